This is an optimization exercise on Yosys and OpenROAD, whose aim is small area, a short achievable clock period and few clock cycles per item, not a production implementation.
RTL that was checked went through simulation tests only; none was proved equivalent to the original.
Order is by start time. A run may have started before the one above it ended, and the first run may already hold edits.
The series may have gaps, and a smaller design here may also do less where the tests do not look.
Function not checked in runs 5 to 9, 16 to 19, 21, 22, 24, 27, 28, 34, 38, 39 and 43: the RTL went through the layout flow alone.
Power and IR drop assume default switching activity.

===== design/flow/run.sh =====
#!/bin/bash
# synth_recipe.tcl (not shown) runs the flow's synth.tcl, then flattens the netlist and writes it again
# the make line also repeats each setting of config.mk as NAME=value (left out here)
make -C /OpenROAD-flow-scripts/flow DESIGN_CONFIG=/design/flow/config.mk WORK_HOME=/design/flow/orfs CLKGATE_MAP_FILE= SYNTH_SCRIPT=/design/flow/synth_recipe.tcl finish

===== design/flow/config.mk =====
export PLATFORM = sky130hd
export DESIGN_NAME = lpc_decoder
export DESIGN_NICKNAME = lpc_decoder
export VERILOG_FILES = /design/flow/design.v
export SDC_FILE = /design/flow/constraint.sdc
export NUM_CORES = 4
export LEC_CHECK = 0
export CAP_MARGIN = 20
export CORE_MARGIN = 2
export CORE_UTILIZATION = 40
export SLEW_MARGIN = 20

===== design/flow/constraint.sdc =====
create_clock -name core_clock -period 5.0 [get_ports {ACLK}]
set_input_delay 1.0000 -clock core_clock [delete_from_list [all_inputs] [get_ports {ACLK}]]
set_output_delay 1.0000 -clock core_clock [all_outputs]
set_load 0.01 [all_outputs]

===== design/flow/design.v =====
module lpc_decoder(
			input wire ACLK,
			input wire ARESET_N,
			input wire[79:0] TDATA,
			input wire TVALID,
			output wire TREADY,
			input wire EN,
			input wire TUSER,
			input wire TLAST,
			output wire[15:0] OUT_DECODED,
			output wire OUT_VALID,
			input wire OUT_READY,
			output wire OUT_LAST,
			output wire OUT_USER
		);
	localparam RECEIVE_STATE=3'b000;
	localparam SYNDROME_STATE=3'b001;
	localparam CORRECTION_STATE=3'b010;
	localparam APPLY_STATE=3'b011;
	localparam TRANSMIT_STATE=3'b100;
	reg[79:0] data_reg, data_nxt;
	reg ready_reg, ready_nxt;
	reg valid_reg, valid_nxt;
	reg[3:0] state_reg, state_nxt;
	reg[7:0] ph_reg, ph_nxt;
	reg[7:0] pv_reg, pv_nxt;
	reg[3:0] cnt_reg, cnt_nxt;
	reg [3:0] out_last_reg, out_last_nxt;
	reg [3:0] out_user_reg, out_user_nxt;
	reg[3:0] idx;
	reg[4:0] err_pos_row_reg, err_pos_row_nxt;
	reg[4:0] err_pos_col_reg, err_pos_col_nxt;
	always@(posedge ACLK or negedge ARESET_N)begin
		if(~ARESET_N)begin
			data_reg<=0;
			ready_reg<=1;
			valid_reg<=0;
			state_reg<=RECEIVE_STATE;
			pv_reg<=0;
			ph_reg<=0;
			err_pos_row_reg<=8;
			err_pos_col_reg<=8;
			cnt_reg<=0;
			out_last_reg<=0;
			out_user_reg<=0;
		end else begin
			data_reg<=data_nxt;
			ready_reg<=ready_nxt;
			valid_reg<=valid_nxt;
			state_reg<=state_nxt;
			pv_reg<=pv_nxt;
			ph_reg<=ph_nxt;
			err_pos_row_reg<=err_pos_row_nxt;
			err_pos_col_reg<=err_pos_col_nxt;
			cnt_reg<=cnt_nxt;
			out_last_reg<=out_last_nxt;
			out_user_reg<=out_user_nxt;
		end
	end
	always@(*)begin
		data_nxt=data_reg;
		ready_nxt=ready_reg;
		valid_nxt=valid_reg;
		state_nxt=state_reg;
		pv_nxt=pv_reg;
		ph_nxt=ph_reg;
		err_pos_row_nxt=err_pos_row_reg;
		err_pos_col_nxt=err_pos_col_reg;
		cnt_nxt=cnt_reg;
		out_last_nxt=out_last_reg;
		out_user_nxt=out_user_reg;
		case(state_reg)
			RECEIVE_STATE: begin
				if(TREADY&TVALID)begin
					data_nxt=TDATA;
					out_last_nxt={TLAST, 3'b0};
					out_user_nxt={3'b0, TUSER};
					ready_nxt=0;
					valid_nxt=0;
					pv_nxt=0;
					ph_nxt=0;
					err_pos_col_nxt=8;
					err_pos_row_nxt=8;
					if(EN)begin
						state_nxt=SYNDROME_STATE;
					end else begin
						state_nxt=TRANSMIT_STATE;
						valid_nxt=1;
					end
				end
			end
			SYNDROME_STATE: begin
				for(idx=0; idx<8; idx=idx+1)begin
					pv_nxt[idx]=^data_reg[8*idx+:8];
				end
				ph_nxt[0]=data_reg[0]^data_reg[8]^data_reg[16]^data_reg[24]^data_reg[32]^data_reg[40]^data_reg[48]^data_reg[56];
				ph_nxt[1]=data_reg[1]^data_reg[9]^data_reg[17]^data_reg[25]^data_reg[33]^data_reg[41]^data_reg[49]^data_reg[57];
				ph_nxt[2]=data_reg[2]^data_reg[10]^data_reg[18]^data_reg[26]^data_reg[34]^data_reg[42]^data_reg[50]^data_reg[58];
				ph_nxt[3]=data_reg[3]^data_reg[11]^data_reg[19]^data_reg[27]^data_reg[35]^data_reg[43]^data_reg[51]^data_reg[59];
				ph_nxt[4]=data_reg[4]^data_reg[12]^data_reg[20]^data_reg[28]^data_reg[36]^data_reg[44]^data_reg[52]^data_reg[60];
				ph_nxt[5]=data_reg[5]^data_reg[13]^data_reg[21]^data_reg[29]^data_reg[37]^data_reg[45]^data_reg[53]^data_reg[61];
				ph_nxt[6]=data_reg[6]^data_reg[14]^data_reg[22]^data_reg[30]^data_reg[38]^data_reg[46]^data_reg[54]^data_reg[62];
				ph_nxt[7]=data_reg[7]^data_reg[15]^data_reg[23]^data_reg[31]^data_reg[39]^data_reg[47]^data_reg[55]^data_reg[63];
				ready_nxt=0;
				valid_nxt=0;
				state_nxt=CORRECTION_STATE;
				err_pos_col_nxt=8;
				err_pos_row_nxt=8;
			end
			CORRECTION_STATE: begin
				ready_nxt=0;
				valid_nxt=0;
				for(idx=0; idx<8; idx=idx+1)begin
					if(pv_reg[idx]!=data_reg[64+idx])begin
						err_pos_row_nxt=idx;
					end
				end
				for(idx=0; idx<8; idx=idx+1)begin
					if(ph_reg[idx]!=data_reg[72+idx])begin
						err_pos_col_nxt=idx;
					end
				end
				state_nxt=APPLY_STATE;
			end
			APPLY_STATE: 	begin
				if(err_pos_col_reg!=8 && err_pos_row_reg!=8)begin
					data_nxt[err_pos_row_reg*8+err_pos_col_reg]= ~data_reg[err_pos_row_reg*8+err_pos_col_reg];
				end
				valid_nxt=1;
				state_nxt=TRANSMIT_STATE;
			end
			TRANSMIT_STATE: begin
				if(OUT_VALID&OUT_READY)begin
					if(cnt_reg==3)begin
						valid_nxt=0;
						ready_nxt=1;
						cnt_nxt=0;
						state_nxt=RECEIVE_STATE;
						err_pos_row_nxt=8;
						err_pos_col_nxt=8;
						ph_nxt=0;
						pv_nxt=0;
						data_nxt=0;
						out_last_nxt=0;
					end else begin
						valid_nxt=1;
						ready_nxt=0;
						cnt_nxt=cnt_reg+1;
						state_nxt=TRANSMIT_STATE;
						data_nxt=data_reg>>16;
						out_last_nxt=out_last_reg>>1;
						out_user_nxt=out_user_reg>>1;
					end
				end
			end
		endcase
	end
assign TREADY=ready_reg;
assign OUT_VALID=valid_reg;
assign OUT_DECODED= {data_reg[7:0],data_reg[15:8]};
assign OUT_LAST = out_last_reg[0];
assign OUT_USER = out_user_reg[0];
endmodule

==> metrics.cfg, run 1 <==
[run_status]
status=no timing/DRC/antenna violations

[layout]
syn_to_final_growth_pct=15.4
layout.nets=1302
largest_register_ffs=80
final_cell_mix=nor2_1 (136), dfrtp_1 (114), xnor2_1 (109)
final_common_cell=nor2_1
layout-drive-gt1-share_pct=9.57

[critical_path]
crit_buf_inv=2
setup.worst_path.start_class=flop
cp.depth=12
critical_path_class=flop to flop
critPathMaxStageDelay_ps=680
crit_start=err_pos_col_reg[3]
crit_required_ps=5320
path_delay_family=simple AND/OR/NAND/NOR gates
critPathMostFrequentCell=ha_1
crit_arrival_ps=4400
slowest_stage=nor2_1
r2r_start=err_pos_col_reg[3]
cp_max_fo=10
worstPathCellList=ha_1 > ha_1 > and3_1 > inv_1 > ha_1 > nand2b_1 > inv_1 > o311ai_1 > nor2_1 > nand3_1 > mux2i_1 > a211o_1
end_kind=flop
ff2ff_path_depth=12

[global_route]
grt_pass1_vias=9264
grt_pass1_wl_um=60200
grt_max_degree=71
antenna_found_initial=2
grtUsageTotal_pct=29.9
grt_overflow=0

[timing]
drv_slew=0
finalSetupViolCount=0
clock_skew_ps=17.3
clock.fmax_mhz=245
finalCritPeriodShare_pct=81.6
finalHoldViolations=0
setup_tns_ps=0
tightest_slew_ps=1060
period_needed_ps=4080
rsz0062_at_grt=false
slew_headroom_pct=29.3

[placement]
gp_congestion=1.01
portBuffers=106
dp.final_hpwl_um=28500

[detailed_routing]
maxUsedRoutingLayer=met4
first_pass_iters=6
drt-met1-wl_um=16900
met3_length_um=3500
vias=9948
ant_nets=0
drc=0
wire_per_inst_um=25.7
drtIter0Drc=1166
avgViaCountPerCell=6.40
wl_met2_um=17600
drt-total-wl_um=40000

[floorplan]
dieWidth_um=165
start_util_pct=41.0
pin_count=107
core.rowCount=58
dieArea_um2=27200
fp.coreArea_um2=25300
die_h_um=165

[hold_path]
hp-start=out_last_reg[1]
worstHoldPathType=flop to flop
min_path_cells=2

[clock_tree]
clock_latency_ps=440
cts_buffers=17
cts.sinks=118
htree_levels=4
cts_resized=0
cts_setup_buffers=0
hold_buffers=0
cts_tree=yes
cts_root_buffer=clkbuf_16
clk_pin_slew_ps=70
clockBufferDepth=2

[synthesis]
synth_area_um2=10300
syn_nets=1294
syn_inst=1202
synth_seq_cells=118
synth-seq-area-share_pct=28.6
syn_avg_cell_area_um2=8.60
synth_edf_count=0
ys_types=87
yosysWarnings=1
async_flop_share_pct=100
yosys_most_used_dff=dfrtp_1

[job]
max-cap-violations=0

[worst reg2reg max path: stages, from the launching register on]
cell	delay, ps
dfstp_2	580
ha_1	210
ha_1	280
and3_1	440
inv_1	140
ha_1	260
nand2b_1	390
inv_1	140
o311ai_1	230
nor2_1	680
nand3_1	180
mux2i_1	160
a211o_1	300
[logic make-up (layout without fill, tap and decap cells)]
group | count (synthesis) | after routing | share of synthesized area, %
AND/OR/NAND/NOR | 388 | 388 | 19.6
AO/OA/AOI/OAI | 342 | 342 | 25.1
buffers and inverters | 156 | 177 | 7.66
XOR/XNOR | 135 | 135 | 11.8
flip-flops | 118 | 118 | 28.6
multiplexers | 58 | 58 | 6.62
adder cells (fa/ha/maj) | 5 | 5 | 0.605
other | 0 | 1 | 0
[synthesized netlist by cell type (4+ instances only)]
cell type,number,area (um2)
mux4_2,8,180
ha_1,5,62.6
xor2_1,24,210
o21ai_0,48,240
a21oi_1,23,115
a22o_1,23,201
and2_1,12,75.1
nor3_1,8,40.0
a31oi_1,32,200
a221o_1,9,90.1
nor4_2,6,75.1
nand3b_1,5,37.5
a221oi_2,5,75.1
a41oi_1,9,78.8
o31ai_1,26,195
nand2b_1,9,56.3
o211ai_1,6,45.0
nor3b_1,4,30.0
nor2_1,139,522
nand4_1,8,50.1
and4_1,15,131
mux2i_1,47,470
o22ai_1,10,62.6
nor2b_1,9,56.3
clkbuf_1,74,278
a221oi_1,68,596
xnor2_1,109,955
nor3_2,5,50.1
or3_1,4,25.0
buf_6,5,56.3
o21ai_1,6,30.0
buf_2,34,170
buf_1,10,37.5
buf_4,22,165
and3_1,22,138
nand2_1,87,327
nand3_1,34,170
dfrtp_1,115,2880
a22oi_1,16,120
a211o_1,23,201
inv_1,7,26.3
[area by class of cell]
cell class	count	area [um2]
diodes	1	2.50
clock buffers	19	433
multi-input cells	928	6630
clock inverters	13	173
inverters	8	30.0
well taps	330	413
repair buffers	137	1290
fillers	2462	13300
flip-flops and latches	118	2960
[stage by stage]
| step | worst slack (ps) | hold slack (ps) | cells | util (%) | instance area, um2 |
|---|---|---|---|---|---|
| after floorplan | 1750 | 438 | 1202 | - | 10300 |
| after global placement | 1030 | 457 | 1521 | 44.8 | 11300 |
| after detailed placement | 1030 | 459 | 1521 | 44.8 | 11300 |
| after CTS | 1010 | 478 | 1553 | 47.2 | 11900 |
| after global routing | 743 | 529 | 1553 | 47.2 | 11900 |
| final | 922 | 480 | 1554 | 47.2 | 11900 |
[worst paths after layout]
check	endpoint	slack, ps
worst min-delay path	out_last_reg[1]	480
min in group asynchronous	data_reg[72]	640
worst max-delay path	data_reg[9]	920
worst max register to register	data_reg[9]	920
max in group asynchronous	data_reg[65]	3300
worst min register to register	out_last_reg[1]	480
[metal layers]
metal  vias up  track usage, %
met3       108            5.17
met1      4816            41.5
met4         0            13.9
met5         -               0
met2       555            45.5
li1       4469               -
Testbench counts, summed over its fixed seeds: cycles 24,394, items 3,200.
Power of run 1 is not shown: the default activity estimate is doubtful for this run.
==> inputs of run 2 (changes only) <==
==> design/flow/design.v (replaced) <==
module lpc_decoder(
			input wire ACLK,
			input wire ARESET_N,
			input wire[79:0] TDATA,
			input wire TVALID,
			output wire TREADY,
			input wire EN,
			input wire TUSER,
			input wire TLAST,
			output wire[15:0] OUT_DECODED,
			output wire OUT_VALID,
			input wire OUT_READY,
			output wire OUT_LAST,
			output wire OUT_USER
		);
	reg        rdy;        
	reg        r_full;     
	reg        r_half;     
	reg [63:0] r_d;
	reg [7:0]  r_rm;       
	reg [7:0]  r_cm;       
	reg        r_en, r_user, r_last;
	reg [15:0] o_lo, o_hi;
	reg        o_v, o_hv;
	reg        o_user, o_last, o_hi_last;
	integer i, j;
	reg [7:0] rm, cm;
	always @(*) begin
		for (i = 0; i < 8; i = i + 1)
			rm[i] = ^TDATA[8*i +: 8] ^ TDATA[64+i];
		for (j = 0; j < 8; j = j + 1) begin
			cm[j] = TDATA[72+j];
			for (i = 0; i < 8; i = i + 1)
				cm[j] = cm[j] ^ TDATA[8*i+j];
		end
	end
	reg [7:0] rh, ch;
	always @(*) begin
		for (i = 0; i < 8; i = i + 1) begin
			rh[i] = r_rm[i] & ~|(r_rm >> (i+1));
			ch[i] = r_cm[i] & ~|(r_cm >> (i+1));
		end
	end
	wire [31:0] pd  = r_half ? r_d[63:32] : r_d[31:0];
	wire [3:0]  prh = r_half ? rh[7:4] : rh[3:0];
	reg  [31:0] cp;
	always @(*) begin
		for (i = 0; i < 4; i = i + 1)
			for (j = 0; j < 8; j = j + 1)
				cp[8*i+j] = pd[8*i+j] ^ (r_en & prh[i] & ch[j]);
	end
	wire xfer   = o_v & OUT_READY;
	wire o_free = ~o_v | (OUT_READY & ~o_hv);
	wire load   = r_full & o_free;
	wire acc    = rdy & TVALID;
	always @(posedge ACLK or negedge ARESET_N) begin
		if (~ARESET_N) begin
			rdy    <= 1'b1;
			r_full <= 1'b0;
			r_half <= 1'b0;
			o_v    <= 1'b0;
			o_hv   <= 1'b0;
		end else begin
			if (acc) begin
				rdy    <= 1'b0;
				r_full <= 1'b1;
				r_half <= 1'b0;
			end else if (load) begin
				r_half <= 1'b1;
				if (r_half) begin
					r_full <= 1'b0;
					rdy    <= 1'b1;
				end
			end
			if (load) begin
				o_v  <= 1'b1;
				o_hv <= 1'b1;
			end else if (xfer) begin
				o_v  <= o_hv;
				o_hv <= 1'b0;
			end
		end
	end
	always @(posedge ACLK) begin
		if (rdy) begin
			r_d    <= TDATA[63:0];
			r_rm   <= rm;
			r_cm   <= cm;
			r_en   <= EN;
			r_user <= TUSER;
			r_last <= TLAST;
		end
		if (load) begin
			o_lo      <= {cp[7:0], cp[15:8]};
			o_hi      <= {cp[23:16], cp[31:24]};
			o_user    <= ~r_half & r_user;
			o_last    <= 1'b0;
			o_hi_last <= r_half & r_last;
		end else if (xfer) begin
			o_lo      <= o_hi;
			o_user    <= 1'b0;
			o_last    <= o_hi_last;
		end
	end
	assign TREADY      = rdy;
	assign OUT_VALID   = o_v;
	assign OUT_DECODED = o_lo;
	assign OUT_USER    = o_user;
	assign OUT_LAST    = o_last;
endmodule
==> run 2 against run 1 <==
Net effect:
- first-iteration DRC count down 84%
- final cell count down 52%
- synthesized cell count down 64%
- clock-buffer cell count up 3
- sequential share of layout area up 22 points
==> metrics.cfg, run 2 <==
[run_status]
status=no timing/DRC/antenna violations  ; unchanged

[floorplan]
core.rowCount=44  ; was 58
dieWidth_um=127  ; was 165 um
start_util_pct=41.1  ; was 41.0%
die_h_um=127  ; was 165 um
dieArea_um2=16100  ; was 27200 um2
fp.coreArea_um2=14600  ; was 25300 um2
pin_count=107  ; unchanged

[power_and_ir_drop]
p_int_mw=2.09
p_sw_uw=533
p_per_area_nw_per_um2=334
power_frac_comb_pct=11.7
power_frac_seq_pct=43.5
leakage_nw=2.50
pwr-share-clk_pct=44.8
p_sw_share_pct=20.3
vdd_ir_drop_max_mv=0.272

[critical_path]
cp.depth=7  ; was 12
critical_path_class=primary input to flop  ; was flop to flop
r2r_setup_slack_ps=2400  ; was 920 ps
crit_buf_inv=3  ; was 2
cp_max_fo=35  ; was 10
crit_arrival_ps=3400  ; was 4400 ps
r2r_start=r_half  ; was err_pos_col_reg[3]
end_kind=flop  ; unchanged
crit_required_ps=5290  ; was 5320 ps
setup.worst_path.start_class=primary input  ; was flop
path_delay_family=buffers and inverters  ; was simple AND/OR/NAND/NOR gates
rr_endpoint=o_lo[13]  ; was data_reg[9]
slowest_stage=inv_1  ; was nor2_1
worstPathCellList=clkdlybuf4s50_1 > inv_1 > o21ai_1 > nand2_1 > inv_1 > nand2_1 > a22o_1  ; was ha_1 > ha_1 > and3_1 > inv_1 > ha_1 > nand2b_1 > inv_1 > o311ai_1 > nor2_1 > nand3_1 > mux2i_1 > a211o_1
critPathMaxStageDelay_ps=770  ; was 680 ps
ff2ff_path_depth=6  ; was 12

[global_route]
grt_max_degree=75  ; was 71
grt_pass1_wl_um=19600  ; was 60200 um
use_met2_pct=24.4  ; was 45.5%
grt_overflow=0  ; unchanged
grt_pass1_vias=3530  ; was 9264
grtUsageTotal_pct=16.5  ; was 29.9%
grt_util_met3_pct=4.26  ; was 5.17%
grt_use_met1_pct=23.6  ; was 41.5%
antenna_found_initial=0  ; was 2
grt_most_used_layer=met2  ; unchanged

[synthesis]
synth-seq-area-share_pct=60.7  ; was 28.6%
syn_inst=434  ; was 1202
async_flop_share_pct=4.07  ; was 100%
ys_types=35  ; was 87
synth.area.top_cells=edfxtp_1 (58%), xnor2_1 (16%), xor2_1 (7.0%)  ; was dfrtp_1 (28%), xnor2_1 (9.2%), a221oi_1 (5.8%)
synth_seq_cells=123  ; was 118
synth_area_um2=6020  ; was 10300 um2
yosys_most_used_dff=edfxtp_1  ; was dfrtp_1
syn_nets=521  ; was 1294
syn_avg_cell_area_um2=13.9  ; was 8.60 um2
synth_edf_count=117  ; was 0
yosysWarnings=1  ; unchanged
yosysMostFrequentCell=edfxtp_1  ; was nor2_1
synth_top_cell_by_area=edfxtp_1  ; was dfrtp_1
synth.top_cell.area_share_pct=58.3  ; was 27.8%
synthTopCellsByCount=edfxtp_1 (117), xnor2_1 (112), xor2_1 (48)  ; was nor2_1 (139), dfrtp_1 (115), xnor2_1 (109)

[clock_tree]
hold_buffers=0  ; unchanged
cts_setup_buffers=0  ; unchanged
cts_buffers=17  ; unchanged
cts_tree=yes  ; unchanged
cts_root_buffer=clkbuf_16  ; unchanged
htree_levels=4  ; unchanged
cts_resized=0  ; unchanged
clk_pin_slew_ps=50  ; was 70 ps
cts.sinks=123  ; was 118
clock_latency_ps=410  ; was 440 ps
clockBufferDepth=2  ; unchanged

[timing]
clock.fmax_mhz=322  ; was 245 MHz
setup_tns_ps=0  ; unchanged
finalCritPeriodShare_pct=62.2  ; was 81.6%
period_needed_ps=3110  ; was 4080 ps
rsz0062_at_grt=false  ; unchanged
finalSetupViolCount=0  ; unchanged
drv_slew=0  ; unchanged
tightest_slew_ps=927  ; was 1060 ps
finalHoldViolations=0  ; unchanged
clock_skew_ps=9.25  ; was 17.3 ps
slew_headroom_pct=38.2  ; was 29.3%

[layout]
num-fill-cells=1258  ; was 2462
syn_to_final_growth_pct=30.6  ; was 15.4%
layout.nets=639  ; was 1302
final_core_util_pct=53.7  ; was 47.2%
layout-drive-gt1-share_pct=6.90  ; was 9.57%
final_common_cell=edfxtp_1  ; was nor2_1
final_cell_mix=edfxtp_1 (117), xnor2_1 (112), clkdlybuf4s50_1 (106)  ; was nor2_1 (136), dfrtp_1 (114), xnor2_1 (109)
num_antenna_cells=0  ; was 1
largest_register_ffs=64  ; was 80

[detailed_routing]
first_pass_iters=5  ; was 6
drt-total-wl_um=12400  ; was 40000 um
vias=3459  ; was 9948
ant_nets=0  ; unchanged
drc=0  ; unchanged
drtIter0Drc=187  ; was 1166
wire_per_inst_um=16.6  ; was 25.7 um
avgViaCountPerCell=4.62  ; was 6.40

[hold_path]
worstHoldPathType=flop to flop  ; unchanged
hold_end=o_last  ; was out_last_reg[1]
min_path_cells=2  ; unchanged
hp-start=o_last  ; was out_last_reg[1]

[placement]
gp_congestion=0.798  ; was 1.01
dp.final_hpwl_um=9590  ; was 28500 um
portBuffers=106  ; unchanged

[job]
max-cap-violations=0  ; unchanged

run 2: tightest hold or removal path, cell delays in order, from the launching register on:
cell and delay (ps):
dfxtp_1 310, nand2_1 50, a21oi_1 50
run 2: cell type report:
class	count	area, um2	share of cell area (%)
Sequential cell	123	3660	46.6
Multi-Input combinational cell	296	2300	29.3
Timing Repair Buffer	109	1080	13.8
Clock buffer	22	444	5.64
Tap cell	184	230	2.93
Clock inverter	10	124	1.57
Inverter	5	18.8	0.239
run 2: logic make-up after synthesis:
| family | count (synthesis) | synth area share (%) |
|---|---|---|
| flops | 123 | 60.7 |
| simple gates | 70 | 6.42 |
| xor+xnor | 160 | 23.3 |
| compound gates | 33 | 3.07 |
| mux | 33 | 5.48 |
| buf+inv | 15 | 1.02 |
run 2: worst max path at each step:
stage / from / to / slack, ps
2_1_floorplan: rdy / TREADY / 2500
3_3_place_gp: OUT_READY / r_full / 1530
3_5_place_dp: OUT_READY / r_full / 1410
4_1_cts: OUT_READY / r_full / 1840
5_1_grt: OUT_READY / r_full / 1610
6_report: OUT_READY / r_full / 1890
run 2: routing by layer:
layer,part of all wire (%),vias up
li1,-,1764
met1,49,1579
met2,46,107
met3,4.6,9
met4,1.2,0
met5,0,-
run 2: power groups by stage:
stage / combinational [mW] / sequential [mW] / clock, mW
4_1_cts: 0.313 / 1.14 / 1.20
2_1_floorplan: 0.178 / 1.16 / 0
6_report: 0.307 / 1.14 / 1.18
5_1_grt: 0.334 / 1.14 / 1.26
3_5_place_dp: 0.311 / 1.16 / 0
3_3_place_gp: 0.310 / 1.16 / 0
run 2: metrics by stage:
stage               setup slack (ps)  hold slack (ps)  cells  total power [mW]  instance area (um2)
finish                          1890              456    749              2.63                 7870
detailed placement              1410              454    717              1.47                 7300
CTS                             1840              461    749              2.66                 7870
global placement                1530              461    717              1.47                 7300
floorplan                       2500              460    434              1.34                 6020
global route                    1610              494    749              2.73                 7870
Testbench counts for the RTL of run 2, summed over its fixed seeds: cycles 12,816, items 3,200.
==> inputs of run 3 (changes only) <==
--- a/design/flow/config.mk
+++ b/design/flow/config.mk
@@ -9,3 +9,4 @@
 export CORE_MARGIN = 2
 export CORE_UTILIZATION = 40
+export SETUP_SLACK_MARGIN = 3.2
 export SLEW_MARGIN = 20
==> run 3 against run 2 <==
Net effect:
- flip-flop and latch count is the same
- clock skew is essentially flat
- sequential share of layout area shrank 4.5 points
- critical endpoint is now TREADY
- global-route usage grew 1.8 points
- maximum frequency grew 42%
==> metrics.cfg, run 3 <==
[run_status]
status=no timing/DRC/antenna violations  ; unchanged

[synthesis]
syn_avg_cell_area_um2=13.9  ; unchanged
synth_edf_count=117  ; unchanged
synth_top_cell_by_area=edfxtp_1  ; unchanged
yosysMostFrequentCell=edfxtp_1  ; unchanged
synth_area_um2=6020  ; unchanged
synthTopCellsByCount=edfxtp_1 (117), xnor2_1 (112), xor2_1 (48)  ; unchanged
ys_types=35  ; unchanged
synth.top_cell.area_share_pct=58.3  ; unchanged
synth_seq_cells=123  ; unchanged
syn_inst=434  ; unchanged
async_flop_share_pct=4.07  ; unchanged
synth.area.top_cells=edfxtp_1 (58%), xnor2_1 (16%), xor2_1 (7.0%)  ; unchanged
syn_nets=521  ; unchanged
yosysWarnings=1  ; unchanged
synth-seq-area-share_pct=60.7  ; unchanged
yosys_most_used_dff=edfxtp_1  ; unchanged

[clock_tree]
cts_root_buffer=clkbuf_16  ; unchanged
htree_levels=4  ; unchanged
cts_buffers=17  ; unchanged
clk_pin_slew_ps=50  ; about the same
cts.sinks=123  ; unchanged
clock_latency_ps=420  ; was 410 ps
clockBufferDepth=2  ; unchanged
cts_tree=yes  ; unchanged

[layout]
final_cell_mix=edfxtp_1 (117), xnor2_1 (73), dlygate4sd2_1 (56)  ; was edfxtp_1 (117), xnor2_1 (112), clkdlybuf4s50_1 (106)
num-fill-cells=1190  ; was 1258
layout-drive-gt1-share_pct=33.7  ; was 6.90%
final_common_cell=edfxtp_1  ; unchanged
largest_register_ffs=64  ; unchanged
layout.nets=679  ; was 639
num_antenna_cells=0  ; unchanged
syn_to_final_growth_pct=44.8  ; was 30.6%
final_core_util_pct=59.6  ; was 53.7%

[detailed_routing]
drt-total-wl_um=14300  ; was 12400 um
first_pass_iters=4  ; was 5
drc=0  ; unchanged
avgViaCountPerCell=4.84  ; was 4.62
vias=3815  ; was 3459
wire_per_inst_um=18.1  ; was 16.6 um
ant_nets=0  ; unchanged
drtIter0Drc=210  ; was 187

[floorplan]
core.rowCount=44  ; unchanged
die_h_um=127  ; unchanged
pin_count=107  ; unchanged
fp.coreArea_um2=14600  ; unchanged
dieArea_um2=16100  ; unchanged
dieWidth_um=127  ; unchanged
start_util_pct=41.1  ; unchanged

[global_route]
grt_pass1_wl_um=21600  ; was 19600 um
grt_max_degree=56  ; was 75
grt_pass1_vias=3868  ; was 3530
antenna_found_initial=0  ; unchanged
grt_overflow=0  ; unchanged
grtUsageTotal_pct=18.4  ; was 16.5%

[critical_path]
critical_path_class=flop to output port  ; was primary input to flop
path_delay_family=flip-flops  ; was buffers and inverters
slowest_stage=dfstp_4  ; was inv_1
ff2ff_path_depth=5  ; was 6
crit_buf_inv=1  ; was 3
end_kind=output port  ; was flop
crit_arrival_ps=1190  ; was 3400 ps
setup.worst_path.start_class=flop  ; was primary input
cp_max_fo=2  ; was 35
critPathMaxStageDelay_ps=660  ; was 770 ps
crit_required_ps=4000  ; was 5290 ps
worstPathCellList=buf_6  ; was clkdlybuf4s50_1 > inv_1 > o21ai_1 > nand2_1 > inv_1 > nand2_1 > a22o_1
cp.depth=1  ; was 7

[timing]
setup_tns_ps=0  ; unchanged
clock.fmax_mhz=457  ; was 322 MHz
drv_slew=0  ; unchanged
finalCritPeriodShare_pct=43.8  ; was 62.2%
finalSetupViolCount=0  ; unchanged
slew_headroom_pct=61.5  ; was 38.2%
period_needed_ps=2190  ; was 3110 ps
tightest_slew_ps=575  ; was 927 ps
rsz0062_at_grt=true  ; was false
clock_skew_ps=9.15  ; was 9.25 ps
whs_ps=479  ; was 456 ps
finalHoldViolations=0  ; unchanged

[placement]
dp.final_hpwl_um=9580  ; was 9590 um
portBuffers=106  ; unchanged
gp_congestion=0.763  ; was 0.798

[power_and_ir_drop]
finalPower_mw=2.59  ; was 2.63 mW
p_per_area_nw_per_um2=297  ; was 334 nW/um2
leakage_nw=3.12  ; was 2.50 nW
vdd_ir_drop_max_mv=0.244  ; was 0.272 mV

[hold_path]
min_path_cells=2  ; unchanged
worstHoldPathType=flop to flop  ; unchanged

[job]
max-cap-violations=0  ; unchanged

## run 3: report_power, final
| part | internal [mW] | switching, mW | leakage, nW |
|---|---|---|---|
| clock | 0.723 | 0.409 | 0.266 |
| combinational | 0.173 | 0.145 | 1.73 |
| sequential | 1.14 | 0.000479 | 1.13 |
## run 3: layout make-up
cell class                      instances  area (um2)  area share, %
Clock buffer                           22         444           5.09
Clock inverter                         10         100           1.15
Inverter                                5        30.0          0.344
Multi-Input combinational cell        298        2970           34.1
Sequential cell                       123        3670           42.0
Tap cell                              184         230           2.64
Timing Repair Buffer                  145        1270           14.5
Timing Repair inverter                  2        15.0          0.172
## run 3: metal layers
metal	GRT usage, %	wire length [um]	vias up
met2	29.4	6900	117
met1	24.3	6360	1830
met5	0	0	-
met3	4.85	774	26
met4	6.59	271	0
li1	-	-	1842
## run 3: logic make-up (layout without fill, tap and decap cells)
| logic type | count (synthesis) | after routing | share of synthesized area [%] |
|---|---|---|---|
| DFF | 123 | 123 | 60.7 |
| and+or+nand+nor | 70 | 72 | 6.42 |
| xor gates and xnor gates | 160 | 160 | 23.3 |
| muxes | 33 | 33 | 5.48 |
| buffers and inverters | 15 | 184 | 1.02 |
| AOI/OAI and AO/OA | 33 | 33 | 3.07 |
## run 3: through the flow
stage               instance area, um2  worst slack, ps  instances
floorplan                         6070             2900        434
global placement                  7330             2190        716
detailed placement                7330             2120        716
CTS                               8300             2790        775
global route                      8720             2790        789
finish                            8720             2810        789
## run 3: worst paths after layout
path                            startpoint      end  slack (ps)
worst min register to register      o_last   o_last         480
min in group asynchronous         ARESET_N     o_hv         800
max in group asynchronous         ARESET_N      rdy        3950
worst min-delay path                o_last   o_last         480
worst max-delay path                   rdy   TREADY        2810
worst max register to register     r_cm[6]  o_hi[2]        2970
## run 3: repair_timing
action	CTS	global route
hold buffers	0	0
gates resized for setup	241	92
gates cloned	5	1
buffers inserted	22	13
endpoints found under the setup margin	163	140
pin swaps	92	57
==> inputs of run 4 (changes only) <==
--- a/design/flow/config.mk
+++ b/design/flow/config.mk
@@ -9,4 +9,4 @@
 export CORE_MARGIN = 2
 export CORE_UTILIZATION = 40
-export SETUP_SLACK_MARGIN = 3.2
+export SETUP_SLACK_MARGIN = 2.5
 export SLEW_MARGIN = 20
==> run 4 against run 3 <==
Net effect:
- still clean
- synthesized cell count unchanged
- synthesized area unchanged
- clock skew down 4.0 ps
- worst hold slack worse by 23 ps
- sequential share of layout area up 4.3 points
- highest routed layer unchanged
==> metrics.cfg, run 4 <==
[global_route]
antenna_found_initial=0  ; unchanged
grt_overflow=0  ; unchanged
grt_pass1_vias=3546  ; was 3868
grt_pass1_wl_um=19800  ; was 21600 um
grt_max_degree=75  ; was 56
grtUsageTotal_pct=16.8  ; was 18.4%

[run_status]
status=no timing/DRC/antenna violations  ; unchanged

[detailed_routing]
first_pass_iters=4  ; unchanged
vias=3462  ; was 3815
ant_nets=0  ; unchanged
drtIter0Drc=209  ; was 210
avgViaCountPerCell=4.61  ; was 4.84
drc=0  ; unchanged
drt-total-wl_um=12700  ; was 14300 um
wire_per_inst_um=16.9  ; was 18.1 um

[synthesis]
synth.area.top_cells=edfxtp_1 (58%), xnor2_1 (16%), xor2_1 (7.0%)  ; unchanged
synth_edf_count=117  ; unchanged
synth_top_cell_by_area=edfxtp_1  ; unchanged
ys_types=35  ; unchanged
synth.top_cell.area_share_pct=58.3  ; unchanged
synthTopCellsByCount=edfxtp_1 (117), xnor2_1 (112), xor2_1 (48)  ; unchanged
synth-seq-area-share_pct=60.7  ; unchanged
yosysWarnings=1  ; unchanged
syn_avg_cell_area_um2=13.9  ; unchanged
async_flop_share_pct=4.07  ; unchanged
syn_inst=434  ; unchanged
syn_nets=521  ; unchanged
synth_area_um2=6020  ; unchanged
yosysMostFrequentCell=edfxtp_1  ; unchanged
synth_seq_cells=123  ; unchanged
yosys_most_used_dff=edfxtp_1  ; unchanged

[critical_path]
critical_path_class=primary input to flop  ; was flop to output port
r2r_setup_slack_ps=2820  ; was 2970 ps
crit_required_ps=5290  ; was 4000 ps
critPathMaxStageDelay_ps=490  ; was 660 ps
cp_max_fo=36  ; was 2
crit_arrival_ps=2640  ; was 1190 ps
ff2ff_path_depth=6  ; was 5
slowest_stage=clkdlybuf4s50_1  ; was dfstp_4
worstPathCellList=clkdlybuf4s50_1 > inv_1 > o21ai_1 > nand2_4 > clkinvlp_4 > nand2_1 > a22o_1  ; was buf_6
end_kind=flop  ; was output port
setup.worst_path.start_class=primary input  ; was flop

[timing]
drv_slew=0  ; unchanged
finalSetupViolCount=0  ; unchanged
setup_tns_ps=0  ; unchanged
slew_headroom_pct=38.5  ; was 61.5%
clock.fmax_mhz=426  ; was 457 MHz
tightest_slew_ps=922  ; was 575 ps
period_needed_ps=2350  ; was 2190 ps
clock_skew_ps=5.20  ; was 9.15 ps
setup_ws_ps=2650  ; was 2810 ps
finalHoldViolations=0  ; unchanged
finalCritPeriodShare_pct=47.0  ; was 43.8%
rsz0062_at_grt=false  ; was true

[power_and_ir_drop]
power_frac_comb_pct=11.7  ; was 12.3%
p_sw_uw=536  ; was 555 uW
p_int_mw=2.09  ; was 2.04 mW
leakage_nw=2.51  ; was 3.12 nW
p_sw_share_pct=20.4  ; was 21.4%
vdd_ir_drop_max_mv=0.272  ; was 0.244 mV
power_frac_seq_pct=43.4  ; was 44.1%
p_per_area_nw_per_um2=333  ; was 297 nW/um2
pwr-share-clk_pct=44.9  ; was 43.7%

[placement]
dp.final_hpwl_um=9590  ; was 9580 um
portBuffers=106  ; unchanged
place_area_um2=7300  ; was 7330 um2
post-place-ws_ps=1410  ; was 2120 ps
gp_congestion=0.798  ; was 0.763
placedCellCount=717  ; was 716

[floorplan]
die_h_um=127  ; unchanged
dieWidth_um=127  ; unchanged
start_util_pct=41.1  ; unchanged
fp.coreArea_um2=14600  ; unchanged
pin_count=107  ; unchanged
core.rowCount=44  ; unchanged
dieArea_um2=16100  ; unchanged

[layout]
design_area_um2=7900  ; was 8720 um2
multi_input_area_um2=2320  ; was 2970 um2
final_core_util_pct=54.0  ; was 59.6%
final_cell_mix=edfxtp_1 (117), xnor2_1 (112), clkdlybuf4s50_1 (105)  ; was edfxtp_1 (117), xnor2_1 (73), dlygate4sd2_1 (56)
layout-drive-gt1-share_pct=7.76  ; was 33.7%
num_antenna_cells=0  ; unchanged
final_common_cell=edfxtp_1  ; unchanged
fin_cells=751  ; was 789
layout.nets=641  ; was 679
num-fill-cells=1257  ; was 1190
syn_to_final_growth_pct=31.2  ; was 44.8%
register_area_um2=3660  ; was 3670 um2
largest_register_ffs=64  ; unchanged

[clock_tree]
cts_tree=yes  ; unchanged
cts.sinks=123  ; unchanged
clk_pin_slew_ps=50  ; about the same
cts_root_buffer=clkbuf_16  ; unchanged
hold_buffers=0  ; unchanged
clock_latency_ps=400  ; was 420 ps
htree_levels=4  ; unchanged
clockBufferDepth=2  ; unchanged
cts_buffers=17  ; unchanged

[job]
max-cap-violations=0  ; unchanged

[hold_path]
min_path_cells=2  ; unchanged
worstHoldPathType=flop to flop  ; unchanged

==> run 4: cell counts after synthesis <==
Identical to the previous run, type by type.
==> run 4: area by class of cell <==
class | count | area share (%)
clock inverter | 10 | 1.57
multi-input combinational | 296 | 29.3
inverter | 5 | 0.285
timing repair inverter | 1 | 0.0950
tap | 184 | 2.91
sequential | 123 | 46.4
timing repair buffer | 110 | 13.8
clock buffer | 22 | 5.62
==> run 4: metal layers <==
layer  vias up  track usage, %  share of wire (%)
li1       1768               -                  -
met1      1584            23.9                 48
met2       101            24.8                 46
met3         9            4.26                5.2
met4         0            6.21                1.2
met5         -               0                  0
==> run 4: kinds of logic after synthesis <==
logic type	Yosys count	share of synthesized area (%)
xor gates and xnor gates	160	23.3
DFF	123	60.7
and+or+nand+nor	70	6.42
AOI/OAI and AO/OA	33	3.07
muxes	33	5.48
buffers and inverters	15	1.02
==> run 4: final timing paths <==
| path | startpoint | endpoint |
|---|---|---|
| max | OUT_READY | r_full |
| min | o_last | o_last |
| max reg2reg | r_half | o_lo[4] |
| min reg2reg | o_last | o_last |
| max in group asynchronous | ARESET_N | rdy |
| min in group asynchronous | ARESET_N | r_half |
==> run 4: metrics by stage <==
stage               hold WS (ps)  total power, mW
global placement             461             1.47
CTS                          461             2.66
finish                       456             2.63
global route                 494             2.73
detailed placement           454             1.47
floorplan                    460             1.34
==> run 4: repair_timing <==
action,4_1_cts,5_1_grt
buffers inserted,1,0
resized for setup,5,2
setup endpoints to repair,31,24
gates cloned,1,0
==> run 4: critical path, delay by kind of cell <==
| kind | cells | cell delay (ps) |
|---|---|---|
| compound gates | 2 | 470 |
| buf+inv | 3 | 810 |
| simple gates | 2 | 350 |
==> run 4: power groups by stage <==
stage	combinational (mW)	sequential, mW	clock (mW)
finish	0.307	1.14	1.18
global route	0.334	1.14	1.26
detailed placement	0.311	1.16	0
global placement	0.310	1.16	0
CTS	0.313	1.14	1.20
floorplan	0.178	1.16	0
==> inputs of run 5 (changes only) <==
==> design/flow/design.v (replaced) <==
module lpc_decoder(
			input wire ACLK,
			input wire ARESET_N,
			input wire[79:0] TDATA,
			input wire TVALID,
			output wire TREADY,
			input wire EN,
			input wire TUSER,
			input wire TLAST,
			output wire[15:0] OUT_DECODED,
			output wire OUT_VALID,
			input wire OUT_READY,
			output wire OUT_LAST,
			output wire OUT_USER
		);
	integer i, j;
	reg [7:0] rm, cm;
	always @(*) begin
		for (i = 0; i < 8; i = i + 1)
			rm[i] = ^TDATA[8*i +: 8] ^ TDATA[64+i];
		for (j = 0; j < 8; j = j + 1) begin
			cm[j] = TDATA[72+j];
			for (i = 0; i < 8; i = i + 1)
				cm[j] = cm[j] ^ TDATA[8*i+j];
		end
	end
	reg [7:0] y_rm, y_cm;
	always @(posedge ACLK) begin
		y_rm <= rm;
		y_cm <= cm;
	end
	reg [7:0] rh, ch;
	reg [2:0] rn, cn;
	always @(*) begin
		for (i = 0; i < 8; i = i + 1) begin
			rh[i] = y_rm[i] & ~|(y_rm >> (i+1));
			ch[i] = y_cm[i] & ~|(y_cm >> (i+1));
		end
		rn = {|rh[7:4], |{rh[7:6], rh[3:2]}, |{rh[7], rh[5], rh[3], rh[1]}};
		cn = {|ch[7:4], |{ch[7:6], ch[3:2]}, |{ch[7], ch[5], ch[3], ch[1]}};
	end
	reg        rdy;        
	reg        r_busy;     
	reg [1:0]  k;          
	reg [63:0] r_d;
	reg        r_user, r_last;
	reg        f_v;        
	reg [2:0]  f_row, f_col;    
	reg [15:0] o_d;
	reg        o_v, o_user, o_last;
	wire acc    = rdy & TVALID;
	wire o_free = ~o_v | OUT_READY;
	wire mv     = r_busy & o_free;             
	wire byp    = acc & o_free;                
	wire r_busy_n = acc ? 1'b1 : (mv ? (k != 2'd3) : r_busy);
	wire [15:0] beat_r = k == 2'd0 ? r_d[15:0] : k == 2'd1 ? r_d[31:16] :
	                     k == 2'd2 ? r_d[47:32] : r_d[63:48];
	wire [15:0] beat   = acc ? TDATA[15:0] : beat_r;
	wire        s_v    = acc ? (EN & |y_rm & |y_cm) : f_v;
	wire [2:0]  s_row  = acc ? rn : f_row;
	wire [2:0]  s_col  = acc ? cn : f_col;
	wire [1:0]  s_k    = acc ? 2'd0 : k;
	reg  [15:0] flip;
	always @(*) begin
		for (j = 0; j < 8; j = j + 1) begin
			flip[j]   = s_v & (s_row == {s_k, 1'b0}) & (s_col == j);
			flip[8+j] = s_v & (s_row == {s_k, 1'b1}) & (s_col == j);
		end
	end
	wire [15:0] beat_c = beat ^ flip;           
	always @(posedge ACLK or negedge ARESET_N) begin
		if (~ARESET_N) begin
			rdy    <= 1'b0;
			r_busy <= 1'b0;
			k      <= 2'd0;
			o_v    <= 1'b0;
		end else begin
			rdy <= TVALID & ~acc & ~r_busy_n;
			if (acc) begin
				r_busy <= 1'b1;
				k      <= byp ? 2'd1 : 2'd0;
			end else if (mv) begin
				k <= k + 2'd1;
				if (k == 2'd3)
					r_busy <= 1'b0;
			end
			if (byp | mv)
				o_v <= 1'b1;
			else if (OUT_READY)
				o_v <= 1'b0;
		end
	end
	always @(posedge ACLK) begin
		if (acc) begin
			r_d    <= TDATA[63:0];
			r_user <= TUSER;
			r_last <= TLAST;
			f_v    <= EN & |y_rm & |y_cm;
			f_row  <= rn;
			f_col  <= cn;
		end
		if (byp | mv) begin
			o_d    <= {beat_c[7:0], beat_c[15:8]};
			o_user <= acc ? TUSER : (k == 2'd0) & r_user;
			o_last <= acc ? 1'b0 : (k == 2'd3) & r_last;
		end
	end
	assign TREADY      = rdy;
	assign OUT_VALID   = o_v;
	assign OUT_DECODED = o_d;
	assign OUT_USER    = o_user;
	assign OUT_LAST    = o_last;
endmodule
--- a/design/flow/config.mk
+++ b/design/flow/config.mk
@@ -9,4 +9,4 @@
 export CORE_MARGIN = 2
 export CORE_UTILIZATION = 40
-export SETUP_SLACK_MARGIN = 2.5
+export SETUP_SLACK_MARGIN = 3.0
 export SLEW_MARGIN = 20
==> run 5 against run 4 <==
Net effect:
- still clean on timing, DRC and antenna
- global-route usage is 1.8 points higher
- sequential power up 28%
- total power increased by 52%
- via count is 13% higher
- first-iteration DRC count grew 11%
- sequential share of layout area is 8.2 points lower
- worst hold slack improved by 54 ps
- synthesized area fell by 5.4%
- non-clock buffer count increased by 31
- maximum frequency increased by 16%
==> metrics.cfg, run 5 <==
[global_route]
grt_pass1_wl_um=20900  ; was 19800 um
grt_overflow=0  ; unchanged
grtUsageTotal_pct=18.6  ; was 16.8%
grt_max_degree=34  ; was 75
grt_pass1_vias=3849  ; was 3546
antenna_found_initial=0  ; unchanged

[critical_path]
critical_path_class=primary input to flop  ; unchanged
end_kind=flop  ; unchanged
crit_start=TVALID  ; was OUT_READY
setup.worst_path.start_class=primary input  ; unchanged
ff2ff_path_depth=5  ; was 6
r2r_start=k[0]  ; was r_half
cp_max_fo=6  ; was 36
crit_required_ps=5080  ; was 5290 ps
crit_arrival_ps=2110  ; was 2640 ps

[floorplan]
dieWidth_um=123  ; was 127 um
core.rowCount=43  ; was 44
dieArea_um2=15200  ; was 16100 um2
pin_count=107  ; unchanged
start_util_pct=41.1  ; about the same
fp.coreArea_um2=13900  ; was 14600 um2
die_h_um=123  ; was 127 um

[clock_tree]
htree_levels=3  ; was 4
cts_root_buffer=clkbuf_16  ; unchanged
clk_pin_slew_ps=70  ; was 50 ps
clock_latency_ps=340  ; was 400 ps
cts.sinks=112  ; was 123
cts_buffers=9  ; was 17
clockBufferDepth=2  ; unchanged
cts_tree=yes  ; unchanged

[hold_path]
hp-start=f_row[2]  ; was o_last
worstHoldPathType=flop to flop  ; unchanged
min_path_cells=2  ; unchanged

[detailed_routing]
drtIter0Drc=231  ; was 209
drt-total-wl_um=13700  ; was 12700 um
avgViaCountPerCell=4.92  ; was 4.61
wire_per_inst_um=17.3  ; was 16.9 um
vias=3895  ; was 3462
ant_nets=0  ; unchanged
drc=0  ; unchanged
first_pass_iters=7  ; was 4

[timing]
clock_skew_ps=7.39  ; was 5.20 ps
period_needed_ps=2030  ; was 2350 ps
drv_slew=0  ; unchanged
tightest_slew_ps=378  ; was 922 ps
slew_headroom_pct=74.7  ; was 38.5%
finalSetupViolCount=0  ; unchanged
finalHoldViolations=0  ; unchanged
rsz0062_at_grt=true  ; was false
finalCritPeriodShare_pct=40.5  ; was 47.0%
setup_tns_ps=0  ; unchanged
clock.fmax_mhz=493  ; was 426 MHz

[synthesis]
synth.area.top_cells=edfxtp_1 (44%), xnor2_1 (16%), dfxtp_1 (8.1%)  ; was edfxtp_1 (58%), xnor2_1 (16%), xor2_1 (7.0%)
synth-seq-area-share_pct=54.5  ; was 60.7%
yosysMostFrequentCell=xnor2_1  ; was edfxtp_1
synthTopCellsByCount=xnor2_1 (102), edfxtp_1 (84), xor2_1 (44)  ; was edfxtp_1 (117), xnor2_1 (112), xor2_1 (48)
syn_avg_cell_area_um2=12.3  ; was 13.9 um2
syn_nets=553  ; was 521
ys_types=40  ; was 35
yosys_most_used_dff=edfxtp_1  ; unchanged
synth_edf_count=84  ; was 117
synth_area_um2=5700  ; was 6020 um2
yosysWarnings=1  ; unchanged
synth_seq_cells=112  ; was 123
synth.top_cell.area_share_pct=44.2  ; was 58.3%
async_flop_share_pct=4.46  ; was 4.07%
synth_top_cell_by_area=edfxtp_1  ; unchanged
syn_inst=462  ; was 434

[power_and_ir_drop]
p_per_area_nw_per_um2=492  ; was 333 nW/um2
vdd_ir_drop_max_mv=0.203  ; was 0.272 mV
leakage_nw=3.03  ; was 2.51 nW

[layout]
layout.nets=698  ; was 641
multi_input_area_um2=2930  ; was 2320 um2
layout-drive-gt1-share_pct=19.4  ; was 7.76%
final_core_util_pct=58.6  ; was 54.0%
register_area_um2=3110  ; was 3660 um2
final_common_cell=xnor2_1  ; was edfxtp_1
num_antenna_cells=0  ; unchanged
final_cell_mix=xnor2_1 (86), edfxtp_1 (84), clkdlybuf4s50_1 (57)  ; was edfxtp_1 (117), xnor2_1 (112), clkdlybuf4s50_1 (105)
num-fill-cells=1111  ; was 1257
syn_to_final_growth_pct=42.8  ; was 31.2%
largest_register_ffs=64  ; unchanged

[run_status]
status=no timing/DRC/antenna violations  ; unchanged

[placement]
dp.final_hpwl_um=9300  ; was 9590 um
gp_congestion=0.826  ; was 0.798
portBuffers=106  ; unchanged

[job]
max-cap-violations=0  ; unchanged

## run 5: cell count changes after synthesis, moves of 6 or more
cell and change:
nand4_1 +7, nor2_1 +10, o21ai_0 +17, nor4_2 +8, o21ai_1 -6, edfxtp_1 -33
xnor2_1 -10, dfxtp_1 +22
## run 5: per-stage QoR
step	hold WS, ps	cell area, um2	std cells	setup WS (ps)	total power, mW
after detailed placement	493	7000	734	1380	2.89
after global routing	527	8140	792	2930	4.22
final	510	8140	792	2970	4.01
after CTS	505	7890	787	2980	3.91
after global placement	492	7000	734	1400	2.87
after floorplan	478	5810	462	2830	2.42
## run 5: layer usage
metal	global-route usage [%]	vias up	part of all wire, %
li1	-	1915	-
met2	31.2	103	50
met1	24.5	1869	44
met3	2.35	8	4.4
met4	6.89	0	1.1
met5	0	-	0
## run 5: logic make-up after synthesis
logic type	share of synthesized area (%)
simple gates	8.58
compound gates	5.86
mux	5.62
flops	54.5
fa+ha+maj	0.878
xor+xnor	22.4
buf+inv	2.11
## run 5: final cells by class
type	instances	share of cell area (%)
clock buffers	12	3.03
repair inverters	5	0.477
clock inverters	4	0.246
flip-flops and latches	112	38.2
repair buffers	141	18.4
well taps	180	2.77
multi-input cells	328	36.0
inverters	10	0.907
## run 5: report_power, final
part	switching, mW	internal, mW
logic	1.01	0.875
registers	0.146	1.31
clock network	0.314	0.349
total	1.47	2.54
## run 5: path summary, 6_finish.rpt
check | to | slack (ps)
worst max-delay path | o_d[5] | 2970
worst min-delay path | f_row[2] | 510
worst max register to register | o_d[10] | 3000
worst min register to register | f_row[2] | 510
max in group asynchronous | rdy | 3890
min in group asynchronous | o_v | 890
## run 5: timing repair
action                     4_1_cts  5_1_grt
hold buffers                     0        0
hold endpoints to repair         0        0
cloned                          10        0
setup buffers                   27        5
setup endpoints to repair      136       60
pin swaps                       25       27
gates resized for setup        101       59
## run 5: worst max-delay path, cell delays in order
cell	delay, ps
buf_12	90
nand2_8	100
inv_16	90
nor2_4	30
a31o_4	240
buf_12	160
nor4_4	300
xor2_1	90
==> inputs of run 6 (changes only) <==
--- a/design/flow/config.mk
+++ b/design/flow/config.mk
@@ -9,4 +9,3 @@
 export CORE_MARGIN = 2
 export CORE_UTILIZATION = 40
-export SETUP_SLACK_MARGIN = 3.0
 export SLEW_MARGIN = 20
==> run 6 against run 5 <==
Net effect:
- clock power is 9.0% higher
- critical path depth stayed put
- clock-buffer cell count stayed put
- non-clock buffer count is 33 lower
- die area stayed put
- total power is 12% lower
- final area is 11% lower
- sequential share of layout area is 4.9 points higher
- synthesized area stayed put
- worst setup slack worse by 1100 ps
- final cell count is 5.2% lower
- register-to-register slack worse by 700 ps
==> metrics.cfg, run 6 <==
[layout]
largest_register_ffs=64  ; unchanged
num_antenna_cells=0  ; unchanged
syn_to_final_growth_pct=26.6  ; was 42.8%
design_area_um2=7210  ; was 8140 um2
final_cell_mix=clkdlybuf4s50_1 (106), xnor2_1 (102), edfxtp_1 (84)  ; was xnor2_1 (86), edfxtp_1 (84), clkdlybuf4s50_1 (57)
layout.nets=657  ; was 698
layout-drive-gt1-share_pct=6.30  ; was 19.4%
multi_input_area_um2=2470  ; was 2930 um2
num-fill-cells=1258  ; was 1111
fin_cells=751  ; was 792
register_area_um2=3110  ; about the same
final_common_cell=clkdlybuf4s50_1  ; was xnor2_1
final_core_util_pct=52.0  ; was 58.6%

[timing]
finalCritPeriodShare_pct=63.3  ; was 40.5%
clock_skew_ps=8.99  ; was 7.39 ps
clock.fmax_mhz=316  ; was 493 MHz
tightest_slew_ps=1100  ; was 378 ps
slew_headroom_pct=26.9  ; was 74.7%
period_needed_ps=3160  ; was 2030 ps
finalHoldViolations=0  ; unchanged
drv_slew=0  ; unchanged
finalSetupViolCount=0  ; unchanged
setup_ws_ps=1840  ; was 2970 ps
rsz0062_at_grt=false  ; was true
whs_ps=501  ; was 510 ps
setup_tns_ps=0  ; unchanged

[detailed_routing]
drt-total-wl_um=12300  ; was 13700 um
ant_nets=0  ; unchanged
vias=3643  ; was 3895
first_pass_iters=4  ; was 7
drtIter0Drc=197  ; was 231
drc=0  ; unchanged
avgViaCountPerCell=4.85  ; was 4.92
wire_per_inst_um=16.4  ; was 17.3 um

[placement]
post-place-ws_ps=1480  ; was 1380 ps
portBuffers=106  ; unchanged
gp_congestion=0.883  ; was 0.826
dp.final_hpwl_um=9530  ; was 9300 um
placedCellCount=735  ; was 734
place_area_um2=6920  ; was 7000 um2

[power_and_ir_drop]
vdd_ir_drop_max_mv=0.192  ; was 0.203 mV
p_sw_share_pct=34.3  ; was 36.6%
leakage_nw=2.43  ; was 3.03 nW
power_frac_comb_pct=38.5  ; was 47.0%
power_frac_seq_pct=41.1  ; was 36.4%
finalPower_mw=3.54  ; was 4.01 mW
p_per_area_nw_per_um2=490  ; was 492 nW/um2
p_sw_mw=1.21  ; was 1.47 mW
pwr-share-clk_pct=20.4  ; was 16.6%
p_int_mw=2.32  ; was 2.54 mW

[global_route]
grt_pass1_vias=3636  ; was 3849
grt_overflow=0  ; unchanged
grtUsageTotal_pct=17.2  ; was 18.6%
antenna_found_initial=0  ; unchanged
grt_pass1_wl_um=19400  ; was 20900 um
grt_max_degree=67  ; was 34

[clock_tree]
clk_pin_slew_ps=70  ; about the same
hold_buffers=0  ; unchanged
htree_levels=3  ; unchanged
cts_tree=yes  ; unchanged
cts_setup_buffers=0  ; was 27
clock_latency_ps=350  ; was 340 ps
cts_buffers=9  ; unchanged
clockBufferDepth=2  ; unchanged
cts_root_buffer=clkbuf_16  ; unchanged
cts_resized=0  ; was 101
cts.sinks=112  ; unchanged

[synthesis]
async_flop_share_pct=4.46  ; unchanged
synth_area_um2=5700  ; unchanged
synth_edf_count=84  ; unchanged
syn_avg_cell_area_um2=12.3  ; unchanged
yosys_most_used_dff=edfxtp_1  ; unchanged
syn_nets=553  ; unchanged
syn_inst=462  ; unchanged
synthTopCellsByCount=xnor2_1 (102), edfxtp_1 (84), xor2_1 (44)  ; unchanged
synth_seq_cells=112  ; unchanged
synth-seq-area-share_pct=54.5  ; unchanged
yosysWarnings=1  ; unchanged
synth_top_cell_by_area=edfxtp_1  ; unchanged
yosysMostFrequentCell=xnor2_1  ; unchanged
synth.area.top_cells=edfxtp_1 (44%), xnor2_1 (16%), dfxtp_1 (8.1%)  ; unchanged
ys_types=40  ; unchanged
synth.top_cell.area_share_pct=44.2  ; unchanged

[critical_path]
worstPathCellList=clkdlybuf4s50_1 > nand2_2 > clkinv_2 > nor2_1 > a31o_1 > inv_2 > nor4_1 > xor2_1  ; was buf_12 > nand2_8 > inv_16 > nor2_4 > a31o_4 > buf_12 > nor4_4 > xor2_1
cp_max_fo=28  ; was 6
critPathMaxStageDelay_ps=450  ; was 300 ps
r2r_setup_slack_ps=2300  ; was 3000 ps
r2r_start=k[0]  ; unchanged
critical_path_class=primary input to flop  ; unchanged
setup.worst_path.start_class=primary input  ; unchanged
slowest_stage=clkdlybuf4s50_1  ; was nor4_4
crit_start=TVALID  ; unchanged
crit_arrival_ps=3250  ; was 2110 ps
crit_required_ps=5090  ; was 5080 ps
end_kind=flop  ; unchanged

[floorplan]
start_util_pct=41.1  ; unchanged
die_h_um=123  ; unchanged
fp.coreArea_um2=13900  ; unchanged
dieWidth_um=123  ; unchanged
dieArea_um2=15200  ; unchanged
pin_count=107  ; unchanged
core.rowCount=43  ; unchanged

[job]
max-cap-violations=0  ; unchanged

[run_status]
status=no timing/DRC/antenna violations  ; unchanged

[hold_path]
worstHoldPathType=flop to flop  ; unchanged
hp-start=rdy  ; was f_row[2]

[run 6: cells by family (layout without fill, tap and decap cells)]
logic type	Yosys count	in the layout	share of synthesized area, %
adder cells (fa/ha/maj)	4	4	0.878
AND/OR/NAND/NOR	86	86	8.58
AO/OA/AOI/OAI	57	57	5.86
flip-flops	112	112	54.5
buffers and inverters	25	134	2.11
XOR/XNOR	146	146	22.4
multiplexers	32	32	5.62
[run 6: routing by layer]
| metal | track usage, % | part of all wire [%] |
|---|---|---|
| met1 | 23.5 | 46 |
| met2 | 27.5 | 47 |
| met3 | 3.14 | 4.8 |
| met4 | 5.89 | 1.4 |
| met5 | 0 | 0 |
[run 6: power by group through the flow]
stage	combinational (mW)	clock, mW	sequential (mW)
final	1.36	0.723	1.45
after global routing	1.51	0.760	1.48
after CTS	1.37	0.728	1.46
after detailed placement	1.37	0	1.47
after global placement	1.36	0	1.47
after floorplan	0.871	0	1.49
[run 6: path summary, 6_finish.rpt]
path                                 to  cells after the start
worst max-delay path            o_d[14]                      8
worst min-delay path                rdy                      1
worst max register to register   o_d[4]                      7
worst min register to register      rdy                      1
max in group asynchronous           rdy                      1
min in group asynchronous          k[0]                      1
[run 6: worst max-delay path, delay by kind of cell]
family / cells / cell delay, ps
xor gates and xnor gates: 1 / 120
and+or+nand+nor: 3 / 750
AOI/OAI and AO/OA: 1 / 390
buffers and inverters: 3 / 980
[run 6: layout make-up]
class / instances / share of cell area [%]
timing repair buffer: 108 / 14.9
sequential: 112 / 43.1
clock inverter: 4 / 0.624
multi-input combinational: 325 / 34.3
tap: 180 / 3.12
inverter: 10 / 0.538
clock buffer: 12 / 3.42
==> inputs of run 7 (changes only) <==
==> design/flow/flow/run.sh (new file) <==
#!/bin/bash
# The standard layout (standard.sh: ORFS synthesis to finish) with three
# changes: port buffers are buf_1 cells instead of the delay cells ORFS picks,
# clock tree synthesis adds no dummy loads, and it may use smaller clock buffers.
# Each make run writes its full output to a log file in this folder.
set -euo pipefail
here=$(pwd)
CTS="-sink_clustering_enable -repair_clock_nets -dont_use_dummy_load"
bash standard.sh \
  BUFFER_PORTS_ARGS="-buffer_cell sky130_fd_sc_hd__buf_1" \
  CTS_ARGS="$CTS" \
  finish > "$here/standard_make.log" 2>&1
==> design/flow/standard.sh (new file) <==
#!/bin/bash
# synth_recipe.tcl (not shown) runs the flow's synth.tcl, then flattens the netlist and writes it again
# the make line also repeats each setting of config.mk as NAME=value (left out here)
make -C /OpenROAD-flow-scripts/flow DESIGN_CONFIG=/design/flow/config.mk WORK_HOME=/design/flow/orfs CLKGATE_MAP_FILE= SYNTH_SCRIPT=/design/flow/synth_recipe.tcl "${@:-finish}"
removed: design/flow/run.sh
==> run 7 against run 6 <==
Net effect:
- flip-flop and latch count unchanged
- largest power group unchanged
- synthesized cell count is the same
- clock skew rose by 1.6 ps
==> metrics.cfg, run 7 <==
[clock_tree]
clock_latency_ps=340  ; was 350 ps
cts_setup_buffers=0  ; unchanged
cts_tree=yes  ; unchanged
htree_levels=3  ; unchanged
cts_resized=0  ; unchanged
clockBufferDepth=2  ; unchanged
cts.sinks=112  ; unchanged
cts_root_buffer=clkbuf_16  ; unchanged
hold_buffers=0  ; unchanged
cts_buffers=9  ; unchanged
clk_pin_slew_ps=60  ; was 70 ps

[critical_path]
setup.worst_path.start_class=primary input  ; unchanged
end_kind=flop  ; unchanged
crit_arrival_ps=3180  ; was 3250 ps
cp_max_fo=48  ; was 28
crit_required_ps=5070  ; was 5090 ps
critical_path_class=primary input to flop  ; unchanged

[job]
max-cap-violations=0  ; unchanged

[synthesis]
synth.top_cell.area_share_pct=44.2  ; unchanged
syn_inst=462  ; unchanged
synth_seq_cells=112  ; unchanged
async_flop_share_pct=4.46  ; unchanged
syn_avg_cell_area_um2=12.3  ; unchanged
synth-seq-area-share_pct=54.5  ; unchanged
syn_nets=553  ; unchanged
yosysMostFrequentCell=xnor2_1  ; unchanged
ys_types=40  ; unchanged
yosys_most_used_dff=edfxtp_1  ; unchanged
yosysWarnings=1  ; unchanged
synthTopCellsByCount=xnor2_1 (102), edfxtp_1 (84), xor2_1 (44)  ; unchanged
synth_edf_count=84  ; unchanged
synth.area.top_cells=edfxtp_1 (44%), xnor2_1 (16%), dfxtp_1 (8.1%)  ; unchanged
synth_area_um2=5700  ; unchanged
synth_top_cell_by_area=edfxtp_1  ; unchanged

[timing]
whs_ps=506  ; was 501 ps
rsz0062_at_grt=false  ; unchanged
setup_tns_ps=0  ; unchanged
drv_slew=0  ; unchanged
finalCritPeriodShare_pct=62.2  ; was 63.3%
finalSetupViolCount=0  ; unchanged
finalHoldViolations=0  ; unchanged
tightest_slew_ps=1060  ; was 1100 ps
clock.fmax_mhz=321  ; was 316 MHz
slew_headroom_pct=29.4  ; was 26.9%
period_needed_ps=3110  ; was 3160 ps
clock_skew_ps=10.6  ; was 8.99 ps

[layout]
final_cell_mix=buf_1 (106), xnor2_1 (102), edfxtp_1 (84)  ; was clkdlybuf4s50_1 (106), xnor2_1 (102), edfxtp_1 (84)
num-fill-cells=1339  ; was 1258
num_antenna_cells=0  ; unchanged
layout-drive-gt1-share_pct=5.32  ; was 6.30%
final_common_cell=buf_1  ; was clkdlybuf4s50_1
design_area_um2=6480  ; was 7210 um2
syn_to_final_growth_pct=13.7  ; was 26.6%
layout.nets=657  ; unchanged
final_core_util_pct=46.7  ; was 52.0%
largest_register_ffs=64  ; unchanged

[power_and_ir_drop]
power_frac_seq_pct=44.3  ; was 41.1%
pwr-share-clk_pct=18.4  ; was 20.4%
p_sw_mw=1.18  ; was 1.21 mW
vdd_ir_drop_max_mv=0.172  ; was 0.192 mV
p_per_area_nw_per_um2=506  ; was 490 nW/um2
power_frac_comb_pct=37.4  ; was 38.5%
p_sw_share_pct=36.0  ; was 34.3%
p_int_mw=2.10  ; was 2.32 mW
finalPower_mw=3.28  ; was 3.54 mW
leakage_nw=2.10  ; was 2.43 nW

[detailed_routing]
wire_per_inst_um=16.0  ; was 16.4 um
avgViaCountPerCell=4.85  ; about the same
vias=3612  ; was 3643
drt-total-wl_um=11900  ; was 12300 um
drtIter0Drc=210  ; was 197
drc=0  ; unchanged
ant_nets=0  ; unchanged
first_pass_iters=4  ; unchanged

[placement]
dp.final_hpwl_um=9310  ; was 9530 um
portBuffers=106  ; unchanged
gp_congestion=0.894  ; was 0.883
place_area_um2=6260  ; was 6920 um2

[floorplan]
dieArea_um2=15200  ; unchanged
dieWidth_um=123  ; unchanged
core.rowCount=43  ; unchanged
pin_count=107  ; unchanged
fp.coreArea_um2=13900  ; unchanged
start_util_pct=41.1  ; unchanged
die_h_um=123  ; unchanged

[global_route]
grt_overflow=0  ; unchanged
grtUsageTotal_pct=16.6  ; was 17.2%
grt_pass1_vias=3570  ; was 3636
antenna_found_initial=0  ; unchanged
grt_max_degree=61  ; was 67
grt_pass1_wl_um=18700  ; was 19400 um

[run_status]
status=no timing/DRC/antenna violations  ; unchanged

[hold_path]
worstHoldPathType=primary input to async pin  ; was flop to flop

-- run 7: cell count changes in the layout (fill, tap and decap cells not counted) --
| cell | change |
|---|---|
| clkbuf_8 | -1 |
| clkdlybuf4s50_1 | -106 |
| ha_2 | -1 |
| ha_1 | +1 |
| bufinv_16 | -1 |
| buf_1 | +106 |
| clkinv_2 | -3 |
| clkbuf_1 | -2 |
-- run 7: cells by family (layout without fill, tap and decap cells) --
family	Yosys count	count (layout)	synth area share, %
xor gates and xnor gates	146	146	22.4
and+or+nand+nor	86	86	8.58
buffers and inverters	25	127	2.11
DFF	112	112	54.5
muxes	32	32	5.62
adders and majority gates	4	4	0.878
AOI/OAI and AO/OA	57	57	5.86
-- run 7: critical path: stages --
cell and delay (ps):
buf_1 140, nand2_2 170, clkinv_2 190, buf_4 470
a31o_1 510, inv_2 180, nor4_1 390, xor2_1 120
-- run 7: final timing paths --
path / startpoint / end / slack, ps / cells after the start
min in group core_clock: f_col[2] / f_col[2] / 510 / 2
min: ARESET_N / o_v / 510 / 1
min reg2reg: f_col[2] / f_col[2] / 510 / 2
max reg2reg: k[0] / o_d[4] / 2260 / 7
max in group asynchronous: ARESET_N / r_busy / 4280 / 1
max: TVALID / o_d[12] / 1890 / 8
-- run 7: per-stage QoR --
step,cells,setup WS (ps)
final,744,1890
after global routing,744,1660
after CTS,744,1890
after detailed placement,735,1530
after global placement,735,1640
after floorplan,462,1170
-- run 7: cell type report --
class	count	area [um2]	area share, %
Sequential cell	112	3110	47.9
Clock buffer	9	225	3.47
Tap cell	180	225	3.47
Inverter	10	38.8	0.598
Multi-Input combinational cell	325	2470	38.1
Timing Repair Buffer	108	413	6.37
-- run 7: power by group through the flow --
stage	clock [mW]	sequential (mW)	combinational, mW
2_1_floorplan	0	1.49	0.871
3_3_place_gp	0	1.47	1.22
3_5_place_dp	0	1.47	1.24
4_1_cts	0.616	1.45	1.24
5_1_grt	0.652	1.48	1.37
6_report	0.603	1.45	1.22
-- run 7: per-layer routing --
metal / share of wire (%) / vias up / GRT usage (%)
li1: - / 1812 / -
met1: 47 / 1693 / 23.0
met2: 47 / 93 / 26.4
met3: 4.6 / 14 / 3.09
met4: 1.6 / 0 / 5.04
met5: 0 / - / 0
==> inputs of run 8 (changes only) <==
--- a/design/flow/design.v
+++ b/design/flow/design.v
@@ -49,5 +49,5 @@
 	reg [15:0] o_d;
 	reg        o_v, o_user, o_last;
-	wire acc    = rdy & TVALID;
+	wire acc    = rdy;                         
 	wire o_free = ~o_v | OUT_READY;
 	wire mv     = r_busy & o_free;             
--- a/design/flow/config.mk
+++ b/design/flow/config.mk
@@ -9,3 +9,4 @@
 export CORE_MARGIN = 2
 export CORE_UTILIZATION = 40
+export SETUP_SLACK_MARGIN = 3.2
 export SLEW_MARGIN = 20
==> run 8 against run 7 <==
Net effect:
- clock skew grew 1.8 ps
- final area grew 8.6%
- clock-buffer cell count is the same
- sequential power grew 7%
- non-clock buffer count grew 30
- utilization grew 4.0 points
- sequential share of layout area shrank 3.7 points
- die area shrank 0.22%
- critical endpoint is now TREADY
- combinational power grew 41%
- synthesized cell count grew 0.65%
- synthesized area shrank 0.22%
- register-to-register slack gained 790 ps
==> metrics.cfg, run 8 <==
[critical_path]
setup.worst_path.start_class=flop  ; was primary input
critical_path_class=flop to output port  ; was primary input to flop
crit_buf_inv=1  ; was 4
r2r_start=rdy  ; was k[0]
critPathMaxStageDelay_ps=560  ; was 510 ps
path_delay_family=flip-flops  ; was buffers and inverters
end_kind=output port  ; was flop
ff2ff_path_depth=6  ; was 7
crit_required_ps=4000  ; was 5070 ps
worstPathCellList=buf_6  ; was buf_1 > nand2_2 > clkinv_2 > buf_4 > a31o_1 > inv_2 > nor4_1 > xor2_1
crit_arrival_ps=1050  ; was 3180 ps
r2r_setup_slack_ps=3050  ; was 2260 ps
cp_max_fo=5  ; was 48
rr_endpoint=o_d[11]  ; was o_d[4]
slowest_stage=dfrtp_4  ; was a31o_1
cp.depth=1  ; was 8

[hold_path]
worstHoldPathType=flop to flop  ; was primary input to async pin
hp-start=f_row[2]
hold_end=f_row[2]
min_path_cells=2

[timing]
setup_tns_ps=0  ; unchanged
clock_skew_ps=12.3  ; was 10.6 ps
drv_slew=0  ; unchanged
rsz0062_at_grt=true  ; was false
finalSetupViolCount=0  ; unchanged
tightest_slew_ps=450  ; was 1060 ps
slew_headroom_pct=70.0  ; was 29.4%
finalHoldViolations=0  ; unchanged
clock.fmax_mhz=488  ; was 321 MHz
finalCritPeriodShare_pct=41.0  ; was 62.2%
period_needed_ps=2050  ; was 3110 ps

[layout]
syn_to_final_growth_pct=23.8  ; was 13.7%
final_core_util_pct=50.7  ; was 46.7%
num-fill-cells=1291  ; was 1339
final_common_cell=xnor2_1  ; was buf_1
layout.nets=690  ; was 657
final_cell_mix=xnor2_1 (113), buf_1 (87), edfxtp_1 (84)  ; was buf_1 (106), xnor2_1 (102), edfxtp_1 (84)
layout-drive-gt1-share_pct=16.2  ; was 5.32%
fin_cells=777  ; was 744
num_antenna_cells=0  ; unchanged
largest_register_ffs=64  ; unchanged

[synthesis]
synth_edf_count=84  ; unchanged
synth_seq_cells=112  ; unchanged
synth_compound_gate_area_share_pct=7.28  ; was 5.86%
synthSimpleGateAreaFrac_pct=7.28  ; was 8.58%
synth_top_family_by_area=XOR/XNOR gates  ; unchanged
synth_xor_area_share_pct=22.5  ; was 22.4%
synthAdderAreaFrac_pct=0.880  ; was 0.878%
syn_inst=465  ; was 462
yosys-mux-area-fraction_pct=5.63  ; was 5.62%
synth.top_cell.area_share_pct=44.3  ; was 44.2%
yosysWarnings=1  ; unchanged
synth.area.top_cells=edfxtp_1 (44%), xnor2_1 (18%), dfxtp_1 (8.1%)  ; was edfxtp_1 (44%), xnor2_1 (16%), dfxtp_1 (8.1%)
yosysMostFrequentCell=xnor2_1  ; unchanged
async_flop_share_pct=4.46  ; unchanged
synth_area_um2=5690  ; was 5700 um2
syn_avg_cell_area_um2=12.2  ; was 12.3 um2
synth_top_cell_by_area=edfxtp_1  ; unchanged
yosys_most_used_dff=edfxtp_1  ; unchanged
synth-seq-area-share_pct=54.6  ; was 54.5%
syn_nets=556  ; was 553
synthTopCellsByCount=xnor2_1 (114), edfxtp_1 (84), nand2_1 (44)  ; was xnor2_1 (102), edfxtp_1 (84), xor2_1 (44)
ys_types=42  ; was 40

[global_route]
grt_pass1_wl_um=20900  ; was 18700 um
antenna_found_initial=0  ; unchanged
grt_max_degree=54  ; was 61
grt_pass1_vias=3738  ; was 3570
grt_overflow=0  ; unchanged
grtUsageTotal_pct=18.8  ; was 16.6%

[detailed_routing]
drt-total-wl_um=13800  ; was 11900 um
vias=3827  ; was 3612
ant_nets=0  ; unchanged
wire_per_inst_um=17.7  ; was 16.0 um
avgViaCountPerCell=4.93  ; was 4.85
first_pass_iters=4  ; unchanged
drc=0  ; unchanged
drtIter0Drc=213  ; was 210

[floorplan]
die_h_um=123  ; about the same
dieWidth_um=123  ; about the same
pin_count=107  ; unchanged
start_util_pct=41.0  ; was 41.1%
fp.coreArea_um2=13900  ; unchanged
dieArea_um2=15200  ; about the same
core.rowCount=43  ; unchanged

[clock_tree]
htree_levels=3  ; unchanged
clk_pin_slew_ps=60  ; about the same
cts.sinks=112  ; unchanged
clock_latency_ps=340  ; about the same
cts_tree=yes  ; unchanged
cts_root_buffer=clkbuf_16  ; unchanged
hold_buffers=0  ; unchanged
clockBufferDepth=2  ; unchanged
cts_buffers=9  ; unchanged

[placement]
dp.final_hpwl_um=9580  ; was 9310 um
gp_congestion=0.852  ; was 0.894
placedCellCount=736  ; was 735
portBuffers=106  ; unchanged

[power_and_ir_drop]
leakage_nw=2.35  ; was 2.10 nW
p_per_area_nw_per_um2=550  ; was 506 nW/um2
vdd_ir_drop_max_mv=0.184  ; was 0.172 mV

[job]
max-cap-violations=0  ; unchanged

[run_status]
status=no timing/DRC/antenna violations  ; unchanged

run 8: worst max-delay path by stage:
stage	startpoint	end	slack, ps
2_1_floorplan	rdy	o_d[10]	2790
3_3_place_gp	rdy	o_d[15]	2430
3_5_place_dp	k[0]	o_d[9]	2370
4_1_cts	rdy	TREADY	2930
5_1_grt	rdy	TREADY	2940
6_report	rdy	TREADY	2950
run 8: timing repair:
item,CTS,global route
buffers inserted,19,11
cloned,2,0
pin swaps,11,6
gates resized for setup,32,42
setup endpoints to repair,82,36
run 8: final cells by class:
class | instances | area [um2] | share of cell area, %
Sequential cell | 112 | 3120 | 44.3
Inverter | 6 | 30.0 | 0.426
Tap cell | 180 | 225 | 3.20
Multi-Input combinational cell | 332 | 2660 | 37.8
Clock buffer | 9 | 225 | 3.20
Timing Repair Buffer | 138 | 782 | 11.1
run 8: report_power, final:
part           internal, mW  leakage [nW]  total [mW]  switching [mW]
Sequential             1.36          1.03        1.55           0.185
Combinational         0.794          1.21        1.72           0.925
Clock                 0.318         0.111       0.603           0.285
run 8: through the flow:
stage	instance area [um2]	power, mW	hold slack, ps	setup slack [ps]
floorplan	5710	2.48	457	2790
global placement	6250	2.82	478	2430
detailed placement	6250	2.85	475	2370
CTS	6860	3.75	486	2930
global route	7040	4.10	515	2940
finish	7040	3.87	488	2950
run 8: per-layer routing:
| metal | global-route usage (%) | wire length, um |
|---|---|---|
| met5 | 0 | 0 |
| met4 | 7.74 | 388 |
| met3 | 2.95 | 672 |
| met2 | 29.9 | 6460 |
| met1 | 25.6 | 6260 |
run 8: cells by family after synthesis:
kind of cell | after synthesis
xor+xnor | 146
compound gates | 63
flops | 112
simple gates | 86
buf+inv | 22
mux | 32
fa+ha+maj | 4
==> inputs of run 9 (changes only) <==
--- a/design/flow/config.mk
+++ b/design/flow/config.mk
@@ -9,4 +9,4 @@
 export CORE_MARGIN = 2
 export CORE_UTILIZATION = 40
-export SETUP_SLACK_MARGIN = 3.2
+export SETUP_SLACK_MARGIN = 2.5
 export SLEW_MARGIN = 20
==> run 9 against run 8 <==
Net effect:
- utilization decreased by 3.7 points
- clock-buffer cell count unchanged
- routed wire length decreased by 8.0%
- sequential power about the same
- synthesized cell count unchanged
- flip-flop and latch count unchanged
- die area unchanged
- combinational power decreased by 24%
- maximum frequency decreased by 12%
- largest cell class unchanged
==> metrics.cfg, run 9 <==
[floorplan]
dieWidth_um=123  ; unchanged
start_util_pct=41.0  ; unchanged
fp.coreArea_um2=13900  ; unchanged
core.rowCount=43  ; unchanged
pin_count=107  ; unchanged
die_h_um=123  ; unchanged
dieArea_um2=15200  ; unchanged

[placement]
dp.final_hpwl_um=9470  ; was 9580 um
gp_congestion=0.842  ; was 0.852
place_area_um2=6240  ; was 6250 um2
placedCellCount=736  ; unchanged
portBuffers=106  ; unchanged
post-place-ws_ps=2160  ; was 2370 ps

[clock_tree]
cts.sinks=112  ; unchanged
clockBufferDepth=2  ; unchanged
htree_levels=3  ; unchanged
clock_latency_ps=340  ; about the same
clk_pin_slew_ps=70  ; was 60 ps
cts_buffers=9  ; unchanged
cts_tree=yes  ; unchanged
hold_buffers=0  ; unchanged
cts_root_buffer=clkbuf_16  ; unchanged

[global_route]
grt_overflow=0  ; unchanged
grt_pass1_vias=3479  ; was 3738
grt_max_degree=47  ; was 54
grt_pass1_wl_um=19300  ; was 20900 um
grtUsageTotal_pct=17.2  ; was 18.8%
antenna_found_initial=0  ; unchanged

[synthesis]
syn_nets=556  ; unchanged
synth_top_cell_by_area=edfxtp_1  ; unchanged
synthTopCellsByCount=xnor2_1 (114), edfxtp_1 (84), nand2_1 (44)  ; unchanged
yosys_most_used_dff=edfxtp_1  ; unchanged
synth_seq_cells=112  ; unchanged
yosysMostFrequentCell=xnor2_1  ; unchanged
synth_area_um2=5690  ; unchanged
async_flop_share_pct=4.46  ; unchanged
synth.top_cell.area_share_pct=44.3  ; unchanged
syn_inst=465  ; unchanged
synth.area.top_cells=edfxtp_1 (44%), xnor2_1 (18%), dfxtp_1 (8.1%)  ; unchanged
syn_avg_cell_area_um2=12.2  ; unchanged
synth-seq-area-share_pct=54.6  ; unchanged
synth_edf_count=84  ; unchanged
ys_types=42  ; unchanged
yosysWarnings=1  ; unchanged

[timing]
rsz0062_at_grt=false  ; was true
finalSetupViolCount=0  ; unchanged
whs_ps=491  ; was 488 ps
slew_headroom_pct=60.0  ; was 70.0%
finalHoldViolations=0  ; unchanged
setup_ws_ps=2670  ; was 2950 ps
drv_slew=0  ; unchanged
clock.fmax_mhz=429  ; was 488 MHz
tightest_slew_ps=600  ; was 450 ps
clock_skew_ps=12.6  ; was 12.3 ps
period_needed_ps=2330  ; was 2050 ps
setup_tns_ps=0  ; unchanged
finalCritPeriodShare_pct=46.7  ; was 41.0%

[critical_path]
critPathMaxStageDelay_ps=650  ; was 560 ps
setup.worst_path.start_class=flop  ; unchanged
crit_arrival_ps=2410  ; was 1050 ps
slowest_stage=dfrtp_4  ; unchanged
crit_start=rdy  ; unchanged
critical_path_class=flop to flop  ; was flop to output port
crit_required_ps=5080  ; was 4000 ps
worstPathCellList=inv_2 > a2111o_1 > a211oi_4 > o2111ai_1 > xnor2_1  ; was buf_6
end_kind=flop  ; was output port
cp_max_fo=22  ; was 5
path_delay_family=compound AO/OA/AOI/OAI gates  ; was flip-flops
r2r_start=rdy  ; unchanged
crit_buf_inv=1  ; unchanged

[layout]
syn_to_final_growth_pct=14.8  ; was 23.8%
largest_register_ffs=64  ; unchanged
multi_input_area_um2=2490  ; was 2660 um2
num_antenna_cells=0  ; unchanged
num-fill-cells=1292  ; was 1291
register_area_um2=3110  ; was 3120 um2
fin_cells=747  ; was 777
design_area_um2=6530  ; was 7040 um2
final_common_cell=xnor2_1  ; unchanged
final_core_util_pct=47.0  ; was 50.7%
final_cell_mix=xnor2_1 (114), buf_1 (106), edfxtp_1 (84)  ; was xnor2_1 (113), buf_1 (87), edfxtp_1 (84)
layout-drive-gt1-share_pct=4.41  ; was 16.2%
layout.nets=660  ; was 690

[power_and_ir_drop]
p_int_mw=2.21  ; was 2.48 mW
vdd_ir_drop_max_mv=0.216  ; was 0.184 mV
p_per_area_nw_per_um2=530  ; was 550 nW/um2
power_frac_comb_pct=38.0  ; was 44.4%
power_frac_seq_pct=44.4  ; was 40.0%
pwr-share-clk_pct=17.6  ; was 15.6%
finalPower_mw=3.46  ; was 3.87 mW
leakage_nw=2.09  ; was 2.35 nW
p_sw_mw=1.25  ; was 1.39 mW
p_sw_share_pct=36.2  ; was 36.0%

[job]
max-cap-violations=0  ; unchanged

[detailed_routing]
ant_nets=0  ; unchanged
vias=3642  ; was 3827
avgViaCountPerCell=4.88  ; was 4.93
drtIter0Drc=191  ; was 213
drt-total-wl_um=12700  ; was 13800 um
first_pass_iters=4  ; unchanged
drc=0  ; unchanged
wire_per_inst_um=17.0  ; was 17.7 um

[hold_path]
worstHoldPathType=primary input to async pin  ; was flop to flop

[run_status]
status=no timing/DRC/antenna violations  ; unchanged

run 9: final timing paths:
| path | slack, ps | cells past startpoint | end |
|---|---|---|---|
| worst max-delay path | 2670 | 5 | o_d[11] |
| worst min-delay path | 490 | 1 | o_v |
| worst max register to register | 2670 | 5 | o_d[11] |
| worst min register to register | 490 | 2 | f_row[2] |
| max in group asynchronous | 4280 | 1 | rdy |
| min in group core_clock | 490 | 2 | f_row[2] |
run 9: power groups by stage:
| stage | logic [mW] | clock network [mW] | registers (mW) |
|---|---|---|---|
| 6_report | 1.31 | 0.610 | 1.54 |
| 5_1_grt | 1.46 | 0.656 | 1.57 |
| 4_1_cts | 1.30 | 0.625 | 1.55 |
| 3_5_place_dp | 1.25 | 0 | 1.60 |
| 3_3_place_gp | 1.22 | 0 | 1.59 |
| 2_1_floorplan | 0.897 | 0 | 1.58 |
run 9: layout make-up:
type	count	share of cell area, %
Sequential cell	112	47.7
Tap cell	180	3.45
Timing Repair Buffer	109	6.94
Multi-Input combinational cell	331	38.2
Inverter	6	0.345
Clock buffer	9	3.45
run 9: logic make-up (layout without fill, tap and decap cells):
kind of cell | Yosys count | after routing | share of synthesized area [%]
mux | 32 | 32 | 5.63
flops | 112 | 112 | 54.6
compound gates | 63 | 63 | 7.28
simple gates | 86 | 86 | 7.28
xor+xnor | 146 | 146 | 22.5
fa+ha+maj | 4 | 4 | 0.880
buf+inv | 22 | 124 | 1.80
run 9: metal layers:
layer	part of all wire, %	vias to the layer above	track usage [%]	wire length [um]
met5	0	-	0	0
met4	0.94	0	4.47	119
met3	4.8	13	3.04	607
met2	46	102	26.8	5880
met1	48	1700	24.8	6080
li1	-	1827	-	-
run 9: timing repair:
action,CTS,global route
setup buffers,1,1
endpoints found under the hold margin,0,0
cloned,0,0
endpoints found under the setup margin,17,11
resized for setup,3,1
==> inputs of run 10 (changes only) <==
--- a/design/flow/design.v
+++ b/design/flow/design.v
@@ -71,10 +71,8 @@
 	always @(posedge ACLK or negedge ARESET_N) begin
 		if (~ARESET_N) begin
-			rdy    <= 1'b0;
 			r_busy <= 1'b0;
 			k      <= 2'd0;
 			o_v    <= 1'b0;
 		end else begin
-			rdy <= TVALID & ~acc & ~r_busy_n;
 			if (acc) begin
 				r_busy <= 1'b1;
@@ -91,4 +89,6 @@
 		end
 	end
+	always @(posedge ACLK)
+		rdy <= TVALID & ~acc & ~r_busy_n;
 	always @(posedge ACLK) begin
 		if (acc) begin
--- a/design/flow/flow/run.sh
+++ b/design/flow/flow/run.sh
@@ -6,5 +6,5 @@
 set -euo pipefail
 here=$(pwd)
-CTS="-sink_clustering_enable -repair_clock_nets -dont_use_dummy_load"
+CTS="-sink_clustering_enable -repair_clock_nets -dont_use_dummy_load -buf_list {sky130_fd_sc_hd__clkbuf_4 sky130_fd_sc_hd__clkbuf_8}"
 bash standard.sh \
   BUFFER_PORTS_ARGS="-buffer_cell sky130_fd_sc_hd__buf_1" \
--- a/design/flow/config.mk
+++ b/design/flow/config.mk
@@ -9,4 +9,4 @@
 export CORE_MARGIN = 2
 export CORE_UTILIZATION = 40
-export SETUP_SLACK_MARGIN = 2.5
+export SETUP_SLACK_MARGIN = 3.0
 export SLEW_MARGIN = 20
==> run 10 against run 9 <==
Net effect:
- maximum frequency up 16%
- critical path depth increased by 1
- routed wire length up 11%
- sequential share of layout area shrank 2.6 points
- final cell count rose by 4.6%
- clock-buffer cell count unchanged
- combinational power grew 25%
- synthesized cell count unchanged
- global-route usage increased by 1.2 points
- register-to-register slack better by 330 ps
- critical endpoint is now o_d[15]
- highest routed layer unchanged
==> metrics.cfg, run 10 <==
[layout]
syn_to_final_growth_pct=21.7  ; was 14.8%
layout.nets=694  ; was 660
num_antenna_cells=0  ; unchanged
final_cell_mix=xnor2_1 (113), buf_1 (105), edfxtp_1 (84)  ; was xnor2_1 (114), buf_1 (106), edfxtp_1 (84)
final_common_cell=xnor2_1  ; unchanged
largest_register_ffs=64  ; unchanged
layout-drive-gt1-share_pct=12.8  ; was 4.41%

[power_and_ir_drop]
p_per_area_nw_per_um2=525  ; was 530 nW/um2
vdd_ir_drop_max_mv=0.219  ; was 0.216 mV
p_sw_mw=1.38  ; was 1.25 mW
finalPower_mw=3.63  ; was 3.46 mW
pwr-share-clk_pct=12.1  ; was 17.6%
leakage_nw=2.26  ; was 2.09 nW
power_frac_seq_pct=42.7  ; was 44.4%
p_int_mw=2.24  ; was 2.21 mW
p_sw_share_pct=38.1  ; was 36.2%
power_frac_comb_pct=45.2  ; was 38.0%

[synthesis]
yosys-mux-area-fraction_pct=5.64  ; was 5.63%
syn_inst=465  ; unchanged
synth_compound_gate_area_share_pct=7.29  ; was 7.28%
syn_nets=556  ; unchanged
yosysMostFrequentCell=xnor2_1  ; unchanged
synthAdderAreaFrac_pct=0.881  ; was 0.880%
synth-seq-area-share_pct=54.6  ; about the same
synth.area.top_cells=edfxtp_1 (44%), xnor2_1 (18%), dfxtp_1 (8.5%)  ; was edfxtp_1 (44%), xnor2_1 (18%), dfxtp_1 (8.1%)
synthTopCellsByCount=xnor2_1 (114), edfxtp_1 (84), nand2_1 (44)  ; unchanged
synth_area_um2=5680  ; was 5690 um2
async_flop_share_pct=3.57  ; was 4.46%
synth_xor_area_share_pct=22.5  ; about the same
synth_edf_count=84  ; unchanged
synth_seq_cells=112  ; unchanged
yosys_most_used_dff=edfxtp_1  ; unchanged
yosysWarnings=1  ; unchanged
synth_top_cell_by_area=edfxtp_1  ; unchanged
ys_types=42  ; unchanged
syn_avg_cell_area_um2=12.2  ; about the same
synthSimpleGateAreaFrac_pct=7.29  ; was 7.28%
synth.top_cell.area_share_pct=44.4  ; was 44.3%
synth_top_family_by_area=XOR/XNOR gates  ; unchanged

[critical_path]
path_delay_family=compound AO/OA/AOI/OAI gates  ; unchanged
crit_start=rdy  ; unchanged
setup.worst_path.start_class=flop  ; unchanged
crit_required_ps=5140  ; was 5080 ps
r2r_start=rdy  ; unchanged
critical_path_class=flop to flop  ; unchanged
worstPathCellList=clkinv_8 > a2111o_1 > a211oi_4 > buf_6 > o2111ai_1 > xnor2_1  ; was inv_2 > a2111o_1 > a211oi_4 > o2111ai_1 > xnor2_1
cp_max_fo=4  ; was 22
crit_buf_inv=2  ; was 1
slowest_stage=dfxtp_4  ; was dfrtp_4
crit_arrival_ps=2140  ; was 2410 ps
critPathMaxStageDelay_ps=470  ; was 650 ps
end_kind=flop  ; unchanged

[global_route]
antenna_found_initial=0  ; unchanged
grt_overflow=0  ; unchanged
grt_max_degree=62  ; was 47
grtUsageTotal_pct=18.4  ; was 17.2%
grt_pass1_vias=3761  ; was 3479
grt_pass1_wl_um=20500  ; was 19300 um

[timing]
finalSetupViolCount=0  ; unchanged
setup_tns_ps=0  ; unchanged
period_needed_ps=2000  ; was 2330 ps
clock.fmax_mhz=499  ; was 429 MHz
finalCritPeriodShare_pct=40.1  ; was 46.7%
finalHoldViolations=0  ; unchanged
clock_skew_ps=30.4  ; was 12.6 ps
drv_slew=0  ; unchanged
rsz0062_at_grt=true  ; was false
tightest_slew_ps=521  ; was 600 ps
slew_headroom_pct=65.3  ; was 60.0%

[detailed_routing]
drc=0  ; unchanged
drtIter0Drc=217  ; was 191
first_pass_iters=5  ; was 4
ant_nets=0  ; unchanged
vias=3935  ; was 3642
drt-total-wl_um=14000  ; was 12700 um
wire_per_inst_um=17.9  ; was 17.0 um
avgViaCountPerCell=5.04  ; was 4.88

[floorplan]
dieWidth_um=123  ; about the same
pin_count=107  ; unchanged
die_h_um=123  ; about the same
dieArea_um2=15200  ; about the same
core.rowCount=43  ; unchanged
start_util_pct=40.9  ; was 41.0%
fp.coreArea_um2=13900  ; unchanged

[clock_tree]
htree_levels=3  ; unchanged
clockBufferDepth=2  ; unchanged
hold_buffers=0  ; unchanged
clk_pin_slew_ps=110  ; was 70 ps
cts_root_buffer=clkbuf_8  ; was clkbuf_16
cts_buffers=9  ; unchanged
clock_latency_ps=380  ; was 340 ps
cts.sinks=112  ; unchanged
cts_tree=yes  ; unchanged

[run_status]
status=no timing/DRC/antenna violations  ; unchanged

[placement]
dp.final_hpwl_um=9630  ; was 9470 um
portBuffers=106  ; unchanged
gp_congestion=0.895  ; was 0.842

[hold_path]
worstHoldPathType=primary input to async pin  ; unchanged

[job]
max-cap-violations=0  ; unchanged

==> run 10: changes by cell type after synthesis <==
cell | previous run | this run
dfrtp_1 | 5 | 4
dfxtp_1 | 23 | 24
==> run 10: worst paths after layout <==
path | endpoint | slack [ps] | cells past startpoint
setup / recovery | o_d[15] | 3000 | 6
hold reg to reg | f_row[1] | 510 | 2
hold / removal | r_busy | 420 | 1
max in group asynchronous | k[1] | 4390 | 1
setup reg to reg | o_d[15] | 3000 | 6
min in group core_clock | f_row[1] | 510 | 2
==> run 10: power by group through the flow <==
stage	clock [mW]	combinational [mW]	sequential [mW]
after detailed placement	0	1.26	1.59
after global routing	0.474	1.79	1.58
after CTS	0.448	1.47	1.54
final	0.438	1.64	1.55
after floorplan	0	0.904	1.58
after global placement	0	1.23	1.59
==> run 10: worst register-to-register path: stages, from the launching register on <==
cell and delay [ps]:
dfxtp_4 470, clkinv_8 80, a2111o_1 470, a211oi_4 250, buf_6 170, o2111ai_1 160, xnor2_1 170
==> run 10: layout make-up <==
class                           instances  area (um2)
Fill cell                            1295        6960
Sequential cell                       112        3110
Multi-Input combinational cell        333        2670
Timing Repair Buffer                  141         748
Tap cell                              180         225
Clock buffer                            9         124
Inverter                                6        37.5
==> run 10: per-stage QoR <==
| step | std cells | util [%] | area [um2] | worst slack, ps | hold slack (ps) |
|---|---|---|---|---|---|
| global route | 781 | 49.8 | 6920 | 2970 | 426 |
| global placement | 736 | 45.0 | 6250 | 2460 | 475 |
| floorplan | 465 | - | 5700 | 2860 | 457 |
| CTS | 766 | 47.7 | 6630 | 3000 | 417 |
| finish | 781 | 49.8 | 6920 | 3000 | 419 |
| detailed placement | 736 | 45.0 | 6250 | 2360 | 484 |
==> run 10: timing repair <==
| action | CTS | global route |
|---|---|---|
| cloned | 0 | 2 |
| resized for setup | 17 | 32 |
| setup buffers | 21 | 13 |
| setup endpoints to repair | 17 | 17 |
| pin swaps | 5 | 19 |
==> run 10: per-layer routing <==
layer / GRT usage (%) / up-vias / part of all wire, %
li1: - / 1905 / -
met1: 25.8 / 1879 / 46
met2: 29.6 / 132 / 48
met3: 2.26 / 19 / 4.9
met4: 6.04 / 0 / 1.7
met5: 0 / - / 0
==> run 10: logic make-up (layout without fill, tap and decap cells) <==
kind of cell | after synthesis | in the layout
and+or+nand+nor | 86 | 86
AOI/OAI and AO/OA | 63 | 65
xor gates and xnor gates | 146 | 146
DFF | 112 | 112
muxes | 32 | 32
buffers and inverters | 22 | 156
adders and majority gates | 4 | 4
Testbench counts for the RTL of run 10, summed over its fixed seeds: cycles 12,816, items 3,200.
==> inputs of run 11 (changes only) <==
--- a/design/flow/flow/run.sh
+++ b/design/flow/flow/run.sh
@@ -6,5 +6,5 @@
 set -euo pipefail
 here=$(pwd)
-CTS="-sink_clustering_enable -repair_clock_nets -dont_use_dummy_load -buf_list {sky130_fd_sc_hd__clkbuf_4 sky130_fd_sc_hd__clkbuf_8}"
+CTS="-sink_clustering_enable -repair_clock_nets -dont_use_dummy_load"
 bash standard.sh \
   BUFFER_PORTS_ARGS="-buffer_cell sky130_fd_sc_hd__buf_1" \
==> run 11 against run 10 <==
Net effect:
- still clean
- via count shrank 2.9%
- final area decreased by 1.0%
- critical path depth unchanged
- global-route usage is 0.52 points lower
- worst setup slack gained 33 ps
- highest routed layer unchanged
==> metrics.cfg, run 11 <==
[global_route]
grtUsageTotal_pct=17.9  ; was 18.4%
antenna_found_initial=0  ; unchanged
grt_pass1_wl_um=20000  ; was 20500 um
grt_max_degree=62  ; unchanged
grt_pass1_vias=3678  ; was 3761
grt_overflow=0  ; unchanged

[critical_path]
cp_max_fo=4  ; unchanged
slowest_stage=a2111o_1  ; was dfxtp_4
setup.worst_path.start_class=flop  ; unchanged
critPathMaxStageDelay_ps=460  ; was 470 ps
crit_required_ps=5070  ; was 5140 ps
crit_arrival_ps=2040  ; was 2140 ps
end_kind=flop  ; unchanged
critical_path_class=flop to flop  ; unchanged
worstPathCellList=nor2b_1 > a2111o_1 > a211oi_4 > buf_4 > o2111ai_1 > xnor2_1  ; was clkinv_8 > a2111o_1 > a211oi_4 > buf_6 > o2111ai_1 > xnor2_1

[timing]
clock_skew_ps=21.7  ; was 30.4 ps
rsz0062_at_grt=true  ; unchanged
drv_slew=0  ; unchanged
whs_ps=471  ; was 419 ps
finalSetupViolCount=0  ; unchanged
period_needed_ps=1970  ; was 2000 ps
clock.fmax_mhz=508  ; was 499 MHz
slew_headroom_pct=65.3  ; about the same
setup_tns_ps=0  ; unchanged
finalHoldViolations=0  ; unchanged
tightest_slew_ps=517  ; was 521 ps
finalCritPeriodShare_pct=39.4  ; was 40.1%

[placement]
portBuffers=106  ; unchanged
place_area_um2=6250  ; unchanged
dp.final_hpwl_um=9630  ; unchanged
gp_congestion=0.895  ; unchanged

[floorplan]
dieArea_um2=15200  ; unchanged
pin_count=107  ; unchanged
die_h_um=123  ; unchanged
core.rowCount=43  ; unchanged
start_util_pct=40.9  ; unchanged
dieWidth_um=123  ; unchanged
fp.coreArea_um2=13900  ; unchanged

[power_and_ir_drop]
p_per_area_nw_per_um2=541  ; was 525 nW/um2
vdd_ir_drop_max_mv=0.229  ; was 0.219 mV
finalPower_mw=3.70  ; was 3.63 mW
leakage_nw=2.25  ; was 2.26 nW

[synthesis]
synth_edf_count=84  ; unchanged
syn_inst=465  ; unchanged
synth-seq-area-share_pct=54.6  ; unchanged
yosys_most_used_dff=edfxtp_1  ; unchanged
synth_area_um2=5680  ; unchanged
synth_top_cell_by_area=edfxtp_1  ; unchanged
synth.area.top_cells=edfxtp_1 (44%), xnor2_1 (18%), dfxtp_1 (8.5%)  ; unchanged
synthTopCellsByCount=xnor2_1 (114), edfxtp_1 (84), nand2_1 (44)  ; unchanged
synth_seq_cells=112  ; unchanged
yosysMostFrequentCell=xnor2_1  ; unchanged
ys_types=42  ; unchanged
synth.top_cell.area_share_pct=44.4  ; unchanged
syn_nets=556  ; unchanged
syn_avg_cell_area_um2=12.2  ; unchanged
async_flop_share_pct=3.57  ; unchanged
yosysWarnings=1  ; unchanged

[clock_tree]
cts_tree=yes  ; unchanged
cts_buffers=9  ; unchanged
clock_latency_ps=340  ; was 380 ps
cts_root_buffer=clkbuf_16  ; was clkbuf_8
cts.sinks=112  ; unchanged
clk_pin_slew_ps=80  ; was 110 ps
clockBufferDepth=2  ; unchanged
hold_buffers=0  ; unchanged
htree_levels=3  ; unchanged

[layout]
largest_register_ffs=64  ; unchanged
num_antenna_cells=0  ; unchanged
final_cell_mix=xnor2_1 (113), buf_1 (106), edfxtp_1 (84)  ; was xnor2_1 (113), buf_1 (105), edfxtp_1 (84)
design_area_um2=6850  ; was 6920 um2
syn_to_final_growth_pct=20.5  ; was 21.7%
layout.nets=685  ; was 694
final_common_cell=xnor2_1  ; unchanged
layout-drive-gt1-share_pct=10.3  ; was 12.8%

[detailed_routing]
first_pass_iters=4  ; was 5
drt-total-wl_um=13500  ; was 14000 um
drtIter0Drc=183  ; was 217
wire_per_inst_um=17.5  ; was 17.9 um
ant_nets=0  ; unchanged
avgViaCountPerCell=4.95  ; was 5.04
vias=3820  ; was 3935
drc=0  ; unchanged

[run_status]
status=no timing/DRC/antenna violations  ; unchanged

[job]
max-cap-violations=0  ; unchanged

[hold_path]
worstHoldPathType=primary input to async pin  ; unchanged

run 11: cell counts after synthesis:
Identical to the previous run, type by type.
run 11: cells by family (layout without fill, tap and decap cells):
family	count (synthesis)	count (layout)	synth area share, %
xor+xnor	146	146	22.5
flops	112	112	54.6
simple gates	86	86	7.29
compound gates	63	63	7.29
mux	32	32	5.64
buf+inv	22	149	1.81
fa+ha+maj	4	4	0.881
run 11: path summary, 6_finish.rpt:
kind,from,endpoint,slack [ps],depth (start not counted)
setup / recovery,y_rm[5],o_d[10],3030,6
hold / removal,ARESET_N,r_busy,470,1
setup reg to reg,y_rm[5],o_d[10],3030,6
hold reg to reg,f_col[1],f_col[1],520,2
max in group asynchronous,ARESET_N,k[1],4330,1
min in group core_clock,f_col[1],f_col[1],520,2
run 11: metrics by stage:
step / worst slack, ps / util (%) / instances
2_1_floorplan: 2860 / - / 465
3_3_place_gp: 2460 / 45.0 / 736
3_5_place_dp: 2360 / 45.0 / 736
4_1_cts: 3000 / 48.4 / 764
5_1_grt: 2970 / 49.3 / 772
6_report: 3030 / 49.3 / 772
run 11: what timing repair did:
| action | in CTS | in global routing |
|---|---|---|
| setup buffers | 19 | 8 |
| pin swaps | 3 | 9 |
| setup endpoints to repair | 17 | 17 |
| resized for setup | 13 | 16 |
run 11: final cells by class:
class | instances | area [um2]
well taps | 180 | 225
repair buffers | 134 | 682
inverters | 6 | 27.5
clock buffers | 9 | 225
multi-input cells | 331 | 2570
fillers | 1307 | 7040
flip-flops and latches | 112 | 3110
run 11: worst max-delay path: cells and delay by family, from the launching register on:
family / cells / cell delay (ps)
AO/OA/AOI/OAI: 3 / 860
flip-flops: 1 / 350
buffers and inverters: 1 / 180
XOR/XNOR: 1 / 180
AND/OR/NAND/NOR: 1 / 140
run 11: per-layer routing:
layer | up-vias | share of wire (%) | wire, um | global-route usage, %
met5 | - | 0 | 0 | 0
met4 | 0 | 1.3 | 182 | 4.19
met3 | 13 | 6.5 | 880 | 2.95
met2 | 130 | 47 | 6370 | 28.7
met1 | 1792 | 45 | 6100 | 25.4
li1 | 1885 | - | - | -
run 11: power by group:
part,total [mW],switching [mW],internal (mW)
logic,1.55,0.873,0.677
registers,1.54,0.179,1.36
clock network,0.608,0.290,0.319
==> inputs of run 12 (changes only) <==
--- a/design/flow/config.mk
+++ b/design/flow/config.mk
@@ -9,4 +9,4 @@
 export CORE_MARGIN = 2
 export CORE_UTILIZATION = 40
-export SETUP_SLACK_MARGIN = 3.0
+export SETUP_SLACK_MARGIN = 3.25
 export SLEW_MARGIN = 20
==> run 12 against run 11 <==
Net effect:
- via count up 3.0%
- total power up 7.8%
- register-to-register slack better by 20 ps
- synthesized cell count unchanged
- non-clock buffer count up 3
- flip-flop and latch count unchanged
- first-iteration DRC count up 0.55%
- sequential share of layout area down 2.1 points
- utilization up 2.5 points
- synthesized area unchanged
- critical endpoint unchanged
- highest routed layer unchanged
==> metrics.cfg, run 12 <==
[run_status]
status=no timing/DRC/antenna violations  ; unchanged

[synthesis]
async_flop_share_pct=3.57  ; unchanged
yosysWarnings=1  ; unchanged
synth_area_um2=5680  ; unchanged
yosys_most_used_dff=edfxtp_1  ; unchanged
synth_top_cell_by_area=edfxtp_1  ; unchanged
synthTopCellsByCount=xnor2_1 (114), edfxtp_1 (84), nand2_1 (44)  ; unchanged
ys_types=42  ; unchanged
synth-seq-area-share_pct=54.6  ; unchanged
synth_seq_cells=112  ; unchanged
synth.area.top_cells=edfxtp_1 (44%), xnor2_1 (18%), dfxtp_1 (8.5%)  ; unchanged
synth.top_cell.area_share_pct=44.4  ; unchanged
syn_nets=556  ; unchanged
synth_edf_count=84  ; unchanged
syn_inst=465  ; unchanged
yosysMostFrequentCell=xnor2_1  ; unchanged
syn_avg_cell_area_um2=12.2  ; unchanged

[timing]
tightest_slew_ps=457  ; was 517 ps
drv_slew=0  ; unchanged
clock.fmax_mhz=512  ; was 508 MHz
finalCritPeriodShare_pct=39.1  ; was 39.4%
finalSetupViolCount=0  ; unchanged
slew_headroom_pct=69.4  ; was 65.3%
clock_skew_ps=16.6  ; was 21.7 ps
rsz0062_at_grt=true  ; unchanged
period_needed_ps=1950  ; was 1970 ps
setup_tns_ps=0  ; unchanged
finalHoldViolations=0  ; unchanged

[detailed_routing]
drtIter0Drc=184  ; was 183
avgViaCountPerCell=5.06  ; was 4.95
drc=0  ; unchanged
wire_per_inst_um=18.6  ; was 17.5 um
drt-total-wl_um=14500  ; was 13500 um
first_pass_iters=4  ; unchanged
vias=3933  ; was 3820
ant_nets=0  ; unchanged

[power_and_ir_drop]
power_frac_seq_pct=39.2  ; was 41.7%
leakage_nw=2.39  ; was 2.25 nW
p_sw_share_pct=37.4  ; was 36.3%
vdd_ir_drop_max_mv=0.211  ; was 0.229 mV
p_sw_mw=1.49  ; was 1.34 mW
finalPower_mw=3.99  ; was 3.70 mW
p_per_area_nw_per_um2=554  ; was 541 nW/um2
power_frac_comb_pct=45.4  ; was 41.9%
pwr-share-clk_pct=15.4  ; was 16.4%
p_int_mw=2.50  ; was 2.36 mW

[critical_path]
rr_endpoint=o_d[10]  ; unchanged
setup.worst_path.start_class=flop  ; unchanged
r2r_start=y_rm[5]  ; unchanged
end_kind=flop  ; unchanged
crit_arrival_ps=2030  ; was 2040 ps
cp_max_fo=4  ; unchanged
slowest_stage=a2111o_1  ; unchanged
worstPathCellList=buf_4 > nor2b_1 > a2111o_1 > a211oi_4 > buf_6 > o2111ai_2 > xnor2_1  ; was nor2b_1 > a2111o_1 > a211oi_4 > buf_4 > o2111ai_1 > xnor2_1
path_delay_family=compound AO/OA/AOI/OAI gates  ; unchanged
crit_buf_inv=2  ; was 1
crit_required_ps=5070  ; about the same
critPathMaxStageDelay_ps=370  ; was 460 ps
r2r_setup_slack_ps=3050  ; was 3030 ps
critical_path_class=flop to flop  ; unchanged
ff2ff_path_depth=7  ; was 6

[layout]
syn_to_final_growth_pct=26.6  ; was 20.5%
largest_register_ffs=64  ; unchanged
layout-drive-gt1-share_pct=18.7  ; was 10.3%
num-fill-cells=1260  ; was 1307
register_area_um2=3120  ; was 3110 um2
final_cell_mix=xnor2_1 (110), buf_1 (87), edfxtp_1 (84)  ; was xnor2_1 (113), buf_1 (106), edfxtp_1 (84)
final_common_cell=xnor2_1  ; unchanged
layout.nets=691  ; was 685
multi_input_area_um2=2810  ; was 2570 um2
num_antenna_cells=0  ; unchanged

[floorplan]
core.rowCount=43  ; unchanged
start_util_pct=40.9  ; unchanged
dieWidth_um=123  ; unchanged
die_h_um=123  ; unchanged
fp.coreArea_um2=13900  ; unchanged
dieArea_um2=15200  ; unchanged
pin_count=107  ; unchanged

[clock_tree]
clock_latency_ps=340  ; about the same
clk_pin_slew_ps=70  ; was 80 ps
clockBufferDepth=2  ; unchanged
cts.sinks=112  ; unchanged
cts_buffers=9  ; unchanged
hold_buffers=0  ; unchanged
htree_levels=3  ; unchanged
cts_tree=yes  ; unchanged
cts_root_buffer=clkbuf_16  ; unchanged

[global_route]
grt_max_degree=77  ; was 62
grt_pass1_wl_um=21900  ; was 20000 um
grt_overflow=0  ; unchanged
antenna_found_initial=0  ; unchanged
grtUsageTotal_pct=19.5  ; was 17.9%
grt_pass1_vias=3932  ; was 3678

[placement]
portBuffers=106  ; unchanged
gp_congestion=0.883  ; was 0.895
dp.final_hpwl_um=9590  ; was 9630 um

[hold_path]
worstHoldPathType=primary input to async pin  ; unchanged

[job]
max-cap-violations=0  ; unchanged

-- run 12: metrics by stage --
| stage | utilization (%) | cells | area, um2 | hold slack (ps) | setup slack, ps |
|---|---|---|---|---|---|
| final | 51.8 | 778 | 7200 | 479 | 3050 |
| after detailed placement | 45.0 | 736 | 6250 | 478 | 2380 |
| after global placement | 45.0 | 736 | 6250 | 475 | 2460 |
| after floorplan | - | 465 | 5700 | 457 | 2860 |
| after global routing | 51.8 | 778 | 7200 | 482 | 2960 |
| after CTS | 51.1 | 773 | 7090 | 474 | 3080 |
-- run 12: power by group through the flow --
stage                     clock network, mW  logic, mW  registers, mW
after CTS                             0.623       1.72           1.55
after global routing                  0.656       1.95           1.58
after global placement                    0       1.24           1.57
after detailed placement                  0       1.28           1.58
after floorplan                           0      0.905           1.58
final                                 0.615       1.81           1.56
-- run 12: logic make-up (layout without fill, tap and decap cells) --
group                    after synthesis  in the layout  synth area share, %
buffers and inverters                 22            152                 1.81
flip-flops                           112            112                 54.6
AO/OA/AOI/OAI                         63             66                 7.29
adder cells (fa/ha/maj)                4              4                0.881
AND/OR/NAND/NOR                       86             86                 7.29
multiplexers                          32             32                 5.64
XOR/XNOR                             146            146                 22.5
-- run 12: layout make-up --
type	count	share of cell area (%)
inverter	6	0.452
clock buffer	9	3.13
tap	180	3.13
timing repair buffer	137	10.9
sequential	112	43.3
multi-input combinational	334	39.1
-- run 12: how the worst max path moves through the flow --
stage                        from      end  depth (start not counted)
after detailed placement     k[0]   o_d[9]                          7
after global placement       k[0]   o_d[9]                          7
after CTS                     rdy   TREADY                          1
after floorplan               rdy  o_d[10]                          5
final                     y_rm[5]  o_d[10]                          7
after global routing      y_rm[5]  o_d[10]                          6
-- run 12: worst reg2reg max path: cells and delay by family (launching register included) --
kind / cells / cell delay (ps)
xor gates and xnor gates: 1 / 170
AOI/OAI and AO/OA: 3 / 720
DFF: 1 / 360
buffers and inverters: 2 / 300
and+or+nand+nor: 1 / 120
-- run 12: metal layers --
| layer | GRT usage (%) | wire length, um | vias to the layer above |
|---|---|---|---|
| li1 | - | - | 1898 |
| met5 | 0 | 0 | - |
| met3 | 3.74 | 852 | 30 |
| met1 | 26.4 | 6360 | 1860 |
| met4 | 6.61 | 329 | 0 |
| met2 | 31.5 | 6950 | 145 |
-- run 12: timing repair --
item	4_1_cts	5_1_grt
gates resized for setup	70	29
setup buffers	25	4
setup endpoints to repair	113	55
pin swaps	31	20
cloned	3	1
==> inputs of run 13 (changes only) <==
--- a/design/flow/config.mk
+++ b/design/flow/config.mk
@@ -8,5 +8,5 @@
 export CAP_MARGIN = 20
 export CORE_MARGIN = 2
-export CORE_UTILIZATION = 40
-export SETUP_SLACK_MARGIN = 3.25
+export CORE_UTILIZATION = 65
+export SETUP_SLACK_MARGIN = 3.0
 export SLEW_MARGIN = 20
==> run 13 against run 12 <==
Net effect:
- synthesized area stayed put
- total power is 11% lower
- synthesized cell count stayed put
- worst hold slack worse by 26 ps
- global-route usage is 7.2 points higher
- critical path depth is 2 higher
- sequential share of layout area is 3.3 points higher
- first-iteration DRC count is 64% higher
- clock-buffer cell count stayed put
- sequential power hardly changed
- still clean on timing, DRC and antenna
- non-clock buffer count is 5 lower
==> metrics.cfg, run 13 <==
[detailed_routing]
drt-total-wl_um=13300  ; was 14500 um
vias=3966  ; was 3933
drc=0  ; unchanged
avgViaCountPerCell=5.67  ; was 5.06
wire_per_inst_um=19.0  ; was 18.6 um
first_pass_iters=5  ; was 4
drtIter0Drc=302  ; was 184
ant_nets=0  ; unchanged

[synthesis]
syn_avg_cell_area_um2=12.2  ; unchanged
ys_types=42  ; unchanged
synth.area.top_cells=edfxtp_1 (44%), xnor2_1 (18%), dfxtp_1 (8.5%)  ; unchanged
yosys_most_used_dff=edfxtp_1  ; unchanged
yosysMostFrequentCell=xnor2_1  ; unchanged
synthTopCellsByCount=xnor2_1 (114), edfxtp_1 (84), nand2_1 (44)  ; unchanged
synthSimpleGateAreaFrac_pct=7.29  ; unchanged
synth_area_um2=5680  ; unchanged
synth_xor_area_share_pct=22.5  ; unchanged
synth_seq_cells=112  ; unchanged
synth.top_cell.area_share_pct=44.4  ; unchanged
synth-seq-area-share_pct=54.6  ; unchanged
yosys-mux-area-fraction_pct=5.64  ; unchanged
syn_inst=465  ; unchanged
async_flop_share_pct=3.57  ; unchanged
synthAdderAreaFrac_pct=0.881  ; unchanged
synth_top_cell_by_area=edfxtp_1  ; unchanged
synth_top_family_by_area=XOR/XNOR gates  ; unchanged
yosysWarnings=1  ; unchanged
synth_edf_count=84  ; unchanged
syn_nets=556  ; unchanged
synth_compound_gate_area_share_pct=7.29  ; unchanged

[timing]
clock_skew_ps=24.0  ; was 16.6 ps
setup_ws_ps=3000  ; was 3050 ps
period_needed_ps=2000  ; was 1950 ps
setup_tns_ps=0  ; unchanged
clock.fmax_mhz=500  ; was 512 MHz
finalHoldViolations=0  ; unchanged
finalSetupViolCount=0  ; unchanged
tightest_slew_ps=654  ; was 457 ps
finalCritPeriodShare_pct=40.0  ; was 39.1%
drv_slew=0  ; unchanged
slew_headroom_pct=56.4  ; was 69.4%
rsz0062_at_grt=true  ; unchanged

[global_route]
grt_max_degree=78  ; was 77
grt_pass1_vias=3826  ; was 3932
antenna_found_initial=0  ; unchanged
grt_overflow=0  ; unchanged
grt_pass1_wl_um=19700  ; was 21900 um
grtUsageTotal_pct=26.7  ; was 19.5%

[placement]
gp_congestion=0.830  ; was 0.883
portBuffers=106  ; unchanged
dp.final_hpwl_um=8960  ; was 9590 um
post-place-ws_ps=2310  ; was 2380 ps

[critical_path]
worstPathCellList=inv_4 > ha_4 > buf_12 > buf_4 > mux2i_1 > o21ai_1 > mux2i_1 > o21ai_0 > xnor2_1  ; was buf_4 > nor2b_1 > a2111o_1 > a211oi_4 > buf_6 > o2111ai_2 > xnor2_1
crit_buf_inv=3  ; was 2
setup.worst_path.start_class=flop  ; unchanged
ff2ff_path_depth=9  ; was 7
critPathMaxStageDelay_ps=450  ; was 370 ps
cp_max_fo=6  ; was 4
path_delay_family=compound AO/OA/AOI/OAI gates  ; unchanged
rr_endpoint=o_d[4]  ; was o_d[10]
critPathMostFrequentCell=mux2i_1
crit_required_ps=5110  ; was 5070 ps
critical_path_class=flop to flop  ; unchanged
r2r_start=k[0]  ; was y_rm[5]
end_kind=flop  ; unchanged
r2r_setup_slack_ps=3000  ; was 3050 ps
crit_arrival_ps=2110  ; was 2030 ps
slowest_stage=dfrtp_2  ; was a2111o_1

[floorplan]
start_util_pct=66.1  ; was 40.9%
die_h_um=97.5  ; was 123 um
dieWidth_um=97.5  ; was 123 um
dieArea_um2=9510  ; was 15200 um2
pin_count=107  ; unchanged
core.rowCount=34  ; was 43
fp.coreArea_um2=8590  ; was 13900 um2

[clock_tree]
clk_pin_slew_ps=100  ; was 70 ps
htree_levels=3  ; unchanged
cts_buffers=9  ; unchanged
cts.sinks=112  ; unchanged
cts_tree=yes  ; unchanged
clock_latency_ps=370  ; was 340 ps
cts_root_buffer=clkbuf_8  ; was clkbuf_16
hold_buffers=0  ; unchanged
clockBufferDepth=2  ; unchanged

[job]
max-cap-violations=0  ; unchanged

[layout]
num_antenna_cells=0  ; unchanged
syn_to_final_growth_pct=17.3  ; was 26.6%
final_cell_mix=xnor2_1 (112), buf_1 (105), edfxtp_1 (84)  ; was xnor2_1 (110), buf_1 (87), edfxtp_1 (84)
largest_register_ffs=64  ; unchanged
layout-drive-gt1-share_pct=11.7  ; was 18.7%
layout.nets=685  ; was 691
final_common_cell=xnor2_1  ; unchanged

[hold_path]
worstHoldPathType=primary input to async pin  ; unchanged

[power_and_ir_drop]
leakage_nw=2.21  ; was 2.39 nW
p_per_area_nw_per_um2=535  ; was 554 nW/um2
vdd_ir_drop_max_mv=0.271  ; was 0.211 mV

[run_status]
status=no timing/DRC/antenna violations  ; unchanged

run 13: cell counts after synthesis:
Identical to the previous run, type by type.
run 13: area by class of cell:
type                       count  area (um2)
clock buffer                   9         124
fill                         570        1930
multi-input combinational    333        2630
tap                          108         135
timing repair buffer         132         638
inverter                       6        27.5
sequential                   112        3110
run 13: worst register-to-register path, stage by stage, from the launching register on:
cell and delay [ps]:
dfrtp_2 450, inv_4 70, ha_4 180, buf_12 140
buf_4 130, mux2i_1 110, o21ai_1 120, mux2i_1 80
o21ai_0 350, xnor2_1 120
run 13: worst max-delay path by stage:
stage                       start  endpoint  slack, ps  cells past startpoint
after global routing      y_cm[5]   o_d[13]       2950                      6
after global placement       k[0]    o_d[6]       2410                      7
after CTS                    k[0]    o_d[9]       2980                      8
after detailed placement     k[0]    o_d[1]       2310                      7
after floorplan               rdy   o_d[10]       2860                      5
final                        k[0]    o_d[4]       3000                      9
run 13: timing repair:
item | in CTS | in global routing
resized for setup | 13 | 27
pin swaps | 2 | 7
gates cloned | 0 | 2
buffers inserted | 14 | 11
setup endpoints to repair | 35 | 17
run 13: logic make-up (layout without fill, tap and decap cells):
kind of cell             Yosys count  after routing
multiplexers                      32             32
AO/OA/AOI/OAI                     63             65
buffers and inverters             22            147
XOR/XNOR                         146            146
AND/OR/NAND/NOR                   86             86
flip-flops                       112            112
adder cells (fa/ha/maj)            4              4
run 13: through the flow:
step	hold slack (ps)	instances	util (%)	power [mW]	area, um2
floorplan	457	465	-	2.48	5700
global placement	477	664	71.7	2.79	6160
detailed placement	478	664	71.7	2.85	6160
CTS	462	687	75.3	3.38	6470
global route	459	700	77.6	3.75	6670
finish	454	700	77.6	3.57	6670
run 13: power by group:
part	total, mW	switching [mW]	internal (mW)
Clock	0.438	0.275	0.163
Combinational	1.59	0.911	0.675
Sequential	1.55	0.182	1.36
Total	3.57	1.37	2.20
run 13: metal layers:
| layer | global-route usage, % | vias up | share of wire (%) |
|---|---|---|---|
| li1 | - | 1885 | - |
| met1 | 36.7 | 1856 | 42 |
| met2 | 45.0 | 202 | 49 |
| met3 | 4.39 | 23 | 6.7 |
| met4 | 6.41 | 0 | 1.6 |
| met5 | 0 | - | 0 |
==> inputs of run 14 (changes only) <==
--- a/design/flow/design.v
+++ b/design/flow/design.v
@@ -57,14 +57,13 @@
 	                     k == 2'd2 ? r_d[47:32] : r_d[63:48];
 	wire [15:0] beat   = acc ? TDATA[15:0] : beat_r;
-	wire        s_v    = acc ? (EN & |y_rm & |y_cm) : f_v;
-	wire [2:0]  s_row  = acc ? rn : f_row;
-	wire [2:0]  s_col  = acc ? cn : f_col;
-	wire [1:0]  s_k    = acc ? 2'd0 : k;
-	reg  [15:0] flip;
+	reg  [15:0] flip_y, flip_f, flip;
 	always @(*) begin
 		for (j = 0; j < 8; j = j + 1) begin
-			flip[j]   = s_v & (s_row == {s_k, 1'b0}) & (s_col == j);
-			flip[8+j] = s_v & (s_row == {s_k, 1'b1}) & (s_col == j);
+			flip_y[j]   = EN & rh[0] & ch[j];
+			flip_y[8+j] = EN & rh[1] & ch[j];
+			flip_f[j]   = f_v & (f_row == {k, 1'b0}) & (f_col == j);
+			flip_f[8+j] = f_v & (f_row == {k, 1'b1}) & (f_col == j);
 		end
+		flip = acc ? flip_y : flip_f;
 	end
 	wire [15:0] beat_c = beat ^ flip;           
@@ -79,5 +78,5 @@
 				k      <= byp ? 2'd1 : 2'd0;
 			end else if (mv) begin
-				k <= k + 2'd1;
+				k <= {k[1] ^ k[0], ~k[0]};
 				if (k == 2'd3)
 					r_busy <= 1'b0;
--- a/design/flow/config.mk
+++ b/design/flow/config.mk
@@ -8,5 +8,5 @@
 export CAP_MARGIN = 20
 export CORE_MARGIN = 2
-export CORE_UTILIZATION = 65
-export SETUP_SLACK_MARGIN = 3.0
+export CORE_UTILIZATION = 50
+export SETUP_SLACK_MARGIN = 3.1
 export SLEW_MARGIN = 20
==> run 14 against run 13 <==
Net effect:
- highest routed layer unchanged
- total power rose by 0.51%
- routed wire length is 0.29% lower
- global-route usage down 4.3 points
- register-to-register slack better by 60 ps
- worst hold slack better by 23 ps
- critical path depth is 2 lower
- still clean on timing, DRC and antenna
- synthesized cell count shrank 6.0%
- critical path type unchanged
- clock-buffer cell count unchanged
- non-clock buffer count is 10 lower
- synthesized area decreased by 0.26%
- worst setup slack better by 60 ps
==> metrics.cfg, run 14 <==
[detailed_routing]
vias=3739  ; was 3966
ant_nets=0  ; unchanged
first_pass_iters=5  ; unchanged
drtIter0Drc=249  ; was 302
drt-total-wl_um=13300  ; about the same
avgViaCountPerCell=5.37  ; was 5.67
wire_per_inst_um=19.1  ; was 19.0 um
drc=0  ; unchanged

[clock_tree]
hold_buffers=0  ; unchanged
htree_levels=3  ; unchanged
clk_pin_slew_ps=70  ; was 100 ps
cts.sinks=112  ; unchanged
clockBufferDepth=2  ; unchanged
clock_latency_ps=350  ; was 370 ps
cts_tree=yes  ; unchanged
cts_root_buffer=clkbuf_16  ; was clkbuf_8
cts_buffers=9  ; unchanged

[hold_path]
worstHoldPathType=primary input to async pin  ; unchanged

[critical_path]
r2r_setup_slack_ps=3060  ; was 3000 ps
crit_start=k[0]  ; unchanged
r2r_start=k[0]  ; unchanged
crit_end=o_d[7]  ; was o_d[4]
critical_path_class=flop to flop  ; unchanged
end_kind=flop  ; unchanged
setup.worst_path.start_class=flop  ; unchanged
cp_max_fo=5  ; was 6
ff2ff_path_depth=7  ; was 9
crit_arrival_ps=2030  ; was 2110 ps
crit_required_ps=5090  ; was 5110 ps
rr_endpoint=o_d[7]  ; was o_d[4]

[power_and_ir_drop]
p_per_area_nw_per_um2=529  ; was 535 nW/um2
finalPower_mw=3.59  ; was 3.57 mW
leakage_nw=2.21  ; about the same
vdd_ir_drop_max_mv=0.362  ; was 0.271 mV

[synthesis]
synth.area.top_cells=edfxtp_1 (48%), xnor2_1 (16%), xor2_1 (6.5%)  ; was edfxtp_1 (44%), xnor2_1 (18%), dfxtp_1 (8.5%)
yosys_most_used_dff=edfxtp_1  ; unchanged
synth.top_cell.area_share_pct=48.2  ; was 44.4%
yosysMostFrequentCell=xnor2_1  ; unchanged
async_flop_share_pct=3.57  ; unchanged
yosysWarnings=1  ; unchanged
synth_area_um2=5670  ; was 5680 um2
synth_top_cell_by_area=edfxtp_1  ; unchanged
syn_nets=528  ; was 556
synthTopCellsByCount=xnor2_1 (104), edfxtp_1 (91), xor2_1 (42)  ; was xnor2_1 (114), edfxtp_1 (84), nand2_1 (44)
synth_edf_count=91  ; was 84
syn_avg_cell_area_um2=13.0  ; was 12.2 um2
ys_types=39  ; was 42
synth_seq_cells=112  ; unchanged
syn_inst=437  ; was 465
synth-seq-area-share_pct=56.0  ; was 54.6%

[timing]
clock.fmax_mhz=515  ; was 500 MHz
finalCritPeriodShare_pct=38.8  ; was 40.0%
rsz0062_at_grt=true  ; unchanged
finalHoldViolations=0  ; unchanged
clock_skew_ps=15.3  ; was 24.0 ps
slew_headroom_pct=56.8  ; was 56.4%
period_needed_ps=1940  ; was 2000 ps
tightest_slew_ps=643  ; was 654 ps
drv_slew=0  ; unchanged
whs_ps=477  ; was 454 ps
setup_tns_ps=0  ; unchanged
finalSetupViolCount=0  ; unchanged

[job]
max-cap-violations=0  ; unchanged

[floorplan]
die_h_um=110  ; was 97.5 um
start_util_pct=51.8  ; was 66.1%
dieArea_um2=12200  ; was 9510 um2
core.rowCount=38  ; was 34
pin_count=107  ; unchanged
dieWidth_um=110  ; was 97.5 um
fp.coreArea_um2=10900  ; was 8590 um2

[layout]
final_common_cell=xnor2_1  ; unchanged
fin_cells=696  ; was 700
layout-drive-gt1-share_pct=13.8  ; was 11.7%
syn_to_final_growth_pct=19.6  ; was 17.3%
num_antenna_cells=0  ; unchanged
layout.nets=649  ; was 685
multi_input_area_um2=2570  ; was 2630 um2
final_cell_mix=xnor2_1 (103), buf_1 (100), edfxtp_1 (91)  ; was xnor2_1 (112), buf_1 (105), edfxtp_1 (84)
largest_register_ffs=64  ; unchanged
register_area_um2=3180  ; was 3110 um2
num-fill-cells=909  ; was 570
final_core_util_pct=62.0  ; was 77.6%

[placement]
placedCellCount=674  ; was 664
dp.final_hpwl_um=9210  ; was 8960 um
gp_congestion=0.807  ; was 0.830
portBuffers=106  ; unchanged

[global_route]
grt_overflow=0  ; unchanged
antenna_found_initial=0  ; unchanged
grt_pass1_vias=3661  ; was 3826
grt_max_degree=45  ; was 78
grt_pass1_wl_um=20700  ; was 19700 um
grtUsageTotal_pct=22.4  ; was 26.7%

[run_status]
status=no timing/DRC/antenna violations  ; unchanged

## run 14: report_power, final
group,internal [mW],switching (mW)
clock,0.319,0.295
sequential,1.36,0.135
combinational,0.635,0.840
## run 14: worst min-delay path by stage
stage,end,start,cells after the start
after floorplan,o_last,r_last,2
after global placement,o_last,r_last,2
after detailed placement,o_last,r_last,2
after CTS,o_v,ARESET_N,1
after global routing,o_v,ARESET_N,1
final,o_v,ARESET_N,1
## run 14: cell families (layout without fill, tap and decap cells)
kind of cell / after synthesis / after routing / share of synthesized area [%]
DFF: 112 / 112 / 56.0
AOI/OAI and AO/OA: 76 / 76 / 9.32
muxes: 16 / 16 / 3.18
xor gates and xnor gates: 146 / 146 / 22.6
adders and majority gates: 4 / 4 / 0.883
and+or+nand+nor: 62 / 62 / 6.49
buffers and inverters: 21 / 140 / 1.59
## run 14: layout make-up
| class | instances | area share [%] |
|---|---|---|
| Multi-Input combinational cell | 304 | 37.8 |
| Tap cell | 140 | 2.58 |
| Inverter | 9 | 0.572 |
| Sequential cell | 112 | 46.9 |
| Clock buffer | 9 | 3.32 |
| Timing Repair Buffer | 122 | 8.80 |
## run 14: metrics by stage
step | setup WS, ps | instance area (um2)
after floorplan | 3100 | 5740
after global placement | 2360 | 6260
after detailed placement | 2350 | 6260
after CTS | 3090 | 6690
after global routing | 3000 | 6780
final | 3060 | 6780
## run 14: layer usage
| metal | track usage (%) | wire [um] | up-vias |
|---|---|---|---|
| met5 | 0 | 0 | - |
| met4 | 7.42 | 173 | 0 |
| met3 | 4.17 | 838 | 11 |
| met2 | 35.3 | 6130 | 155 |
| met1 | 31.5 | 6120 | 1761 |
| li1 | - | - | 1812 |
## run 14: worst max-delay path, stage by stage (launching register included)
cell and delay, ps:
dfrtp_2 410, inv_2 70, ha_4 150, buf_12 120, mux2_2 340, o211ai_1 290
a2bb2oi_2 120, xor2_1 180
## run 14: repair_timing
action,in CTS,in global routing
gates resized for setup,14,20
pin swaps,7,20
setup buffers,13,0
setup endpoints to repair,18,22
Testbench counts for the RTL of run 14, summed over its fixed seeds: cycles 12,816, items 3,200.
==> inputs of run 15 (changes only) <==
--- a/design/flow/config.mk
+++ b/design/flow/config.mk
@@ -6,7 +6,8 @@
 export NUM_CORES = 4
 export LEC_CHECK = 0
+export ABC_AREA = 1
 export CAP_MARGIN = 20
 export CORE_MARGIN = 2
-export CORE_UTILIZATION = 50
-export SETUP_SLACK_MARGIN = 3.1
+export CORE_UTILIZATION = 40
+export SETUP_SLACK_MARGIN = 3.0
 export SLEW_MARGIN = 20
==> run 15 against run 14 <==
Net effect:
- still clean on timing, DRC and antenna
- die area grew 41%
- largest power group is now combinational logic
- combinational power grew 12%
- total power grew 4.8%
- critical path depth shrank 6
==> metrics.cfg, run 15 <==
[floorplan]
die_h_um=131  ; was 110 um
dieWidth_um=131  ; was 110 um
core.rowCount=46  ; was 38
dieArea_um2=17200  ; was 12200 um2
pin_count=107  ; unchanged
fp.coreArea_um2=15900  ; was 10900 um2
start_util_pct=40.8  ; was 51.8%

[layout]
num_antenna_cells=0  ; unchanged
final_cell_mix=nand2_1 (287), buf_1 (105), edfxtp_1 (91)  ; was xnor2_1 (103), buf_1 (100), edfxtp_1 (91)
register_area_um2=3180  ; about the same
num-fill-cells=1617  ; was 909
layout-drive-gt1-share_pct=6.78  ; was 13.8%
multi_input_area_um2=2970  ; was 2570 um2
final_common_cell=nand2_1  ; was xnor2_1
layout.nets=993  ; was 649
syn_to_final_growth_pct=16.0  ; was 19.6%
largest_register_ffs=64  ; unchanged

[critical_path]
r2r_start=k[1]  ; was k[0]
crit_arrival_ps=950  ; was 2030 ps
critPathMaxStageDelay_ps=430  ; was 410 ps
rr_endpoint=o_d[8]  ; was o_d[7]
path_delay_family=flip-flops  ; unchanged
setup.worst_path.start_class=flop  ; unchanged
crit_buf_inv=1  ; was 2
ff2ff_path_depth=10  ; was 7
worstPathCellList=buf_1  ; was inv_2 > ha_4 > buf_12 > mux2_2 > o211ai_1 > a2bb2oi_2 > xor2_1
r2r_setup_slack_ps=3130  ; was 3060 ps
critical_path_class=flop to output port  ; was flop to flop
cp_max_fo=9  ; was 5
slowest_stage=dfxtp_4  ; was dfrtp_2
end_kind=output port  ; was flop
crit_required_ps=4000  ; was 5090 ps

[job]
max-cap-violations=0  ; unchanged

[power_and_ir_drop]
leakage_nw=3.27  ; was 2.21 nW
p_sw_mw=1.49  ; was 1.27 mW
p_sw_share_pct=39.6  ; was 35.4%
power_frac_seq_pct=39.9  ; was 41.8%
power_frac_comb_pct=43.6  ; was 41.1%
finalPower_mw=3.76  ; was 3.59 mW
pwr-share-clk_pct=16.5  ; was 17.1%
p_int_mw=2.27  ; was 2.32 mW
p_per_area_nw_per_um2=500  ; was 529 nW/um2
vdd_ir_drop_max_mv=0.202  ; was 0.362 mV

[clock_tree]
clock_latency_ps=360  ; was 350 ps
hold_buffers=0  ; unchanged
cts.sinks=112  ; unchanged
clk_pin_slew_ps=70  ; about the same
clockBufferDepth=2  ; unchanged
cts_buffers=9  ; unchanged
cts_tree=yes  ; unchanged
cts_root_buffer=clkbuf_16  ; unchanged
htree_levels=3  ; unchanged

[hold_path]
worstHoldPathType=primary input to async pin  ; unchanged

[timing]
finalCritPeriodShare_pct=38.9  ; was 38.8%
slew_headroom_pct=57.2  ; was 56.8%
setup_tns_ps=0  ; unchanged
clock_skew_ps=14.9  ; was 15.3 ps
clock.fmax_mhz=514  ; was 515 MHz
period_needed_ps=1950  ; was 1940 ps
finalHoldViolations=0  ; unchanged
finalSetupViolCount=0  ; unchanged
rsz0062_at_grt=false  ; was true
drv_slew=0  ; unchanged
tightest_slew_ps=643  ; about the same

[global_route]
grt_overflow=0  ; unchanged
grt_pass1_wl_um=25400  ; was 20700 um
antenna_found_initial=0  ; unchanged
grt_max_degree=54  ; was 45
grt_pass1_vias=4735  ; was 3661
grtUsageTotal_pct=19.1  ; was 22.4%

[synthesis]
yosys_most_used_dff=edfxtp_1  ; unchanged
ys_types=37  ; was 39
synth.area.top_cells=edfxtp_1 (42%), nand2_1 (17%), xnor2_1 (8.2%)  ; was edfxtp_1 (48%), xnor2_1 (16%), xor2_1 (6.5%)
async_flop_share_pct=3.57  ; unchanged
syn_nets=873  ; was 528
synthTopCellsByCount=nand2_1 (287), edfxtp_1 (91), inv_1 (76), nand3_1 (76), nor2_1 (65)  ; was xnor2_1 (104), edfxtp_1 (91), xor2_1 (42)
synth-seq-area-share_pct=48.9  ; was 56.0%
syn_avg_cell_area_um2=8.29  ; was 13.0 um2
yosysMostFrequentCell=nand2_1  ; was xnor2_1
synth_seq_cells=112  ; unchanged
synth.top_cell.area_share_pct=42.2  ; was 48.2%
synth_area_um2=6480  ; was 5670 um2
syn_inst=782  ; was 437
synth_top_cell_by_area=edfxtp_1  ; unchanged
synth_edf_count=91  ; unchanged
yosysWarnings=1  ; unchanged

[detailed_routing]
drtIter0Drc=310  ; was 249
first_pass_iters=5  ; unchanged
avgViaCountPerCell=4.58  ; was 5.37
vias=5109  ; was 3739
drt-total-wl_um=15900  ; was 13300 um
drc=0  ; unchanged
wire_per_inst_um=14.2  ; was 19.1 um
ant_nets=0  ; unchanged

[placement]
dp.final_hpwl_um=11800  ; was 9210 um
portBuffers=106  ; unchanged
gp_congestion=0.811  ; was 0.807

[run_status]
status=no timing/DRC/antenna violations  ; unchanged

run 15: power by group through the flow:
stage               clock [mW]  combinational (mW)  sequential [mW]
floorplan                    0               0.994             1.58
global placement             0                1.38             1.58
detailed placement           0                1.39             1.57
CTS                      0.639                1.57             1.51
global route             0.667                1.87             1.53
finish                   0.621                1.64             1.50
run 15: cell type report:
class                   instances  share of cell area, %
flip-flops and latches        112                   42.3
multi-input cells             575                   39.4
repair buffers                123                   7.55
inverters                      80                   4.08
well taps                     216                   3.59
clock buffers                   9                   2.99
repair inverters                1                 0.0998
run 15: what timing repair did:
item | in CTS | in global routing
setup buffers | 7 | 9
cloned | 1 | 0
gates resized for setup | 7 | 5
setup endpoints to repair | 35 | 16
pin swaps | 0 | 0
run 15: cells by family after synthesis:
logic type               Yosys count  synth area share (%)
AND/OR/NAND/NOR                  472                  31.5
flip-flops                       112                  48.9
buffers and inverters             95                  6.00
XOR/XNOR                          83                  11.2
AO/OA/AOI/OAI                     16                  1.56
adder cells (fa/ha/maj)            4                 0.772
run 15: layer usage:
layer | up-vias | wire [um] | global-route usage (%)
met4 | 0 | 340 | 7.91
met3 | 19 | 671 | 2.74
met2 | 122 | 6860 | 28.9
met5 | - | 0 | 0
li1 | 2718 | - | -
met1 | 2250 | 7980 | 27.4
run 15: how the worst max path moves through the flow:
stage | start | to | slack [ps] | depth (start not counted)
global route | TDATA[3] | y_cm[3] | 3010 | 9
finish | rdy | TREADY | 3050 | 1
floorplan | rdy | o_d[0] | 3010 | 4
global placement | k[0] | o_d[8] | 2600 | 11
detailed placement | k[0] | o_d[8] | 2600 | 11
CTS | rdy | TREADY | 2900 | 1
run 15: through the flow:
stage,hold slack [ps],instances,cell area (um2),util (%),worst slack [ps]
6_report,463,1116,7520,47.3,3050
5_1_grt,473,1116,7520,47.3,3010
4_1_cts,460,1107,7440,46.8,2900
3_5_place_dp,510,1090,7080,44.6,2600
3_3_place_gp,509,1090,7080,44.6,2600
2_1_floorplan,491,782,6500,-,3010
==> inputs of run 16 (changes only) <==
--- a/design/flow/design.v
+++ b/design/flow/design.v
@@ -25,26 +25,10 @@
 		end
 	end
-	reg [7:0] y_rm, y_cm;
-	always @(posedge ACLK) begin
-		y_rm <= rm;
-		y_cm <= cm;
-	end
-	reg [7:0] rh, ch;
-	reg [2:0] rn, cn;
-	always @(*) begin
-		for (i = 0; i < 8; i = i + 1) begin
-			rh[i] = y_rm[i] & ~|(y_rm >> (i+1));
-			ch[i] = y_cm[i] & ~|(y_cm >> (i+1));
-		end
-		rn = {|rh[7:4], |{rh[7:6], rh[3:2]}, |{rh[7], rh[5], rh[3], rh[1]}};
-		cn = {|ch[7:4], |{ch[7:6], ch[3:2]}, |{ch[7], ch[5], ch[3], ch[1]}};
-	end
 	reg        rdy;        
 	reg        r_busy;     
 	reg [1:0]  k;          
 	reg [63:0] r_d;
-	reg        r_user, r_last;
-	reg        f_v;        
-	reg [2:0]  f_row, f_col;    
+	reg        r_en, r_user, r_last;
+	reg [7:0]  y_rm, y_cm;
 	reg [15:0] o_d;
 	reg        o_v, o_user, o_last;
@@ -54,18 +38,18 @@
 	wire byp    = acc & o_free;                
 	wire r_busy_n = acc ? 1'b1 : (mv ? (k != 2'd3) : r_busy);
+	reg [7:0] rh, ch;
+	always @(*) begin
+		for (i = 0; i < 8; i = i + 1) begin
+			rh[i] = y_rm[i] & ~|(y_rm >> (i+1));
+			ch[i] = y_cm[i] & ~|(y_cm >> (i+1));
+		end
+	end
 	wire [15:0] beat_r = k == 2'd0 ? r_d[15:0] : k == 2'd1 ? r_d[31:16] :
 	                     k == 2'd2 ? r_d[47:32] : r_d[63:48];
 	wire [15:0] beat   = acc ? TDATA[15:0] : beat_r;
-	reg  [15:0] flip_y, flip_f, flip;
-	always @(*) begin
-		for (j = 0; j < 8; j = j + 1) begin
-			flip_y[j]   = EN & rh[0] & ch[j];
-			flip_y[8+j] = EN & rh[1] & ch[j];
-			flip_f[j]   = f_v & (f_row == {k, 1'b0}) & (f_col == j);
-			flip_f[8+j] = f_v & (f_row == {k, 1'b1}) & (f_col == j);
-		end
-		flip = acc ? flip_y : flip_f;
-	end
-	wire [15:0] beat_c = beat ^ flip;           
+	wire [1:0]  rh_k   = k == 2'd0 ? rh[1:0] : k == 2'd1 ? rh[3:2] :
+	                     k == 2'd2 ? rh[5:4] : rh[7:6];
+	wire [1:0]  sel    = acc ? {2{EN}} & rh[1:0] : {2{r_en}} & rh_k;
+	wire [15:0] beat_c = beat ^ {{8{sel[1]}} & ch, {8{sel[0]}} & ch};
 	always @(posedge ACLK or negedge ARESET_N) begin
 		if (~ARESET_N) begin
@@ -91,11 +75,13 @@
 		rdy <= TVALID & ~acc & ~r_busy_n;
 	always @(posedge ACLK) begin
+		if (~r_busy_n) begin
+			y_rm <= rm;
+			y_cm <= cm;
+		end
 		if (acc) begin
 			r_d    <= TDATA[63:0];
+			r_en   <= EN;
 			r_user <= TUSER;
 			r_last <= TLAST;
-			f_v    <= EN & |y_rm & |y_cm;
-			f_row  <= rn;
-			f_col  <= cn;
 		end
 		if (byp | mv) begin
--- a/design/flow/config.mk
+++ b/design/flow/config.mk
@@ -6,5 +6,4 @@
 export NUM_CORES = 4
 export LEC_CHECK = 0
-export ABC_AREA = 1
 export CAP_MARGIN = 20
 export CORE_MARGIN = 2
==> run 16 against run 15 <==
Net effect:
- sequential power about the same
- combinational power down 3%
- die area down 12%
- critical path depth up 6
==> metrics.cfg, run 16 <==
[floorplan]
start_util_pct=40.9  ; was 40.8%
pin_count=107  ; unchanged
die_h_um=123  ; was 131 um
fp.coreArea_um2=13800  ; was 15900 um2
dieArea_um2=15100  ; was 17200 um2
core.rowCount=43  ; was 46
dieWidth_um=123  ; was 131 um

[timing]
rsz0062_at_grt=true  ; was false
period_needed_ps=2000  ; was 1950 ps
finalHoldViolations=0  ; unchanged
slew_headroom_pct=62.2  ; was 57.2%
setup_tns_ps=0  ; unchanged
finalCritPeriodShare_pct=39.9  ; was 38.9%
tightest_slew_ps=562  ; was 643 ps
setup_ws_ps=3000  ; was 3050 ps
finalSetupViolCount=0  ; unchanged
drv_slew=0  ; unchanged
clock.fmax_mhz=501  ; was 514 MHz
clock_skew_ps=10.7  ; was 14.9 ps

[detailed_routing]
vias=3758  ; was 5109
drtIter0Drc=213  ; was 310
drc=0  ; unchanged
avgViaCountPerCell=5.06  ; was 4.58
ant_nets=0  ; unchanged
first_pass_iters=4  ; was 5
wire_per_inst_um=18.1  ; was 14.2 um
drt-total-wl_um=13400  ; was 15900 um

[synthesis]
syn_inst=438  ; was 782
async_flop_share_pct=3.77  ; was 3.57%
syn_nets=529  ; was 873
synth.area.top_cells=edfxtp_1 (54%), xnor2_1 (18%), o211ai_1 (4.3%)  ; was edfxtp_1 (42%), nand2_1 (17%), xnor2_1 (8.2%)
yosysWarnings=1  ; unchanged
synth_edf_count=101  ; was 91
syn_avg_cell_area_um2=12.9  ; was 8.29 um2
yosys_most_used_dff=edfxtp_1  ; unchanged
yosysMostFrequentCell=xnor2_1  ; was nand2_1
synth-seq-area-share_pct=55.8  ; was 48.9%
synth_area_um2=5650  ; was 6480 um2
ys_types=38  ; was 37
synth_top_cell_by_area=edfxtp_1  ; unchanged
synth_seq_cells=106  ; was 112
synthTopCellsByCount=xnor2_1 (117), edfxtp_1 (101), nand2_1 (42)  ; was nand2_1 (287), edfxtp_1 (91), inv_1 (76), nand3_1 (76), nor2_1 (65)
synth.top_cell.area_share_pct=53.7  ; was 42.2%

[job]
max-cap-violations=0  ; unchanged

[global_route]
grtUsageTotal_pct=18.3  ; was 19.1%
grt_max_degree=62  ; was 54
grt_overflow=0  ; unchanged
grt_pass1_wl_um=20400  ; was 25400 um
antenna_found_initial=0  ; unchanged
grt_pass1_vias=3669  ; was 4735

[clock_tree]
cts.sinks=106  ; was 112
clock_latency_ps=340  ; was 360 ps
cts_buffers=9  ; unchanged
cts_root_buffer=clkbuf_16  ; unchanged
htree_levels=3  ; unchanged
clockBufferDepth=2  ; unchanged
cts_tree=yes  ; unchanged
hold_buffers=0  ; unchanged
clk_pin_slew_ps=60  ; was 70 ps

[critical_path]
critical_path_class=flop to flop  ; was flop to output port
cp_max_fo=8  ; was 9
end_kind=flop  ; was output port
setup.worst_path.start_class=flop  ; unchanged
crit_arrival_ps=2080  ; was 950 ps
crit_required_ps=5080  ; was 4000 ps

[layout]
final_common_cell=xnor2_1  ; was nand2_1
layout.nets=656  ; was 993
num_antenna_cells=0  ; unchanged
final_cell_mix=xnor2_1 (117), buf_1 (106), edfxtp_1 (101)  ; was nand2_1 (287), buf_1 (105), edfxtp_1 (91)
syn_to_final_growth_pct=22.0  ; was 16.0%
largest_register_ffs=64  ; unchanged
layout-drive-gt1-share_pct=10.8  ; was 6.78%
num-fill-cells=1262  ; was 1617

[placement]
portBuffers=106  ; unchanged
gp_congestion=0.854  ; was 0.811
post-place-ws_ps=2220  ; was 2600 ps
dp.final_hpwl_um=9390  ; was 11800 um

[hold_path]
worstHoldPathType=primary input to async pin  ; unchanged

[power_and_ir_drop]
vdd_ir_drop_max_mv=0.178  ; was 0.202 mV
leakage_nw=2.11  ; was 3.27 nW
p_per_area_nw_per_um2=536  ; was 500 nW/um2

[run_status]
status=no timing/DRC/antenna violations  ; unchanged

==> run 16: changes by cell type after synthesis, moves of 31 or more <==
cell      delta
inv_1       -70
xnor2_1     +56
o211ai_1    +31
nand3_1     -70
nand2_1    -245
nor2_1      -61
==> run 16: repair_timing <==
item | CTS | global route
cloned | 2 | 1
resized for setup | 24 | 14
pin swaps | 6 | 13
setup buffers | 9 | 9
endpoints found under the setup margin | 35 | 50
==> run 16: metrics by stage <==
stage | utilization (%) | total power, mW | cell area, um2 | hold WS [ps] | cells
after floorplan | - | 2.41 | 5690 | 530 | 438
after global placement | 45.3 | 2.77 | 6260 | 555 | 713
after detailed placement | 45.3 | 2.80 | 6260 | 574 | 713
after CTS | 48.6 | 3.59 | 6720 | 486 | 733
after global routing | 49.9 | 3.89 | 6890 | 501 | 743
final | 49.9 | 3.69 | 6890 | 490 | 743
==> run 16: path summary, 6_finish.rpt <==
path | start | endpoint | slack, ps | cells past startpoint
hold / removal | ARESET_N | o_v | 490 | 1
setup reg to reg | k[0] | o_d[1] | 3000 | 7
hold reg to reg | o_v | o_v | 580 | 2
min in group core_clock | o_v | o_v | 580 | 2
max in group asynchronous | ARESET_N | k[0] | 4300 | 1
setup / recovery | k[0] | o_d[1] | 3000 | 7
==> run 16: cell type report <==
class	count	area [um2]	area share (%)
flip-flops and latches	106	3160	45.8
repair buffers	127	623	9.04
inverters	6	28.8	0.417
clock buffers	9	225	3.27
repair inverters	1	7.51	0.109
well taps	180	225	3.27
multi-input cells	314	2630	38.1
==> run 16: logic make-up (layout without fill, tap and decap cells) <==
group	after synthesis	count (layout)	synth area share [%]
flip-flops	106	106	55.8
adder cells (fa/ha/maj)	4	4	0.886
multiplexers	16	16	2.83
AO/OA/AOI/OAI	60	61	7.79
AND/OR/NAND/NOR	90	90	8.99
XOR/XNOR	143	143	22.2
buffers and inverters	19	143	1.55
==> run 16: layer usage <==
metal  share of wire [%]  global-route usage, %
met4                 1.4                   5.68
met5                   0                      0
met1                  43                   24.8
met2                  50                   29.9
met3                 5.7                   2.97
==> run 16: critical path: stages (launching register included) <==
cell	delay, ps
dfrtp_2	460
inv_4	90
ha_4	160
buf_12	130
and3b_1	230
o2111ai_4	360
a31oi_1	160
xnor2_1	150
==> run 16: power breakdown <==
group	total (mW)	internal (mW)	switching (mW)
combinational	1.59	0.704	0.890
clock	0.600	0.318	0.281
sequential	1.50	1.35	0.152
==> inputs of run 17 (changes only) <==
--- a/design/flow/design.v
+++ b/design/flow/design.v
@@ -26,6 +26,5 @@
 	end
 	reg        rdy;        
-	reg        r_busy;     
-	reg [1:0]  k;          
+	reg [3:0]  kh;         
 	reg [63:0] r_d;
 	reg        r_en, r_user, r_last;
@@ -35,7 +34,8 @@
 	wire acc    = rdy;                         
 	wire o_free = ~o_v | OUT_READY;
+	wire r_busy = |kh;                         
 	wire mv     = r_busy & o_free;             
 	wire byp    = acc & o_free;                
-	wire r_busy_n = acc ? 1'b1 : (mv ? (k != 2'd3) : r_busy);
+	wire r_busy_n = acc | (mv ? |kh[2:0] : r_busy);
 	reg [7:0] rh, ch;
 	always @(*) begin
@@ -45,25 +45,20 @@
 		end
 	end
-	wire [15:0] beat_r = k == 2'd0 ? r_d[15:0] : k == 2'd1 ? r_d[31:16] :
-	                     k == 2'd2 ? r_d[47:32] : r_d[63:48];
-	wire [15:0] beat   = acc ? TDATA[15:0] : beat_r;
-	wire [1:0]  rh_k   = k == 2'd0 ? rh[1:0] : k == 2'd1 ? rh[3:2] :
-	                     k == 2'd2 ? rh[5:4] : rh[7:6];
-	wire [1:0]  sel    = acc ? {2{EN}} & rh[1:0] : {2{r_en}} & rh_k;
+	wire [15:0] beat   = {16{acc}} & TDATA[15:0] | {16{kh[0]}} & r_d[15:0] |
+	                     {16{kh[1]}} & r_d[31:16] | {16{kh[2]}} & r_d[47:32] |
+	                     {16{kh[3]}} & r_d[63:48];
+	wire [1:0]  rh_k   = {2{kh[0]}} & rh[1:0] | {2{kh[1]}} & rh[3:2] |
+	                     {2{kh[2]}} & rh[5:4] | {2{kh[3]}} & rh[7:6];
+	wire [1:0]  sel    = {2{acc & EN}} & rh[1:0] | {2{r_en}} & rh_k;
 	wire [15:0] beat_c = beat ^ {{8{sel[1]}} & ch, {8{sel[0]}} & ch};
 	always @(posedge ACLK or negedge ARESET_N) begin
 		if (~ARESET_N) begin
-			r_busy <= 1'b0;
-			k      <= 2'd0;
+			kh     <= 4'd0;
 			o_v    <= 1'b0;
 		end else begin
-			if (acc) begin
-				r_busy <= 1'b1;
-				k      <= byp ? 2'd1 : 2'd0;
-			end else if (mv) begin
-				k <= {k[1] ^ k[0], ~k[0]};
-				if (k == 2'd3)
-					r_busy <= 1'b0;
-			end
+			if (acc)
+				kh <= byp ? 4'b0010 : 4'b0001;
+			else if (mv)
+				kh <= {kh[2:0], 1'b0};
 			if (byp | mv)
 				o_v <= 1'b1;
@@ -87,6 +82,6 @@
 		if (byp | mv) begin
 			o_d    <= {beat_c[7:0], beat_c[15:8]};
-			o_user <= acc ? TUSER : (k == 2'd0) & r_user;
-			o_last <= acc ? 1'b0 : (k == 2'd3) & r_last;
+			o_user <= acc ? TUSER : kh[0] & r_user;
+			o_last <= kh[3] & r_last;
 		end
 	end
==> run 17 against run 16 <==
Net effect:
- worst hold slack better by 26 ps
- flip-flop and latch count rose by 1
- worst setup slack worse by 29 ps
- synthesized cell count shrank 10%
- clock power down 1%
- sequential power is 13% higher
- largest cell class unchanged
- clock skew fell by 1.4 ps
- sequential share of layout area is 3.4 points higher
==> metrics.cfg, run 17 <==
[critical_path]
crit_buf_inv=1  ; was 2
critPathMaxStageDelay_ps=590  ; was 460 ps
end_kind=flop  ; unchanged
path_delay_family=simple AND/OR/NAND/NOR gates  ; was compound AO/OA/AOI/OAI gates
slowest_stage=or4_4  ; was dfrtp_2
critical_path_class=flop to flop  ; unchanged
cp_max_fo=8  ; unchanged
ff2ff_path_depth=5  ; was 7
worstPathCellList=or4_4 > a2111oi_4 > buf_6 > o311ai_4 > xnor2_1  ; was inv_4 > ha_4 > buf_12 > and3b_1 > o2111ai_4 > a31oi_1 > xnor2_1
crit_start=y_rm[5]  ; was k[0]
r2r_start=y_rm[5]  ; was k[0]
crit_required_ps=5080  ; about the same
setup.worst_path.start_class=flop  ; unchanged
crit_arrival_ps=2110  ; was 2080 ps
cp.depth=5  ; was 7

[detailed_routing]
drc=0  ; unchanged
avgViaCountPerCell=5.19  ; was 5.06
wire_per_inst_um=18.4  ; was 18.1 um
drtIter0Drc=333  ; was 213
ant_nets=0  ; unchanged
first_pass_iters=5  ; was 4
vias=3593  ; was 3758
drt-total-wl_um=12800  ; was 13400 um

[timing]
tightest_slew_ps=691  ; was 562 ps
rsz0062_at_grt=true  ; unchanged
setup_ws_ps=2970  ; was 3000 ps
finalHoldViolations=0  ; unchanged
finalCritPeriodShare_pct=40.5  ; was 39.9%
slew_headroom_pct=54.0  ; was 62.2%
clock.fmax_mhz=494  ; was 501 MHz
setup_tns_ps=0  ; unchanged
finalSetupViolCount=0  ; unchanged
drv_slew=0  ; unchanged
clock_skew_ps=9.29  ; was 10.7 ps
period_needed_ps=2030  ; was 2000 ps
whs_ps=516  ; was 490 ps

[synthesis]
synth_seq_cells=107  ; was 106
synth_area_um2=5370  ; was 5650 um2
synth-seq-area-share_pct=59.2  ; was 55.8%
async_flop_share_pct=4.67  ; was 3.77%
synthTopCellsByCount=xnor2_1 (110), edfxtp_1 (101), nand2_1 (34), xor2_1 (34)  ; was xnor2_1 (117), edfxtp_1 (101), nand2_1 (42)
syn_nets=481  ; was 529
ys_types=38  ; unchanged
yosys_most_used_dff=edfxtp_1  ; unchanged
synth_top_cell_by_area=edfxtp_1  ; unchanged
syn_avg_cell_area_um2=13.6  ; was 12.9 um2
yosysWarnings=1  ; unchanged
yosysMostFrequentCell=xnor2_1  ; unchanged
syn_inst=394  ; was 438
synth.top_cell.area_share_pct=56.5  ; was 53.7%
synth.area.top_cells=edfxtp_1 (56%), xnor2_1 (18%), xor2_1 (5.5%)  ; was edfxtp_1 (54%), xnor2_1 (18%), o211ai_1 (4.3%)
synth_edf_count=101  ; unchanged

[layout]
design_area_um2=6480  ; was 6890 um2
fin_cells=692  ; was 743
num_antenna_cells=0  ; unchanged
syn_to_final_growth_pct=20.6  ; was 22.0%
largest_register_ffs=64  ; unchanged
num-fill-cells=1212  ; was 1262
final_cell_mix=xnor2_1 (110), buf_1 (106), edfxtp_1 (101)  ; was xnor2_1 (117), buf_1 (106), edfxtp_1 (101)
layout-drive-gt1-share_pct=9.88  ; was 10.8%
layout.nets=605  ; was 656
final_common_cell=xnor2_1  ; unchanged
final_core_util_pct=49.1  ; was 49.9%

[placement]
portBuffers=106  ; unchanged
gp_congestion=0.854  ; about the same
place_area_um2=5980  ; was 6260 um2
post-place-ws_ps=2500  ; was 2220 ps
dp.final_hpwl_um=9180  ; was 9390 um
placedCellCount=666  ; was 713

[global_route]
grt_overflow=0  ; unchanged
grtUsageTotal_pct=18.2  ; was 18.3%
grt_pass1_vias=3564  ; was 3669
antenna_found_initial=0  ; unchanged
grt_pass1_wl_um=19500  ; was 20400 um
grt_max_degree=61  ; was 62

[clock_tree]
clk_pin_slew_ps=60  ; about the same
htree_levels=3  ; unchanged
clockBufferDepth=2  ; unchanged
cts_root_buffer=clkbuf_16  ; unchanged
cts_buffers=9  ; unchanged
clock_latency_ps=340  ; about the same
cts_tree=yes  ; unchanged
cts.sinks=107  ; was 106

[floorplan]
dieWidth_um=120  ; was 123 um
fp.coreArea_um2=13200  ; was 13800 um2
dieArea_um2=14400  ; was 15100 um2
die_h_um=120  ; was 123 um
core.rowCount=42  ; was 43
pin_count=107  ; unchanged
start_util_pct=40.7  ; was 40.9%

[power_and_ir_drop]
finalPower_mw=3.59  ; was 3.69 mW
vdd_ir_drop_max_mv=0.202  ; was 0.178 mV
leakage_nw=2.04  ; was 2.11 nW
p_per_area_nw_per_um2=554  ; was 536 nW/um2

[hold_path]
worstHoldPathType=primary input to async pin  ; unchanged

[run_status]
status=no timing/DRC/antenna violations  ; unchanged

[job]
max-cap-violations=0  ; unchanged

[run 17: changes by cell type after synthesis, moves of 5 or more]
cell / change
a222oi_1: +16
a22oi_1: +16
a31oi_1: -15
clkbuf_1: +5
mux2i_1: -16
nand2_1: -8
nor2b_1: -15
o211ai_1: -32
xnor2_1: -7
xor2_1: +8
[run 17: final cells by class]
cell class	count	area [um2]	share of cell area, %
flip-flops and latches	107	3190	49.3
clock buffers	9	225	3.48
repair buffers	125	556	8.57
well taps	176	220	3.40
multi-input cells	273	2280	35.2
inverters	2	7.51	0.116
[run 17: power breakdown]
part / switching, mW / internal [mW]
Combinational: 0.814 / 0.483
Sequential: 0.213 / 1.49
Clock: 0.276 / 0.318
[run 17: worst paths after layout]
| check | to | slack, ps |
|---|---|---|
| worst max-delay path | o_d[8] | 2970 |
| worst min register to register | o_last | 530 |
| worst min-delay path | kh[1] | 520 |
| worst max register to register | o_d[8] | 2970 |
| min in group core_clock | o_last | 530 |
| max in group asynchronous | kh[0] | 4230 |
[run 17: worst register-to-register path, stage by stage, from the launching register on]
cell and delay (ps):
edfxtp_1 410, or4_4 590, a2111oi_4 300, buf_6 210, o311ai_4 100, xnor2_1 160
[run 17: kinds of logic (layout without fill, tap and decap cells)]
group | Yosys count | after routing | share of synthesized area [%]
xor gates and xnor gates | 144 | 144 | 23.5
DFF | 107 | 107 | 59.2
and+or+nand+nor | 72 | 72 | 7.17
AOI/OAI and AO/OA | 57 | 57 | 9.18
buffers and inverters | 14 | 136 | 1.00
[run 17: layer usage]
metal | vias up | routed length (um) | track usage (%)
met5 | - | 0 | 0
met4 | 0 | 291 | 5.96
met3 | 21 | 718 | 3.09
met2 | 142 | 6380 | 31.1
met1 | 1720 | 5370 | 23.6
li1 | 1710 | - | -
[run 17: what timing repair did]
item | CTS | global route
resized for setup | 13 | 12
setup buffers | 12 | 5
hold buffers | 0 | 0
setup endpoints to repair | 35 | 16
pin swaps | 7 | 9
==> inputs of run 18 (changes only) <==
--- a/design/flow/design.v
+++ b/design/flow/design.v
@@ -25,9 +25,25 @@
 		end
 	end
+	reg [7:0] y_rm, y_cm;
+	always @(posedge ACLK) begin
+		y_rm <= rm;
+		y_cm <= cm;
+	end
+	reg [7:0] rh, ch;
+	reg [2:0] rn, cn;
+	always @(*) begin
+		for (i = 0; i < 8; i = i + 1) begin
+			rh[i] = y_rm[i] & ~|(y_rm >> (i+1));
+			ch[i] = y_cm[i] & ~|(y_cm >> (i+1));
+		end
+		rn = {|rh[7:4], |{rh[7:6], rh[3:2]}, |{rh[7], rh[5], rh[3], rh[1]}};
+		cn = {|ch[7:4], |{ch[7:6], ch[3:2]}, |{ch[7], ch[5], ch[3], ch[1]}};
+	end
 	reg        rdy;        
 	reg [3:0]  kh;         
 	reg [63:0] r_d;
-	reg        r_en, r_user, r_last;
-	reg [7:0]  y_rm, y_cm;
+	reg        r_user, r_last;
+	reg        f_v;        
+	reg [2:0]  f_row, f_col;    
 	reg [15:0] o_d;
 	reg        o_v, o_user, o_last;
@@ -38,18 +54,19 @@
 	wire byp    = acc & o_free;                
 	wire r_busy_n = acc | (mv ? |kh[2:0] : r_busy);
-	reg [7:0] rh, ch;
-	always @(*) begin
-		for (i = 0; i < 8; i = i + 1) begin
-			rh[i] = y_rm[i] & ~|(y_rm >> (i+1));
-			ch[i] = y_cm[i] & ~|(y_cm >> (i+1));
-		end
-	end
 	wire [15:0] beat   = {16{acc}} & TDATA[15:0] | {16{kh[0]}} & r_d[15:0] |
 	                     {16{kh[1]}} & r_d[31:16] | {16{kh[2]}} & r_d[47:32] |
 	                     {16{kh[3]}} & r_d[63:48];
-	wire [1:0]  rh_k   = {2{kh[0]}} & rh[1:0] | {2{kh[1]}} & rh[3:2] |
-	                     {2{kh[2]}} & rh[5:4] | {2{kh[3]}} & rh[7:6];
-	wire [1:0]  sel    = {2{acc & EN}} & rh[1:0] | {2{r_en}} & rh_k;
-	wire [15:0] beat_c = beat ^ {{8{sel[1]}} & ch, {8{sel[0]}} & ch};
+	wire [1:0]  k      = {kh[3] | kh[2], kh[3] | kh[1]};
+	reg  [15:0] flip_y, flip_f, flip;
+	always @(*) begin
+		for (j = 0; j < 8; j = j + 1) begin
+			flip_y[j]   = EN & rh[0] & ch[j];
+			flip_y[8+j] = EN & rh[1] & ch[j];
+			flip_f[j]   = f_v & (f_row == {k, 1'b0}) & (f_col == j);
+			flip_f[8+j] = f_v & (f_row == {k, 1'b1}) & (f_col == j);
+		end
+		flip = acc ? flip_y : flip_f;
+	end
+	wire [15:0] beat_c = beat ^ flip;           
 	always @(posedge ACLK or negedge ARESET_N) begin
 		if (~ARESET_N) begin
@@ -70,13 +87,11 @@
 		rdy <= TVALID & ~acc & ~r_busy_n;
 	always @(posedge ACLK) begin
-		if (~r_busy_n) begin
-			y_rm <= rm;
-			y_cm <= cm;
-		end
 		if (acc) begin
 			r_d    <= TDATA[63:0];
-			r_en   <= EN;
 			r_user <= TUSER;
 			r_last <= TLAST;
+			f_v    <= EN & |y_rm & |y_cm;
+			f_row  <= rn;
+			f_col  <= cn;
 		end
 		if (byp | mv) begin
==> run 18 against run 17 <==
Net effect:
- flip-flop and latch count grew 6
- clock-buffer cell count grew 8
- non-clock buffer count shrank 11
- utilization grew 0.43 points
- critical path depth shrank 4
- via count grew 4.4%
- total power grew 5.1%
==> metrics.cfg, run 18 <==
[layout]
syn_to_final_growth_pct=20.5  ; was 20.6%
layout.nets=630  ; was 605
layout-drive-gt1-share_pct=8.32  ; was 9.88%
largest_register_ffs=64  ; unchanged
final_common_cell=xnor2_1  ; unchanged
final_cell_mix=xnor2_1 (112), buf_1 (105), edfxtp_1 (91)  ; was xnor2_1 (110), buf_1 (106), edfxtp_1 (101)
num_antenna_cells=0  ; unchanged

[detailed_routing]
drtIter0Drc=381  ; was 333
wire_per_inst_um=18.6  ; was 18.4 um
avgViaCountPerCell=5.23  ; was 5.19
drc=0  ; unchanged
ant_nets=0  ; unchanged
drt-total-wl_um=13400  ; was 12800 um
vias=3752  ; was 3593
first_pass_iters=7  ; was 5

[timing]
slew_headroom_pct=55.4  ; was 54.0%
drv_slew=0  ; unchanged
finalSetupViolCount=0  ; unchanged
setup_tns_ps=0  ; unchanged
whs_ps=444  ; was 516 ps
finalCritPeriodShare_pct=39.6  ; was 40.5%
period_needed_ps=1980  ; was 2030 ps
clock_skew_ps=18.3  ; was 9.29 ps
rsz0062_at_grt=false  ; was true
finalHoldViolations=0  ; unchanged
tightest_slew_ps=668  ; was 691 ps
clock.fmax_mhz=506  ; was 494 MHz

[clock_tree]
clockBufferDepth=2  ; unchanged
hold_buffers=0  ; unchanged
clk_pin_slew_ps=50  ; was 60 ps
cts_root_buffer=clkbuf_16  ; unchanged
cts_buffers=17  ; was 9
clock_latency_ps=400  ; was 340 ps
htree_levels=4  ; was 3
cts_tree=yes  ; unchanged
cts.sinks=113  ; was 107

[floorplan]
fp.coreArea_um2=13300  ; was 13200 um2
pin_count=107  ; unchanged
die_h_um=121  ; was 120 um
core.rowCount=42  ; unchanged
dieArea_um2=14700  ; was 14400 um2
dieWidth_um=121  ; was 120 um
start_util_pct=41.1  ; was 40.7%

[global_route]
grt_max_degree=52  ; was 61
grt_overflow=0  ; unchanged
grt_pass1_wl_um=19900  ; was 19500 um
grtUsageTotal_pct=18.5  ; was 18.2%
grt_pass1_vias=3639  ; was 3564
antenna_found_initial=0  ; unchanged

[synthesis]
synthTopCellsByCount=xnor2_1 (112), edfxtp_1 (91), xor2_1 (33)  ; was xnor2_1 (110), edfxtp_1 (101), nand2_1 (34), xor2_1 (34)
syn_nets=508  ; was 481
synth_edf_count=91  ; was 101
async_flop_share_pct=4.42  ; was 4.67%
synth.top_cell.area_share_pct=49.8  ; was 56.5%
synth_area_um2=5490  ; was 5370 um2
yosysWarnings=1  ; unchanged
syn_avg_cell_area_um2=13.0  ; was 13.6 um2
synth_top_cell_by_area=edfxtp_1  ; unchanged
synth-seq-area-share_pct=58.2  ; was 59.2%
yosys_most_used_dff=edfxtp_1  ; unchanged
ys_types=38  ; unchanged
synth_seq_cells=113  ; was 107
yosysMostFrequentCell=xnor2_1  ; unchanged
syn_inst=421  ; was 394
synth.area.top_cells=edfxtp_1 (50%), xnor2_1 (18%), dfxtp_1 (6.2%)  ; was edfxtp_1 (56%), xnor2_1 (18%), xor2_1 (5.5%)

[job]
max-cap-violations=0  ; unchanged

[placement]
portBuffers=106  ; unchanged
dp.final_hpwl_um=9290  ; was 9180 um
gp_congestion=0.791  ; was 0.854

[critical_path]
crit_start=rdy  ; was y_rm[5]
cp_max_fo=7  ; was 8
crit_required_ps=4000  ; was 5080 ps
slowest_stage=dfxtp_4  ; was or4_4
r2r_start=kh[2]  ; was y_rm[5]
cp.depth=1  ; was 5
path_delay_family=flip-flops  ; was simple AND/OR/NAND/NOR gates
ff2ff_path_depth=5  ; unchanged
crit_end=TREADY  ; was o_d[8]
r2r_setup_slack_ps=3060  ; was 2970 ps
rr_endpoint=o_d[8]  ; unchanged
crit_buf_inv=1  ; unchanged
end_kind=output port  ; was flop
setup.worst_path.start_class=flop  ; unchanged
critical_path_class=flop to output port  ; was flop to flop
crit_arrival_ps=980  ; was 2110 ps
critPathMaxStageDelay_ps=420  ; was 590 ps
worstPathCellList=clkbuf_2  ; was or4_4 > a2111oi_4 > buf_6 > o311ai_4 > xnor2_1

[power_and_ir_drop]
p_per_area_nw_per_um2=570  ; was 554 nW/um2
leakage_nw=2.12  ; was 2.04 nW
vdd_ir_drop_max_mv=0.234  ; was 0.202 mV
finalPower_mw=3.77  ; was 3.59 mW

[hold_path]
worstHoldPathType=primary input to async pin  ; unchanged

[run_status]
status=no timing/DRC/antenna violations  ; unchanged

-- run 18: cell count changes after synthesis, sizes merged, moves of 10 or more --
cell,change
dfxtp,+16
nor2,+15
a31oi,+12
edfxtp,-10
-- run 18: timing repair --
item                                   4_1_cts  5_1_grt
endpoints found under the hold margin        0        0
setup endpoints to repair                   35       17
gates cloned                                 0        1
buffers inserted                             2        5
resized for setup                            4        7
-- run 18: worst min-delay path by stage --
| stage | end | cells after the start |
|---|---|---|
| 3_5_place_dp | o_last | 1 |
| 4_1_cts | kh[0] | 1 |
| 2_1_floorplan | o_last | 1 |
| 6_report | kh[0] | 1 |
| 5_1_grt | kh[0] | 1 |
| 3_3_place_gp | o_last | 1 |
-- run 18: cell type report --
type / instances / area (um2)
clock buffers: 17 / 425
fillers: 1221 / 6730
inverters: 6 / 22.5
multi-input cells: 291 / 2250
flip-flops and latches: 113 / 3210
well taps: 176 / 220
repair buffers: 114 / 483
-- run 18: worst reg2reg max path: cells and delay by family, from the launching register on --
| family | cells | cell delay (ps) |
|---|---|---|
| AO/OA/AOI/OAI | 3 | 730 |
| XOR/XNOR | 2 | 370 |
| flip-flops | 1 | 580 |
-- run 18: per-layer routing --
| layer | up-vias | wire [um] | GRT usage [%] |
|---|---|---|---|
| met3 | 9 | 901 | 4.75 |
| li1 | 1770 | - | - |
| met4 | 0 | 115 | 5.32 |
| met2 | 166 | 6570 | 30.3 |
| met1 | 1807 | 5780 | 24.4 |
| met5 | - | 0 | 0 |
-- run 18: stage by stage --
stage	instances	setup slack (ps)	utilization, %	instance area [um2]
global placement	692	2810	45.5	6070
global route	717	3000	49.6	6620
floorplan	421	3010	-	5500
detailed placement	692	2710	45.5	6070
finish	717	3020	49.6	6620
CTS	711	2920	49.0	6540
-- run 18: cell families (layout without fill, tap and decap cells) --
logic type      after synthesis  after routing  synth area share [%]
flops                       113            113                  58.2
compound gates               61             62                  8.75
simple gates                 84             84                  8.41
buf+inv                      18            137                  1.46
xor+xnor                    145            145                  23.1
-- run 18: power breakdown --
group	internal, mW	switching [mW]
Sequential	1.44	0.255
Combinational	0.463	0.689
Clock	0.584	0.345
Total	2.48	1.29
==> inputs of run 19 (changes only) <==
--- a/design/flow/design.v
+++ b/design/flow/design.v
@@ -25,25 +25,9 @@
 		end
 	end
-	reg [7:0] y_rm, y_cm;
-	always @(posedge ACLK) begin
-		y_rm <= rm;
-		y_cm <= cm;
-	end
-	reg [7:0] rh, ch;
-	reg [2:0] rn, cn;
-	always @(*) begin
-		for (i = 0; i < 8; i = i + 1) begin
-			rh[i] = y_rm[i] & ~|(y_rm >> (i+1));
-			ch[i] = y_cm[i] & ~|(y_cm >> (i+1));
-		end
-		rn = {|rh[7:4], |{rh[7:6], rh[3:2]}, |{rh[7], rh[5], rh[3], rh[1]}};
-		cn = {|ch[7:4], |{ch[7:6], ch[3:2]}, |{ch[7], ch[5], ch[3], ch[1]}};
-	end
 	reg        rdy;        
 	reg [3:0]  kh;         
 	reg [63:0] r_d;
-	reg        r_user, r_last;
-	reg        f_v;        
-	reg [2:0]  f_row, f_col;    
+	reg        r_en, r_user, r_last;
+	reg [7:0]  y_rm, y_cm;
 	reg [15:0] o_d;
 	reg        o_v, o_user, o_last;
@@ -54,19 +38,18 @@
 	wire byp    = acc & o_free;                
 	wire r_busy_n = acc | (mv ? |kh[2:0] : r_busy);
+	reg [7:0] rh, ch;
+	always @(*) begin
+		for (i = 0; i < 8; i = i + 1) begin
+			rh[i] = y_rm[i] & ~|(y_rm >> (i+1));
+			ch[i] = y_cm[i] & ~|(y_cm >> (i+1));
+		end
+	end
 	wire [15:0] beat   = {16{acc}} & TDATA[15:0] | {16{kh[0]}} & r_d[15:0] |
 	                     {16{kh[1]}} & r_d[31:16] | {16{kh[2]}} & r_d[47:32] |
 	                     {16{kh[3]}} & r_d[63:48];
-	wire [1:0]  k      = {kh[3] | kh[2], kh[3] | kh[1]};
-	reg  [15:0] flip_y, flip_f, flip;
-	always @(*) begin
-		for (j = 0; j < 8; j = j + 1) begin
-			flip_y[j]   = EN & rh[0] & ch[j];
-			flip_y[8+j] = EN & rh[1] & ch[j];
-			flip_f[j]   = f_v & (f_row == {k, 1'b0}) & (f_col == j);
-			flip_f[8+j] = f_v & (f_row == {k, 1'b1}) & (f_col == j);
-		end
-		flip = acc ? flip_y : flip_f;
-	end
-	wire [15:0] beat_c = beat ^ flip;           
+	wire [1:0]  rh_k   = {2{kh[0]}} & rh[1:0] | {2{kh[1]}} & rh[3:2] |
+	                     {2{kh[2]}} & rh[5:4] | {2{kh[3]}} & rh[7:6];
+	wire [1:0]  sel    = {2{acc & EN}} & rh[1:0] | {2{r_en}} & rh_k;
+	wire [15:0] beat_c = beat ^ {{8{sel[1]}} & ch, {8{sel[0]}} & ch};
 	always @(posedge ACLK or negedge ARESET_N) begin
 		if (~ARESET_N) begin
@@ -87,11 +70,13 @@
 		rdy <= TVALID & ~acc & ~r_busy_n;
 	always @(posedge ACLK) begin
+		if (~r_busy_n) begin
+			y_rm <= rm;
+			y_cm <= cm;
+		end
 		if (acc) begin
 			r_d    <= TDATA[63:0];
+			r_en   <= EN;
 			r_user <= TUSER;
 			r_last <= TLAST;
-			f_v    <= EN & |y_rm & |y_cm;
-			f_row  <= rn;
-			f_col  <= cn;
 		end
 		if (byp | mv) begin
--- a/design/flow/config.mk
+++ b/design/flow/config.mk
@@ -6,4 +6,5 @@
 export NUM_CORES = 4
 export LEC_CHECK = 0
+export ABC_CLOCK_PERIOD_IN_PS = 1500
 export CAP_MARGIN = 20
 export CORE_MARGIN = 2
==> run 19 against run 18 <==
Net effect:
- still clean
- sequential power about the same
- clock skew decreased by 9.0 ps
- maximum frequency decreased by 2.4%
- global-route usage decreased by 0.32 points
- via count decreased by 4.2%
- die area decreased by 2.1%
- utilization decreased by 0.43 points
- critical endpoint is now o_d[8]
- highest routed layer unchanged
==> metrics.cfg, run 19 <==
[run_status]
status=no timing/DRC/antenna violations  ; unchanged

[synthesis]
yosys_most_used_dff=edfxtp_1  ; unchanged
synthTopCellsByCount=xnor2_1 (110), edfxtp_1 (101), nand2_1 (34), xor2_1 (34)  ; was xnor2_1 (112), edfxtp_1 (91), xor2_1 (33)
yosysWarnings=1  ; unchanged
yosysMostFrequentCell=xnor2_1  ; unchanged
syn_nets=481  ; was 508
syn_inst=394  ; was 421
synth_area_um2=5370  ; was 5490 um2
synth-seq-area-share_pct=59.2  ; was 58.2%
synth_seq_cells=107  ; was 113
synth.area.top_cells=edfxtp_1 (56%), xnor2_1 (18%), xor2_1 (5.5%)  ; was edfxtp_1 (50%), xnor2_1 (18%), dfxtp_1 (6.2%)
synth_top_cell_by_area=edfxtp_1  ; unchanged
synth_edf_count=101  ; was 91
synth.top_cell.area_share_pct=56.5  ; was 49.8%
async_flop_share_pct=4.67  ; was 4.42%
syn_avg_cell_area_um2=13.6  ; was 13.0 um2
ys_types=38  ; unchanged

[clock_tree]
clk_pin_slew_ps=60  ; was 50 ps
cts.sinks=107  ; was 113
htree_levels=3  ; was 4
cts_root_buffer=clkbuf_16  ; unchanged
hold_buffers=0  ; unchanged
cts_tree=yes  ; unchanged
clockBufferDepth=2  ; unchanged
clock_latency_ps=340  ; was 400 ps
cts_buffers=9  ; was 17

[layout]
register_area_um2=3190  ; was 3210 um2
layout.nets=605  ; was 630
design_area_um2=6480  ; was 6620 um2
largest_register_ffs=64  ; unchanged
num_antenna_cells=0  ; unchanged
multi_input_area_um2=2280  ; was 2250 um2
layout-drive-gt1-share_pct=9.88  ; was 8.32%
final_common_cell=xnor2_1  ; unchanged
final_cell_mix=xnor2_1 (110), buf_1 (106), edfxtp_1 (101)  ; was xnor2_1 (112), buf_1 (105), edfxtp_1 (91)
syn_to_final_growth_pct=20.6  ; was 20.5%
num-fill-cells=1212  ; was 1221

[critical_path]
end_kind=flop  ; was output port
r2r_start=y_rm[5]  ; was kh[2]
crit_required_ps=5080  ; was 4000 ps
crit_arrival_ps=2110  ; was 980 ps
setup.worst_path.start_class=flop  ; unchanged
cp_max_fo=8  ; was 7
critical_path_class=flop to flop  ; was flop to output port
crit_start=y_rm[5]  ; was rdy

[placement]
post-place-ws_ps=2500  ; was 2710 ps
portBuffers=106  ; unchanged
dp.final_hpwl_um=9180  ; was 9290 um
place_area_um2=5980  ; was 6070 um2
gp_congestion=0.854  ; was 0.791

[timing]
slew_headroom_pct=54.0  ; was 55.4%
clock.fmax_mhz=494  ; was 506 MHz
tightest_slew_ps=691  ; was 668 ps
drv_slew=0  ; unchanged
setup_ws_ps=2970  ; was 3020 ps
finalSetupViolCount=0  ; unchanged
period_needed_ps=2030  ; was 1980 ps
rsz0062_at_grt=true  ; was false
whs_ps=516  ; was 444 ps
finalCritPeriodShare_pct=40.5  ; was 39.6%
finalHoldViolations=0  ; unchanged
clock_skew_ps=9.29  ; was 18.3 ps
setup_tns_ps=0  ; unchanged

[global_route]
grt_pass1_wl_um=19500  ; was 19900 um
antenna_found_initial=0  ; unchanged
grt_max_degree=61  ; was 52
grt_overflow=0  ; unchanged
grtUsageTotal_pct=18.2  ; was 18.5%
grt_pass1_vias=3564  ; was 3639

[power_and_ir_drop]
vdd_ir_drop_max_mv=0.202  ; was 0.234 mV
leakage_nw=2.04  ; was 2.12 nW
p_per_area_nw_per_um2=554  ; was 570 nW/um2
finalPower_mw=3.59  ; was 3.77 mW

[detailed_routing]
drc=0  ; unchanged
vias=3593  ; was 3752
avgViaCountPerCell=5.19  ; was 5.23
first_pass_iters=5  ; was 7
drtIter0Drc=333  ; was 381
wire_per_inst_um=18.4  ; was 18.6 um
drt-total-wl_um=12800  ; was 13400 um
ant_nets=0  ; unchanged

[floorplan]
die_h_um=120  ; was 121 um
pin_count=107  ; unchanged
fp.coreArea_um2=13200  ; was 13300 um2
start_util_pct=40.7  ; was 41.1%
dieWidth_um=120  ; was 121 um
core.rowCount=42  ; unchanged
dieArea_um2=14400  ; was 14700 um2

[hold_path]
worstHoldPathType=primary input to async pin  ; unchanged

[job]
max-cap-violations=0  ; unchanged

-- run 19: cell count changes after synthesis, moves of 10 or more --
cell	delta
a31oi_1	-12
nor2_1	-15
edfxtp_1	+10
dfxtp_1	-16
-- run 19: through the flow --
step | cells | util (%)
2_1_floorplan | 394 | -
6_report | 692 | 49.1
3_5_place_dp | 666 | 45.3
5_1_grt | 692 | 49.1
4_1_cts | 687 | 48.2
3_3_place_gp | 666 | 45.3
-- run 19: kinds of logic after synthesis --
kind of cell    count (synthesis)  share of synthesized area (%)
compound gates                 57                           9.18
xor+xnor                      144                           23.5
flops                         107                           59.2
simple gates                   72                           7.17
buf+inv                        14                           1.00
-- run 19: timing repair --
action | 4_1_cts | 5_1_grt
pin swaps | 7 | 9
setup buffers | 12 | 5
setup endpoints to repair | 35 | 16
gates resized for setup | 13 | 12
-- run 19: final timing paths --
check	cells past startpoint	slack, ps	endpoint
min	1	520	kh[1]
min in group core_clock	1	530	o_last
max reg2reg	5	2970	o_d[8]
max	5	2970	o_d[8]
min reg2reg	1	530	o_last
max in group asynchronous	1	4230	kh[0]
-- run 19: final cells by class --
class	instances	area share, %
Sequential cell	107	49.3
Multi-Input combinational cell	273	35.2
Timing Repair Buffer	125	8.57
Clock buffer	9	3.48
Tap cell	176	3.40
Inverter	2	0.116
-- run 19: power by group --
| group | internal [mW] | switching (mW) | leakage (nW) |
|---|---|---|---|
| registers | 1.49 | 0.213 | 1.02 |
| logic | 0.483 | 0.814 | 0.902 |
| clock network | 0.318 | 0.276 | 0.111 |
| total | 2.29 | 1.30 | 2.04 |
-- run 19: per-layer routing --
layer | GRT usage [%] | up-vias | wire (um)
met5 | 0 | - | 0
met4 | 5.96 | 0 | 291
met3 | 3.09 | 21 | 718
met2 | 31.1 | 142 | 6380
met1 | 23.6 | 1720 | 5370
li1 | - | 1710 | -
-- run 19: critical path: stages (launching register included) --
cell and delay, ps:
edfxtp_1 410, or4_4 590, a2111oi_4 300, buf_6 210, o311ai_4 90, xnor2_1 160
==> inputs of run 20 (changes only) <==
==> design/flow/design.v: back to that of run 14 <==
--- a/design/flow/config.mk
+++ b/design/flow/config.mk
@@ -6,5 +6,4 @@
 export NUM_CORES = 4
 export LEC_CHECK = 0
-export ABC_CLOCK_PERIOD_IN_PS = 1500
 export CAP_MARGIN = 20
 export CORE_MARGIN = 2
==> run 20 against run 19 <==
Net effect:
- maximum frequency rose by 4.3%
- clock-buffer cell count is the same
- synthesized cell count is 11% higher
- worst hold slack worse by 23 ps
- worst setup slack gained 83 ps
- critical path depth increased by 2
- via count is 0.92% higher
- non-clock buffer count is 9 lower
- combinational power about the same
- register-to-register slack better by 80 ps
==> metrics.cfg, run 20 <==
[timing]
setup_tns_ps=0  ; unchanged
drv_slew=0  ; unchanged
finalCritPeriodShare_pct=38.9  ; was 40.5%
finalSetupViolCount=0  ; unchanged
period_needed_ps=1940  ; was 2030 ps
slew_headroom_pct=59.9  ; was 54.0%
clock_skew_ps=8.78  ; was 9.29 ps
whs_ps=493  ; was 516 ps
finalHoldViolations=0  ; unchanged
rsz0062_at_grt=true  ; unchanged
tightest_slew_ps=598  ; was 691 ps
clock.fmax_mhz=515  ; was 494 MHz

[synthesis]
synth_area_um2=5670  ; was 5370 um2
synthTopCellsByCount=xnor2_1 (104), edfxtp_1 (91), xor2_1 (42)  ; was xnor2_1 (110), edfxtp_1 (101), nand2_1 (34), xor2_1 (34)
synth.top_cell.area_share_pct=48.2  ; was 56.5%
syn_avg_cell_area_um2=13.0  ; was 13.6 um2
ys_types=39  ; was 38
yosysWarnings=1  ; unchanged
synth_edf_count=91  ; was 101
yosysMostFrequentCell=xnor2_1  ; unchanged
async_flop_share_pct=3.57  ; was 4.67%
synth_seq_cells=112  ; was 107
synth-seq-area-share_pct=56.0  ; was 59.2%
syn_nets=528  ; was 481
syn_inst=437  ; was 394
yosys_most_used_dff=edfxtp_1  ; unchanged
synth_top_cell_by_area=edfxtp_1  ; unchanged
synth.area.top_cells=edfxtp_1 (48%), xnor2_1 (16%), xor2_1 (6.5%)  ; was edfxtp_1 (56%), xnor2_1 (18%), xor2_1 (5.5%)

[critical_path]
critPathMaxStageDelay_ps=430  ; was 590 ps
end_kind=flop  ; unchanged
r2r_start=k[0]  ; was y_rm[5]
setup.worst_path.start_class=flop  ; unchanged
cp_max_fo=11  ; was 8
crit_start=k[0]  ; was y_rm[5]
crit_buf_inv=2  ; was 1
worstPathCellList=inv_4 > ha_4 > buf_12 > mux2_2 > o211ai_1 > a2bb2oi_2 > xor2_1  ; was or4_4 > a2111oi_4 > buf_6 > o311ai_4 > xnor2_1
crit_required_ps=5080  ; about the same
path_delay_family=flip-flops  ; was simple AND/OR/NAND/NOR gates
critical_path_class=flop to flop  ; unchanged
slowest_stage=dfrtp_2  ; was or4_4
crit_arrival_ps=2020  ; was 2110 ps

[floorplan]
dieWidth_um=123  ; was 120 um
start_util_pct=40.8  ; was 40.7%
dieArea_um2=15100  ; was 14400 um2
pin_count=107  ; unchanged
fp.coreArea_um2=13900  ; was 13200 um2
core.rowCount=43  ; was 42
die_h_um=123  ; was 120 um

[clock_tree]
hold_buffers=0  ; unchanged
htree_levels=3  ; unchanged
cts_root_buffer=clkbuf_16  ; unchanged
cts_buffers=9  ; unchanged
clockBufferDepth=2  ; unchanged
clk_pin_slew_ps=60  ; about the same
clock_latency_ps=340  ; about the same
cts.sinks=112  ; was 107
cts_tree=yes  ; unchanged

[layout]
num_antenna_cells=0  ; unchanged
largest_register_ffs=64  ; unchanged
syn_to_final_growth_pct=17.1  ; was 20.6%
layout-drive-gt1-share_pct=8.91  ; was 9.88%
final_cell_mix=buf_1 (106), xnor2_1 (104), edfxtp_1 (91)  ; was xnor2_1 (110), buf_1 (106), edfxtp_1 (101)
final_common_cell=buf_1  ; was xnor2_1
layout.nets=643  ; was 605

[hold_path]
worstHoldPathType=primary input to async pin  ; unchanged

[detailed_routing]
drt-total-wl_um=12900  ; was 12800 um
avgViaCountPerCell=4.97  ; was 5.19
ant_nets=0  ; unchanged
wire_per_inst_um=17.6  ; was 18.4 um
drc=0  ; unchanged
first_pass_iters=4  ; was 5
drtIter0Drc=184  ; was 333
vias=3626  ; was 3593

[power_and_ir_drop]
finalPower_mw=3.43  ; was 3.59 mW
vdd_ir_drop_max_mv=0.202  ; about the same
leakage_nw=2.13  ; was 2.04 nW
p_per_area_nw_per_um2=517  ; was 554 nW/um2

[global_route]
grt_max_degree=39  ; was 61
grt_overflow=0  ; unchanged
grt_pass1_wl_um=19700  ; was 19500 um
antenna_found_initial=0  ; unchanged
grt_pass1_vias=3514  ; was 3564
grtUsageTotal_pct=17.7  ; was 18.2%

[placement]
dp.final_hpwl_um=9480  ; was 9180 um
gp_congestion=0.838  ; was 0.854
portBuffers=106  ; unchanged

[job]
max-cap-violations=0  ; unchanged

[run_status]
status=no timing/DRC/antenna violations  ; unchanged

-- run 20: kinds of logic (layout without fill, tap and decap cells) --
family | Yosys count | count (layout) | share of synthesized area, %
XOR/XNOR | 146 | 146 | 22.6
multiplexers | 16 | 16 | 3.18
adder cells (fa/ha/maj) | 4 | 4 | 0.883
buffers and inverters | 21 | 134 | 1.59
AND/OR/NAND/NOR | 62 | 62 | 6.49
flip-flops | 112 | 112 | 56.0
AO/OA/AOI/OAI | 76 | 76 | 9.32
-- run 20: area by class of cell --
class / instances / area [um2]
Fill cell: 1281 / 7240
Multi-Input combinational cell: 304 / 2440
Sequential cell: 112 / 3180
Timing Repair Buffer: 116 / 526
Tap cell: 180 / 225
Inverter: 9 / 40.0
Clock buffer: 9 / 225
-- run 20: per-stage QoR --
step	cell area (um2)	utilization [%]	worst slack [ps]	std cells
floorplan	5690	-	3010	437
global placement	6270	45.2	2490	714
detailed placement	6270	45.2	2450	714
CTS	6600	47.6	3000	728
global route	6640	47.8	2990	730
finish	6640	47.8	3060	730
-- run 20: per-layer routing --
| layer | wire length, um | track usage, % |
|---|---|---|
| met1 | 5910 | 24.8 |
| met2 | 5940 | 27.1 |
| met3 | 752 | 3.64 |
| met4 | 270 | 6.39 |
| met5 | 0 | 0 |
-- run 20: timing repair --
item,4_1_cts,5_1_grt
endpoints found under the hold margin,0,0
endpoints found under the setup margin,17,14
gates resized for setup,8,2
pin swaps,0,2
buffers inserted,5,2
-- run 20: worst paths after layout --
kind | slack [ps] | end | cells after the start
max | 3060 | o_d[7] | 7
min | 490 | k[1] | 1
max reg2reg | 3060 | o_d[7] | 7
min reg2reg | 560 | o_last | 2
max in group asynchronous | 4290 | k[0] | 1
min in group core_clock | 560 | o_last | 2
-- run 20: where the power goes --
part / total (mW) / internal, mW / switching, mW
Sequential: 1.50 / 1.36 / 0.135
Clock: 0.607 / 0.319 / 0.288
Combinational: 1.33 / 0.559 / 0.771
Total: 3.43 / 2.24 / 1.19
Testbench counts for the RTL of run 20, summed over its fixed seeds: cycles 12,816, items 3,200.
==> inputs of run 21 (changes only) <==
--- a/design/flow/design.v
+++ b/design/flow/design.v
@@ -41,6 +41,5 @@
 	end
 	reg        rdy;        
-	reg        r_busy;     
-	reg [1:0]  k;          
+	reg [3:0]  kh;         
 	reg [63:0] r_d;
 	reg        r_user, r_last;
@@ -51,10 +50,12 @@
 	wire acc    = rdy;                         
 	wire o_free = ~o_v | OUT_READY;
+	wire r_busy = |kh;                         
 	wire mv     = r_busy & o_free;             
 	wire byp    = acc & o_free;                
-	wire r_busy_n = acc ? 1'b1 : (mv ? (k != 2'd3) : r_busy);
-	wire [15:0] beat_r = k == 2'd0 ? r_d[15:0] : k == 2'd1 ? r_d[31:16] :
-	                     k == 2'd2 ? r_d[47:32] : r_d[63:48];
-	wire [15:0] beat   = acc ? TDATA[15:0] : beat_r;
+	wire r_busy_n = acc | (mv ? |kh[2:0] : r_busy);
+	wire [15:0] beat   = {16{acc}} & TDATA[15:0] | {16{kh[0]}} & r_d[15:0] |
+	                     {16{kh[1]}} & r_d[31:16] | {16{kh[2]}} & r_d[47:32] |
+	                     {16{kh[3]}} & r_d[63:48];
+	wire [1:0]  k      = {kh[3] | kh[2], kh[3] | kh[1]};
 	reg  [15:0] flip_y, flip_f, flip;
 	always @(*) begin
@@ -70,16 +71,11 @@
 	always @(posedge ACLK or negedge ARESET_N) begin
 		if (~ARESET_N) begin
-			r_busy <= 1'b0;
-			k      <= 2'd0;
+			kh     <= 4'd0;
 			o_v    <= 1'b0;
 		end else begin
-			if (acc) begin
-				r_busy <= 1'b1;
-				k      <= byp ? 2'd1 : 2'd0;
-			end else if (mv) begin
-				k <= {k[1] ^ k[0], ~k[0]};
-				if (k == 2'd3)
-					r_busy <= 1'b0;
-			end
+			if (acc)
+				kh <= byp ? 4'b0010 : 4'b0001;
+			else if (mv)
+				kh <= {kh[2:0], 1'b0};
 			if (byp | mv)
 				o_v <= 1'b1;
@@ -101,6 +97,6 @@
 		if (byp | mv) begin
 			o_d    <= {beat_c[7:0], beat_c[15:8]};
-			o_user <= acc ? TUSER : (k == 2'd0) & r_user;
-			o_last <= acc ? 1'b0 : (k == 2'd3) & r_last;
+			o_user <= acc ? TUSER : kh[0] & r_user;
+			o_last <= kh[3] & r_last;
 		end
 	end
--- a/design/flow/flow/run.sh
+++ b/design/flow/flow/run.sh
@@ -6,5 +6,5 @@
 set -euo pipefail
 here=$(pwd)
-CTS="-sink_clustering_enable -repair_clock_nets -dont_use_dummy_load"
+CTS="-sink_clustering_enable -repair_clock_nets -dont_use_dummy_load -sink_clustering_size 30 -sink_clustering_max_diameter 100"
 bash standard.sh \
   BUFFER_PORTS_ARGS="-buffer_cell sky130_fd_sc_hd__buf_1" \
==> run 21 against run 20 <==
Net effect:
- sequential share of layout area is 0.71 points higher
- worst hold slack worse by 49 ps
- routed wire length is 3.8% higher
- clock skew is 9.5 ps higher
- clock-buffer cell count is 8 higher
- combinational power is 14% lower
- total power is 9.8% higher
- critical path type is now flop to output port
- highest routed layer unchanged
==> metrics.cfg, run 21 <==
[layout]
final_core_util_pct=49.6  ; was 47.8%
syn_to_final_growth_pct=20.5  ; was 17.1%
largest_register_ffs=64  ; unchanged
register_area_um2=3210  ; was 3180 um2
num_antenna_cells=0  ; unchanged
layout-drive-gt1-share_pct=8.32  ; was 8.91%
layout.nets=630  ; was 643
multi_input_area_um2=2250  ; was 2440 um2
fin_cells=717  ; was 730
final_common_cell=xnor2_1  ; was buf_1
final_cell_mix=xnor2_1 (112), buf_1 (105), edfxtp_1 (91)  ; was buf_1 (106), xnor2_1 (104), edfxtp_1 (91)
num-fill-cells=1221  ; was 1281

[clock_tree]
cts.sinks=113  ; was 112
clk_pin_slew_ps=50  ; was 60 ps
cts_tree=yes  ; unchanged
clock_latency_ps=400  ; was 340 ps
cts_root_buffer=clkbuf_16  ; unchanged
cts_buffers=17  ; was 9
clockBufferDepth=2  ; unchanged
hold_buffers=0  ; unchanged
htree_levels=4  ; was 3

[global_route]
grt_max_degree=52  ; was 39
grt_use_met1_pct=24.4  ; was 24.8%
grt_util_met3_pct=4.75  ; was 3.64%
antenna_found_initial=0  ; unchanged
grt_pass1_wl_um=19900  ; was 19700 um
grtUsageTotal_pct=18.5  ; was 17.7%
grt_overflow=0  ; unchanged
grt_pass1_vias=3639  ; was 3514
grt_most_used_layer=met2  ; unchanged
use_met2_pct=30.3  ; was 27.1%

[timing]
period_needed_ps=1980  ; was 1940 ps
clock_skew_ps=18.3  ; was 8.78 ps
finalHoldViolations=0  ; unchanged
drv_slew=0  ; unchanged
finalSetupViolCount=0  ; unchanged
clock.fmax_mhz=506  ; was 515 MHz
slew_headroom_pct=55.4  ; was 59.9%
rsz0062_at_grt=false  ; was true
tightest_slew_ps=668  ; was 598 ps
finalCritPeriodShare_pct=39.6  ; was 38.9%
setup_tns_ps=0  ; unchanged

[power_and_ir_drop]
leakage_nw=2.12  ; was 2.13 nW
p_int_mw=2.48  ; was 2.24 mW
pwr-share-clk_pct=24.6  ; was 17.7%
p_sw_mw=1.29  ; was 1.19 mW
p_per_area_nw_per_um2=570  ; was 517 nW/um2
p_sw_share_pct=34.2  ; was 34.8%
power_frac_comb_pct=30.6  ; was 38.7%
power_frac_seq_pct=44.8  ; was 43.6%
vdd_ir_drop_max_mv=0.234  ; was 0.202 mV

[critical_path]
path_delay_family=flip-flops  ; unchanged
crit_arrival_ps=980  ; was 2020 ps
worstPathCellList=clkbuf_2  ; was inv_4 > ha_4 > buf_12 > mux2_2 > o211ai_1 > a2bb2oi_2 > xor2_1
critical_path_class=flop to output port  ; was flop to flop
crit_buf_inv=1  ; was 2
critPathMaxStageDelay_ps=420  ; was 430 ps
end_kind=output port  ; was flop
crit_required_ps=4000  ; was 5080 ps
slowest_stage=dfxtp_4  ; was dfrtp_2
setup.worst_path.start_class=flop  ; unchanged
cp_max_fo=7  ; was 11

[detailed_routing]
wire_per_inst_um=18.6  ; was 17.6 um
vias=3752  ; was 3626
drtIter0Drc=381  ; was 184
ant_nets=0  ; unchanged
first_pass_iters=7  ; was 4
drc=0  ; unchanged
drt-total-wl_um=13400  ; was 12900 um
avgViaCountPerCell=5.23  ; was 4.97

[hold_path]
worstHoldPathType=primary input to async pin  ; unchanged

[synthesis]
yosysMostFrequentCell=xnor2_1  ; unchanged
ys_types=38  ; was 39
yosysWarnings=1  ; unchanged
synth_seq_cells=113  ; was 112
synth.top_cell.area_share_pct=49.8  ; was 48.2%
synth_xor_area_share_pct=23.1  ; was 22.6%
synth_edf_count=91  ; unchanged
synthTopCellsByCount=xnor2_1 (112), edfxtp_1 (91), xor2_1 (33)  ; was xnor2_1 (104), edfxtp_1 (91), xor2_1 (42)
syn_inst=421  ; was 437
synth-seq-area-share_pct=58.2  ; was 56.0%
synthSimpleGateAreaFrac_pct=8.41  ; was 6.49%
yosys_most_used_dff=edfxtp_1  ; unchanged
synth_top_family_by_area=XOR/XNOR gates  ; unchanged
async_flop_share_pct=4.42  ; was 3.57%
synth_compound_gate_area_share_pct=8.75  ; was 9.32%
synth_top_cell_by_area=edfxtp_1  ; unchanged
yosys-mux-area-fraction_pct=0  ; was 3.18%
synth_area_um2=5490  ; was 5670 um2
synth.area.top_cells=edfxtp_1 (50%), xnor2_1 (18%), dfxtp_1 (6.2%)  ; was edfxtp_1 (48%), xnor2_1 (16%), xor2_1 (6.5%)
synthAdderAreaFrac_pct=0  ; was 0.883%
syn_avg_cell_area_um2=13.0  ; about the same
syn_nets=508  ; was 528

[floorplan]
die_h_um=121  ; was 123 um
fp.coreArea_um2=13300  ; was 13900 um2
core.rowCount=42  ; was 43
dieWidth_um=121  ; was 123 um
dieArea_um2=14700  ; was 15100 um2
pin_count=107  ; unchanged
start_util_pct=41.1  ; was 40.8%

[placement]
portBuffers=106  ; unchanged
dp.final_hpwl_um=9290  ; was 9480 um
placedCellCount=692  ; was 714
gp_congestion=0.791  ; was 0.838

[run_status]
status=no timing/DRC/antenna violations  ; unchanged

[job]
max-cap-violations=0  ; unchanged

[run 21: cell types whose count changed after synthesis, sizes merged, moves of 12 or more]
cell / delta
a222oi: +16
a22oi: +16
a2bb2oi: -16
mux2: -16
nand2: +18
nand2b: -17
nor2: +12
o211ai: -16
o22ai: -16
[run 21: final timing paths]
check	end	from	slack, ps	cells after the start
setup / recovery	TREADY	rdy	3020	1
hold / removal	kh[0]	ARESET_N	440	1
setup reg to reg	o_d[8]	kh[2]	3060	5
hold reg to reg	o_last	r_last	530	1
max in group asynchronous	kh[3]	ARESET_N	4310	1
min in group core_clock	o_last	r_last	530	1
[run 21: per-stage QoR]
step | instance area (um2) | power [mW] | setup slack, ps | hold WS (ps)
floorplan | 5500 | 2.38 | 3010 | 503
global placement | 6070 | 2.73 | 2810 | 513
detailed placement | 6070 | 2.75 | 2710 | 520
CTS | 6540 | 3.71 | 2920 | 443
global route | 6620 | 3.97 | 3000 | 448
finish | 6620 | 3.77 | 3020 | 444
[run 21: power by group through the flow]
stage / registers (mW) / clock network [mW] / logic [mW]
2_1_floorplan: 1.67 / 0 / 0.719
3_3_place_gp: 1.74 / 0 / 0.989
3_5_place_dp: 1.75 / 0 / 1.00
4_1_cts: 1.70 / 0.941 / 1.07
5_1_grt: 1.73 / 0.982 / 1.26
6_report: 1.69 / 0.928 / 1.15
[run 21: repair_timing]
action,CTS,global route
endpoints found under the setup margin,35,17
gates resized for setup,4,7
setup buffers,2,5
cloned,0,1
[run 21: metal layers]
metal | vias up | routed length, um
li1 | 1770 | -
met1 | 1807 | 5780
met2 | 166 | 6570
met3 | 9 | 901
met4 | 0 | 115
met5 | - | 0
[run 21: cell type report]
cell class | instances | area share (%)
clock buffer | 17 | 6.43
inverter | 6 | 0.340
multi-input combinational | 291 | 34.0
timing repair buffer | 114 | 7.30
sequential | 113 | 48.6
tap | 176 | 3.33
[run 21: kinds of logic after synthesis]
family,Yosys count
simple gates,84
compound gates,61
xor+xnor,145
flops,113
buf+inv,18
==> inputs of run 22 (changes only) <==
--- a/design/flow/design.v
+++ b/design/flow/design.v
@@ -95,9 +95,10 @@
 			f_col  <= cn;
 		end
-		if (byp | mv) begin
-			o_d    <= {beat_c[7:0], beat_c[15:8]};
-			o_user <= acc ? TUSER : kh[0] & r_user;
-			o_last <= kh[3] & r_last;
-		end
+	end
+	wire ld = byp | mv;
+	always @(posedge ACLK) begin
+		o_d    <= {16{ld}} & {beat_c[7:0], beat_c[15:8]} | {16{~ld}} & o_d;
+		o_user <= ld & (acc ? TUSER : kh[0] & r_user) | ~ld & o_user;
+		o_last <= ld & kh[3] & r_last | ~ld & o_last;
 	end
 	assign TREADY      = rdy;
--- a/design/flow/flow/run.sh
+++ b/design/flow/flow/run.sh
@@ -6,5 +6,5 @@
 set -euo pipefail
 here=$(pwd)
-CTS="-sink_clustering_enable -repair_clock_nets -dont_use_dummy_load -sink_clustering_size 30 -sink_clustering_max_diameter 100"
+CTS="-sink_clustering_enable -repair_clock_nets -dont_use_dummy_load"
 bash standard.sh \
   BUFFER_PORTS_ARGS="-buffer_cell sky130_fd_sc_hd__buf_1" \
--- a/design/flow/config.mk
+++ b/design/flow/config.mk
@@ -9,4 +9,4 @@
 export CORE_MARGIN = 2
 export CORE_UTILIZATION = 40
-export SETUP_SLACK_MARGIN = 3.0
+export SETUP_SLACK_MARGIN = 3.15
 export SLEW_MARGIN = 20
==> run 22 against run 21 <==
Net effect:
- synthesized area is 0.32% lower
- utilization rose by 2.6 points
- sequential share of layout area shrank 2.3 points
- register-to-register slack about the same
- combinational power rose by 26%
- first-iteration DRC count fell by 0.79%
- routed wire length up 3.3%
- flip-flop and latch count unchanged
- worst hold slack better by 7.0 ps
- via count up 3.5%
- critical path depth up 5
- critical path type is now flop to flop
==> metrics.cfg, run 22 <==
[critical_path]
critical_path_class=flop to flop  ; was flop to output port
setup.worst_path.start_class=flop  ; unchanged
end_kind=flop  ; was output port
crit_required_ps=5140  ; was 4000 ps
crit_arrival_ps=2090  ; was 980 ps
crit_start=kh[2]  ; was rdy
cp_max_fo=8  ; was 7
r2r_start=kh[2]  ; unchanged

[placement]
place_area_um2=6110  ; was 6070 um2
placedCellCount=698  ; was 692
post-place-ws_ps=2410  ; was 2710 ps
dp.final_hpwl_um=9590  ; was 9290 um
portBuffers=106  ; unchanged
gp_congestion=0.806  ; was 0.791

[clock_tree]
cts_root_buffer=clkbuf_16  ; unchanged
cts_buffers=17  ; unchanged
clock_latency_ps=400  ; about the same
clk_pin_slew_ps=50  ; about the same
cts_tree=yes  ; unchanged
clockBufferDepth=2  ; unchanged
htree_levels=4  ; unchanged
hold_buffers=0  ; unchanged
cts.sinks=113  ; unchanged

[timing]
finalHoldViolations=0  ; unchanged
tightest_slew_ps=485  ; was 668 ps
rsz0062_at_grt=true  ; was false
clock.fmax_mhz=514  ; was 506 MHz
setup_ws_ps=3050  ; was 3020 ps
clock_skew_ps=14.6  ; was 18.3 ps
slew_headroom_pct=67.6  ; was 55.4%
finalSetupViolCount=0  ; unchanged
finalCritPeriodShare_pct=38.9  ; was 39.6%
drv_slew=0  ; unchanged
setup_tns_ps=0  ; unchanged
period_needed_ps=1950  ; was 1980 ps
whs_ps=451  ; was 444 ps

[floorplan]
pin_count=107  ; unchanged
core.rowCount=42  ; unchanged
dieArea_um2=14600  ; was 14700 um2
start_util_pct=41.2  ; was 41.1%
dieWidth_um=121  ; about the same
fp.coreArea_um2=13300  ; about the same
die_h_um=121  ; about the same

[layout]
final_core_util_pct=52.2  ; was 49.6%
layout.nets=648  ; was 630
layout-drive-gt1-share_pct=16.5  ; was 8.32%
final_common_cell=xnor2_1  ; unchanged
syn_to_final_growth_pct=26.7  ; was 20.5%
design_area_um2=6930  ; was 6620 um2
final_cell_mix=xnor2_1 (98), edfxtp_1 (90), buf_1 (90)  ; was xnor2_1 (112), buf_1 (105), edfxtp_1 (91)
fin_cells=735  ; was 717
num_antenna_cells=0  ; unchanged

[global_route]
grt_pass1_wl_um=21100  ; was 19900 um
antenna_found_initial=0  ; unchanged
grtUsageTotal_pct=19.6  ; was 18.5%
grt_overflow=0  ; unchanged
grt_max_degree=36  ; was 52
grt_pass1_vias=3931  ; was 3639

[detailed_routing]
first_pass_iters=6  ; was 7
wire_per_inst_um=18.8  ; was 18.6 um
ant_nets=0  ; unchanged
avgViaCountPerCell=5.29  ; was 5.23
drt-total-wl_um=13800  ; was 13400 um
vias=3885  ; was 3752
drc=0  ; unchanged
drtIter0Drc=378  ; was 381

[synthesis]
yosys_most_used_dff=edfxtp_1  ; unchanged
yosysMostFrequentCell=xnor2_1  ; unchanged
syn_avg_cell_area_um2=12.8  ; was 13.0 um2
synth_top_cell_by_area=edfxtp_1  ; unchanged
async_flop_share_pct=4.42  ; unchanged
synthTopCellsByCount=xnor2_1 (98), edfxtp_1 (90), xor2_1 (47)  ; was xnor2_1 (112), edfxtp_1 (91), xor2_1 (33)
synth.top_cell.area_share_pct=49.4  ; was 49.8%
syn_inst=428  ; was 421
ys_types=43  ; was 38
synth.area.top_cells=edfxtp_1 (49%), xnor2_1 (16%), xor2_1 (7.5%)  ; was edfxtp_1 (50%), xnor2_1 (18%), dfxtp_1 (6.2%)
synth_seq_cells=113  ; unchanged
synth_edf_count=90  ; was 91
synth-seq-area-share_pct=58.3  ; was 58.2%
yosysWarnings=1  ; unchanged
syn_nets=515  ; was 508
synth_area_um2=5470  ; was 5490 um2

[power_and_ir_drop]
finalPower_mw=4.08  ; was 3.77 mW
vdd_ir_drop_max_mv=0.259  ; was 0.234 mV
leakage_nw=2.36  ; was 2.12 nW
p_per_area_nw_per_um2=588  ; was 570 nW/um2

[job]
max-cap-violations=0  ; unchanged

[run_status]
status=no timing/DRC/antenna violations  ; unchanged

[hold_path]
worstHoldPathType=primary input to async pin  ; unchanged

run 22: critical path: stages (launching register included):
cell and delay (ps):
dfrtp_4 470, xor2_1 150, or4_4 440, o211a_4 230
buf_6 140, o31ai_4 170, xor2_1 100
run 22: layer usage:
layer	vias to the layer above	track usage (%)	wire, um
met2	171	31.8	6660
met1	1873	25.3	5860
met5	-	0	0
met3	26	4.37	964
li1	1815	-	-
met4	0	8.50	321
run 22: logic make-up after synthesis:
logic type      synth area share (%)
buf+inv                         1.35
xor+xnor                        23.2
compound gates                  8.78
simple gates                    8.41
flops                           58.3
run 22: path summary, 6_finish.rpt:
path                                to  slack (ps)  depth (start not counted)
worst max register to register    flop        3050                          6
min in group core_clock         o_last         460                          2
max in group asynchronous        kh[3]        4300                          1
worst min register to register  o_last         460                          2
worst max-delay path              flop        3050                          6
worst min-delay path             kh[0]         450                          1
run 22: what timing repair did:
| item | in CTS | in global routing |
|---|---|---|
| pin swaps | 9 | 8 |
| cloned | 1 | 0 |
| resized for setup | 32 | 26 |
| setup buffers | 15 | 4 |
| setup endpoints to repair | 54 | 52 |
run 22: power breakdown:
part | total [mW] | switching, mW | leakage, nW | internal, mW
logic | 1.45 | 0.869 | 1.10 | 0.584
clock network | 0.929 | 0.345 | 0.209 | 0.584
registers | 1.70 | 0.207 | 1.05 | 1.49
run 22: final cells by class:
| type | count | area (um2) |
|---|---|---|
| inverter | 6 | 22.5 |
| sequential | 113 | 3210 |
| fill | 1151 | 6360 |
| multi-input combinational | 297 | 2420 |
| tap | 176 | 220 |
| clock buffer | 17 | 425 |
| timing repair buffer | 126 | 634 |
==> inputs of run 23 (changes only) <==
--- a/design/flow/design.v
+++ b/design/flow/design.v
@@ -41,5 +41,6 @@
 	end
 	reg        rdy;        
-	reg [3:0]  kh;         
+	reg        r_busy;     
+	reg [1:0]  k;          
 	reg [63:0] r_d;
 	reg        r_user, r_last;
@@ -50,12 +51,11 @@
 	wire acc    = rdy;                         
 	wire o_free = ~o_v | OUT_READY;
-	wire r_busy = |kh;                         
 	wire mv     = r_busy & o_free;             
 	wire byp    = acc & o_free;                
-	wire r_busy_n = acc | (mv ? |kh[2:0] : r_busy);
+	wire r_busy_n = acc | (mv ? ~&k : r_busy);
+	wire [3:0] kh = {4{r_busy}} & {k == 2'd3, k == 2'd2, k == 2'd1, k == 2'd0};
 	wire [15:0] beat   = {16{acc}} & TDATA[15:0] | {16{kh[0]}} & r_d[15:0] |
 	                     {16{kh[1]}} & r_d[31:16] | {16{kh[2]}} & r_d[47:32] |
 	                     {16{kh[3]}} & r_d[63:48];
-	wire [1:0]  k      = {kh[3] | kh[2], kh[3] | kh[1]};
 	reg  [15:0] flip_y, flip_f, flip;
 	always @(*) begin
@@ -71,11 +71,16 @@
 	always @(posedge ACLK or negedge ARESET_N) begin
 		if (~ARESET_N) begin
-			kh     <= 4'd0;
+			r_busy <= 1'b0;
+			k      <= 2'd0;
 			o_v    <= 1'b0;
 		end else begin
-			if (acc)
-				kh <= byp ? 4'b0010 : 4'b0001;
-			else if (mv)
-				kh <= {kh[2:0], 1'b0};
+			if (acc) begin
+				r_busy <= 1'b1;
+				k      <= {1'b0, byp};
+			end else if (mv) begin
+				k <= {k[1] ^ k[0], ~k[0]};
+				if (&k)
+					r_busy <= 1'b0;
+			end
 			if (byp | mv)
 				o_v <= 1'b1;
@@ -95,10 +100,9 @@
 			f_col  <= cn;
 		end
-	end
-	wire ld = byp | mv;
-	always @(posedge ACLK) begin
-		o_d    <= {16{ld}} & {beat_c[7:0], beat_c[15:8]} | {16{~ld}} & o_d;
-		o_user <= ld & (acc ? TUSER : kh[0] & r_user) | ~ld & o_user;
-		o_last <= ld & kh[3] & r_last | ~ld & o_last;
+		if (byp | mv) begin
+			o_d    <= {beat_c[7:0], beat_c[15:8]};
+			o_user <= acc ? TUSER : kh[0] & r_user;
+			o_last <= kh[3] & r_last;
+		end
 	end
 	assign TREADY      = rdy;
--- a/design/flow/config.mk
+++ b/design/flow/config.mk
@@ -9,4 +9,4 @@
 export CORE_MARGIN = 2
 export CORE_UTILIZATION = 40
-export SETUP_SLACK_MARGIN = 3.15
+export SETUP_SLACK_MARGIN = 3.0
 export SLEW_MARGIN = 20
==> run 23 against run 22 <==
Net effect:
- first-iteration DRC count fell by 28%
- flip-flop and latch count decreased by 1
- largest cell class unchanged
- synthesized cell count down 1.6%
- total power fell by 21%
- sequential share of layout area up 3.7 points
- global-route usage down 1.8 points
- clock power fell by 36%
- sequential power decreased by about 10%
- register-to-register slack better by 90 ps
- synthesized area shrank 0.11%
- still clean on timing, DRC and antenna
==> metrics.cfg, run 23 <==
[global_route]
grt_util_met3_pct=4.04  ; was 4.37%
antenna_found_initial=0  ; unchanged
grt_most_used_layer=met2  ; unchanged
grtUsageTotal_pct=17.8  ; was 19.6%
grt_max_degree=55  ; was 36
use_met2_pct=27.1  ; was 31.8%
grt_overflow=0  ; unchanged
grt_pass1_wl_um=19400  ; was 21100 um
grt_use_met1_pct=25.5  ; was 25.3%
grt_pass1_vias=3546  ; was 3931

[synthesis]
synth.area.top_cells=edfxtp_1 (50%), xnor2_1 (19%), a22oi_1 (6.6%)  ; was edfxtp_1 (49%), xnor2_1 (16%), xor2_1 (7.5%)
syn_inst=421  ; was 428
async_flop_share_pct=3.57  ; was 4.42%
synth_xor_area_share_pct=23.4  ; was 23.2%
synth-seq-area-share_pct=58.0  ; was 58.3%
ys_types=32  ; was 43
synthSimpleGateAreaFrac_pct=6.64  ; was 8.41%
synth_top_family_by_area=XOR/XNOR gates  ; unchanged
synthAdderAreaFrac_pct=0.916  ; was 0%
yosys_most_used_dff=edfxtp_1  ; unchanged
synthTopCellsByCount=xnor2_1 (120), edfxtp_1 (91), a22oi_1 (48)  ; was xnor2_1 (98), edfxtp_1 (90), xor2_1 (47)
synth_seq_cells=112  ; was 113
yosysMostFrequentCell=xnor2_1  ; unchanged
synth_area_um2=5470  ; about the same
syn_avg_cell_area_um2=13.0  ; was 12.8 um2
synth_top_cell_by_area=edfxtp_1  ; unchanged
yosys-mux-area-fraction_pct=0  ; unchanged
syn_nets=512  ; was 515
synth_edf_count=91  ; was 90
synth.top_cell.area_share_pct=50.0  ; was 49.4%
yosysWarnings=1  ; unchanged
synth_compound_gate_area_share_pct=9.64  ; was 8.78%

[layout]
design_area_um2=6350  ; was 6930 um2
final_common_cell=xnor2_1  ; unchanged
num-fill-cells=1214  ; was 1151
layout-drive-gt1-share_pct=5.29  ; was 16.5%
syn_to_final_growth_pct=16.2  ; was 26.7%
layout.nets=622  ; was 648
num_antenna_cells=0  ; unchanged
register_area_um2=3180  ; was 3210 um2
largest_register_ffs=64
multi_input_area_um2=2240  ; was 2420 um2
final_cell_mix=xnor2_1 (120), buf_1 (106), edfxtp_1 (91)  ; was xnor2_1 (98), edfxtp_1 (90), buf_1 (90)

[critical_path]
slowest_stage=dfxtp_4  ; was dfrtp_4
path_delay_family=flip-flops  ; unchanged
worstPathCellList=buf_1  ; was xor2_1 > or4_4 > o211a_4 > buf_6 > o31ai_4 > xor2_1
crit_required_ps=4000  ; was 5140 ps
crit_buf_inv=1  ; unchanged
crit_arrival_ps=910  ; was 2090 ps
setup.worst_path.start_class=flop  ; unchanged
cp_max_fo=8  ; unchanged
critical_path_class=flop to output port  ; was flop to flop
end_kind=output port  ; was flop
critPathMaxStageDelay_ps=410  ; was 470 ps

[detailed_routing]
avgViaCountPerCell=5.09  ; was 5.29
first_pass_iters=4  ; was 6
drt-total-wl_um=12700  ; was 13800 um
wire_per_inst_um=18.0  ; was 18.8 um
vias=3587  ; was 3885
drc=0  ; unchanged
drtIter0Drc=273  ; was 378
ant_nets=0  ; unchanged

[placement]
place_area_um2=6060  ; was 6110 um2
dp.final_hpwl_um=9540  ; was 9590 um
gp_congestion=0.849  ; was 0.806
portBuffers=106  ; unchanged

[timing]
rsz0062_at_grt=false  ; was true
finalCritPeriodShare_pct=38.2  ; was 38.9%
setup_tns_ps=0  ; unchanged
clock_skew_ps=8.68  ; was 14.6 ps
finalSetupViolCount=0  ; unchanged
slew_headroom_pct=43.6  ; was 67.6%
finalHoldViolations=0  ; unchanged
clock.fmax_mhz=524  ; was 514 MHz
tightest_slew_ps=846  ; was 485 ps
drv_slew=0  ; unchanged
period_needed_ps=1910  ; was 1950 ps

[clock_tree]
cts_tree=yes  ; unchanged
htree_levels=3  ; was 4
cts.sinks=112  ; was 113
cts_buffers=9  ; was 17
cts_root_buffer=clkbuf_16  ; unchanged
clk_pin_slew_ps=60  ; was 50 ps
clockBufferDepth=2  ; unchanged
clock_latency_ps=330  ; was 400 ps

[power_and_ir_drop]
leakage_nw=2.02  ; was 2.36 nW
p_per_area_nw_per_um2=510  ; was 588 nW/um2
vdd_ir_drop_max_mv=0.192  ; was 0.259 mV

[floorplan]
fp.coreArea_um2=13300  ; unchanged
dieArea_um2=14600  ; about the same
start_util_pct=41.1  ; was 41.2%
core.rowCount=42  ; unchanged
die_h_um=121  ; about the same
dieWidth_um=121  ; about the same
pin_count=107  ; unchanged

[job]
max-cap-violations=0  ; unchanged

[hold_path]
worstHoldPathType=primary input to async pin  ; unchanged

[run_status]
status=no timing/DRC/antenna violations  ; unchanged

run 23: changes by cell type after synthesis, moves of 3 or more:
cell	previous run	this run
a22oi_1	16	48
xnor2_1	98	120
xor2_1	47	26
a222oi_1	16	0
nand2_1	39	26
o22ai_1	9	16
nand3_1	8	3
nor2_1	15	10
clkbuf_1	9	13
ha_1	0	4
nand4_1	2	5
run 23: area by class of cell:
type / count / area share, %
flip-flops and latches: 112 / 50.0
repair buffers: 112 / 7.29
multi-input cells: 289 / 35.3
inverters: 7 / 0.414
clock buffers: 9 / 3.55
well taps: 176 / 3.47
run 23: layer usage:
layer	wire length [um]	up-vias
li1	-	1730
met1	5730	1730
met2	5950	117
met3	828	10
met4	153	0
met5	0	-
run 23: kinds of logic after synthesis:
| logic type | Yosys count |
|---|---|
| fa+ha+maj | 4 |
| compound gates | 75 |
| flops | 112 |
| simple gates | 64 |
| xor+xnor | 146 |
| buf+inv | 20 |
run 23: path summary, 6_finish.rpt:
kind	from	to	slack, ps	depth (start not counted)
worst max register to register	r_busy	o_d[5]	3140	2
worst min-delay path	ARESET_N	r_busy	480	1
min in group core_clock	rdy	o_v	580	2
worst max-delay path	rdy	TREADY	3090	1
worst min register to register	rdy	o_v	580	2
max in group asynchronous	ARESET_N	k[1]	4330	1
run 23: repair_timing:
action | CTS | global route
hold buffers | 0 | 0
resized for setup | 4 | 0
cloned | 0 | 0
setup endpoints to repair | 17 | 1
buffers inserted | 2 | 3
run 23: metrics by stage:
step	std cells	hold WS, ps	total power [mW]	utilization, %	setup WS (ps)
floorplan	421	535	2.28	-	3000
global placement	691	567	2.60	45.6	2870
detailed placement	691	570	2.62	45.6	2870
CTS	702	484	3.25	47.6	3000
global route	705	490	3.44	47.8	3010
finish	705	485	3.24	47.8	3090
run 23: power by group:
group	internal, mW	switching [mW]
registers	1.36	0.173
clock network	0.318	0.280
logic	0.452	0.658
Testbench counts for the RTL of run 23, summed over its fixed seeds: cycles 12,816, items 3,200.
==> inputs of run 24 (changes only) <==
--- a/design/flow/design.v
+++ b/design/flow/design.v
@@ -55,5 +55,6 @@
 	wire r_busy_n = acc | (mv ? ~&k : r_busy);
 	wire [3:0] kh = {4{r_busy}} & {k == 2'd3, k == 2'd2, k == 2'd1, k == 2'd0};
-	wire [15:0] beat   = {16{acc}} & TDATA[15:0] | {16{kh[0]}} & r_d[15:0] |
+	wire idle = ~r_busy;
+	wire [15:0] beat   = {16{idle}} & TDATA[15:0] | {16{kh[0]}} & r_d[15:0] |
 	                     {16{kh[1]}} & r_d[31:16] | {16{kh[2]}} & r_d[47:32] |
 	                     {16{kh[3]}} & r_d[63:48];
@@ -66,5 +67,5 @@
 			flip_f[8+j] = f_v & (f_row == {k, 1'b1}) & (f_col == j);
 		end
-		flip = acc ? flip_y : flip_f;
+		flip = idle ? flip_y : flip_f;
 	end
 	wire [15:0] beat_c = beat ^ flip;           
@@ -92,5 +93,5 @@
 		rdy <= TVALID & ~acc & ~r_busy_n;
 	always @(posedge ACLK) begin
-		if (acc) begin
+		if (idle) begin
 			r_d    <= TDATA[63:0];
 			r_user <= TUSER;
@@ -102,5 +103,5 @@
 		if (byp | mv) begin
 			o_d    <= {beat_c[7:0], beat_c[15:8]};
-			o_user <= acc ? TUSER : kh[0] & r_user;
+			o_user <= idle ? TUSER : kh[0] & r_user;
 			o_last <= kh[3] & r_last;
 		end
--- a/design/flow/config.mk
+++ b/design/flow/config.mk
@@ -9,4 +9,4 @@
 export CORE_MARGIN = 2
 export CORE_UTILIZATION = 40
-export SETUP_SLACK_MARGIN = 3.0
+export SETUP_SLACK_MARGIN = 3.1
 export SLEW_MARGIN = 20
==> run 24 against run 23 <==
Net effect:
- first-iteration DRC count is 14% lower
- final cell count is 0.57% higher
- final area up 1.5%
- worst hold slack got worse by 26 ps
- clock power rose by 2%
- clock skew about the same
- combinational power increased by 12%
- critical path type unchanged
- highest routed layer unchanged
==> metrics.cfg, run 24 <==
[run_status]
status=no timing/DRC/antenna violations  ; unchanged

[synthesis]
synth_area_um2=5520  ; was 5470 um2
syn_nets=520  ; was 512
synthTopCellsByCount=xnor2_1 (112), edfxtp_1 (91), a21oi_1 (36), xor2_1 (36), a22oi_1 (34)  ; was xnor2_1 (120), edfxtp_1 (91), a22oi_1 (48)
syn_avg_cell_area_um2=12.9  ; was 13.0 um2
synth_top_cell_by_area=edfxtp_1  ; unchanged
synth-seq-area-share_pct=57.5  ; was 58.0%
synth_seq_cells=112  ; unchanged
ys_types=36  ; was 32
synth.top_cell.area_share_pct=49.5  ; was 50.0%
async_flop_share_pct=3.57  ; unchanged
synth_edf_count=91  ; unchanged
yosysWarnings=1  ; unchanged
synth.area.top_cells=edfxtp_1 (50%), xnor2_1 (18%), dfxtp_1 (6.2%)  ; was edfxtp_1 (50%), xnor2_1 (19%), a22oi_1 (6.6%)
yosysMostFrequentCell=xnor2_1  ; unchanged
yosys_most_used_dff=edfxtp_1  ; unchanged
syn_inst=429  ; was 421

[timing]
clock_skew_ps=8.73  ; was 8.68 ps
tightest_slew_ps=513  ; was 846 ps
rsz0062_at_grt=true  ; was false
drv_slew=0  ; unchanged
finalHoldViolations=0  ; unchanged
whs_ps=459  ; was 485 ps
clock.fmax_mhz=521  ; was 524 MHz
period_needed_ps=1920  ; was 1910 ps
finalSetupViolCount=0  ; unchanged
slew_headroom_pct=65.8  ; was 43.6%
setup_tns_ps=0  ; unchanged
finalCritPeriodShare_pct=38.4  ; was 38.2%

[global_route]
grt_max_degree=56  ; was 55
grtUsageTotal_pct=18.2  ; was 17.8%
grt_pass1_vias=3582  ; was 3546
grt_pass1_wl_um=19900  ; was 19400 um
antenna_found_initial=0  ; unchanged
grt_overflow=0  ; unchanged

[layout]
syn_to_final_growth_pct=16.8  ; was 16.2%
final_cell_mix=xnor2_1 (112), buf_1 (101), edfxtp_1 (91)  ; was xnor2_1 (120), buf_1 (106), edfxtp_1 (91)
largest_register_ffs=64  ; unchanged
final_common_cell=xnor2_1  ; unchanged
layout.nets=626  ; was 622
layout-drive-gt1-share_pct=6.57  ; was 5.29%
num_antenna_cells=0  ; unchanged
design_area_um2=6440  ; was 6350 um2

[power_and_ir_drop]
power_frac_seq_pct=47.0  ; was 47.3%
p_int_mw=2.23  ; was 2.13 mW
power_frac_comb_pct=35.6  ; was 34.2%
pwr-share-clk_pct=17.5  ; was 18.5%
finalPower_mw=3.48  ; was 3.24 mW
p_sw_mw=1.25  ; was 1.11 mW
leakage_nw=1.99  ; was 2.02 nW
vdd_ir_drop_max_mv=0.217  ; was 0.192 mV
p_per_area_nw_per_um2=540  ; was 510 nW/um2
p_sw_share_pct=36.0  ; was 34.3%

[detailed_routing]
drc=0  ; unchanged
drt-total-wl_um=13300  ; was 12700 um
ant_nets=0  ; unchanged
avgViaCountPerCell=5.18  ; was 5.09
vias=3676  ; was 3587
drtIter0Drc=235  ; was 273
wire_per_inst_um=18.7  ; was 18.0 um
first_pass_iters=4  ; unchanged

[critical_path]
end_kind=output port  ; unchanged
crit_buf_inv=1  ; unchanged
crit_required_ps=4000  ; about the same
critical_path_class=flop to output port  ; unchanged
worstPathCellList=clkbuf_2  ; was buf_1
crit_arrival_ps=920  ; was 910 ps
critPathMaxStageDelay_ps=430  ; was 410 ps
setup.worst_path.start_class=flop  ; unchanged
path_delay_family=flip-flops  ; unchanged
slowest_stage=edfxtp_1  ; was dfxtp_4
cp_max_fo=1  ; was 8

[floorplan]
core.rowCount=42  ; unchanged
fp.coreArea_um2=13300  ; about the same
start_util_pct=41.3  ; was 41.1%
dieWidth_um=121  ; about the same
dieArea_um2=14800  ; was 14600 um2
pin_count=107  ; unchanged
die_h_um=121  ; about the same

[placement]
dp.final_hpwl_um=9600  ; was 9540 um
place_area_um2=6090  ; was 6060 um2
portBuffers=106  ; unchanged
gp_congestion=0.810  ; was 0.849

[clock_tree]
cts.sinks=112  ; unchanged
cts_root_buffer=clkbuf_16  ; unchanged
hold_buffers=0  ; unchanged
clockBufferDepth=2  ; unchanged
cts_tree=yes  ; unchanged
clk_pin_slew_ps=70  ; was 60 ps
htree_levels=3  ; unchanged
clock_latency_ps=340  ; was 330 ps
cts_buffers=9  ; unchanged

[job]
max-cap-violations=0  ; unchanged

[hold_path]
worstHoldPathType=flop to flop  ; was primary input to async pin

-- run 24: area by class of cell --
type / count / area (um2)
flip-flops and latches: 112 / 3180
inverters: 8 / 42.5
multi-input cells: 295 / 2340
clock buffers: 9 / 225
repair buffers: 109 / 434
well taps: 176 / 220
fillers: 1235 / 6900
-- run 24: worst paths after layout --
kind / from / to / slack [ps] / cells after the start
setup / recovery: o_d[3] / OUT_DECODED[3] / 3080 / 1
hold / removal: rdy / k[1] / 460 / 1
setup reg to reg: k[0] / o_d[6] / 3140 / 6
hold reg to reg: rdy / k[1] / 460 / 1
max in group asynchronous: ARESET_N / k[0] / 4300 / 1
min in group asynchronous: ARESET_N / o_v / 480 / 1
-- run 24: logic make-up after synthesis --
kind of cell,after synthesis,share of synthesized area [%]
buffers and inverters,22,1.68
DFF,112,57.5
xor gates and xnor gates,148,23.5
and+or+nand+nor,50,5.56
adders and majority gates,4,0.907
AOI/OAI and AO/OA,93,10.9
-- run 24: repair_timing --
item                       CTS  global route
resized for setup           15            13
setup endpoints to repair   60            19
pin swaps                    0             3
setup buffers                0             2
-- run 24: metal layers --
layer / vias to the layer above / routed length (um) / track usage (%)
met2: 130 / 6420 / 29.5
met4: 0 / 147 / 4.31
li1: 1757 / - / -
met1: 1776 / 5850 / 25.2
met3: 13 / 848 / 3.52
met5: - / 0 / 0
-- run 24: through the flow --
stage,setup WS [ps],util [%],cells
after floorplan,3090,-,429
after global placement,2490,45.6,698
after detailed placement,2320,45.6,698
after CTS,3080,47.8,707
after global routing,3030,48.3,709
final,3080,48.3,709
-- run 24: power groups by stage --
stage | clock, mW | combinational (mW) | sequential [mW]
final | 0.609 | 1.24 | 1.63
after global routing | 0.652 | 1.35 | 1.66
after CTS | 0.617 | 1.20 | 1.63
after detailed placement | 0 | 1.15 | 1.64
after global placement | 0 | 1.12 | 1.63
after floorplan | 0 | 0.797 | 1.61
==> inputs of run 25 (changes only) <==
--- a/design/flow/design.v
+++ b/design/flow/design.v
@@ -55,6 +55,5 @@
 	wire r_busy_n = acc | (mv ? ~&k : r_busy);
 	wire [3:0] kh = {4{r_busy}} & {k == 2'd3, k == 2'd2, k == 2'd1, k == 2'd0};
-	wire idle = ~r_busy;
-	wire [15:0] beat   = {16{idle}} & TDATA[15:0] | {16{kh[0]}} & r_d[15:0] |
+	wire [15:0] beat   = {16{acc}} & TDATA[15:0] | {16{kh[0]}} & r_d[15:0] |
 	                     {16{kh[1]}} & r_d[31:16] | {16{kh[2]}} & r_d[47:32] |
 	                     {16{kh[3]}} & r_d[63:48];
@@ -67,5 +66,5 @@
 			flip_f[8+j] = f_v & (f_row == {k, 1'b1}) & (f_col == j);
 		end
-		flip = idle ? flip_y : flip_f;
+		flip = acc ? flip_y : flip_f;
 	end
 	wire [15:0] beat_c = beat ^ flip;           
@@ -93,5 +92,5 @@
 		rdy <= TVALID & ~acc & ~r_busy_n;
 	always @(posedge ACLK) begin
-		if (idle) begin
+		if (acc) begin
 			r_d    <= TDATA[63:0];
 			r_user <= TUSER;
@@ -103,5 +102,5 @@
 		if (byp | mv) begin
 			o_d    <= {beat_c[7:0], beat_c[15:8]};
-			o_user <= idle ? TUSER : kh[0] & r_user;
+			o_user <= acc ? TUSER : kh[0] & r_user;
 			o_last <= kh[3] & r_last;
 		end
--- a/design/flow/flow/run.sh
+++ b/design/flow/flow/run.sh
@@ -6,5 +6,5 @@
 set -euo pipefail
 here=$(pwd)
-CTS="-sink_clustering_enable -repair_clock_nets -dont_use_dummy_load"
+CTS="-sink_clustering_enable -repair_clock_nets -dont_use_dummy_load -buf_list sky130_fd_sc_hd__clkbuf_8 -root_buf sky130_fd_sc_hd__clkbuf_16"
 bash standard.sh \
   BUFFER_PORTS_ARGS="-buffer_cell sky130_fd_sc_hd__buf_1" \
--- a/design/flow/config.mk
+++ b/design/flow/config.mk
@@ -9,4 +9,4 @@
 export CORE_MARGIN = 2
 export CORE_UTILIZATION = 40
-export SETUP_SLACK_MARGIN = 3.1
+export SETUP_SLACK_MARGIN = 3.0
 export SLEW_MARGIN = 20
==> run 25 against run 24 <==
Net effect:
- critical path type unchanged
- total power shrank 6.9%
- clock power fell by 2%
- still clean
- via count down 2.4%
==> metrics.cfg, run 25 <==
[run_status]
status=no timing/DRC/antenna violations  ; unchanged

[placement]
portBuffers=106  ; unchanged
gp_congestion=0.849  ; was 0.810
post-place-ws_ps=2870  ; was 2320 ps
dp.final_hpwl_um=9540  ; was 9600 um

[timing]
drv_slew=0  ; unchanged
finalCritPeriodShare_pct=38.2  ; was 38.4%
period_needed_ps=1910  ; was 1920 ps
clock.fmax_mhz=524  ; was 521 MHz
finalSetupViolCount=0  ; unchanged
finalHoldViolations=0  ; unchanged
slew_headroom_pct=43.6  ; was 65.8%
rsz0062_at_grt=false  ; was true
setup_ws_ps=3090  ; was 3080 ps
clock_skew_ps=8.68  ; was 8.73 ps
tightest_slew_ps=846  ; was 513 ps
setup_tns_ps=0  ; unchanged

[detailed_routing]
wl_met2_um=5950  ; was 6420 um
met3_length_um=828  ; was 848 um
maxUsedRoutingLayer=met4  ; unchanged
vias=3587  ; was 3676
drt-met1-wl_um=5730  ; was 5850 um
first_pass_iters=4  ; unchanged
avgViaCountPerCell=5.09  ; was 5.18
wire_per_inst_um=18.0  ; was 18.7 um
ant_nets=0  ; unchanged
drtIter0Drc=273  ; was 235
drt-total-wl_um=12700  ; was 13300 um
drc=0  ; unchanged

[clock_tree]
cts_root_buffer=clkbuf_16  ; unchanged
clock_latency_ps=330  ; was 340 ps
cts.sinks=112  ; unchanged
hold_buffers=0  ; unchanged
cts_buffers=9  ; unchanged
clockBufferDepth=2  ; unchanged
htree_levels=3  ; unchanged
clk_pin_slew_ps=60  ; was 70 ps
cts_tree=yes  ; unchanged

[critical_path]
critical_path_class=flop to output port  ; unchanged
worstPathCellList=buf_1  ; was clkbuf_2
critPathMaxStageDelay_ps=410  ; was 430 ps
cp_max_fo=8  ; was 1
crit_required_ps=4000  ; about the same
end_kind=output port  ; unchanged
setup.worst_path.start_class=flop  ; unchanged
crit_buf_inv=1  ; unchanged
crit_arrival_ps=910  ; was 920 ps
slowest_stage=dfxtp_4  ; was edfxtp_1
path_delay_family=flip-flops  ; unchanged

[layout]
num-fill-cells=1214  ; was 1235
final_cell_mix=xnor2_1 (120), buf_1 (106), edfxtp_1 (91)  ; was xnor2_1 (112), buf_1 (101), edfxtp_1 (91)
largest_register_ffs=64  ; unchanged
num_antenna_cells=0  ; unchanged
final_common_cell=xnor2_1  ; unchanged
layout.nets=622  ; was 626
syn_to_final_growth_pct=16.2  ; was 16.8%
layout-drive-gt1-share_pct=5.29  ; was 6.57%

[global_route]
grt_max_degree=55  ; was 56
grt_overflow=0  ; unchanged
grt_pass1_wl_um=19400  ; was 19900 um
antenna_found_initial=0  ; unchanged
grt_pass1_vias=3546  ; was 3582
grtUsageTotal_pct=17.8  ; was 18.2%

[synthesis]
yosys_most_used_dff=edfxtp_1  ; unchanged
synth_edf_count=91  ; unchanged
ys_types=32  ; was 36
synth_seq_cells=112  ; unchanged
synth_area_um2=5470  ; was 5520 um2
async_flop_share_pct=3.57  ; unchanged
syn_nets=512  ; was 520
synth.top_cell.area_share_pct=50.0  ; was 49.5%
synth.area.top_cells=edfxtp_1 (50%), xnor2_1 (19%), a22oi_1 (6.6%)  ; was edfxtp_1 (50%), xnor2_1 (18%), dfxtp_1 (6.2%)
syn_inst=421  ; was 429
synth_top_cell_by_area=edfxtp_1  ; unchanged
yosysWarnings=1  ; unchanged
synthTopCellsByCount=xnor2_1 (120), edfxtp_1 (91), a22oi_1 (48)  ; was xnor2_1 (112), edfxtp_1 (91), a21oi_1 (36), xor2_1 (36), a22oi_1 (34)
yosysMostFrequentCell=xnor2_1  ; unchanged
syn_avg_cell_area_um2=13.0  ; was 12.9 um2
synth-seq-area-share_pct=58.0  ; was 57.5%

[floorplan]
core.rowCount=42  ; unchanged
die_h_um=121  ; about the same
dieWidth_um=121  ; about the same
start_util_pct=41.1  ; was 41.3%
dieArea_um2=14600  ; was 14800 um2
fp.coreArea_um2=13300  ; about the same
pin_count=107  ; unchanged

[power_and_ir_drop]
p_sw_share_pct=34.3  ; was 36.0%
p_sw_mw=1.11  ; was 1.25 mW
p_per_area_nw_per_um2=510  ; was 540 nW/um2
power_frac_seq_pct=47.3  ; was 47.0%
pwr-share-clk_pct=18.5  ; was 17.5%
vdd_ir_drop_max_mv=0.192  ; was 0.217 mV
leakage_nw=2.02  ; was 1.99 nW
p_int_mw=2.13  ; was 2.23 mW
power_frac_comb_pct=34.2  ; was 35.6%

[job]
max-cap-violations=0  ; unchanged

[hold_path]
worstHoldPathType=primary input to async pin  ; was flop to flop

## run 25: cell types whose count changed in the layout (fill, tap and decap cells not counted), moves of 5 or more
cell      change
a21oi_1      -33
a32oi_1       -6
buf_1         +5
xnor2_1       +8
xor2_1       -10
o22ai_1      +11
clkbuf_2      -5
a22oi_1      +14
nand2_1      +17
## run 25: area by class of cell
cell class / instances / area (um2) / share of cell area (%)
Timing Repair Buffer: 112 / 463 / 7.29
Inverter: 7 / 26.3 / 0.414
Tap cell: 176 / 220 / 3.47
Multi-Input combinational cell: 289 / 2240 / 35.3
Sequential cell: 112 / 3180 / 50.0
Clock buffer: 9 / 225 / 3.55
## run 25: per-stage QoR
stage | util (%) | instance area, um2 | hold WS (ps) | power [mW] | std cells
CTS | 47.6 | 6330 | 484 | 3.25 | 702
global route | 47.8 | 6350 | 490 | 3.44 | 705
finish | 47.8 | 6350 | 485 | 3.24 | 705
detailed placement | 45.6 | 6060 | 570 | 2.62 | 691
floorplan | - | 5500 | 535 | 2.28 | 421
global placement | 45.6 | 6060 | 567 | 2.60 | 691
## run 25: cells by family after synthesis
kind of cell / synth area share [%]
xor+xnor: 23.4
buf+inv: 1.37
compound gates: 9.64
fa+ha+maj: 0.916
simple gates: 6.64
flops: 58.0
## run 25: worst register-to-register path: stages, from the launching register on
cell and delay, ps:
dfrtp_1 890, nor2_2 110, nor2_4 480
## run 25: power groups by stage
stage               Clock (mW)  Sequential [mW]  Combinational [mW]
global placement             0             1.58                1.02
finish                   0.598             1.53                1.11
CTS                      0.611             1.54                1.10
global route             0.651             1.56                1.23
detailed placement           0             1.58                1.05
floorplan                    0             1.57               0.708
## run 25: worst paths after layout
path / startpoint / to / slack (ps) / cells after the start
min: ARESET_N / r_busy / 480 / 1
max in group asynchronous: ARESET_N / k[1] / 4330 / 1
max reg2reg: r_busy / o_d[5] / 3140 / 2
min reg2reg: rdy / o_v / 580 / 2
max: rdy / TREADY / 3090 / 1
min in group core_clock: rdy / o_v / 580 / 2
## run 25: repair_timing
item | in CTS | in global routing
gates resized for setup | 4 | 0
setup endpoints to repair | 17 | 1
buffers inserted | 2 | 3
## run 25: layer usage
| metal | up-vias | global-route usage [%] |
|---|---|---|
| met5 | - | 0 |
| met4 | 0 | 5.23 |
| met3 | 10 | 4.04 |
| met2 | 117 | 27.1 |
| met1 | 1730 | 25.5 |
| li1 | 1730 | - |
Testbench counts for the RTL of run 25, summed over its fixed seeds: cycles 12,816, items 3,200.
==> inputs of run 26 (changes only) <==
--- a/design/flow/flow/run.sh
+++ b/design/flow/flow/run.sh
@@ -6,5 +6,5 @@
 set -euo pipefail
 here=$(pwd)
-CTS="-sink_clustering_enable -repair_clock_nets -dont_use_dummy_load -buf_list sky130_fd_sc_hd__clkbuf_8 -root_buf sky130_fd_sc_hd__clkbuf_16"
+CTS="-sink_clustering_enable -repair_clock_nets -dont_use_dummy_load"
 bash standard.sh \
   BUFFER_PORTS_ARGS="-buffer_cell sky130_fd_sc_hd__buf_1" \
--- a/design/flow/config.mk
+++ b/design/flow/config.mk
@@ -9,4 +9,4 @@
 export CORE_MARGIN = 2
 export CORE_UTILIZATION = 40
-export SETUP_SLACK_MARGIN = 3.0
+export SETUP_SLACK_MARGIN = 3.15
 export SLEW_MARGIN = 20
==> run 26 against run 25 <==
Net effect:
- worst setup slack improved by 11 ps
- maximum frequency rose by 0.60%
- sequential share of layout area shrank 1.6 points
- combinational power is 8% higher
- clock-buffer cell count unchanged
- still clean on timing, DRC and antenna
- critical path type unchanged
- clock power about the same
==> metrics.cfg, run 26 <==
[global_route]
use_met2_pct=28.7  ; was 27.1%
grt_pass1_vias=3497  ; was 3546
grt_most_used_layer=met2  ; unchanged
antenna_found_initial=0  ; unchanged
grt_use_met1_pct=26.4  ; was 25.5%
grt_max_degree=36  ; was 55
grt_overflow=0  ; unchanged
grt_pass1_wl_um=20000  ; was 19400 um
grt_util_met3_pct=4.23  ; was 4.04%
grtUsageTotal_pct=18.5  ; was 17.8%

[critical_path]
crit_required_ps=4000  ; about the same
crit_buf_inv=1  ; unchanged
crit_arrival_ps=900  ; was 910 ps
cp_max_fo=1  ; was 8
path_delay_family=flip-flops  ; unchanged
critPathMaxStageDelay_ps=420  ; was 410 ps
cp.depth=1  ; unchanged
r2r_setup_slack_ps=3210  ; was 3140 ps
slowest_stage=edfxtp_1  ; was dfxtp_4
critical_path_class=flop to output port  ; unchanged
setup.worst_path.start_class=flop  ; unchanged
ff2ff_path_depth=6  ; was 2
worstPathCellList=clkbuf_2  ; was buf_1
end_kind=output port  ; unchanged

[synthesis]
synth_edf_count=91  ; unchanged
synth_seq_cells=112  ; unchanged
synthTopCellsByCount=xnor2_1 (120), edfxtp_1 (91), a22oi_1 (48)  ; unchanged
yosys_most_used_dff=edfxtp_1  ; unchanged
async_flop_share_pct=3.57  ; unchanged
synth_area_um2=5470  ; unchanged
synth-seq-area-share_pct=58.0  ; unchanged
syn_inst=421  ; unchanged
yosysMostFrequentCell=xnor2_1  ; unchanged
syn_nets=512  ; unchanged
yosysWarnings=1  ; unchanged
synth.top_cell.area_share_pct=50.0  ; unchanged
synth.area.top_cells=edfxtp_1 (50%), xnor2_1 (19%), a22oi_1 (6.6%)  ; unchanged
ys_types=32  ; unchanged
syn_avg_cell_area_um2=13.0  ; unchanged
synth_top_cell_by_area=edfxtp_1  ; unchanged

[layout]
num-fill-cells=1200  ; was 1214
num_antenna_cells=0  ; unchanged
syn_to_final_growth_pct=20.1  ; was 16.2%
final_common_cell=xnor2_1  ; unchanged
register_area_um2=3180  ; about the same
layout-drive-gt1-share_pct=13.2  ; was 5.29%
layout.nets=623  ; was 622
largest_register_ffs=64  ; unchanged
design_area_um2=6570  ; was 6350 um2
final_cell_mix=xnor2_1 (120), edfxtp_1 (91), buf_1 (89)  ; was xnor2_1 (120), buf_1 (106), edfxtp_1 (91)
multi_input_area_um2=2410  ; was 2240 um2

[run_status]
status=no timing/DRC/antenna violations  ; unchanged

[floorplan]
dieWidth_um=121  ; unchanged
dieArea_um2=14600  ; unchanged
die_h_um=121  ; unchanged
start_util_pct=41.1  ; unchanged
pin_count=107  ; unchanged
core.rowCount=42  ; unchanged
fp.coreArea_um2=13300  ; unchanged

[placement]
portBuffers=106  ; unchanged
place_area_um2=6160  ; was 6060 um2
dp.final_hpwl_um=9630  ; was 9540 um
gp_congestion=0.796  ; was 0.849

[detailed_routing]
vias=3590  ; was 3587
drt-total-wl_um=13000  ; was 12700 um
drc=0  ; unchanged
drtIter0Drc=232  ; was 273
avgViaCountPerCell=5.08  ; was 5.09
first_pass_iters=5  ; was 4
wire_per_inst_um=18.4  ; was 18.0 um
ant_nets=0  ; unchanged

[job]
max-cap-violations=0  ; unchanged

[timing]
finalHoldViolations=0  ; unchanged
rsz0062_at_grt=true  ; was false
period_needed_ps=1900  ; was 1910 ps
clock_skew_ps=10.4  ; was 8.68 ps
drv_slew=0  ; unchanged
finalCritPeriodShare_pct=38.0  ; was 38.2%
finalSetupViolCount=0  ; unchanged
setup_tns_ps=0  ; unchanged
slew_headroom_pct=63.4  ; was 43.6%
clock.fmax_mhz=527  ; was 524 MHz
tightest_slew_ps=548  ; was 846 ps

[clock_tree]
clk_pin_slew_ps=70  ; was 60 ps
clock_latency_ps=340  ; was 330 ps
cts.sinks=112  ; unchanged
htree_levels=3  ; unchanged
cts_tree=yes  ; unchanged
cts_buffers=9  ; unchanged
clockBufferDepth=2  ; unchanged
cts_root_buffer=clkbuf_16  ; unchanged

[power_and_ir_drop]
finalPower_mw=3.34  ; was 3.24 mW
p_per_area_nw_per_um2=509  ; was 510 nW/um2
leakage_nw=2.09  ; was 2.02 nW
vdd_ir_drop_max_mv=0.173  ; was 0.192 mV

[hold_path]
worstHoldPathType=primary input to async pin  ; unchanged

## run 26: per-stage QoR
| stage | std cells | setup slack, ps | hold slack (ps) | util [%] |
|---|---|---|---|---|
| finish | 706 | 3100 | 482 | 49.4 |
| global route | 706 | 3060 | 486 | 49.4 |
| CTS | 703 | 3090 | 479 | 48.7 |
| detailed placement | 691 | 2840 | 560 | 46.4 |
| global placement | 691 | 2850 | 567 | 46.4 |
| floorplan | 421 | 3010 | 535 | - |
## run 26: kinds of logic after synthesis
| logic type | synth area share, % |
|---|---|
| buf+inv | 1.37 |
| flops | 58.0 |
| xor+xnor | 23.4 |
| fa+ha+maj | 0.916 |
| compound gates | 9.64 |
| simple gates | 6.64 |
## run 26: worst register-to-register path, delay by kind of cell (launching register included)
family	cells	cell delay, ps
adders and majority gates	1	260
xor gates and xnor gates	1	120
buffers and inverters	1	150
and+or+nand+nor	1	80
DFF	1	430
AOI/OAI and AO/OA	2	510
## run 26: what timing repair did
| action | 4_1_cts | 5_1_grt |
|---|---|---|
| endpoints found under the setup margin | 45 | 35 |
| hold buffers | 0 | 0 |
| resized for setup | 10 | 26 |
| pin swaps | 0 | 4 |
| setup buffers | 3 | 3 |
## run 26: final cells by class
class,instances,area share [%]
Sequential cell,112,48.4
Multi-Input combinational cell,289,36.7
Timing Repair Buffer,113,7.68
Clock buffer,9,3.43
Tap cell,176,3.35
Inverter,7,0.400
## run 26: where the power goes
group | switching [mW] | internal, mW
Combinational | 0.697 | 0.506
Sequential | 0.180 | 1.36
Clock | 0.281 | 0.318
## run 26: final timing paths
check / start / to
hold / removal: ARESET_N / k[1]
min in group core_clock: r_last / o_last
setup reg to reg: k[0] / o_d[5]
max in group asynchronous: ARESET_N / k[0]
setup / recovery: o_d[2] / OUT_DECODED[2]
hold reg to reg: r_last / o_last
## run 26: per-layer routing
metal	wire length (um)	share of wire (%)
met5	0	0
met3	792	6.1
met4	106	0.82
met1	5980	46
met2	6090	47
==> inputs of run 27 (changes only) <==
--- a/design/flow/design.v
+++ b/design/flow/design.v
@@ -92,5 +92,5 @@
 		rdy <= TVALID & ~acc & ~r_busy_n;
 	always @(posedge ACLK) begin
-		if (acc) begin
+		if (~r_busy) begin
 			r_d    <= TDATA[63:0];
 			r_user <= TUSER;
@@ -100,9 +100,13 @@
 			f_col  <= cn;
 		end
-		if (byp | mv) begin
-			o_d    <= {beat_c[7:0], beat_c[15:8]};
-			o_user <= acc ? TUSER : kh[0] & r_user;
-			o_last <= kh[3] & r_last;
-		end
+	end
+	wire        ld     = byp | mv;
+	wire [15:0] o_d_n  = {beat_c[7:0], beat_c[15:8]};
+	wire        o_user_n = acc ? TUSER : kh[0] & r_user;
+	wire        o_last_n = kh[3] & r_last;
+	always @(posedge ACLK) begin
+		o_d    <= o_d    ^ ({16{ld}} & (o_d_n ^ o_d));
+		o_user <= o_user ^ (ld & (o_user_n ^ o_user));
+		o_last <= o_last ^ (ld & (o_last_n ^ o_last));
 	end
 	assign TREADY      = rdy;
--- a/design/flow/config.mk
+++ b/design/flow/config.mk
@@ -9,4 +9,4 @@
 export CORE_MARGIN = 2
 export CORE_UTILIZATION = 40
-export SETUP_SLACK_MARGIN = 3.15
+export SETUP_SLACK_MARGIN = 3.1
 export SLEW_MARGIN = 20
==> run 27 against run 26 <==
Net effect:
- still clean on timing, DRC and antenna
- utilization decreased by 0.92 points
- first-iteration DRC count increased by 66%
- worst setup slack got worse by 38 ps
- final area increased by 1.3%
- final cell count increased by 2.1%
- non-clock buffer count increased by 5
- clock-buffer cell count unchanged
- clock skew increased by 1.6 ps
- critical endpoint is now TREADY
- largest cell class unchanged
- highest routed layer unchanged
==> metrics.cfg, run 27 <==
[run_status]
status=no timing/DRC/antenna violations  ; unchanged

[layout]
layout.nets=634  ; was 623
design_area_um2=6650  ; was 6570 um2
final_common_cell=xnor2_1  ; unchanged
num_antenna_cells=0  ; unchanged
syn_to_final_growth_pct=19.7  ; was 20.1%
final_cell_mix=xnor2_1 (107), buf_1 (103), edfxtp_1 (91)  ; was xnor2_1 (120), edfxtp_1 (91), buf_1 (89)
fin_cells=721  ; was 706
layout-drive-gt1-share_pct=9.24  ; was 13.2%
final_core_util_pct=48.5  ; was 49.4%

[timing]
setup_tns_ps=0  ; unchanged
setup_ws_ps=3060  ; was 3100 ps
period_needed_ps=1940  ; was 1900 ps
finalCritPeriodShare_pct=38.7  ; was 38.0%
finalSetupViolCount=0  ; unchanged
clock.fmax_mhz=516  ; was 527 MHz
drv_slew=0  ; unchanged
finalHoldViolations=0  ; unchanged
slew_headroom_pct=63.6  ; was 63.4%
tightest_slew_ps=544  ; was 548 ps
rsz0062_at_grt=true  ; unchanged
clock_skew_ps=12.0  ; was 10.4 ps

[synthesis]
async_flop_share_pct=3.57  ; unchanged
yosys_most_used_dff=edfxtp_1  ; unchanged
synth_edf_count=91  ; unchanged
synth.area.top_cells=edfxtp_1 (49%), xnor2_1 (17%), xor2_1 (6.1%)  ; was edfxtp_1 (50%), xnor2_1 (19%), a22oi_1 (6.6%)
synth_seq_cells=112  ; unchanged
synth.top_cell.area_share_pct=49.2  ; was 50.0%
yosysWarnings=1  ; unchanged
yosysMostFrequentCell=xnor2_1  ; unchanged
synth_top_cell_by_area=edfxtp_1  ; unchanged
synthTopCellsByCount=xnor2_1 (107), edfxtp_1 (91), xor2_1 (39)  ; was xnor2_1 (120), edfxtp_1 (91), a22oi_1 (48)
synth_area_um2=5560  ; was 5470 um2
syn_inst=428  ; was 421
ys_types=40  ; was 32
syn_nets=519  ; was 512
synth-seq-area-share_pct=57.1  ; was 58.0%
syn_avg_cell_area_um2=13.0  ; about the same

[power_and_ir_drop]
p_sw_mw=1.27  ; was 1.16 mW
pwr-share-clk_pct=17.1  ; was 17.9%
vdd_ir_drop_max_mv=0.216  ; was 0.173 mV
power_frac_comb_pct=37.5  ; was 36.0%
power_frac_seq_pct=45.4  ; was 46.1%
p_per_area_nw_per_um2=535  ; was 509 nW/um2
p_sw_share_pct=35.6  ; was 34.6%
leakage_nw=2.06  ; was 2.09 nW
p_int_mw=2.29  ; was 2.18 mW

[clock_tree]
cts_tree=yes  ; unchanged
cts_root_buffer=clkbuf_16  ; unchanged
htree_levels=3  ; unchanged
hold_buffers=0  ; unchanged
clock_latency_ps=350  ; was 340 ps
clk_pin_slew_ps=70  ; about the same
cts.sinks=112  ; unchanged
clockBufferDepth=2  ; unchanged
cts_buffers=9  ; unchanged

[placement]
gp_congestion=0.868  ; was 0.796
placedCellCount=702  ; was 691
post-place-ws_ps=2780  ; was 2840 ps
dp.final_hpwl_um=9570  ; was 9630 um
portBuffers=106  ; unchanged
place_area_um2=6150  ; was 6160 um2

[global_route]
antenna_found_initial=0  ; unchanged
grt_pass1_vias=3643  ; was 3497
grt_overflow=0  ; unchanged
grtUsageTotal_pct=18.0  ; was 18.5%
grt_pass1_wl_um=19800  ; was 20000 um
grt_max_degree=48  ; was 36

[critical_path]
slowest_stage=dfxtp_4  ; was edfxtp_1
critical_path_class=flop to output port  ; unchanged
crit_arrival_ps=940  ; was 900 ps
r2r_setup_slack_ps=3160  ; was 3210 ps
r2r_start=f_row[1]  ; was k[0]
cp_max_fo=4  ; was 1
setup.worst_path.start_class=flop  ; unchanged
critPathMaxStageDelay_ps=350  ; was 420 ps
worstPathCellList=buf_12 > buf_6  ; was clkbuf_2
crit_required_ps=4000  ; about the same
ff2ff_path_depth=5  ; was 6
end_kind=output port  ; unchanged

[floorplan]
start_util_pct=40.5  ; was 41.1%
dieArea_um2=14800  ; was 14600 um2
dieWidth_um=122  ; was 121 um
die_h_um=122  ; was 121 um
fp.coreArea_um2=13700  ; was 13300 um2
pin_count=107  ; unchanged
core.rowCount=43  ; was 42

[detailed_routing]
drc=0  ; unchanged
wire_per_inst_um=18.2  ; was 18.4 um
first_pass_iters=5  ; unchanged
ant_nets=0  ; unchanged
vias=3673  ; was 3590
avgViaCountPerCell=5.09  ; was 5.08
drtIter0Drc=386  ; was 232
drt-total-wl_um=13100  ; was 13000 um

[hold_path]
worstHoldPathType=primary input to async pin  ; unchanged

[job]
max-cap-violations=0  ; unchanged

==> run 27: changes by cell type after synthesis, moves of 4 or more <==
cell	before	now
a21oi_1	3	36
a22oi_1	48	32
a32oi_1	0	9
xnor2_1	120	107
o22ai_1	16	0
xor2_1	26	39
nand2_1	26	6
o2bb2ai_1	0	4
==> run 27: cell families after synthesis <==
group | count (synthesis) | synth area share [%]
xor gates and xnor gates | 146 | 23.0
DFF | 112 | 57.1
AOI/OAI and AO/OA | 92 | 11.4
and+or+nand+nor | 52 | 5.97
buffers and inverters | 22 | 1.62
adders and majority gates | 4 | 0.901
==> run 27: timing repair <==
action	4_1_cts	5_1_grt
setup buffers	2	7
setup endpoints to repair	20	18
resized for setup	13	24
cloned	1	0
pin swaps	1	6
==> run 27: layout make-up <==
cell class / count / area [um2]
Clock buffer: 9 / 225
Fill cell: 1259 / 7070
Inverter: 8 / 37.5
Multi-Input combinational cell: 294 / 2430
Sequential cell: 112 / 3180
Tap cell: 180 / 225
Timing Repair Buffer: 118 / 548
==> run 27: power by group through the flow <==
stage	Sequential (mW)	Combinational [mW]	Clock [mW]
after global placement	1.61	1.16	0
after CTS	1.60	1.23	0.616
after detailed placement	1.61	1.18	0
after global routing	1.65	1.46	0.654
after floorplan	1.61	0.786	0
final	1.62	1.33	0.610
==> run 27: through the flow <==
stage	power, mW	hold WS, ps
2_1_floorplan	2.39	535
3_3_place_gp	2.76	507
3_5_place_dp	2.79	509
4_1_cts	3.44	477
5_1_grt	3.76	493
6_report	3.56	476
==> run 27: per-layer routing <==
| layer | GRT usage (%) | up-vias | wire, um |
|---|---|---|---|
| li1 | - | 1782 | - |
| met1 | 24.7 | 1737 | 5900 |
| met2 | 28.8 | 135 | 6210 |
| met3 | 3.37 | 19 | 738 |
| met4 | 6.54 | 0 | 263 |
| met5 | 0 | - | 0 |
==> run 27: worst max path at each step <==
| stage | from | to | slack (ps) |
|---|---|---|---|
| finish | rdy | TREADY | 3060 |
| global route | k[0] | flop | 3040 |
| CTS | rdy | TREADY | 3020 |
| detailed placement | EN | flop | 2780 |
| global placement | r_busy | flop | 2800 |
| floorplan | EN | flop | 3100 |
==> run 27: worst max-delay path, delay by kind of cell (launching register included) <==
family	cells	cell delay [ps]
buffers and inverters	2	240
flip-flops	1	350
==> inputs of run 28 (changes only) <==
--- a/design/flow/design.v
+++ b/design/flow/design.v
@@ -92,5 +92,5 @@
 		rdy <= TVALID & ~acc & ~r_busy_n;
 	always @(posedge ACLK) begin
-		if (~r_busy) begin
+		if (acc) begin
 			r_d    <= TDATA[63:0];
 			r_user <= TUSER;
==> run 28 against run 27 <==
Net effect:
- sequential power down 4%
- utilization shrank 0.13 points
- via count up 0.49%
==> metrics.cfg, run 28 <==
[layout]
layout.nets=633  ; was 634
syn_to_final_growth_pct=19.4  ; was 19.7%
final_common_cell=xnor2_1  ; unchanged
num_antenna_cells=0  ; unchanged
design_area_um2=6660  ; was 6650 um2
layout-drive-gt1-share_pct=9.26  ; was 9.24%
final_cell_mix=xnor2_1 (107), buf_1 (103), edfxtp_1 (91)  ; unchanged

[clock_tree]
cts_root_buffer=clkbuf_16  ; unchanged
cts_tree=yes  ; unchanged
clock_latency_ps=350  ; about the same
cts.sinks=112  ; unchanged
clk_pin_slew_ps=70  ; about the same
clockBufferDepth=2  ; unchanged
hold_buffers=0  ; unchanged
htree_levels=3  ; unchanged
cts_buffers=9  ; unchanged

[global_route]
use_met2_pct=31.4  ; was 28.8%
grt_overflow=0  ; unchanged
grt_use_met1_pct=25.9  ; was 24.7%
grt_pass1_wl_um=20900  ; was 19800 um
grt_max_degree=39  ; was 48
grt_most_used_layer=met2  ; unchanged
grt_pass1_vias=3726  ; was 3643
grtUsageTotal_pct=19.1  ; was 18.0%
antenna_found_initial=0  ; unchanged
grt_util_met3_pct=2.39  ; was 3.37%

[critical_path]
critPathMaxStageDelay_ps=410  ; was 350 ps
worstPathCellList=buf_6  ; was buf_12 > buf_6
crit_arrival_ps=870  ; was 940 ps
critical_path_class=flop to output port  ; unchanged
path_delay_family=flip-flops  ; unchanged
crit_required_ps=4000  ; about the same
setup.worst_path.start_class=flop  ; unchanged
slowest_stage=dfxtp_4  ; unchanged
end_kind=output port  ; unchanged
cp_max_fo=4  ; unchanged
crit_buf_inv=1  ; was 2

[timing]
whs_ps=488  ; was 476 ps
setup_tns_ps=0  ; unchanged
finalHoldViolations=0  ; unchanged
rsz0062_at_grt=true  ; unchanged
clock.fmax_mhz=535  ; was 516 MHz
finalSetupViolCount=0  ; unchanged
finalCritPeriodShare_pct=37.4  ; was 38.7%
drv_slew=0  ; unchanged
clock_skew_ps=7.97  ; was 12.0 ps
tightest_slew_ps=534  ; was 544 ps
slew_headroom_pct=64.3  ; was 63.6%
period_needed_ps=1870  ; was 1940 ps

[power_and_ir_drop]
power_frac_comb_pct=37.5  ; about the same
power_frac_seq_pct=45.0  ; was 45.4%
finalPower_mw=3.47  ; was 3.56 mW
p_sw_mw=1.25  ; was 1.27 mW
p_int_mw=2.22  ; was 2.29 mW
pwr-share-clk_pct=17.5  ; was 17.1%
leakage_nw=2.10  ; was 2.06 nW
p_per_area_nw_per_um2=521  ; was 535 nW/um2
p_sw_share_pct=36.1  ; was 35.6%
vdd_ir_drop_max_mv=0.212  ; was 0.216 mV

[synthesis]
synth.area.top_cells=edfxtp_1 (49%), xnor2_1 (17%), a22oi_1 (6.5%)  ; was edfxtp_1 (49%), xnor2_1 (17%), xor2_1 (6.1%)
async_flop_share_pct=3.57  ; unchanged
synth_xor_area_share_pct=22.9  ; was 23.0%
ys_types=40  ; unchanged
synth_seq_cells=112  ; unchanged
synthAdderAreaFrac_pct=0.898  ; was 0.901%
synth_area_um2=5580  ; was 5560 um2
synthSimpleGateAreaFrac_pct=7.07  ; was 5.97%
yosys-mux-area-fraction_pct=0  ; unchanged
synth_compound_gate_area_share_pct=10.6  ; was 11.4%
synth.top_cell.area_share_pct=49.0  ; was 49.2%
synth_top_cell_by_area=edfxtp_1  ; unchanged
yosys_most_used_dff=edfxtp_1  ; unchanged
synthTopCellsByCount=xnor2_1 (107), edfxtp_1 (91), a22oi_1 (48)  ; was xnor2_1 (107), edfxtp_1 (91), xor2_1 (39)
yosysWarnings=1  ; unchanged
synth-seq-area-share_pct=56.9  ; was 57.1%
syn_inst=428  ; unchanged
syn_nets=519  ; unchanged
syn_avg_cell_area_um2=13.0  ; about the same
synth_edf_count=91  ; unchanged
synth_top_family_by_area=XOR/XNOR gates  ; unchanged
yosysMostFrequentCell=xnor2_1  ; unchanged

[floorplan]
dieArea_um2=14900  ; was 14800 um2
core.rowCount=43  ; unchanged
die_h_um=122  ; about the same
pin_count=107  ; unchanged
fp.coreArea_um2=13800  ; was 13700 um2
dieWidth_um=122  ; about the same
start_util_pct=40.5  ; about the same

[detailed_routing]
vias=3691  ; was 3673
wire_per_inst_um=19.1  ; was 18.2 um
ant_nets=0  ; unchanged
drt-total-wl_um=13700  ; was 13100 um
drtIter0Drc=241  ; was 386
avgViaCountPerCell=5.13  ; was 5.09
first_pass_iters=4  ; was 5
drc=0  ; unchanged

[placement]
dp.final_hpwl_um=9860  ; was 9570 um
portBuffers=106  ; unchanged
place_area_um2=6160  ; was 6150 um2
gp_congestion=0.818  ; was 0.868

[hold_path]
worstHoldPathType=primary input to async pin  ; unchanged

[job]
max-cap-violations=0  ; unchanged

[run_status]
status=no timing/DRC/antenna violations  ; unchanged

## run 28: changes by cell type in the layout (fill, tap and decap cells not counted), moves of 2 or more
cell / before / now
a22oi_1: 32 / 41
nor4_4: 2 / 4
a22oi_2: 0 / 7
a21oi_2: 2 / 0
buf_8: 0 / 2
nand2_1: 6 / 24
a21oi_1: 34 / 3
nor4_2: 3 / 1
buf_4: 9 / 7
## run 28: cells by family (layout without fill, tap and decap cells)
kind of cell | Yosys count | count (layout)
xor+xnor | 146 | 146
fa+ha+maj | 4 | 4
compound gates | 76 | 76
simple gates | 69 | 69
flops | 112 | 112
buf+inv | 21 | 133
## run 28: power by group through the flow
stage / clock network, mW / registers, mW / logic (mW)
3_5_place_dp: 0 / 1.63 / 1.07
5_1_grt: 0.650 / 1.59 / 1.44
6_report: 0.608 / 1.56 / 1.30
4_1_cts: 0.620 / 1.55 / 1.21
2_1_floorplan: 0 / 1.59 / 0.713
3_3_place_gp: 0 / 1.63 / 1.06
## run 28: final timing paths
kind                           from      to  slack (ps)  depth (start not counted)
max                             rdy  TREADY        3130                          1
min                        ARESET_N  r_busy         490                          1
max reg2reg                    k[1]    flop        3140                          4
min reg2reg                  r_last    flop         560                          1
max in group asynchronous  ARESET_N    k[0]        4290                          1
min in group core_clock      r_last    flop         560                          1
## run 28: final cells by class
cell class | count | area (um2)
flip-flops and latches | 112 | 3180
fillers | 1270 | 7110
repair buffers | 117 | 522
clock buffers | 9 | 225
multi-input cells | 295 | 2480
inverters | 7 | 26.3
well taps | 180 | 225
## run 28: metrics by stage
stage	std cells	util (%)	worst slack, ps
global route	720	48.3	3030
floorplan	428	-	3050
finish	720	48.3	3130
CTS	714	47.2	3070
detailed placement	701	44.7	2550
global placement	701	44.7	2570
## run 28: worst reg2reg max path, cell delays in order, from the launching register on
cell and delay, ps:
dfrtp_2 470, xor2_2 270, or4_1 540, o32ai_2 250
xnor2_1 90
## run 28: timing repair
item,CTS,global route
setup endpoints to repair,35,18
setup buffers,4,6
gates resized for setup,14,19
pin swaps,1,3
## run 28: per-layer routing
metal | up-vias | routed length, um
met4 | 0 | 262
met3 | 18 | 670
met5 | - | 0
li1 | 1789 | -
met2 | 115 | 6790
met1 | 1769 | 6000
==> inputs of run 29 (changes only) <==
--- a/design/flow/design.v
+++ b/design/flow/design.v
@@ -100,13 +100,9 @@
 			f_col  <= cn;
 		end
-	end
-	wire        ld     = byp | mv;
-	wire [15:0] o_d_n  = {beat_c[7:0], beat_c[15:8]};
-	wire        o_user_n = acc ? TUSER : kh[0] & r_user;
-	wire        o_last_n = kh[3] & r_last;
-	always @(posedge ACLK) begin
-		o_d    <= o_d    ^ ({16{ld}} & (o_d_n ^ o_d));
-		o_user <= o_user ^ (ld & (o_user_n ^ o_user));
-		o_last <= o_last ^ (ld & (o_last_n ^ o_last));
+		if (byp | mv) begin
+			o_d    <= {beat_c[7:0], beat_c[15:8]};
+			o_user <= acc ? TUSER : kh[0] & r_user;
+			o_last <= kh[3] & r_last;
+		end
 	end
 	assign TREADY      = rdy;
--- a/design/flow/config.mk
+++ b/design/flow/config.mk
@@ -9,4 +9,4 @@
 export CORE_MARGIN = 2
 export CORE_UTILIZATION = 40
-export SETUP_SLACK_MARGIN = 3.1
+export SETUP_SLACK_MARGIN = 2.9
 export SLEW_MARGIN = 20
==> run 29 against run 28 <==
Net effect:
- final cell count is 2.5% lower
- critical path depth stayed put
- worst setup slack worse by 180 ps
- flip-flop and latch count stayed put
- final area is 5.0% lower
- global-route usage is 1.3 points lower
- critical endpoint unchanged
==> metrics.cfg, run 29 <==
[timing]
period_needed_ps=2060  ; was 1870 ps
finalHoldViolations=0  ; unchanged
clock_skew_ps=11.9  ; was 7.97 ps
finalSetupViolCount=0  ; unchanged
finalCritPeriodShare_pct=41.1  ; was 37.4%
clock.fmax_mhz=486  ; was 535 MHz
rsz0062_at_grt=false  ; was true
drv_slew=0  ; unchanged
tightest_slew_ps=819  ; was 534 ps
setup_tns_ps=0  ; unchanged
setup_ws_ps=2940  ; was 3130 ps
slew_headroom_pct=45.4  ; was 64.3%

[power_and_ir_drop]
vdd_ir_drop_max_mv=0.188  ; was 0.212 mV
leakage_nw=2.00  ; was 2.10 nW
p_per_area_nw_per_um2=510  ; was 521 nW/um2

[synthesis]
yosysWarnings=1  ; unchanged
yosysMostFrequentCell=xnor2_1  ; unchanged
synthTopCellsByCount=xnor2_1 (120), edfxtp_1 (91), a22oi_1 (48)  ; was xnor2_1 (107), edfxtp_1 (91), a22oi_1 (48)
synth.top_cell.area_share_pct=50.0  ; was 49.0%
synth_area_um2=5470  ; was 5580 um2
yosys_most_used_dff=edfxtp_1  ; unchanged
synth_edf_count=91  ; unchanged
syn_inst=421  ; was 428
async_flop_share_pct=3.57  ; unchanged
synth_seq_cells=112  ; unchanged
synth.area.top_cells=edfxtp_1 (50%), xnor2_1 (19%), a22oi_1 (6.6%)  ; was edfxtp_1 (49%), xnor2_1 (17%), a22oi_1 (6.5%)
synth-seq-area-share_pct=58.0  ; was 56.9%
syn_nets=512  ; was 519
syn_avg_cell_area_um2=13.0  ; about the same
synth_top_cell_by_area=edfxtp_1  ; unchanged
ys_types=32  ; was 40

[floorplan]
start_util_pct=41.1  ; was 40.5%
fp.coreArea_um2=13300  ; was 13800 um2
die_h_um=121  ; was 122 um
pin_count=107  ; unchanged
core.rowCount=42  ; was 43
dieArea_um2=14600  ; was 14900 um2
dieWidth_um=121  ; was 122 um

[detailed_routing]
drtIter0Drc=235  ; was 241
vias=3561  ; was 3691
drt-total-wl_um=12500  ; was 13700 um
drc=0  ; unchanged
first_pass_iters=4  ; unchanged
ant_nets=0  ; unchanged
wire_per_inst_um=17.9  ; was 19.1 um
avgViaCountPerCell=5.07  ; was 5.13

[placement]
gp_congestion=0.884  ; was 0.818
placedCellCount=691  ; was 701
post-place-ws_ps=2750  ; was 2550 ps
place_area_um2=6050  ; was 6160 um2
dp.final_hpwl_um=9410  ; was 9860 um
portBuffers=106  ; unchanged

[critical_path]
crit_required_ps=4000  ; about the same
crit_arrival_ps=1060  ; was 870 ps
cp_max_fo=20  ; was 4
slowest_stage=dfxtp_4  ; unchanged
critPathMaxStageDelay_ps=530  ; was 410 ps
end_kind=output port  ; unchanged
setup.worst_path.start_class=flop  ; unchanged
critical_path_class=flop to output port  ; unchanged
path_delay_family=flip-flops  ; unchanged
worstPathCellList=buf_1  ; was buf_6
crit_buf_inv=1  ; unchanged

[layout]
syn_to_final_growth_pct=15.7  ; was 19.4%
largest_register_ffs=64
layout-drive-gt1-share_pct=4.37  ; was 9.26%
layout.nets=619  ; was 633
final_cell_mix=xnor2_1 (120), buf_1 (106), edfxtp_1 (91)  ; was xnor2_1 (107), buf_1 (103), edfxtp_1 (91)
num_antenna_cells=0  ; unchanged
final_common_cell=xnor2_1  ; unchanged
final_core_util_pct=47.6  ; was 48.3%
design_area_um2=6320  ; was 6660 um2
fin_cells=702  ; was 720

[global_route]
antenna_found_initial=0  ; unchanged
grt_overflow=0  ; unchanged
grt_max_degree=36  ; was 39
grtUsageTotal_pct=17.8  ; was 19.1%
grt_pass1_vias=3546  ; was 3726
grt_pass1_wl_um=19500  ; was 20900 um

[job]
max-cap-violations=0  ; unchanged

[clock_tree]
clock_latency_ps=340  ; was 350 ps
hold_buffers=0  ; unchanged
clk_pin_slew_ps=60  ; was 70 ps
cts_tree=yes  ; unchanged
cts_buffers=9  ; unchanged
clockBufferDepth=2  ; unchanged
htree_levels=3  ; unchanged
cts.sinks=112  ; unchanged
cts_root_buffer=clkbuf_16  ; unchanged

[hold_path]
worstHoldPathType=primary input to async pin  ; unchanged

[run_status]
status=no timing/DRC/antenna violations  ; unchanged

==> run 29: kinds of logic after synthesis <==
logic type	synth area share [%]
xor+xnor	23.4
buf+inv	1.37
compound gates	9.64
simple gates	6.64
fa+ha+maj	0.916
flops	58.0
==> run 29: area by class of cell <==
| class | count | area (um2) |
|---|---|---|
| clock buffer | 9 | 225 |
| sequential | 112 | 3180 |
| timing repair buffer | 109 | 440 |
| multi-input combinational | 289 | 2240 |
| tap | 176 | 220 |
| fill | 1250 | 6970 |
| inverter | 7 | 26.3 |
==> run 29: through the flow <==
step | power (mW) | hold slack [ps]
global route | 3.42 | 496
CTS | 3.24 | 486
floorplan | 2.26 | 535
finish | 3.23 | 490
global placement | 2.60 | 554
detailed placement | 2.62 | 550
==> run 29: what timing repair did <==
item                                    in CTS  in global routing
pin swaps                                    0                  0
endpoints found under the setup margin       3                 16
buffers inserted                             2                  0
hold endpoints to repair                     0                  0
gates resized for setup                      0                  4
==> run 29: per-layer routing <==
layer	vias up	GRT usage, %	wire length, um
met4	0	6.54	231
met1	1689	24.7	5590
li1	1731	-	-
met2	124	27.5	5890
met5	-	0	0
met3	17	4.09	836
==> run 29: power breakdown <==
group / leakage, nW / total (mW) / switching [mW] / internal (mW)
clock network: 0.111 / 0.600 / 0.281 / 0.318
registers: 1.04 / 1.54 / 0.182 / 1.36
logic: 0.851 / 1.09 / 0.649 / 0.440
total: 2.00 / 3.23 / 1.11 / 2.12
==> run 29: path summary, 6_finish.rpt <==
check,startpoint,to,slack [ps],cells after the start
max,rdy,TREADY,2940,1
min,ARESET_N,r_busy,490,1
max reg2reg,r_busy,o_d[5],3080,2
min reg2reg,r_last,o_last,570,1
max in group asynchronous,ARESET_N,k[1],4320,1
min in group core_clock,r_last,o_last,570,1
Testbench counts for the RTL of run 29, summed over its fixed seeds: cycles 12,816, items 3,200.
==> inputs of run 30 (changes only) <==
--- a/design/flow/config.mk
+++ b/design/flow/config.mk
@@ -9,4 +9,4 @@
 export CORE_MARGIN = 2
 export CORE_UTILIZATION = 40
-export SETUP_SLACK_MARGIN = 2.9
+export SETUP_SLACK_MARGIN = 3.05
 export SLEW_MARGIN = 20
==> run 30 against run 29 <==
Net effect:
- clock-buffer cell count is the same
- worst setup slack better by 160 ps
- synthesized area unchanged
- via count decreased by 1.0%
- sequential power hardly changed
- utilization up 0.81 points
- register-to-register slack improved by 50 ps
- synthesized cell count did not move
- worst hold slack got worse by 9.9 ps
==> metrics.cfg, run 30 <==
[global_route]
antenna_found_initial=0  ; unchanged
grtUsageTotal_pct=18.2  ; was 17.8%
grt_pass1_wl_um=19600  ; was 19500 um
grt_overflow=0  ; unchanged
grt_max_degree=48  ; was 36
grt_pass1_vias=3480  ; was 3546

[synthesis]
syn_inst=421  ; unchanged
synth-seq-area-share_pct=58.0  ; unchanged
yosysWarnings=1  ; unchanged
async_flop_share_pct=3.57  ; unchanged
yosys_most_used_dff=edfxtp_1  ; unchanged
synth.area.top_cells=edfxtp_1 (50%), xnor2_1 (19%), a22oi_1 (6.6%)  ; unchanged
synth_seq_cells=112  ; unchanged
syn_nets=512  ; unchanged
synth_area_um2=5470  ; unchanged
synth_edf_count=91  ; unchanged
synthTopCellsByCount=xnor2_1 (120), edfxtp_1 (91), a22oi_1 (48)  ; unchanged
synth_top_cell_by_area=edfxtp_1  ; unchanged
syn_avg_cell_area_um2=13.0  ; unchanged
synth.top_cell.area_share_pct=50.0  ; unchanged
ys_types=32  ; unchanged
yosysMostFrequentCell=xnor2_1  ; unchanged

[clock_tree]
clock_latency_ps=350  ; was 340 ps
htree_levels=3  ; unchanged
cts_buffers=9  ; unchanged
cts.sinks=112  ; unchanged
clk_pin_slew_ps=60  ; about the same
clockBufferDepth=2  ; unchanged
cts_root_buffer=clkbuf_16  ; unchanged
hold_buffers=0  ; unchanged
cts_tree=yes  ; unchanged

[layout]
final_cell_mix=xnor2_1 (120), buf_1 (106), edfxtp_1 (91)  ; unchanged
layout.nets=621  ; was 619
design_area_um2=6430  ; was 6320 um2
syn_to_final_growth_pct=17.7  ; was 15.7%
fin_cells=704  ; was 702
final_core_util_pct=48.4  ; was 47.6%
final_common_cell=xnor2_1  ; unchanged
num_antenna_cells=0  ; unchanged
largest_register_ffs=64  ; unchanged
layout-drive-gt1-share_pct=6.44  ; was 4.37%

[run_status]
status=no timing/DRC/antenna violations  ; unchanged

[critical_path]
slowest_stage=dfxtp_4  ; unchanged
path_delay_family=flip-flops  ; unchanged
cp_max_fo=4  ; was 20
r2r_start=k[0]  ; was r_busy
crit_buf_inv=1  ; unchanged
ff2ff_path_depth=6  ; was 2
end_kind=output port  ; unchanged
critPathMaxStageDelay_ps=400  ; was 530 ps
critical_path_class=flop to output port  ; unchanged
setup.worst_path.start_class=flop  ; unchanged
crit_required_ps=4000  ; about the same
r2r_setup_slack_ps=3130  ; was 3080 ps
crit_arrival_ps=900  ; was 1060 ps
worstPathCellList=buf_1  ; unchanged
rr_endpoint=o_d[5]  ; unchanged

[hold_path]
worstHoldPathType=primary input to async pin  ; unchanged

[placement]
placedCellCount=691  ; unchanged
portBuffers=106  ; unchanged
place_area_um2=6060  ; was 6050 um2
gp_congestion=0.818  ; was 0.884
dp.final_hpwl_um=9300  ; was 9410 um
post-place-ws_ps=2540  ; was 2750 ps

[timing]
rsz0062_at_grt=false  ; unchanged
drv_slew=0  ; unchanged
slew_headroom_pct=64.4  ; was 45.4%
tightest_slew_ps=529  ; was 819 ps
finalSetupViolCount=0  ; unchanged
finalCritPeriodShare_pct=38.0  ; was 41.1%
finalHoldViolations=0  ; unchanged
clock_skew_ps=10.4  ; was 11.9 ps
setup_ws_ps=3100  ; was 2940 ps
period_needed_ps=1900  ; was 2060 ps
setup_tns_ps=0  ; unchanged
clock.fmax_mhz=526  ; was 486 MHz
whs_ps=480  ; was 490 ps

[floorplan]
fp.coreArea_um2=13300  ; unchanged
die_h_um=121  ; unchanged
pin_count=107  ; unchanged
core.rowCount=42  ; unchanged
dieWidth_um=121  ; unchanged
start_util_pct=41.1  ; unchanged
dieArea_um2=14600  ; unchanged

[power_and_ir_drop]
power_frac_seq_pct=45.9  ; was 47.7%
p_sw_share_pct=35.2  ; was 34.4%
leakage_nw=2.02  ; was 2.00 nW
vdd_ir_drop_max_mv=0.179  ; was 0.188 mV
p_int_mw=2.16  ; was 2.12 mW
pwr-share-clk_pct=18.3  ; was 18.6%
finalPower_mw=3.34  ; was 3.23 mW
p_sw_mw=1.17  ; was 1.11 mW
power_frac_comb_pct=35.9  ; was 33.7%
p_per_area_nw_per_um2=519  ; was 510 nW/um2

[job]
max-cap-violations=0  ; unchanged

[detailed_routing]
first_pass_iters=4  ; unchanged
drtIter0Drc=263  ; was 235
wire_per_inst_um=18.1  ; was 17.9 um
drc=0  ; unchanged
avgViaCountPerCell=5.01  ; was 5.07
drt-total-wl_um=12700  ; was 12500 um
ant_nets=0  ; unchanged
vias=3525  ; was 3561

run 30: timing repair:
action,in CTS,in global routing
endpoints found under the setup margin,17,33
setup buffers,4,0
resized for setup,5,14
run 30: per-layer routing:
layer / wire (um) / track usage (%) / up-vias
met5: 0 / 0 / -
met4: 165 / 5.23 / 0
met3: 686 / 2.96 / 11
met2: 6060 / 28.6 / 102
met1: 5830 / 25.9 / 1676
li1: - / - / 1736
run 30: final cells by class:
type	instances	area [um2]
repair buffers	111	472
well taps	176	220
clock buffers	9	225
inverters	7	26.3
multi-input cells	289	2310
fillers	1233	6860
flip-flops and latches	112	3180
run 30: how the worst max path moves through the flow:
stage               from  endpoint  slack [ps]  depth (start not counted)
floorplan            rdy    o_d[0]        3010                          4
global placement     rdy    o_d[4]        2620                          5
detailed placement   rdy    o_d[9]        2540                          5
CTS                 k[0]    o_d[1]        3060                          6
global route        k[0]   o_d[11]        3050                          6
finish               rdy    TREADY        3100                          1
run 30: kinds of logic after synthesis:
logic type               synth area share (%)
adder cells (fa/ha/maj)                 0.916
flip-flops                               58.0
AO/OA/AOI/OAI                            9.64
XOR/XNOR                                 23.4
AND/OR/NAND/NOR                          6.64
buffers and inverters                    1.37
run 30: power groups by stage:
stage	Sequential [mW]	Combinational, mW	Clock (mW)
finish	1.53	1.20	0.610
global route	1.56	1.31	0.652
CTS	1.52	1.17	0.620
detailed placement	1.58	1.07	0
global placement	1.57	1.06	0
floorplan	1.57	0.712	0
==> inputs of run 31 (changes only) <==
--- a/design/flow/config.mk
+++ b/design/flow/config.mk
@@ -9,4 +9,5 @@
 export CORE_MARGIN = 2
 export CORE_UTILIZATION = 40
-export SETUP_SLACK_MARGIN = 3.05
+export GPL_TIMING_DRIVEN = 0
+export SETUP_SLACK_MARGIN = 3.0
 export SLEW_MARGIN = 20
==> run 31 against run 30 <==
Net effect:
- still clean
- die area unchanged
- final cell count up 2.4%
- clock-buffer cell count unchanged
- global-route usage up 0.89 points
- worst hold slack better by 3.2 ps
- critical path depth unchanged
- utilization up 1.1 points
- final area up 2.2%
- critical path type unchanged
- highest routed layer unchanged
==> metrics.cfg, run 31 <==
[clock_tree]
cts_buffers=9  ; unchanged
cts_root_buffer=clkbuf_16  ; unchanged
clk_pin_slew_ps=70  ; was 60 ps
cts_tree=yes  ; unchanged
clockBufferDepth=2  ; unchanged
hold_buffers=0  ; unchanged
cts.sinks=112  ; unchanged
htree_levels=3  ; unchanged
clock_latency_ps=340  ; was 350 ps

[placement]
place_area_um2=6120  ; was 6060 um2
portBuffers=106  ; unchanged
placedCellCount=703  ; was 691
dp.final_hpwl_um=9910  ; was 9300 um
gp_congestion=0.802  ; was 0.818
post-place-ws_ps=2510  ; was 2540 ps

[power_and_ir_drop]
finalPower_mw=3.42  ; was 3.34 mW
leakage_nw=2.10  ; was 2.02 nW
p_per_area_nw_per_um2=520  ; was 519 nW/um2
vdd_ir_drop_max_mv=0.192  ; was 0.179 mV

[timing]
finalHoldViolations=0  ; unchanged
period_needed_ps=1970  ; was 1900 ps
setup_ws_ps=3030  ; was 3100 ps
slew_headroom_pct=54.1  ; was 64.4%
clock.fmax_mhz=508  ; was 526 MHz
finalSetupViolCount=0  ; unchanged
rsz0062_at_grt=true  ; was false
drv_slew=0  ; unchanged
setup_tns_ps=0  ; unchanged
finalCritPeriodShare_pct=39.4  ; was 38.0%
clock_skew_ps=6.93  ; was 10.4 ps
tightest_slew_ps=689  ; was 529 ps

[floorplan]
dieArea_um2=14600  ; unchanged
dieWidth_um=121  ; unchanged
fp.coreArea_um2=13300  ; unchanged
start_util_pct=41.1  ; unchanged
die_h_um=121  ; unchanged
pin_count=107  ; unchanged
core.rowCount=42  ; unchanged

[detailed_routing]
drtIter0Drc=198  ; was 263
drt-total-wl_um=13400  ; was 12700 um
ant_nets=0  ; unchanged
drc=0  ; unchanged
wire_per_inst_um=18.6  ; was 18.1 um
avgViaCountPerCell=5.12  ; was 5.01
vias=3695  ; was 3525
first_pass_iters=5  ; was 4

[global_route]
grt_overflow=0  ; unchanged
grtUsageTotal_pct=19.0  ; was 18.2%
antenna_found_initial=0  ; unchanged
grt_max_degree=38  ; was 48
grt_pass1_vias=3657  ; was 3480
grt_pass1_wl_um=20600  ; was 19600 um

[layout]
num_antenna_cells=0  ; unchanged
layout.nets=638  ; was 621
layout-drive-gt1-share_pct=10.1  ; was 6.44%
final_cell_mix=xnor2_1 (120), buf_1 (106), edfxtp_1 (91)  ; unchanged
fin_cells=721  ; was 704
design_area_um2=6580  ; was 6430 um2
largest_register_ffs=64  ; unchanged
syn_to_final_growth_pct=20.3  ; was 17.7%
final_common_cell=xnor2_1  ; unchanged

[synthesis]
synth_top_cell_by_area=edfxtp_1  ; unchanged
yosysMostFrequentCell=xnor2_1  ; unchanged
synth.area.top_cells=edfxtp_1 (50%), xnor2_1 (19%), a22oi_1 (6.6%)  ; unchanged
yosys_most_used_dff=edfxtp_1  ; unchanged
synth-seq-area-share_pct=58.0  ; unchanged
synth_area_um2=5470  ; unchanged
yosysWarnings=1  ; unchanged
async_flop_share_pct=3.57  ; unchanged
synth_edf_count=91  ; unchanged
syn_nets=512  ; unchanged
syn_inst=421  ; unchanged
synthTopCellsByCount=xnor2_1 (120), edfxtp_1 (91), a22oi_1 (48)  ; unchanged
synth_seq_cells=112  ; unchanged
syn_avg_cell_area_um2=13.0  ; unchanged
synth.top_cell.area_share_pct=50.0  ; unchanged
ys_types=32  ; unchanged

[hold_path]
worstHoldPathType=primary input to async pin  ; unchanged

[critical_path]
worstPathCellList=buf_1  ; unchanged
crit_buf_inv=1  ; unchanged
setup.worst_path.start_class=flop  ; unchanged
critical_path_class=flop to output port  ; unchanged
slowest_stage=dfxtp_4  ; unchanged
end_kind=output port  ; unchanged
crit_required_ps=4000  ; about the same
critPathMaxStageDelay_ps=460  ; was 400 ps
cp_max_fo=10  ; was 4
crit_arrival_ps=970  ; was 900 ps
path_delay_family=flip-flops  ; unchanged

[run_status]
status=no timing/DRC/antenna violations  ; unchanged

[job]
max-cap-violations=0  ; unchanged

==> run 31: routing by layer <==
metal  vias to the layer above  GRT usage [%]  wire length (um)
li1                       1767              -                 -
met1                      1780           26.1              5900
met2                       138           31.6              6620
met3                        10           2.82               764
met4                         0           5.31               165
met5                         -              0                 0
==> run 31: logic make-up (layout without fill, tap and decap cells) <==
| family | count (synthesis) | after routing | synth area share, % |
|---|---|---|---|
| AO/OA/AOI/OAI | 75 | 75 | 9.64 |
| AND/OR/NAND/NOR | 64 | 64 | 6.64 |
| buffers and inverters | 20 | 144 | 1.37 |
| XOR/XNOR | 146 | 146 | 23.4 |
| adder cells (fa/ha/maj) | 4 | 4 | 0.916 |
| flip-flops | 112 | 112 | 58.0 |
==> run 31: where the power goes <==
part / internal (mW) / total [mW] / switching (mW)
Sequential: 1.36 / 1.51 / 0.153
Clock: 0.318 / 0.606 / 0.287
Combinational: 0.539 / 1.30 / 0.764
Total: 2.22 / 3.42 / 1.21
==> run 31: area by class of cell <==
class / count / area, um2
fill: 1223 / 6720
sequential: 112 / 3180
multi-input combinational: 289 / 2310
timing repair buffer: 115 / 489
clock buffer: 9 / 225
tap: 176 / 220
buffer: 13 / 124
inverter: 7 / 26.3
==> run 31: stage by stage <==
| step | util (%) | hold WS (ps) |
|---|---|---|
| 2_1_floorplan | - | 535 |
| 3_3_place_gp | 46.0 | 549 |
| 3_5_place_dp | 46.0 | 566 |
| 4_1_cts | 48.9 | 486 |
| 5_1_grt | 49.5 | 494 |
| 6_report | 49.5 | 483 |
==> run 31: timing repair <==
action / in CTS / in global routing
pin swaps: 0 / 3
resized for setup: 31 / 7
endpoints found under the setup margin: 39 / 13
setup buffers: 4 / 5
==> run 31: worst paths after layout <==
path                                from       to  slack, ps  cells after the start
worst max-delay path                 rdy   TREADY       3030                      1
worst min-delay path            ARESET_N     k[0]        480                      1
worst max register to register      k[0]  o_d[15]       3040                      8
worst min register to register    r_last   o_last        570                      1
max in group asynchronous       ARESET_N     k[1]       4300                      1
min in group core_clock           r_last   o_last        570                      1
==> inputs of run 32 (changes only) <==
--- a/design/flow/config.mk
+++ b/design/flow/config.mk
@@ -8,6 +8,5 @@
 export CAP_MARGIN = 20
 export CORE_MARGIN = 2
-export CORE_UTILIZATION = 40
-export GPL_TIMING_DRIVEN = 0
+export CORE_UTILIZATION = 50
 export SETUP_SLACK_MARGIN = 3.0
 export SLEW_MARGIN = 20
==> run 32 against run 31 <==
Net effect:
- still clean
- maximum frequency increased by 2.0%
- sequential power about the same
- non-clock buffer count decreased by 17
- combinational power decreased by 15%
- worst hold slack got worse by 21 ps
- critical path type unchanged
==> metrics.cfg, run 32 <==
[placement]
post-place-ws_ps=2870  ; was 2510 ps
placedCellCount=655  ; was 703
place_area_um2=6010  ; was 6120 um2
portBuffers=106  ; unchanged
gp_congestion=0.800  ; was 0.802
dp.final_hpwl_um=9210  ; was 9910 um

[layout]
final_core_util_pct=57.7  ; was 49.5%
num_antenna_cells=0  ; unchanged
layout.nets=621  ; was 638
layout-drive-gt1-share_pct=5.11  ; was 10.1%
largest_register_ffs=64  ; unchanged
num-fill-cells=939  ; was 1223
final_cell_mix=xnor2_1 (120), buf_1 (106), edfxtp_1 (91)  ; unchanged
syn_to_final_growth_pct=13.3  ; was 20.3%
fin_cells=668  ; was 721
final_common_cell=xnor2_1  ; unchanged
design_area_um2=6190  ; was 6580 um2

[critical_path]
r2r_start=k[0]  ; unchanged
slowest_stage=edfxtp_1  ; was dfxtp_4
critPathMaxStageDelay_ps=420  ; was 460 ps
path_delay_family=flip-flops  ; unchanged
crit_arrival_ps=930  ; was 970 ps
crit_required_ps=4000  ; about the same
ff2ff_path_depth=6  ; was 8
rr_endpoint=o_d[2]  ; was o_d[15]
crit_buf_inv=1  ; unchanged
critical_path_class=flop to output port  ; unchanged
r2r_setup_slack_ps=3120  ; was 3040 ps
worstPathCellList=buf_1  ; unchanged
cp_max_fo=1  ; was 10
end_kind=output port  ; unchanged
setup.worst_path.start_class=flop  ; unchanged

[timing]
finalCritPeriodShare_pct=38.6  ; was 39.4%
setup_tns_ps=0  ; unchanged
setup_ws_ps=3070  ; was 3030 ps
clock.fmax_mhz=518  ; was 508 MHz
tightest_slew_ps=801  ; was 689 ps
finalSetupViolCount=0  ; unchanged
finalHoldViolations=0  ; unchanged
whs_ps=462  ; was 483 ps
rsz0062_at_grt=false  ; was true
clock_skew_ps=22.8  ; was 6.93 ps
period_needed_ps=1930  ; was 1970 ps
slew_headroom_pct=46.6  ; was 54.1%
drv_slew=0  ; unchanged

[floorplan]
die_h_um=109  ; was 121 um
pin_count=107  ; unchanged
core.rowCount=38  ; was 42
start_util_pct=50.9  ; was 41.1%
fp.coreArea_um2=10700  ; was 13300 um2
dieWidth_um=109  ; was 121 um
dieArea_um2=11800  ; was 14600 um2

[clock_tree]
clockBufferDepth=2  ; unchanged
htree_levels=3  ; unchanged
clk_pin_slew_ps=90  ; was 70 ps
cts_tree=yes  ; unchanged
cts_buffers=9  ; unchanged
clock_latency_ps=370  ; was 340 ps
cts_root_buffer=clkbuf_8  ; was clkbuf_16
hold_buffers=0  ; unchanged
cts.sinks=112  ; unchanged

[power_and_ir_drop]
p_sw_share_pct=35.9  ; was 35.2%
finalPower_mw=3.07  ; was 3.42 mW
leakage_nw=1.96  ; was 2.10 nW
vdd_ir_drop_max_mv=0.233  ; was 0.192 mV
pwr-share-clk_pct=14.0  ; was 17.7%
p_int_mw=1.97  ; was 2.22 mW
p_per_area_nw_per_um2=495  ; was 520 nW/um2
p_sw_mw=1.10  ; was 1.21 mW
power_frac_seq_pct=49.7  ; was 44.2%
power_frac_comb_pct=36.3  ; was 38.1%

[synthesis]
synth_edf_count=91  ; unchanged
yosysMostFrequentCell=xnor2_1  ; unchanged
synth_seq_cells=112  ; unchanged
syn_inst=421  ; unchanged
async_flop_share_pct=3.57  ; unchanged
syn_avg_cell_area_um2=13.0  ; unchanged
ys_types=32  ; unchanged
synthTopCellsByCount=xnor2_1 (120), edfxtp_1 (91), a22oi_1 (48)  ; unchanged
synth-seq-area-share_pct=58.0  ; unchanged
synth_area_um2=5470  ; unchanged
synth.top_cell.area_share_pct=50.0  ; unchanged
synth.area.top_cells=edfxtp_1 (50%), xnor2_1 (19%), a22oi_1 (6.6%)  ; unchanged
yosys_most_used_dff=edfxtp_1  ; unchanged
syn_nets=512  ; unchanged
yosysWarnings=1  ; unchanged
synth_top_cell_by_area=edfxtp_1  ; unchanged

[global_route]
grt_pass1_vias=3472  ; was 3657
grt_pass1_wl_um=19400  ; was 20600 um
grt_overflow=0  ; unchanged
grtUsageTotal_pct=22.6  ; was 19.0%
grt_max_degree=47  ; was 38
antenna_found_initial=0  ; unchanged

[detailed_routing]
vias=3590  ; was 3695
drc=0  ; unchanged
avgViaCountPerCell=5.37  ; was 5.12
drt-total-wl_um=12500  ; was 13400 um
wire_per_inst_um=18.7  ; was 18.6 um
ant_nets=0  ; unchanged
drtIter0Drc=224  ; was 198
first_pass_iters=5  ; unchanged

[job]
max-cap-violations=0  ; unchanged

[hold_path]
worstHoldPathType=primary input to async pin  ; unchanged

[run_status]
status=no timing/DRC/antenna violations  ; unchanged

==> run 32: layout make-up <==
class / count / area [um2] / share of cell area, %
Clock buffer: 9 / 124 / 2.00
Inverter: 7 / 26.3 / 0.424
Tap cell: 140 / 175 / 2.83
Multi-Input combinational cell: 289 / 2240 / 36.2
Sequential cell: 112 / 3180 / 51.3
Timing Repair Buffer: 111 / 452 / 7.29
==> run 32: worst max path at each step <==
stage	cells after the start	slack (ps)	start	endpoint
2_1_floorplan	4	3000	rdy	o_d[0]
4_1_cts	1	3050	o_d[5]	OUT_DECODED[5]
3_5_place_dp	5	2870	EN	o_d[5]
6_report	1	3070	o_d[5]	OUT_DECODED[5]
5_1_grt	4	3010	y_cm[7]	o_d[9]
3_3_place_gp	5	2880	EN	o_d[5]
==> run 32: power by group through the flow <==
stage / sequential, mW / combinational (mW) / clock [mW]
after floorplan: 1.57 / 0.708 / 0
after global placement: 1.58 / 1.02 / 0
after detailed placement: 1.59 / 1.03 / 0
after CTS: 1.52 / 1.12 / 0.439
after global routing: 1.55 / 1.22 / 0.474
final: 1.52 / 1.11 / 0.430
==> run 32: cell families after synthesis <==
kind of cell             Yosys count  share of synthesized area (%)
AO/OA/AOI/OAI                     75                           9.64
XOR/XNOR                         146                           23.4
adder cells (fa/ha/maj)            4                          0.916
flip-flops                       112                           58.0
AND/OR/NAND/NOR                   64                           6.64
buffers and inverters             20                           1.37
==> run 32: metal layers <==
layer / global-route usage, % / part of all wire [%] / wire (um)
met5: 0 / 0 / 0
met3: 3.62 / 5.9 / 735
met4: 7.23 / 1.1 / 135
met2: 33.8 / 45 / 5690
met1: 33.9 / 48 / 5960
==> run 32: repair_timing <==
action / 4_1_cts / 5_1_grt
resized for setup: 4 / 0
setup buffers: 4 / 0
setup endpoints to repair: 16 / 0
==> inputs of run 33 (changes only) <==
--- a/design/flow/config.mk
+++ b/design/flow/config.mk
@@ -8,5 +8,5 @@
 export CAP_MARGIN = 20
 export CORE_MARGIN = 2
-export CORE_UTILIZATION = 50
+export CORE_UTILIZATION = 55
 export SETUP_SLACK_MARGIN = 3.0
 export SLEW_MARGIN = 20
==> run 33 against run 32 <==
Net effect:
- still clean on timing, DRC and antenna
- total power is 0.12% higher
- global-route usage up 0.97 points
- via count up 0.31%
- die area decreased by 8.8%
- final cell count is 0.60% lower
- maximum frequency is 1.5% lower
- routed wire length fell by 0.65%
- worst setup slack got worse by 29 ps
- clock-buffer cell count is the same
- sequential share of layout area is 0.14 points lower
- critical path type unchanged
- largest cell class unchanged
==> metrics.cfg, run 33 <==
[run_status]
status=no timing/DRC/antenna violations  ; unchanged

[synthesis]
synth_top_cell_by_area=edfxtp_1  ; unchanged
synth_seq_cells=112  ; unchanged
synth-seq-area-share_pct=58.0  ; unchanged
syn_inst=421  ; unchanged
async_flop_share_pct=3.57  ; unchanged
yosysMostFrequentCell=xnor2_1  ; unchanged
syn_avg_cell_area_um2=13.0  ; unchanged
synth_edf_count=91  ; unchanged
yosys_most_used_dff=edfxtp_1  ; unchanged
syn_nets=512  ; unchanged
yosysWarnings=1  ; unchanged
synth.area.top_cells=edfxtp_1 (50%), xnor2_1 (19%), a22oi_1 (6.6%)  ; unchanged
synth.top_cell.area_share_pct=50.0  ; unchanged
synth_area_um2=5470  ; unchanged
ys_types=32  ; unchanged
synthTopCellsByCount=xnor2_1 (120), edfxtp_1 (91), a22oi_1 (48)  ; unchanged

[clock_tree]
hold_buffers=0  ; unchanged
clockBufferDepth=2  ; unchanged
cts_buffers=9  ; unchanged
cts.sinks=112  ; unchanged
clk_pin_slew_ps=90  ; about the same
htree_levels=3  ; unchanged
cts_tree=yes  ; unchanged
cts_root_buffer=clkbuf_8  ; unchanged
clock_latency_ps=380  ; was 370 ps

[critical_path]
critical_path_class=flop to output port  ; unchanged
rr_endpoint=o_d[5]  ; was o_d[2]
ff2ff_path_depth=6  ; unchanged
slowest_stage=dfxtp_4  ; was edfxtp_1
cp_max_fo=6  ; was 1
end_kind=output port  ; unchanged
worstPathCellList=buf_1  ; unchanged
setup.worst_path.start_class=flop  ; unchanged
crit_required_ps=4000  ; about the same
crit_start=rdy  ; was o_d[5]
crit_buf_inv=1  ; unchanged
r2r_start=k[0]  ; unchanged
critPathMaxStageDelay_ps=430  ; was 420 ps
r2r_setup_slack_ps=3160  ; was 3120 ps
path_delay_family=flip-flops  ; unchanged
crit_arrival_ps=960  ; was 930 ps

[placement]
gp_congestion=0.866  ; was 0.800
place_area_um2=6010  ; about the same
dp.final_hpwl_um=9130  ; was 9210 um
post-place-ws_ps=2870  ; about the same
portBuffers=106  ; unchanged

[detailed_routing]
vias=3601  ; was 3590
drtIter0Drc=247  ; was 224
ant_nets=0  ; unchanged
wire_per_inst_um=18.7  ; about the same
drc=0  ; unchanged
drt-total-wl_um=12400  ; was 12500 um
avgViaCountPerCell=5.42  ; was 5.37
first_pass_iters=5  ; unchanged

[timing]
clock_skew_ps=27.6  ; was 22.8 ps
finalSetupViolCount=0  ; unchanged
period_needed_ps=1960  ; was 1930 ps
finalHoldViolations=0  ; unchanged
slew_headroom_pct=44.2  ; was 46.6%
clock.fmax_mhz=510  ; was 518 MHz
finalCritPeriodShare_pct=39.2  ; was 38.6%
tightest_slew_ps=837  ; was 801 ps
rsz0062_at_grt=false  ; unchanged
setup_tns_ps=0  ; unchanged
setup_ws_ps=3040  ; was 3070 ps
drv_slew=0  ; unchanged

[global_route]
grt_pass1_vias=3493  ; was 3472
antenna_found_initial=0  ; unchanged
grt_overflow=0  ; unchanged
grt_max_degree=44  ; was 47
grtUsageTotal_pct=23.6  ; was 22.6%
grt_pass1_wl_um=19300  ; was 19400 um

[power_and_ir_drop]
p_per_area_nw_per_um2=494  ; was 495 nW/um2
finalPower_mw=3.07  ; about the same
vdd_ir_drop_max_mv=0.274  ; was 0.233 mV
leakage_nw=1.98  ; was 1.96 nW

[layout]
multi_input_area_um2=2240  ; unchanged
layout-drive-gt1-share_pct=5.65  ; was 5.11%
layout.nets=624  ; was 621
final_cell_mix=xnor2_1 (120), buf_1 (106), edfxtp_1 (91)  ; unchanged
design_area_um2=6210  ; was 6190 um2
register_area_um2=3180  ; unchanged
final_common_cell=xnor2_1  ; unchanged
num_antenna_cells=0  ; unchanged
syn_to_final_growth_pct=13.6  ; was 13.3%
num-fill-cells=836  ; was 939
largest_register_ffs=64  ; unchanged

[floorplan]
dieWidth_um=104  ; was 109 um
fp.coreArea_um2=9730  ; was 10700 um2
dieArea_um2=10800  ; was 11800 um2
pin_count=107  ; unchanged
start_util_pct=56.2  ; was 50.9%
core.rowCount=36  ; was 38
die_h_um=104  ; was 109 um

[job]
max-cap-violations=0  ; unchanged

[hold_path]
worstHoldPathType=primary input to async pin  ; unchanged

==> run 33: logic make-up after synthesis <==
group / share of synthesized area [%]
XOR/XNOR: 23.4
flip-flops: 58.0
AO/OA/AOI/OAI: 9.64
AND/OR/NAND/NOR: 6.64
buffers and inverters: 1.37
adder cells (fa/ha/maj): 0.916
==> run 33: worst max path at each step <==
stage                     slack [ps]  cells past startpoint       to
final                           3040                      1   TREADY
after global routing            3020                      6   o_d[2]
after CTS                       2900                      1   TREADY
after detailed placement        2870                      3   o_d[4]
after global placement          2880                      3  o_d[14]
after floorplan                 3000                      4   o_d[0]
==> run 33: per-stage QoR <==
stage	hold slack, ps	instances	utilization (%)
after floorplan	535	421	-
after global placement	560	648	61.7
after detailed placement	559	648	61.7
after CTS	451	659	63.5
after global routing	477	664	63.9
final	464	664	63.9
==> run 33: layout make-up <==
type,count,share of cell area (%)
Timing Repair Buffer,114,7.69
Tap cell,133,2.68
Clock buffer,9,1.99
Sequential cell,112,51.1
Multi-Input combinational cell,289,36.1
Inverter,7,0.423
==> run 33: repair_timing <==
item,in CTS,in global routing
setup endpoints to repair,17,1
gates cloned,0,0
buffers inserted,2,5
gates resized for setup,4,0
==> run 33: where the power goes <==
group	internal (mW)	total, mW	switching [mW]
Clock	0.162	0.426	0.264
Combinational	0.457	1.11	0.655
Sequential	1.36	1.53	0.176
Total	1.98	3.07	1.09
==> run 33: layer usage <==
layer / vias to the layer above / wire (um) / GRT usage (%)
li1: 1736 / - / -
met1: 1680 / 5810 / 36.2
met2: 169 / 5530 / 34.2
met3: 16 / 947 / 4.66
met4: 0 / 150 / 7.14
met5: - / 0 / 0
==> inputs of run 34 (changes only) <==
--- a/design/flow/design.v
+++ b/design/flow/design.v
@@ -92,5 +92,5 @@
 		rdy <= TVALID & ~acc & ~r_busy_n;
 	always @(posedge ACLK) begin
-		if (acc) begin
+		if (~r_busy) begin
 			r_d    <= TDATA[63:0];
 			r_user <= TUSER;
--- a/design/flow/config.mk
+++ b/design/flow/config.mk
@@ -8,5 +8,5 @@
 export CAP_MARGIN = 20
 export CORE_MARGIN = 2
-export CORE_UTILIZATION = 55
+export CORE_UTILIZATION = 45
 export SETUP_SLACK_MARGIN = 3.0
 export SLEW_MARGIN = 20
==> run 34 against run 33 <==
Net effect:
- still clean
- clock-buffer cell count is the same
- critical path type unchanged
- final area rose by 1.0%
- clock skew decreased by 13 ps
- final cell count grew 1.4%
- global-route usage down 3.6 points
==> metrics.cfg, run 34 <==
[run_status]
status=no timing/DRC/antenna violations  ; unchanged

[layout]
fin_cells=673  ; was 664
layout-drive-gt1-share_pct=4.56  ; was 5.65%
syn_to_final_growth_pct=15.2  ; was 13.6%
register_area_um2=3180  ; unchanged
multi_input_area_um2=2210  ; was 2240 um2
num-fill-cells=1097  ; was 836
final_common_cell=xnor2_1  ; unchanged
largest_register_ffs=64  ; unchanged
final_cell_mix=xnor2_1 (120), buf_1 (106), edfxtp_1 (91)  ; unchanged
num_antenna_cells=0  ; unchanged
layout.nets=619  ; was 624

[synthesis]
synth_area_um2=5450  ; was 5470 um2
synth_seq_cells=112  ; unchanged
syn_inst=420  ; was 421
yosysMostFrequentCell=xnor2_1  ; unchanged
ys_types=34  ; was 32
synthAdderAreaFrac_pct=0.919  ; was 0.916%
synth_edf_count=91  ; unchanged
synth.top_cell.area_share_pct=50.2  ; was 50.0%
yosysWarnings=1  ; unchanged
syn_nets=511  ; was 512
synth_top_family_by_area=XOR/XNOR gates  ; unchanged
syn_avg_cell_area_um2=13.0  ; about the same
synth-seq-area-share_pct=58.2  ; was 58.0%
async_flop_share_pct=3.57  ; unchanged
synth_xor_area_share_pct=23.5  ; was 23.4%
yosys_most_used_dff=edfxtp_1  ; unchanged
synth.area.top_cells=edfxtp_1 (50%), xnor2_1 (19%), dfxtp_1 (6.2%)  ; was edfxtp_1 (50%), xnor2_1 (19%), a22oi_1 (6.6%)
synth_compound_gate_area_share_pct=10.5  ; was 9.64%
yosys-mux-area-fraction_pct=0  ; unchanged
synthSimpleGateAreaFrac_pct=5.37  ; was 6.64%
synth_top_cell_by_area=edfxtp_1  ; unchanged
synthTopCellsByCount=xnor2_1 (120), edfxtp_1 (91), a21oi_1 (36)  ; was xnor2_1 (120), edfxtp_1 (91), a22oi_1 (48)

[critical_path]
critPathMaxStageDelay_ps=430  ; about the same
critical_path_class=flop to output port  ; unchanged
crit_arrival_ps=920  ; was 960 ps
setup.worst_path.start_class=flop  ; unchanged
end_kind=output port  ; unchanged
cp_max_fo=1  ; was 6
crit_required_ps=4000  ; about the same
worstPathCellList=buf_1  ; unchanged
path_delay_family=flip-flops  ; unchanged
slowest_stage=edfxtp_1  ; was dfxtp_4
crit_buf_inv=1  ; unchanged

[placement]
gp_congestion=0.826  ; was 0.866
dp.final_hpwl_um=9380  ; was 9130 um
post-place-ws_ps=2640  ; was 2870 ps
placedCellCount=662  ; was 648
portBuffers=106  ; unchanged

[timing]
drv_slew=0  ; unchanged
finalSetupViolCount=0  ; unchanged
clock_skew_ps=14.5  ; was 27.6 ps
slew_headroom_pct=62.9  ; was 44.2%
setup_ws_ps=3080  ; was 3040 ps
rsz0062_at_grt=false  ; unchanged
period_needed_ps=1920  ; was 1960 ps
clock.fmax_mhz=520  ; was 510 MHz
tightest_slew_ps=552  ; was 837 ps
setup_tns_ps=0  ; unchanged
finalCritPeriodShare_pct=38.5  ; was 39.2%
finalHoldViolations=0  ; unchanged

[power_and_ir_drop]
vdd_ir_drop_max_mv=0.199  ; was 0.274 mV
p_per_area_nw_per_um2=540  ; was 494 nW/um2
finalPower_mw=3.39  ; was 3.07 mW
leakage_nw=1.95  ; was 1.98 nW

[floorplan]
pin_count=107  ; unchanged
dieArea_um2=13000  ; was 10800 um2
dieWidth_um=114  ; was 104 um
start_util_pct=45.7  ; was 56.2%
fp.coreArea_um2=11900  ; was 9730 um2
core.rowCount=40  ; was 36
die_h_um=114  ; was 104 um

[detailed_routing]
drc=0  ; unchanged
ant_nets=0  ; unchanged
vias=3575  ; was 3601
avgViaCountPerCell=5.31  ; was 5.42
first_pass_iters=5  ; unchanged
drtIter0Drc=300  ; was 247
drt-total-wl_um=12600  ; was 12400 um
wire_per_inst_um=18.8  ; was 18.7 um

[global_route]
antenna_found_initial=0  ; unchanged
grt_pass1_wl_um=19400  ; was 19300 um
grt_pass1_vias=3515  ; was 3493
grt_max_degree=51  ; was 44
grtUsageTotal_pct=20.1  ; was 23.6%
grt_overflow=0  ; unchanged

[clock_tree]
cts_tree=yes  ; unchanged
cts_root_buffer=clkbuf_16  ; was clkbuf_8
cts_buffers=9  ; unchanged
hold_buffers=0  ; unchanged
htree_levels=3  ; unchanged
cts.sinks=112  ; unchanged
clockBufferDepth=2  ; unchanged
clk_pin_slew_ps=70  ; was 90 ps
clock_latency_ps=340  ; was 380 ps

[hold_path]
worstHoldPathType=primary input to async pin  ; unchanged

[job]
max-cap-violations=0  ; unchanged

[run 34: cell count changes after synthesis]
cell      change
a21oi_1      +33
nand2_1      -18
a22oi_1      -16
clkbuf_1      -5
buf_2         +4
a21o_1        -1
inv_1         +1
nand3_1       -1
nand3b_1      -1
nor2_1        +1
o32ai_1       +1
or2_1         +1
[run 34: worst reg2reg max path: stages, from the launching register on]
cell and delay (ps):
dfrtp_1 430, inv_1 140, ha_2 470, a22oi_1 150, a21oi_1 190, a21oi_1 100, xnor2_1 150
[run 34: per-layer routing]
metal  vias up  part of all wire, %  global-route usage (%)
met1      1703                   48                    30.3
li1       1733                    -                       -
met3        13                  5.1                    3.56
met5         -                    0                       0
met4         0                  1.6                    5.77
met2       126                   45                    29.8
[run 34: power by group]
part | internal (mW) | switching, mW | leakage (nW)
registers | 1.43 | 0.166 | 1.05
logic | 0.466 | 0.722 | 0.787
clock network | 0.319 | 0.289 | 0.111
total | 2.21 | 1.18 | 1.95
[run 34: through the flow]
stage / hold slack [ps] / utilization (%) / instance area (um2)
after floorplan: 521 / - / 5450
after global placement: 513 / 50.3 / 5990
after detailed placement: 546 / 50.3 / 5990
after CTS: 511 / 52.5 / 6250
after global routing: 504 / 52.7 / 6270
final: 499 / 52.7 / 6270
[run 34: area by class of cell]
class | instances | share of cell area [%]
well taps | 147 | 2.93
inverters | 8 | 0.698
multi-input cells | 288 | 35.3
repair buffers | 109 | 6.90
clock buffers | 9 | 3.59
flip-flops and latches | 112 | 50.6
[run 34: worst paths after layout]
kind | startpoint | endpoint | slack [ps] | cells past startpoint
setup reg to reg | k[0] | o_d[12] | 3140 | 6
min in group core_clock | o_v | o_v | 570 | 2
setup / recovery | o_d[3] | OUT_DECODED[3] | 3080 | 1
hold / removal | ARESET_N | r_busy | 500 | 1
hold reg to reg | o_v | o_v | 570 | 2
max in group asynchronous | ARESET_N | k[1] | 4270 | 1
[run 34: cell families after synthesis]
logic type	count (synthesis)
xor gates and xnor gates	146
DFF	112
adders and majority gates	4
and+or+nand+nor	46
buffers and inverters	20
AOI/OAI and AO/OA	92
[run 34: repair_timing]
action,4_1_cts,5_1_grt
resized for setup,9,4
setup endpoints to repair,37,4
setup buffers,1,1
hold endpoints to repair,0,0
==> inputs of run 35 (changes only) <==
--- a/design/flow/design.v
+++ b/design/flow/design.v
@@ -92,5 +92,5 @@
 		rdy <= TVALID & ~acc & ~r_busy_n;
 	always @(posedge ACLK) begin
-		if (~r_busy) begin
+		if (acc) begin
 			r_d    <= TDATA[63:0];
 			r_user <= TUSER;
==> run 35 against run 34 <==
Net effect:
- maximum frequency up 1.7%
- largest cell class unchanged
- global-route usage up 0.77 points
- critical path type unchanged
- die area up 0.33%
- critical path depth unchanged
- flip-flop and latch count unchanged
- sequential share of layout area down 0.24 points
- first-iteration DRC count down 16%
- routed wire length up 3.4%
- still clean
- utilization up 0.25 points
==> metrics.cfg, run 35 <==
[synthesis]
synth.top_cell.area_share_pct=50.0  ; was 50.2%
synth_top_cell_by_area=edfxtp_1  ; unchanged
synth.area.top_cells=edfxtp_1 (50%), xnor2_1 (19%), a22oi_1 (6.6%)  ; was edfxtp_1 (50%), xnor2_1 (19%), dfxtp_1 (6.2%)
synth_top_family_by_area=XOR/XNOR gates  ; unchanged
synthAdderAreaFrac_pct=0.916  ; was 0.919%
ys_types=32  ; was 34
yosys_most_used_dff=edfxtp_1  ; unchanged
async_flop_share_pct=3.57  ; unchanged
synth-seq-area-share_pct=58.0  ; was 58.2%
synth_edf_count=91  ; unchanged
yosysMostFrequentCell=xnor2_1  ; unchanged
synth_area_um2=5470  ; was 5450 um2
yosys-mux-area-fraction_pct=0  ; unchanged
synth_seq_cells=112  ; unchanged
synthTopCellsByCount=xnor2_1 (120), edfxtp_1 (91), a22oi_1 (48)  ; was xnor2_1 (120), edfxtp_1 (91), a21oi_1 (36)
syn_avg_cell_area_um2=13.0  ; about the same
synth_compound_gate_area_share_pct=9.64  ; was 10.5%
syn_nets=512  ; was 511
synth_xor_area_share_pct=23.4  ; was 23.5%
syn_inst=421  ; was 420
yosysWarnings=1  ; unchanged
synthSimpleGateAreaFrac_pct=6.64  ; was 5.37%

[layout]
num_antenna_cells=0  ; unchanged
layout.nets=621  ; was 619
final_common_cell=xnor2_1  ; unchanged
design_area_um2=6300  ; was 6270 um2
final_cell_mix=xnor2_1 (120), buf_1 (106), edfxtp_1 (91)  ; unchanged
syn_to_final_growth_pct=15.3  ; was 15.2%
register_area_um2=3180  ; unchanged
num-fill-cells=1089  ; was 1097
largest_register_ffs=64  ; unchanged
multi_input_area_um2=2240  ; was 2210 um2
fin_cells=675  ; was 673
layout-drive-gt1-share_pct=5.11  ; was 4.56%

[critical_path]
crit_arrival_ps=890  ; was 920 ps
crit_buf_inv=1  ; unchanged
critPathMaxStageDelay_ps=390  ; was 430 ps
end_kind=output port  ; unchanged
path_delay_family=flip-flops  ; unchanged
critical_path_class=flop to output port  ; unchanged
worstPathCellList=buf_1  ; unchanged
cp_max_fo=1  ; unchanged
r2r_setup_slack_ps=3140  ; about the same
crit_required_ps=4000  ; about the same
slowest_stage=edfxtp_1  ; unchanged
setup.worst_path.start_class=flop  ; unchanged

[clock_tree]
cts.sinks=112  ; unchanged
cts_tree=yes  ; unchanged
clock_latency_ps=350  ; was 340 ps
clk_pin_slew_ps=70  ; about the same
hold_buffers=0  ; unchanged
clockBufferDepth=2  ; unchanged
cts_buffers=9  ; unchanged
cts_root_buffer=clkbuf_16  ; unchanged
htree_levels=3  ; unchanged

[detailed_routing]
drt-total-wl_um=13100  ; was 12600 um
ant_nets=0  ; unchanged
drc=0  ; unchanged
vias=3649  ; was 3575
first_pass_iters=5  ; unchanged
drtIter0Drc=251  ; was 300
avgViaCountPerCell=5.41  ; was 5.31
wire_per_inst_um=19.4  ; was 18.8 um

[power_and_ir_drop]
p_per_area_nw_per_um2=516  ; was 540 nW/um2
vdd_ir_drop_max_mv=0.181  ; was 0.199 mV
leakage_nw=2.01  ; was 1.95 nW

[hold_path]
worstHoldPathType=primary input to async pin  ; unchanged

[floorplan]
pin_count=107  ; unchanged
fp.coreArea_um2=11900  ; unchanged
die_h_um=114  ; about the same
core.rowCount=40  ; unchanged
dieWidth_um=114  ; about the same
start_util_pct=45.9  ; was 45.7%
dieArea_um2=13000  ; about the same

[run_status]
status=no timing/DRC/antenna violations  ; unchanged

[global_route]
grt_overflow=0  ; unchanged
grt_use_met1_pct=30.6  ; was 30.3%
grt_most_used_layer=met2  ; was met1
use_met2_pct=30.8  ; was 29.8%
grt_max_degree=46  ; was 51
antenna_found_initial=0  ; unchanged
grtUsageTotal_pct=20.8  ; was 20.1%
grt_pass1_wl_um=19900  ; was 19400 um
grt_pass1_vias=3480  ; was 3515
grt_util_met3_pct=3.65  ; was 3.56%

[timing]
finalHoldViolations=0  ; unchanged
setup_tns_ps=0  ; unchanged
tightest_slew_ps=816  ; was 552 ps
drv_slew=0  ; unchanged
clock_skew_ps=13.2  ; was 14.5 ps
finalCritPeriodShare_pct=37.8  ; was 38.5%
slew_headroom_pct=45.6  ; was 62.9%
rsz0062_at_grt=false  ; unchanged
finalSetupViolCount=0  ; unchanged
period_needed_ps=1890  ; was 1920 ps
clock.fmax_mhz=529  ; was 520 MHz

[placement]
dp.final_hpwl_um=9600  ; was 9380 um
portBuffers=106  ; unchanged
placedCellCount=662  ; unchanged
gp_congestion=0.880  ; was 0.826
place_area_um2=6020  ; was 5990 um2

[job]
max-cap-violations=0  ; unchanged

run 35: changes by cell type after synthesis, sizes merged, moves of 4 or more:
cell    before  now
a21oi       36    3
nand2        8   26
a22oi       32   48
clkbuf       8   13
buf          4    0
run 35: final timing paths:
path | startpoint | end | depth (start not counted)
worst max register to register | r_busy | o_d[7] | 2
worst min register to register | r_last | o_last | 1
worst min-delay path | ARESET_N | k[1] | 1
min in group core_clock | r_last | o_last | 1
max in group asynchronous | ARESET_N | r_busy | 1
worst max-delay path | o_d[3] | OUT_DECODED[3] | 1
run 35: per-layer routing:
layer	vias to the layer above	share of wire, %
li1	1728	-
met1	1753	47
met2	155	45
met3	13	6.3
met4	0	1.9
met5	-	0
run 35: metrics by stage:
stage	util, %	hold slack [ps]	setup WS [ps]	power, mW
final	52.9	480	3110	3.26
after global routing	52.9	488	3030	3.44
after CTS	52.9	484	3040	3.27
after detailed placement	50.6	575	2840	2.63
after global placement	50.6	560	2820	2.60
after floorplan	-	535	3000	2.28
run 35: report_power, final:
part	leakage, nW	total (mW)	internal [mW]	switching (mW)
Combinational	0.862	1.11	0.447	0.668
Sequential	1.04	1.53	1.36	0.172
Clock	0.111	0.609	0.318	0.291
run 35: layout make-up:
class	count	area share [%]
clock buffers	9	3.57
inverters	7	0.417
flip-flops and latches	112	50.4
repair buffers	111	7.16
well taps	147	2.92
multi-input cells	289	35.5
run 35: repair_timing:
action / in CTS / in global routing
gates cloned: 0 / 0
endpoints found under the setup margin: 13 / 15
resized for setup: 3 / 1
buffers inserted: 4 / 0
run 35: cell families after synthesis:
family,after synthesis
XOR/XNOR,146
flip-flops,112
AO/OA/AOI/OAI,75
AND/OR/NAND/NOR,64
buffers and inverters,20
adder cells (fa/ha/maj),4
Testbench counts for the RTL of run 35, summed over its fixed seeds: cycles 12,816, items 3,200.
==> inputs of run 36 (changes only) <==
--- a/design/flow/config.mk
+++ b/design/flow/config.mk
@@ -9,4 +9,5 @@
 export CORE_MARGIN = 2
 export CORE_UTILIZATION = 45
+export PLACE_DENSITY = 0.75
 export SETUP_SLACK_MARGIN = 3.0
 export SLEW_MARGIN = 20
==> run 36 against run 35 <==
Net effect:
- still clean
- sequential power about the same
- combinational power about the same
- clock-buffer cell count unchanged
- global-route usage down 1.3 points
- critical path type unchanged
- largest cell class unchanged
==> metrics.cfg, run 36 <==
[synthesis]
synth.top_cell.area_share_pct=50.0  ; unchanged
synth-seq-area-share_pct=58.0  ; unchanged
synth_top_family_by_area=XOR/XNOR gates  ; unchanged
syn_avg_cell_area_um2=13.0  ; unchanged
syn_inst=421  ; unchanged
syn_nets=512  ; unchanged
synth_seq_cells=112  ; unchanged
async_flop_share_pct=3.57  ; unchanged
ys_types=32  ; unchanged
yosys-mux-area-fraction_pct=0  ; unchanged
synthAdderAreaFrac_pct=0.916  ; unchanged
synthTopCellsByCount=xnor2_1 (120), edfxtp_1 (91), a22oi_1 (48)  ; unchanged
synth.area.top_cells=edfxtp_1 (50%), xnor2_1 (19%), a22oi_1 (6.6%)  ; unchanged
synthSimpleGateAreaFrac_pct=6.64  ; unchanged
yosysMostFrequentCell=xnor2_1  ; unchanged
synth_top_cell_by_area=edfxtp_1  ; unchanged
synth_area_um2=5470  ; unchanged
yosysWarnings=1  ; unchanged
synth_xor_area_share_pct=23.4  ; unchanged
synth_edf_count=91  ; unchanged
yosys_most_used_dff=edfxtp_1  ; unchanged
synth_compound_gate_area_share_pct=9.64  ; unchanged

[power_and_ir_drop]
p_sw_mw=1.11  ; was 1.13 mW
p_int_mw=2.13  ; was 2.12 mW
vdd_ir_drop_max_mv=0.221  ; was 0.181 mV
p_sw_share_pct=34.3  ; was 34.8%
power_frac_seq_pct=47.4  ; was 47.0%
p_per_area_nw_per_um2=513  ; was 516 nW/um2
power_frac_comb_pct=34.0  ; was 34.2%
leakage_nw=2.02  ; was 2.01 nW
pwr-share-clk_pct=18.6  ; was 18.7%

[layout]
num-fill-cells=1030  ; was 1089
register_area_um2=3180  ; unchanged
multi_input_area_um2=2240  ; unchanged
final_cell_mix=xnor2_1 (120), buf_1 (106), edfxtp_1 (91)  ; unchanged
syn_to_final_growth_pct=15.6  ; was 15.3%
layout-drive-gt1-share_pct=5.65  ; was 5.11%
final_common_cell=xnor2_1  ; unchanged
num_antenna_cells=0  ; unchanged
largest_register_ffs=64  ; unchanged
layout.nets=624  ; was 621

[global_route]
grt_pass1_wl_um=19100  ; was 19900 um
grt_overflow=0  ; unchanged
grt_max_degree=73  ; was 46
grt_pass1_vias=3486  ; was 3480
grtUsageTotal_pct=19.5  ; was 20.8%
antenna_found_initial=0  ; unchanged

[floorplan]
core.rowCount=40  ; unchanged
die_h_um=114  ; unchanged
fp.coreArea_um2=11900  ; unchanged
dieWidth_um=114  ; unchanged
start_util_pct=45.9  ; unchanged
dieArea_um2=13000  ; unchanged
pin_count=107  ; unchanged

[timing]
clock_skew_ps=8.33  ; was 13.2 ps
period_needed_ps=1930  ; was 1890 ps
tightest_slew_ps=802  ; was 816 ps
finalCritPeriodShare_pct=38.6  ; was 37.8%
setup_tns_ps=0  ; unchanged
finalHoldViolations=0  ; unchanged
setup_ws_ps=3070  ; was 3110 ps
finalSetupViolCount=0  ; unchanged
slew_headroom_pct=46.6  ; was 45.6%
clock.fmax_mhz=518  ; was 529 MHz
drv_slew=0  ; unchanged
rsz0062_at_grt=false  ; unchanged

[placement]
post-place-ws_ps=2890  ; was 2840 ps
gp_congestion=0.880  ; about the same
portBuffers=106  ; unchanged
dp.final_hpwl_um=9400  ; was 9600 um

[critical_path]
path_delay_family=flip-flops  ; unchanged
ff2ff_path_depth=6  ; was 2
setup.worst_path.start_class=flop  ; unchanged
end_kind=output port  ; unchanged
critical_path_class=flop to output port  ; unchanged
crit_buf_inv=1  ; unchanged
cp_max_fo=11  ; was 1
cp.depth=1  ; unchanged
crit_required_ps=4000  ; about the same
critPathMaxStageDelay_ps=420  ; was 390 ps
worstPathCellList=buf_1  ; unchanged
crit_arrival_ps=930  ; was 890 ps
slowest_stage=dfxtp_4  ; was edfxtp_1

[run_status]
status=no timing/DRC/antenna violations  ; unchanged

[clock_tree]
cts_tree=yes  ; unchanged
hold_buffers=0  ; unchanged
cts_root_buffer=clkbuf_16  ; unchanged
clk_pin_slew_ps=60  ; was 70 ps
clockBufferDepth=2  ; unchanged
cts_buffers=9  ; unchanged
cts.sinks=112  ; unchanged
htree_levels=3  ; unchanged
clock_latency_ps=340  ; was 350 ps

[job]
max-cap-violations=0  ; unchanged

[detailed_routing]
ant_nets=0  ; unchanged
avgViaCountPerCell=5.41  ; about the same
wire_per_inst_um=18.5  ; was 19.4 um
drt-total-wl_um=12500  ; was 13100 um
vias=3667  ; was 3649
first_pass_iters=5  ; unchanged
drtIter0Drc=303  ; was 251
drc=0  ; unchanged

[hold_path]
worstHoldPathType=primary input to async pin  ; unchanged

[run 36: repair_timing]
action	in CTS	in global routing
gates resized for setup	3	2
endpoints found under the setup margin	11	15
endpoints found under the hold margin	0	0
setup buffers	1	6
[run 36: worst paths after layout]
| kind | endpoint | slack (ps) | start |
|---|---|---|---|
| setup reg to reg | o_d[9] | 3170 | k[0] |
| hold / removal | o_v | 500 | ARESET_N |
| hold reg to reg | f_col[2] | 570 | rdy |
| min in group core_clock | f_col[2] | 570 | rdy |
| setup / recovery | TREADY | 3070 | rdy |
| max in group asynchronous | k[0] | 4300 | ARESET_N |
[run 36: per-layer routing]
layer,track usage (%),routed length (um),up-vias
met5,0,0,-
met3,3.44,737,14
met4,5.69,171,0
met2,31.5,6080,147
li1,-,-,1735
met1,27.1,5540,1771
[run 36: power groups by stage]
| stage | clock network (mW) | registers [mW] | logic, mW |
|---|---|---|---|
| after floorplan | 0 | 1.57 | 0.708 |
| after global placement | 0 | 1.56 | 1.01 |
| after detailed placement | 0 | 1.57 | 1.05 |
| after CTS | 0.607 | 1.54 | 1.07 |
| after global routing | 0.639 | 1.56 | 1.21 |
| final | 0.603 | 1.54 | 1.10 |
[run 36: final cells by class]
class / count / area share [%]
sequential: 112 / 50.3
inverter: 7 / 0.416
tap: 147 / 2.91
timing repair buffer: 114 / 7.37
clock buffer: 9 / 3.56
multi-input combinational: 289 / 35.5
[run 36: per-stage QoR]
step	cells	utilization (%)	hold slack [ps]	power [mW]	instance area, um2
floorplan	421	-	535	2.28	5500
global placement	662	50.6	566	2.57	6020
detailed placement	662	50.6	570	2.61	6020
CTS	672	52.6	499	3.22	6270
global route	678	53.0	499	3.41	6320
finish	678	53.0	496	3.24	6320
[run 36: cell families after synthesis]
kind of cell | after synthesis
flops | 112
buf+inv | 20
xor+xnor | 146
simple gates | 64
compound gates | 75
fa+ha+maj | 4
==> inputs of run 37 (changes only) <==
--- a/design/flow/config.mk
+++ b/design/flow/config.mk
@@ -9,5 +9,5 @@
 export CORE_MARGIN = 2
 export CORE_UTILIZATION = 45
-export PLACE_DENSITY = 0.75
+export PLACE_DENSITY = 0.5
 export SETUP_SLACK_MARGIN = 3.0
 export SLEW_MARGIN = 20
==> run 37 against run 36 <==
Net effect:
- still clean
- combinational power barely moved
- sequential power barely moved
- final cell count fell by 0.44%
- synthesized area did not move
- critical path depth did not move
- clock power rose by 0.7%
- die area did not move
- via count fell by 3.4%
- first-iteration DRC count fell by 11%
- worst setup slack got worse by 8.7 ps
- total power rose by 0.51%
- sequential share of layout area barely moved
- critical endpoint unchanged
- largest power group unchanged
- highest routed layer unchanged
==> metrics.cfg, run 37 <==
[layout]
layout.nets=621  ; was 624
final_common_cell=xnor2_1  ; unchanged
num_antenna_cells=0  ; unchanged
syn_to_final_growth_pct=15.6  ; about the same
design_area_um2=6320  ; about the same
fin_cells=675  ; was 678
final_core_util_pct=53.1  ; was 53.0%
largest_register_ffs=64  ; unchanged
final_cell_mix=xnor2_1 (120), buf_1 (106), edfxtp_1 (91)  ; unchanged
layout-drive-gt1-share_pct=5.30  ; was 5.65%

[critical_path]
crit_buf_inv=1  ; unchanged
critPathMaxStageDelay_ps=410  ; was 420 ps
r2r_setup_slack_ps=3130  ; was 3170 ps
rr_endpoint=o_d[5]  ; was o_d[9]
path_delay_family=flip-flops  ; unchanged
cp_max_fo=8  ; was 11
worstPathCellList=buf_1  ; unchanged
crit_end=TREADY  ; unchanged
r2r_start=rdy  ; was k[0]
setup.worst_path.start_class=flop  ; unchanged
end_kind=output port  ; unchanged
crit_start=rdy  ; unchanged
cp.depth=1  ; unchanged
crit_arrival_ps=940  ; was 930 ps
crit_required_ps=4000  ; about the same
slowest_stage=dfxtp_4  ; unchanged
ff2ff_path_depth=4  ; was 6
critical_path_class=flop to output port  ; unchanged

[clock_tree]
cts_root_buffer=clkbuf_16  ; unchanged
cts_buffers=9  ; unchanged
cts.sinks=112  ; unchanged
cts_tree=yes  ; unchanged
htree_levels=3  ; unchanged
clock_latency_ps=340  ; about the same
clockBufferDepth=2  ; unchanged
clk_pin_slew_ps=70  ; was 60 ps

[timing]
clock_skew_ps=6.14  ; was 8.33 ps
finalHoldViolations=0  ; unchanged
setup_tns_ps=0  ; unchanged
clock.fmax_mhz=516  ; was 518 MHz
rsz0062_at_grt=false  ; unchanged
tightest_slew_ps=864  ; was 802 ps
setup_ws_ps=3060  ; was 3070 ps
drv_slew=0  ; unchanged
whs_ps=475  ; was 496 ps
period_needed_ps=1940  ; was 1930 ps
finalSetupViolCount=0  ; unchanged
finalCritPeriodShare_pct=38.8  ; was 38.6%
slew_headroom_pct=42.4  ; was 46.6%

[power_and_ir_drop]
leakage_nw=2.01  ; was 2.02 nW
power_frac_comb_pct=34.8  ; was 34.0%
power_frac_seq_pct=46.6  ; was 47.4%
pwr-share-clk_pct=18.6  ; about the same
p_sw_mw=1.13  ; was 1.11 mW
p_int_mw=2.13  ; about the same
p_sw_share_pct=34.6  ; was 34.3%
p_per_area_nw_per_um2=516  ; was 513 nW/um2
vdd_ir_drop_max_mv=0.178  ; was 0.221 mV
finalPower_mw=3.26  ; was 3.24 mW

[job]
max-cap-violations=0  ; unchanged

[synthesis]
yosysMostFrequentCell=xnor2_1  ; unchanged
synth_edf_count=91  ; unchanged
synth_area_um2=5470  ; unchanged
synthTopCellsByCount=xnor2_1 (120), edfxtp_1 (91), a22oi_1 (48)  ; unchanged
syn_avg_cell_area_um2=13.0  ; unchanged
synth-seq-area-share_pct=58.0  ; unchanged
yosysWarnings=1  ; unchanged
ys_types=32  ; unchanged
async_flop_share_pct=3.57  ; unchanged
synth_seq_cells=112  ; unchanged
synth.area.top_cells=edfxtp_1 (50%), xnor2_1 (19%), a22oi_1 (6.6%)  ; unchanged
syn_nets=512  ; unchanged
synth_top_cell_by_area=edfxtp_1  ; unchanged
syn_inst=421  ; unchanged
yosys_most_used_dff=edfxtp_1  ; unchanged
synth.top_cell.area_share_pct=50.0  ; unchanged

[placement]
post-place-ws_ps=2670  ; was 2890 ps
placedCellCount=662  ; unchanged
gp_congestion=0.791  ; was 0.880
place_area_um2=6020  ; unchanged
portBuffers=106  ; unchanged
dp.final_hpwl_um=9540  ; was 9400 um

[global_route]
antenna_found_initial=0  ; unchanged
grt_max_degree=57  ; was 73
grt_pass1_vias=3433  ; was 3486
grt_pass1_wl_um=19200  ; was 19100 um
grtUsageTotal_pct=20.3  ; was 19.5%
grt_overflow=0  ; unchanged

[run_status]
status=no timing/DRC/antenna violations  ; unchanged

[detailed_routing]
first_pass_iters=4  ; was 5
drc=0  ; unchanged
ant_nets=0  ; unchanged
vias=3542  ; was 3667
drt-total-wl_um=12700  ; was 12500 um
avgViaCountPerCell=5.25  ; was 5.41
drtIter0Drc=269  ; was 303
wire_per_inst_um=18.7  ; was 18.5 um

[floorplan]
core.rowCount=40  ; unchanged
start_util_pct=45.9  ; unchanged
die_h_um=114  ; unchanged
dieArea_um2=13000  ; unchanged
pin_count=107  ; unchanged
dieWidth_um=114  ; unchanged
fp.coreArea_um2=11900  ; unchanged

[hold_path]
worstHoldPathType=primary input to async pin  ; unchanged

## run 37: cell counts after synthesis
Identical to the previous run, type by type.
## run 37: power groups by stage
stage	clock network, mW	logic, mW	registers, mW
after CTS	0.618	1.14	1.52
after detailed placement	0	1.06	1.57
after global placement	0	1.05	1.57
after floorplan	0	0.708	1.57
after global routing	0.648	1.25	1.55
final	0.607	1.13	1.52
## run 37: repair_timing
item	4_1_cts	5_1_grt
setup endpoints to repair	35	1
hold buffers	0	0
hold endpoints to repair	0	0
setup buffers	4	0
resized for setup	5	1
## run 37: how the worst min path moves through the flow
stage	from	end	slack, ps	depth (start not counted)
CTS	ARESET_N	o_v	480	1
global route	ARESET_N	o_v	490	1
finish	ARESET_N	o_v	480	1
global placement	r_last	o_last	550	1
floorplan	r_last	o_last	530	1
detailed placement	r_last	o_last	550	1
## run 37: layout make-up
type / instances / area, um2
repair buffers: 111 / 463
inverters: 7 / 26.3
well taps: 147 / 184
flip-flops and latches: 112 / 3180
clock buffers: 9 / 225
fillers: 1081 / 5590
multi-input cells: 289 / 2250
## run 37: cell families after synthesis
group | share of synthesized area (%)
DFF | 58.0
adders and majority gates | 0.916
xor gates and xnor gates | 23.4
AOI/OAI and AO/OA | 9.64
buffers and inverters | 1.37
and+or+nand+nor | 6.64
## run 37: layer usage
layer  track usage (%)  vias up  part of all wire (%)
met5                 0        -                     0
met4              8.13        0                   1.8
met3              2.65       15                   4.3
met2              30.8      109                    46
met1              29.8     1686                    48
li1                  -     1732                     -
==> inputs of run 38 (changes only) <==
--- a/design/flow/design.v
+++ b/design/flow/design.v
@@ -26,10 +26,5 @@
 	end
 	reg [7:0] y_rm, y_cm;
-	always @(posedge ACLK) begin
-		y_rm <= rm;
-		y_cm <= cm;
-	end
 	reg [7:0] rh, ch;
-	reg [2:0] rn, cn;
 	always @(*) begin
 		for (i = 0; i < 8; i = i + 1) begin
@@ -37,6 +32,4 @@
 			ch[i] = y_cm[i] & ~|(y_cm >> (i+1));
 		end
-		rn = {|rh[7:4], |{rh[7:6], rh[3:2]}, |{rh[7], rh[5], rh[3], rh[1]}};
-		cn = {|ch[7:4], |{ch[7:6], ch[3:2]}, |{ch[7], ch[5], ch[3], ch[1]}};
 	end
 	reg        rdy;        
@@ -44,7 +37,5 @@
 	reg [1:0]  k;          
 	reg [63:0] r_d;
-	reg        r_user, r_last;
-	reg        f_v;        
-	reg [2:0]  f_row, f_col;    
+	reg        r_en, r_user, r_last;
 	reg [15:0] o_d;
 	reg        o_v, o_user, o_last;
@@ -58,14 +49,8 @@
 	                     {16{kh[1]}} & r_d[31:16] | {16{kh[2]}} & r_d[47:32] |
 	                     {16{kh[3]}} & r_d[63:48];
-	reg  [15:0] flip_y, flip_f, flip;
-	always @(*) begin
-		for (j = 0; j < 8; j = j + 1) begin
-			flip_y[j]   = EN & rh[0] & ch[j];
-			flip_y[8+j] = EN & rh[1] & ch[j];
-			flip_f[j]   = f_v & (f_row == {k, 1'b0}) & (f_col == j);
-			flip_f[8+j] = f_v & (f_row == {k, 1'b1}) & (f_col == j);
-		end
-		flip = acc ? flip_y : flip_f;
-	end
+	wire [1:0]  rh_k   = {2{kh[0]}} & rh[1:0] | {2{kh[1]}} & rh[3:2] |
+	                     {2{kh[2]}} & rh[5:4] | {2{kh[3]}} & rh[7:6];
+	wire [1:0]  sel    = {2{acc & EN}} & rh[1:0] | {2{r_en}} & rh_k;
+	wire [15:0] flip   = {{8{sel[1]}} & ch, {8{sel[0]}} & ch};
 	wire [15:0] beat_c = beat ^ flip;           
 	always @(posedge ACLK or negedge ARESET_N) begin
@@ -92,11 +77,13 @@
 		rdy <= TVALID & ~acc & ~r_busy_n;
 	always @(posedge ACLK) begin
+		if (~r_busy_n) begin
+			y_rm <= rm;
+			y_cm <= cm;
+		end
 		if (acc) begin
 			r_d    <= TDATA[63:0];
+			r_en   <= EN;
 			r_user <= TUSER;
 			r_last <= TLAST;
-			f_v    <= EN & |y_rm & |y_cm;
-			f_row  <= rn;
-			f_col  <= cn;
 		end
 		if (byp | mv) begin
--- a/design/flow/config.mk
+++ b/design/flow/config.mk
@@ -9,5 +9,4 @@
 export CORE_MARGIN = 2
 export CORE_UTILIZATION = 45
-export PLACE_DENSITY = 0.5
 export SETUP_SLACK_MARGIN = 3.0
 export SLEW_MARGIN = 20
==> run 38 against run 37 <==
Net effect:
- critical endpoint is now o_d[11]
- flip-flop and latch count shrank 6
- maximum frequency shrank 7.4%
- via count shrank 2.6%
- worst hold slack gained 31 ps
- die area shrank 1.8%
- total power grew 0.57%
==> metrics.cfg, run 38 <==
[floorplan]
die_h_um=113  ; was 114 um
core.rowCount=39  ; was 40
dieArea_um2=12800  ; was 13000 um2
start_util_pct=46.6  ; was 45.9%
dieWidth_um=113  ; was 114 um
pin_count=107  ; unchanged
fp.coreArea_um2=11500  ; was 11900 um2

[synthesis]
ys_types=35  ; was 32
synth_top_cell_by_area=edfxtp_1  ; unchanged
synth.area.top_cells=edfxtp_1 (57%), xnor2_1 (18%), a22oi_1 (6.7%)  ; was edfxtp_1 (50%), xnor2_1 (19%), a22oi_1 (6.6%)
syn_inst=401  ; was 421
synth-seq-area-share_pct=58.8  ; was 58.0%
synth.top_cell.area_share_pct=56.6  ; was 50.0%
async_flop_share_pct=3.77  ; was 3.57%
synth_edf_count=101  ; was 91
synth_seq_cells=106  ; was 112
syn_avg_cell_area_um2=13.4  ; was 13.0 um2
synth_area_um2=5360  ; was 5470 um2
synthTopCellsByCount=xnor2_1 (112), edfxtp_1 (101), a22oi_1 (48)  ; was xnor2_1 (120), edfxtp_1 (91), a22oi_1 (48)
yosysWarnings=1  ; unchanged
yosys_most_used_dff=edfxtp_1  ; unchanged
syn_nets=492  ; was 512
yosysMostFrequentCell=xnor2_1  ; unchanged

[critical_path]
crit_arrival_ps=2170  ; was 940 ps
setup.worst_path.start_class=flop  ; unchanged
critPathMaxStageDelay_ps=570  ; was 410 ps
critical_path_class=flop to flop  ; was flop to output port
crit_required_ps=5080  ; was 4000 ps
slowest_stage=or4_4  ; was dfxtp_4
cp_max_fo=8  ; unchanged
end_kind=flop  ; was output port
r2r_setup_slack_ps=2910  ; was 3130 ps
worstPathCellList=or4_4 > or3_4 > o32a_4 > a21oi_2 > xnor2_1  ; was buf_1

[layout]
largest_register_ffs=64  ; unchanged
layout.nets=611  ; was 621
final_cell_mix=xnor2_1 (112), buf_1 (105), edfxtp_1 (101)  ; was xnor2_1 (120), buf_1 (106), edfxtp_1 (91)
final_common_cell=xnor2_1  ; unchanged
num_antenna_cells=0  ; unchanged
syn_to_final_growth_pct=18.7  ; was 15.6%
layout-drive-gt1-share_pct=10.6  ; was 5.30%

[clock_tree]
cts_root_buffer=clkbuf_16  ; unchanged
htree_levels=3  ; unchanged
hold_buffers=0  ; unchanged
cts_tree=yes  ; unchanged
cts_buffers=9  ; unchanged
clock_latency_ps=340  ; about the same
clockBufferDepth=2  ; unchanged
cts.sinks=106  ; was 112
clk_pin_slew_ps=70  ; about the same

[detailed_routing]
ant_nets=0  ; unchanged
vias=3449  ; was 3542
first_pass_iters=15  ; was 4
drt-total-wl_um=12000  ; was 12700 um
drc=0  ; unchanged
wire_per_inst_um=18.1  ; was 18.7 um
avgViaCountPerCell=5.22  ; was 5.25
drtIter0Drc=258  ; was 269

[timing]
finalCritPeriodShare_pct=41.8  ; was 38.8%
rsz0062_at_grt=true  ; was false
period_needed_ps=2090  ; was 1940 ps
setup_tns_ps=0  ; unchanged
finalHoldViolations=0  ; unchanged
slew_headroom_pct=54.0  ; was 42.4%
clock.fmax_mhz=478  ; was 516 MHz
clock_skew_ps=10.1  ; was 6.14 ps
tightest_slew_ps=689  ; was 864 ps
finalSetupViolCount=0  ; unchanged
drv_slew=0  ; unchanged

[placement]
dp.final_hpwl_um=8910  ; was 9540 um
gp_congestion=0.828  ; was 0.791
portBuffers=106  ; unchanged

[global_route]
grt_pass1_vias=3341  ; was 3433
grtUsageTotal_pct=20.1  ; was 20.3%
grt_max_degree=81  ; was 57
grt_most_used_layer=met2  ; unchanged
grt_util_met3_pct=2.95  ; was 2.65%
grt_use_met1_pct=29.7  ; was 29.8%
use_met2_pct=30.7  ; was 30.8%
grt_overflow=0  ; unchanged
grt_pass1_wl_um=19000  ; was 19200 um
antenna_found_initial=0  ; unchanged

[power_and_ir_drop]
finalPower_mw=3.28  ; was 3.26 mW
leakage_nw=2.01  ; about the same
vdd_ir_drop_max_mv=0.186  ; was 0.178 mV
p_per_area_nw_per_um2=515  ; was 516 nW/um2

[hold_path]
worstHoldPathType=primary input to async pin  ; unchanged

[run_status]
status=no timing/DRC/antenna violations  ; unchanged

[job]
max-cap-violations=0  ; unchanged

run 38: cells by family after synthesis:
logic type | count (synthesis) | share of synthesized area (%)
adders and majority gates | 4 | 0.933
and+or+nand+nor | 64 | 6.00
DFF | 106 | 58.8
xor gates and xnor gates | 144 | 23.5
buffers and inverters | 17 | 1.52
AOI/OAI and AO/OA | 66 | 9.24
run 38: worst max-delay path, delay by kind of cell (launching register included):
kind | cells | cell delay (ps)
simple gates | 2 | 920
compound gates | 2 | 440
flops | 1 | 390
xor+xnor | 1 | 90
run 38: metrics by stage:
| stage | setup WS (ps) | instances | area (um2) | util (%) | hold slack [ps] |
|---|---|---|---|---|---|
| global route | 2810 | 661 | 6360 | 55.3 | 527 |
| floorplan | 2900 | 401 | 5400 | - | 529 |
| global placement | 2550 | 638 | 5910 | 51.3 | 540 |
| CTS | 2890 | 657 | 6300 | 54.7 | 506 |
| finish | 2910 | 661 | 6360 | 55.3 | 506 |
| detailed placement | 2480 | 638 | 5910 | 51.3 | 553 |
run 38: area by class of cell:
type / instances / area [um2]
Fill cell: 1005 / 5150
Sequential cell: 106 / 3160
Multi-Input combinational cell: 278 / 2250
Timing Repair Buffer: 121 / 528
Clock buffer: 9 / 225
Tap cell: 143 / 179
Inverter: 4 / 17.5
run 38: metal layers:
metal / vias to the layer above / wire (um)
met4: 0 / 176
met5: - / 0
li1: 1674 / -
met3: 12 / 506
met2: 103 / 5590
met1: 1660 / 5710
run 38: path summary, 6_finish.rpt:
kind,startpoint,end,depth (start not counted)
max in group asynchronous,ARESET_N,r_busy,1
worst min register to register,r_last,o_last,1
min in group core_clock,r_last,o_last,1
worst max register to register,y_rm[4],o_d[11],5
worst max-delay path,y_rm[4],o_d[11],5
worst min-delay path,ARESET_N,o_v,1
run 38: timing repair:
item / CTS / global route
setup endpoints to repair: 35 / 32
pin swaps: 14 / 16
buffers inserted: 10 / 4
gates resized for setup: 19 / 6
run 38: where the power goes:
group          switching (mW)  internal (mW)
clock network           0.272          0.318
registers               0.135           1.34
logic                   0.710          0.505
total                    1.12           2.16
==> inputs of run 39 (changes only) <==
--- a/design/flow/design.v
+++ b/design/flow/design.v
@@ -87,5 +87,5 @@
 			r_last <= TLAST;
 		end
-		if (byp | mv) begin
+		if (o_free) begin
 			o_d    <= {beat_c[7:0], beat_c[15:8]};
 			o_user <= acc ? TUSER : kh[0] & r_user;
==> run 39 against run 38 <==
Net effect:
- utilization increased by 0.63 points
- highest routed layer is now met5
- critical path type unchanged
- still clean
- global-route usage up 0.28 points
- worst hold slack worse by 22 ps
- final cell count rose by 0.61%
- largest power group unchanged
- critical path depth decreased by 1
==> metrics.cfg, run 39 <==
[run_status]
status=no timing/DRC/antenna violations  ; unchanged

[timing]
tightest_slew_ps=525  ; was 689 ps
slew_headroom_pct=65.0  ; was 54.0%
rsz0062_at_grt=true  ; unchanged
period_needed_ps=2110  ; was 2090 ps
setup_tns_ps=0  ; unchanged
finalHoldViolations=0  ; unchanged
clock.fmax_mhz=474  ; was 478 MHz
drv_slew=0  ; unchanged
clock_skew_ps=22.2  ; was 10.1 ps
finalSetupViolCount=0  ; unchanged
finalCritPeriodShare_pct=42.2  ; was 41.8%

[layout]
syn_to_final_growth_pct=20.2  ; was 18.7%
layout-drive-gt1-share_pct=12.3  ; was 10.6%
fin_cells=665  ; was 661
final_cell_mix=xnor2_1 (112), buf_1 (106), edfxtp_1 (101)  ; was xnor2_1 (112), buf_1 (105), edfxtp_1 (101)
final_common_cell=xnor2_1  ; unchanged
layout.nets=615  ; was 611
num_antenna_cells=0  ; unchanged
final_core_util_pct=55.9  ; was 55.3%
largest_register_ffs=64  ; unchanged
design_area_um2=6440  ; was 6360 um2

[placement]
place_area_um2=5920  ; was 5910 um2
gp_congestion=0.847  ; was 0.828
dp.final_hpwl_um=8790  ; was 8910 um
portBuffers=106  ; unchanged
placedCellCount=636  ; was 638

[synthesis]
synth-seq-area-share_pct=58.9  ; was 58.8%
async_flop_share_pct=3.77  ; unchanged
synth.top_cell.area_share_pct=56.6  ; about the same
synthTopCellsByCount=xnor2_1 (112), edfxtp_1 (101), a22oi_1 (48)  ; unchanged
syn_avg_cell_area_um2=13.4  ; about the same
syn_nets=490  ; was 492
ys_types=35  ; unchanged
synth_top_cell_by_area=edfxtp_1  ; unchanged
yosys_most_used_dff=edfxtp_1  ; unchanged
synth_area_um2=5360  ; about the same
synth_seq_cells=106  ; unchanged
yosysMostFrequentCell=xnor2_1  ; unchanged
synth.area.top_cells=edfxtp_1 (57%), xnor2_1 (18%), a22oi_1 (6.7%)  ; unchanged
syn_inst=399  ; was 401
synth_edf_count=101  ; unchanged
yosysWarnings=1  ; unchanged

[critical_path]
path_delay_family=simple AND/OR/NAND/NOR gates  ; unchanged
crit_buf_inv=0  ; unchanged
critPathMostFrequentCell=or4_4
setup.worst_path.start_class=flop  ; unchanged
crit_required_ps=5070  ; was 5080 ps
crit_arrival_ps=2180  ; was 2170 ps
worstPathCellList=or4_4 > or4_4 > a21oi_2 > xnor2_1  ; was or4_4 > or3_4 > o32a_4 > a21oi_2 > xnor2_1
cp_max_fo=8  ; unchanged
slowest_stage=or4_4  ; unchanged
end_kind=flop  ; unchanged
critical_path_class=flop to flop  ; unchanged
critPathMaxStageDelay_ps=600  ; was 570 ps

[detailed_routing]
avgViaCountPerCell=5.25  ; was 5.22
drc=0  ; unchanged
wire_per_inst_um=18.9  ; was 18.1 um
drtIter0Drc=212  ; was 258
first_pass_iters=24  ; was 15
vias=3491  ; was 3449
ant_nets=0  ; unchanged
drt-total-wl_um=12600  ; was 12000 um

[power_and_ir_drop]
p_per_area_nw_per_um2=517  ; was 515 nW/um2
leakage_nw=2.05  ; was 2.01 nW
vdd_ir_drop_max_mv=0.195  ; was 0.186 mV
finalPower_mw=3.32  ; was 3.28 mW

[clock_tree]
cts_buffers=9  ; unchanged
clockBufferDepth=2  ; unchanged
cts_tree=yes  ; unchanged
hold_buffers=0  ; unchanged
cts_root_buffer=clkbuf_16  ; unchanged
htree_levels=3  ; unchanged
clock_latency_ps=340  ; about the same
clk_pin_slew_ps=70  ; about the same
cts.sinks=106  ; unchanged

[floorplan]
pin_count=107  ; unchanged
fp.coreArea_um2=11500  ; unchanged
dieWidth_um=113  ; about the same
die_h_um=113  ; about the same
dieArea_um2=12800  ; about the same
core.rowCount=39  ; unchanged
start_util_pct=46.5  ; was 46.6%

[global_route]
grt_pass1_vias=3435  ; was 3341
use_met2_pct=31.6  ; was 30.7%
grt_overflow=0  ; unchanged
grt_use_met1_pct=29.9  ; was 29.7%
grt_pass1_wl_um=19400  ; was 19000 um
grt_most_used_layer=met2  ; unchanged
grt_max_degree=45  ; was 81
grt_util_met3_pct=3.96  ; was 2.95%
grtUsageTotal_pct=20.3  ; was 20.1%
antenna_found_initial=1  ; was 0

[job]
max-cap-violations=0  ; unchanged

[hold_path]
worstHoldPathType=primary input to async pin  ; unchanged

run 39: power by group:
group          switching, mW  total [mW]  internal, mW
logic                  0.717        1.26         0.539
registers              0.143        1.47          1.33
clock network          0.279       0.598         0.318
total                   1.14        3.32          2.19
run 39: worst register-to-register path, delay by kind of cell (launching register included):
family / cells / cell delay [ps]
AND/OR/NAND/NOR: 2 / 1140
AO/OA/AOI/OAI: 1 / 200
flip-flops: 1 / 440
XOR/XNOR: 1 / 80
run 39: layout make-up:
| type | count | area, um2 |
|---|---|---|
| Timing Repair Buffer | 127 | 584 |
| Multi-Input combinational cell | 275 | 2250 |
| Fill cell | 998 | 5080 |
| Sequential cell | 106 | 3160 |
| Inverter | 5 | 31.3 |
| Clock buffer | 9 | 225 |
| Tap cell | 143 | 179 |
run 39: final timing paths:
| kind | start | to | slack (ps) | depth (start not counted) |
|---|---|---|---|---|
| setup / recovery | y_rm[7] | o_d[13] | 2890 | 4 |
| hold / removal | ARESET_N | o_v | 480 | 1 |
| setup reg to reg | y_rm[7] | o_d[13] | 2890 | 4 |
| hold reg to reg | r_last | o_last | 590 | 1 |
| max in group asynchronous | ARESET_N | r_busy | 4280 | 1 |
| min in group core_clock | r_last | o_last | 590 | 1 |
run 39: routing by layer:
metal | wire [um] | part of all wire (%)
met3 | 805 | 6.4
met2 | 6000 | 48
met1 | 5640 | 45
met4 | 119 | 0.95
met5 | 13 | 0.10
run 39: cells by family (layout without fill, tap and decap cells):
kind of cell | count (synthesis) | in the layout | synth area share [%]
xor+xnor | 144 | 144 | 23.6
flops | 106 | 106 | 58.9
compound gates | 66 | 66 | 9.25
simple gates | 61 | 61 | 5.79
buf+inv | 18 | 141 | 1.59
fa+ha+maj | 4 | 4 | 0.935
run 39: metrics by stage:
stage | hold WS [ps] | setup WS (ps)
2_1_floorplan | 529 | 2900
3_3_place_gp | 554 | 2550
3_5_place_dp | 557 | 2480
4_1_cts | 487 | 2930
5_1_grt | 491 | 2850
6_report | 484 | 2890
run 39: repair_timing:
action	4_1_cts	5_1_grt
resized for setup	17	9
buffers inserted	14	6
pin swaps	14	10
endpoints found under the setup margin	35	32
hold endpoints to repair	0	0
==> inputs of run 40 (changes only) <==
--- a/design/flow/design.v
+++ b/design/flow/design.v
@@ -26,5 +26,10 @@
 	end
 	reg [7:0] y_rm, y_cm;
+	always @(posedge ACLK) begin
+		y_rm <= rm;
+		y_cm <= cm;
+	end
 	reg [7:0] rh, ch;
+	reg [2:0] rn, cn;
 	always @(*) begin
 		for (i = 0; i < 8; i = i + 1) begin
@@ -32,4 +37,6 @@
 			ch[i] = y_cm[i] & ~|(y_cm >> (i+1));
 		end
+		rn = {|rh[7:4], |{rh[7:6], rh[3:2]}, |{rh[7], rh[5], rh[3], rh[1]}};
+		cn = {|ch[7:4], |{ch[7:6], ch[3:2]}, |{ch[7], ch[5], ch[3], ch[1]}};
 	end
 	reg        rdy;        
@@ -37,5 +44,7 @@
 	reg [1:0]  k;          
 	reg [63:0] r_d;
-	reg        r_en, r_user, r_last;
+	reg        r_user, r_last;
+	reg        f_v;        
+	reg [2:0]  f_row, f_col;    
 	reg [15:0] o_d;
 	reg        o_v, o_user, o_last;
@@ -49,8 +58,14 @@
 	                     {16{kh[1]}} & r_d[31:16] | {16{kh[2]}} & r_d[47:32] |
 	                     {16{kh[3]}} & r_d[63:48];
-	wire [1:0]  rh_k   = {2{kh[0]}} & rh[1:0] | {2{kh[1]}} & rh[3:2] |
-	                     {2{kh[2]}} & rh[5:4] | {2{kh[3]}} & rh[7:6];
-	wire [1:0]  sel    = {2{acc & EN}} & rh[1:0] | {2{r_en}} & rh_k;
-	wire [15:0] flip   = {{8{sel[1]}} & ch, {8{sel[0]}} & ch};
+	reg  [15:0] flip_y, flip_f, flip;
+	always @(*) begin
+		for (j = 0; j < 8; j = j + 1) begin
+			flip_y[j]   = EN & rh[0] & ch[j];
+			flip_y[8+j] = EN & rh[1] & ch[j];
+			flip_f[j]   = f_v & (f_row == {k, 1'b0}) & (f_col == j);
+			flip_f[8+j] = f_v & (f_row == {k, 1'b1}) & (f_col == j);
+		end
+		flip = acc ? flip_y : flip_f;
+	end
 	wire [15:0] beat_c = beat ^ flip;           
 	always @(posedge ACLK or negedge ARESET_N) begin
@@ -77,13 +92,11 @@
 		rdy <= TVALID & ~acc & ~r_busy_n;
 	always @(posedge ACLK) begin
-		if (~r_busy_n) begin
-			y_rm <= rm;
-			y_cm <= cm;
-		end
 		if (acc) begin
 			r_d    <= TDATA[63:0];
-			r_en   <= EN;
 			r_user <= TUSER;
 			r_last <= TLAST;
+			f_v    <= EN & |y_rm & |y_cm;
+			f_row  <= rn;
+			f_col  <= cn;
 		end
 		if (o_free) begin
==> run 40 against run 39 <==
Net effect:
- highest routed layer is now met4
- die area increased by 1.9%
- largest power group unchanged
- sequential share of layout area increased by 1.4 points
- final area decreased by 2.3%
- maximum frequency increased by 14%
- flip-flop and latch count increased by 6
- clock power increased by 2%
- routed wire length decreased by 0.33%
- still clean
==> metrics.cfg, run 40 <==
[layout]
final_cell_mix=xnor2_1 (120), buf_1 (106), edfxtp_1 (91)  ; was xnor2_1 (112), buf_1 (106), edfxtp_1 (101)
largest_register_ffs=64  ; unchanged
final_common_cell=xnor2_1  ; unchanged
layout-drive-gt1-share_pct=4.95  ; was 12.3%
layout.nets=618  ; was 615
num_antenna_cells=0  ; unchanged
syn_to_final_growth_pct=15.2  ; was 20.2%

[detailed_routing]
drtIter0Drc=244  ; was 212
ant_nets=0  ; unchanged
first_pass_iters=5  ; was 24
drc=0  ; unchanged
wire_per_inst_um=18.7  ; was 18.9 um
avgViaCountPerCell=5.20  ; was 5.25
vias=3494  ; was 3491
drt-total-wl_um=12500  ; was 12600 um

[placement]
post-place-ws_ps=2800  ; was 2480 ps
dp.final_hpwl_um=9290  ; was 8790 um
gp_congestion=0.848  ; was 0.847
portBuffers=106  ; unchanged

[hold_path]
worstHoldPathType=primary input to async pin  ; unchanged

[clock_tree]
cts_tree=yes  ; unchanged
cts_buffers=9  ; unchanged
cts_root_buffer=clkbuf_16  ; unchanged
clockBufferDepth=2  ; unchanged
hold_buffers=0  ; unchanged
cts.sinks=112  ; was 106
clk_pin_slew_ps=60  ; was 70 ps
clock_latency_ps=350  ; was 340 ps
htree_levels=3  ; unchanged

[timing]
whs_ps=490  ; was 484 ps
tightest_slew_ps=808  ; was 525 ps
slew_headroom_pct=46.1  ; was 65.0%
clock_skew_ps=16.9  ; was 22.2 ps
period_needed_ps=1860  ; was 2110 ps
rsz0062_at_grt=false  ; was true
setup_tns_ps=0  ; unchanged
finalSetupViolCount=0  ; unchanged
finalHoldViolations=0  ; unchanged
clock.fmax_mhz=538  ; was 474 MHz
finalCritPeriodShare_pct=37.2  ; was 42.2%
setup_ws_ps=3140  ; was 2890 ps
drv_slew=0  ; unchanged

[job]
max-cap-violations=0  ; unchanged

[critical_path]
crit_buf_inv=1  ; was 0
cp_max_fo=2  ; was 8
critical_path_class=flop to output port  ; was flop to flop
critPathMaxStageDelay_ps=360  ; was 600 ps
path_delay_family=flip-flops  ; was simple AND/OR/NAND/NOR gates
crit_required_ps=4000  ; was 5070 ps
slowest_stage=dfxtp_4  ; was or4_4
worstPathCellList=buf_1  ; was or4_4 > or4_4 > a21oi_2 > xnor2_1
setup.worst_path.start_class=flop  ; unchanged
crit_arrival_ps=860  ; was 2180 ps
end_kind=output port  ; was flop

[synthesis]
synth-seq-area-share_pct=58.1  ; was 58.9%
async_flop_share_pct=3.57  ; was 3.77%
yosys_most_used_dff=edfxtp_1  ; unchanged
synth_top_cell_by_area=edfxtp_1  ; unchanged
synth_seq_cells=112  ; was 106
synth_edf_count=91  ; was 101
synth.area.top_cells=edfxtp_1 (50%), xnor2_1 (19%), a22oi_1 (6.6%)  ; was edfxtp_1 (57%), xnor2_1 (18%), a22oi_1 (6.7%)
syn_nets=510  ; was 490
syn_avg_cell_area_um2=13.0  ; was 13.4 um2
yosysMostFrequentCell=xnor2_1  ; unchanged
synth_area_um2=5460  ; was 5360 um2
syn_inst=419  ; was 399
yosysWarnings=1  ; unchanged
synthTopCellsByCount=xnor2_1 (120), edfxtp_1 (91), a22oi_1 (48)  ; was xnor2_1 (112), edfxtp_1 (101), a22oi_1 (48)
synth.top_cell.area_share_pct=50.1  ; was 56.6%
ys_types=33  ; was 35

[floorplan]
die_h_um=114  ; was 113 um
dieArea_um2=13000  ; was 12800 um2
core.rowCount=40  ; was 39
pin_count=107  ; unchanged
start_util_pct=45.8  ; was 46.5%
dieWidth_um=114  ; was 113 um
fp.coreArea_um2=11900  ; was 11500 um2

[global_route]
grt_overflow=0  ; unchanged
grt_pass1_vias=3408  ; was 3435
grt_pass1_wl_um=19500  ; was 19400 um
grtUsageTotal_pct=20.2  ; was 20.3%
antenna_found_initial=0  ; was 1
grt_max_degree=35  ; was 45

[power_and_ir_drop]
p_per_area_nw_per_um2=510  ; was 517 nW/um2
leakage_nw=2.00  ; was 2.05 nW
finalPower_mw=3.21  ; was 3.32 mW
vdd_ir_drop_max_mv=0.164  ; was 0.195 mV

[run_status]
status=no timing/DRC/antenna violations  ; unchanged

-- run 40: changes by cell type in the layout (fill, tap and decap cells not counted), sizes merged, moves of 6 or more --
cell	delta
nand4	+7
xor2	-6
o22ai	+16
xnor2	+8
buf	-17
dfxtp	+16
edfxtp	-10
a21oi	-9
-- run 40: cells by family (layout without fill, tap and decap cells) --
| logic type | count (synthesis) | in the layout | share of synthesized area [%] |
|---|---|---|---|
| AOI/OAI and AO/OA | 75 | 75 | 9.65 |
| DFF | 112 | 112 | 58.1 |
| adders and majority gates | 4 | 4 | 0.917 |
| and+or+nand+nor | 61 | 61 | 6.44 |
| buffers and inverters | 21 | 127 | 1.44 |
| xor gates and xnor gates | 146 | 146 | 23.4 |
-- run 40: repair_timing --
| action | 4_1_cts | 5_1_grt |
|---|---|---|
| pin swaps | 0 | 0 |
| hold endpoints to repair | 0 | 0 |
| setup endpoints to repair | 17 | 2 |
| setup buffers | 3 | 0 |
| resized for setup | 4 | 2 |
-- run 40: routing by layer --
| metal | global-route usage (%) | share of wire, % |
|---|---|---|
| met5 | 0 | 0 |
| met4 | 5.12 | 0.84 |
| met3 | 3.60 | 5.0 |
| met2 | 30.2 | 45 |
| met1 | 30.5 | 49 |
-- run 40: final cells by class --
| cell class | instances | area [um2] |
|---|---|---|
| clock buffers | 9 | 225 |
| fillers | 1094 | 5620 |
| inverters | 8 | 30.0 |
| multi-input cells | 286 | 2220 |
| flip-flops and latches | 112 | 3180 |
| well taps | 147 | 184 |
| repair buffers | 110 | 448 |
-- run 40: where the power goes --
group / switching [mW] / internal (mW) / total, mW
clock network: 0.289 / 0.319 / 0.607
registers: 0.161 / 1.35 / 1.51
logic: 0.648 / 0.443 / 1.09
total: 1.10 / 2.11 / 3.21
-- run 40: metrics by stage --
| step | instance area, um2 | instances | utilization (%) |
|---|---|---|---|
| 4_1_cts | 6280 | 672 | 52.8 |
| 2_1_floorplan | 5480 | 419 | - |
| 5_1_grt | 6290 | 672 | 52.8 |
| 6_report | 6290 | 672 | 52.8 |
| 3_3_place_gp | 6010 | 660 | 50.4 |
| 3_5_place_dp | 6010 | 660 | 50.4 |
-- run 40: worst paths after layout --
check                               from      to  slack [ps]  depth (start not counted)
min in group core_clock           r_last  o_last         580                          1
max in group asynchronous       ARESET_N    k[0]        4290                          1
worst min-delay path            ARESET_N     o_v         490                          1
worst max register to register      k[1]  o_d[4]        3170                          6
worst min register to register    r_last  o_last         580                          1
worst max-delay path                 rdy  TREADY        3140                          1
Testbench counts for the RTL of run 40, summed over its fixed seeds: cycles 12,816, items 3,200.
==> inputs of run 41 (changes only) <==
--- a/design/flow/config.mk
+++ b/design/flow/config.mk
@@ -9,4 +9,4 @@
 export CORE_MARGIN = 2
 export CORE_UTILIZATION = 45
-export SETUP_SLACK_MARGIN = 3.0
+export SETUP_SLACK_MARGIN = 3.15
 export SLEW_MARGIN = 20
==> run 41 against run 40 <==
Net effect:
- still clean on timing, DRC and antenna
- clock power is 1% lower
- sequential share of layout area is 1.0 points lower
- critical path depth stayed put
- critical path type unchanged
- highest routed layer unchanged
==> metrics.cfg, run 41 <==
[run_status]
status=no timing/DRC/antenna violations  ; unchanged

[global_route]
antenna_found_initial=0  ; unchanged
grt_max_degree=37  ; was 35
grt_pass1_wl_um=20000  ; was 19500 um
grt_overflow=0  ; unchanged
grt_pass1_vias=3459  ; was 3408
grtUsageTotal_pct=21.0  ; was 20.2%

[detailed_routing]
drtIter0Drc=313  ; was 244
wire_per_inst_um=19.4  ; was 18.7 um
drt-total-wl_um=13000  ; was 12500 um
ant_nets=0  ; unchanged
first_pass_iters=4  ; was 5
drc=0  ; unchanged
avgViaCountPerCell=5.35  ; was 5.20
vias=3599  ; was 3494

[power_and_ir_drop]
power_frac_seq_pct=46.5  ; was 47.1%
vdd_ir_drop_max_mv=0.190  ; was 0.164 mV
p_sw_share_pct=34.4  ; was 34.2%
p_per_area_nw_per_um2=513  ; was 510 nW/um2
pwr-share-clk_pct=18.2  ; was 18.9%
power_frac_comb_pct=35.3  ; was 34.0%
p_int_mw=2.16  ; was 2.11 mW
p_sw_mw=1.14  ; was 1.10 mW
leakage_nw=2.06  ; was 2.00 nW

[clock_tree]
clk_pin_slew_ps=70  ; was 60 ps
clock_latency_ps=340  ; was 350 ps
cts_tree=yes  ; unchanged
htree_levels=3  ; unchanged
cts.sinks=112  ; unchanged
clockBufferDepth=2  ; unchanged
cts_root_buffer=clkbuf_16  ; unchanged
cts_buffers=9  ; unchanged
hold_buffers=0  ; unchanged

[timing]
clock.fmax_mhz=535  ; was 538 MHz
slew_headroom_pct=40.4  ; was 46.1%
period_needed_ps=1870  ; was 1860 ps
tightest_slew_ps=894  ; was 808 ps
setup_tns_ps=0  ; unchanged
finalHoldViolations=0  ; unchanged
clock_skew_ps=13.5  ; was 16.9 ps
finalCritPeriodShare_pct=37.4  ; was 37.2%
rsz0062_at_grt=true  ; was false
drv_slew=0  ; unchanged
finalSetupViolCount=0  ; unchanged

[layout]
design_area_um2=6420  ; was 6290 um2
largest_register_ffs=64  ; unchanged
final_common_cell=xnor2_1  ; unchanged
layout-drive-gt1-share_pct=9.70  ; was 4.95%
final_core_util_pct=53.9  ; was 52.8%
final_cell_mix=xnor2_1 (120), buf_1 (94), edfxtp_1 (91)  ; was xnor2_1 (120), buf_1 (106), edfxtp_1 (91)
fin_cells=673  ; was 672
layout.nets=619  ; was 618
num_antenna_cells=0  ; unchanged
syn_to_final_growth_pct=17.7  ; was 15.2%

[critical_path]
worstPathCellList=clkbuf_2  ; was buf_1
path_delay_family=flip-flops  ; unchanged
ff2ff_path_depth=4  ; was 6
crit_arrival_ps=870  ; was 860 ps
r2r_start=k[1]  ; unchanged
end_kind=output port  ; unchanged
critical_path_class=flop to output port  ; unchanged
rr_endpoint=o_d[8]  ; was o_d[4]
critPathMaxStageDelay_ps=390  ; was 360 ps
crit_buf_inv=1  ; unchanged
r2r_setup_slack_ps=3230  ; was 3170 ps
crit_required_ps=4000  ; about the same
slowest_stage=edfxtp_1  ; was dfxtp_4
cp_max_fo=1  ; was 2
setup.worst_path.start_class=flop  ; unchanged

[synthesis]
synth_top_cell_by_area=edfxtp_1  ; unchanged
async_flop_share_pct=3.57  ; unchanged
synth_seq_cells=112  ; unchanged
yosysMostFrequentCell=xnor2_1  ; unchanged
synth.top_cell.area_share_pct=50.1  ; unchanged
syn_avg_cell_area_um2=13.0  ; unchanged
synth.area.top_cells=edfxtp_1 (50%), xnor2_1 (19%), a22oi_1 (6.6%)  ; unchanged
synthTopCellsByCount=xnor2_1 (120), edfxtp_1 (91), a22oi_1 (48)  ; unchanged
syn_inst=419  ; unchanged
ys_types=33  ; unchanged
syn_nets=510  ; unchanged
synth-seq-area-share_pct=58.1  ; unchanged
synth_area_um2=5460  ; unchanged
yosysWarnings=1  ; unchanged
yosys_most_used_dff=edfxtp_1  ; unchanged
synth_edf_count=91  ; unchanged

[placement]
gp_congestion=0.844  ; was 0.848
dp.final_hpwl_um=9500  ; was 9290 um
placedCellCount=660  ; unchanged
portBuffers=106  ; unchanged
place_area_um2=6030  ; was 6010 um2

[hold_path]
worstHoldPathType=primary input to async pin  ; unchanged

[floorplan]
start_util_pct=45.8  ; unchanged
pin_count=107  ; unchanged
fp.coreArea_um2=11900  ; unchanged
die_h_um=114  ; unchanged
core.rowCount=40  ; unchanged
dieArea_um2=13000  ; unchanged
dieWidth_um=114  ; unchanged

[job]
max-cap-violations=0  ; unchanged

[run 41: kinds of logic (layout without fill, tap and decap cells)]
kind of cell | Yosys count | count (layout) | share of synthesized area [%]
XOR/XNOR | 146 | 146 | 23.4
flip-flops | 112 | 112 | 58.1
AO/OA/AOI/OAI | 75 | 75 | 9.65
AND/OR/NAND/NOR | 61 | 61 | 6.44
buffers and inverters | 21 | 128 | 1.44
adder cells (fa/ha/maj) | 4 | 4 | 0.917
[run 41: metal layers]
| metal | up-vias | share of wire, % | track usage (%) |
|---|---|---|---|
| met5 | - | 0 | 0 |
| met4 | 0 | 1.1 | 5.77 |
| met3 | 9 | 6.3 | 3.49 |
| met2 | 137 | 45 | 30.0 |
| met1 | 1724 | 48 | 32.8 |
| li1 | 1729 | - | - |
[run 41: how the worst max path moves through the flow]
| stage | start | endpoint | slack (ps) | cells past startpoint |
|---|---|---|---|---|
| after global placement | EN | o_d[10] | 2870 | 5 |
| after global routing | o_d[6] | OUT_DECODED[6] | 3080 | 1 |
| after CTS | o_d[5] | OUT_DECODED[5] | 3110 | 1 |
| after detailed placement | EN | o_d[0] | 2860 | 5 |
| final | o_d[5] | OUT_DECODED[5] | 3130 | 1 |
| after floorplan | rdy | o_d[10] | 3060 | 5 |
[run 41: stage by stage]
step | setup slack [ps] | power (mW) | hold slack [ps]
2_1_floorplan | 3060 | 2.25 | 535
3_3_place_gp | 2870 | 2.56 | 578
3_5_place_dp | 2860 | 2.58 | 565
4_1_cts | 3110 | 3.23 | 514
5_1_grt | 3080 | 3.50 | 508
6_report | 3130 | 3.30 | 520
[run 41: repair_timing]
action / 4_1_cts / 5_1_grt
buffers inserted: 4 / 0
setup endpoints to repair: 25 / 33
resized for setup: 4 / 28
[run 41: layout make-up]
cell class	count	area [um2]
well taps	147	184
repair buffers	111	477
inverters	8	30.0
multi-input cells	286	2330
clock buffers	9	225
fillers	1049	5490
flip-flops and latches	112	3180
[run 41: power groups by stage]
stage	combinational [mW]	clock (mW)	sequential [mW]
after floorplan	0.692	0	1.56
final	1.16	0.601	1.53
after global routing	1.28	0.655	1.56
after detailed placement	1.00	0	1.58
after CTS	1.10	0.613	1.51
after global placement	0.979	0	1.58
[run 41: worst register-to-register path, cell delays in order (launching register included)]
cell and delay [ps]:
dfrtp_2 470, xnor2_1 350, nand4_1 300, o22ai_1 280
xnor2_1 120
==> inputs of run 42 (changes only) <==
--- a/design/flow/config.mk
+++ b/design/flow/config.mk
@@ -8,5 +8,5 @@
 export CAP_MARGIN = 20
 export CORE_MARGIN = 2
-export CORE_UTILIZATION = 45
-export SETUP_SLACK_MARGIN = 3.15
+export CORE_UTILIZATION = 50
+export SETUP_SLACK_MARGIN = 3.0
 export SLEW_MARGIN = 20
==> run 42 against run 41 <==
Net effect:
- still clean
- sequential share of layout area up 1.6 points
- combinational power barely moved
- final area fell by 3.3%
- non-clock buffer count unchanged
- sequential power is essentially flat
- utilization grew 3.9 points
- via count fell by 1.9%
- synthesized cell count stayed put
- largest power group unchanged
- highest routed layer unchanged
==> metrics.cfg, run 42 <==
[power_and_ir_drop]
finalPower_mw=3.08  ; was 3.30 mW
p_per_area_nw_per_um2=496  ; was 513 nW/um2
leakage_nw=1.97  ; was 2.06 nW
vdd_ir_drop_max_mv=0.235  ; was 0.190 mV

[floorplan]
dieArea_um2=11800  ; was 13000 um2
start_util_pct=50.8  ; was 45.8%
fp.coreArea_um2=10700  ; was 11900 um2
pin_count=107  ; unchanged
die_h_um=108  ; was 114 um
dieWidth_um=108  ; was 114 um
core.rowCount=38  ; was 40

[global_route]
grtUsageTotal_pct=23.2  ; was 21.0%
grt_overflow=0  ; unchanged
antenna_found_initial=0  ; unchanged
grt_pass1_vias=3468  ; was 3459
grt_pass1_wl_um=19900  ; was 20000 um
grt_max_degree=38  ; was 37

[detailed_routing]
drc=0  ; unchanged
wire_per_inst_um=19.2  ; was 19.4 um
drtIter0Drc=201  ; was 313
first_pass_iters=5  ; was 4
drt-total-wl_um=12800  ; was 13000 um
ant_nets=0  ; unchanged
avgViaCountPerCell=5.30  ; was 5.35
vias=3532  ; was 3599

[timing]
tightest_slew_ps=897  ; was 894 ps
finalSetupViolCount=0  ; unchanged
period_needed_ps=1920  ; was 1870 ps
rsz0062_at_grt=false  ; was true
finalHoldViolations=0  ; unchanged
finalCritPeriodShare_pct=38.4  ; was 37.4%
slew_headroom_pct=40.2  ; was 40.4%
clock_skew_ps=30.9  ; was 13.5 ps
clock.fmax_mhz=521  ; was 535 MHz
drv_slew=0  ; unchanged
setup_tns_ps=0  ; unchanged
whs_ps=426  ; was 520 ps

[clock_tree]
clockBufferDepth=2  ; unchanged
clk_pin_slew_ps=110  ; was 70 ps
cts_root_buffer=clkbuf_8  ; was clkbuf_16
cts_buffers=9  ; unchanged
cts.sinks=112  ; unchanged
hold_buffers=0  ; unchanged
clock_latency_ps=380  ; was 340 ps
cts_tree=yes  ; unchanged
htree_levels=3  ; unchanged

[hold_path]
worstHoldPathType=primary input to async pin  ; unchanged

[synthesis]
synthTopCellsByCount=xnor2_1 (120), edfxtp_1 (91), a22oi_1 (48)  ; unchanged
synth.area.top_cells=edfxtp_1 (50%), xnor2_1 (19%), a22oi_1 (6.6%)  ; unchanged
synth_seq_cells=112  ; unchanged
synth_top_family_by_area=XOR/XNOR gates  ; unchanged
synth_edf_count=91  ; unchanged
syn_nets=510  ; unchanged
synth.top_cell.area_share_pct=50.1  ; unchanged
yosysMostFrequentCell=xnor2_1  ; unchanged
syn_inst=419  ; unchanged
synth_area_um2=5460  ; unchanged
syn_avg_cell_area_um2=13.0  ; unchanged
synth_compound_gate_area_share_pct=9.65  ; unchanged
synth_top_cell_by_area=edfxtp_1  ; unchanged
yosys_most_used_dff=edfxtp_1  ; unchanged
synthSimpleGateAreaFrac_pct=6.44  ; unchanged
async_flop_share_pct=3.57  ; unchanged
yosys-mux-area-fraction_pct=0  ; unchanged
yosysWarnings=1  ; unchanged
synthAdderAreaFrac_pct=0.917  ; unchanged
ys_types=33  ; unchanged
synth_xor_area_share_pct=23.4  ; unchanged
synth-seq-area-share_pct=58.1  ; unchanged

[critical_path]
crit_required_ps=4000  ; about the same
ff2ff_path_depth=6  ; was 4
rr_endpoint=o_d[2]  ; was o_d[8]
crit_buf_inv=1  ; unchanged
r2r_start=k[1]  ; unchanged
r2r_setup_slack_ps=3090  ; was 3230 ps
cp_max_fo=3  ; was 1
critPathMaxStageDelay_ps=390  ; about the same
end_kind=output port  ; unchanged
slowest_stage=dfxtp_4  ; was edfxtp_1
setup.worst_path.start_class=flop  ; unchanged
crit_arrival_ps=920  ; was 870 ps
critical_path_class=flop to output port  ; unchanged
worstPathCellList=buf_1  ; was clkbuf_2
path_delay_family=flip-flops  ; unchanged

[layout]
final_cell_mix=xnor2_1 (120), buf_1 (106), edfxtp_1 (91)  ; was xnor2_1 (120), buf_1 (94), edfxtp_1 (91)
layout.nets=619  ; unchanged
layout-drive-gt1-share_pct=4.94  ; was 9.70%
syn_to_final_growth_pct=13.9  ; was 17.7%
register_area_um2=3180  ; about the same
num_antenna_cells=0  ; unchanged
num-fill-cells=936  ; was 1049
largest_register_ffs=64  ; unchanged
multi_input_area_um2=2250  ; was 2330 um2
final_common_cell=xnor2_1  ; unchanged

[job]
max-cap-violations=0  ; unchanged

[placement]
dp.final_hpwl_um=8990  ; was 9500 um
gp_congestion=0.795  ; was 0.844
portBuffers=106  ; unchanged

[run_status]
status=no timing/DRC/antenna violations  ; unchanged

-- run 42: layout make-up --
| type | count | area share, % |
|---|---|---|
| clock buffer | 9 | 1.99 |
| inverter | 8 | 0.483 |
| multi-input combinational | 286 | 36.2 |
| sequential | 112 | 51.1 |
| tap | 140 | 2.82 |
| timing repair buffer | 111 | 7.39 |
-- run 42: timing repair --
action                                  4_1_cts  5_1_grt
setup buffers                                 3        1
gates resized for setup                       4        4
endpoints found under the setup margin       17       11
endpoints found under the hold margin         0        0
pin swaps                                     0        0
-- run 42: kinds of logic (layout without fill, tap and decap cells) --
| group | Yosys count | count (layout) |
|---|---|---|
| fa+ha+maj | 4 | 4 |
| buf+inv | 21 | 128 |
| compound gates | 75 | 75 |
| simple gates | 61 | 61 |
| xor+xnor | 146 | 146 |
| flops | 112 | 112 |
-- run 42: how the worst max path moves through the flow --
stage | from | end | cells past startpoint
3_3_place_gp | rdy | TREADY | 1
3_5_place_dp | OUT_READY | k[1] | 6
6_report | rdy | TREADY | 1
5_1_grt | k[1] | o_d[5] | 6
2_1_floorplan | rdy | o_d[4] | 5
4_1_cts | rdy | TREADY | 1
-- run 42: power by group --
group / switching [mW] / internal [mW] / total [mW]
combinational: 0.676 / 0.464 / 1.14
sequential: 0.161 / 1.35 / 1.51
clock: 0.270 / 0.163 / 0.433
-- run 42: per-layer routing --
metal  GRT usage (%)  share of wire, %  vias to the layer above
met3            3.25               6.3                       10
met4            5.59              0.91                        0
met5               0                 0                        -
li1                -                 -                     1722
met1            35.2                47                     1666
met2            35.3                46                      134
-- run 42: metrics by stage --
step           std cells  setup slack, ps  cell area [um2]  util (%)
2_1_floorplan        419             3060             5480         -
5_1_grt              666             2980             6220      57.8
3_3_place_gp         653             2830             6000      55.8
3_5_place_dp         653             2720             6000      55.8
6_report             666             3080             6220      57.8
4_1_cts              665             2940             6180      57.5
==> inputs of run 43 (changes only) <==
--- a/design/flow/design.v
+++ b/design/flow/design.v
@@ -92,5 +92,5 @@
 		rdy <= TVALID & ~acc & ~r_busy_n;
 	always @(posedge ACLK) begin
-		if (acc) begin
+		if (~r_busy) begin
 			r_d    <= TDATA[63:0];
 			r_user <= TUSER;
--- a/design/flow/config.mk
+++ b/design/flow/config.mk
@@ -8,5 +8,5 @@
 export CAP_MARGIN = 20
 export CORE_MARGIN = 2
-export CORE_UTILIZATION = 50
+export CORE_UTILIZATION = 45
 export SETUP_SLACK_MARGIN = 3.0
 export SLEW_MARGIN = 20
==> run 43 against run 42 <==
Net effect:
- worst hold slack improved by 65 ps
- synthesized cell count decreased by 0.24%
- first-iteration DRC count increased by 29%
- worst setup slack got worse by 15 ps
- critical path type is now primary input to flop
- critical endpoint is now o_d[9]
- largest cell class unchanged
- largest power group unchanged
==> metrics.cfg, run 43 <==
[critical_path]
r2r_start=y_cm[7]  ; was k[1]
ff2ff_path_depth=4  ; was 6
slowest_stage=o22ai_1  ; was dfxtp_4
critical_path_class=primary input to flop  ; was flop to output port
r2r_setup_slack_ps=3130  ; was 3090 ps
crit_arrival_ps=2010  ; was 920 ps
crit_required_ps=5080  ; was 4000 ps
setup.worst_path.start_class=primary input  ; was flop
end_kind=flop  ; was output port
rr_endpoint=o_d[9]  ; was o_d[2]
critPathMaxStageDelay_ps=320  ; was 390 ps
cp_max_fo=8  ; was 3
worstPathCellList=buf_1 > and2_1 > nand4_4 > o22ai_1 > xnor2_1  ; was buf_1

[synthesis]
ys_types=35  ; was 33
synth_seq_cells=112  ; unchanged
syn_inst=418  ; was 419
synth_top_cell_by_area=edfxtp_1  ; unchanged
async_flop_share_pct=3.57  ; unchanged
yosysMostFrequentCell=xnor2_1  ; unchanged
yosysWarnings=1  ; unchanged
synth-seq-area-share_pct=58.3  ; was 58.1%
yosys_most_used_dff=edfxtp_1  ; unchanged
synthTopCellsByCount=xnor2_1 (120), edfxtp_1 (91), a21oi_1 (36)  ; was xnor2_1 (120), edfxtp_1 (91), a22oi_1 (48)
syn_avg_cell_area_um2=13.0  ; about the same
synth.area.top_cells=edfxtp_1 (50%), xnor2_1 (19%), dfxtp_1 (6.3%)  ; was edfxtp_1 (50%), xnor2_1 (19%), a22oi_1 (6.6%)
syn_nets=509  ; was 510
synth.top_cell.area_share_pct=50.2  ; was 50.1%
synth_area_um2=5440  ; was 5460 um2
synth_edf_count=91  ; unchanged

[detailed_routing]
wire_per_inst_um=18.6  ; was 19.2 um
first_pass_iters=7  ; was 5
vias=3550  ; was 3532
maxUsedRoutingLayer=met4  ; unchanged
avgViaCountPerCell=5.27  ; was 5.30
drt-met1-wl_um=5990  ; was 6020 um
drc=0  ; unchanged
wl_met2_um=5790  ; was 5820 um
drtIter0Drc=260  ; was 201
met3_length_um=613  ; was 810 um
drt-total-wl_um=12500  ; was 12800 um
ant_nets=0  ; unchanged

[clock_tree]
clockBufferDepth=2  ; unchanged
cts_buffers=9  ; unchanged
htree_levels=3  ; unchanged
clock_latency_ps=330  ; was 380 ps
cts.sinks=112  ; unchanged
cts_tree=yes  ; unchanged
hold_buffers=0  ; unchanged
cts_root_buffer=clkbuf_16  ; was clkbuf_8
clk_pin_slew_ps=70  ; was 110 ps

[power_and_ir_drop]
vdd_ir_drop_max_mv=0.193  ; was 0.235 mV
p_per_area_nw_per_um2=538  ; was 496 nW/um2
leakage_nw=1.96  ; was 1.97 nW

[timing]
finalCritPeriodShare_pct=38.7  ; was 38.4%
rsz0062_at_grt=true  ; was false
drv_slew=0  ; unchanged
clock.fmax_mhz=517  ; was 521 MHz
period_needed_ps=1930  ; was 1920 ps
tightest_slew_ps=544  ; was 897 ps
setup_tns_ps=0  ; unchanged
finalSetupViolCount=0  ; unchanged
clock_skew_ps=11.7  ; was 30.9 ps
slew_headroom_pct=63.5  ; was 40.2%
setup_ws_ps=3070  ; was 3080 ps
finalHoldViolations=0  ; unchanged

[layout]
layout.nets=619  ; unchanged
num_antenna_cells=0  ; unchanged
design_area_um2=6340  ; was 6220 um2
largest_register_ffs=64  ; unchanged
final_cell_mix=xnor2_1 (120), buf_1 (106), edfxtp_1 (91)  ; unchanged
syn_to_final_growth_pct=16.5  ; was 13.9%
final_common_cell=xnor2_1  ; unchanged
layout-drive-gt1-share_pct=5.13  ; was 4.94%

[floorplan]
start_util_pct=45.7  ; was 50.8%
dieWidth_um=114  ; was 108 um
pin_count=107  ; unchanged
dieArea_um2=13000  ; was 11800 um2
core.rowCount=40  ; was 38
fp.coreArea_um2=11900  ; was 10700 um2
die_h_um=114  ; was 108 um

[global_route]
grtUsageTotal_pct=19.8  ; was 23.2%
antenna_found_initial=0  ; unchanged
grt_overflow=0  ; unchanged
grt_pass1_vias=3440  ; was 3468
grt_max_degree=63  ; was 38
grt_pass1_wl_um=19200  ; was 19900 um

[placement]
place_area_um2=5980  ; was 6000 um2
gp_congestion=0.827  ; was 0.795
dp.final_hpwl_um=9280  ; was 8990 um
post-place-ws_ps=2490  ; was 2720 ps
portBuffers=106  ; unchanged

[job]
max-cap-violations=0  ; unchanged

[run_status]
status=no timing/DRC/antenna violations  ; unchanged

[hold_path]
worstHoldPathType=primary input to async pin  ; unchanged

-- run 43: cell count changes after synthesis, moves of 4 or more --
cell      delta
a21oi_1     +33
a22oi_1     -16
buf_2        +4
clkbuf_1     -5
nand2_1     -18
-- run 43: area by class of cell --
type / instances / area [um2]
Clock buffer: 9 / 225
Inverter: 9 / 63.8
Tap cell: 147 / 184
Multi-Input combinational cell: 285 / 2230
Timing Repair Buffer: 111 / 455
Fill cell: 1072 / 5570
Sequential cell: 112 / 3180
-- run 43: worst max-delay path by stage --
stage	startpoint	endpoint	cells past startpoint
6_report	EN	o_d[9]	5
5_1_grt	k[0]	o_d[3]	6
4_1_cts	rdy	TREADY	1
3_5_place_dp	r_busy	o_d[5]	5
3_3_place_gp	r_busy	o_d[5]	5
2_1_floorplan	OUT_READY	rdy	5
-- run 43: critical path: cells and delay by family --
family | cells | cell delay [ps]
compound gates | 1 | 320
xor+xnor | 1 | 130
buf+inv | 1 | 120
simple gates | 2 | 430
-- run 43: cells by family after synthesis --
group	synth area share [%]
AO/OA/AOI/OAI	10.5
adder cells (fa/ha/maj)	0.920
XOR/XNOR	23.5
flip-flops	58.3
buffers and inverters	1.54
AND/OR/NAND/NOR	5.17
-- run 43: where the power goes --
group	internal, mW	switching (mW)
combinational	0.498	0.731
sequential	1.42	0.173
clock	0.318	0.275
total	2.23	1.18
-- run 43: through the flow --
stage | utilization (%) | hold WS, ps | instances | total power [mW]
after floorplan | - | 498 | 418 | 2.36
after global placement | 50.2 | 555 | 660 | 2.72
after detailed placement | 50.2 | 547 | 660 | 2.75
after CTS | 52.6 | 488 | 671 | 3.35
after global routing | 53.2 | 493 | 673 | 3.62
final | 53.2 | 492 | 673 | 3.41
-- run 43: repair_timing --
action,in CTS,in global routing
setup endpoints to repair,45,9
resized for setup,9,7
cloned,0,0
buffers inserted,2,2
-- run 43: per-layer routing --
| metal | vias to the layer above | global-route usage [%] |
|---|---|---|
| li1 | 1721 | - |
| met1 | 1691 | 29.9 |
| met2 | 127 | 30.0 |
| met3 | 11 | 3.13 |
| met4 | 0 | 4.80 |
| met5 | - | 0 |

[separate check: timing with driven ports]
The results above use ideal ports. As a check the final layouts listed here were re-extracted and re-timed, cells and wires unchanged. Step 1 sets driving cells, clkbuf_16 on the clock port and buf_2 on the other inputs (assumed; they add their load-dependent delay and slew). Step 2 moves the port delays by t, midway between the first and last clock arrival at a register: inputs arrive t later, outputs are due t later. That takes back most of the time a late clock gives input paths. Slacks: ideal ports / drivers / drivers and shift; pairs: ideal ports / drivers.
run | shift t [ns] | slack for setup (ns) | slew at the worst register clock pin (ns) | worst data-port slew with drivers (ns)
run 1 | 0.481 | 0.922 / 0.922 / 0.922 | 0.07 / 0.07 | 0.04
run 2 | 0.445 | 1.892 / 1.908 / 1.463 | 0.06 / 0.06 | 0.04
run 3 | 0.456 | 2.811 / 2.769 / 2.768 | 0.06 / 0.06 | 0.04
run 4 | 0.444 | 2.651 / 2.608 / 2.222 | 0.05 / 0.05 | 0.04
run 5 | 0.376 | 2.973 / 2.938 / 2.562 | 0.07 / 0.07 | 0.07
run 6 | 0.386 | 1.835 / 1.853 / 1.468 | 0.07 / 0.07 | 0.04
run 7 | 0.376 | 1.889 / 1.895 / 1.519 | 0.07 / 0.07 | 0.04
run 8 | 0.376 | 2.949 / 2.909 / 2.765 | 0.07 / 0.07 | 0.04
run 9 | 0.374 | 2.667 / 2.667 / 2.515 | 0.07 / 0.07 | 0.03
run 10 | 0.402 | 2.997 / 2.976 / 2.799 | 0.11 / 0.11 | 0.04
run 11 | 0.371 | 3.030 / 3.009 / 2.742 | 0.08 / 0.08 | 0.04
run 12 | 0.371 | 3.046 / 3.046 / 2.774 | 0.07 / 0.07 | 0.05
run 13 | 0.389 | 2.999 / 2.989 / 2.840 | 0.10 / 0.10 | 0.04
run 14 | 0.381 | 3.059 / 3.049 / 2.803 | 0.07 / 0.07 | 0.04
run 15 | 0.392 | 3.053 / 3.012 / 2.721 | 0.08 / 0.08 | 0.04
run 16 | 0.379 | 3.003 / 3.003 / 2.693 | 0.07 / 0.07 | 0.05
run 17 | 0.370 | 2.974 / 2.974 / 2.724 | 0.06 / 0.06 | 0.04
run 18 | 0.437 | 3.022 / 2.981 / 2.726 | 0.06 / 0.06 | 0.04
run 19 | 0.370 | 2.974 / 2.974 / 2.724 | 0.06 / 0.06 | 0.04
run 20 | 0.373 | 3.057 / 3.019 / 2.724 | 0.07 / 0.07 | 0.04
run 21 | 0.437 | 3.022 / 2.981 / 2.726 | 0.06 / 0.06 | 0.04
run 22 | 0.431 | 3.054 / 3.053 / 2.726 | 0.05 / 0.05 | 0.04
run 23 | 0.367 | 3.090 / 3.052 / 2.836 | 0.07 / 0.07 | 0.03
run 24 | 0.374 | 3.081 / 3.041 / 2.740 | 0.07 / 0.07 | 0.04
run 25 | 0.367 | 3.090 / 3.052 / 2.836 | 0.07 / 0.07 | 0.03
run 26 | 0.371 | 3.101 / 3.063 / 2.867 | 0.07 / 0.07 | 0.03
run 27 | 0.381 | 3.064 / 3.024 / 2.849 | 0.07 / 0.07 | 0.04
run 28 | 0.381 | 3.129 / 3.090 / 2.781 | 0.07 / 0.07 | 0.05
run 29 | 0.373 | 2.944 / 2.906 / 2.758 | 0.07 / 0.07 | 0.04
run 30 | 0.379 | 3.099 / 3.063 / 2.885 | 0.07 / 0.07 | 0.04
run 31 | 0.374 | 3.031 / 2.994 / 2.804 | 0.07 / 0.07 | 0.05
run 32 | 0.394 | 3.070 / 3.036 / 2.846 | 0.10 / 0.10 | 0.04
run 33 | 0.397 | 3.041 / 3.008 / 2.878 | 0.11 / 0.11 | 0.04
run 34 | 0.374 | 3.077 / 3.039 / 2.777 | 0.07 / 0.07 | 0.03
run 35 | 0.384 | 3.108 / 3.068 / 2.826 | 0.07 / 0.07 | 0.03
run 36 | 0.371 | 3.071 / 3.033 / 2.850 | 0.07 / 0.07 | 0.04
run 37 | 0.381 | 3.062 / 3.022 / 2.858 | 0.07 / 0.07 | 0.03
run 38 | 0.374 | 2.908 / 2.908 / 2.664 | 0.07 / 0.07 | 0.04
run 39 | 0.370 | 2.890 / 2.890 / 2.663 | 0.08 / 0.08 | 0.04
run 40 | 0.380 | 3.142 / 3.100 / 2.802 | 0.08 / 0.08 | 0.04
run 41 | 0.377 | 3.131 / 3.089 / 2.839 | 0.07 / 0.07 | 0.03
run 42 | 0.394 | 3.082 / 3.047 / 2.742 | 0.11 / 0.11 | 0.04
run 43 | 0.368 | 3.067 / 3.068 / 2.711 | 0.07 / 0.07 | 0.04
After both steps setup and hold are still met in every run listed.
